What follows belongs to an exercise in optimizing a design on an open flow for small area and a short achievable clock period; a production flow would make more cautious choices.
At most, simulation tests tie the RTL to the original design; equivalence was not proved.
Runs are listed by start time; runs that overlapped did not see each other's results, and the first one shown may already differ from the original design.
The series may have gaps, and a smaller design here may also do less where the tests do not look.
Only the layout flow was run in runs 2, 16, 17, 20 and 30; the RTL was not checked for function there.

$ cat flow/run.sh
#!/bin/bash
# synth_recipe.tcl (not shown) runs the flow's synth.tcl, then flattens the netlist and writes it again
# the make line also repeats each setting of config.mk as NAME=value (left out here)
make -C /OpenROAD-flow-scripts/flow DESIGN_CONFIG=/design/flow/config.mk WORK_HOME=/design/flow/orfs CLKGATE_MAP_FILE= SYNTH_SCRIPT=/design/flow/synth_recipe.tcl finish
$ cat flow/constraint.sdc
create_clock -name core_clock -period 35.0 [get_ports {clock}]
set_input_delay 7.0000 -clock core_clock [delete_from_list [all_inputs] [get_ports {clock}]]
set_output_delay 7.0000 -clock core_clock [all_outputs]
set_load 0.01 [all_outputs]
$ cat flow/design.v
module fp_addsub_core (a, b, op, z);
parameter sig_width = 17;
parameter exp_width = 6;
localparam W    = sig_width + exp_width + 1;
localparam EMAX = (1 << exp_width) - 1;
localparam SW1  = sig_width + 1;           
localparam XW   = SW1 + 3;                 
input  [W-1:0] a, b;
input          op;
output [W-1:0] z;
reg    [W-1:0] z;
wire                 sa = a[W-1];
wire                 sb = b[W-1] ^ op;
wire [exp_width-1:0] ea = a[W-2:sig_width];
wire [exp_width-1:0] eb = b[W-2:sig_width];
wire [sig_width-1:0] fa = a[sig_width-1:0];
wire [sig_width-1:0] fb = b[sig_width-1:0];
wire a_nan = (ea == EMAX) && (fa != 0);
wire b_nan = (eb == EMAX) && (fb != 0);
wire a_inf = (ea == EMAX) && (fa == 0);
wire b_inf = (eb == EMAX) && (fb == 0);
wire swap = {eb, fb} > {ea, fa};
wire                 sx = swap ? sb : sa;
wire                 sy = swap ? sa : sb;
wire [exp_width-1:0] ex = swap ? eb : ea;
wire [exp_width-1:0] ey = swap ? ea : eb;
wire [sig_width-1:0] fx = swap ? fb : fa;
wire [sig_width-1:0] fy = swap ? fa : fb;
wire [exp_width-1:0] ex1 = (ex == 0) ? 1 : ex;
wire [exp_width-1:0] ey1 = (ey == 0) ? 1 : ey;
wire [SW1-1:0] mx = {(ex != 0), fx};
wire [SW1-1:0] my = {(ey != 0), fy};
wire [exp_width-1:0] d = ex1 - ey1;
wire sub = sx ^ sy;
wire [2*XW-1:0] yshift = {my, 3'b000, {XW{1'b0}}} >> d;
wire [XW-1:0]   ax = {mx, 3'b000};
wire [XW-1:0]   ay = {yshift[2*XW-1:XW+1], yshift[XW] | (|yshift[XW-1:0])};
wire [XW:0]     sum = sub ? ({1'b0, ax} - {1'b0, ay}) : ({1'b0, ax} + {1'b0, ay});
reg  [XW:0] t;
reg  [4:0]  lz;
always @(*) begin
   t  = sum;
   lz = 5'd0;
   if (t[XW:XW-15] == 0) begin t = t << 16; lz = lz + 5'd16; end
   if (t[XW:XW-7]  == 0) begin t = t << 8;  lz = lz + 5'd8;  end
   if (t[XW:XW-3]  == 0) begin t = t << 4;  lz = lz + 5'd4;  end
   if (t[XW:XW-1]  == 0) begin t = t << 2;  lz = lz + 5'd2;  end
   if (t[XW]       == 0) begin t = t << 1;  lz = lz + 5'd1;  end
end
reg  [XW:0]          norm;
reg  [exp_width:0]   er;
always @(*) begin
   if (lz == 0) begin
      norm = {1'b0, sum[XW:2], sum[1] | sum[0]};
      er   = {1'b0, ex1} + 1'b1;
   end
   else if ({1'b0, lz} - 6'd1 < {1'b0, ex1}) begin
      norm = sum << (lz - 5'd1);
      er   = {1'b0, ex1} - ({2'b00, lz} - 7'd1);
   end
   else begin
      norm = sum << (ex1 - 1'b1);
      er   = 0;
   end
end
wire [SW1-1:0] sig = norm[XW-1:3];
wire           g   = norm[2];
wire           s   = norm[1] | norm[0];
wire           rup = g & (s | sig[0]);
wire [W-2:0]   mag = {er[exp_width-1:0], sig[sig_width-1:0]} + {{(W-2){1'b0}}, rup};
always @(*) begin
   if (a_nan || b_nan || (a_inf && b_inf && (sa != sb)))
      z = {1'b0, {exp_width{1'b1}}, {(sig_width-1){1'b0}}, 1'b1};
   else if (a_inf)
      z = {sa, {exp_width{1'b1}}, {sig_width{1'b0}}};
   else if (b_inf)
      z = {sb, {exp_width{1'b1}}, {sig_width{1'b0}}};
   else if (sum == 0)
      z = {sa & sb, {(W-1){1'b0}}};
   else if (er[exp_width] || er[exp_width-1:0] == EMAX || mag[W-2:sig_width] == EMAX)
      z = {sx, {exp_width{1'b1}}, {sig_width{1'b0}}};
   else
      z = {sx, mag};
end
endmodule
module fp_mult_core (a, b, z);
parameter sig_width = 17;
parameter exp_width = 6;
localparam W    = sig_width + exp_width + 1;
localparam EMAX = (1 << exp_width) - 1;
localparam BIAS = (1 << (exp_width - 1)) - 1;
localparam SW1  = sig_width + 1;           
localparam PW   = 2 * SW1;                 
localparam RW   = PW + 26;                 
input  [W-1:0] a, b;
output [W-1:0] z;
reg    [W-1:0] z;
wire                 sa = a[W-1];
wire                 sb = b[W-1];
wire [exp_width-1:0] ea = a[W-2:sig_width];
wire [exp_width-1:0] eb = b[W-2:sig_width];
wire [sig_width-1:0] fa = a[sig_width-1:0];
wire [sig_width-1:0] fb = b[sig_width-1:0];
wire                 sz = sa ^ sb;
wire a_nan  = (ea == EMAX) && (fa != 0);
wire b_nan  = (eb == EMAX) && (fb != 0);
wire a_inf  = (ea == EMAX) && (fa == 0);
wire b_inf  = (eb == EMAX) && (fb == 0);
wire a_zero = (ea == 0) && (fa == 0);
wire b_zero = (eb == 0) && (fb == 0);
wire [exp_width-1:0] ea1 = (ea == 0) ? 1 : ea;
wire [exp_width-1:0] eb1 = (eb == 0) ? 1 : eb;
wire [SW1-1:0] ma = {(ea != 0), fa};
wire [SW1-1:0] mb = {(eb != 0), fb};
wire [PW-1:0] p = ma * mb;
reg  [PW-1:0] n;
reg  [5:0]    lz;
always @(*) begin
   n  = p;
   lz = 6'd0;
   if (n[PW-1:PW-32] == 0) begin n = n << 32; lz = lz + 6'd32; end
   if (n[PW-1:PW-16] == 0) begin n = n << 16; lz = lz + 6'd16; end
   if (n[PW-1:PW-8]  == 0) begin n = n << 8;  lz = lz + 6'd8;  end
   if (n[PW-1:PW-4]  == 0) begin n = n << 4;  lz = lz + 6'd4;  end
   if (n[PW-1:PW-2]  == 0) begin n = n << 2;  lz = lz + 6'd2;  end
   if (n[PW-1]       == 0) begin n = n << 1;  lz = lz + 6'd1;  end
end
wire signed [8:0] er = $signed({3'b000, ea1}) + $signed({3'b000, eb1})
                       - BIAS + 1 - $signed({3'b000, lz});
wire [8:0]    rs_full = 9'd1 - er;
wire          rs_big  = (er < -60);
wire [5:0]    rs      = rs_full[5:0];
wire [RW-1:0] wide    = {n, 26'd0};
wire [RW-1:0] shr     = rs_big ? {RW{1'b0}} : (wide >> rs);
wire [RW-1:0] lostm   = rs_big ? {RW{1'b1}} : ~({RW{1'b1}} << rs);
wire          lost    = |(wide & lostm);
wire          norm_ok = (er >= 1);
wire [SW1-1:0] sig = norm_ok ? n[PW-1:PW-SW1] : shr[RW-1:RW-SW1];
wire           g   = norm_ok ? n[PW-SW1-1]    : shr[RW-SW1-1];
wire           s   = norm_ok ? (|n[PW-SW1-2:0]) : ((|shr[RW-SW1-2:0]) | lost);
wire           rup = g & (s | sig[0]);
wire [exp_width-1:0] ef = norm_ok ? er[exp_width-1:0] : {exp_width{1'b0}};
wire [W-2:0]   mag = {ef, sig[sig_width-1:0]} + {{(W-2){1'b0}}, rup};
always @(*) begin
   if (a_nan || b_nan || (a_inf && b_zero) || (b_inf && a_zero))
      z = {1'b0, {exp_width{1'b1}}, {(sig_width-1){1'b0}}, 1'b1};
   else if (a_inf || b_inf)
      z = {sz, {exp_width{1'b1}}, {sig_width{1'b0}}};
   else if (a_zero || b_zero)
      z = {sz, {(W-1){1'b0}}};
   else if ((er >= EMAX) || (mag[W-2:sig_width] == EMAX))
      z = {sz, {exp_width{1'b1}}, {sig_width{1'b0}}};
   else
      z = {sz, mag};
end
endmodule
module fp_addsub_24(in1,in2,mode,opt);
parameter sig_width = 17;
parameter exp_width = 6;
parameter ieee_compliance = 1;
input [sig_width+exp_width : 0] in1;
input [sig_width+exp_width: 0] in2;
output [sig_width+exp_width :0]opt;
input mode;
    fp_addsub_core #(sig_width, exp_width)
	  U1 ( .a(in1), .b(in2), .op(mode), .z(opt));
endmodule
module DW_fp_mult_inst( inst_a, inst_b,z_inst);
parameter sig_width = 17;
parameter exp_width = 6;
parameter ieee_compliance = 1;
input [sig_width+exp_width : 0] inst_a;
input [sig_width+exp_width: 0] inst_b;
output [sig_width+exp_width: 0] z_inst;
    fp_mult_core #(sig_width, exp_width)
	  U1 ( .a(inst_a), .b(inst_b), .z(z_inst) );
endmodule
module mlt_cplx(in1,in2,op,clock);
parameter width=48; 
parameter msb =(width)/2;
parameter lsb =(width-2)/2;
input [width-1 :0] in1,in2;
input clock;
output reg [(width-1) :0] op;
wire [(width-2)/2 :0] m_r_t,m_i_t;
wire [(width-2)/2 :0] in1_r,in1_i,in2_r,in2_i;
wire [(width-2)/2 :0] m_rr,m_ii,m_ri,m_ir;
assign in1_r=in1[width-1:msb];
assign in1_i=in1[lsb:0];
assign in2_r=in2[width-1:msb];
assign in2_i=in2[lsb:0];
DW_fp_mult_inst m1(in1_r,in2_r,m_rr);
DW_fp_mult_inst m2(in1_i,in2_i,m_ii);
DW_fp_mult_inst m3(in1_r,in2_i,m_ri);
DW_fp_mult_inst m4(in1_i,in2_r,m_ir);
fp_addsub_24 m5(m_rr,m_ii,1'b1,m_r_t);
fp_addsub_24 m6(m_ri,m_ir,1'b0,m_i_t); 
always@(posedge clock)
	op <= {m_r_t,m_i_t};
endmodule
$ cat flow/config.mk
export PLATFORM = sky130hd
export DESIGN_NAME = mlt_cplx
export DESIGN_NICKNAME = mlt_cplx
export VERILOG_FILES = /design/flow/design.v
export SDC_FILE = /design/flow/constraint.sdc
export NUM_CORES = 8
export LEC_CHECK = 0
export CAP_MARGIN = 20
export CORE_MARGIN = 2
export CORE_UTILIZATION = 40
export SLEW_MARGIN = 20
==> load_flow_metrics.sql, run 1 <==
INSERT INTO impl_metrics (metric_group, metric, value, unit) VALUES
('layout', 'largestRegisters', 'op x48', ''),
('grt', 'initial_antenna_violation_count', '30', ''),
('floorplan', 'floorplan.core_area', '248200', 'sq um'),
('worst_setup_path', 'critical_path_depth', '145', ''),
('timing', 'timing.final.max_slew_violations', '0', ''),
('routing', 'drt_first_iter_violations', '11470', ''),
('routing', 'viasPerCell', '6.000', ''),
('worst_setup_path', 'crit_path_top_delay_cell', 'fa_1', ''),
('timing', 'period_share', '97.22', '%'),
('worst_setup_path', 'worst_path_dominant_cell_family', 'simple AND/OR/NAND/NOR gates', ''),
('timing', 'rsz0062_at_grt', 'true', ''),
('place', 'dpl.cell_count', '18260', ''),
('worst_setup_path', 'critical_path_arrival', '34210', 'ps'),
('floorplan', 'die_h', '503.1', 'um'),
('timing', 'finalCriticalPeriod', '34030', 'ps'),
('worst_setup_path', 'critPathMaxStageDelay', '550', 'ps'),
('worst_setup_path', 'worstSetupPathType', 'input port to flop', ''),
('yosys', 'ys.flop_type', 'dfxtp_1', ''),
('run_status', 'status', 'timing/DRC/antenna clean', ''),
('timing', 'whs', '7736', 'ps'),
('yosys', 'synth.lib_cells_used.distinct', '184', ''),
('grt', 'maximum_number_of_pins_on_one_net_before_global_route_repair', '75', ''),
('layout', 'largest_reg_flops', '48', ''),
('floorplan', 'design.portCount', '145', ''),
('routing', 'wl_per_cell', '23.30', 'um'),
('grt', 'first_global_vias', '108400', ''),
('timing', 'final_hold_violations', '0', ''),
('yosys', 'synth_seq_cells', '48', ''),
('worst_setup_path', 'timing.critical_path.from_type', 'input port', ''),
('clocking', 'htree_num_levels', '2', ''),
('timing', 'fmaxAchievable', '29.39', 'MHz'),
('timing', 'setup_viol_count_final', '0', ''),
('layout', 'largest_register', 'op', ''),
('grt', 'gr-total-overflow', '0', ''),
('layout', 'mostFrequentLayoutCells', 'buf_4 (2,291), inv_1 (1,531), and2_1 (1,333), fa_1 (1,022), nand2_1 (1,016)', ''),
('routing', 'route.final.wire_length', '430.2', 'mm'),
('floorplan', 'die_w', '503.1', 'um'),
('yosys', 'synth-seq-area-share', '0.9644', '%'),
('routing', 'routed-via-count', '110800', ''),
('routing', 'first_pass_iters', '9', ''),
('yosys', 'yosysWarningCount', '3', ''),
('timing', 'timing_worst_slew_pin_value', '1190', 'ps'),
('place', 'numPortBuffers', '144', ''),
('worst_setup_path', 'cpMostUsedCell', 'nor2_1', ''),
('floorplan', 'fp.dieArea', '253100', 'sq um'),
('routing', 'detail_route.drc_violations', '0', ''),
('grt', 'grt_first_pass_wirelength', '649.7', 'mm'),
('yosys', 'synth_cells', '13400', ''),
('clocking', 'clock_sinks', '48', ''),
('yosys', 'cell_type_with_the_largest_total_area_after_synthesis', 'fa_1', ''),
('job', 'maxCapViolCount', '0', ''),
('grt', 'global_route.usage.total', '32.32', '%'),
('hold_path', 'holdPathStages', '4', ''),
('clocking', 'cts_root_buf', 'clkbuf_16', ''),
('worst_setup_path', 'critical_path.endpoint_type', 'flop', ''),
('clocking', 'holdBufCountCts', '0', ''),
('routing', 'drtAntennaViolNets', '0', ''),
('place', 'hpwlAfterDp', '346.1', 'mm'),
('hold_path', 'type_of_the_most_critical_hold_path', 'input port to flop', ''),
('timing', 'max-slew-margin-rel', '20.00', '%'),
('yosys', 'synth.top_cell.area_share', '20.86', '%'),
('yosys', 'async_reset_ff_share', '0', '%'),
('worst_setup_path', 'cp.required', '35180', 'ps'),
('worst_setup_path', 'path_max_fanout', '24', ''),
('layout', 'synthToLayoutAreaGrowth', '24.50', '%'),
('place', 'gpl.final_weighted_congestion', '1.046', ''),
('layout', 'nNetsFinal', '16970', ''),
('floorplan', 'initial_util', '40.14', '%'),
('worst_setup_path', 'crit_buf_inv', '23', ''),
('yosys', 'synthesis.area_per_instance', '7.437', 'sq um'),
('layout', 'post_route_non_filler_standard_cell_count', '18460', ''),
('clocking', 'clockBufferDepth', '2', ''),
('floorplan', 'floorplan.rows', '183', ''),
('yosys', 'yosys-top-cells-area', 'fa_1 (21%), ha_1 (9.0%), and2_1 (8.4%)', ''),
('layout', 'final_layout_size_suffix_gt1_share', '23.79', '%'),
('layout', 'final_common_cell', 'buf_4', ''),
('yosys', 'synth_edf_count', '0', ''),
('clocking', 'cts-buffers-inserted', '5', ''),
('layout', 'final_core_util', '49.98', '%'),
('clocking', 'clk_pin_slew_worst_paths', '70', 'ps'),
('yosys', 'synth.cell_area', '99640', 'sq um'),
('clocking', 'tritoncts_clock_tree', 'done', '');
-- repair_timing --
item                                    CTS  global route
pin swaps                                 6           345
endpoints found under the setup margin   39            46
gates cloned                              0            22
setup buffers                             3           159
gates resized for setup                  54           841
-- metrics by stage --
step / setup TNS [ps] / worst slack [ps] / instance area (sq um)
final: 0 / 972.4 / 124000
after global routing: -8561 / -393.1 / 124000
after CTS: 0 / 4.576 / 119000
after detailed placement: -26680 / -1215 / 118500
after global placement: -25030 / -1273 / 118500
after floorplan: 0 / 5.752 / 99970
-- path summary, 6_finish.rpt --
| kind | start | end | slack, ps |
|---|---|---|---|
| min | in1[47] | op[23] | 7740 |
| max | in1[21] | op[35] | 970 |
-- cell usage after synthesis (44+ instances only) --
library cell,number
nand2b_1,90
o22ai_1,107
mux2_2,111
buf_4,44
a31oi_1,173
a21oi_1,655
clkbuf_1,571
o2111ai_1,47
and2_1,1345
nor4_1,148
xor2_1,118
nor2_1,883
mux2i_1,243
inv_1,1549
or3_1,84
mux4_2,51
nand3_1,335
a2111oi_0,51
a221oi_1,60
a21o_1,156
a22oi_1,67
nor3_1,388
o21bai_1,80
a211oi_1,157
or2_2,71
o31ai_1,95
nor2b_1,45
dfxtp_1,48
xnor2_1,196
o211ai_1,187
buf_2,105
o21a_1,97
nand2_1,1039
a211o_1,50
and3_1,98
ha_1,718
nand4_1,155
o21ai_0,553
fa_1,1038
o21ai_1,59
o221ai_1,69
clkbuf_8,70
a32oi_1,50
-- per-layer routing --
metal,global-route usage [%],wire length (um)
met5,0,84
met4,11.00,18600
met1,44.33,184400
met2,52.44,192600
met3,3.772,34550
-- layout make-up --
class	instances	area, sq um
fillers	25020	124200
multi-input cells	10920	91890
repair buffers	2573	20930
inverters	1570	5902
well taps	3330	4167
flip-flops and latches	48	960.9
clock buffers	6	128.9
diodes	15	37.54
clock inverters	2	35.03
-- tightest hold or removal path, stage by stage --
cell and delay [ps]:
clkdlybuf4s50_1 450, xor2_1 230, nand4_1 100, a21boi_0 160
-- kinds of logic (layout without fill, tap and decap cells) --
| family | Yosys count | after routing | synth area share [%] |
|---|---|---|---|
| AOI/OAI and AO/OA | 3455 | 3455 | 24.73 |
| xor gates and xnor gates | 314 | 314 | 2.760 |
| adders and majority gates | 1759 | 1759 | 29.90 |
| buffers and inverters | 2431 | 4151 | 10.43 |
| DFF | 48 | 48 | 0.9644 |
| muxes | 414 | 414 | 4.980 |
| other | 0 | 15 | 0 |
| and+or+nand+nor | 4976 | 4976 | 26.23 |
Power of run 1 is not shown: default switching activity piles up to over one toggle a cycle in this logic, so the estimate is an artifact.
==> run 2, diff against run 1 <==
==> flow/design.v (replaced) <==
module fp_add(a, b, z);
parameter SUB = 0;
input  [23:0] a, b;
output reg [23:0] z;
wire        sa = a[23];
wire        sb = b[23] ^ SUB;
wire [5:0]  ea = a[22:17], eb = b[22:17];
wire [16:0] fa = a[16:0],  fb = b[16:0];
wire ha = |ea, hb = |eb;
wire a_max = &ea, b_max = &eb;
wire a_f0 = ~|fa, b_f0 = ~|fb;
wire a_nan = a_max & ~a_f0, b_nan = b_max & ~b_f0;
wire a_inf = a_max & a_f0,  b_inf = b_max & b_f0;
wire        swap = {eb, fb} > {ea, fa};
wire        sx  = swap ? sb : sa;
wire [5:0]  ex  = swap ? eb : ea;
wire [5:0]  ey  = swap ? ea : eb;
wire [17:0] mx  = swap ? {hb, fb} : {ha, fa};
wire [17:0] my  = swap ? {ha, fa} : {hb, fb};
wire [5:0]  ex1 = {ex[5:1], ex[0] | ~|ex};
wire [5:0]  ey1 = {ey[5:1], ey[0] | ~|ey};
wire [5:0]  d   = ex1 - ey1;
wire        eff_sub = sa ^ sb;
reg [20:0] v;
reg        st;
always @(*) begin
   v  = {my, 3'b000};
   st = 1'b0;
   if (d[5]) begin st = |v;          v = 21'd0;              end
   if (d[4]) begin st = st | |v[15:0]; v = {16'd0, v[20:16]}; end
   if (d[3]) begin st = st | |v[7:0];  v = {8'd0, v[20:8]};   end
   if (d[2]) begin st = st | |v[3:0];  v = {4'd0, v[20:4]};   end
   if (d[1]) begin st = st | |v[1:0];  v = {2'd0, v[20:2]};   end
   if (d[0]) begin st = st | v[0];     v = {1'd0, v[20:1]};   end
end
wire [20:0] ay  = {v[20:1], v[0] | st};
wire [20:0] ax  = {mx, 3'b000};
wire [21:0] sum = eff_sub ? ({1'b0, ax} - {1'b0, ay}) : ({1'b0, ax} + {1'b0, ay});
reg [4:0] lz;
integer k;
always @(*) begin
   lz = 5'd31;
   for (k = 0; k < 22; k = k + 1)
      if (sum[k]) lz = 21 - k;
end
wire        lim = ({1'b0, lz} > {1'b0, ex1}) ;
wire [5:0]  sh  = lim ? ex1 : {1'b0, lz};
wire [21:0] nrm = sum << sh;
wire [6:0]  en  = {1'b0, ex1} + 7'd1 - {1'b0, sh};
wire [5:0]  ee  = nrm[21] ? en[5:0] : 6'd0;
wire        g   = nrm[3];
wire        s   = |nrm[2:0];
wire        rup = g & (s | nrm[4]);
wire [22:0] mag = {ee, nrm[20:4]} + {22'd0, rup};
always @(*) begin
   if (a_nan || b_nan || (a_inf && b_inf && eff_sub))
      z = 24'h7e0001;
   else if (a_inf)
      z = {sa, 6'h3f, 17'd0};
   else if (b_inf)
      z = {sb, 6'h3f, 17'd0};
   else if (sum == 22'd0)
      z = {sa & sb, 23'd0};
   else if (en[6] || (en[5:0] == 6'h3f && nrm[21]) || mag[22:17] == 6'h3f)
      z = {sx, 6'h3f, 17'd0};
   else
      z = {sx, mag};
end
endmodule
module fp_unpack(x, s, e, m, c);
input  [23:0] x;
output        s;
output signed [7:0] e;
output [17:0] m;
output [2:0]  c;
wire [5:0]  ex = x[22:17];
wire [16:0] fx = x[16:0];
wire        en = (ex != 6'd0);
wire [17:0] mx = {en, fx};
reg [4:0] lz;
integer k;
always @(*) begin
   lz = 5'd17;
   for (k = 0; k < 18; k = k + 1)
      if (mx[k]) lz = 17 - k;
end
assign s = x[23];
assign m = mx << lz;
assign e = $signed({2'b00, en ? ex : 6'd1}) - $signed({3'b000, lz});
assign c = {(ex == 6'd63) && (fx != 0), (ex == 6'd63) && (fx == 0), !en && (fx == 0)};
endmodule
module fp_mult_core(sa, ea, ma, ca, sb, eb, mb, cb, z);
input        sa, sb;
input signed [7:0] ea, eb;
input [17:0] ma, mb;
input [2:0]  ca, cb;
output reg [23:0] z;
wire sz = sa ^ sb;
wire [35:0] p;
mul_sig u_mul (.a(ma[16:0]), .b(mb[16:0]), .p(p));
wire hi = p[35];
wire signed [8:0] er = ea + eb - 9'sd31 + $signed({8'd0, hi});
wire [18:0] sig19 = hi ? p[35:17] : p[34:16];
wire        st0   = hi ? (|p[16:0]) : (|p[15:0]);
wire        norm  = (er > 0);
wire        big   = (er < -9'sd18);
wire [4:0]  sh    = norm ? 5'd0 : big ? 5'd19 : (5'd1 - er[4:0]);
wire [18:0] sigs  = sig19 >> sh;
wire        lost  = |(sig19 & ~({19{1'b1}} << sh));
wire [17:0] fr  = sigs[18:1];
wire        g   = sigs[0];
wire        st  = st0 | lost;
wire        rup = g & (st | fr[0]);
wire [5:0]  ef  = norm ? er[5:0] : 6'd0;
wire [22:0] mag = {ef, fr[16:0]} + {22'd0, rup};
always @(*) begin
   if (ca[2] || cb[2] || (ca[1] && cb[0]) || (cb[1] && ca[0]))
      z = 24'h7e0001;
   else if (ca[1] || cb[1])
      z = {sz, 6'h3f, 17'd0};
   else if (ca[0] || cb[0])
      z = {sz, 23'd0};
   else if ((er >= 9'sd63) || (mag[22:17] == 6'h3f))
      z = {sz, 6'h3f, 17'd0};
   else
      z = {sz, mag};
end
endmodule
module mul_sig(a, b, p);
input  [16:0] a, b;
output [35:0] p;
wire pp1;
wire pp2;
wire pp3;
wire pp4;
wire pp5;
wire pp6;
wire pp7;
wire pp8;
wire pp9;
wire pp10;
wire pp11;
wire pp12;
wire pp13;
wire pp14;
wire pp15;
wire pp16;
wire pp17;
wire pp18;
wire pp19;
wire pp20;
wire pp21;
wire pp22;
wire pp23;
wire pp24;
wire pp25;
wire pp26;
wire pp27;
wire pp28;
wire pp29;
wire pp30;
wire pp31;
wire pp32;
wire pp33;
wire pp34;
wire pp35;
wire pp36;
wire pp37;
wire pp38;
wire pp39;
wire pp40;
wire pp41;
wire pp42;
wire pp43;
wire pp44;
wire pp45;
wire pp46;
wire pp47;
wire pp48;
wire pp49;
wire pp50;
wire pp51;
wire pp52;
wire pp53;
wire pp54;
wire pp55;
wire pp56;
wire pp57;
wire pp58;
wire pp59;
wire pp60;
wire pp61;
wire pp62;
wire pp63;
wire pp64;
wire pp65;
wire pp66;
wire pp67;
wire pp68;
wire pp69;
wire pp70;
wire pp71;
wire pp72;
wire pp73;
wire pp74;
wire pp75;
wire pp76;
wire pp77;
wire pp78;
wire pp79;
wire pp80;
wire pp81;
wire pp82;
wire pp83;
wire pp84;
wire pp85;
wire pp86;
wire pp87;
wire pp88;
wire pp89;
wire pp90;
wire pp91;
wire pp92;
wire pp93;
wire pp94;
wire pp95;
wire pp96;
wire pp97;
wire pp98;
wire pp99;
wire pp100;
wire pp101;
wire pp102;
wire pp103;
wire pp104;
wire pp105;
wire pp106;
wire pp107;
wire pp108;
wire pp109;
wire pp110;
wire pp111;
wire pp112;
wire pp113;
wire pp114;
wire pp115;
wire pp116;
wire pp117;
wire pp118;
wire pp119;
wire pp120;
wire pp121;
wire pp122;
wire pp123;
wire pp124;
wire pp125;
wire pp126;
wire pp127;
wire pp128;
wire pp129;
wire pp130;
wire pp131;
wire pp132;
wire pp133;
wire pp134;
wire pp135;
wire pp136;
wire pp137;
wire pp138;
wire pp139;
wire pp140;
wire pp141;
wire pp142;
wire pp143;
wire pp144;
wire pp145;
wire pp146;
wire pp147;
wire pp148;
wire pp149;
wire pp150;
wire pp151;
wire pp152;
wire pp153;
wire pp154;
wire pp155;
wire pp156;
wire pp157;
wire pp158;
wire pp159;
wire pp160;
wire pp161;
wire pp162;
wire pp163;
wire pp164;
wire pp165;
wire pp166;
wire pp167;
wire pp168;
wire pp169;
wire pp170;
wire pp171;
wire pp172;
wire pp173;
wire pp174;
wire pp175;
wire pp176;
wire pp177;
wire pp178;
wire pp179;
wire pp180;
wire pp181;
wire pp182;
wire pp183;
wire pp184;
wire pp185;
wire pp186;
wire pp187;
wire pp188;
wire pp189;
wire pp190;
wire pp191;
wire pp192;
wire pp193;
wire pp194;
wire pp195;
wire pp196;
wire pp197;
wire pp198;
wire pp199;
wire pp200;
wire pp201;
wire pp202;
wire pp203;
wire pp204;
wire pp205;
wire pp206;
wire pp207;
wire pp208;
wire pp209;
wire pp210;
wire pp211;
wire pp212;
wire pp213;
wire pp214;
wire pp215;
wire pp216;
wire pp217;
wire pp218;
wire pp219;
wire pp220;
wire pp221;
wire pp222;
wire pp223;
wire pp224;
wire pp225;
wire pp226;
wire pp227;
wire pp228;
wire pp229;
wire pp230;
wire pp231;
wire pp232;
wire pp233;
wire pp234;
wire pp235;
wire pp236;
wire pp237;
wire pp238;
wire pp239;
wire pp240;
wire pp241;
wire pp242;
wire pp243;
wire pp244;
wire pp245;
wire pp246;
wire pp247;
wire pp248;
wire pp249;
wire pp250;
wire pp251;
wire pp252;
wire pp253;
wire pp254;
wire pp255;
wire pp256;
wire pp257;
wire pp258;
wire pp259;
wire pp260;
wire pp261;
wire pp262;
wire pp263;
wire pp264;
wire pp265;
wire pp266;
wire pp267;
wire pp268;
wire pp269;
wire pp270;
wire pp271;
wire pp272;
wire pp273;
wire pp274;
wire pp275;
wire pp276;
wire pp277;
wire pp278;
wire pp279;
wire pp280;
wire pp281;
wire pp282;
wire pp283;
wire pp284;
wire pp285;
wire pp286;
wire pp287;
wire pp288;
wire pp289;
wire pa290;
wire pb291;
wire pa292;
wire pb293;
wire pa294;
wire pb295;
wire pa296;
wire pb297;
wire pa298;
wire pb299;
wire pa300;
wire pb301;
wire pa302;
wire pb303;
wire pa304;
wire pb305;
wire pa306;
wire pb307;
wire pa308;
wire pb309;
wire pa310;
wire pb311;
wire pa312;
wire pb313;
wire pa314;
wire pb315;
wire pa316;
wire pb317;
wire pa318;
wire pb319;
wire pa320;
wire pb321;
wire pa322;
wire pb323;
wire s324;
wire c325;
wire s326;
wire c327;
wire s328;
wire c329;
wire s330;
wire c331;
wire s332;
wire c333;
wire s334;
wire c335;
wire s336;
wire c337;
wire s338;
wire c339;
wire s340;
wire c341;
wire s342;
wire c343;
wire s344;
wire c345;
wire s346;
wire c347;
wire s348;
wire c349;
wire s350;
wire c351;
wire s352;
wire c353;
wire s354;
wire c355;
wire s356;
wire c357;
wire s358;
wire c359;
wire s360;
wire c361;
wire s362;
wire c363;
wire s364;
wire c365;
wire s366;
wire c367;
wire s368;
wire c369;
wire s370;
wire c371;
wire s372;
wire c373;
wire s374;
wire c375;
wire s376;
wire c377;
wire s378;
wire c379;
wire s380;
wire c381;
wire s382;
wire c383;
wire s384;
wire c385;
wire s386;
wire c387;
wire s388;
wire c389;
wire s390;
wire c391;
wire s392;
wire c393;
wire s394;
wire c395;
wire s396;
wire c397;
wire s398;
wire c399;
wire s400;
wire c401;
wire s402;
wire c403;
wire s404;
wire c405;
wire s406;
wire c407;
wire s408;
wire c409;
wire s410;
wire c411;
wire s412;
wire c413;
wire s414;
wire c415;
wire s416;
wire c417;
wire s418;
wire c419;
wire s420;
wire c421;
wire s422;
wire c423;
wire s424;
wire c425;
wire s426;
wire c427;
wire s428;
wire c429;
wire s430;
wire c431;
wire s432;
wire c433;
wire s434;
wire c435;
wire s436;
wire c437;
wire s438;
wire c439;
wire s440;
wire c441;
wire s442;
wire c443;
wire s444;
wire c445;
wire s446;
wire c447;
wire s448;
wire c449;
wire s450;
wire c451;
wire s452;
wire c453;
wire s454;
wire c455;
wire s456;
wire c457;
wire s458;
wire c459;
wire s460;
wire c461;
wire s462;
wire c463;
wire s464;
wire c465;
wire s466;
wire c467;
wire s468;
wire c469;
wire s470;
wire c471;
wire s472;
wire c473;
wire s474;
wire c475;
wire s476;
wire c477;
wire s478;
wire c479;
wire s480;
wire c481;
wire s482;
wire c483;
wire s484;
wire c485;
wire s486;
wire c487;
wire s488;
wire c489;
wire s490;
wire c491;
wire s492;
wire c493;
wire s494;
wire c495;
wire s496;
wire c497;
wire s498;
wire c499;
wire s500;
wire c501;
wire s502;
wire c503;
wire s504;
wire c505;
wire s506;
wire c507;
wire s508;
wire c509;
wire s510;
wire c511;
wire s512;
wire c513;
wire s514;
wire c515;
wire s516;
wire c517;
wire s518;
wire c519;
wire s520;
wire c521;
wire s522;
wire c523;
wire s524;
wire c525;
wire s526;
wire c527;
wire s528;
wire c529;
wire s530;
wire c531;
wire s532;
wire c533;
wire s534;
wire c535;
wire s536;
wire c537;
wire s538;
wire c539;
wire s540;
wire c541;
wire s542;
wire c543;
wire s544;
wire c545;
wire s546;
wire c547;
wire s548;
wire c549;
wire s550;
wire c551;
wire s552;
wire c553;
wire s554;
wire c555;
wire s556;
wire c557;
wire s558;
wire c559;
wire s560;
wire c561;
wire s562;
wire c563;
wire s564;
wire c565;
wire s566;
wire c567;
wire s568;
wire c569;
wire s570;
wire c571;
wire s572;
wire c573;
wire s574;
wire c575;
wire s576;
wire c577;
wire s578;
wire c579;
wire s580;
wire c581;
wire s582;
wire c583;
wire s584;
wire c585;
wire s586;
wire c587;
wire s588;
wire c589;
wire s590;
wire c591;
wire s592;
wire c593;
wire s594;
wire c595;
wire s596;
wire c597;
wire s598;
wire c599;
wire s600;
wire c601;
wire s602;
wire c603;
wire s604;
wire c605;
wire s606;
wire c607;
wire s608;
wire c609;
wire s610;
wire c611;
wire s612;
wire c613;
wire s614;
wire c615;
wire s616;
wire c617;
wire s618;
wire c619;
wire s620;
wire c621;
wire s622;
wire c623;
wire s624;
wire c625;
wire s626;
wire c627;
wire s628;
wire c629;
wire s630;
wire c631;
wire s632;
wire c633;
wire s634;
wire c635;
wire s636;
wire c637;
wire s638;
wire c639;
wire s640;
wire c641;
wire s642;
wire c643;
wire s644;
wire c645;
wire s646;
wire c647;
wire s648;
wire c649;
wire s650;
wire c651;
wire s652;
wire c653;
wire s654;
wire c655;
wire s656;
wire c657;
wire s658;
wire c659;
wire s660;
wire c661;
wire s662;
wire c663;
wire s664;
wire c665;
wire s666;
wire c667;
wire s668;
wire c669;
wire s670;
wire c671;
wire s672;
wire c673;
wire s674;
wire c675;
wire s676;
wire c677;
wire s678;
wire c679;
wire s680;
wire c681;
wire s682;
wire c683;
wire s684;
wire c685;
wire s686;
wire c687;
wire s688;
wire c689;
wire s690;
wire c691;
wire s692;
wire c693;
wire s694;
wire c695;
wire s696;
wire c697;
wire s698;
wire c699;
wire s700;
wire c701;
wire s702;
wire c703;
wire s704;
wire c705;
wire s706;
wire c707;
wire s708;
wire c709;
wire s710;
wire c711;
wire s712;
wire c713;
wire s714;
wire c715;
wire s716;
wire c717;
wire s718;
wire c719;
wire s720;
wire c721;
wire s722;
wire c723;
wire s724;
wire c725;
wire s726;
wire c727;
wire s728;
wire c729;
wire s730;
wire c731;
wire s732;
wire c733;
wire s734;
wire c735;
wire s736;
wire c737;
wire s738;
wire c739;
wire s740;
wire c741;
wire s742;
wire c743;
wire s744;
wire c745;
wire s746;
wire c747;
wire s748;
wire c749;
wire s750;
wire c751;
wire s752;
wire c753;
wire s754;
wire c755;
wire s756;
wire c757;
wire s758;
wire c759;
wire s760;
wire c761;
wire s762;
wire c763;
wire s764;
wire c765;
wire s766;
wire c767;
wire s768;
wire c769;
wire s770;
wire c771;
wire s772;
wire c773;
wire s774;
wire c775;
wire s776;
wire c777;
wire s778;
wire c779;
wire s780;
wire c781;
wire s782;
wire c783;
wire s784;
wire c785;
wire s786;
wire c787;
wire s788;
wire c789;
wire s790;
wire c791;
wire s792;
wire c793;
wire s794;
wire c795;
wire s796;
wire c797;
wire s798;
wire c799;
wire s800;
wire c801;
wire s802;
wire c803;
wire s804;
wire c805;
wire s806;
wire c807;
wire s808;
wire c809;
wire s810;
wire c811;
wire s812;
wire c813;
wire s814;
wire c815;
wire s816;
wire c817;
wire s818;
wire c819;
wire s820;
wire c821;
wire s822;
wire c823;
wire s824;
wire c825;
wire s826;
wire c827;
wire s828;
wire c829;
wire s830;
wire c831;
wire s832;
wire c833;
wire s834;
wire c835;
wire s836;
wire c837;
wire s838;
wire c839;
wire s840;
wire c841;
wire s842;
wire c843;
wire s844;
wire c845;
wire s846;
wire c847;
wire s848;
wire c849;
wire s850;
wire c851;
wire s852;
wire c853;
wire s854;
wire c855;
wire s856;
wire c857;
wire s858;
wire c859;
wire s860;
wire c861;
wire s862;
wire c863;
wire s864;
wire c865;
wire s866;
wire c867;
assign pp1 = ~(a[0] & b[0]);
assign pp2 = ~(a[0] & b[1]);
assign pp3 = ~(a[0] & b[2]);
assign pp4 = ~(a[0] & b[3]);
assign pp5 = ~(a[0] & b[4]);
assign pp6 = ~(a[0] & b[5]);
assign pp7 = ~(a[0] & b[6]);
assign pp8 = ~(a[0] & b[7]);
assign pp9 = ~(a[0] & b[8]);
assign pp10 = ~(a[0] & b[9]);
assign pp11 = ~(a[0] & b[10]);
assign pp12 = ~(a[0] & b[11]);
assign pp13 = ~(a[0] & b[12]);
assign pp14 = ~(a[0] & b[13]);
assign pp15 = ~(a[0] & b[14]);
assign pp16 = ~(a[0] & b[15]);
assign pp17 = ~(a[0] & b[16]);
assign pp18 = ~(a[1] & b[0]);
assign pp19 = ~(a[1] & b[1]);
assign pp20 = ~(a[1] & b[2]);
assign pp21 = ~(a[1] & b[3]);
assign pp22 = ~(a[1] & b[4]);
assign pp23 = ~(a[1] & b[5]);
assign pp24 = ~(a[1] & b[6]);
assign pp25 = ~(a[1] & b[7]);
assign pp26 = ~(a[1] & b[8]);
assign pp27 = ~(a[1] & b[9]);
assign pp28 = ~(a[1] & b[10]);
assign pp29 = ~(a[1] & b[11]);
assign pp30 = ~(a[1] & b[12]);
assign pp31 = ~(a[1] & b[13]);
assign pp32 = ~(a[1] & b[14]);
assign pp33 = ~(a[1] & b[15]);
assign pp34 = ~(a[1] & b[16]);
assign pp35 = ~(a[2] & b[0]);
assign pp36 = ~(a[2] & b[1]);
assign pp37 = ~(a[2] & b[2]);
assign pp38 = ~(a[2] & b[3]);
assign pp39 = ~(a[2] & b[4]);
assign pp40 = ~(a[2] & b[5]);
assign pp41 = ~(a[2] & b[6]);
assign pp42 = ~(a[2] & b[7]);
assign pp43 = ~(a[2] & b[8]);
assign pp44 = ~(a[2] & b[9]);
assign pp45 = ~(a[2] & b[10]);
assign pp46 = ~(a[2] & b[11]);
assign pp47 = ~(a[2] & b[12]);
assign pp48 = ~(a[2] & b[13]);
assign pp49 = ~(a[2] & b[14]);
assign pp50 = ~(a[2] & b[15]);
assign pp51 = ~(a[2] & b[16]);
assign pp52 = ~(a[3] & b[0]);
assign pp53 = ~(a[3] & b[1]);
assign pp54 = ~(a[3] & b[2]);
assign pp55 = ~(a[3] & b[3]);
assign pp56 = ~(a[3] & b[4]);
assign pp57 = ~(a[3] & b[5]);
assign pp58 = ~(a[3] & b[6]);
assign pp59 = ~(a[3] & b[7]);
assign pp60 = ~(a[3] & b[8]);
assign pp61 = ~(a[3] & b[9]);
assign pp62 = ~(a[3] & b[10]);
assign pp63 = ~(a[3] & b[11]);
assign pp64 = ~(a[3] & b[12]);
assign pp65 = ~(a[3] & b[13]);
assign pp66 = ~(a[3] & b[14]);
assign pp67 = ~(a[3] & b[15]);
assign pp68 = ~(a[3] & b[16]);
assign pp69 = ~(a[4] & b[0]);
assign pp70 = ~(a[4] & b[1]);
assign pp71 = ~(a[4] & b[2]);
assign pp72 = ~(a[4] & b[3]);
assign pp73 = ~(a[4] & b[4]);
assign pp74 = ~(a[4] & b[5]);
assign pp75 = ~(a[4] & b[6]);
assign pp76 = ~(a[4] & b[7]);
assign pp77 = ~(a[4] & b[8]);
assign pp78 = ~(a[4] & b[9]);
assign pp79 = ~(a[4] & b[10]);
assign pp80 = ~(a[4] & b[11]);
assign pp81 = ~(a[4] & b[12]);
assign pp82 = ~(a[4] & b[13]);
assign pp83 = ~(a[4] & b[14]);
assign pp84 = ~(a[4] & b[15]);
assign pp85 = ~(a[4] & b[16]);
assign pp86 = ~(a[5] & b[0]);
assign pp87 = ~(a[5] & b[1]);
assign pp88 = ~(a[5] & b[2]);
assign pp89 = ~(a[5] & b[3]);
assign pp90 = ~(a[5] & b[4]);
assign pp91 = ~(a[5] & b[5]);
assign pp92 = ~(a[5] & b[6]);
assign pp93 = ~(a[5] & b[7]);
assign pp94 = ~(a[5] & b[8]);
assign pp95 = ~(a[5] & b[9]);
assign pp96 = ~(a[5] & b[10]);
assign pp97 = ~(a[5] & b[11]);
assign pp98 = ~(a[5] & b[12]);
assign pp99 = ~(a[5] & b[13]);
assign pp100 = ~(a[5] & b[14]);
assign pp101 = ~(a[5] & b[15]);
assign pp102 = ~(a[5] & b[16]);
assign pp103 = ~(a[6] & b[0]);
assign pp104 = ~(a[6] & b[1]);
assign pp105 = ~(a[6] & b[2]);
assign pp106 = ~(a[6] & b[3]);
assign pp107 = ~(a[6] & b[4]);
assign pp108 = ~(a[6] & b[5]);
assign pp109 = ~(a[6] & b[6]);
assign pp110 = ~(a[6] & b[7]);
assign pp111 = ~(a[6] & b[8]);
assign pp112 = ~(a[6] & b[9]);
assign pp113 = ~(a[6] & b[10]);
assign pp114 = ~(a[6] & b[11]);
assign pp115 = ~(a[6] & b[12]);
assign pp116 = ~(a[6] & b[13]);
assign pp117 = ~(a[6] & b[14]);
assign pp118 = ~(a[6] & b[15]);
assign pp119 = ~(a[6] & b[16]);
assign pp120 = ~(a[7] & b[0]);
assign pp121 = ~(a[7] & b[1]);
assign pp122 = ~(a[7] & b[2]);
assign pp123 = ~(a[7] & b[3]);
assign pp124 = ~(a[7] & b[4]);
assign pp125 = ~(a[7] & b[5]);
assign pp126 = ~(a[7] & b[6]);
assign pp127 = ~(a[7] & b[7]);
assign pp128 = ~(a[7] & b[8]);
assign pp129 = ~(a[7] & b[9]);
assign pp130 = ~(a[7] & b[10]);
assign pp131 = ~(a[7] & b[11]);
assign pp132 = ~(a[7] & b[12]);
assign pp133 = ~(a[7] & b[13]);
assign pp134 = ~(a[7] & b[14]);
assign pp135 = ~(a[7] & b[15]);
assign pp136 = ~(a[7] & b[16]);
assign pp137 = ~(a[8] & b[0]);
assign pp138 = ~(a[8] & b[1]);
assign pp139 = ~(a[8] & b[2]);
assign pp140 = ~(a[8] & b[3]);
assign pp141 = ~(a[8] & b[4]);
assign pp142 = ~(a[8] & b[5]);
assign pp143 = ~(a[8] & b[6]);
assign pp144 = ~(a[8] & b[7]);
assign pp145 = ~(a[8] & b[8]);
assign pp146 = ~(a[8] & b[9]);
assign pp147 = ~(a[8] & b[10]);
assign pp148 = ~(a[8] & b[11]);
assign pp149 = ~(a[8] & b[12]);
assign pp150 = ~(a[8] & b[13]);
assign pp151 = ~(a[8] & b[14]);
assign pp152 = ~(a[8] & b[15]);
assign pp153 = ~(a[8] & b[16]);
assign pp154 = ~(a[9] & b[0]);
assign pp155 = ~(a[9] & b[1]);
assign pp156 = ~(a[9] & b[2]);
assign pp157 = ~(a[9] & b[3]);
assign pp158 = ~(a[9] & b[4]);
assign pp159 = ~(a[9] & b[5]);
assign pp160 = ~(a[9] & b[6]);
assign pp161 = ~(a[9] & b[7]);
assign pp162 = ~(a[9] & b[8]);
assign pp163 = ~(a[9] & b[9]);
assign pp164 = ~(a[9] & b[10]);
assign pp165 = ~(a[9] & b[11]);
assign pp166 = ~(a[9] & b[12]);
assign pp167 = ~(a[9] & b[13]);
assign pp168 = ~(a[9] & b[14]);
assign pp169 = ~(a[9] & b[15]);
assign pp170 = ~(a[9] & b[16]);
assign pp171 = ~(a[10] & b[0]);
assign pp172 = ~(a[10] & b[1]);
assign pp173 = ~(a[10] & b[2]);
assign pp174 = ~(a[10] & b[3]);
assign pp175 = ~(a[10] & b[4]);
assign pp176 = ~(a[10] & b[5]);
assign pp177 = ~(a[10] & b[6]);
assign pp178 = ~(a[10] & b[7]);
assign pp179 = ~(a[10] & b[8]);
assign pp180 = ~(a[10] & b[9]);
assign pp181 = ~(a[10] & b[10]);
assign pp182 = ~(a[10] & b[11]);
assign pp183 = ~(a[10] & b[12]);
assign pp184 = ~(a[10] & b[13]);
assign pp185 = ~(a[10] & b[14]);
assign pp186 = ~(a[10] & b[15]);
assign pp187 = ~(a[10] & b[16]);
assign pp188 = ~(a[11] & b[0]);
assign pp189 = ~(a[11] & b[1]);
assign pp190 = ~(a[11] & b[2]);
assign pp191 = ~(a[11] & b[3]);
assign pp192 = ~(a[11] & b[4]);
assign pp193 = ~(a[11] & b[5]);
assign pp194 = ~(a[11] & b[6]);
assign pp195 = ~(a[11] & b[7]);
assign pp196 = ~(a[11] & b[8]);
assign pp197 = ~(a[11] & b[9]);
assign pp198 = ~(a[11] & b[10]);
assign pp199 = ~(a[11] & b[11]);
assign pp200 = ~(a[11] & b[12]);
assign pp201 = ~(a[11] & b[13]);
assign pp202 = ~(a[11] & b[14]);
assign pp203 = ~(a[11] & b[15]);
assign pp204 = ~(a[11] & b[16]);
assign pp205 = ~(a[12] & b[0]);
assign pp206 = ~(a[12] & b[1]);
assign pp207 = ~(a[12] & b[2]);
assign pp208 = ~(a[12] & b[3]);
assign pp209 = ~(a[12] & b[4]);
assign pp210 = ~(a[12] & b[5]);
assign pp211 = ~(a[12] & b[6]);
assign pp212 = ~(a[12] & b[7]);
assign pp213 = ~(a[12] & b[8]);
assign pp214 = ~(a[12] & b[9]);
assign pp215 = ~(a[12] & b[10]);
assign pp216 = ~(a[12] & b[11]);
assign pp217 = ~(a[12] & b[12]);
assign pp218 = ~(a[12] & b[13]);
assign pp219 = ~(a[12] & b[14]);
assign pp220 = ~(a[12] & b[15]);
assign pp221 = ~(a[12] & b[16]);
assign pp222 = ~(a[13] & b[0]);
assign pp223 = ~(a[13] & b[1]);
assign pp224 = ~(a[13] & b[2]);
assign pp225 = ~(a[13] & b[3]);
assign pp226 = ~(a[13] & b[4]);
assign pp227 = ~(a[13] & b[5]);
assign pp228 = ~(a[13] & b[6]);
assign pp229 = ~(a[13] & b[7]);
assign pp230 = ~(a[13] & b[8]);
assign pp231 = ~(a[13] & b[9]);
assign pp232 = ~(a[13] & b[10]);
assign pp233 = ~(a[13] & b[11]);
assign pp234 = ~(a[13] & b[12]);
assign pp235 = ~(a[13] & b[13]);
assign pp236 = ~(a[13] & b[14]);
assign pp237 = ~(a[13] & b[15]);
assign pp238 = ~(a[13] & b[16]);
assign pp239 = ~(a[14] & b[0]);
assign pp240 = ~(a[14] & b[1]);
assign pp241 = ~(a[14] & b[2]);
assign pp242 = ~(a[14] & b[3]);
assign pp243 = ~(a[14] & b[4]);
assign pp244 = ~(a[14] & b[5]);
assign pp245 = ~(a[14] & b[6]);
assign pp246 = ~(a[14] & b[7]);
assign pp247 = ~(a[14] & b[8]);
assign pp248 = ~(a[14] & b[9]);
assign pp249 = ~(a[14] & b[10]);
assign pp250 = ~(a[14] & b[11]);
assign pp251 = ~(a[14] & b[12]);
assign pp252 = ~(a[14] & b[13]);
assign pp253 = ~(a[14] & b[14]);
assign pp254 = ~(a[14] & b[15]);
assign pp255 = ~(a[14] & b[16]);
assign pp256 = ~(a[15] & b[0]);
assign pp257 = ~(a[15] & b[1]);
assign pp258 = ~(a[15] & b[2]);
assign pp259 = ~(a[15] & b[3]);
assign pp260 = ~(a[15] & b[4]);
assign pp261 = ~(a[15] & b[5]);
assign pp262 = ~(a[15] & b[6]);
assign pp263 = ~(a[15] & b[7]);
assign pp264 = ~(a[15] & b[8]);
assign pp265 = ~(a[15] & b[9]);
assign pp266 = ~(a[15] & b[10]);
assign pp267 = ~(a[15] & b[11]);
assign pp268 = ~(a[15] & b[12]);
assign pp269 = ~(a[15] & b[13]);
assign pp270 = ~(a[15] & b[14]);
assign pp271 = ~(a[15] & b[15]);
assign pp272 = ~(a[15] & b[16]);
assign pp273 = ~(a[16] & b[0]);
assign pp274 = ~(a[16] & b[1]);
assign pp275 = ~(a[16] & b[2]);
assign pp276 = ~(a[16] & b[3]);
assign pp277 = ~(a[16] & b[4]);
assign pp278 = ~(a[16] & b[5]);
assign pp279 = ~(a[16] & b[6]);
assign pp280 = ~(a[16] & b[7]);
assign pp281 = ~(a[16] & b[8]);
assign pp282 = ~(a[16] & b[9]);
assign pp283 = ~(a[16] & b[10]);
assign pp284 = ~(a[16] & b[11]);
assign pp285 = ~(a[16] & b[12]);
assign pp286 = ~(a[16] & b[13]);
assign pp287 = ~(a[16] & b[14]);
assign pp288 = ~(a[16] & b[15]);
assign pp289 = ~(a[16] & b[16]);
assign pa290 = ~a[0];
assign pb291 = ~b[0];
assign pa292 = ~a[1];
assign pb293 = ~b[1];
assign pa294 = ~a[2];
assign pb295 = ~b[2];
assign pa296 = ~a[3];
assign pb297 = ~b[3];
assign pa298 = ~a[4];
assign pb299 = ~b[4];
assign pa300 = ~a[5];
assign pb301 = ~b[5];
assign pa302 = ~a[6];
assign pb303 = ~b[6];
assign pa304 = ~a[7];
assign pb305 = ~b[7];
assign pa306 = ~a[8];
assign pb307 = ~b[8];
assign pa308 = ~a[9];
assign pb309 = ~b[9];
assign pa310 = ~a[10];
assign pb311 = ~b[10];
assign pa312 = ~a[11];
assign pb313 = ~b[11];
assign pa314 = ~a[12];
assign pb315 = ~b[12];
assign pa316 = ~a[13];
assign pb317 = ~b[13];
assign pa318 = ~a[14];
assign pb319 = ~b[14];
assign pa320 = ~a[15];
assign pb321 = ~b[15];
assign pa322 = ~a[16];
assign pb323 = ~b[16];
assign s324 = ~(pp14 ^ pp30);
assign c325 = pp14 | pp30;
assign s326 = pp15 ^ pp31 ^ pp47;
assign c327 = (pp15 & pp31) | (pp15 & pp47) | (pp31 & pp47);
assign s328 = ~(pp63 ^ pp79);
assign c329 = pp63 | pp79;
assign s330 = pp16 ^ pp32 ^ pp48;
assign c331 = (pp16 & pp32) | (pp16 & pp48) | (pp32 & pp48);
assign s332 = pp64 ^ pp80 ^ pp96;
assign c333 = (pp64 & pp80) | (pp64 & pp96) | (pp80 & pp96);
assign s334 = ~(pp112 ^ pp128);
assign c335 = pp112 | pp128;
assign s336 = pp17 ^ pp33 ^ pp49;
assign c337 = (pp17 & pp33) | (pp17 & pp49) | (pp33 & pp49);
assign s338 = pp65 ^ pp81 ^ pp97;
assign c339 = (pp65 & pp81) | (pp65 & pp97) | (pp81 & pp97);
assign s340 = pp113 ^ pp129 ^ pp145;
assign c341 = (pp113 & pp129) | (pp113 & pp145) | (pp129 & pp145);
assign s342 = ~(pp161 ^ pp177);
assign c343 = pp161 | pp177;
assign s344 = pp34 ^ pp50 ^ pp66;
assign c345 = (pp34 & pp50) | (pp34 & pp66) | (pp50 & pp66);
assign s346 = pp82 ^ pp98 ^ pp114;
assign c347 = (pp82 & pp98) | (pp82 & pp114) | (pp98 & pp114);
assign s348 = pp130 ^ pp146 ^ pp162;
assign c349 = (pp130 & pp146) | (pp130 & pp162) | (pp146 & pp162);
assign s350 = pp178 ^ pp194 ^ pp210;
assign c351 = (pp178 & pp194) | (pp178 & pp210) | (pp194 & pp210);
assign s352 = ~(pp226 ^ pp242);
assign c353 = pp226 | pp242;
assign s354 = pp51 ^ pp67 ^ pp83;
assign c355 = (pp51 & pp67) | (pp51 & pp83) | (pp67 & pp83);
assign s356 = pp99 ^ pp115 ^ pp131;
assign c357 = (pp99 & pp115) | (pp99 & pp131) | (pp115 & pp131);
assign s358 = pp147 ^ pp163 ^ pp179;
assign c359 = (pp147 & pp163) | (pp147 & pp179) | (pp163 & pp179);
assign s360 = pp195 ^ pp211 ^ pp227;
assign c361 = (pp195 & pp211) | (pp195 & pp227) | (pp211 & pp227);
assign s362 = ~(pp243 ^ pp259);
assign c363 = pp243 | pp259;
assign s364 = pp68 ^ pp84 ^ pp100;
assign c365 = (pp68 & pp84) | (pp68 & pp100) | (pp84 & pp100);
assign s366 = pp116 ^ pp132 ^ pp148;
assign c367 = (pp116 & pp132) | (pp116 & pp148) | (pp132 & pp148);
assign s368 = pp164 ^ pp180 ^ pp196;
assign c369 = (pp164 & pp180) | (pp164 & pp196) | (pp180 & pp196);
assign s370 = pp212 ^ pp228 ^ pp244;
assign c371 = (pp212 & pp228) | (pp212 & pp244) | (pp228 & pp244);
assign s372 = pp85 ^ pp101 ^ pp117;
assign c373 = (pp85 & pp101) | (pp85 & pp117) | (pp101 & pp117);
assign s374 = pp133 ^ pp149 ^ pp165;
assign c375 = (pp133 & pp149) | (pp133 & pp165) | (pp149 & pp165);
assign s376 = pp181 ^ pp197 ^ pp213;
assign c377 = (pp181 & pp197) | (pp181 & pp213) | (pp197 & pp213);
assign s378 = pp102 ^ pp118 ^ pp134;
assign c379 = (pp102 & pp118) | (pp102 & pp134) | (pp118 & pp134);
assign s380 = pp150 ^ pp166 ^ pp182;
assign c381 = (pp150 & pp166) | (pp150 & pp182) | (pp166 & pp182);
assign s382 = pp119 ^ pp135 ^ pp151;
assign c383 = (pp119 & pp135) | (pp119 & pp151) | (pp135 & pp151);
assign s384 = ~(pp10 ^ pp26);
assign c385 = pp10 | pp26;
assign s386 = pp11 ^ pp27 ^ pp43;
assign c387 = (pp11 & pp27) | (pp11 & pp43) | (pp27 & pp43);
assign s388 = ~(pp59 ^ pp75);
assign c389 = pp59 | pp75;
assign s390 = pp12 ^ pp28 ^ pp44;
assign c391 = (pp12 & pp28) | (pp12 & pp44) | (pp28 & pp44);
assign s392 = pp60 ^ pp76 ^ pp92;
assign c393 = (pp60 & pp76) | (pp60 & pp92) | (pp76 & pp92);
assign s394 = ~(pp108 ^ pp124);
assign c395 = pp108 | pp124;
assign s396 = pp13 ^ pp29 ^ pp45;
assign c397 = (pp13 & pp29) | (pp13 & pp45) | (pp29 & pp45);
assign s398 = pp61 ^ pp77 ^ pp93;
assign c399 = (pp61 & pp77) | (pp61 & pp93) | (pp77 & pp93);
assign s400 = pp109 ^ pp125 ^ pp141;
assign c401 = (pp109 & pp125) | (pp109 & pp141) | (pp125 & pp141);
assign s402 = ~(pp157 ^ pp173);
assign c403 = pp157 | pp173;
assign s404 = s324 ^ pp46 ^ pp62;
assign c405 = (s324 & pp46) | (s324 & pp62) | (pp46 & pp62);
assign s406 = pp78 ^ pp94 ^ pp110;
assign c407 = (pp78 & pp94) | (pp78 & pp110) | (pp94 & pp110);
assign s408 = pp126 ^ pp142 ^ pp158;
assign c409 = (pp126 & pp142) | (pp126 & pp158) | (pp142 & pp158);
assign s410 = pp174 ^ pp190 ^ pp206;
assign c411 = (pp174 & pp190) | (pp174 & pp206) | (pp190 & pp206);
assign s412 = c325 ^ s326 ^ s328;
assign c413 = (c325 & s326) | (c325 & s328) | (s326 & s328);
assign s414 = pp95 ^ pp111 ^ pp127;
assign c415 = (pp95 & pp111) | (pp95 & pp127) | (pp111 & pp127);
assign s416 = pp143 ^ pp159 ^ pp175;
assign c417 = (pp143 & pp159) | (pp143 & pp175) | (pp159 & pp175);
assign s418 = pp191 ^ pp207 ^ pp223;
assign c419 = (pp191 & pp207) | (pp191 & pp223) | (pp207 & pp223);
assign s420 = c327 ^ c329 ^ s330;
assign c421 = (c327 & c329) | (c327 & s330) | (c329 & s330);
assign s422 = s332 ^ s334 ^ pp144;
assign c423 = (s332 & s334) | (s332 & pp144) | (s334 & pp144);
assign s424 = pp160 ^ pp176 ^ pp192;
assign c425 = (pp160 & pp176) | (pp160 & pp192) | (pp176 & pp192);
assign s426 = pp208 ^ pp224 ^ pp240;
assign c427 = (pp208 & pp224) | (pp208 & pp240) | (pp224 & pp240);
assign s428 = c331 ^ c333 ^ c335;
assign c429 = (c331 & c333) | (c331 & c335) | (c333 & c335);
assign s430 = s336 ^ s338 ^ s340;
assign c431 = (s336 & s338) | (s336 & s340) | (s338 & s340);
assign s432 = s342 ^ pp193 ^ pp209;
assign c433 = (s342 & pp193) | (s342 & pp209) | (pp193 & pp209);
assign s434 = pp225 ^ pp241 ^ pp257;
assign c435 = (pp225 & pp241) | (pp225 & pp257) | (pp241 & pp257);
assign s436 = c337 ^ c339 ^ c341;
assign c437 = (c337 & c339) | (c337 & c341) | (c339 & c341);
assign s438 = c343 ^ s344 ^ s346;
assign c439 = (c343 & s344) | (c343 & s346) | (s344 & s346);
assign s440 = s348 ^ s350 ^ s352;
assign c441 = (s348 & s350) | (s348 & s352) | (s350 & s352);
assign s442 = pp258 ^ pp274 ^ pa290;
assign c443 = (pp258 & pp274) | (pp258 & pa290) | (pp274 & pa290);
assign s444 = c345 ^ c347 ^ c349;
assign c445 = (c345 & c347) | (c345 & c349) | (c347 & c349);
assign s446 = c351 ^ c353 ^ s354;
assign c447 = (c351 & c353) | (c351 & s354) | (c353 & s354);
assign s448 = s356 ^ s358 ^ s360;
assign c449 = (s356 & s358) | (s356 & s360) | (s358 & s360);
assign s450 = s362 ^ pp275 ^ pa292;
assign c451 = (s362 & pp275) | (s362 & pa292) | (pp275 & pa292);
assign s452 = c355 ^ c357 ^ c359;
assign c453 = (c355 & c357) | (c355 & c359) | (c357 & c359);
assign s454 = c361 ^ c363 ^ s364;
assign c455 = (c361 & c363) | (c361 & s364) | (c363 & s364);
assign s456 = s366 ^ s368 ^ s370;
assign c457 = (s366 & s368) | (s366 & s370) | (s368 & s370);
assign s458 = pp260 ^ pp276 ^ pa294;
assign c459 = (pp260 & pp276) | (pp260 & pa294) | (pp276 & pa294);
assign s460 = c365 ^ c367 ^ c369;
assign c461 = (c365 & c367) | (c365 & c369) | (c367 & c369);
assign s462 = c371 ^ s372 ^ s374;
assign c463 = (c371 & s372) | (c371 & s374) | (s372 & s374);
assign s464 = s376 ^ pp229 ^ pp245;
assign c465 = (s376 & pp229) | (s376 & pp245) | (pp229 & pp245);
assign s466 = pp261 ^ pp277 ^ pa296;
assign c467 = (pp261 & pp277) | (pp261 & pa296) | (pp277 & pa296);
assign s468 = c373 ^ c375 ^ c377;
assign c469 = (c373 & c375) | (c373 & c377) | (c375 & c377);
assign s470 = s378 ^ s380 ^ pp198;
assign c471 = (s378 & s380) | (s378 & pp198) | (s380 & pp198);
assign s472 = pp214 ^ pp230 ^ pp246;
assign c473 = (pp214 & pp230) | (pp214 & pp246) | (pp230 & pp246);
assign s474 = pp262 ^ pp278 ^ pa298;
assign c475 = (pp262 & pp278) | (pp262 & pa298) | (pp278 & pa298);
assign s476 = c379 ^ c381 ^ s382;
assign c477 = (c379 & c381) | (c379 & s382) | (c381 & s382);
assign s478 = pp167 ^ pp183 ^ pp199;
assign c479 = (pp167 & pp183) | (pp167 & pp199) | (pp183 & pp199);
assign s480 = pp215 ^ pp231 ^ pp247;
assign c481 = (pp215 & pp231) | (pp215 & pp247) | (pp231 & pp247);
assign s482 = pp263 ^ pp279 ^ pa300;
assign c483 = (pp263 & pp279) | (pp263 & pa300) | (pp279 & pa300);
assign s484 = c383 ^ pp136 ^ pp152;
assign c485 = (c383 & pp136) | (c383 & pp152) | (pp136 & pp152);
assign s486 = pp168 ^ pp184 ^ pp200;
assign c487 = (pp168 & pp184) | (pp168 & pp200) | (pp184 & pp200);
assign s488 = pp216 ^ pp232 ^ pp248;
assign c489 = (pp216 & pp232) | (pp216 & pp248) | (pp232 & pp248);
assign s490 = pp264 ^ pp280 ^ pa302;
assign c491 = (pp264 & pp280) | (pp264 & pa302) | (pp280 & pa302);
assign s492 = pp153 ^ pp169 ^ pp185;
assign c493 = (pp153 & pp169) | (pp153 & pp185) | (pp169 & pp185);
assign s494 = pp201 ^ pp217 ^ pp233;
assign c495 = (pp201 & pp217) | (pp201 & pp233) | (pp217 & pp233);
assign s496 = pp249 ^ pp265 ^ pp281;
assign c497 = (pp249 & pp265) | (pp249 & pp281) | (pp265 & pp281);
assign s498 = pp170 ^ pp186 ^ pp202;
assign c499 = (pp170 & pp186) | (pp170 & pp202) | (pp186 & pp202);
assign s500 = pp218 ^ pp234 ^ pp250;
assign c501 = (pp218 & pp234) | (pp218 & pp250) | (pp234 & pp250);
assign s502 = pp187 ^ pp203 ^ pp219;
assign c503 = (pp187 & pp203) | (pp187 & pp219) | (pp203 & pp219);
assign s504 = ~(pp7 ^ pp23);
assign c505 = pp7 | pp23;
assign s506 = pp8 ^ pp24 ^ pp40;
assign c507 = (pp8 & pp24) | (pp8 & pp40) | (pp24 & pp40);
assign s508 = ~(pp56 ^ pp72);
assign c509 = pp56 | pp72;
assign s510 = pp9 ^ pp25 ^ pp41;
assign c511 = (pp9 & pp25) | (pp9 & pp41) | (pp25 & pp41);
assign s512 = pp57 ^ pp73 ^ pp89;
assign c513 = (pp57 & pp73) | (pp57 & pp89) | (pp73 & pp89);
assign s514 = ~(pp105 ^ pp121);
assign c515 = pp105 | pp121;
assign s516 = s384 ^ pp42 ^ pp58;
assign c517 = (s384 & pp42) | (s384 & pp58) | (pp42 & pp58);
assign s518 = pp74 ^ pp90 ^ pp106;
assign c519 = (pp74 & pp90) | (pp74 & pp106) | (pp90 & pp106);
assign s520 = pp122 ^ pp138 ^ pp154;
assign c521 = (pp122 & pp138) | (pp122 & pp154) | (pp138 & pp154);
assign s522 = c385 ^ s386 ^ s388;
assign c523 = (c385 & s386) | (c385 & s388) | (s386 & s388);
assign s524 = pp91 ^ pp107 ^ pp123;
assign c525 = (pp91 & pp107) | (pp91 & pp123) | (pp107 & pp123);
assign s526 = pp139 ^ pp155 ^ pp171;
assign c527 = (pp139 & pp155) | (pp139 & pp171) | (pp155 & pp171);
assign s528 = c387 ^ c389 ^ s390;
assign c529 = (c387 & c389) | (c387 & s390) | (c389 & s390);
assign s530 = s392 ^ s394 ^ pp140;
assign c531 = (s392 & s394) | (s392 & pp140) | (s394 & pp140);
assign s532 = pp156 ^ pp172 ^ pp188;
assign c533 = (pp156 & pp172) | (pp156 & pp188) | (pp172 & pp188);
assign s534 = c391 ^ c393 ^ c395;
assign c535 = (c391 & c393) | (c391 & c395) | (c393 & c395);
assign s536 = s396 ^ s398 ^ s400;
assign c537 = (s396 & s398) | (s396 & s400) | (s398 & s400);
assign s538 = s402 ^ pp189 ^ pp205;
assign c539 = (s402 & pp189) | (s402 & pp205) | (pp189 & pp205);
assign s540 = c397 ^ c399 ^ c401;
assign c541 = (c397 & c399) | (c397 & c401) | (c399 & c401);
assign s542 = c403 ^ s404 ^ s406;
assign c543 = (c403 & s404) | (c403 & s406) | (s404 & s406);
assign s544 = s408 ^ s410 ^ pp222;
assign c545 = (s408 & s410) | (s408 & pp222) | (s410 & pp222);
assign s546 = c405 ^ c407 ^ c409;
assign c547 = (c405 & c407) | (c405 & c409) | (c407 & c409);
assign s548 = c411 ^ s412 ^ s414;
assign c549 = (c411 & s412) | (c411 & s414) | (s412 & s414);
assign s550 = s416 ^ s418 ^ pp239;
assign c551 = (s416 & s418) | (s416 & pp239) | (s418 & pp239);
assign s552 = c413 ^ c415 ^ c417;
assign c553 = (c413 & c415) | (c413 & c417) | (c415 & c417);
assign s554 = c419 ^ s420 ^ s422;
assign c555 = (c419 & s420) | (c419 & s422) | (s420 & s422);
assign s556 = s424 ^ s426 ^ pp256;
assign c557 = (s424 & s426) | (s424 & pp256) | (s426 & pp256);
assign s558 = c421 ^ c423 ^ c425;
assign c559 = (c421 & c423) | (c421 & c425) | (c423 & c425);
assign s560 = c427 ^ s428 ^ s430;
assign c561 = (c427 & s428) | (c427 & s430) | (s428 & s430);
assign s562 = s432 ^ s434 ^ pp273;
assign c563 = (s432 & s434) | (s432 & pp273) | (s434 & pp273);
assign s564 = c429 ^ c431 ^ c433;
assign c565 = (c429 & c431) | (c429 & c433) | (c431 & c433);
assign s566 = c435 ^ s436 ^ s438;
assign c567 = (c435 & s436) | (c435 & s438) | (s436 & s438);
assign s568 = s440 ^ s442 ^ pb291;
assign c569 = (s440 & s442) | (s440 & pb291) | (s442 & pb291);
assign s570 = c437 ^ c439 ^ c441;
assign c571 = (c437 & c439) | (c437 & c441) | (c439 & c441);
assign s572 = c443 ^ s444 ^ s446;
assign c573 = (c443 & s444) | (c443 & s446) | (s444 & s446);
assign s574 = s448 ^ s450 ^ pb293;
assign c575 = (s448 & s450) | (s448 & pb293) | (s450 & pb293);
assign s576 = c445 ^ c447 ^ c449;
assign c577 = (c445 & c447) | (c445 & c449) | (c447 & c449);
assign s578 = c451 ^ s452 ^ s454;
assign c579 = (c451 & s452) | (c451 & s454) | (s452 & s454);
assign s580 = s456 ^ s458 ^ pb295;
assign c581 = (s456 & s458) | (s456 & pb295) | (s458 & pb295);
assign s582 = c453 ^ c455 ^ c457;
assign c583 = (c453 & c455) | (c453 & c457) | (c455 & c457);
assign s584 = c459 ^ s460 ^ s462;
assign c585 = (c459 & s460) | (c459 & s462) | (s460 & s462);
assign s586 = s464 ^ s466 ^ pb297;
assign c587 = (s464 & s466) | (s464 & pb297) | (s466 & pb297);
assign s588 = c461 ^ c463 ^ c465;
assign c589 = (c461 & c463) | (c461 & c465) | (c463 & c465);
assign s590 = c467 ^ s468 ^ s470;
assign c591 = (c467 & s468) | (c467 & s470) | (s468 & s470);
assign s592 = s472 ^ s474 ^ pb299;
assign c593 = (s472 & s474) | (s472 & pb299) | (s474 & pb299);
assign s594 = c469 ^ c471 ^ c473;
assign c595 = (c469 & c471) | (c469 & c473) | (c471 & c473);
assign s596 = c475 ^ s476 ^ s478;
assign c597 = (c475 & s476) | (c475 & s478) | (s476 & s478);
assign s598 = s480 ^ s482 ^ pb301;
assign c599 = (s480 & s482) | (s480 & pb301) | (s482 & pb301);
assign s600 = c477 ^ c479 ^ c481;
assign c601 = (c477 & c479) | (c477 & c481) | (c479 & c481);
assign s602 = c483 ^ s484 ^ s486;
assign c603 = (c483 & s484) | (c483 & s486) | (s484 & s486);
assign s604 = s488 ^ s490 ^ pb303;
assign c605 = (s488 & s490) | (s488 & pb303) | (s490 & pb303);
assign s606 = c485 ^ c487 ^ c489;
assign c607 = (c485 & c487) | (c485 & c489) | (c487 & c489);
assign s608 = c491 ^ s492 ^ s494;
assign c609 = (c491 & s492) | (c491 & s494) | (s492 & s494);
assign s610 = s496 ^ pa304 ^ pb305;
assign c611 = (s496 & pa304) | (s496 & pb305) | (pa304 & pb305);
assign s612 = c493 ^ c495 ^ c497;
assign c613 = (c493 & c495) | (c493 & c497) | (c495 & c497);
assign s614 = s498 ^ s500 ^ pp266;
assign c615 = (s498 & s500) | (s498 & pp266) | (s500 & pp266);
assign s616 = pp282 ^ pa306 ^ pb307;
assign c617 = (pp282 & pa306) | (pp282 & pb307) | (pa306 & pb307);
assign s618 = c499 ^ c501 ^ s502;
assign c619 = (c499 & c501) | (c499 & s502) | (c501 & s502);
assign s620 = pp235 ^ pp251 ^ pp267;
assign c621 = (pp235 & pp251) | (pp235 & pp267) | (pp251 & pp267);
assign s622 = pp283 ^ pa308 ^ pb309;
assign c623 = (pp283 & pa308) | (pp283 & pb309) | (pa308 & pb309);
assign s624 = c503 ^ pp204 ^ pp220;
assign c625 = (c503 & pp204) | (c503 & pp220) | (pp204 & pp220);
assign s626 = pp236 ^ pp252 ^ pp268;
assign c627 = (pp236 & pp252) | (pp236 & pp268) | (pp252 & pp268);
assign s628 = pp284 ^ pa310 ^ pb311;
assign c629 = (pp284 & pa310) | (pp284 & pb311) | (pa310 & pb311);
assign s630 = pp221 ^ pp237 ^ pp253;
assign c631 = (pp221 & pp237) | (pp221 & pp253) | (pp237 & pp253);
assign s632 = pp269 ^ pp285 ^ pa312;
assign c633 = (pp269 & pp285) | (pp269 & pa312) | (pp285 & pa312);
assign s634 = pp238 ^ pp254 ^ pp270;
assign c635 = (pp238 & pp254) | (pp238 & pp270) | (pp254 & pp270);
assign s636 = ~(pp5 ^ pp21);
assign c637 = pp5 | pp21;
assign s638 = pp6 ^ pp22 ^ pp38;
assign c639 = (pp6 & pp22) | (pp6 & pp38) | (pp22 & pp38);
assign s640 = ~(pp54 ^ pp70);
assign c641 = pp54 | pp70;
assign s642 = s504 ^ pp39 ^ pp55;
assign c643 = (s504 & pp39) | (s504 & pp55) | (pp39 & pp55);
assign s644 = pp71 ^ pp87 ^ pp103;
assign c645 = (pp71 & pp87) | (pp71 & pp103) | (pp87 & pp103);
assign s646 = c505 ^ s506 ^ s508;
assign c647 = (c505 & s506) | (c505 & s508) | (s506 & s508);
assign s648 = pp88 ^ pp104 ^ pp120;
assign c649 = (pp88 & pp104) | (pp88 & pp120) | (pp104 & pp120);
assign s650 = c507 ^ c509 ^ s510;
assign c651 = (c507 & c509) | (c507 & s510) | (c509 & s510);
assign s652 = s512 ^ s514 ^ pp137;
assign c653 = (s512 & s514) | (s512 & pp137) | (s514 & pp137);
assign s654 = c511 ^ c513 ^ c515;
assign c655 = (c511 & c513) | (c511 & c515) | (c513 & c515);
assign s656 = s516 ^ s518 ^ s520;
assign c657 = (s516 & s518) | (s516 & s520) | (s518 & s520);
assign s658 = c517 ^ c519 ^ c521;
assign c659 = (c517 & c519) | (c517 & c521) | (c519 & c521);
assign s660 = s522 ^ s524 ^ s526;
assign c661 = (s522 & s524) | (s522 & s526) | (s524 & s526);
assign s662 = c523 ^ c525 ^ c527;
assign c663 = (c523 & c525) | (c523 & c527) | (c525 & c527);
assign s664 = s528 ^ s530 ^ s532;
assign c665 = (s528 & s530) | (s528 & s532) | (s530 & s532);
assign s666 = c529 ^ c531 ^ c533;
assign c667 = (c529 & c531) | (c529 & c533) | (c531 & c533);
assign s668 = s534 ^ s536 ^ s538;
assign c669 = (s534 & s536) | (s534 & s538) | (s536 & s538);
assign s670 = c535 ^ c537 ^ c539;
assign c671 = (c535 & c537) | (c535 & c539) | (c537 & c539);
assign s672 = s540 ^ s542 ^ s544;
assign c673 = (s540 & s542) | (s540 & s544) | (s542 & s544);
assign s674 = c541 ^ c543 ^ c545;
assign c675 = (c541 & c543) | (c541 & c545) | (c543 & c545);
assign s676 = s546 ^ s548 ^ s550;
assign c677 = (s546 & s548) | (s546 & s550) | (s548 & s550);
assign s678 = c547 ^ c549 ^ c551;
assign c679 = (c547 & c549) | (c547 & c551) | (c549 & c551);
assign s680 = s552 ^ s554 ^ s556;
assign c681 = (s552 & s554) | (s552 & s556) | (s554 & s556);
assign s682 = c553 ^ c555 ^ c557;
assign c683 = (c553 & c555) | (c553 & c557) | (c555 & c557);
assign s684 = s558 ^ s560 ^ s562;
assign c685 = (s558 & s560) | (s558 & s562) | (s560 & s562);
assign s686 = c559 ^ c561 ^ c563;
assign c687 = (c559 & c561) | (c559 & c563) | (c561 & c563);
assign s688 = s564 ^ s566 ^ s568;
assign c689 = (s564 & s566) | (s564 & s568) | (s566 & s568);
assign s690 = c565 ^ c567 ^ c569;
assign c691 = (c565 & c567) | (c565 & c569) | (c567 & c569);
assign s692 = s570 ^ s572 ^ s574;
assign c693 = (s570 & s572) | (s570 & s574) | (s572 & s574);
assign s694 = c571 ^ c573 ^ c575;
assign c695 = (c571 & c573) | (c571 & c575) | (c573 & c575);
assign s696 = s576 ^ s578 ^ s580;
assign c697 = (s576 & s578) | (s576 & s580) | (s578 & s580);
assign s698 = c577 ^ c579 ^ c581;
assign c699 = (c577 & c579) | (c577 & c581) | (c579 & c581);
assign s700 = s582 ^ s584 ^ s586;
assign c701 = (s582 & s584) | (s582 & s586) | (s584 & s586);
assign s702 = c583 ^ c585 ^ c587;
assign c703 = (c583 & c585) | (c583 & c587) | (c585 & c587);
assign s704 = s588 ^ s590 ^ s592;
assign c705 = (s588 & s590) | (s588 & s592) | (s590 & s592);
assign s706 = c589 ^ c591 ^ c593;
assign c707 = (c589 & c591) | (c589 & c593) | (c591 & c593);
assign s708 = s594 ^ s596 ^ s598;
assign c709 = (s594 & s596) | (s594 & s598) | (s596 & s598);
assign s710 = c595 ^ c597 ^ c599;
assign c711 = (c595 & c597) | (c595 & c599) | (c597 & c599);
assign s712 = s600 ^ s602 ^ s604;
assign c713 = (s600 & s602) | (s600 & s604) | (s602 & s604);
assign s714 = c601 ^ c603 ^ c605;
assign c715 = (c601 & c603) | (c601 & c605) | (c603 & c605);
assign s716 = s606 ^ s608 ^ s610;
assign c717 = (s606 & s608) | (s606 & s610) | (s608 & s610);
assign s718 = c607 ^ c609 ^ c611;
assign c719 = (c607 & c609) | (c607 & c611) | (c609 & c611);
assign s720 = s612 ^ s614 ^ s616;
assign c721 = (s612 & s614) | (s612 & s616) | (s614 & s616);
assign s722 = c613 ^ c615 ^ c617;
assign c723 = (c613 & c615) | (c613 & c617) | (c615 & c617);
assign s724 = s618 ^ s620 ^ s622;
assign c725 = (s618 & s620) | (s618 & s622) | (s620 & s622);
assign s726 = c619 ^ c621 ^ c623;
assign c727 = (c619 & c621) | (c619 & c623) | (c621 & c623);
assign s728 = s624 ^ s626 ^ s628;
assign c729 = (s624 & s626) | (s624 & s628) | (s626 & s628);
assign s730 = c625 ^ c627 ^ c629;
assign c731 = (c625 & c627) | (c625 & c629) | (c627 & c629);
assign s732 = s630 ^ s632 ^ pb313;
assign c733 = (s630 & s632) | (s630 & pb313) | (s632 & pb313);
assign s734 = c631 ^ c633 ^ s634;
assign c735 = (c631 & c633) | (c631 & s634) | (c633 & s634);
assign s736 = pp286 ^ pa314 ^ pb315;
assign c737 = (pp286 & pa314) | (pp286 & pb315) | (pa314 & pb315);
assign s738 = c635 ^ pp255 ^ pp271;
assign c739 = (c635 & pp255) | (c635 & pp271) | (pp255 & pp271);
assign s740 = pp287 ^ pa316 ^ pb317;
assign c741 = (pp287 & pa316) | (pp287 & pb317) | (pa316 & pb317);
assign s742 = pp272 ^ pp288 ^ pa318;
assign c743 = (pp272 & pp288) | (pp272 & pa318) | (pp288 & pa318);
assign s744 = ~(pp4 ^ pp20);
assign c745 = pp4 | pp20;
assign s746 = s636 ^ pp37 ^ pp53;
assign c747 = (s636 & pp37) | (s636 & pp53) | (pp37 & pp53);
assign s748 = c637 ^ s638 ^ s640;
assign c749 = (c637 & s638) | (c637 & s640) | (s638 & s640);
assign s750 = c639 ^ c641 ^ s642;
assign c751 = (c639 & c641) | (c639 & s642) | (c641 & s642);
assign s752 = c643 ^ c645 ^ s646;
assign c753 = (c643 & c645) | (c643 & s646) | (c645 & s646);
assign s754 = c647 ^ c649 ^ s650;
assign c755 = (c647 & c649) | (c647 & s650) | (c649 & s650);
assign s756 = c651 ^ c653 ^ s654;
assign c757 = (c651 & c653) | (c651 & s654) | (c653 & s654);
assign s758 = c655 ^ c657 ^ s658;
assign c759 = (c655 & c657) | (c655 & s658) | (c657 & s658);
assign s760 = c659 ^ c661 ^ s662;
assign c761 = (c659 & c661) | (c659 & s662) | (c661 & s662);
assign s762 = c663 ^ c665 ^ s666;
assign c763 = (c663 & c665) | (c663 & s666) | (c665 & s666);
assign s764 = c667 ^ c669 ^ s670;
assign c765 = (c667 & c669) | (c667 & s670) | (c669 & s670);
assign s766 = c671 ^ c673 ^ s674;
assign c767 = (c671 & c673) | (c671 & s674) | (c673 & s674);
assign s768 = c675 ^ c677 ^ s678;
assign c769 = (c675 & c677) | (c675 & s678) | (c677 & s678);
assign s770 = c679 ^ c681 ^ s682;
assign c771 = (c679 & c681) | (c679 & s682) | (c681 & s682);
assign s772 = c683 ^ c685 ^ s686;
assign c773 = (c683 & c685) | (c683 & s686) | (c685 & s686);
assign s774 = c687 ^ c689 ^ s690;
assign c775 = (c687 & c689) | (c687 & s690) | (c689 & s690);
assign s776 = c691 ^ c693 ^ s694;
assign c777 = (c691 & c693) | (c691 & s694) | (c693 & s694);
assign s778 = c695 ^ c697 ^ s698;
assign c779 = (c695 & c697) | (c695 & s698) | (c697 & s698);
assign s780 = c699 ^ c701 ^ s702;
assign c781 = (c699 & c701) | (c699 & s702) | (c701 & s702);
assign s782 = c703 ^ c705 ^ s706;
assign c783 = (c703 & c705) | (c703 & s706) | (c705 & s706);
assign s784 = c707 ^ c709 ^ s710;
assign c785 = (c707 & c709) | (c707 & s710) | (c709 & s710);
assign s786 = c711 ^ c713 ^ s714;
assign c787 = (c711 & c713) | (c711 & s714) | (c713 & s714);
assign s788 = c715 ^ c717 ^ s718;
assign c789 = (c715 & c717) | (c715 & s718) | (c717 & s718);
assign s790 = c719 ^ c721 ^ s722;
assign c791 = (c719 & c721) | (c719 & s722) | (c721 & s722);
assign s792 = c723 ^ c725 ^ s726;
assign c793 = (c723 & c725) | (c723 & s726) | (c725 & s726);
assign s794 = c727 ^ c729 ^ s730;
assign c795 = (c727 & c729) | (c727 & s730) | (c729 & s730);
assign s796 = c731 ^ c733 ^ s734;
assign c797 = (c731 & c733) | (c731 & s734) | (c733 & s734);
assign s798 = c735 ^ c737 ^ s738;
assign c799 = (c735 & c737) | (c735 & s738) | (c737 & s738);
assign s800 = c739 ^ c741 ^ s742;
assign c801 = (c739 & c741) | (c739 & s742) | (c741 & s742);
assign s802 = c743 ^ pp289 ^ pa320;
assign c803 = (c743 & pp289) | (c743 & pa320) | (pp289 & pa320);
assign s804 = ~(pp3 ^ pp19);
assign c805 = pp3 | pp19;
assign s806 = s744 ^ pp36 ^ pp52;
assign c807 = (s744 & pp36) | (s744 & pp52) | (pp36 & pp52);
assign s808 = c745 ^ s746 ^ pp69;
assign c809 = (c745 & s746) | (c745 & pp69) | (s746 & pp69);
assign s810 = c747 ^ s748 ^ pp86;
assign c811 = (c747 & s748) | (c747 & pp86) | (s748 & pp86);
assign s812 = c749 ^ s750 ^ s644;
assign c813 = (c749 & s750) | (c749 & s644) | (s750 & s644);
assign s814 = c751 ^ s752 ^ s648;
assign c815 = (c751 & s752) | (c751 & s648) | (s752 & s648);
assign s816 = c753 ^ s754 ^ s652;
assign c817 = (c753 & s754) | (c753 & s652) | (s754 & s652);
assign s818 = c755 ^ s756 ^ s656;
assign c819 = (c755 & s756) | (c755 & s656) | (s756 & s656);
assign s820 = c757 ^ s758 ^ s660;
assign c821 = (c757 & s758) | (c757 & s660) | (s758 & s660);
assign s822 = c759 ^ s760 ^ s664;
assign c823 = (c759 & s760) | (c759 & s664) | (s760 & s664);
assign s824 = c761 ^ s762 ^ s668;
assign c825 = (c761 & s762) | (c761 & s668) | (s762 & s668);
assign s826 = c763 ^ s764 ^ s672;
assign c827 = (c763 & s764) | (c763 & s672) | (s764 & s672);
assign s828 = c765 ^ s766 ^ s676;
assign c829 = (c765 & s766) | (c765 & s676) | (s766 & s676);
assign s830 = c767 ^ s768 ^ s680;
assign c831 = (c767 & s768) | (c767 & s680) | (s768 & s680);
assign s832 = c769 ^ s770 ^ s684;
assign c833 = (c769 & s770) | (c769 & s684) | (s770 & s684);
assign s834 = c771 ^ s772 ^ s688;
assign c835 = (c771 & s772) | (c771 & s688) | (s772 & s688);
assign s836 = c773 ^ s774 ^ s692;
assign c837 = (c773 & s774) | (c773 & s692) | (s774 & s692);
assign s838 = c775 ^ s776 ^ s696;
assign c839 = (c775 & s776) | (c775 & s696) | (s776 & s696);
assign s840 = c777 ^ s778 ^ s700;
assign c841 = (c777 & s778) | (c777 & s700) | (s778 & s700);
assign s842 = c779 ^ s780 ^ s704;
assign c843 = (c779 & s780) | (c779 & s704) | (s780 & s704);
assign s844 = c781 ^ s782 ^ s708;
assign c845 = (c781 & s782) | (c781 & s708) | (s782 & s708);
assign s846 = c783 ^ s784 ^ s712;
assign c847 = (c783 & s784) | (c783 & s712) | (s784 & s712);
assign s848 = c785 ^ s786 ^ s716;
assign c849 = (c785 & s786) | (c785 & s716) | (s786 & s716);
assign s850 = c787 ^ s788 ^ s720;
assign c851 = (c787 & s788) | (c787 & s720) | (s788 & s720);
assign s852 = c789 ^ s790 ^ s724;
assign c853 = (c789 & s790) | (c789 & s724) | (s790 & s724);
assign s854 = c791 ^ s792 ^ s728;
assign c855 = (c791 & s792) | (c791 & s728) | (s792 & s728);
assign s856 = c793 ^ s794 ^ s732;
assign c857 = (c793 & s794) | (c793 & s732) | (s794 & s732);
assign s858 = c795 ^ s796 ^ s736;
assign c859 = (c795 & s796) | (c795 & s736) | (s796 & s736);
assign s860 = c797 ^ s798 ^ s740;
assign c861 = (c797 & s798) | (c797 & s740) | (s798 & s740);
assign s862 = c799 ^ s800 ^ pb319;
assign c863 = (c799 & s800) | (c799 & pb319) | (s800 & pb319);
assign s864 = c801 ^ s802 ^ pb321;
assign c865 = (c801 & s802) | (c801 & pb321) | (s802 & pb321);
assign s866 = c803 ^ pa322 ^ pb323;
assign c867 = (c803 & pa322) | (c803 & pb323) | (pa322 & pb323);
wire [35:0] x = {1'b1, c867, c865, c863, c861, c859, c857, c855, c853, c851, c849, c847, c845, c843, c841, c839, c837, c835, c833, c831, c829, c827, c825, c823, c821, c819, c817, c815, c813, c811, c809, c807, c805, s804, pp2, pp1};
wire [35:0] y = {1'b1, 1'b0, s866, s864, s862, s860, s858, s856, s854, s852, s850, s848, s846, s844, s842, s840, s838, s836, s834, s832, s830, s828, s826, s824, s822, s820, s818, s816, s814, s812, s810, s808, s806, pp35, pp18, 1'b1};
wire [35:0] g0 = ~(x | y);
wire [35:0] p0 = x ^ y;
wire G1 = g0[1] | (p0[1] & g0[0]);
wire P1 = p0[1] & p0[0];
wire G2 = g0[3] | (p0[3] & g0[2]);
wire P2 = p0[3] & p0[2];
wire G3 = g0[5] | (p0[5] & g0[4]);
wire P3 = p0[5] & p0[4];
wire G4 = g0[7] | (p0[7] & g0[6]);
wire P4 = p0[7] & p0[6];
wire G5 = g0[9] | (p0[9] & g0[8]);
wire P5 = p0[9] & p0[8];
wire G6 = g0[11] | (p0[11] & g0[10]);
wire P6 = p0[11] & p0[10];
wire G7 = g0[13] | (p0[13] & g0[12]);
wire P7 = p0[13] & p0[12];
wire G8 = g0[15] | (p0[15] & g0[14]);
wire P8 = p0[15] & p0[14];
wire G9 = g0[17] | (p0[17] & g0[16]);
wire P9 = p0[17] & p0[16];
wire G10 = g0[19] | (p0[19] & g0[18]);
wire P10 = p0[19] & p0[18];
wire G11 = g0[21] | (p0[21] & g0[20]);
wire P11 = p0[21] & p0[20];
wire G12 = g0[23] | (p0[23] & g0[22]);
wire P12 = p0[23] & p0[22];
wire G13 = g0[25] | (p0[25] & g0[24]);
wire P13 = p0[25] & p0[24];
wire G14 = g0[27] | (p0[27] & g0[26]);
wire P14 = p0[27] & p0[26];
wire G15 = g0[29] | (p0[29] & g0[28]);
wire P15 = p0[29] & p0[28];
wire G16 = g0[31] | (p0[31] & g0[30]);
wire P16 = p0[31] & p0[30];
wire G17 = g0[33] | (p0[33] & g0[32]);
wire P17 = p0[33] & p0[32];
wire G18 = g0[35] | (p0[35] & g0[34]);
wire P18 = p0[35] & p0[34];
wire G19 = g0[2] | (p0[2] & G1);
wire P19 = p0[2] & P1;
wire G20 = G2 | (P2 & G1);
wire P20 = P2 & P1;
wire G21 = g0[6] | (p0[6] & G3);
wire P21 = p0[6] & P3;
wire G22 = G4 | (P4 & G3);
wire P22 = P4 & P3;
wire G23 = g0[10] | (p0[10] & G5);
wire P23 = p0[10] & P5;
wire G24 = G6 | (P6 & G5);
wire P24 = P6 & P5;
wire G25 = g0[14] | (p0[14] & G7);
wire P25 = p0[14] & P7;
wire G26 = G8 | (P8 & G7);
wire P26 = P8 & P7;
wire G27 = g0[18] | (p0[18] & G9);
wire P27 = p0[18] & P9;
wire G28 = G10 | (P10 & G9);
wire P28 = P10 & P9;
wire G29 = g0[22] | (p0[22] & G11);
wire P29 = p0[22] & P11;
wire G30 = G12 | (P12 & G11);
wire P30 = P12 & P11;
wire G31 = g0[26] | (p0[26] & G13);
wire P31 = p0[26] & P13;
wire G32 = G14 | (P14 & G13);
wire P32 = P14 & P13;
wire G33 = g0[30] | (p0[30] & G15);
wire P33 = p0[30] & P15;
wire G34 = G16 | (P16 & G15);
wire P34 = P16 & P15;
wire G35 = g0[34] | (p0[34] & G17);
wire P35 = p0[34] & P17;
wire G36 = G18 | (P18 & G17);
wire P36 = P18 & P17;
wire G37 = g0[4] | (p0[4] & G20);
wire P37 = p0[4] & P20;
wire G38 = G3 | (P3 & G20);
wire P38 = P3 & P20;
wire G39 = G21 | (P21 & G20);
wire P39 = P21 & P20;
wire G40 = G22 | (P22 & G20);
wire P40 = P22 & P20;
wire G41 = g0[12] | (p0[12] & G24);
wire P41 = p0[12] & P24;
wire G42 = G7 | (P7 & G24);
wire P42 = P7 & P24;
wire G43 = G25 | (P25 & G24);
wire P43 = P25 & P24;
wire G44 = G26 | (P26 & G24);
wire P44 = P26 & P24;
wire G45 = g0[20] | (p0[20] & G28);
wire P45 = p0[20] & P28;
wire G46 = G11 | (P11 & G28);
wire P46 = P11 & P28;
wire G47 = G29 | (P29 & G28);
wire P47 = P29 & P28;
wire G48 = G30 | (P30 & G28);
wire P48 = P30 & P28;
wire G49 = g0[28] | (p0[28] & G32);
wire P49 = p0[28] & P32;
wire G50 = G15 | (P15 & G32);
wire P50 = P15 & P32;
wire G51 = G33 | (P33 & G32);
wire P51 = P33 & P32;
wire G52 = G34 | (P34 & G32);
wire P52 = P34 & P32;
wire G53 = g0[8] | (p0[8] & G40);
wire P53 = p0[8] & P40;
wire G54 = G5 | (P5 & G40);
wire P54 = P5 & P40;
wire G55 = G23 | (P23 & G40);
wire P55 = P23 & P40;
wire G56 = G24 | (P24 & G40);
wire P56 = P24 & P40;
wire G57 = G41 | (P41 & G40);
wire P57 = P41 & P40;
wire G58 = G42 | (P42 & G40);
wire P58 = P42 & P40;
wire G59 = G43 | (P43 & G40);
wire P59 = P43 & P40;
wire G60 = G44 | (P44 & G40);
wire P60 = P44 & P40;
wire G61 = g0[24] | (p0[24] & G48);
wire P61 = p0[24] & P48;
wire G62 = G13 | (P13 & G48);
wire P62 = P13 & P48;
wire G63 = G31 | (P31 & G48);
wire P63 = P31 & P48;
wire G64 = G32 | (P32 & G48);
wire P64 = P32 & P48;
wire G65 = G49 | (P49 & G48);
wire P65 = P49 & P48;
wire G66 = G50 | (P50 & G48);
wire P66 = P50 & P48;
wire G67 = G51 | (P51 & G48);
wire P67 = P51 & P48;
wire G68 = G52 | (P52 & G48);
wire P68 = P52 & P48;
wire G69 = g0[16] | (p0[16] & G60);
wire P69 = p0[16] & P60;
wire G70 = G9 | (P9 & G60);
wire P70 = P9 & P60;
wire G71 = G27 | (P27 & G60);
wire P71 = P27 & P60;
wire G72 = G28 | (P28 & G60);
wire P72 = P28 & P60;
wire G73 = G45 | (P45 & G60);
wire P73 = P45 & P60;
wire G74 = G46 | (P46 & G60);
wire P74 = P46 & P60;
wire G75 = G47 | (P47 & G60);
wire P75 = P47 & P60;
wire G76 = G48 | (P48 & G60);
wire P76 = P48 & P60;
wire G77 = G61 | (P61 & G60);
wire P77 = P61 & P60;
wire G78 = G62 | (P62 & G60);
wire P78 = P62 & P60;
wire G79 = G63 | (P63 & G60);
wire P79 = P63 & P60;
wire G80 = G64 | (P64 & G60);
wire P80 = P64 & P60;
wire G81 = G65 | (P65 & G60);
wire P81 = P65 & P60;
wire G82 = G66 | (P66 & G60);
wire P82 = P66 & P60;
wire G83 = G67 | (P67 & G60);
wire P83 = P67 & P60;
wire G84 = G68 | (P68 & G60);
wire P84 = P68 & P60;
wire G85 = g0[32] | (p0[32] & G84);
wire P85 = p0[32] & P84;
wire G86 = G17 | (P17 & G84);
wire P86 = P17 & P84;
wire G87 = G35 | (P35 & G84);
wire P87 = P35 & P84;
wire G88 = G36 | (P36 & G84);
wire P88 = P36 & P84;
wire [35:0] cg = {G88, G87, G86, G85, G84, G83, G82, G81, G80, G79, G78, G77, G76, G75, G74, G73, G72, G71, G70, G69, G60, G59, G58, G57, G56, G55, G54, G53, G40, G39, G38, G37, G20, G19, G1, g0[0]};
assign p = p0 ^ {cg[34:0], 1'b0};
endmodule
module mlt_cplx(in1, in2, op, clock);
input  [47:0] in1, in2;
input         clock;
output [47:0] op;
wire        s_ar, s_ai, s_br, s_bi;
wire signed [7:0] e_ar, e_ai, e_br, e_bi;
wire [17:0] m_ar, m_ai, m_br, m_bi;
wire [2:0]  c_ar, c_ai, c_br, c_bi;
fp_unpack u_ar (.x(in1[47:24]), .s(s_ar), .e(e_ar), .m(m_ar), .c(c_ar));
fp_unpack u_ai (.x(in1[23:0]),  .s(s_ai), .e(e_ai), .m(m_ai), .c(c_ai));
fp_unpack u_br (.x(in2[47:24]), .s(s_br), .e(e_br), .m(m_br), .c(c_br));
fp_unpack u_bi (.x(in2[23:0]),  .s(s_bi), .e(e_bi), .m(m_bi), .c(c_bi));
wire [23:0] rr, ii, ri, ir;
fp_mult_core m1 (s_ar, e_ar, m_ar, c_ar, s_br, e_br, m_br, c_br, rr);
fp_mult_core m2 (s_ai, e_ai, m_ai, c_ai, s_bi, e_bi, m_bi, c_bi, ii);
fp_mult_core m3 (s_ar, e_ar, m_ar, c_ar, s_bi, e_bi, m_bi, c_bi, ri);
fp_mult_core m4 (s_ai, e_ai, m_ai, c_ai, s_br, e_br, m_br, c_br, ir);
reg [23:0] p_rr, p_ii, p_ri, p_ir;
always @(posedge clock) begin
   p_rr <= rr;
   p_ii <= ii;
   p_ri <= ri;
   p_ir <= ir;
end
fp_add #(1) a_re (.a(p_rr), .b(p_ii), .z(op[47:24]));
fp_add #(0) a_im (.a(p_ri), .b(p_ir), .z(op[23:0]));
endmodule
==> load_flow_metrics.sql, run 2 <==
INSERT INTO impl_metrics (metric_group, metric, value, unit) VALUES
('timing', 'timing_worst_slew_pin_value', '1135', 'ps'),
('worst_setup_path', 'critPathMaxStageDelay', '760', 'ps'),
('timing', 'setup_tns', '0', 'ps'),
('clocking', 'htree_num_levels', '3', ''),
('routing', 'wl_per_cell', '23.63', 'um'),
('worst_setup_path', 'worstSetupPathType', 'flop to output port', ''),
('place', 'gpl.final_weighted_congestion', '1.022', ''),
('worst_setup_path', 'worst_setup_path_startpoint', 'p_rr[19]', ''),
('routing', 'route.final.wire_length', '276.0', 'mm'),
('floorplan', 'floorplan.core_area', '176100', 'sq um'),
('worst_setup_path', 'timing.critical_path.from_type', 'flop', ''),
('job', 'maxCapViolCount', '0', ''),
('grt', 'first_global_vias', '69770', ''),
('timing', 'finalCriticalPeriod', '26430', 'ps'),
('grt', 'maximum_number_of_pins_on_one_net_before_global_route_repair', '72', ''),
('yosys', 'yosys.cell_count.top_type', 'nor2_1', ''),
('worst_setup_path', 'worst_path_dominant_cell_family', 'compound AO/OA/AOI/OAI gates', ''),
('timing', 'max-slew-margin-rel', '22.36', '%'),
('clocking', 'clk_pin_slew_worst_paths', '70', 'ps'),
('floorplan', 'floorplan.rows', '154', ''),
('yosys', 'async_reset_ff_share', '0', '%'),
('timing', 'final_hold_violations', '0', ''),
('yosys', 'synth.lib_cells_used.distinct', '163', ''),
('place', 'numPortBuffers', '144', ''),
('hold_path', 'type_of_the_most_critical_hold_path', 'input port to flop', ''),
('worst_setup_path', 'path_max_fanout', '25', ''),
('worst_setup_path', 'crit_path_top_delay_cell', 'a21o_1', ''),
('clocking', 'cts_root_buf', 'clkbuf_16', ''),
('layout', 'final_common_cell', 'nor2_1', ''),
('floorplan', 'die_h', '425.1', 'um'),
('yosys', 'yosysWarningCount', '5', ''),
('routing', 'first_pass_iters', '6', ''),
('clocking', 'holdBufCountCts', '0', ''),
('floorplan', 'initial_util', '40.27', '%'),
('worst_setup_path', 'cpMostUsedCell', 'a21oi_1', ''),
('yosys', 'ys.flop_type', 'dfxtp_1', ''),
('floorplan', 'fp.dieArea', '180700', 'sq um'),
('routing', 'routed-via-count', '70290', ''),
('grt', 'global_route.usage.total', '30.05', '%'),
('run_status', 'status', 'timing/DRC/antenna clean', ''),
('yosys', 'synth_edf_count', '0', ''),
('timing', 'timing.final.max_slew_violations', '0', ''),
('layout', 'synthToLayoutAreaGrowth', '6.103', '%'),
('timing', 'period_share', '75.50', '%'),
('timing', 'rsz0062_at_grt', 'false', ''),
('routing', 'viasPerCell', '6.017', ''),
('clocking', 'cts-buffers-inserted', '9', ''),
('place', 'hpwlAfterDp', '217.8', 'mm'),
('yosys', 'synth_cells', '9456', ''),
('worst_setup_path', 'critical_path.endpoint_type', 'output port', ''),
('clocking', 'cts_repair_resize_count', '0', ''),
('yosys', 'synthesis.area_per_instance', '7.500', 'sq um'),
('layout', 'filler_cells', '18190', ''),
('layout', 'ff_latch_area', '1922', 'sq um'),
('clocking', 'tritoncts_clock_tree', 'done', ''),
('floorplan', 'die_w', '425.1', 'um'),
('routing', 'drt_first_iter_violations', '6528', ''),
('timing', 'setup_viol_count_final', '0', ''),
('yosys', 'synth_top_cells_by_count', 'nor2_1 (1,371), inv_1 (1,227), fa_1 (1,051)', ''),
('yosys', 'synth.top_cell.area_share', '29.67', '%'),
('yosys', 'synth-seq-area-share', '2.710', '%'),
('yosys', 'synth.cell_area', '70920', 'sq um'),
('clocking', 'post-cts-setup-buffer-count', '0', ''),
('routing', 'drtAntennaViolNets', '0', ''),
('routing', 'detail_route.drc_violations', '0', ''),
('grt', 'grt_first_pass_wirelength', '424.2', 'mm'),
('worst_setup_path', 'critical_path_arrival', '19430', 'ps'),
('yosys', 'yosys-top-cells-area', 'fa_1 (30%), ha_1 (7.9%), nor2_1 (7.3%)', ''),
('worst_setup_path', 'crit_buf_inv', '8', ''),
('clocking', 'clock_sinks', '96', ''),
('grt', 'gr-total-overflow', '0', ''),
('clocking', 'clockBufferDepth', '2', ''),
('layout', 'final_layout_size_suffix_gt1_share', '5.653', '%'),
('worst_setup_path', 'critical_path.endpoint', 'op[45]', ''),
('layout', 'nNetsFinal', '10930', ''),
('grt', 'initial_antenna_violation_count', '3', ''),
('layout', 'mostFrequentLayoutCells', 'nor2_1 (1,365), inv_1 (1,226), fa_1 (1,051), nand2_1 (1,037), a21oi_1 (479)', ''),
('layout', 'multiInputGateArea', '62450', 'sq um'),
('worst_setup_path', 'cp.required', '28000', 'ps'),
('yosys', 'synth_seq_cells', '96', ''),
('worst_setup_path', 'critical_path_depth', '69', ''),
('yosys', 'cell_type_with_the_largest_total_area_after_synthesis', 'fa_1', ''),
('timing', 'fmaxAchievable', '37.84', 'MHz'),
('floorplan', 'design.portCount', '145', '');
==> run 2: stage by stage <==
step / worst slack, ps / util (%) / hold WS, ps / instances / cell area, sq um
floorplan: 12520 / - / 7137 / 9456 / 70920
global placement: 9361 / 42.55 / 7823 / 11660 / 74930
detailed placement: 9216 / 42.55 / 7844 / 11660 / 74930
CTS: 8897 / 42.71 / 7451 / 11680 / 75210
global route: 6866 / 42.72 / 7484 / 11680 / 75240
finish: 8574 / 42.73 / 7454 / 11680 / 75250
==> run 2: logic make-up after synthesis <==
| logic type | after synthesis | share of synthesized area (%) |
|---|---|---|
| multiplexers | 289 | 4.391 |
| XOR/XNOR | 307 | 3.839 |
| flip-flops | 96 | 2.710 |
| AND/OR/NAND/NOR | 3588 | 23.17 |
| adder cells (fa/ha/maj) | 1499 | 37.57 |
| AO/OA/AOI/OAI | 1946 | 18.79 |
| buffers and inverters | 1731 | 9.534 |
==> run 2: layout make-up <==
class                   count  area share (%)
diodes                      2        0.006651
clock buffers              10          0.3043
clock inverters             6         0.06651
inverters                1255           6.274
multi-input cells        7629           82.99
flip-flops and latches     96           2.554
well taps                2340           3.891
repair buffers            344           3.911
==> run 2: worst min-delay path by stage <==
stage	start	endpoint	slack [ps]	cells after the start
6_report	in1[47]	p_ri[23]	7450	3
3_5_place_dp	in1[47]	p_ri[23]	7840	3
4_1_cts	in1[47]	p_ri[23]	7450	3
2_1_floorplan	in2[23]	p_ri[23]	7140	2
5_1_grt	in1[47]	p_ri[23]	7480	3
3_3_place_gp	in2[23]	p_ri[23]	7820	3
==> run 2: metal layers <==
| layer | up-vias | routed length (um) | track usage [%] |
|---|---|---|---|
| met1 | 34700 | 113300 | 39.96 |
| met5 | - | 41 | 0 |
| met3 | 660 | 22940 | 4.098 |
| met2 | 3359 | 126600 | 49.25 |
| li1 | 31560 | - | - |
| met4 | 6 | 13150 | 11.90 |
Power of run 2 is left out for the same reason.
==> run 3: too many edits to list; what changed since run 2 <==
flow/design.v: 2075 -> 1832 lines; modules unchanged: 0
  fp_add: edited, 69 -> 86 lines
  fp_unpack: edited, 22 -> 26 lines
  fp_mulr: new, 38 lines
  mul18: new, 1648 lines, shown in part
  fa_cell: new, 6 lines
  mlt_cplx: edited, 27 -> 28 lines
  removed: fp_mult_core, mul_sig
==> module fp_add as of run 3 <==
module fp_add(a, b, z);
parameter SUB = 0;
input  [23:0] a, b;
output reg [23:0] z;
wire        sa = a[23];
wire        sb = b[23] ^ SUB;
wire [5:0]  ea = a[22:17], eb = b[22:17];
wire [16:0] fa = a[16:0],  fb = b[16:0];
wire ha = |ea, hb = |eb;
wire a_max = &ea, b_max = &eb;
wire a_f0 = ~|fa, b_f0 = ~|fb;
wire a_nan = a_max & ~a_f0, b_nan = b_max & ~b_f0;
wire a_inf = a_max & a_f0,  b_inf = b_max & b_f0;
wire [5:0]  ea1 = {ea[5:1], ea[0] | ~ha};
wire [5:0]  eb1 = {eb[5:1], eb[0] | ~hb};
wire [6:0]  dab  = {1'b0, ea1} - {1'b0, eb1};
wire [5:0]  dba  = eb1 - ea1;
wire        swap = dab[6];
wire [5:0]  d    = swap ? dba : dab[5:0];
wire        sx   = swap ? sb : sa;
wire        sy   = swap ? sa : sb;
wire [5:0]  ex1  = swap ? eb1 : ea1;
wire [17:0] mx   = swap ? {hb, fb} : {ha, fa};
wire [17:0] my   = swap ? {ha, fa} : {hb, fb};
wire        eff_sub = sa ^ sb;
reg [20:0] v;
reg        st;
always @(*) begin
   v  = {my, 3'b000};
   st = 1'b0;
   if (d[5]) begin st = |v;            v = 21'd0;              end
   if (d[4]) begin st = st | |v[15:0]; v = {16'd0, v[20:16]}; end
   if (d[3]) begin st = st | |v[7:0];  v = {8'd0, v[20:8]};   end
   if (d[2]) begin st = st | |v[3:0];  v = {4'd0, v[20:4]};   end
   if (d[1]) begin st = st | |v[1:0];  v = {2'd0, v[20:2]};   end
   if (d[0]) begin st = st | v[0];     v = {1'd0, v[20:1]};   end
end
wire [20:0] ax = {mx, 3'b000};
wire [20:0] ay = {v[20:1], v[0] | st} ^ {21{eff_sub}};
wire [20:0] g0 = ax & ay, p0 = ax ^ ay;
reg  [20:0] gg, pp;    
integer i, k;
always @(*) begin
   gg = g0; pp = p0;
   for (k = 1; k < 21; k = k * 2)
      for (i = 20; i >= 0; i = i - 1)
         if (i & k) begin
            gg[i] = gg[i] | (pp[i] & gg[(i & ~(k - 1)) - 1]);
            pp[i] = pp[i] & pp[(i & ~(k - 1)) - 1];
         end
end
wire [21:0] s0 = {gg[20], p0 ^ {gg[19:0], 1'b0}};
wire [21:0] s1 = {gg[20] | pp[20], p0 ^ {gg[19:0] | pp[19:0], 1'b1}};
wire        neg = eff_sub & ~gg[20];
wire [21:0] sum = ~eff_sub ? s0 : (neg ? {1'b0, ~s0[20:0]} : {1'b0, s1[20:0]});
wire        sr  = neg ? sy : sx;
wire [21:0] mark = (ex1 > 6'd21) ? 22'd0 : (22'h200000 >> ex1);
wire [21:0] sm   = sum | mark;
reg  [4:0]  lz;
always @(*) begin
   lz = 5'd0;
   for (k = 0; k < 22; k = k + 1)
      if (sm[k]) lz = 21 - k;
end
wire [21:0] nrm = sum << lz;
wire [6:0]  en  = {1'b0, ex1} + 7'd1 - {2'b00, lz};
wire [5:0]  ee  = nrm[21] ? en[5:0] : 6'd0;
wire        g   = nrm[3];
wire        s   = |nrm[2:0];
wire        rup = g & (s | nrm[4]);
wire [22:0] mag = {ee, nrm[20:4]} + {22'd0, rup};
always @(*) begin
   if (a_nan || b_nan || (a_inf && b_inf && eff_sub))
      z = 24'h7e0001;
   else if (a_inf)
      z = {sa, 6'h3f, 17'd0};
   else if (b_inf)
      z = {sb, 6'h3f, 17'd0};
   else if (sum == 22'd0)
      z = {sa & sb, 23'd0};
   else if ((nrm[21] && (en[6] || (&en[5:0]))) || (&mag[22:17]))
      z = {sr, 6'h3f, 17'd0};
   else
      z = {sr, mag};
end
endmodule
==> module fp_unpack as of run 3 <==
module fp_unpack(x, e, f, tz, c);
input  [23:0] x;
output [6:0]  e;
output [16:0] f;
output reg [4:0] tz;
output [2:0]  c;
wire [5:0]  ex = x[22:17];
wire [16:0] fx = x[16:0];
wire        en = |ex;
reg [4:0] lz;
integer k;
always @(*) begin
   lz = 5'd17;
   for (k = 0; k < 17; k = k + 1)
      if (fx[k]) lz = 17 - k;
end
wire [4:0]  sh = en ? 5'd0 : lz;
assign f = fx << sh;
assign e = en ? {1'b0, ex} : (7'd1 - {2'b00, lz});
always @(*) begin
   tz = 5'd17;
   for (k = 16; k >= 0; k = k - 1)
      if (f[k]) tz = k;
end
assign c = {(&ex) & (|fx), (&ex) & ~(|fx), ~en & ~(|fx)};
endmodule
==> module fp_mulr as of run 3 <==
module fp_mulr(sa, ea, fa, ta, ca, sb, eb, fb, tb, cb, z);
input        sa, sb;
input [6:0]  ea, eb;
input [16:0] fa, fb;
input [4:0]  ta, tb;
input [2:0]  ca, cb;
output reg [23:0] z;
wire        sz = sa ^ sb;
wire [35:15] pn;
wire [35:15] p = ~pn;
mul18 u_mul (.a(fa), .b(fb), .pn(pn));
wire [7:0]  eb0 = {ea[6], ea} + {eb[6], eb} - 8'd31;
wire [7:0]  ebx = eb0 + 8'd1;
wire        nf  = ~eb0[7] & (eb0 != 8'd0);             
wire [7:0]  rr  = 8'd1 - eb0;
wire [4:0]  r   = nf ? 5'd0 : ((rr[7:5] != 3'd0) ? 5'd21 : (rr[4:0] > 5'd21 ? 5'd21 : rr[4:0]));
wire [5:0]  tzp = {1'b0, ta} + {1'b0, tb};
wire        st0 = tzp < ({1'b0, r} + 6'd16);
wire [20:0] w    = p[35:15] >> r;
wire        corr = w[20];
wire [17:0] sig  = corr ? w[20:3] : w[19:2];
wire        g    = corr ? w[2] : w[1];
wire        s    = st0 | (corr & w[1]);
wire        rup  = g & (s | sig[0]);
wire [7:0]  ee   = nf ? (corr ? ebx : eb0) : {7'd0, sig[17]};
wire [22:0] mag  = {ee[5:0], sig[16:0]} + {22'd0, rup};
wire        ovf  = (nf & ((ee[7:6] != 2'b00) | (&ee[5:0]))) | (&mag[22:17]);
always @(*) begin
   if (ca[2] || cb[2] || (ca[1] && cb[0]) || (cb[1] && ca[0]))
      z = 24'h7e0001;
   else if (ca[1] || cb[1] || ovf)
      z = {sz, 6'h3f, 17'd0};
   else if (ca[0] || cb[0])
      z = {sz, 23'd0};
   else
      z = {sz, mag};
end
endmodule
==> module mul18 as of run 3, first 156 of 1648 lines <==
module mul18(a, b, pn);
input  [16:0] a, b;
output [35:15] pn;
wire pp1;
wire pp2;
wire pp3;
wire pp4;
wire pp5;
wire pp6;
wire pp7;
wire pp8;
wire pp9;
wire pp10;
wire pp11;
wire pp12;
wire pp13;
wire pp14;
wire pp15;
wire pp16;
wire pp17;
wire pp18;
wire pp19;
wire pp20;
wire pp21;
wire pp22;
wire pp23;
wire pp24;
wire pp25;
wire pp26;
wire pp27;
wire pp28;
wire pp29;
wire pp30;
wire pp31;
wire pp32;
wire pp33;
wire pp34;
wire pp35;
wire pp36;
wire pp37;
wire pp38;
wire pp39;
wire pp40;
wire pp41;
wire pp42;
wire pp43;
wire pp44;
wire pp45;
wire pp46;
wire pp47;
wire pp48;
wire pp49;
wire pp50;
wire pp51;
wire pp52;
wire pp53;
wire pp54;
wire pp55;
wire pp56;
wire pp57;
wire pp58;
wire pp59;
wire pp60;
wire pp61;
wire pp62;
wire pp63;
wire pp64;
wire pp65;
wire pp66;
wire pp67;
wire pp68;
wire pp69;
wire pp70;
wire pp71;
wire pp72;
wire pp73;
wire pp74;
wire pp75;
wire pp76;
wire pp77;
wire pp78;
wire pp79;
wire pp80;
wire pp81;
wire pp82;
wire pp83;
wire pp84;
wire pp85;
wire pp86;
wire pp87;
wire pp88;
wire pp89;
wire pp90;
wire pp91;
wire pp92;
wire pp93;
wire pp94;
wire pp95;
wire pp96;
wire pp97;
wire pp98;
wire pp99;
wire pp100;
wire pp101;
wire pp102;
wire pp103;
wire pp104;
wire pp105;
wire pp106;
wire pp107;
wire pp108;
wire pp109;
wire pp110;
wire pp111;
wire pp112;
wire pp113;
wire pp114;
wire pp115;
wire pp116;
wire pp117;
wire pp118;
wire pp119;
wire pp120;
wire pp121;
wire pp122;
wire pp123;
wire pp124;
wire pp125;
wire pp126;
wire pp127;
wire pp128;
wire pp129;
wire pp130;
wire pp131;
wire pp132;
wire pp133;
wire pp134;
wire pp135;
wire pp136;
wire pp137;
wire pp138;
wire pp139;
wire pp140;
wire pp141;
wire pp142;
wire pp143;
wire pp144;
wire pp145;
wire pp146;
wire pp147;
wire pp148;
wire pp149;
wire pp150;
wire pp151;
wire pp152;
wire pp153;
==> module fa_cell as of run 3 <==
module fa_cell(a, b, c, s, co);
input a, b, c;
output s, co;
assign s = a ^ b ^ c;
assign co = (a & b) | (a & c) | (b & c);
endmodule
==> module mlt_cplx as of run 3 <==
module mlt_cplx(in1, in2, op, clock);
input  [47:0] in1, in2;
input         clock;
output [47:0] op;
wire [6:0]  e_ar, e_ai, e_br, e_bi;
wire [16:0] f_ar, f_ai, f_br, f_bi;
wire [4:0]  t_ar, t_ai, t_br, t_bi;
wire [2:0]  c_ar, c_ai, c_br, c_bi;
fp_unpack u_ar (.x(in1[47:24]), .e(e_ar), .f(f_ar), .tz(t_ar), .c(c_ar));
fp_unpack u_ai (.x(in1[23:0]),  .e(e_ai), .f(f_ai), .tz(t_ai), .c(c_ai));
fp_unpack u_br (.x(in2[47:24]), .e(e_br), .f(f_br), .tz(t_br), .c(c_br));
fp_unpack u_bi (.x(in2[23:0]),  .e(e_bi), .f(f_bi), .tz(t_bi), .c(c_bi));
wire s_ar = in1[47], s_ai = in1[23], s_br = in2[47], s_bi = in2[23];
wire [23:0] rr, ii, ri, ir;
fp_mulr m1 (s_ar, e_ar, f_ar, t_ar, c_ar, s_br, e_br, f_br, t_br, c_br, rr);
fp_mulr m2 (s_ai, e_ai, f_ai, t_ai, c_ai, s_bi, e_bi, f_bi, t_bi, c_bi, ii);
fp_mulr m3 (s_ar, e_ar, f_ar, t_ar, c_ar, s_bi, e_bi, f_bi, t_bi, c_bi, ri);
fp_mulr m4 (s_ai, e_ai, f_ai, t_ai, c_ai, s_br, e_br, f_br, t_br, c_br, ir);
reg [23:0] p_rr, p_ii, p_ri, p_ir;
always @(posedge clock) begin
   p_rr <= rr;
   p_ii <= ii;
   p_ri <= ri;
   p_ir <= ir;
end
fp_add #(1) a_re (.a(p_rr), .b(p_ii), .z(op[47:24]));
fp_add #(0) a_im (.a(p_ri), .b(p_ir), .z(op[23:0]));
endmodule
--- a/flow/config.mk
+++ b/flow/config.mk
@@ -6,6 +6,8 @@
 export NUM_CORES = 8
 export LEC_CHECK = 0
+export ABC_AREA = 1
 export CAP_MARGIN = 20
 export CORE_MARGIN = 2
-export CORE_UTILIZATION = 40
+export CORE_UTILIZATION = 60
 export SLEW_MARGIN = 20
+export SYNTH_HIERARCHICAL = 1
==> load_flow_metrics.sql, run 3 <==
INSERT INTO impl_metrics (metric_group, metric, value, unit) VALUES
('worst_setup_path', 'critical_path.endpoint_type', 'output port', ''),
('place', 'gpl.final_weighted_congestion', '1.012', ''),
('floorplan', 'floorplan.core_area', '117600', 'sq um'),
('layout', 'nNetsFinal', '11870', ''),
('clocking', 'holdBufCountCts', '0', ''),
('routing', 'detail_route.drc_violations', '0', ''),
('clocking', 'htree_num_levels', '3', ''),
('place', 'hpwlAfterDp', '181.6', 'mm'),
('clocking', 'cts_root_buf', 'clkbuf_16', ''),
('place', 'numPortBuffers', '144', ''),
('grt', 'grt_first_pass_wirelength', '372.8', 'mm'),
('floorplan', 'fp.dieArea', '120900', 'sq um'),
('clocking', 'clk_pin_slew_worst_paths', '70', 'ps'),
('layout', 'final_layout_size_suffix_gt1_share', '7.750', '%'),
('routing', 'drt_first_iter_violations', '7167', ''),
('worst_setup_path', 'timing.critical_path.from_type', 'flop', ''),
('worst_setup_path', 'cpMostUsedCell', 'nand2_1', ''),
('floorplan', 'initial_util', '60.24', '%'),
('timing', 'rsz0062_at_grt', 'false', ''),
('layout', 'final_common_cell', 'nand2_1', ''),
('timing', 'period_share', '57.03', '%'),
('layout', 'filler_cells', '11270', ''),
('grt', 'gr-total-overflow', '0', ''),
('grt', 'first_global_vias', '69090', ''),
('clocking', 'tritoncts_clock_tree', 'done', ''),
('worst_setup_path', 'cp.required', '28000', 'ps'),
('job', 'maxCapViolCount', '0', ''),
('layout', 'multiInputGateArea', '62030', 'sq um'),
('layout', 'mostFrequentLayoutCells', 'nand2_1 (3,457), nand3_1 (1,350), fa_1 (1,116), inv_1 (1,075), nor2_1 (611)', ''),
('timing', 'setup_tns', '0', 'ps'),
('timing', 'final_hold_violations', '0', ''),
('timing', 'timing.final.max_slew_violations', '0', ''),
('worst_setup_path', 'critPathMaxStageDelay', '600', 'ps'),
('yosys', 'synthesis.area_per_instance', '6.729', 'sq um'),
('timing', 'fmaxAchievable', '50.10', 'MHz'),
('yosys', 'synth.cell_area', '70850', 'sq um'),
('routing', 'wl_per_cell', '19.55', 'um'),
('floorplan', 'die_h', '347.6', 'um'),
('routing', 'drtAntennaViolNets', '0', ''),
('routing', 'viasPerCell', '5.964', ''),
('yosys', 'synth_cells', '10530', ''),
('worst_setup_path', 'critical_path_arrival', '12960', 'ps'),
('routing', 'route.final.wire_length', '231.9', 'mm'),
('worst_setup_path', 'worstSetupPathType', 'flop to output port', ''),
('floorplan', 'design.portCount', '145', ''),
('clocking', 'cts_repair_resize_count', '0', ''),
('timing', 'timing_worst_slew_pin_value', '1139', 'ps'),
('layout', 'synthToLayoutAreaGrowth', '2.760', '%'),
('run_status', 'status', 'timing/DRC/antenna clean', ''),
('clocking', 'cts-buffers-inserted', '9', ''),
('clocking', 'clockBufferDepth', '2', ''),
('floorplan', 'die_w', '347.6', 'um'),
('clocking', 'post-cts-setup-buffer-count', '0', ''),
('floorplan', 'floorplan.rows', '126', ''),
('routing', 'first_pass_iters', '9', ''),
('timing', 'max-slew-margin-rel', '23.79', '%'),
('worst_setup_path', 'path_max_fanout', '53', ''),
('timing', 'setup_viol_count_final', '0', ''),
('hold_path', 'type_of_the_most_critical_hold_path', 'input port to flop', ''),
('yosys', 'yosysWarningCount', '11', ''),
('grt', 'initial_antenna_violation_count', '1', ''),
('grt', 'global_route.usage.total', '38.47', '%'),
('layout', 'ff_latch_area', '1922', 'sq um'),
('clocking', 'clock_sinks', '96', ''),
('grt', 'maximum_number_of_pins_on_one_net_before_global_route_repair', '79', ''),
('worst_setup_path', 'crit_path_top_delay_cell', 'nor2_2', ''),
('routing', 'routed-via-count', '70730', ''),
('timing', 'finalCriticalPeriod', '19960', 'ps');
==> run 3: final timing paths <==
path	from	end	slack (ps)	cells past startpoint
setup / recovery	p_rr[18]	op[25]	15040	60
hold / removal	in1[23]	p_ir[23]	7320	3
==> run 3: stage by stage <==
step / setup WS (ps) / area, sq um / hold slack [ps] / utilization, % / std cells
after floorplan: 19110 / 71090 / 7152 / - / 10590
after global routing: 13870 / 72800 / 7332 / 61.90 / 11860
after detailed placement: 15680 / 72500 / 7720 / 61.64 / 11840
after global placement: 15960 / 72500 / 7705 / 61.64 / 11840
final: 15040 / 72810 / 7316 / 61.91 / 11860
after CTS: 15250 / 72800 / 7310 / 61.90 / 11860
==> run 3: layout make-up <==
type | count | area share [%]
clock buffers | 10 | 0.3282
repair buffers | 233 | 2.897
diodes | 2 | 0.006874
clock inverters | 6 | 0.08593
inverters | 1200 | 6.204
multi-input cells | 8777 | 85.20
well taps | 1536 | 2.640
flip-flops and latches | 96 | 2.640
==> run 3: per-layer routing <==
metal  track usage [%]  wire, um  up-vias  part of all wire [%]
li1                  -         -    32740                     -
met1             53.40     96430    33970                    42
met5                 0        13        -                0.0056
met4             13.97      9544        2                   4.1
met3             7.513     24330      532                    10
met2             59.73    101600     3485                    44
==> run 3: worst max-delay path, delay by kind of cell, from the launching register on <==
family                     cells  cell delay [ps]
AOI/OAI and AO/OA             12             2700
xor gates and xnor gates       2              350
adders and majority gates      6             1610
buffers and inverters         11             2660
DFF                            1              360
and+or+nand+nor               29             4870
Power of run 3 is left out for the same reason.
==> run 4, diff against run 3 <==
--- a/flow/config.mk
+++ b/flow/config.mk
@@ -9,5 +9,6 @@
 export CAP_MARGIN = 20
 export CORE_MARGIN = 2
-export CORE_UTILIZATION = 60
+export CORE_UTILIZATION = 40
+export GPL_TIMING_DRIVEN = 0
 export SLEW_MARGIN = 20
 export SYNTH_HIERARCHICAL = 1
==> load_flow_metrics.sql, run 4 <==
INSERT INTO impl_metrics (metric_group, metric, value, unit) VALUES
('run_status', 'status', 'timing/DRC/antenna clean', ''),
('grt', 'global_route.usage.total', '28.12', '%'),
('floorplan', 'fp.dieArea', '180500', 'sq um'),
('timing', 'finalCriticalPeriod', '19000', 'ps'),
('worst_setup_path', 'crit_buf_inv', '14', ''),
('grt', 'maximum_number_of_pins_on_one_net_before_global_route_repair', '22', ''),
('floorplan', 'floorplan.rows', '154', ''),
('place', 'gpl.final_weighted_congestion', '0.9997', ''),
('clocking', 'clockBufferDepth', '2', ''),
('routing', 'drt_first_iter_violations', '6445', ''),
('place', 'hpwlAfterDp', '218.7', 'mm'),
('routing', 'wl_per_cell', '19.62', 'um'),
('floorplan', 'design.portCount', '145', ''),
('job', 'maxCapViolCount', '0', ''),
('clocking', 'htree_num_levels', '3', ''),
('worst_setup_path', 'critical_path.endpoint_type', 'output port', ''),
('grt', 'gr-total-overflow', '0', ''),
('layout', 'final_layout_size_suffix_gt1_share', '8.212', '%'),
('layout', 'filler_cells', '18640', ''),
('timing', 'fmaxAchievable', '52.63', 'MHz'),
('place', 'numPortBuffers', '144', ''),
('routing', 'routed-via-count', '71520', ''),
('timing', 'period_share', '54.29', '%'),
('clocking', 'cts-buffers-inserted', '9', ''),
('floorplan', 'die_w', '424.9', 'um'),
('worst_setup_path', 'worstSetupPathType', 'flop to output port', ''),
('layout', 'ff_latch_area', '1922', 'sq um'),
('grt', 'initial_antenna_violation_count', '14', ''),
('routing', 'viasPerCell', '5.458', ''),
('hold_path', 'type_of_the_most_critical_hold_path', 'input port to flop', ''),
('timing', 'setup_tns', '0', 'ps'),
('floorplan', 'initial_util', '40.23', '%'),
('grt', 'first_global_vias', '71630', ''),
('worst_setup_path', 'worst_path_dominant_cell_family', 'simple AND/OR/NAND/NOR gates', ''),
('routing', 'route.final.wire_length', '257.0', 'mm'),
('clocking', 'post-cts-setup-buffer-count', '0', ''),
('worst_setup_path', 'critical_path_arrival', '12000', 'ps'),
('layout', 'multiInputGateArea', '61850', 'sq um'),
('hold_path', 'worst_hold_path.endpoint', 'p_ii[23]', ''),
('layout', 'nNetsFinal', '12300', ''),
('grt', 'grt_first_pass_wirelength', '403.0', 'mm'),
('floorplan', 'die_h', '424.9', 'um'),
('worst_setup_path', 'cp.required', '28000', 'ps'),
('clocking', 'cts_repair_resize_count', '0', ''),
('worst_setup_path', 'timing.critical_path.from_type', 'flop', ''),
('clocking', 'holdBufCountCts', '0', ''),
('yosys', 'yosysWarningCount', '11', ''),
('yosys', 'synthesis.area_per_instance', '6.729', 'sq um'),
('timing', 'rsz0062_at_grt', 'false', ''),
('yosys', 'synth.cell_area', '70850', 'sq um'),
('floorplan', 'floorplan.core_area', '176100', 'sq um'),
('routing', 'detail_route.drc_violations', '0', ''),
('routing', 'first_pass_iters', '6', ''),
('layout', 'final_common_cell', 'nand2_1', ''),
('clocking', 'clock_sinks', '96', ''),
('clocking', 'tritoncts_clock_tree', 'done', ''),
('clocking', 'cts_root_buf', 'clkbuf_16', ''),
('hold_path', 'hp-start', 'in1[23]', ''),
('layout', 'synthToLayoutAreaGrowth', '6.995', '%'),
('worst_setup_path', 'crit_path_top_delay_cell', 'clkdlybuf4s50_1', ''),
('worst_setup_path', 'cpMostUsedCell', 'nand2_1', ''),
('timing', 'final_hold_violations', '0', ''),
('timing', 'max-slew-margin-rel', '18.90', '%'),
('yosys', 'synth_cells', '10530', ''),
('timing', 'timing_worst_slew_pin_value', '1212', 'ps'),
('clocking', 'clk_pin_slew_worst_paths', '80', 'ps'),
('routing', 'drtAntennaViolNets', '0', ''),
('worst_setup_path', 'critPathMaxStageDelay', '530', 'ps'),
('layout', 'mostFrequentLayoutCells', 'nand2_1 (3,457), nand3_1 (1,350), fa_1 (1,116), inv_1 (1,077), nor2_1 (639)', ''),
('timing', 'setup_viol_count_final', '0', ''),
('timing', 'timing.final.max_slew_violations', '0', ''),
('worst_setup_path', 'path_max_fanout', '10', ''),
('hold_path', 'holdPathStages', '3', '');
## run 4: final cells by class
cell class              instances  share of cell area [%]
repair buffers                144                   1.901
multi-input cells            8777                   81.59
plain buffers                 520                   3.699
well taps                    2340                   3.862
inverters                    1200                   5.958
diodes                         10                 0.03301
clock inverters                 7                  0.1238
clock buffers                   9                  0.2971
flip-flops and latches         96                   2.535
## run 4: through the flow
stage | instances | util (%) | hold slack, ps | worst slack [ps] | cell area (sq um)
after floorplan | 10590 | - | 7152 | 19110 | 71090
after global placement | 13080 | 42.85 | 7778 | 16140 | 75460
after detailed placement | 13080 | 42.85 | 7778 | 16000 | 75460
after CTS | 13090 | 43.03 | 7386 | 16030 | 75780
after global routing | 13100 | 43.04 | 7467 | 14770 | 75800
final | 13100 | 43.04 | 7409 | 16000 | 75810
## run 4: worst max-delay path by stage
stage	startpoint	endpoint	depth (start not counted)
2_1_floorplan	p_ir[18]	op[10]	65
3_3_place_gp	in2[20]	p_ii[22]	49
3_5_place_dp	in2[20]	p_ii[7]	51
4_1_cts	p_ir[18]	op[7]	66
5_1_grt	p_ir[18]	op[13]	75
6_report	p_ir[18]	op[7]	66
## run 4: routing by layer
layer	track usage (%)	part of all wire [%]	up-vias
met4	12.00	4.9	8
met5	0	0.018	-
met2	46.06	46	2955
met3	2.619	6.4	492
met1	37.92	43	34410
li1	-	-	33660
Power of run 4 is left out for the same reason.
==> run 5, diff against run 4 <==
==> flow/flow/run.sh (new file) <==
#!/bin/bash
# The standard layout, with the port buffers made of plain buffers.
export BUFFER_PORTS_ARGS="-buffer_cell sky130_fd_sc_hd__buf_4"
bash standard.sh > standard.log 2>&1
==> flow/standard.sh (new file) <==
#!/bin/bash
# synth_recipe.tcl (not shown) runs the flow's synth.tcl, then flattens the netlist and writes it again
# the make line also repeats each setting of config.mk as NAME=value (left out here)
make -C /OpenROAD-flow-scripts/flow DESIGN_CONFIG=/design/flow/config.mk WORK_HOME=/design/flow/orfs CLKGATE_MAP_FILE= SYNTH_SCRIPT=/design/flow/synth_recipe.tcl "${@:-finish}"
removed: flow/run.sh
==> load_flow_metrics.sql, run 5 <==
INSERT INTO impl_metrics (metric_group, metric, value, unit) VALUES
('run_status', 'status', 'timing/DRC/antenna clean', ''),
('timing', 'max-slew-margin-rel', '25.29', '%'),
('layout', 'ff_latch_area', '1922', 'sq um'),
('yosys', 'yosysWarningCount', '11', ''),
('place', 'placement.setup.worst_slack', '16650', 'ps'),
('floorplan', 'floorplan.core_area', '176100', 'sq um'),
('clocking', 'clk_pin_slew_worst_paths', '80', 'ps'),
('routing', 'first_pass_iters', '8', ''),
('floorplan', 'fp.dieArea', '180500', 'sq um'),
('timing', 'fmaxAchievable', '53.42', 'MHz'),
('worst_setup_path', 'crit_path_top_delay_cell', 'fa_1', ''),
('timing', 'setup_tns', '0', 'ps'),
('grt', 'gr-usage-met3', '2.390', '%'),
('grt', 'met1_usage', '38.40', '%'),
('worst_setup_path', 'critical_path.endpoint_type', 'output port', ''),
('worst_setup_path', 'crit_buf_inv', '14', ''),
('worst_setup_path', 'timing.critical_path.from_type', 'flop', ''),
('timing', 'setup_viol_count_final', '0', ''),
('timing', 'finalCriticalPeriod', '18720', 'ps'),
('clocking', 'post-cts-setup-buffer-count', '0', ''),
('routing', 'routed-via-count', '71460', ''),
('floorplan', 'die_w', '424.9', 'um'),
('layout', 'final_core_util', '42.84', '%'),
('timing', 'timing_worst_slew_pin_value', '1116', 'ps'),
('routing', 'drt_first_iter_violations', '6427', ''),
('hold_path', 'type_of_the_most_critical_hold_path', 'input port to flop', ''),
('grt', 'initial_antenna_violation_count', '14', ''),
('grt', 'most_used_routing_layer', 'met2', ''),
('layout', 'final_common_cell', 'nand2_1', ''),
('layout', 'post_route_non_filler_standard_cell_count', '13110', ''),
('place', 'gpl.final_weighted_congestion', '1.013', ''),
('worst_setup_path', 'worst_setup_path_startpoint', 'p_ir[18]', ''),
('layout', 'final_layout_size_suffix_gt1_share', '9.559', '%'),
('clocking', 'clock_sinks', '96', ''),
('timing', 'postLayoutSetupSlackWorst', '16280', 'ps'),
('routing', 'drtAntennaViolNets', '0', ''),
('floorplan', 'design.portCount', '145', ''),
('yosys', 'synth.cell_area', '70850', 'sq um'),
('yosys', 'synth_cells', '10530', ''),
('timing', 'final_hold_violations', '0', ''),
('clocking', 'htree_num_levels', '3', ''),
('layout', 'multiInputGateArea', '61850', 'sq um'),
('worst_setup_path', 'critical_path_arrival', '11720', 'ps'),
('clocking', 'cts_repair_resize_count', '0', ''),
('routing', 'viasPerCell', '5.452', ''),
('layout', 'mostFrequentLayoutCells', 'nand2_1 (3,457), nand3_1 (1,350), fa_1 (1,116), inv_1 (1,077), nor2_1 (639)', ''),
('worst_setup_path', 'critPathMaxStageDelay', '490', 'ps'),
('clocking', 'cts_root_buf', 'clkbuf_16', ''),
('grt', 'globalRouteMet2Util', '46.28', '%'),
('grt', 'first_global_vias', '70680', ''),
('layout', 'synthToLayoutAreaGrowth', '6.497', '%'),
('layout', 'filler_cells', '18680', ''),
('worst_setup_path', 'cpMostUsedCell', 'nand2_1', ''),
('hold_path', 'hp-start', 'in1[23]', ''),
('grt', 'global_route.usage.total', '28.23', '%'),
('routing', 'detail_route.drc_violations', '0', ''),
('timing', 'period_share', '53.48', '%'),
('clocking', 'tritoncts_clock_tree', 'done', ''),
('place', 'dpl.cell_count', '13080', ''),
('routing', 'wl_per_cell', '19.72', 'um'),
('worst_setup_path', 'path_max_fanout', '10', ''),
('grt', 'maximum_number_of_pins_on_one_net_before_global_route_repair', '22', ''),
('worst_setup_path', 'cp.required', '28000', 'ps'),
('worst_setup_path', 'worst_path_dominant_cell_family', 'simple AND/OR/NAND/NOR gates', ''),
('timing', 'rsz0062_at_grt', 'false', ''),
('yosys', 'synthesis.area_per_instance', '6.729', 'sq um'),
('grt', 'grt_first_pass_wirelength', '403.8', 'mm'),
('job', 'maxCapViolCount', '0', ''),
('clocking', 'holdBufCountCts', '0', ''),
('routing', 'route.final.wire_length', '258.4', 'mm'),
('place', 'hpwlAfterDp', '220.1', 'mm'),
('floorplan', 'initial_util', '40.23', '%'),
('floorplan', 'die_h', '424.9', 'um'),
('grt', 'gr-total-overflow', '0', ''),
('worst_setup_path', 'worstSetupPathType', 'flop to output port', ''),
('clocking', 'clockBufferDepth', '2', ''),
('place', 'numPortBuffers', '144', ''),
('clocking', 'cts-buffers-inserted', '9', ''),
('layout', 'nNetsFinal', '12300', ''),
('floorplan', 'floorplan.rows', '154', ''),
('timing', 'timing.final.max_slew_violations', '0', '');
run 5: layout make-up:
type / count / share of cell area, %
diodes: 12 / 0.03980
plain buffers: 520 / 3.716
clock buffers: 9 / 0.2985
clock inverters: 7 / 0.1211
inverters: 1200 / 5.986
multi-input cells: 8777 / 81.97
flip-flops and latches: 96 / 2.547
well taps: 2340 / 3.880
repair buffers: 145 / 1.439
run 5: tightest hold or removal path: stages:
cell and delay [ps]:
buf_4 90, xnor2_1 110, nor2_1 110
run 5: final timing paths:
path	to	cells past startpoint
setup / recovery	op[13]	65
hold / removal	p_ii[23]	3
run 5: routing by layer:
| metal | wire [um] | part of all wire [%] | vias to the layer above |
|---|---|---|---|
| met1 | 112200 | 43 | 34530 |
| li1 | - | - | 33670 |
| met5 | 37 | 0.014 | - |
| met2 | 118600 | 46 | 2819 |
| met3 | 15720 | 6.1 | 440 |
| met4 | 11830 | 4.6 | 6 |
run 5: per-stage QoR:
stage,area (sq um),hold slack (ps)
floorplan,71090,7152
global placement,75100,7340
detailed placement,75110,7337
CTS,75420,6955
global route,75440,6987
finish,75450,6989
Power of run 5 is left out for the same reason.
==> run 6, diff against run 5 <==
==> flow/flow/run.sh (replaced) <==
#!/bin/bash
# Layout flow for this design.
#  1. Synthesis: the standard flow's own synthesis script (ORFS synth.tcl, hierarchical
#     as set in config.mk), changed so that only the full adders of the
#     multiplier arrays (module fa_cell) are mapped to adder cells; the rest
#     of the logic is flattened just before ABC, which maps it in one piece
#     with flow/abc.script.  Yosys's early "abc -fast" pass is skipped so
#     that the adders stay as written.  Registers are untouched, so they keep
#     the names and cell types of the standard synthesis.
#  2. Floorplan to finish: the standard steps (standard.sh).
# Each tool's output goes to a log file of its own in this folder.
set -o pipefail
W=$(pwd)
S=$FLOW_HOME/scripts

# synthesis script
sed -e "s|^source \$::env(SCRIPTS_DIR)/synth_preamble.tcl\$|&\nset abc_args [list -script $W/flow/abc.script {*}\$lib_args {*}\$lib_dont_use_args -constr \$::env(OBJECTS_DIR)/abc.constr]|" \
    -e "s|^\(  *\)extract_fa {\*}\[dont_use_extract_fa_args\]\$|\1extract_fa {*}[dont_use_extract_fa_args] fa_cell|" \
    -e "s|^\(  *\)log_cmd abc {\*}\$abc_args\$|\1setattr -mod -unset keep_hierarchy\n\1flatten\n\1hierarchy -top \$::env(DESIGN_NAME)\n\1opt_clean -purge\n&|" \
    $S/synth.tcl > my_synth.tcl
sed -e "s|yosys synth -nofsm -noshare|yosys synth -nofsm -noshare -noabc|" \
    -e "s|^source \$::env(SCRIPTS_DIR)/synth.tcl\$|source $W/my_synth.tcl|" \
    synth_recipe.tcl > my_synth_recipe.tcl
diff $S/synth.tcl my_synth.tcl > my_synth.diff
diff synth_recipe.tcl my_synth_recipe.tcl > my_synth_recipe.diff

# the standard make command, for the synthesis target with the script above
MK=$(grep '^make ' standard.sh | sed -e "s|SYNTH_SCRIPT=[^ ]*|SYNTH_SCRIPT=$W/my_synth_recipe.tcl|" -e 's|"\${@:-finish}"|synth|')
eval "$MK" > synth.log 2>&1 || exit 1

# floorplan to finish
bash standard.sh > standard.log 2>&1
==> flow/flow/abc.script (new file) <==
strash
dch
map -B 0.9
topo
stime -c
buffer -c
upsize -c
dnsize -c
--- a/flow/config.mk
+++ b/flow/config.mk
@@ -6,9 +6,7 @@
 export NUM_CORES = 8
 export LEC_CHECK = 0
-export ABC_AREA = 1
 export CAP_MARGIN = 20
 export CORE_MARGIN = 2
 export CORE_UTILIZATION = 40
-export GPL_TIMING_DRIVEN = 0
 export SLEW_MARGIN = 20
 export SYNTH_HIERARCHICAL = 1
==> load_flow_metrics.sql, run 6 <==
INSERT INTO impl_metrics (metric_group, metric, value, unit) VALUES
('clocking', 'clockBufferDepth', '2', ''),
('yosys', 'yosys-top-cells-area', 'fa_1 (34%), nand2_1 (21%), nand3_1 (9.7%)', ''),
('place', 'hpwlAfterDp', '203.0', 'mm'),
('yosys', 'synth.lib_cells_used.distinct', '79', ''),
('layout', 'final_common_cell', 'nand2_1', ''),
('grt', 'gr-total-overflow', '0', ''),
('layout', 'mostFrequentLayoutCells', 'nand2_1 (3,508), nand3_1 (1,226), fa_1 (1,088), inv_1 (1,003), nor2_1 (916)', ''),
('clocking', 'tritoncts_clock_tree', 'done', ''),
('hold_path', 'type_of_the_most_critical_hold_path', 'input port to flop', ''),
('layout', 'final_layout_size_suffix_gt1_share', '5.130', '%'),
('layout', 'synthToLayoutAreaGrowth', '6.048', '%'),
('clocking', 'holdBufCountCts', '0', ''),
('floorplan', 'fp.dieArea', '161800', 'sq um'),
('clocking', 'cts_repair_resize_count', '0', ''),
('worst_setup_path', 'cpMostUsedCell', 'nand2_1', ''),
('yosys', 'cell_type_with_the_largest_total_area_after_synthesis', 'fa_1', ''),
('timing', 'max-slew-margin-rel', '15.53', '%'),
('yosys', 'synth_top_cells_by_count', 'nand2_1 (3,508), nand3_1 (1,226), fa_1 (1,088)', ''),
('floorplan', 'floorplan.core_area', '158000', 'sq um'),
('timing', 'period_share', '58.42', '%'),
('timing', 'setup_viol_count_final', '0', ''),
('timing', 'finalCriticalPeriod', '20450', 'ps'),
('layout', 'fin_area', '67290', 'sq um'),
('worst_setup_path', 'worstSetupPathType', 'input port to flop', ''),
('yosys', 'synth_edf_count', '0', ''),
('yosys', 'ys.flop_type', 'dfxtp_1', ''),
('floorplan', 'initial_util', '40.16', '%'),
('timing', 'timing_worst_slew_pin_value', '1254', 'ps'),
('worst_setup_path', 'worst_path_dominant_cell_family', 'simple AND/OR/NAND/NOR gates', ''),
('routing', 'route.final.wire_length', '255.3', 'mm'),
('yosys', 'synth_cells', '10060', ''),
('yosys', 'synthesis.area_per_instance', '6.308', 'sq um'),
('floorplan', 'die_w', '402.3', 'um'),
('worst_setup_path', 'path_max_fanout', '36', ''),
('worst_setup_path', 'critical_path.endpoint_type', 'flop', ''),
('layout', 'filler_cells', '16850', ''),
('grt', 'global_route.usage.total', '31.11', '%'),
('worst_setup_path', 'crit_buf_inv', '9', ''),
('worst_setup_path', 'critical_path_arrival', '20700', 'ps'),
('worst_setup_path', 'timing.critical_path.from_type', 'input port', ''),
('yosys', 'synth_seq_cells', '96', ''),
('yosys', 'async_reset_ff_share', '0', '%'),
('clocking', 'cts_root_buf', 'clkbuf_16', ''),
('job', 'maxCapViolCount', '0', ''),
('yosys', 'yosys.cell_count.top_type', 'nand2_1', ''),
('clocking', 'clock_sinks', '96', ''),
('timing', 'rsz0062_at_grt', 'false', ''),
('timing', 'timing.final.max_slew_violations', '0', ''),
('floorplan', 'die_h', '402.3', 'um'),
('floorplan', 'design.portCount', '145', ''),
('yosys', 'synth.top_cell.area_share', '34.33', '%'),
('timing', 'setup_tns', '0', 'ps'),
('clocking', 'post-cts-setup-buffer-count', '0', ''),
('worst_setup_path', 'crit_path_top_delay_cell', 'nor2_1', ''),
('grt', 'initial_antenna_violation_count', '9', ''),
('clocking', 'htree_num_levels', '3', ''),
('layout', 'multiInputGateArea', '55970', 'sq um'),
('routing', 'wl_per_cell', '21.17', 'um'),
('routing', 'drt_first_iter_violations', '6469', ''),
('timing', 'fmaxAchievable', '48.91', 'MHz'),
('routing', 'viasPerCell', '5.597', ''),
('place', 'gpl.final_weighted_congestion', '0.9893', ''),
('grt', 'first_global_vias', '65750', ''),
('place', 'numPortBuffers', '144', ''),
('layout', 'ff_latch_area', '1922', 'sq um'),
('timing', 'final_hold_violations', '0', ''),
('layout', 'nNetsFinal', '11160', ''),
('clocking', 'cts-buffers-inserted', '9', ''),
('yosys', 'yosysWarningCount', '11', ''),
('place', 'detailed_place.area', '66930', 'sq um'),
('yosys', 'synth-seq-area-share', '3.029', '%'),
('routing', 'routed-via-count', '67490', ''),
('routing', 'first_pass_iters', '9', ''),
('yosys', 'synth.cell_area', '63450', 'sq um'),
('routing', 'detail_route.drc_violations', '0', ''),
('worst_setup_path', 'critPathMaxStageDelay', '960', 'ps'),
('grt', 'maximum_number_of_pins_on_one_net_before_global_route_repair', '72', ''),
('grt', 'grt_first_pass_wirelength', '391.7', 'mm'),
('worst_setup_path', 'cp.required', '35250', 'ps'),
('routing', 'drtAntennaViolNets', '0', ''),
('floorplan', 'floorplan.rows', '146', ''),
('run_status', 'status', 'timing/DRC/antenna clean', ''),
('clocking', 'clk_pin_slew_worst_paths', '70', 'ps');
-- run 6: cell families (layout without fill, tap and decap cells) --
group / count (synthesis) / count (layout) / synth area share, %
compound gates: 886 / 886 / 8.018
xor+xnor: 205 / 205 / 2.830
fa+ha+maj: 1095 / 1095 / 34.44
buf+inv: 1535 / 1389 / 9.570
flops: 96 / 96 / 3.029
mux: 5 / 5 / 0.07888
other cells: 1 / 75 / 0.005910
simple gates: 6236 / 6236 / 42.03
-- run 6: worst paths after layout --
| check | from | to | slack, ps | depth (start not counted) |
|---|---|---|---|---|
| setup / recovery | in2[20] | p_ri[22] | 14550 | 52 |
| hold / removal | in2[47] | p_rr[23] | 7390 | 3 |
-- run 6: cell type report --
class / count / share of cell area [%]
multi-input combinational: 8495 / 83.18
timing repair buffer: 247 / 3.291
clock buffer: 9 / 0.3347
clock inverter: 7 / 0.1748
tap: 2072 / 3.853
inverter: 1126 / 6.281
antenna: 7 / 0.02603
sequential: 96 / 2.856
-- run 6: worst min-delay path, cell delays in order --
cell,delay (ps)
clkdlybuf4s50_1,510
xnor2_1,130
nor2_1,110
-- run 6: layer usage --
| layer | global-route usage, % | vias up | wire (um) |
|---|---|---|---|
| li1 | - | 31400 | - |
| met1 | 42.72 | 32790 | 110000 |
| met2 | 49.15 | 2801 | 113900 |
| met3 | 4.113 | 502 | 19350 |
| met4 | 13.28 | 2 | 12130 |
| met5 | 0 | - | 7 |
-- run 6: metrics by stage --
| step | setup WS (ps) | cells | utilization [%] | hold WS, ps |
|---|---|---|---|---|
| after floorplan | 18250 | 10130 | - | 7152 |
| after global placement | 13710 | 12040 | 42.35 | 7797 |
| after detailed placement | 14320 | 12040 | 42.36 | 7811 |
| after CTS | 14700 | 12050 | 42.57 | 7385 |
| after global routing | 13230 | 12060 | 42.58 | 7407 |
| final | 14550 | 12060 | 42.58 | 7389 |
Power of run 6 is left out for the same reason.
==> run 7, diff against run 6 <==
--- a/flow/flow/run.sh
+++ b/flow/flow/run.sh
@@ -29,4 +29,7 @@
 eval "$MK" > synth.log 2>&1 || exit 1
 
-# floorplan to finish
+# floorplan to finish: port buffers of plain buffers, and the timing repair
+# aiming for extra setup slack (the clock and constraints are unchanged)
+export BUFFER_PORTS_ARGS="-buffer_cell sky130_fd_sc_hd__buf_4"
+export SETUP_SLACK_MARGIN=$(cat flow/margin.txt)
 bash standard.sh > standard.log 2>&1
==> flow/flow/margin.txt (new file) <==
19
==> load_flow_metrics.sql, run 7 <==
INSERT INTO impl_metrics (metric_group, metric, value, unit) VALUES
('run_status', 'status', 'timing/DRC/antenna clean', ''),
('routing', 'routed-via-count', '73390', ''),
('floorplan', 'die_w', '402.3', 'um'),
('routing', 'drtAntennaViolNets', '0', ''),
('yosys', 'yosys.area_share.xor_xnor', '2.830', '%'),
('yosys', 'synth_edf_count', '0', ''),
('hold_path', 'type_of_the_most_critical_hold_path', 'input port to flop', ''),
('grt', 'global_route.usage.total', '34.02', '%'),
('routing', 'route.final.wire_length', '289.2', 'mm'),
('timing', 'rsz0062_at_grt', 'true', ''),
('routing', 'route.met3.wl', '31.45', 'mm'),
('place', 'hpwlAfterDp', '200.1', 'mm'),
('place', 'numPortBuffers', '144', ''),
('routing', 'met2_wirelength', '124.5', 'mm'),
('timing', 'max-slew-margin-rel', '12.95', '%'),
('floorplan', 'fp.dieArea', '161800', 'sq um'),
('timing', 'setup_tns', '0', 'ps'),
('hold_path', 'hp-start', 'in1[23]', ''),
('timing', 'timing.final.max_slew_violations', '0', ''),
('yosys', 'main_combinational_cell_family_by_area_after_synthesis', 'simple AND/OR/NAND/NOR gates', ''),
('floorplan', 'design.portCount', '145', ''),
('grt', 'first_global_vias', '70790', ''),
('worst_setup_path', 'cp.required', '35290', 'ps'),
('layout', 'synthToLayoutAreaGrowth', '28.07', '%'),
('layout', 'post_route_non_filler_standard_cell_count', '12810', ''),
('timing', 'setup_viol_count_final', '0', ''),
('yosys', 'synth_seq_cells', '96', ''),
('grt', 'gr-total-overflow', '0', ''),
('timing', 'fmaxAchievable', '60.89', 'MHz'),
('clocking', 'cts-buffers-inserted', '9', ''),
('worst_setup_path', 'critical_path.endpoint_type', 'flop', ''),
('clocking', 'clockBufferDepth', '2', ''),
('yosys', 'yosys-mux-area-fraction', '0.07888', '%'),
('yosys', 'synth_top_cells_by_count', 'nand2_1 (3,508), nand3_1 (1,226), fa_1 (1,088)', ''),
('layout', 'final_common_cell', 'nand2_1', ''),
('yosys', 'yosysWarningCount', '11', ''),
('yosys', 'synthesized_area_fraction_occupied_by_ao_oa_aoi_and_oai_cells', '8.018', '%'),
('yosys', 'synth_cells', '10060', ''),
('floorplan', 'initial_util', '40.16', '%'),
('grt', 'maximum_number_of_pins_on_one_net_before_global_route_repair', '71', ''),
('yosys', 'synth-seq-area-share', '3.029', '%'),
('layout', 'mostFrequentLayoutCells', 'nand2_1 (3,264), nand3_1 (1,069), inv_1 (915), fa_1 (882), buf_4 (742)', ''),
('worst_setup_path', 'cpMostUsedCell', 'buf_4', ''),
('yosys', 'ys.flop_type', 'dfxtp_1', ''),
('worst_setup_path', 'critical_path_arrival', '16710', 'ps'),
('grt', 'initial_antenna_violation_count', '12', ''),
('layout', 'final_layout_size_suffix_gt1_share', '24.45', '%'),
('job', 'maxCapViolCount', '0', ''),
('floorplan', 'floorplan.core_area', '158000', 'sq um'),
('grt', 'grt_first_pass_wirelength', '425.3', 'mm'),
('routing', 'drt-met1-wl', '112.5', 'mm'),
('layout', 'nNetsFinal', '11910', ''),
('routing', 'drt_first_iter_violations', '7377', ''),
('routing', 'highest_layer', 'met5', ''),
('yosys', 'synth.lib_cells_used.distinct', '79', ''),
('worst_setup_path', 'crit_path_top_delay_cell', 'fa_2', ''),
('yosys', 'synth_adder_area_share', '34.44', '%'),
('floorplan', 'floorplan.rows', '146', ''),
('yosys', 'synth.top_cell.area_share', '34.33', '%'),
('clocking', 'clk_pin_slew_worst_paths', '70', 'ps'),
('timing', 'postLayoutSetupSlackWorst', '18580', 'ps'),
('place', 'gpl.final_weighted_congestion', '0.9714', ''),
('routing', 'wl_per_cell', '22.59', 'um'),
('place', 'dpl.cell_count', '12030', ''),
('worst_setup_path', 'path_max_fanout', '19', ''),
('yosys', 'yosys.area_share.simple', '42.03', '%'),
('worst_setup_path', 'critPathMaxStageDelay', '590', 'ps'),
('clocking', 'tritoncts_clock_tree', 'done', ''),
('yosys', 'cell_type_with_the_largest_total_area_after_synthesis', 'fa_1', ''),
('worst_setup_path', 'worst_setup_path_startpoint', 'in1[19]', ''),
('yosys', 'yosys-top-cells-area', 'fa_1 (34%), nand2_1 (21%), nand3_1 (9.7%)', ''),
('routing', 'first_pass_iters', '8', ''),
('yosys', 'synth.cell_area', '63450', 'sq um'),
('floorplan', 'die_h', '402.3', 'um'),
('routing', 'viasPerCell', '5.731', ''),
('clocking', 'cts_root_buf', 'clkbuf_16', ''),
('worst_setup_path', 'timing.critical_path.from_type', 'input port', ''),
('clocking', 'htree_num_levels', '3', ''),
('yosys', 'synthesis.area_per_instance', '6.308', 'sq um'),
('worst_setup_path', 'worstSetupPathType', 'input port to flop', ''),
('clocking', 'clock_sinks', '96', ''),
('place', 'placement.setup.worst_slack', '15430', 'ps'),
('timing', 'period_share', '46.92', '%'),
('yosys', 'async_reset_ff_share', '0', '%'),
('timing', 'finalCriticalPeriod', '16420', 'ps'),
('timing', 'final_hold_violations', '0', ''),
('routing', 'detail_route.drc_violations', '0', ''),
('timing', 'timing_worst_slew_pin_value', '1301', 'ps'),
('yosys', 'yosys.cell_count.top_type', 'nand2_1', '');
run 7: kinds of logic after synthesis:
group                      count (synthesis)
other                                      1
adders and majority gates               1095
xor gates and xnor gates                 205
AOI/OAI and AO/OA                        886
muxes                                      5
DFF                                       96
and+or+nand+nor                         6236
buffers and inverters                   1535
run 7: what timing repair did:
action,4_1_cts,5_1_grt
hold buffers,0,0
cloned,71,25
setup endpoints to repair,138,138
buffers inserted,432,222
pin swaps,372,466
gates resized for setup,1231,824
run 7: final timing paths:
| path | to | slack [ps] | cells past startpoint |
|---|---|---|---|
| setup / recovery | p_ii[20] | 18580 | 48 |
| hold / removal | p_ir[23] | 6890 | 3 |
run 7: critical path, delay by kind of cell:
| family | cells | cell delay [ps] |
|---|---|---|
| XOR/XNOR | 2 | 300 |
| buffers and inverters | 14 | 2670 |
| AO/OA/AOI/OAI | 6 | 1020 |
| adder cells (fa/ha/maj) | 6 | 2930 |
| AND/OR/NAND/NOR | 20 | 2740 |
run 7: layer usage:
layer	vias up	track usage, %
li1	33060	-
met1	35360	44.17
met2	3943	52.11
met3	1007	8.068
met4	16	18.84
met5	-	0
run 7: final cells by class:
cell class	count	area (sq um)
Antenna cell	5	12.51
Clock buffer	9	225.2
Inverter	1126	4582
Clock inverter	7	61.31
Multi-Input combinational cell	8530	62150
Timing Repair Buffer	947	9602
Sequential cell	96	1934
Tap cell	2072	2592
Timing Repair inverter	13	106.4
Fill cell	15570	76750
run 7: stage by stage:
step	area [sq um]	utilization (%)	hold slack, ps
floorplan	63860	-	7152
global placement	66590	42.14	7280
detailed placement	66590	42.14	7278
CTS	76040	48.12	6856
global route	81260	51.42	6924
finish	81260	51.43	6885
Power of run 7 is left out for the same reason.
==> run 8, diff against run 7 <==
==> flow/run.sh (new file) <==
#!/bin/bash
# synth_recipe.tcl (not shown) runs the flow's synth.tcl, then flattens the netlist and writes it again
# the make line also repeats each setting of config.mk as NAME=value (left out here)
make -C /OpenROAD-flow-scripts/flow DESIGN_CONFIG=/design/flow/config.mk WORK_HOME=/design/flow/orfs CLKGATE_MAP_FILE= SYNTH_SCRIPT=/design/flow/synth_recipe.tcl finish
--- a/flow/config.mk
+++ b/flow/config.mk
@@ -6,4 +6,5 @@
 export NUM_CORES = 8
 export LEC_CHECK = 0
+export ABC_AREA = 1
 export CAP_MARGIN = 20
 export CORE_MARGIN = 2
removed: flow/flow/run.sh
removed: flow/flow/abc.script
removed: flow/flow/margin.txt
removed: flow/standard.sh
==> load_flow_metrics.sql, run 8 <==
INSERT INTO impl_metrics (metric_group, metric, value, unit) VALUES
('grt', 'global_route.usage.total', '27.25', '%'),
('floorplan', 'floorplan.core_area', '176100', 'sq um'),
('grt', 'initial_antenna_violation_count', '7', ''),
('worst_setup_path', 'timing.critical_path.from_type', 'flop', ''),
('clocking', 'clock_sinks', '96', ''),
('worst_setup_path', 'worst_path_dominant_cell_family', 'simple AND/OR/NAND/NOR gates', ''),
('clocking', 'clockBufferDepth', '2', ''),
('place', 'numPortBuffers', '144', ''),
('routing', 'wl_per_cell', '19.49', 'um'),
('timing', 'rsz0062_at_grt', 'false', ''),
('worst_setup_path', 'worstSetupPathType', 'flop to output port', ''),
('clocking', 'clk_pin_slew_worst_paths', '60', 'ps'),
('timing', 'timing.final.max_slew_violations', '0', ''),
('hold_path', 'holdPathStages', '3', ''),
('routing', 'routed-via-count', '69210', ''),
('worst_setup_path', 'critical_path.endpoint_type', 'output port', ''),
('clocking', 'cts_root_buf', 'clkbuf_16', ''),
('timing', 'setup_tns', '0', 'ps'),
('clocking', 'cts-buffers-inserted', '9', ''),
('timing', 'fmaxAchievable', '50.52', 'MHz'),
('layout', 'filler_cells', '18480', ''),
('job', 'maxCapViolCount', '0', ''),
('worst_setup_path', 'cp.required', '28000', 'ps'),
('clocking', 'cts_repair_resize_count', '0', ''),
('grt', 'first_global_vias', '69030', ''),
('run_status', 'status', 'timing/DRC/antenna clean', ''),
('floorplan', 'die_h', '424.9', 'um'),
('clocking', 'post-cts-setup-buffer-count', '0', ''),
('clocking', 'holdBufCountCts', '0', ''),
('grt', 'grt_first_pass_wirelength', '390.7', 'mm'),
('worst_setup_path', 'critical_path_arrival', '12790', 'ps'),
('layout', 'final_layout_size_suffix_gt1_share', '7.917', '%'),
('worst_setup_path', 'path_max_fanout', '31', ''),
('timing', 'final_hold_violations', '0', ''),
('layout', 'nNetsFinal', '11870', ''),
('timing', 'finalCriticalPeriod', '19790', 'ps'),
('worst_setup_path', 'critPathMaxStageDelay', '690', 'ps'),
('yosys', 'yosysWarningCount', '11', ''),
('hold_path', 'worst_hold_path.endpoint', 'p_ii[23]', ''),
('routing', 'first_pass_iters', '8', ''),
('routing', 'viasPerCell', '5.465', ''),
('place', 'gpl.final_weighted_congestion', '0.9637', ''),
('routing', 'drt_first_iter_violations', '5744', ''),
('yosys', 'synth.cell_area', '70850', 'sq um'),
('clocking', 'htree_num_levels', '3', ''),
('hold_path', 'type_of_the_most_critical_hold_path', 'input port to flop', ''),
('floorplan', 'fp.dieArea', '180500', 'sq um'),
('place', 'hpwlAfterDp', '195.4', 'mm'),
('floorplan', 'floorplan.rows', '154', ''),
('worst_setup_path', 'crit_path_top_delay_cell', 'nor2_2', ''),
('grt', 'gr-total-overflow', '0', ''),
('floorplan', 'die_w', '424.9', 'um'),
('yosys', 'synth_cells', '10530', ''),
('timing', 'timing_worst_slew_pin_value', '1104', 'ps'),
('clocking', 'tritoncts_clock_tree', 'done', ''),
('layout', 'synthToLayoutAreaGrowth', '4.192', '%'),
('routing', 'route.final.wire_length', '246.9', 'mm'),
('worst_setup_path', 'crit_buf_inv', '12', ''),
('timing', 'setup_viol_count_final', '0', ''),
('routing', 'detail_route.drc_violations', '0', ''),
('yosys', 'synthesis.area_per_instance', '6.729', 'sq um'),
('timing', 'period_share', '56.56', '%'),
('layout', 'final_common_cell', 'nand2_1', ''),
('routing', 'drtAntennaViolNets', '0', ''),
('grt', 'maximum_number_of_pins_on_one_net_before_global_route_repair', '62', ''),
('worst_setup_path', 'cpMostUsedCell', 'nand2_1', ''),
('timing', 'max-slew-margin-rel', '26.29', '%'),
('floorplan', 'initial_util', '40.23', '%'),
('worst_setup_path', 'critical_path_depth', '63', ''),
('floorplan', 'design.portCount', '145', ''),
('hold_path', 'hp-start', 'in1[23]', ''),
('layout', 'mostFrequentLayoutCells', 'nand2_1 (3,457), nand3_1 (1,350), fa_1 (1,116), inv_1 (1,062), nor2_1 (608)', '');
[run 8: cell types whose count changed in the layout (fill, tap and decap cells not counted), moves of 118 or more]
cell	before	now
clkdlybuf4s50_1	0	144
buf_4	742	87
nand2_2	241	123
fa_1	882	1116
inv_1	915	1062
fa_2	206	0
nand2_1	3264	3457
nand3_1	1069	1350
nand3_2	164	42
ha_1	0	338
[run 8: metal layers]
layer  routed length (um)  part of all wire (%)  vias to the layer above  track usage, %
met5                    0                     0                        -               0
met4                11730                   4.8                        0           11.18
met3                17850                   7.2                      435           3.687
met2               113800                    46                     2627           44.99
met1               103500                    42                    33400           35.90
li1                     -                     -                    32750               -
[run 8: how the worst max path moves through the flow]
stage               slack [ps]     end  startpoint
finish                   15210  op[29]    p_rr[18]
global route             13920  op[26]    p_rr[18]
CTS                      15220  op[26]    p_rr[18]
detailed placement       15640  op[26]    p_rr[18]
global placement         15790  op[28]    p_rr[18]
floorplan                19110  op[10]    p_ir[18]
[run 8: area by class of cell]
class                      count  area (sq um)  area share, %
antenna                        5         12.51        0.01695
sequential                    96          1922          2.603
multi-input combinational   8777         62010          84.00
clock inverter                 6         115.1         0.1559
timing repair buffer         231          2095          2.837
inverter                    1200          4517          6.119
tap                         2340          2928          3.966
clock buffer                   9         225.2         0.3051
[run 8: metrics by stage]
step	cell area [sq um]	hold slack, ps	cells	setup slack [ps]	util [%]
4_1_cts	73810	7391	12660	15220	41.91
2_1_floorplan	71090	7152	10590	19110	-
3_3_place_gp	73460	7759	12640	15790	41.71
6_report	73820	7402	12660	15210	41.92
3_5_place_dp	73470	7772	12640	15640	41.71
5_1_grt	73820	7434	12660	13920	41.91
[run 8: tightest hold or removal path: stages]
cell and delay (ps):
clkdlybuf4s50_1 520, xnor2_1 110, nor2_1 100
Power of run 8 is left out for the same reason.
==> run 9, diff against run 8 <==
==> flow/flow/run.sh (new file) <==
#!/bin/bash
# The standard layout, with the port buffers made of plain buffers and the
# timing repair aiming for extra setup slack.
export BUFFER_PORTS_ARGS="-buffer_cell sky130_fd_sc_hd__buf_4"
export SETUP_SLACK_MARGIN=19
bash standard.sh > standard.log 2>&1
==> flow/standard.sh (new file) <==
#!/bin/bash
# synth_recipe.tcl (not shown) runs the flow's synth.tcl, then flattens the netlist and writes it again
# the make line also repeats each setting of config.mk as NAME=value (left out here)
make -C /OpenROAD-flow-scripts/flow DESIGN_CONFIG=/design/flow/config.mk WORK_HOME=/design/flow/orfs CLKGATE_MAP_FILE= SYNTH_SCRIPT=/design/flow/synth_recipe.tcl "${@:-finish}"
--- a/flow/config.mk
+++ b/flow/config.mk
@@ -10,4 +10,5 @@
 export CORE_MARGIN = 2
 export CORE_UTILIZATION = 40
+export GPL_TIMING_DRIVEN = 0
 export SLEW_MARGIN = 20
 export SYNTH_HIERARCHICAL = 1
removed: flow/run.sh
==> load_flow_metrics.sql, run 9 <==
INSERT INTO impl_metrics (metric_group, metric, value, unit) VALUES
('run_status', 'status', 'timing/DRC/antenna clean', ''),
('clocking', 'tritoncts_clock_tree', 'done', ''),
('floorplan', 'design.portCount', '145', ''),
('routing', 'route.final.wire_length', '275.1', 'mm'),
('layout', 'nNetsFinal', '12930', ''),
('place', 'hpwlAfterDp', '220.1', 'mm'),
('clocking', 'cts_root_buf', 'clkbuf_16', ''),
('grt', 'grt_first_pass_wirelength', '417.2', 'mm'),
('yosys', 'synthesis.area_per_instance', '6.729', 'sq um'),
('timing', 'whs', '6981', 'ps'),
('worst_setup_path', 'critical_path_arrival', '9560', 'ps'),
('timing', 'timing_worst_slew_pin_value', '1143', 'ps'),
('floorplan', 'initial_util', '40.23', '%'),
('layout', 'final_layout_size_suffix_gt1_share', '27.53', '%'),
('clocking', 'htree_num_levels', '3', ''),
('yosys', 'yosysWarningCount', '11', ''),
('layout', 'final_common_cell', 'nand2_1', ''),
('layout', 'mostFrequentLayoutCells', 'nand2_1 (3,209), nand3_1 (1,159), inv_1 (995), fa_1 (888), buf_4 (704)', ''),
('routing', 'drtAntennaViolNets', '0', ''),
('job', 'maxCapViolCount', '0', ''),
('timing', 'setup_tns', '0', 'ps'),
('layout', 'fin_area', '89110', 'sq um'),
('clocking', 'clock_sinks', '96', ''),
('hold_path', 'type_of_the_most_critical_hold_path', 'input port to flop', ''),
('timing', 'finalCriticalPeriod', '16560', 'ps'),
('timing', 'max-slew-margin-rel', '23.50', '%'),
('worst_setup_path', 'timing.critical_path.from_type', 'flop', ''),
('worst_setup_path', 'cp.required', '28000', 'ps'),
('timing', 'final_hold_violations', '0', ''),
('place', 'detailed_place.area', '75110', 'sq um'),
('clocking', 'clockBufferDepth', '2', ''),
('clocking', 'cts-buffers-inserted', '9', ''),
('grt', 'global_route.usage.total', '29.15', '%'),
('grt', 'maximum_number_of_pins_on_one_net_before_global_route_repair', '22', ''),
('layout', 'final_core_util', '50.60', '%'),
('worst_setup_path', 'crit_path_top_delay_cell', 'fa_2', ''),
('worst_setup_path', 'critPathMaxStageDelay', '560', 'ps'),
('grt', 'first_global_vias', '73650', ''),
('timing', 'setup_viol_count_final', '0', ''),
('timing', 'rsz0062_at_grt', 'true', ''),
('routing', 'viasPerCell', '5.490', ''),
('routing', 'first_pass_iters', '8', ''),
('worst_setup_path', 'worstSetupPathType', 'flop to output port', ''),
('routing', 'highest_layer', 'met5', ''),
('floorplan', 'floorplan.rows', '154', ''),
('layout', 'synthToLayoutAreaGrowth', '25.77', '%'),
('worst_setup_path', 'path_max_fanout', '6', ''),
('yosys', 'synth.cell_area', '70850', 'sq um'),
('timing', 'fmaxAchievable', '60.40', 'MHz'),
('timing', 'timing.final.max_slew_violations', '0', ''),
('floorplan', 'fp.dieArea', '180500', 'sq um'),
('floorplan', 'floorplan.core_area', '176100', 'sq um'),
('timing', 'period_share', '47.31', '%'),
('routing', 'drt-met1-wl', '115.1', 'mm'),
('place', 'gpl.final_weighted_congestion', '1.013', ''),
('routing', 'met2_wirelength', '129.7', 'mm'),
('routing', 'drt_first_iter_violations', '6465', ''),
('floorplan', 'die_w', '424.9', 'um'),
('routing', 'routed-via-count', '75400', ''),
('place', 'numPortBuffers', '144', ''),
('grt', 'gr-total-overflow', '0', ''),
('grt', 'initial_antenna_violation_count', '13', ''),
('clocking', 'clk_pin_slew_worst_paths', '80', 'ps'),
('routing', 'wl_per_cell', '20.03', 'um'),
('yosys', 'synth_cells', '10530', ''),
('floorplan', 'die_h', '424.9', 'um'),
('clocking', 'holdBufCountCts', '0', ''),
('routing', 'detail_route.drc_violations', '0', ''),
('routing', 'route.met3.wl', '17.05', 'mm'),
('worst_setup_path', 'critical_path.endpoint_type', 'output port', '');
==> run 9: layer usage <==
metal | vias up | track usage (%)
met2 | 3036 | 48.24
met5 | - | 0
met1 | 36830 | 38.73
li1 | 34960 | -
met4 | 10 | 12.60
met3 | 563 | 2.887
==> run 9: repair_timing <==
action,in CTS,in global routing
endpoints found under the setup margin,140,139
buffers inserted,341,269
cloned,11,12
resized for setup,1294,1189
pin swaps,279,534
==> run 9: final timing paths <==
kind / startpoint / end / slack [ps] / cells after the start
worst max-delay path: p_ir[17] / op[12] / 18440 / 74
worst min-delay path: in1[23] / p_ii[23] / 6980 / 3
==> run 9: critical path: cells and delay by family, from the launching register on <==
kind / cells / cell delay (ps)
fa+ha+maj: 6 / 1780
simple gates: 40 / 4240
flops: 1 / 350
compound gates: 7 / 960
xor+xnor: 1 / 170
buf+inv: 20 / 1660
==> run 9: layout make-up <==
| type | instances | area, sq um |
|---|---|---|
| clock inverter | 7 | 91.34 |
| antenna | 8 | 20.02 |
| clock buffer | 9 | 225.2 |
| timing repair inverter | 1 | 5.005 |
| multi-input combinational | 8780 | 67730 |
| sequential | 96 | 1964 |
| inverter | 1200 | 4621 |
| fill | 17320 | 87000 |
| tap | 2340 | 2928 |
| buffer | 520 | 4937 |
| timing repair buffer | 774 | 6588 |
==> run 9: metrics by stage <==
step	instances	worst slack, ps
2_1_floorplan	10590	19110
3_3_place_gp	13080	16700
3_5_place_dp	13080	16650
4_1_cts	13450	18570
5_1_grt	13730	17880
6_report	13740	18440
Power of run 9 is left out for the same reason.
==> run 10, diff against run 9 <==
==> flow/flow/run.sh (replaced) <==
#!/bin/bash
# The standard layout, with the port buffers made of plain buffers and the
# timing repair aiming for extra setup slack.
export BUFFER_PORTS_ARGS="-buffer_cell sky130_fd_sc_hd__buf_4"
export SETUP_SLACK_MARGIN=17
bash standard.sh > standard.log 2>&1
==> load_flow_metrics.sql, run 10 <==
INSERT INTO impl_metrics (metric_group, metric, value, unit) VALUES
('grt', 'initial_antenna_violation_count', '14', ''),
('clocking', 'cts-buffers-inserted', '9', ''),
('clocking', 'holdBufCountCts', '0', ''),
('clocking', 'clock_sinks', '96', ''),
('timing', 'timing.final.max_slew_violations', '0', ''),
('routing', 'route.final.wire_length', '259.5', 'mm'),
('clocking', 'htree_num_levels', '3', ''),
('place', 'dpl.cell_count', '13080', ''),
('layout', 'multiInputGateArea', '62230', 'sq um'),
('layout', 'final_layout_size_suffix_gt1_share', '11.99', '%'),
('clocking', 'clockBufferDepth', '2', ''),
('place', 'numPortBuffers', '144', ''),
('hold_path', 'type_of_the_most_critical_hold_path', 'input port to flop', ''),
('worst_setup_path', 'timing.critical_path.from_type', 'input port', ''),
('layout', 'ff_latch_area', '1924', 'sq um'),
('clocking', 'tritoncts_clock_tree', 'done', ''),
('floorplan', 'fp.dieArea', '180500', 'sq um'),
('layout', 'mostFrequentLayoutCells', 'nand2_1 (3,446), nand3_1 (1,348), fa_1 (1,112), inv_1 (1,069), nor2_1 (627)', ''),
('grt', 'global_route.usage.total', '28.25', '%'),
('routing', 'drt_first_iter_violations', '6200', ''),
('yosys', 'synth.cell_area', '70850', 'sq um'),
('job', 'maxCapViolCount', '0', ''),
('layout', 'filler_cells', '18630', ''),
('floorplan', 'floorplan.core_area', '176100', 'sq um'),
('grt', 'gr-usage-met3', '2.387', '%'),
('routing', 'viasPerCell', '5.460', ''),
('worst_setup_path', 'path_max_fanout', '10', ''),
('layout', 'final_core_util', '43.41', '%'),
('routing', 'first_pass_iters', '6', ''),
('layout', 'synthToLayoutAreaGrowth', '7.913', '%'),
('grt', 'globalRouteMet2Util', '46.32', '%'),
('hold_path', 'worst_hold_path.endpoint', 'p_ii[23]', ''),
('timing', 'rsz0062_at_grt', 'false', ''),
('worst_setup_path', 'critical_path_arrival', '17670', 'ps'),
('yosys', 'synthesis.area_per_instance', '6.729', 'sq um'),
('worst_setup_path', 'critical_path.endpoint_type', 'flop', ''),
('run_status', 'status', 'timing/DRC/antenna clean', ''),
('routing', 'routed-via-count', '71810', ''),
('routing', 'wl_per_cell', '19.73', 'um'),
('hold_path', 'hp-start', 'in1[23]', ''),
('worst_setup_path', 'cp.required', '35300', 'ps'),
('grt', 'maximum_number_of_pins_on_one_net_before_global_route_repair', '22', ''),
('place', 'hpwlAfterDp', '220.1', 'mm'),
('timing', 'final_hold_violations', '0', ''),
('floorplan', 'die_w', '424.9', 'um'),
('worst_setup_path', 'worstSetupPathType', 'input port to flop', ''),
('worst_setup_path', 'cpMostUsedCell', 'nand2_1', ''),
('grt', 'first_global_vias', '70710', ''),
('hold_path', 'holdPathStages', '3', ''),
('layout', 'final_common_cell', 'nand2_1', ''),
('timing', 'setup_viol_count_final', '0', ''),
('floorplan', 'die_h', '424.9', 'um'),
('clocking', 'cts_root_buf', 'clkbuf_16', ''),
('grt', 'most_used_routing_layer', 'met2', ''),
('timing', 'period_share', '49.61', '%'),
('yosys', 'yosysWarningCount', '11', ''),
('routing', 'detail_route.drc_violations', '0', ''),
('worst_setup_path', 'critPathMaxStageDelay', '610', 'ps'),
('layout', 'nNetsFinal', '12350', ''),
('worst_setup_path', 'crit_path_top_delay_cell', 'fa_1', ''),
('timing', 'fmaxAchievable', '57.60', 'MHz'),
('grt', 'gr-total-overflow', '0', ''),
('timing', 'postLayoutSetupSlackWorst', '17640', 'ps'),
('yosys', 'synth_cells', '10530', ''),
('timing', 'finalCriticalPeriod', '17360', 'ps'),
('layout', 'post_route_non_filler_standard_cell_count', '13150', ''),
('place', 'placement.setup.worst_slack', '16650', 'ps'),
('grt', 'grt_first_pass_wirelength', '404.0', 'mm'),
('grt', 'met1_usage', '38.42', '%'),
('timing', 'timing_worst_slew_pin_value', '1112', 'ps'),
('floorplan', 'initial_util', '40.23', '%'),
('place', 'gpl.final_weighted_congestion', '1.013', ''),
('floorplan', 'design.portCount', '145', ''),
('routing', 'drtAntennaViolNets', '0', ''),
('timing', 'setup_tns', '0', 'ps'),
('clocking', 'clk_pin_slew_worst_paths', '80', 'ps'),
('floorplan', 'floorplan.rows', '154', ''),
('timing', 'max-slew-margin-rel', '25.59', '%');
-- run 10: cell count changes in the layout (fill, tap and decap cells not counted), moves of 169 or more --
| cell | delta |
|---|---|
| buf_4 | -469 |
| fa_1 | +224 |
| fa_2 | -224 |
| nand2_1 | +237 |
| nand2_2 | -196 |
| nand3_1 | +189 |
| nand3_2 | -169 |
-- run 10: timing repair --
item / CTS / global route
endpoints found under the setup margin: 46 / 138
setup buffers: 3 / 44
gates cloned: 0 / 1
resized for setup: 23 / 374
hold endpoints to repair: 0 / 0
pin swaps: 5 / 29
-- run 10: layout make-up --
cell class / count / share of cell area (%)
Clock buffer: 9 / 0.2946
Clock inverter: 7 / 0.1195
Tap cell: 2340 / 3.829
Timing Repair Buffer: 193 / 1.915
Multi-Input combinational cell: 8777 / 81.39
Buffer: 520 / 3.977
Sequential cell: 96 / 2.517
Antenna cell: 10 / 0.03273
Inverter: 1200 / 5.921
-- run 10: metal layers --
layer	part of all wire (%)	up-vias
met5	0.019	-
met4	4.7	8
met3	6.3	484
met2	46	2811
met1	43	34750
li1	-	33760
-- run 10: worst max path at each step --
stage / startpoint / to / slack [ps] / cells past startpoint
after floorplan: p_ir[18] / op[10] / 19110 / 65
after global placement: in2[20] / p_ri[16] / 16700 / 53
after detailed placement: in2[20] / p_ri[16] / 16650 / 53
after CTS: in2[18] / p_ri[16] / 17000 / 53
after global routing: p_ii[18] / op[37] / 16970 / 78
final: in2[3] / p_ri[16] / 17640 / 65
-- run 10: worst max-delay path, delay by kind of cell --
| kind | cells | cell delay, ps |
|---|---|---|
| and+or+nand+nor | 45 | 4630 |
| xor gates and xnor gates | 1 | 200 |
| AOI/OAI and AO/OA | 4 | 620 |
| buffers and inverters | 6 | 1220 |
| adders and majority gates | 9 | 3950 |
-- run 10: stage by stage --
stage	hold WS, ps	area, sq um
2_1_floorplan	7152	71090
3_3_place_gp	7340	75100
3_5_place_dp	7337	75110
4_1_cts	6955	75510
5_1_grt	6987	76450
6_report	6987	76460
Power of run 10 is left out for the same reason.
==> run 11, diff against run 10 <==
==> flow/flow/run.sh (replaced) <==
#!/bin/bash
# The standard layout, with the port buffers made of plain buffers and the
# timing repair aiming for extra setup slack.
export BUFFER_PORTS_ARGS="-buffer_cell sky130_fd_sc_hd__buf_4"
export SETUP_SLACK_MARGIN=16
bash standard.sh > standard.log 2>&1
==> load_flow_metrics.sql, run 11 <==
INSERT INTO impl_metrics (metric_group, metric, value, unit) VALUES
('floorplan', 'floorplan.rows', '154', ''),
('hold_path', 'type_of_the_most_critical_hold_path', 'input port to flop', ''),
('yosys', 'synth_cells', '10530', ''),
('timing', 'fmaxAchievable', '54.61', 'MHz'),
('routing', 'drtAntennaViolNets', '0', ''),
('grt', 'first_global_vias', '70680', ''),
('place', 'numPortBuffers', '144', ''),
('clocking', 'cts-buffers-inserted', '9', ''),
('grt', 'maximum_number_of_pins_on_one_net_before_global_route_repair', '22', ''),
('timing', 'setup_viol_count_final', '0', ''),
('layout', 'fin_area', '75550', 'sq um'),
('floorplan', 'fp.dieArea', '180500', 'sq um'),
('yosys', 'synthesis.area_per_instance', '6.729', 'sq um'),
('worst_setup_path', 'crit_path_top_delay_cell', 'clkbuf_1', ''),
('timing', 'finalCriticalPeriod', '18310', 'ps'),
('place', 'hpwlAfterDp', '220.1', 'mm'),
('clocking', 'clock_sinks', '96', ''),
('clocking', 'clockBufferDepth', '2', ''),
('timing', 'max-slew-margin-rel', '25.76', '%'),
('timing', 'postLayoutSetupSlackWorst', '16690', 'ps'),
('timing', 'setup_tns', '0', 'ps'),
('worst_setup_path', 'critical_path_arrival', '18610', 'ps'),
('grt', 'global_route.usage.total', '28.23', '%'),
('clocking', 'clk_pin_slew_worst_paths', '80', 'ps'),
('worst_setup_path', 'path_max_fanout', '10', ''),
('worst_setup_path', 'critical_path.endpoint_type', 'flop', ''),
('clocking', 'cts_root_buf', 'clkbuf_16', ''),
('worst_setup_path', 'cpMostUsedCell', 'nand2_1', ''),
('routing', 'drt_first_iter_violations', '6592', ''),
('job', 'maxCapViolCount', '0', ''),
('floorplan', 'die_h', '424.9', 'um'),
('routing', 'route.final.wire_length', '258.1', 'mm'),
('place', 'detailed_place.area', '75110', 'sq um'),
('floorplan', 'die_w', '424.9', 'um'),
('clocking', 'htree_num_levels', '3', ''),
('layout', 'nNetsFinal', '12300', ''),
('timing', 'final_hold_violations', '0', ''),
('run_status', 'status', 'timing/DRC/antenna clean', ''),
('worst_setup_path', 'worstSetupPathType', 'input port to flop', ''),
('routing', 'viasPerCell', '5.442', ''),
('yosys', 'synth.cell_area', '70850', 'sq um'),
('grt', 'initial_antenna_violation_count', '14', ''),
('place', 'gpl.final_weighted_congestion', '1.013', ''),
('layout', 'final_layout_size_suffix_gt1_share', '9.742', '%'),
('timing', 'rsz0062_at_grt', 'true', ''),
('yosys', 'yosysWarningCount', '11', ''),
('worst_setup_path', 'cp.required', '35300', 'ps'),
('layout', 'synthToLayoutAreaGrowth', '6.630', '%'),
('floorplan', 'initial_util', '40.23', '%'),
('routing', 'routed-via-count', '71330', ''),
('timing', 'period_share', '52.31', '%'),
('worst_setup_path', 'worst_path_dominant_cell_family', 'simple AND/OR/NAND/NOR gates', ''),
('routing', 'wl_per_cell', '19.69', 'um'),
('clocking', 'tritoncts_clock_tree', 'done', ''),
('routing', 'detail_route.drc_violations', '0', ''),
('layout', 'mostFrequentLayoutCells', 'nand2_1 (3,457), nand3_1 (1,350), fa_1 (1,115), inv_1 (1,077), nor2_1 (639)', ''),
('grt', 'gr-total-overflow', '0', ''),
('worst_setup_path', 'timing.critical_path.from_type', 'input port', ''),
('floorplan', 'design.portCount', '145', ''),
('layout', 'final_common_cell', 'nand2_1', ''),
('routing', 'first_pass_iters', '8', ''),
('place', 'placement.setup.worst_slack', '16650', 'ps'),
('clocking', 'holdBufCountCts', '0', ''),
('timing', 'timing_worst_slew_pin_value', '1109', 'ps'),
('grt', 'grt_first_pass_wirelength', '403.8', 'mm'),
('floorplan', 'floorplan.core_area', '176100', 'sq um'),
('worst_setup_path', 'critPathMaxStageDelay', '710', 'ps'),
('timing', 'timing.final.max_slew_violations', '0', ''),
('worst_setup_path', 'crit_buf_inv', '7', '');
-- run 11: path summary, 6_finish.rpt --
| check | startpoint | endpoint | depth (start not counted) |
|---|---|---|---|
| worst max-delay path | in2[18] | p_ri[16] | 53 |
| worst min-delay path | in1[23] | p_ii[23] | 3 |
-- run 11: cell type report --
type                    count  area [sq um]
flip-flops and latches     96          1923
well taps                2340          2928
diodes                      8         20.02
plain buffers             520          2813
multi-input cells        8777         61910
clock inverters             7         91.34
clock buffers               9         225.2
fillers                 18680        100600
inverters                1200          4522
repair buffers            149          1116
-- run 11: worst min-delay path, stage by stage --
cell and delay, ps:
buf_4 90, xnor2_1 100, nor2_1 110
-- run 11: timing repair --
| item | 4_1_cts | 5_1_grt |
|---|---|---|
| setup endpoints to repair | 0 | 46 |
| setup buffers | 0 | 4 |
| gates resized for setup | 0 | 26 |
| endpoints found under the hold margin | 0 | 0 |
-- run 11: through the flow --
step / instances / utilization (%) / hold slack (ps)
floorplan: 10590 / - / 7152
global placement: 13080 / 42.64 / 7340
detailed placement: 13080 / 42.65 / 7337
CTS: 13090 / 42.83 / 6955
global route: 13110 / 42.90 / 6987
finish: 13110 / 42.90 / 6971
-- run 11: metal layers --
| layer | wire length, um | global-route usage (%) | up-vias | part of all wire [%] |
|---|---|---|---|---|
| met1 | 112200 | 38.40 | 34420 | 43 |
| li1 | - | - | 33690 | - |
| met2 | 118500 | 46.28 | 2774 | 46 |
| met5 | 66 | 0 | - | 0.026 |
| met4 | 11640 | 11.51 | 10 | 4.5 |
| met3 | 15620 | 2.390 | 434 | 6.1 |
Power of run 11 is left out for the same reason.
==> run 12, diff against run 11 <==
==> flow/flow/run.sh (replaced) <==
#!/bin/bash
# Layout flow for this design.
#  1. Synthesis: the standard flow's own synthesis script (ORFS synth.tcl, hierarchical
#     as set in config.mk), changed so that only the full adders of the
#     multiplier arrays (module fa_cell) are mapped to adder cells; the rest
#     of the logic is flattened just before ABC, which maps it in one piece
#     with flow/abc.script.  Yosys's early "abc -fast" pass is skipped so
#     that the adders stay as written.  Registers are untouched, so they keep
#     the names and cell types of the standard synthesis.
#  2. Floorplan to finish: the standard steps (standard.sh).
# Each tool's output goes to a log file of its own in this folder.
set -o pipefail
W=$(pwd)
S=$FLOW_HOME/scripts

# synthesis script
sed -e "s|^source \$::env(SCRIPTS_DIR)/synth_preamble.tcl\$|&\nset abc_args [list -script $W/flow/abc.script {*}\$lib_args {*}\$lib_dont_use_args -constr \$::env(OBJECTS_DIR)/abc.constr]|" \
    -e "s|^\(  *\)extract_fa {\*}\[dont_use_extract_fa_args\]\$|\1extract_fa {*}[dont_use_extract_fa_args] fa_cell|" \
    -e "s|^\(  *\)log_cmd abc {\*}\$abc_args\$|\1setattr -mod -unset keep_hierarchy\n\1flatten\n\1hierarchy -top \$::env(DESIGN_NAME)\n\1opt_clean -purge\n&|" \
    $S/synth.tcl > my_synth.tcl
sed -e "s|yosys synth -nofsm -noshare|yosys synth -nofsm -noshare -noabc|" \
    -e "s|^source \$::env(SCRIPTS_DIR)/synth.tcl\$|source $W/my_synth.tcl|" \
    synth_recipe.tcl > my_synth_recipe.tcl
diff $S/synth.tcl my_synth.tcl > my_synth.diff
diff synth_recipe.tcl my_synth_recipe.tcl > my_synth_recipe.diff

# the standard make command, for the synthesis target with the script above
MK=$(grep '^make ' standard.sh | sed -e "s|SYNTH_SCRIPT=[^ ]*|SYNTH_SCRIPT=$W/my_synth_recipe.tcl|" -e 's|"\${@:-finish}"|synth|')
eval "$MK" > synth.log 2>&1 || exit 1

# floorplan to finish: port buffers of plain buffers, and the timing repair
# aiming for extra setup slack (the clock and constraints are unchanged)
export BUFFER_PORTS_ARGS="-buffer_cell sky130_fd_sc_hd__buf_4"
export SETUP_SLACK_MARGIN=$(cat flow/margin.txt)
bash standard.sh > standard.log 2>&1
==> flow/flow/abc.script (new file) <==
strash
dch
map -B 0.9
topo
stime -c
buffer -c
upsize -c
dnsize -c
==> flow/flow/margin.txt (new file) <==
17
--- a/flow/config.mk
+++ b/flow/config.mk
@@ -6,9 +6,7 @@
 export NUM_CORES = 8
 export LEC_CHECK = 0
-export ABC_AREA = 1
 export CAP_MARGIN = 20
 export CORE_MARGIN = 2
 export CORE_UTILIZATION = 40
-export GPL_TIMING_DRIVEN = 0
 export SLEW_MARGIN = 20
 export SYNTH_HIERARCHICAL = 1
==> load_flow_metrics.sql, run 12 <==
INSERT INTO impl_metrics (metric_group, metric, value, unit) VALUES
('floorplan', 'die_h', '402.3', 'um'),
('run_status', 'status', 'timing/DRC/antenna clean', ''),
('timing', 'fmaxAchievable', '57.49', 'MHz'),
('timing', 'period_share', '49.70', '%'),
('timing', 'timing_worst_slew_pin_value', '1153', 'ps'),
('grt', 'gr-total-overflow', '0', ''),
('routing', 'met2_wirelength', '111.2', 'mm'),
('routing', 'first_pass_iters', '7', ''),
('clocking', 'clockBufferDepth', '2', ''),
('timing', 'postLayoutSetupSlackWorst', '17610', 'ps'),
('routing', 'highest_layer', 'met5', ''),
('layout', 'post_route_non_filler_standard_cell_count', '12110', ''),
('place', 'dpl.cell_count', '12040', ''),
('floorplan', 'design.portCount', '145', ''),
('yosys', 'synth_top_cells_by_count', 'nand2_1 (3,508), nand3_1 (1,226), fa_1 (1,088)', ''),
('timing', 'max-slew-margin-rel', '22.29', '%'),
('layout', 'synthToLayoutAreaGrowth', '7.718', '%'),
('grt', 'initial_antenna_violation_count', '6', ''),
('clocking', 'clk_pin_slew_worst_paths', '70', 'ps'),
('yosys', 'cell_type_with_the_largest_total_area_after_synthesis', 'fa_1', ''),
('place', 'numPortBuffers', '144', ''),
('yosys', 'yosys.cell_count.top_type', 'nand2_1', ''),
('grt', 'global_route.usage.total', '30.66', '%'),
('floorplan', 'floorplan.core_area', '158000', 'sq um'),
('yosys', 'synth_edf_count', '0', ''),
('place', 'placement.setup.worst_slack', '14970', 'ps'),
('worst_setup_path', 'critical_path_arrival', '17710', 'ps'),
('floorplan', 'die_w', '402.3', 'um'),
('place', 'gpl.final_weighted_congestion', '1.007', ''),
('worst_setup_path', 'timing.critical_path.from_type', 'input port', ''),
('clocking', 'cts_root_buf', 'clkbuf_16', ''),
('worst_setup_path', 'cp.required', '35320', 'ps'),
('floorplan', 'initial_util', '40.16', '%'),
('timing', 'finalCriticalPeriod', '17390', 'ps'),
('layout', 'final_layout_size_suffix_gt1_share', '8.372', '%'),
('yosys', 'synth.top_cell.area_share', '34.33', '%'),
('hold_path', 'type_of_the_most_critical_hold_path', 'input port to flop', ''),
('routing', 'drt-met1-wl', '107.7', 'mm'),
('layout', 'final_common_cell', 'nand2_1', ''),
('job', 'maxCapViolCount', '0', ''),
('routing', 'drtAntennaViolNets', '0', ''),
('clocking', 'clock_sinks', '96', ''),
('worst_setup_path', 'worstSetupPathType', 'input port to flop', ''),
('place', 'hpwlAfterDp', '199.2', 'mm'),
('layout', 'nNetsFinal', '11210', ''),
('routing', 'routed-via-count', '67860', ''),
('routing', 'route.final.wire_length', '252.4', 'mm'),
('yosys', 'synth_seq_cells', '96', ''),
('timing', 'final_hold_violations', '0', ''),
('grt', 'first_global_vias', '65450', ''),
('yosys', 'synth.cell_area', '63450', 'sq um'),
('yosys', 'synthesis.area_per_instance', '6.308', 'sq um'),
('worst_setup_path', 'crit_path_top_delay_cell', 'fa_1', ''),
('yosys', 'yosysWarningCount', '11', ''),
('yosys', 'synth-seq-area-share', '3.029', '%'),
('worst_setup_path', 'cpMostUsedCell', 'nand2_1', ''),
('worst_setup_path', 'path_max_fanout', '27', ''),
('routing', 'drt_first_iter_violations', '6296', ''),
('worst_setup_path', 'critPathMaxStageDelay', '580', 'ps'),
('routing', 'route.met3.wl', '21.27', 'mm'),
('clocking', 'htree_num_levels', '3', ''),
('timing', 'rsz0062_at_grt', 'false', ''),
('floorplan', 'floorplan.rows', '146', ''),
('clocking', 'holdBufCountCts', '0', ''),
('routing', 'wl_per_cell', '20.85', 'um'),
('yosys', 'synth.lib_cells_used.distinct', '79', ''),
('worst_setup_path', 'critical_path.endpoint_type', 'flop', ''),
('grt', 'maximum_number_of_pins_on_one_net_before_global_route_repair', '72', ''),
('timing', 'setup_viol_count_final', '0', ''),
('routing', 'viasPerCell', '5.606', ''),
('yosys', 'async_reset_ff_share', '0', '%'),
('clocking', 'cts-buffers-inserted', '9', ''),
('layout', 'mostFrequentLayoutCells', 'nand2_1 (3,483), nand3_1 (1,225), fa_1 (1,087), inv_1 (997), nor2_1 (881)', ''),
('routing', 'detail_route.drc_violations', '0', ''),
('yosys', 'ys.flop_type', 'dfxtp_1', ''),
('floorplan', 'fp.dieArea', '161800', 'sq um'),
('clocking', 'tritoncts_clock_tree', 'done', ''),
('grt', 'grt_first_pass_wirelength', '387.9', 'mm'),
('yosys', 'yosys-top-cells-area', 'fa_1 (34%), nand2_1 (21%), nand3_1 (9.7%)', ''),
('timing', 'setup_tns', '0', 'ps'),
('timing', 'timing.final.max_slew_violations', '0', ''),
('yosys', 'synth_cells', '10060', '');
[run 12: worst paths after layout]
path,to,depth (start not counted),startpoint,slack (ps)
max,p_ii[12],54,in1[19],17610
min,p_rr[23],3,in2[47],6980
[run 12: layer usage]
metal | track usage [%] | up-vias
met5 | 0 | -
met4 | 12.60 | 6
met3 | 4.968 | 475
met2 | 48.27 | 2923
met1 | 41.85 | 32920
li1 | - | 31540
[run 12: metrics by stage]
step                      util, %  hold WS [ps]  area [sq um]
final                       43.25          6978         68350
after global routing        43.25          7003         68350
after CTS                   42.58          6954         67280
after detailed placement    42.13          7372         66560
after global placement      42.12          7371         66550
after floorplan                 -          7152         63700
[run 12: layout make-up]
| class | instances | area (sq um) |
|---|---|---|
| antenna | 1 | 2.502 |
| clock buffer | 10 | 239.0 |
| clock inverter | 6 | 90.09 |
| fill | 16820 | 89670 |
| inverter | 1126 | 4324 |
| multi-input combinational | 8499 | 56670 |
| sequential | 96 | 1922 |
| tap | 2072 | 2592 |
| timing repair buffer | 296 | 2505 |
[run 12: cells by family after synthesis]
| logic type | Yosys count | share of synthesized area, % |
|---|---|---|
| xor+xnor | 205 | 2.830 |
| other cells | 1 | 0.005910 |
| mux | 5 | 0.07888 |
| compound gates | 886 | 8.018 |
| simple gates | 6236 | 42.03 |
| flops | 96 | 3.029 |
| fa+ha+maj | 1095 | 34.44 |
| buf+inv | 1535 | 9.570 |
[run 12: critical path, delay by kind of cell]
kind,cells,cell delay (ps)
AO/OA/AOI/OAI,9,1740
adder cells (fa/ha/maj),6,2990
buffers and inverters,13,2540
AND/OR/NAND/NOR,26,3370
[run 12: what timing repair did]
| action | CTS | global route |
|---|---|---|
| setup endpoints to repair | 92 | 111 |
| gates cloned | 0 | 6 |
| resized for setup | 91 | 233 |
| pin swaps | 5 | 27 |
| setup buffers | 14 | 34 |
Power of run 12 is left out for the same reason.
==> run 13, diff against run 12 <==
==> flow/flow/abc.script (replaced) <==
strash
dch
map -D 7000
topo
stime -c
buffer -c
upsize -c
dnsize -c
==> load_flow_metrics.sql, run 13 <==
INSERT INTO impl_metrics (metric_group, metric, value, unit) VALUES
('run_status', 'status', 'timing/DRC/antenna clean', ''),
('timing', 'setup_viol_count_final', '0', ''),
('worst_setup_path', 'critical_path.endpoint', 'p_rr[20]', ''),
('routing', 'routed-via-count', '62810', ''),
('worst_setup_path', 'worstSetupPathType', 'input port to flop', ''),
('worst_setup_path', 'cp.required', '35250', 'ps'),
('layout', 'final_common_cell', 'nand2_1', ''),
('routing', 'detail_route.drc_violations', '0', ''),
('routing', 'drt_first_iter_violations', '5539', ''),
('yosys', 'synth_top_cells_by_count', 'nand2_1 (2,580), nor2_1 (1,245), fa_1 (1,088)', ''),
('layout', 'mostFrequentLayoutCells', 'nand2_1 (2,492), nor2_1 (1,088), fa_1 (995), inv_1 (893), buf_4 (603)', ''),
('layout', 'filler_cells', '14500', ''),
('clocking', 'htree_num_levels', '3', ''),
('place', 'hpwlAfterDp', '170.8', 'mm'),
('worst_setup_path', 'cpMostUsedCell', 'nand2_1', ''),
('routing', 'wl_per_cell', '21.40', 'um'),
('yosys', 'yosysWarningCount', '11', ''),
('timing', 'max-slew-margin-rel', '12.87', '%'),
('layout', 'synthToLayoutAreaGrowth', '21.19', '%'),
('floorplan', 'floorplan.rows', '141', ''),
('floorplan', 'die_w', '388.8', 'um'),
('grt', 'initial_antenna_violation_count', '2', ''),
('worst_setup_path', 'path_max_fanout', '9', ''),
('worst_setup_path', 'critical_path_arrival', '19080', 'ps'),
('timing', 'period_share', '53.80', '%'),
('clocking', 'clock_sinks', '96', ''),
('floorplan', 'fp.dieArea', '151100', 'sq um'),
('timing', 'timing.final.max_slew_violations', '0', ''),
('timing', 'final_hold_violations', '0', ''),
('hold_path', 'type_of_the_most_critical_hold_path', 'input port to flop', ''),
('layout', 'multiInputGateArea', '55800', 'sq um'),
('grt', 'grt_first_pass_wirelength', '353.6', 'mm'),
('routing', 'drtAntennaViolNets', '0', ''),
('timing', 'timing_worst_slew_pin_value', '1293', 'ps'),
('routing', 'first_pass_iters', '9', ''),
('yosys', 'synth_edf_count', '0', ''),
('grt', 'global_route.usage.total', '29.95', '%'),
('clocking', 'clk_pin_slew_worst_paths', '70', 'ps'),
('yosys', 'synth.top_cell.area_share', '36.78', '%'),
('worst_setup_path', 'critPathMaxStageDelay', '550', 'ps'),
('yosys', 'synth.cell_area', '59220', 'sq um'),
('place', 'detailed_place.area', '62710', 'sq um'),
('yosys', 'synth.lib_cells_used.distinct', '105', ''),
('timing', 'finalCriticalPeriod', '18830', 'ps'),
('worst_setup_path', 'crit_path_top_delay_cell', 'fa_1', ''),
('yosys', 'synth_cells', '8856', ''),
('layout', 'ff_latch_area', '1924', 'sq um'),
('worst_setup_path', 'timing.critical_path.from_type', 'input port', ''),
('yosys', 'synth_seq_cells', '96', ''),
('grt', 'maximum_number_of_pins_on_one_net_before_global_route_repair', '67', ''),
('routing', 'route.final.wire_length', '240.5', 'mm'),
('job', 'maxCapViolCount', '0', ''),
('yosys', 'synth-seq-area-share', '3.246', '%'),
('floorplan', 'design.portCount', '145', ''),
('timing', 'fmaxAchievable', '53.11', 'MHz'),
('clocking', 'cts_root_buf', 'clkbuf_16', ''),
('timing', 'rsz0062_at_grt', 'true', ''),
('clocking', 'tritoncts_clock_tree', 'done', ''),
('place', 'numPortBuffers', '144', ''),
('timing', 'setup_tns', '0', 'ps'),
('yosys', 'async_reset_ff_share', '0', '%'),
('worst_setup_path', 'worst_setup_path_startpoint', 'in2[25]', ''),
('routing', 'viasPerCell', '5.587', ''),
('layout', 'final_layout_size_suffix_gt1_share', '18.61', '%'),
('yosys', 'synthesis.area_per_instance', '6.686', 'sq um'),
('floorplan', 'initial_util', '40.20', '%'),
('layout', 'nNetsFinal', '10490', ''),
('floorplan', 'floorplan.core_area', '147300', 'sq um'),
('layout', 'fin_area', '71760', 'sq um'),
('place', 'gpl.final_weighted_congestion', '0.9792', ''),
('clocking', 'cts-buffers-inserted', '9', ''),
('timing', 'postLayoutSetupSlackWorst', '16170', 'ps'),
('yosys', 'cell_type_with_the_largest_total_area_after_synthesis', 'fa_1', ''),
('floorplan', 'die_h', '388.8', 'um'),
('yosys', 'yosys.cell_count.top_type', 'nand2_1', ''),
('grt', 'gr-total-overflow', '0', ''),
('yosys', 'yosys-top-cells-area', 'fa_1 (37%), nand2_1 (16%), nor2_1 (7.9%)', ''),
('yosys', 'ys.flop_type', 'dfxtp_1', ''),
('worst_setup_path', 'critical_path.endpoint_type', 'flop', ''),
('clocking', 'clockBufferDepth', '2', ''),
('place', 'placement.setup.worst_slack', '13340', 'ps'),
('grt', 'first_global_vias', '61010', '');
-- run 13: cell types whose count changed in the layout (fill, tap and decap cells not counted), sizes merged, moves of 33 or more --
cell,before,now
nand4,103,66
and2,21,65
a31oi,24,80
nand2,3588,2604
nor3,99,174
buf,292,711
mux2i,5,54
o21ai,454,644
a21oi,212,380
nor4,46,79
inv,1090,974
xor2,153,215
nor2,1015,1287
nand3,1250,169
-- run 13: worst min-delay path by stage --
| stage | startpoint | end | cells after the start |
|---|---|---|---|
| 5_1_grt | in1[23] | p_ir[23] | 3 |
| 2_1_floorplan | in2[23] | p_ri[23] | 2 |
| 4_1_cts | in1[23] | p_ir[23] | 3 |
| 6_report | in1[23] | p_ir[23] | 3 |
| 3_3_place_gp | in1[23] | p_ir[23] | 3 |
| 3_5_place_dp | in1[23] | p_ir[23] | 3 |
-- run 13: per-stage QoR --
step | util (%) | std cells | hold slack, ps
final | 48.72 | 11240 | 6891
after global routing | 48.72 | 11240 | 6915
after CTS | 46.00 | 11020 | 6890
after detailed placement | 42.57 | 10700 | 7275
after global placement | 42.57 | 10700 | 7283
after floorplan | - | 8923 | 7152
-- run 13: cell families after synthesis --
kind of cell,share of synthesized area (%)
buffers and inverters,9.434
xor gates and xnor gates,4.251
other,0.006333
AOI/OAI and AO/OA,13.57
DFF,3.245
muxes,0.9339
adders and majority gates,36.85
and+or+nand+nor,31.70
-- run 13: critical path: cells and delay by family --
kind	cells	cell delay, ps
compound gates	21	2710
xor+xnor	2	300
fa+ha+maj	6	2910
buf+inv	13	1360
mux	1	230
simple gates	33	4550
-- run 13: timing repair --
action,in CTS,in global routing
pin swaps,212,264
hold buffers,0,0
endpoints found under the setup margin,138,138
endpoints found under the hold margin,0,0
buffers inserted,270,197
cloned,35,25
resized for setup,544,529
-- run 13: layout make-up --
class	instances	area share, %
Timing Repair Buffer	747	10.03
Antenna cell	2	0.006974
Sequential cell	96	2.682
Clock inverter	6	0.1604
Clock buffer	9	0.3138
Multi-Input combinational cell	7437	77.75
Tap cell	1930	3.365
Timing Repair inverter	8	0.07497
Inverter	1006	5.614
-- run 13: per-layer routing --
| layer | up-vias | GRT usage [%] | wire (um) |
|---|---|---|---|
| met5 | - | 0 | 0 |
| met4 | 0 | 13.16 | 14830 |
| met3 | 665 | 4.916 | 20290 |
| met2 | 2889 | 50.26 | 111700 |
| met1 | 30510 | 37.93 | 93770 |
| li1 | 28740 | - | - |
Power of run 13 is left out for the same reason.
--- run 14: outline of the changes from run 13 ---
flow/design.v: 1832 -> 1828 lines; modules unchanged: 2
  fp_opinfo: new, 18 lines
  fp_mulr: edited, 38 -> 41 lines
  mul18: edited, 1648 -> 1650 lines, shown in part
  mlt_cplx: edited, 28 -> 27 lines
  removed: fp_unpack
==> module fp_opinfo as of run 14 <==
module fp_opinfo(x, lz, tz, c);
input  [23:0] x;
output reg [4:0] lz, tz;
output [2:0] c;
wire [5:0]  e = x[22:17];
wire [16:0] f = x[16:0];
wire [17:0] m = {|e, f};
integer k;
always @(*) begin
   lz = 5'd18;
   tz = 5'd18;
   for (k = 0; k < 18; k = k + 1) begin
      if (m[k]) lz = 17 - k;
      if (m[17 - k]) tz = 17 - k;
   end
end
assign c = {(&e) & (|f), (&e) & ~(|f), ~(|e) & ~(|f)};
endmodule
==> module fp_mulr as of run 14 <==
module fp_mulr(a, la, ta, ca, b, lb, tb, cb, z);
input  [23:0] a, b;
input  [4:0]  la, ta, lb, tb;
input  [2:0]  ca, cb;
output reg [23:0] z;
wire        sz  = a[23] ^ b[23];
wire [5:0]  ea  = a[22:17], eb = b[22:17];
wire [5:0]  ea1 = {ea[5:1], ea[0] | ~|ea};
wire [5:0]  eb1 = {eb[5:1], eb[0] | ~|eb};
wire [35:0] pn;
wire [35:0] p = ~pn;
mul18 u_mul (.a({|ea, a[16:0]}), .b({|eb, b[16:0]}), .pn(pn));
wire signed [7:0] lm = 8'sd17 - $signed({3'b000, la}) - $signed({3'b000, lb});
wire signed [7:0] q  = 8'sd49 - $signed({2'b00, ea1}) - $signed({2'b00, eb1});
wire              nf = (lm >= q);                        
wire signed [7:0] l0 = nf ? lm : q;
wire [5:0]        sh = l0[7] ? 6'd0 : (l0[6] ? 6'd63 : l0[5:0]);
wire [7:0]        eb0 = {2'b00, ea1} + {2'b00, eb1} - {3'b000, la} - {3'b000, lb} - 8'd31;
wire [7:0]        eb1x = eb0 + 8'd1;
wire              st = ({2'b00, ta} + {2'b00, tb} + 7'd2) <= {1'b0, sh};
wire [36:0] p2 = {p, 1'b0};
wire [19:0] w  = p2 >> sh;
wire        corr = w[19];
wire [17:0] sig  = corr ? w[19:2] : w[18:1];
wire        g    = corr ? w[1] : w[0];
wire        s    = st | (corr & w[0]);
wire        rup  = g & (s | sig[0]);
wire [7:0]  ee   = nf ? (corr ? eb1x : eb0) : {7'd0, sig[17]};
wire [22:0] mag  = {ee[5:0], sig[16:0]} + {22'd0, rup};
wire        ovf  = (nf & ((ee[7:6] != 2'b00) | (&ee[5:0]))) | (&mag[22:17]);
always @(*) begin
   if (ca[2] || cb[2] || (ca[1] && cb[0]) || (cb[1] && ca[0]))
      z = 24'h7e0001;
   else if (ca[1] || cb[1] || ovf)
      z = {sz, 6'h3f, 17'd0};
   else if (ca[0] || cb[0])
      z = {sz, 23'd0};
   else
      z = {sz, mag};
end
endmodule
==> module mul18 as of run 14, first 156 of 1650 lines <==
module mul18(a, b, pn);
input  [17:0] a, b;
output [35:0] pn;
wire pp1;
wire pp2;
wire pp3;
wire pp4;
wire pp5;
wire pp6;
wire pp7;
wire pp8;
wire pp9;
wire pp10;
wire pp11;
wire pp12;
wire pp13;
wire pp14;
wire pp15;
wire pp16;
wire pp17;
wire pp18;
wire pp19;
wire pp20;
wire pp21;
wire pp22;
wire pp23;
wire pp24;
wire pp25;
wire pp26;
wire pp27;
wire pp28;
wire pp29;
wire pp30;
wire pp31;
wire pp32;
wire pp33;
wire pp34;
wire pp35;
wire pp36;
wire pp37;
wire pp38;
wire pp39;
wire pp40;
wire pp41;
wire pp42;
wire pp43;
wire pp44;
wire pp45;
wire pp46;
wire pp47;
wire pp48;
wire pp49;
wire pp50;
wire pp51;
wire pp52;
wire pp53;
wire pp54;
wire pp55;
wire pp56;
wire pp57;
wire pp58;
wire pp59;
wire pp60;
wire pp61;
wire pp62;
wire pp63;
wire pp64;
wire pp65;
wire pp66;
wire pp67;
wire pp68;
wire pp69;
wire pp70;
wire pp71;
wire pp72;
wire pp73;
wire pp74;
wire pp75;
wire pp76;
wire pp77;
wire pp78;
wire pp79;
wire pp80;
wire pp81;
wire pp82;
wire pp83;
wire pp84;
wire pp85;
wire pp86;
wire pp87;
wire pp88;
wire pp89;
wire pp90;
wire pp91;
wire pp92;
wire pp93;
wire pp94;
wire pp95;
wire pp96;
wire pp97;
wire pp98;
wire pp99;
wire pp100;
wire pp101;
wire pp102;
wire pp103;
wire pp104;
wire pp105;
wire pp106;
wire pp107;
wire pp108;
wire pp109;
wire pp110;
wire pp111;
wire pp112;
wire pp113;
wire pp114;
wire pp115;
wire pp116;
wire pp117;
wire pp118;
wire pp119;
wire pp120;
wire pp121;
wire pp122;
wire pp123;
wire pp124;
wire pp125;
wire pp126;
wire pp127;
wire pp128;
wire pp129;
wire pp130;
wire pp131;
wire pp132;
wire pp133;
wire pp134;
wire pp135;
wire pp136;
wire pp137;
wire pp138;
wire pp139;
wire pp140;
wire pp141;
wire pp142;
wire pp143;
wire pp144;
wire pp145;
wire pp146;
wire pp147;
wire pp148;
wire pp149;
wire pp150;
wire pp151;
wire pp152;
wire pp153;
==> module mlt_cplx as of run 14 <==
module mlt_cplx(in1, in2, op, clock);
input  [47:0] in1, in2;
input         clock;
output [47:0] op;
wire [23:0] ar = in1[47:24], ai = in1[23:0];
wire [23:0] br = in2[47:24], bi = in2[23:0];
wire [4:0] lz_ar, lz_ai, lz_br, lz_bi, tz_ar, tz_ai, tz_br, tz_bi;
wire [2:0] c_ar, c_ai, c_br, c_bi;
fp_opinfo o_ar (.x(ar), .lz(lz_ar), .tz(tz_ar), .c(c_ar));
fp_opinfo o_ai (.x(ai), .lz(lz_ai), .tz(tz_ai), .c(c_ai));
fp_opinfo o_br (.x(br), .lz(lz_br), .tz(tz_br), .c(c_br));
fp_opinfo o_bi (.x(bi), .lz(lz_bi), .tz(tz_bi), .c(c_bi));
wire [23:0] rr, ii, ri, ir;
fp_mulr m1 (.a(ar), .la(lz_ar), .ta(tz_ar), .ca(c_ar), .b(br), .lb(lz_br), .tb(tz_br), .cb(c_br), .z(rr));
fp_mulr m2 (.a(ai), .la(lz_ai), .ta(tz_ai), .ca(c_ai), .b(bi), .lb(lz_bi), .tb(tz_bi), .cb(c_bi), .z(ii));
fp_mulr m3 (.a(ar), .la(lz_ar), .ta(tz_ar), .ca(c_ar), .b(bi), .lb(lz_bi), .tb(tz_bi), .cb(c_bi), .z(ri));
fp_mulr m4 (.a(ai), .la(lz_ai), .ta(tz_ai), .ca(c_ai), .b(br), .lb(lz_br), .tb(tz_br), .cb(c_br), .z(ir));
reg [23:0] p_rr, p_ii, p_ri, p_ir;
always @(posedge clock) begin
   p_rr <= rr;
   p_ii <= ii;
   p_ri <= ri;
   p_ir <= ir;
end
fp_add #(1) a_re (.a(p_rr), .b(p_ii), .z(op[47:24]));
fp_add #(0) a_im (.a(p_ri), .b(p_ir), .z(op[23:0]));
endmodule
==> flow/flow/abc.script (replaced) <==
strash
dch
map -B 0.9
topo
stime -c
buffer -c
upsize -c
dnsize -c
==> load_flow_metrics.sql, run 14 <==
INSERT INTO impl_metrics (metric_group, metric, value, unit) VALUES
('routing', 'detail_route.drc_violations', '0', ''),
('routing', 'first_pass_iters', '8', ''),
('yosys', 'yosys.area_share.simple', '39.59', '%'),
('layout', 'mostFrequentLayoutCells', 'nand2_1 (4,030), fa_1 (1,088), nor2_1 (969), inv_1 (959), nand3_1 (868)', ''),
('timing', 'setup_tns', '0', 'ps'),
('floorplan', 'floorplan.rows', '151', ''),
('yosys', 'yosys-mux-area-fraction', '0.3970', '%'),
('yosys', 'async_reset_ff_share', '0', '%'),
('yosys', 'synth_cells', '10890', ''),
('grt', 'grt_first_pass_wirelength', '388.6', 'mm'),
('clocking', 'clockBufferDepth', '2', ''),
('clocking', 'htree_num_levels', '3', ''),
('clocking', 'tritoncts_clock_tree', 'done', ''),
('yosys', 'synth.lib_cells_used.distinct', '78', ''),
('layout', 'filler_cells', '18310', ''),
('run_status', 'status', 'timing/DRC/antenna clean', ''),
('grt', 'initial_antenna_violation_count', '12', ''),
('timing', 'finalCriticalPeriod', '16970', 'ps'),
('worst_setup_path', 'worstSetupPathType', 'input port to flop', ''),
('yosys', 'yosys.area_share.xor_xnor', '5.679', '%'),
('worst_setup_path', 'critical_path.endpoint_type', 'flop', ''),
('worst_setup_path', 'timing.critical_path.from_type', 'input port', ''),
('timing', 'timing_worst_slew_pin_value', '1188', 'ps'),
('worst_setup_path', 'worst_path_dominant_cell_family', 'simple AND/OR/NAND/NOR gates', ''),
('floorplan', 'die_w', '416.5', 'um'),
('floorplan', 'floorplan.core_area', '169300', 'sq um'),
('layout', 'final_common_cell', 'nand2_1', ''),
('floorplan', 'design.portCount', '145', ''),
('timing', 'final_hold_violations', '0', ''),
('place', 'gpl.final_weighted_congestion', '1.033', ''),
('place', 'detailed_place.area', '70150', 'sq um'),
('yosys', 'yosysWarningCount', '11', ''),
('timing', 'rsz0062_at_grt', 'false', ''),
('yosys', 'synth-seq-area-share', '2.823', '%'),
('yosys', 'ys.flop_type', 'dfxtp_1', ''),
('worst_setup_path', 'crit_path_top_delay_cell', 'nand2_1', ''),
('yosys', 'synthesis.area_per_instance', '6.253', 'sq um'),
('clocking', 'clk_pin_slew_worst_paths', '70', 'ps'),
('place', 'dpl.cell_count', '12830', ''),
('yosys', 'synth.top_cell.area_share', '32.00', '%'),
('yosys', 'synth_top_cells_by_count', 'nand2_1 (4,030), fa_1 (1,088), nor2_1 (971)', ''),
('routing', 'drtAntennaViolNets', '0', ''),
('worst_setup_path', 'critical_path_arrival', '17230', 'ps'),
('grt', 'global_route.usage.total', '28.19', '%'),
('timing', 'max-slew-margin-rel', '19.97', '%'),
('layout', 'nNetsFinal', '11800', ''),
('timing', 'whs', '6988', 'ps'),
('routing', 'route.final.wire_length', '248.5', 'mm'),
('routing', 'wl_per_cell', '19.34', 'um'),
('worst_setup_path', 'critPathMaxStageDelay', '610', 'ps'),
('timing', 'setup_viol_count_final', '0', ''),
('timing', 'timing.final.max_slew_violations', '0', ''),
('timing', 'period_share', '48.47', '%'),
('grt', 'first_global_vias', '69040', ''),
('yosys', 'synth.cell_area', '68070', 'sq um'),
('floorplan', 'die_h', '416.5', 'um'),
('yosys', 'synthesized_area_fraction_occupied_by_ao_oa_aoi_and_oai_cells', '9.771', '%'),
('place', 'numPortBuffers', '144', ''),
('floorplan', 'fp.dieArea', '173500', 'sq um'),
('layout', 'synthToLayoutAreaGrowth', '3.538', '%'),
('clocking', 'post-cts-setup-buffer-count', '0', ''),
('worst_setup_path', 'crit_buf_inv', '7', ''),
('yosys', 'synth_adder_area_share', '32.23', '%'),
('floorplan', 'initial_util', '40.21', '%'),
('yosys', 'main_combinational_cell_family_by_area_after_synthesis', 'simple AND/OR/NAND/NOR gates', ''),
('clocking', 'clock_sinks', '96', ''),
('routing', 'routed-via-count', '70180', ''),
('layout', 'post_route_non_filler_standard_cell_count', '12850', ''),
('yosys', 'yosys-top-cells-area', 'fa_1 (32%), nand2_1 (22%), nand3_1 (6.4%)', ''),
('yosys', 'cell_type_with_the_largest_total_area_after_synthesis', 'fa_1', ''),
('worst_setup_path', 'cpMostUsedCell', 'nand2_1', ''),
('place', 'hpwlAfterDp', '193.2', 'mm'),
('timing', 'fmaxAchievable', '58.94', 'MHz'),
('yosys', 'synth_edf_count', '0', ''),
('worst_setup_path', 'path_max_fanout', '25', ''),
('clocking', 'holdBufCountCts', '0', ''),
('worst_setup_path', 'cp.required', '35260', 'ps'),
('yosys', 'synth_seq_cells', '96', ''),
('grt', 'maximum_number_of_pins_on_one_net_before_global_route_repair', '79', ''),
('grt', 'gr-total-overflow', '0', ''),
('yosys', 'yosys.cell_count.top_type', 'nand2_1', ''),
('hold_path', 'type_of_the_most_critical_hold_path', 'input port to flop', ''),
('clocking', 'cts_root_buf', 'clkbuf_16', ''),
('clocking', 'cts-buffers-inserted', '9', ''),
('routing', 'drt_first_iter_violations', '5733', ''),
('job', 'maxCapViolCount', '0', ''),
('routing', 'viasPerCell', '5.462', ''),
('layout', 'final_layout_size_suffix_gt1_share', '5.733', '%'),
('layout', 'fin_area', '70480', 'sq um');
[run 14: cell families (layout without fill, tap and decap cells)]
group	Yosys count	after routing
buffers and inverters	1610	1279
DFF	96	96
xor gates and xnor gates	438	438
muxes	27	27
AOI/OAI and AO/OA	1196	1196
other	1	75
adders and majority gates	1104	1104
and+or+nand+nor	6415	6415
[run 14: final cells by class]
type	instances	area, sq um	share of cell area, %
Multi-Input combinational cell	9248	59970	85.09
Tap cell	2218	2775	3.937
Inverter	1069	4028	5.714
Antenna cell	7	17.52	0.02485
Timing Repair Buffer	194	1456	2.066
Clock inverter	6	72.57	0.1030
Clock buffer	10	239.0	0.3391
Sequential cell	96	1922	2.727
[run 14: what timing repair did]
item,CTS,global route
endpoints found under the hold margin,0,0
setup endpoints to repair,0,23
resized for setup,0,2
[run 14: worst paths after layout]
check | startpoint | end | slack, ps | depth (start not counted)
min | in2[47] | p_rr[23] | 6990 | 3
max | in2[18] | p_ii[2] | 18030 | 49
[run 14: metal layers]
layer / global-route usage, % / wire (um)
met5: 0 / 0
met4: 10.57 / 10170
met3: 2.667 / 15430
met2: 48.30 / 118300
met1: 36.76 / 104700
[run 14: through the flow]
step | worst slack, ps | util (%)
6_report | 18030 | 41.64
5_1_grt | 17010 | 41.64
4_1_cts | 18180 | 41.62
3_5_place_dp | 17800 | 41.44
3_3_place_gp | 17980 | 41.44
2_1_floorplan | 19630 | -
[run 14: tightest hold or removal path, stage by stage]
cell     delay, ps
buf_4           90
xnor2_1        100
nor2_1         120
Power of run 14 is left out for the same reason.
==> run 15, diff against run 14 <==
==> flow/design.v: back to that of run 3 <==
--- a/flow/flow/run.sh
+++ b/flow/flow/run.sh
@@ -4,7 +4,8 @@
 #     as set in config.mk), changed so that only the full adders of the
 #     multiplier arrays (module fa_cell) are mapped to adder cells; the rest
-#     of the logic is flattened just before ABC, which maps it in one piece
-#     with flow/abc.script.  Yosys's early "abc -fast" pass is skipped so
-#     that the adders stay as written.  Registers are untouched, so they keep
+#     of the logic, except the multiplier arrays (module mul18), is
+#     flattened just before ABC, which maps it with flow/abc.script.
+#     Yosys's early "abc -fast" pass is skipped so that the adders stay as
+#     written.  Registers are untouched, so they keep
 #     the names and cell types of the standard synthesis.
 #  2. Floorplan to finish: the standard steps (standard.sh).
@@ -17,5 +18,5 @@
 sed -e "s|^source \$::env(SCRIPTS_DIR)/synth_preamble.tcl\$|&\nset abc_args [list -script $W/flow/abc.script {*}\$lib_args {*}\$lib_dont_use_args -constr \$::env(OBJECTS_DIR)/abc.constr]|" \
     -e "s|^\(  *\)extract_fa {\*}\[dont_use_extract_fa_args\]\$|\1extract_fa {*}[dont_use_extract_fa_args] fa_cell|" \
-    -e "s|^\(  *\)log_cmd abc {\*}\$abc_args\$|\1setattr -mod -unset keep_hierarchy\n\1flatten\n\1hierarchy -top \$::env(DESIGN_NAME)\n\1opt_clean -purge\n&|" \
+    -e "s|^\(  *\)log_cmd abc {\*}\$abc_args\$|\1setattr -mod -unset keep_hierarchy\n\1setattr -mod -set keep_hierarchy 1 mul18\n\1flatten\n\1hierarchy -top \$::env(DESIGN_NAME)\n\1opt_clean -purge\n&|" \
     $S/synth.tcl > my_synth.tcl
 sed -e "s|yosys synth -nofsm -noshare|yosys synth -nofsm -noshare -noabc|" \
==> load_flow_metrics.sql, run 15 <==
INSERT INTO impl_metrics (metric_group, metric, value, unit) VALUES
('run_status', 'status', 'timing/DRC/antenna clean', ''),
('grt', 'grt_first_pass_wirelength', '372.5', 'mm'),
('layout', 'ff_latch_area', '1922', 'sq um'),
('layout', 'synthToLayoutAreaGrowth', '6.910', '%'),
('worst_setup_path', 'critical_path_arrival', '17540', 'ps'),
('timing', 'finalCriticalPeriod', '17260', 'ps'),
('timing', 'max-slew-margin-rel', '23.47', '%'),
('layout', 'nNetsFinal', '11380', ''),
('worst_setup_path', 'worst_setup_path_startpoint', 'in1[25]', ''),
('grt', 'global_route.usage.total', '28.04', '%'),
('timing', 'final_hold_violations', '0', ''),
('layout', 'mostFrequentLayoutCells', 'nand2_1 (3,617), inv_1 (1,177), fa_1 (1,088), nor2_1 (847), nand3_1 (830)', ''),
('worst_setup_path', 'critical_path.endpoint', 'p_rr[11]', ''),
('hold_path', 'type_of_the_most_critical_hold_path', 'input port to flop', ''),
('worst_setup_path', 'cpMostUsedCell', 'nand2_1', ''),
('timing', 'timing.final.max_slew_violations', '0', ''),
('timing', 'rsz0062_at_grt', 'false', ''),
('clocking', 'holdBufCountCts', '0', ''),
('layout', 'final_layout_size_suffix_gt1_share', '9.498', '%'),
('floorplan', 'die_h', '408.4', 'um'),
('clocking', 'htree_num_levels', '3', ''),
('yosys', 'synth_cells', '10280', ''),
('timing', 'timing_worst_slew_pin_value', '1148', 'ps'),
('routing', 'viasPerCell', '5.442', ''),
('grt', 'gr-total-overflow', '0', ''),
('timing', 'setup_viol_count_final', '0', ''),
('clocking', 'clock_sinks', '96', ''),
('timing', 'setup_tns', '0', 'ps'),
('floorplan', 'floorplan.core_area', '162600', 'sq um'),
('worst_setup_path', 'crit_path_top_delay_cell', 'fa_1', ''),
('yosys', 'synthesis.area_per_instance', '6.362', 'sq um'),
('clocking', 'cts-buffers-inserted', '9', ''),
('routing', 'detail_route.drc_violations', '0', ''),
('floorplan', 'fp.dieArea', '166800', 'sq um'),
('routing', 'route.final.wire_length', '239.2', 'mm'),
('routing', 'routed-via-count', '67370', ''),
('clocking', 'tritoncts_clock_tree', 'done', ''),
('worst_setup_path', 'cp.required', '35280', 'ps'),
('yosys', 'synth.cell_area', '65420', 'sq um'),
('timing', 'fmaxAchievable', '57.94', 'MHz'),
('grt', 'initial_antenna_violation_count', '6', ''),
('place', 'hpwlAfterDp', '186.9', 'mm'),
('worst_setup_path', 'timing.critical_path.from_type', 'input port', ''),
('grt', 'maximum_number_of_pins_on_one_net_before_global_route_repair', '74', ''),
('floorplan', 'design.portCount', '145', ''),
('floorplan', 'die_w', '408.4', 'um'),
('layout', 'filler_cells', '17280', ''),
('clocking', 'cts_root_buf', 'clkbuf_16', ''),
('job', 'maxCapViolCount', '0', ''),
('timing', 'period_share', '49.31', '%'),
('layout', 'final_common_cell', 'nand2_1', ''),
('clocking', 'clk_pin_slew_worst_paths', '70', 'ps'),
('yosys', 'yosysWarningCount', '11', ''),
('worst_setup_path', 'path_max_fanout', '38', ''),
('timing', 'whs', '6990', 'ps'),
('routing', 'first_pass_iters', '6', ''),
('routing', 'drtAntennaViolNets', '0', ''),
('clocking', 'clockBufferDepth', '2', ''),
('floorplan', 'initial_util', '40.24', '%'),
('floorplan', 'floorplan.rows', '148', ''),
('worst_setup_path', 'worstSetupPathType', 'input port to flop', ''),
('place', 'numPortBuffers', '144', ''),
('routing', 'wl_per_cell', '19.32', 'um'),
('place', 'gpl.final_weighted_congestion', '1.017', ''),
('worst_setup_path', 'critical_path.endpoint_type', 'flop', ''),
('worst_setup_path', 'critPathMaxStageDelay', '540', 'ps'),
('grt', 'first_global_vias', '66190', ''),
('routing', 'drt_first_iter_violations', '5866', ''),
('layout', 'multiInputGateArea', '57480', 'sq um');
run 15: area by class of cell:
| type | instances | area share, % |
|---|---|---|
| multi-input cells | 8499 | 82.19 |
| inverters | 1302 | 7.081 |
| well taps | 2175 | 3.891 |
| repair buffers | 288 | 3.648 |
| flip-flops and latches | 96 | 2.748 |
| clock buffers | 10 | 0.3274 |
| clock inverters | 6 | 0.09839 |
| repair inverters | 1 | 0.01073 |
| diodes | 2 | 0.007156 |
run 15: how the worst min path moves through the flow:
stage,start,end,slack [ps],cells past startpoint
after floorplan,in2[23],p_ii[23],7150,2
after global placement,in2[23],p_ii[23],7370,3
after detailed placement,in2[23],p_ii[23],7380,3
after CTS,in2[23],p_ii[23],6990,3
after global routing,in2[23],p_ii[23],7030,3
final,in2[23],p_ii[23],6990,3
run 15: repair_timing:
item,4_1_cts,5_1_grt
pin swaps,2,17
buffers inserted,7,34
setup endpoints to repair,83,92
gates resized for setup,30,185
gates cloned,0,8
run 15: per-layer routing:
| layer | wire length, um | global-route usage (%) | part of all wire [%] |
|---|---|---|---|
| met2 | 108300 | 45.84 | 45 |
| met5 | 23 | 0 | 0.0096 |
| met3 | 20520 | 4.099 | 8.6 |
| met1 | 101800 | 38.18 | 43 |
| met4 | 8586 | 8.761 | 3.6 |
run 15: worst max-delay path, delay by kind of cell:
kind / cells / cell delay [ps]
adders and majority gates: 6 / 2970
and+or+nand+nor: 29 / 4390
buffers and inverters: 10 / 1300
AOI/OAI and AO/OA: 14 / 1850
run 15: metrics by stage:
| stage | setup slack, ps | std cells | util, % | instance area, sq um |
|---|---|---|---|---|
| floorplan | 18410 | 10350 | - | 65660 |
| global placement | 15760 | 12310 | 42.14 | 68520 |
| detailed placement | 15710 | 12310 | 42.15 | 68530 |
| CTS | 17030 | 12340 | 42.44 | 69000 |
| global route | 16970 | 12380 | 43.01 | 69930 |
| finish | 17740 | 12380 | 43.02 | 69940 |
Power of run 15 is left out for the same reason.
==> run 16, diff against run 15 <==
--- a/flow/design.v
+++ b/flow/design.v
@@ -94,14 +94,41 @@
 wire [16:0] fx = x[16:0];
 wire        en = |ex;
-reg [4:0] lz;
-integer k;
-always @(*) begin
-   lz = 5'd17;
-   for (k = 0; k < 17; k = k + 1)
-      if (fx[k]) lz = 17 - k;
-end
+wire [31:0] q = {fx, 15'h7fff};
+wire [15:0] z1;    
+wire [15:0] c1;
+genvar i;
+generate
+   for (i = 0; i < 16; i = i + 1) begin : l1
+      assign z1[i] = ~q[2*i+1] & ~q[2*i];
+      assign c1[i] = ~q[2*i+1];
+   end
+endgenerate
+wire [7:0] z2;  wire [15:0] c2;
+generate
+   for (i = 0; i < 8; i = i + 1) begin : l2
+      assign z2[i] = z1[2*i+1] & z1[2*i];
+      assign c2[2*i+1:2*i] = z1[2*i+1] ? {1'b1, c1[2*i]} : {1'b0, c1[2*i+1]};
+   end
+endgenerate
+wire [3:0] z3;  wire [11:0] c3;
+generate
+   for (i = 0; i < 4; i = i + 1) begin : l3
+      assign z3[i] = z2[2*i+1] & z2[2*i];
+      assign c3[3*i+2:3*i] = z2[2*i+1] ? {1'b1, c2[4*i+1:4*i]} : {1'b0, c2[4*i+3:4*i+2]};
+   end
+endgenerate
+wire [1:0] z4;  wire [7:0] c4;
+generate
+   for (i = 0; i < 2; i = i + 1) begin : l4
+      assign z4[i] = z3[2*i+1] & z3[2*i];
+      assign c4[4*i+3:4*i] = z3[2*i+1] ? {1'b1, c3[6*i+2:6*i]} : {1'b0, c3[6*i+5:6*i+3]};
+   end
+endgenerate
+wire [4:0] lz0 = z4[1] ? {1'b1, c4[3:0]} : {1'b0, c4[7:4]};
+wire [4:0] lz = lz0 + 5'd1;
 wire [4:0]  sh = en ? 5'd0 : lz;
 assign f = fx << sh;
 assign e = en ? {1'b0, ex} : (7'd1 - {2'b00, lz});
+integer k;
 always @(*) begin
    tz = 5'd17;
@@ -111,5 +138,5 @@
 assign c = {(&ex) & (|fx), (&ex) & ~(|fx), ~en & ~(|fx)};
 endmodule
-module fp_mulr(sa, ea, fa, ta, ca, sb, eb, fb, tb, cb, z);
+module fp_mulr(sa, ea, fa, ta, ca, sb, eb, fb, tb, cb, u);
 input        sa, sb;
 input [6:0]  ea, eb;
@@ -117,11 +144,10 @@
 input [4:0]  ta, tb;
 input [2:0]  ca, cb;
-output reg [23:0] z;
+output [31:0] u;
 wire        sz = sa ^ sb;
-wire [35:15] pn;
-wire [35:15] p = ~pn;
+wire [35:16] pn;
 mul18 u_mul (.a(fa), .b(fb), .pn(pn));
+wire [35:16] p = ~pn;
 wire [7:0]  eb0 = {ea[6], ea} + {eb[6], eb} - 8'd31;
-wire [7:0]  ebx = eb0 + 8'd1;
 wire        nf  = ~eb0[7] & (eb0 != 8'd0);             
 wire [7:0]  rr  = 8'd1 - eb0;
@@ -129,27 +155,44 @@
 wire [5:0]  tzp = {1'b0, ta} + {1'b0, tb};
 wire        st0 = tzp < ({1'b0, r} + 6'd16);
-wire [20:0] w    = p[35:15] >> r;
+wire [6:0]  x   = nf ? eb0[6:0] : {2'b00, r};
+wire        nan  = ca[2] | cb[2] | (ca[1] & cb[0]) | (cb[1] & ca[0]);
+wire        inf  = ca[1] | cb[1];
+wire        zero = ca[0] | cb[0];
+wire [1:0]  cls  = nan ? 2'd3 : inf ? 2'd2 : zero ? 2'd1 : 2'd0;
+assign u = {sz, cls, nf, x, st0, p};
+endmodule
+module fp_round(u, z);
+input  [31:0] u;
+output reg [23:0] z;
+wire        sz  = u[31];
+wire [1:0]  cls = u[30:29];
+wire        nf  = u[28];
+wire [6:0]  x   = u[27:21];
+wire        st0 = u[20];
+wire [35:16] p  = u[19:0];
+wire [4:0]  r   = nf ? 5'd0 : x[4:0];
+wire [7:0]  eb0 = {1'b0, x};
+wire [7:0]  ebx = eb0 + 8'd1;
+wire [20:1] w    = p[35:16] >> r;
 wire        corr = w[20];
 wire [17:0] sig  = corr ? w[20:3] : w[19:2];
 wire        g    = corr ? w[2] : w[1];
 wire        s    = st0 | (corr & w[1]);
-wire        rup  = g & (s | sig[0]);
 wire [7:0]  ee   = nf ? (corr ? ebx : eb0) : {7'd0, sig[17]};
+wire        rup  = g & (s | sig[0]);
 wire [22:0] mag  = {ee[5:0], sig[16:0]} + {22'd0, rup};
-wire        ovf  = (nf & ((ee[7:6] != 2'b00) | (&ee[5:0]))) | (&mag[22:17]);
+wire        ovf  = (ee[7:6] != 2'b00) | (&ee[5:0]) | (&mag[22:17]);
 always @(*) begin
-   if (ca[2] || cb[2] || (ca[1] && cb[0]) || (cb[1] && ca[0]))
-      z = 24'h7e0001;
-   else if (ca[1] || cb[1] || ovf)
-      z = {sz, 6'h3f, 17'd0};
-   else if (ca[0] || cb[0])
-      z = {sz, 23'd0};
-   else
-      z = {sz, mag};
+   case (cls)
+      2'd3: z = 24'h7e0001;
+      2'd2: z = {sz, 6'h3f, 17'd0};
+      2'd1: z = {sz, 23'd0};
+      default: z = ovf ? {sz, 6'h3f, 17'd0} : {sz, mag};
+   endcase
 end
 endmodule
 module mul18(a, b, pn);
 input  [16:0] a, b;
-output [35:15] pn;
+output [35:16] pn;
 wire pp1;
 wire pp2;
@@ -1616,4 +1659,9 @@
 wire [35:0] x = {1'b1, c867, c865, c863, c861, c859, c857, c855, c853, c851, c849, c847, c845, c843, c841, c839, c837, c835, c833, c831, c829, c827, c825, c823, c821, c819, c817, c815, c813, c811, c809, c807, c805, s804, pp2, pp1};
 wire [35:0] y = {1'b1, 1'b0, s866, s864, s862, s860, s858, s856, s854, s852, s850, s848, s846, s844, s842, s840, s838, s836, s834, s832, s830, s828, s826, s824, s822, s820, s818, s816, s814, s812, s810, s808, s806, pp35, pp18, 1'b1};
+mul18_cpa u_cpa (.x(x), .y(y), .pn(pn));
+endmodule
+module mul18_cpa(x, y, pn);
+input  [35:0] x, y;
+output [35:16] pn;
 wire [35:0] g0 = x & y;
 wire [35:0] p0 = x ^ y;
@@ -1795,5 +1843,5 @@
 wire G88 = G36 | (P36 & G84);
 wire P88 = P36 & P84;
-assign pn = {(p0[35] ^ G87), (p0[34] ^ G86), (p0[33] ^ G85), (p0[32] ^ G84), (p0[31] ^ G83), (p0[30] ^ G82), (p0[29] ^ G81), (p0[28] ^ G80), (p0[27] ^ G79), (p0[26] ^ G78), (p0[25] ^ G77), (p0[24] ^ G76), (p0[23] ^ G75), (p0[22] ^ G74), (p0[21] ^ G73), (p0[20] ^ G72), (p0[19] ^ G71), (p0[18] ^ G70), (p0[17] ^ G69), (p0[16] ^ G60), (p0[15] ^ G59)};
+assign pn = {(p0[35] ^ G87), (p0[34] ^ G86), (p0[33] ^ G85), (p0[32] ^ G84), (p0[31] ^ G83), (p0[30] ^ G82), (p0[29] ^ G81), (p0[28] ^ G80), (p0[27] ^ G79), (p0[26] ^ G78), (p0[25] ^ G77), (p0[24] ^ G76), (p0[23] ^ G75), (p0[22] ^ G74), (p0[21] ^ G73), (p0[20] ^ G72), (p0[19] ^ G71), (p0[18] ^ G70), (p0[17] ^ G69), (p0[16] ^ G60)};
 endmodule
 module fa_cell(a, b, c, s, co);
@@ -1816,10 +1864,10 @@
 fp_unpack u_bi (.x(in2[23:0]),  .e(e_bi), .f(f_bi), .tz(t_bi), .c(c_bi));
 wire s_ar = in1[47], s_ai = in1[23], s_br = in2[47], s_bi = in2[23];
-wire [23:0] rr, ii, ri, ir;
+wire [31:0] rr, ii, ri, ir;
 fp_mulr m1 (s_ar, e_ar, f_ar, t_ar, c_ar, s_br, e_br, f_br, t_br, c_br, rr);
 fp_mulr m2 (s_ai, e_ai, f_ai, t_ai, c_ai, s_bi, e_bi, f_bi, t_bi, c_bi, ii);
 fp_mulr m3 (s_ar, e_ar, f_ar, t_ar, c_ar, s_bi, e_bi, f_bi, t_bi, c_bi, ri);
 fp_mulr m4 (s_ai, e_ai, f_ai, t_ai, c_ai, s_br, e_br, f_br, t_br, c_br, ir);
-reg [23:0] p_rr, p_ii, p_ri, p_ir;
+reg [31:0] p_rr, p_ii, p_ri, p_ir;
 always @(posedge clock) begin
    p_rr <= rr;
@@ -1828,5 +1876,10 @@
    p_ir <= ir;
 end
-fp_add #(1) a_re (.a(p_rr), .b(p_ii), .z(op[47:24]));
-fp_add #(0) a_im (.a(p_ri), .b(p_ir), .z(op[23:0]));
+wire [23:0] q_rr, q_ii, q_ri, q_ir;
+fp_round r1 (.u(p_rr), .z(q_rr));
+fp_round r2 (.u(p_ii), .z(q_ii));
+fp_round r3 (.u(p_ri), .z(q_ri));
+fp_round r4 (.u(p_ir), .z(q_ir));
+fp_add #(1) a_re (.a(q_rr), .b(q_ii), .z(op[47:24]));
+fp_add #(0) a_im (.a(q_ri), .b(q_ir), .z(op[23:0]));
 endmodule
==> flow/flow/margin.txt (replaced) <==
18
==> load_flow_metrics.sql, run 16 <==
INSERT INTO impl_metrics (metric_group, metric, value, unit) VALUES
('timing', 'period_share', '48.21', '%'),
('yosys', 'synth_top_cells_by_count', 'nand2_1 (3,763), nand3_1 (1,241), inv_1 (1,179)', ''),
('floorplan', 'fp.dieArea', '172900', 'sq um'),
('grt', 'global_route.usage.total', '28.06', '%'),
('routing', 'viasPerCell', '5.522', ''),
('yosys', 'synthesis.area_per_instance', '6.348', 'sq um'),
('yosys', 'yosys-top-cells-area', 'fa_1 (32%), nand2_1 (21%), nand3_1 (9.2%)', ''),
('yosys', 'synth_edf_count', '0', ''),
('timing', 'setup_tns', '0', 'ps'),
('yosys', 'yosys.cell_count.top_type', 'nand2_1', ''),
('routing', 'route.final.wire_length', '260.9', 'mm'),
('layout', 'filler_cells', '16860', ''),
('grt', 'maximum_number_of_pins_on_one_net_before_global_route_repair', '49', ''),
('timing', 'final_hold_violations', '0', ''),
('floorplan', 'floorplan.core_area', '168900', 'sq um'),
('yosys', 'ys.flop_type', 'dfxtp_1', ''),
('layout', 'final_common_cell', 'nand2_1', ''),
('yosys', 'synth.lib_cells_used.distinct', '84', ''),
('worst_setup_path', 'crit_path_top_delay_cell', 'dfxtp_4', ''),
('grt', 'grt_first_pass_wirelength', '387.3', 'mm'),
('worst_setup_path', 'worst_setup_path_startpoint', 'p_rr[28]', ''),
('routing', 'drtAntennaViolNets', '0', ''),
('layout', 'final_layout_size_suffix_gt1_share', '22.17', '%'),
('yosys', 'yosysWarningCount', '11', ''),
('floorplan', 'floorplan.rows', '151', ''),
('layout', 'nNetsFinal', '12240', ''),
('worst_setup_path', 'worstSetupPathType', 'flop to output port', ''),
('clocking', 'htree_num_levels', '4', ''),
('layout', 'mostFrequentLayoutCells', 'nand2_1 (3,406), inv_1 (1,148), fa_1 (1,088), nand3_1 (896), nor2_1 (682)', ''),
('clocking', 'clockBufferDepth', '2', ''),
('floorplan', 'die_w', '415.8', 'um'),
('timing', 'setup_viol_count_final', '0', ''),
('layout', 'synthToLayoutAreaGrowth', '22.07', '%'),
('yosys', 'async_reset_ff_share', '0', '%'),
('hold_path', 'hp-start', 'in1[23]', ''),
('timing', 'rsz0062_at_grt', 'true', ''),
('yosys', 'synth-seq-area-share', '3.777', '%'),
('job', 'maxCapViolCount', '0', ''),
('timing', 'timing.final.max_slew_violations', '0', ''),
('yosys', 'synth_seq_cells', '128', ''),
('timing', 'finalCriticalPeriod', '16870', 'ps'),
('grt', 'gr-total-overflow', '0', ''),
('routing', 'wl_per_cell', '19.61', 'um'),
('place', 'gpl.final_weighted_congestion', '0.9673', ''),
('hold_path', 'type_of_the_most_critical_hold_path', 'input port to flop', ''),
('grt', 'initial_antenna_violation_count', '5', ''),
('timing', 'fmaxAchievable', '59.27', 'MHz'),
('clocking', 'cts-buffers-inserted', '17', ''),
('grt', 'first_global_vias', '69250', ''),
('routing', 'routed-via-count', '73470', ''),
('place', 'numPortBuffers', '144', ''),
('timing', 'timing_worst_slew_pin_value', '1437', 'ps'),
('worst_setup_path', 'cp.required', '28000', 'ps'),
('floorplan', 'die_h', '415.8', 'um'),
('yosys', 'synth.cell_area', '67840', 'sq um'),
('place', 'hpwlAfterDp', '190.7', 'mm'),
('clocking', 'clk_pin_slew_worst_paths', '90', 'ps'),
('floorplan', 'design.portCount', '145', ''),
('clocking', 'tritoncts_clock_tree', 'done', ''),
('floorplan', 'initial_util', '40.16', '%'),
('yosys', 'cell_type_with_the_largest_total_area_after_synthesis', 'fa_1', ''),
('worst_setup_path', 'critical_path.endpoint_type', 'output port', ''),
('worst_setup_path', 'critical_path_arrival', '9870', 'ps'),
('layout', 'multiInputGateArea', '65180', 'sq um'),
('yosys', 'synth.top_cell.area_share', '32.11', '%'),
('run_status', 'status', 'timing/DRC/antenna clean', ''),
('timing', 'max-slew-margin-rel', '3.895', '%'),
('worst_setup_path', 'cpMostUsedCell', 'nand2_2', ''),
('worst_setup_path', 'timing.critical_path.from_type', 'flop', ''),
('clocking', 'clock_sinks', '128', ''),
('routing', 'detail_route.drc_violations', '0', ''),
('routing', 'drt_first_iter_violations', '6566', ''),
('layout', 'ff_latch_area', '2606', 'sq um'),
('worst_setup_path', 'critPathMaxStageDelay', '390', 'ps'),
('routing', 'first_pass_iters', '9', ''),
('yosys', 'synth_cells', '10690', ''),
('worst_setup_path', 'path_max_fanout', '8', ''),
('clocking', 'cts_root_buf', 'clkbuf_16', '');
run 16: stage by stage:
| step | hold slack [ps] | area, sq um | cells | worst slack, ps | utilization, % |
|---|---|---|---|---|---|
| after floorplan | 7093 | 68080 | 10750 | 20170 | - |
| after global placement | 7202 | 70480 | 12720 | 15660 | 41.73 |
| after detailed placement | 7208 | 70480 | 12720 | 15550 | 41.73 |
| after CTS | 6670 | 73310 | 12860 | 18010 | 43.40 |
| after global routing | 6695 | 82800 | 13300 | 17590 | 49.02 |
| final | 6690 | 82810 | 13310 | 18130 | 49.03 |
run 16: Yosys stat by module (local to each module, per instance):
module,cell area [sq um],flip-flops and latches,cells inside
mlt_cplx,34570,128,6834
mul18,8317,0,963
run 16: area by class of cell:
cell class | count | area share (%)
Antenna cell | 17 | 0.05137
Timing Repair inverter | 16 | 0.1617
Multi-Input combinational cell | 8881 | 78.71
Clock inverter | 14 | 0.2025
Timing Repair Buffer | 708 | 7.521
Tap cell | 2218 | 3.351
Inverter | 1305 | 6.328
Sequential cell | 128 | 3.147
Clock buffer | 18 | 0.5303
run 16: critical path: cells and delay by family (launching register included):
family,cells,cell delay (ps)
simple gates,50,5940
buf+inv,14,1860
compound gates,6,1140
flops,1,390
run 16: kinds of logic after synthesis:
group / count (synthesis) / synth area share [%]
adder cells (fa/ha/maj): 1097 / 32.24
flip-flops: 128 / 3.777
multiplexers: 13 / 0.1918
buffers and inverters: 1792 / 11.19
AO/OA/AOI/OAI: 880 / 7.569
XOR/XNOR: 242 / 3.274
AND/OR/NAND/NOR: 6530 / 41.73
other: 4 / 0.02213
run 16: what timing repair did:
action	4_1_cts	5_1_grt
gates resized for setup	274	1424
setup endpoints to repair	48	83
buffers inserted	84	372
endpoints found under the hold margin	0	0
gates cloned	28	53
hold buffers	0	0
pin swaps	58	462
run 16: worst paths after layout:
| kind | end | depth (start not counted) |
|---|---|---|
| worst max-delay path | op[37] | 70 |
| worst min-delay path | p_ir[31] | 2 |
run 16: per-layer routing:
layer / track usage (%) / wire (um) / vias up
met3: 3.658 / 20070 / 595
met4: 12.81 / 13530 / 2
met2: 45.55 / 121500 / 3235
met5: 0 / 13 / -
li1: - / - / 34040
met1: 37.20 / 105800 / 35600
Power of run 16 is left out for the same reason.
==> run 17, diff against run 16 <==
==> flow/flow/margin.txt (replaced) <==
16
==> load_flow_metrics.sql, run 17 <==
INSERT INTO impl_metrics (metric_group, metric, value, unit) VALUES
('clocking', 'clockBufferDepth', '2', ''),
('timing', 'finalCriticalPeriod', '17980', 'ps'),
('run_status', 'status', 'timing/DRC/antenna clean', ''),
('grt', 'gr-total-overflow', '0', ''),
('place', 'numPortBuffers', '144', ''),
('timing', 'final_hold_violations', '0', ''),
('worst_setup_path', 'critPathMaxStageDelay', '480', 'ps'),
('clocking', 'clock_sinks', '128', ''),
('timing', 'setup_tns', '0', 'ps'),
('routing', 'routed-via-count', '69620', ''),
('yosys', 'async_reset_ff_share', '0', '%'),
('place', 'hpwlAfterDp', '190.7', 'mm'),
('layout', 'synthToLayoutAreaGrowth', '6.094', '%'),
('yosys', 'ys.flop_type', 'dfxtp_1', ''),
('layout', 'filler_cells', '17960', ''),
('routing', 'drtAntennaViolNets', '0', ''),
('worst_setup_path', 'cpMostUsedCell', 'nand2_1', ''),
('worst_setup_path', 'worstSetupPathType', 'flop to output port', ''),
('timing', 'timing_worst_slew_pin_value', '1327', 'ps'),
('clocking', 'cts_root_buf', 'clkbuf_16', ''),
('floorplan', 'floorplan.core_area', '168900', 'sq um'),
('floorplan', 'die_w', '415.8', 'um'),
('grt', 'first_global_vias', '67990', ''),
('layout', 'multiInputGateArea', '58870', 'sq um'),
('grt', 'globalRouteMet2Util', '44.72', '%'),
('hold_path', 'holdPathStages', '2', ''),
('hold_path', 'worst_hold_path.endpoint', 'p_ir[31]', ''),
('layout', 'nNetsFinal', '11750', ''),
('yosys', 'yosys-top-cells-area', 'fa_1 (32%), nand2_1 (21%), nand3_1 (9.2%)', ''),
('yosys', 'yosys.cell_count.top_type', 'nand2_1', ''),
('yosys', 'synth.cell_area', '67840', 'sq um'),
('worst_setup_path', 'crit_path_top_delay_cell', 'nor2_1', ''),
('timing', 'fmaxAchievable', '55.61', 'MHz'),
('yosys', 'yosysWarningCount', '11', ''),
('worst_setup_path', 'path_max_fanout', '36', ''),
('grt', 'global_route.usage.total', '27.57', '%'),
('yosys', 'cell_type_with_the_largest_total_area_after_synthesis', 'fa_1', ''),
('routing', 'viasPerCell', '5.435', ''),
('worst_setup_path', 'critical_path.endpoint_type', 'output port', ''),
('clocking', 'clk_pin_slew_worst_paths', '90', 'ps'),
('routing', 'detail_route.drc_violations', '0', ''),
('layout', 'ff_latch_area', '2584', 'sq um'),
('clocking', 'cts-buffers-inserted', '17', ''),
('yosys', 'synth.lib_cells_used.distinct', '84', ''),
('yosys', 'synth.top_cell.area_share', '32.11', '%'),
('layout', 'fin_area', '71970', 'sq um'),
('layout', 'post_route_non_filler_standard_cell_count', '12810', ''),
('floorplan', 'die_h', '415.8', 'um'),
('timing', 'timing.final.max_slew_violations', '0', ''),
('timing', 'period_share', '51.38', '%'),
('grt', 'most_used_routing_layer', 'met2', ''),
('routing', 'wl_per_cell', '18.97', 'um'),
('yosys', 'synth_cells', '10690', ''),
('grt', 'grt_first_pass_wirelength', '380.3', 'mm'),
('yosys', 'synth_top_cells_by_count', 'nand2_1 (3,763), nand3_1 (1,241), inv_1 (1,179)', ''),
('timing', 'whs', '6701', 'ps'),
('floorplan', 'initial_util', '40.16', '%'),
('clocking', 'tritoncts_clock_tree', 'done', ''),
('yosys', 'synth-seq-area-share', '3.777', '%'),
('layout', 'mostFrequentLayoutCells', 'nand2_1 (3,758), nand3_1 (1,240), inv_1 (1,175), fa_1 (1,088), nor2_1 (821)', ''),
('routing', 'drt_first_iter_violations', '6163', ''),
('clocking', 'htree_num_levels', '4', ''),
('yosys', 'synth_seq_cells', '128', ''),
('hold_path', 'hp-start', 'in1[23]', ''),
('job', 'maxCapViolCount', '0', ''),
('hold_path', 'type_of_the_most_critical_hold_path', 'input port to flop', ''),
('grt', 'gr-usage-met3', '3.535', '%'),
('layout', 'final_common_cell', 'nand2_1', ''),
('floorplan', 'floorplan.rows', '151', ''),
('layout', 'final_layout_size_suffix_gt1_share', '9.040', '%'),
('timing', 'rsz0062_at_grt', 'false', ''),
('routing', 'first_pass_iters', '9', ''),
('floorplan', 'fp.dieArea', '172900', 'sq um'),
('worst_setup_path', 'critical_path_arrival', '10980', 'ps'),
('timing', 'setup_viol_count_final', '0', ''),
('place', 'detailed_place.area', '70480', 'sq um'),
('grt', 'met1_usage', '36.81', '%'),
('grt', 'initial_antenna_violation_count', '4', ''),
('floorplan', 'design.portCount', '145', ''),
('worst_setup_path', 'cp.required', '28000', 'ps'),
('yosys', 'synthesis.area_per_instance', '6.348', 'sq um'),
('place', 'dpl.cell_count', '12720', ''),
('worst_setup_path', 'timing.critical_path.from_type', 'flop', ''),
('grt', 'maximum_number_of_pins_on_one_net_before_global_route_repair', '73', ''),
('timing', 'max-slew-margin-rel', '11.24', '%'),
('routing', 'route.final.wire_length', '243.0', 'mm'),
('yosys', 'synth_edf_count', '0', ''),
('place', 'gpl.final_weighted_congestion', '0.9673', '');
## run 17: cell counts after synthesis
No cell type changed its count.
## run 17: through the flow
stage | worst slack (ps) | utilization, %
global placement | 15660 | 41.73
global route | 16010 | 42.61
detailed placement | 15550 | 41.73
finish | 17020 | 42.61
CTS | 15990 | 42.14
floorplan | 20170 | -
## run 17: critical path: cells and delay by family, from the launching register on
| family | cells | cell delay, ps |
|---|---|---|
| flip-flops | 1 | 360 |
| AND/OR/NAND/NOR | 58 | 7910 |
| AO/OA/AOI/OAI | 4 | 810 |
| buffers and inverters | 10 | 1350 |
## run 17: routing by layer
| layer | share of wire (%) | vias up |
|---|---|---|
| met5 | 0 | - |
| met2 | 45 | 2760 |
| met3 | 7.6 | 469 |
| li1 | - | 32980 |
| met4 | 4.8 | 0 |
| met1 | 42 | 33410 |
## run 17: kinds of logic (layout without fill, tap and decap cells)
| group | after synthesis | in the layout | synth area share (%) |
|---|---|---|---|
| simple gates | 6530 | 6538 | 41.73 |
| flops | 128 | 128 | 3.777 |
| fa+ha+maj | 1097 | 1097 | 32.24 |
| buf+inv | 1792 | 1607 | 11.19 |
| compound gates | 880 | 881 | 7.569 |
| other cells | 4 | 84 | 0.02213 |
| xor+xnor | 242 | 243 | 3.274 |
| mux | 13 | 13 | 0.1918 |
## run 17: area by class of cell
type | instances | share of cell area (%)
multi-input cells | 8840 | 81.79
inverters | 1305 | 6.922
well taps | 2218 | 3.856
flip-flops and latches | 128 | 3.590
repair buffers | 267 | 2.914
clock buffers | 18 | 0.6102
clock inverters | 14 | 0.2330
diodes | 16 | 0.05563
repair inverters | 3 | 0.02781
## run 17: modules after synthesis (local to each module, per instance)
module | times used | cell area (sq um) | flip-flops and latches | cells inside
mul18 | 4 | 8317 | 0 | 963
mlt_cplx | 1 | 34570 | 128 | 6834
## run 17: worst max-delay path by stage
| stage | from | endpoint | slack, ps | depth (start not counted) |
|---|---|---|---|---|
| final | p_rr[23] | op[24] | 17020 | 72 |
| after global routing | p_ii[23] | op[24] | 16010 | 80 |
| after CTS | p_ri[28] | op[15] | 15990 | 73 |
| after detailed placement | p_ir[28] | op[15] | 15550 | 62 |
| after global placement | p_ir[28] | op[0] | 15660 | 63 |
| after floorplan | p_ii[28] | op[25] | 20170 | 71 |
## run 17: timing repair
item	CTS	global route
endpoints found under the setup margin	46	46
gates resized for setup	11	104
buffers inserted	2	26
pin swaps	3	12
hold buffers	0	0
gates cloned	3	11
Power of run 17 is left out for the same reason.
==> run 18, diff against run 17 <==
==> flow/design.v: back to that of run 3 <==
==> flow/flow/margin.txt (replaced) <==
16.5
==> load_flow_metrics.sql, run 18 <==
INSERT INTO impl_metrics (metric_group, metric, value, unit) VALUES
('run_status', 'status', 'timing/DRC/antenna clean', ''),
('layout', 'final_antenna_diode_count', '0', ''),
('yosys', 'synth_cells', '10280', ''),
('grt', 'first_global_vias', '66170', ''),
('routing', 'drtAntennaViolNets', '0', ''),
('grt', 'grt_first_pass_wirelength', '372.0', 'mm'),
('worst_setup_path', 'cp.required', '35290', 'ps'),
('layout', 'filler_cells', '17330', ''),
('floorplan', 'initial_util', '40.24', '%'),
('worst_setup_path', 'timing.critical_path.from_type', 'input port', ''),
('worst_setup_path', 'path_max_fanout', '21', ''),
('timing', 'finalCriticalPeriod', '17810', 'ps'),
('routing', 'first_pass_iters', '6', ''),
('worst_setup_path', 'critical_path.endpoint_type', 'flop', ''),
('hold_path', 'hp-start', 'in2[23]', ''),
('hold_path', 'type_of_the_most_critical_hold_path', 'input port to flop', ''),
('worst_setup_path', 'worst_setup_path_startpoint', 'in2[43]', ''),
('grt', 'initial_antenna_violation_count', '6', ''),
('floorplan', 'floorplan.core_area', '162600', 'sq um'),
('timing', 'setup_viol_count_final', '0', ''),
('floorplan', 'design.portCount', '145', ''),
('routing', 'drt_first_iter_violations', '5697', ''),
('timing', 'rsz0062_at_grt', 'true', ''),
('timing', 'max-slew-margin-rel', '24.85', '%'),
('routing', 'routed-via-count', '66940', ''),
('floorplan', 'die_h', '408.4', 'um'),
('clocking', 'htree_num_levels', '3', ''),
('routing', 'detail_route.drc_violations', '0', ''),
('hold_path', 'holdPathStages', '3', ''),
('grt', 'maximum_number_of_pins_on_one_net_before_global_route_repair', '74', ''),
('worst_setup_path', 'critPathMaxStageDelay', '820', 'ps'),
('layout', 'final_layout_size_suffix_gt1_share', '8.990', '%'),
('floorplan', 'die_w', '408.4', 'um'),
('layout', 'multiInputGateArea', '57310', 'sq um'),
('worst_setup_path', 'worstSetupPathType', 'input port to flop', ''),
('timing', 'timing.final.max_slew_violations', '0', ''),
('routing', 'wl_per_cell', '19.15', 'um'),
('routing', 'route.final.wire_length', '236.4', 'mm'),
('place', 'hpwlAfterDp', '186.9', 'mm'),
('layout', 'ff_latch_area', '1922', 'sq um'),
('layout', 'synthToLayoutAreaGrowth', '5.935', '%'),
('layout', 'nNetsFinal', '11350', ''),
('timing', 'final_hold_violations', '0', ''),
('yosys', 'synthesis.area_per_instance', '6.362', 'sq um'),
('place', 'dpl.cell_count', '12310', ''),
('clocking', 'cts_root_buf', 'clkbuf_16', ''),
('clocking', 'clockBufferDepth', '2', ''),
('hold_path', 'worst_hold_path.endpoint', 'p_ii[23]', ''),
('grt', 'gr-total-overflow', '0', ''),
('floorplan', 'floorplan.rows', '148', ''),
('layout', 'final_common_cell', 'nand2_1', ''),
('clocking', 'clock_sinks', '96', ''),
('job', 'maxCapViolCount', '0', ''),
('layout', 'mostFrequentLayoutCells', 'nand2_1 (3,618), inv_1 (1,179), fa_1 (1,088), nor2_1 (852), nand3_1 (830)', ''),
('worst_setup_path', 'critical_path_arrival', '18110', 'ps'),
('timing', 'period_share', '50.89', '%'),
('floorplan', 'fp.dieArea', '166800', 'sq um'),
('clocking', 'holdBufCountCts', '0', ''),
('yosys', 'yosysWarningCount', '11', ''),
('grt', 'global_route.usage.total', '28.00', '%'),
('clocking', 'clk_pin_slew_worst_paths', '70', 'ps'),
('routing', 'viasPerCell', '5.423', ''),
('place', 'gpl.final_weighted_congestion', '1.017', ''),
('timing', 'fmaxAchievable', '56.14', 'MHz'),
('yosys', 'synth.cell_area', '65420', 'sq um'),
('layout', 'post_route_non_filler_standard_cell_count', '12340', ''),
('timing', 'timing_worst_slew_pin_value', '1127', 'ps'),
('worst_setup_path', 'crit_path_top_delay_cell', 'o21ai_4', ''),
('place', 'numPortBuffers', '144', ''),
('clocking', 'tritoncts_clock_tree', 'done', ''),
('timing', 'setup_tns', '0', 'ps'),
('clocking', 'cts-buffers-inserted', '9', '');
-- run 18: cell type report --
cell class / count / share of cell area, %
clock buffers: 10 / 0.3304
clock inverters: 6 / 0.09930
inverters: 1302 / 7.115
multi-input cells: 8496 / 82.69
well taps: 2175 / 3.927
flip-flops and latches: 96 / 2.773
repair buffers: 257 / 3.060
-- run 18: routing by layer --
| layer | global-route usage, % | part of all wire [%] | vias to the layer above |
|---|---|---|---|
| li1 | - | - | 31590 |
| met1 | 38.15 | 43 | 32290 |
| met2 | 45.89 | 46 | 2651 |
| met3 | 3.949 | 8.2 | 401 |
| met4 | 8.614 | 3.2 | 4 |
| met5 | 0 | 0.0097 | - |
-- run 18: worst max-delay path, delay by kind of cell --
family / cells / cell delay, ps
buffers and inverters: 11 / 1910
AO/OA/AOI/OAI: 6 / 1550
AND/OR/NAND/NOR: 29 / 4590
adder cells (fa/ha/maj): 6 / 2960
-- run 18: through the flow --
stage	hold slack, ps	cell area, sq um	utilization, %	setup slack (ps)
2_1_floorplan	7152	65660	-	18410
3_3_place_gp	7373	68520	42.14	15760
5_1_grt	7028	69300	42.62	16430
3_5_place_dp	7381	68530	42.15	15710
6_report	6988	69300	42.62	17190
4_1_cts	6991	68840	42.34	16500
-- run 18: how the worst max path moves through the flow --
stage / endpoint / slack [ps] / depth (start not counted)
after floorplan: p_rr[10] / 18410 / 58
after global placement: p_ii[22] / 15760 / 57
after detailed placement: p_ir[15] / 15710 / 54
after CTS: p_ii[21] / 16500 / 57
after global routing: p_ii[0] / 16430 / 58
final: p_ir[15] / 17190 / 52
-- run 18: repair_timing --
item,in CTS,in global routing
cloned,0,0
pin swaps,0,6
gates resized for setup,4,104
buffers inserted,0,14
setup endpoints to repair,52,92
Power of run 18 is left out for the same reason.
==> run 19, diff against run 18 <==
==> flow/flow/margin.txt (replaced) <==
17.5
==> load_flow_metrics.sql, run 19 <==
INSERT INTO impl_metrics (metric_group, metric, value, unit) VALUES
('floorplan', 'initial_util', '40.24', '%'),
('worst_setup_path', 'worstSetupPathType', 'input port to flop', ''),
('grt', 'global_route.usage.total', '28.05', '%'),
('timing', 'setup_tns', '0', 'ps'),
('worst_setup_path', 'critical_path_arrival', '17210', 'ps'),
('worst_setup_path', 'timing.critical_path.from_type', 'input port', ''),
('layout', 'final_common_cell', 'nand2_1', ''),
('layout', 'final_core_util', '44.07', '%'),
('yosys', 'synth_cells', '10280', ''),
('routing', 'detail_route.drc_violations', '0', ''),
('worst_setup_path', 'cp.required', '35240', 'ps'),
('clocking', 'tritoncts_clock_tree', 'done', ''),
('layout', 'final_antenna_diode_count', '0', ''),
('timing', 'finalCriticalPeriod', '16970', 'ps'),
('floorplan', 'design.portCount', '145', ''),
('worst_setup_path', 'critPathMaxStageDelay', '620', 'ps'),
('routing', 'drtAntennaViolNets', '0', ''),
('job', 'maxCapViolCount', '0', ''),
('timing', 'max-slew-margin-rel', '19.93', '%'),
('grt', 'first_global_vias', '66330', ''),
('grt', 'initial_antenna_violation_count', '7', ''),
('timing', 'final_hold_violations', '0', ''),
('grt', 'gr-total-overflow', '0', ''),
('floorplan', 'die_h', '408.4', 'um'),
('layout', 'synthToLayoutAreaGrowth', '9.517', '%'),
('place', 'numPortBuffers', '144', ''),
('layout', 'filler_cells', '17170', ''),
('worst_setup_path', 'critical_path.endpoint', 'p_rr[11]', ''),
('routing', 'routed-via-count', '67960', ''),
('routing', 'route.final.wire_length', '245.6', 'mm'),
('worst_setup_path', 'path_max_fanout', '39', ''),
('layout', 'mostFrequentLayoutCells', 'nand2_1 (3,600), inv_1 (1,169), fa_1 (1,083), nand3_1 (830), nor2_1 (827)', ''),
('clocking', 'cts_root_buf', 'clkbuf_16', ''),
('floorplan', 'fp.dieArea', '166800', 'sq um'),
('clocking', 'cts-buffers-inserted', '9', ''),
('layout', 'final_layout_size_suffix_gt1_share', '11.42', '%'),
('floorplan', 'floorplan.core_area', '162600', 'sq um'),
('timing', 'period_share', '48.48', '%'),
('layout', 'nNetsFinal', '11480', ''),
('clocking', 'clockBufferDepth', '2', ''),
('routing', 'viasPerCell', '5.447', ''),
('clocking', 'htree_num_levels', '3', ''),
('routing', 'first_pass_iters', '8', ''),
('floorplan', 'floorplan.rows', '148', ''),
('yosys', 'synthesis.area_per_instance', '6.362', 'sq um'),
('run_status', 'status', 'timing/DRC/antenna clean', ''),
('timing', 'timing.final.max_slew_violations', '0', ''),
('clocking', 'clock_sinks', '96', ''),
('grt', 'grt_first_pass_wirelength', '372.9', 'mm'),
('worst_setup_path', 'crit_path_top_delay_cell', 'nor2_1', ''),
('worst_setup_path', 'critical_path.endpoint_type', 'flop', ''),
('timing', 'rsz0062_at_grt', 'true', ''),
('timing', 'fmaxAchievable', '58.93', 'MHz'),
('grt', 'maximum_number_of_pins_on_one_net_before_global_route_repair', '74', ''),
('routing', 'wl_per_cell', '19.68', 'um'),
('hold_path', 'type_of_the_most_critical_hold_path', 'input port to flop', ''),
('clocking', 'clk_pin_slew_worst_paths', '70', 'ps'),
('yosys', 'yosysWarningCount', '11', ''),
('timing', 'timing_worst_slew_pin_value', '1201', 'ps'),
('routing', 'drt_first_iter_violations', '5741', ''),
('timing', 'setup_viol_count_final', '0', ''),
('worst_setup_path', 'worst_setup_path_startpoint', 'in1[44]', ''),
('floorplan', 'die_w', '408.4', 'um'),
('place', 'hpwlAfterDp', '186.9', 'mm'),
('place', 'gpl.final_weighted_congestion', '1.017', ''),
('yosys', 'synth.cell_area', '65420', 'sq um');
-- run 19: final cells by class --
| cell class | count | area, sq um | area share [%] |
|---|---|---|---|
| multi-input combinational | 8503 | 57990 | 80.94 |
| inverter | 1302 | 4967 | 6.933 |
| timing repair buffer | 385 | 3737 | 5.216 |
| tap | 2175 | 2721 | 3.798 |
| sequential | 96 | 1922 | 2.682 |
| clock buffer | 10 | 229.0 | 0.3196 |
| clock inverter | 6 | 68.82 | 0.09605 |
| timing repair inverter | 1 | 7.507 | 0.01048 |
-- run 19: worst min path at each step --
stage          startpoint  endpoint  slack, ps  cells after the start
2_1_floorplan     in2[23]  p_ii[23]       7150                      2
3_3_place_gp      in2[23]  p_ii[23]       7370                      3
3_5_place_dp      in2[23]  p_ii[23]       7380                      3
4_1_cts           in2[23]  p_ii[23]       6990                      3
5_1_grt           in2[23]  p_ii[23]       7030                      3
6_report          in2[23]  p_ii[23]       6990                      3
-- run 19: per-stage QoR --
step | hold WS, ps | instances | cell area [sq um] | worst slack [ps]
final | 6987 | 12480 | 71650 | 18030
after global routing | 7028 | 12480 | 71650 | 17320
after CTS | 6991 | 12340 | 69310 | 17510
after detailed placement | 7381 | 12310 | 68530 | 15710
after global placement | 7373 | 12310 | 68520 | 15760
after floorplan | 7152 | 10350 | 65660 | 18410
-- run 19: what timing repair did --
item | 4_1_cts | 5_1_grt
buffers inserted | 15 | 105
gates cloned | 0 | 29
pin swaps | 7 | 46
endpoints found under the hold margin | 0 | 0
endpoints found under the setup margin | 92 | 108
resized for setup | 99 | 336
hold buffers | 0 | 0
-- run 19: per-layer routing --
| layer | vias to the layer above | wire [um] | GRT usage [%] |
|---|---|---|---|
| met5 | - | 36 | 0 |
| met3 | 496 | 22310 | 4.473 |
| met4 | 6 | 9804 | 8.805 |
| li1 | 31880 | - | - |
| met1 | 32810 | 103300 | 37.91 |
| met2 | 2776 | 110100 | 45.90 |
-- run 19: critical path: cells and delay by family --
family          cells  cell delay (ps)
buf+inv            11             1940
simple gates       25             4470
compound gates      6              830
fa+ha+maj           6             2890
Power of run 19 is left out for the same reason.
==> run 20, diff against run 19 <==
--- a/flow/design.v
+++ b/flow/design.v
@@ -94,14 +94,41 @@
 wire [16:0] fx = x[16:0];
 wire        en = |ex;
-reg [4:0] lz;
-integer k;
-always @(*) begin
-   lz = 5'd17;
-   for (k = 0; k < 17; k = k + 1)
-      if (fx[k]) lz = 17 - k;
-end
+wire [31:0] q = {fx, 15'h7fff};
+wire [15:0] z1;    
+wire [15:0] c1;
+genvar i;
+generate
+   for (i = 0; i < 16; i = i + 1) begin : l1
+      assign z1[i] = ~q[2*i+1] & ~q[2*i];
+      assign c1[i] = ~q[2*i+1];
+   end
+endgenerate
+wire [7:0] z2;  wire [15:0] c2;
+generate
+   for (i = 0; i < 8; i = i + 1) begin : l2
+      assign z2[i] = z1[2*i+1] & z1[2*i];
+      assign c2[2*i+1:2*i] = z1[2*i+1] ? {1'b1, c1[2*i]} : {1'b0, c1[2*i+1]};
+   end
+endgenerate
+wire [3:0] z3;  wire [11:0] c3;
+generate
+   for (i = 0; i < 4; i = i + 1) begin : l3
+      assign z3[i] = z2[2*i+1] & z2[2*i];
+      assign c3[3*i+2:3*i] = z2[2*i+1] ? {1'b1, c2[4*i+1:4*i]} : {1'b0, c2[4*i+3:4*i+2]};
+   end
+endgenerate
+wire [1:0] z4;  wire [7:0] c4;
+generate
+   for (i = 0; i < 2; i = i + 1) begin : l4
+      assign z4[i] = z3[2*i+1] & z3[2*i];
+      assign c4[4*i+3:4*i] = z3[2*i+1] ? {1'b1, c3[6*i+2:6*i]} : {1'b0, c3[6*i+5:6*i+3]};
+   end
+endgenerate
+wire [4:0] lz0 = z4[1] ? {1'b1, c4[3:0]} : {1'b0, c4[7:4]};
+wire [4:0] lz = lz0 + 5'd1;
 wire [4:0]  sh = en ? 5'd0 : lz;
 assign f = fx << sh;
 assign e = en ? {1'b0, ex} : (7'd1 - {2'b00, lz});
+integer k;
 always @(*) begin
    tz = 5'd17;
@@ -111,5 +138,5 @@
 assign c = {(&ex) & (|fx), (&ex) & ~(|fx), ~en & ~(|fx)};
 endmodule
-module fp_mulr(sa, ea, fa, ta, ca, sb, eb, fb, tb, cb, z);
+module fp_mulr(sa, ea, fa, ta, ca, sb, eb, fb, tb, cb, u);
 input        sa, sb;
 input [6:0]  ea, eb;
@@ -117,9 +144,9 @@
 input [4:0]  ta, tb;
 input [2:0]  ca, cb;
-output reg [23:0] z;
+output [30:0] u;
 wire        sz = sa ^ sb;
 wire [35:15] pn;
-wire [35:15] p = ~pn;
 mul18 u_mul (.a(fa), .b(fb), .pn(pn));
+wire [35:15] p = ~pn;
 wire [7:0]  eb0 = {ea[6], ea} + {eb[6], eb} - 8'd31;
 wire [7:0]  ebx = eb0 + 8'd1;
@@ -134,17 +161,30 @@
 wire        g    = corr ? w[2] : w[1];
 wire        s    = st0 | (corr & w[1]);
-wire        rup  = g & (s | sig[0]);
 wire [7:0]  ee   = nf ? (corr ? ebx : eb0) : {7'd0, sig[17]};
-wire [22:0] mag  = {ee[5:0], sig[16:0]} + {22'd0, rup};
-wire        ovf  = (nf & ((ee[7:6] != 2'b00) | (&ee[5:0]))) | (&mag[22:17]);
+wire        nan  = ca[2] | cb[2] | (ca[1] & cb[0]) | (cb[1] & ca[0]);
+wire        inf  = ca[1] | cb[1];
+wire        zero = ca[0] | cb[0];
+wire [1:0]  cls  = nan ? 2'd3 : inf ? 2'd2 : zero ? 2'd1 : 2'd0;
+assign u = {sz, cls, ee, sig, g, s};
+endmodule
+module fp_round(u, z);
+input  [30:0] u;
+output reg [23:0] z;
+wire        sz  = u[30];
+wire [1:0]  cls = u[29:28];
+wire [7:0]  ee  = u[27:20];
+wire [17:0] sig = u[19:2];
+wire        g   = u[1];
+wire        s   = u[0];
+wire        rup = g & (s | sig[0]);
+wire [22:0] mag = {ee[5:0], sig[16:0]} + {22'd0, rup};
+wire        ovf = (ee[7:6] != 2'b00) | (&ee[5:0]) | (&mag[22:17]);
 always @(*) begin
-   if (ca[2] || cb[2] || (ca[1] && cb[0]) || (cb[1] && ca[0]))
-      z = 24'h7e0001;
-   else if (ca[1] || cb[1] || ovf)
-      z = {sz, 6'h3f, 17'd0};
-   else if (ca[0] || cb[0])
-      z = {sz, 23'd0};
-   else
-      z = {sz, mag};
+   case (cls)
+      2'd3: z = 24'h7e0001;
+      2'd2: z = {sz, 6'h3f, 17'd0};
+      2'd1: z = {sz, 23'd0};
+      default: z = ovf ? {sz, 6'h3f, 17'd0} : {sz, mag};
+   endcase
 end
 endmodule
@@ -1816,10 +1856,10 @@
 fp_unpack u_bi (.x(in2[23:0]),  .e(e_bi), .f(f_bi), .tz(t_bi), .c(c_bi));
 wire s_ar = in1[47], s_ai = in1[23], s_br = in2[47], s_bi = in2[23];
-wire [23:0] rr, ii, ri, ir;
+wire [30:0] rr, ii, ri, ir;
 fp_mulr m1 (s_ar, e_ar, f_ar, t_ar, c_ar, s_br, e_br, f_br, t_br, c_br, rr);
 fp_mulr m2 (s_ai, e_ai, f_ai, t_ai, c_ai, s_bi, e_bi, f_bi, t_bi, c_bi, ii);
 fp_mulr m3 (s_ar, e_ar, f_ar, t_ar, c_ar, s_bi, e_bi, f_bi, t_bi, c_bi, ri);
 fp_mulr m4 (s_ai, e_ai, f_ai, t_ai, c_ai, s_br, e_br, f_br, t_br, c_br, ir);
-reg [23:0] p_rr, p_ii, p_ri, p_ir;
+reg [30:0] p_rr, p_ii, p_ri, p_ir;
 always @(posedge clock) begin
    p_rr <= rr;
@@ -1828,5 +1868,10 @@
    p_ir <= ir;
 end
-fp_add #(1) a_re (.a(p_rr), .b(p_ii), .z(op[47:24]));
-fp_add #(0) a_im (.a(p_ri), .b(p_ir), .z(op[23:0]));
+wire [23:0] q_rr, q_ii, q_ri, q_ir;
+fp_round r1 (.u(p_rr), .z(q_rr));
+fp_round r2 (.u(p_ii), .z(q_ii));
+fp_round r3 (.u(p_ri), .z(q_ri));
+fp_round r4 (.u(p_ir), .z(q_ir));
+fp_add #(1) a_re (.a(q_rr), .b(q_ii), .z(op[47:24]));
+fp_add #(0) a_im (.a(q_ri), .b(q_ir), .z(op[23:0]));
 endmodule
--- a/flow/flow/run.sh
+++ b/flow/flow/run.sh
@@ -18,5 +18,5 @@
 sed -e "s|^source \$::env(SCRIPTS_DIR)/synth_preamble.tcl\$|&\nset abc_args [list -script $W/flow/abc.script {*}\$lib_args {*}\$lib_dont_use_args -constr \$::env(OBJECTS_DIR)/abc.constr]|" \
     -e "s|^\(  *\)extract_fa {\*}\[dont_use_extract_fa_args\]\$|\1extract_fa {*}[dont_use_extract_fa_args] fa_cell|" \
-    -e "s|^\(  *\)log_cmd abc {\*}\$abc_args\$|\1setattr -mod -unset keep_hierarchy\n\1setattr -mod -set keep_hierarchy 1 mul18\n\1flatten\n\1hierarchy -top \$::env(DESIGN_NAME)\n\1opt_clean -purge\n&|" \
+    -e "s|^\(  *\)log_cmd abc {\*}\$abc_args\$|\1setattr -mod -unset keep_hierarchy\n\1setattr -mod -set keep_hierarchy 1 mul18 fp_unpack\n\1flatten\n\1hierarchy -top \$::env(DESIGN_NAME)\n\1opt_clean -purge\n&|" \
     $S/synth.tcl > my_synth.tcl
 sed -e "s|yosys synth -nofsm -noshare|yosys synth -nofsm -noshare -noabc|" \
==> flow/flow/margin.txt (replaced) <==
17
==> load_flow_metrics.sql, run 20 <==
INSERT INTO impl_metrics (metric_group, metric, value, unit) VALUES
('layout', 'final_layout_size_suffix_gt1_share', '9.647', '%'),
('routing', 'routed-via-count', '68830', ''),
('worst_setup_path', 'timing.critical_path.from_type', 'input port', ''),
('floorplan', 'design.portCount', '145', ''),
('place', 'gpl.final_weighted_congestion', '0.9860', ''),
('worst_setup_path', 'crit_path_top_delay_cell', 'nor3_4', ''),
('floorplan', 'die_w', '417.0', 'um'),
('clocking', 'holdBufCountCts', '0', ''),
('hold_path', 'hp-start', 'in1[23]', ''),
('place', 'numPortBuffers', '144', ''),
('hold_path', 'type_of_the_most_critical_hold_path', 'input port to flop', ''),
('grt', 'grt_first_pass_wirelength', '373.4', 'mm'),
('routing', 'wl_per_cell', '18.53', 'um'),
('yosys', 'synthesis.area_per_instance', '6.388', 'sq um'),
('floorplan', 'floorplan.core_area', '169500', 'sq um'),
('layout', 'final_common_cell', 'nand2_1', ''),
('worst_setup_path', 'cp.required', '35300', 'ps'),
('worst_setup_path', 'cpMostUsedCell', 'inv_1', ''),
('grt', 'global_route.usage.total', '26.87', '%'),
('yosys', 'yosysWarningCount', '11', ''),
('routing', 'drt_first_iter_violations', '5603', ''),
('grt', 'initial_antenna_violation_count', '7', ''),
('worst_setup_path', 'critPathMaxStageDelay', '630', 'ps'),
('timing', 'fmaxAchievable', '58.70', 'MHz'),
('layout', 'filler_cells', '17930', ''),
('timing', 'timing_worst_slew_pin_value', '1118', 'ps'),
('timing', 'max-slew-margin-rel', '25.27', '%'),
('timing', 'final_hold_violations', '0', ''),
('timing', 'finalCriticalPeriod', '17040', 'ps'),
('layout', 'nNetsFinal', '11720', ''),
('clocking', 'cts_root_buf', 'clkbuf_16', ''),
('layout', 'final_core_util', '42.39', '%'),
('worst_setup_path', 'path_max_fanout', '35', ''),
('place', 'placement.setup.worst_slack', '17260', 'ps'),
('grt', 'maximum_number_of_pins_on_one_net_before_global_route_repair', '86', ''),
('timing', 'rsz0062_at_grt', 'false', ''),
('worst_setup_path', 'critical_path.endpoint_type', 'flop', ''),
('timing', 'period_share', '48.68', '%'),
('yosys', 'synth_cells', '10680', ''),
('grt', 'gr-total-overflow', '0', ''),
('floorplan', 'fp.dieArea', '173900', 'sq um'),
('clocking', 'clock_sinks', '120', ''),
('grt', 'first_global_vias', '67530', ''),
('job', 'maxCapViolCount', '0', ''),
('layout', 'synthToLayoutAreaGrowth', '5.296', '%'),
('timing', 'setup_viol_count_final', '0', ''),
('clocking', 'clockBufferDepth', '2', ''),
('routing', 'drtAntennaViolNets', '0', ''),
('run_status', 'status', 'timing/DRC/antenna clean', ''),
('clocking', 'tritoncts_clock_tree', 'done', ''),
('timing', 'timing.final.max_slew_violations', '0', ''),
('floorplan', 'floorplan.rows', '151', ''),
('routing', 'route.final.wire_length', '236.8', 'mm'),
('layout', 'mostFrequentLayoutCells', 'nand2_1 (3,986), inv_1 (1,110), fa_1 (1,088), nand3_1 (922), nor2_1 (846)', ''),
('place', 'hpwlAfterDp', '185.0', 'mm'),
('floorplan', 'die_h', '417.0', 'um'),
('worst_setup_path', 'worstSetupPathType', 'input port to flop', ''),
('clocking', 'cts-buffers-inserted', '17', ''),
('routing', 'detail_route.drc_violations', '0', ''),
('yosys', 'synth.cell_area', '68230', 'sq um'),
('routing', 'first_pass_iters', '8', ''),
('timing', 'postLayoutSetupSlackWorst', '17960', 'ps'),
('worst_setup_path', 'critical_path.endpoint', 'p_rr[26]', ''),
('worst_setup_path', 'critical_path_arrival', '17340', 'ps'),
('worst_setup_path', 'worst_setup_path_startpoint', 'in2[44]', ''),
('floorplan', 'initial_util', '40.26', '%'),
('timing', 'setup_tns', '0', 'ps'),
('routing', 'viasPerCell', '5.386', ''),
('clocking', 'clk_pin_slew_worst_paths', '70', 'ps'),
('clocking', 'htree_num_levels', '4', '');
[run 20: cell count changes in the layout (fill, tap and decap cells not counted), sizes merged, moves of 17 or more]
cell	delta
nor2	+20
o221ai	-20
buf	-106
nand3	+119
nand2	+380
a211oi	-19
and2	+27
o21ai	-106
nand4	+44
mux2i	-17
clkbuf	-17
inv	-41
dfxtp	+24
nor3	-20
[run 20: layer usage]
layer,wire length (um),global-route usage [%]
met1,97810,34.41
met5,13,0
met3,15760,3.083
met2,112700,45.97
met4,10510,11.05
[run 20: worst max-delay path, delay by kind of cell]
family	cells	cell delay (ps)
buf+inv	15	2620
simple gates	21	4150
fa+ha+maj	6	2990
compound gates	5	520
[run 20: through the flow]
stage	std cells	area, sq um	hold WS, ps
3_3_place_gp	12710	70830	7297
4_1_cts	12750	71440	6825
3_5_place_dp	12710	70830	7290
2_1_floorplan	10750	68470	7093
5_1_grt	12780	71830	6835
6_report	12780	71840	6850
[run 20: cell type report]
type / instances / area [sq um] / share of cell area [%]
Multi-Input combinational cell: 8899 / 59390 / 82.67
Inverter: 1247 / 4715 / 6.563
Tap cell: 2218 / 2775 / 3.863
Sequential cell: 120 / 2402 / 3.344
Timing Repair Buffer: 254 / 1944 / 2.707
Clock buffer: 18 / 439.2 / 0.6113
Clock inverter: 14 / 151.4 / 0.2107
Antenna cell: 8 / 20.02 / 0.02787
[run 20: how the worst min path moves through the flow]
stage          endpoint  slack [ps]  depth (start not counted)
2_1_floorplan  p_ii[30]        7090                          1
3_3_place_gp   p_ir[30]        7300                          2
3_5_place_dp   p_ir[30]        7290                          2
4_1_cts        p_ir[30]        6820                          2
5_1_grt        p_ir[30]        6840                          2
6_report       p_ir[30]        6850                          2
[run 20: timing repair]
item	in CTS	in global routing
setup buffers	0	21
pin swaps	0	5
gates resized for setup	0	38
setup endpoints to repair	1	48
cloned	1	3
Power of run 20 is left out for the same reason.
==> run 21, diff against run 20 <==
==> flow/design.v: back to that of run 3 <==
==> load_flow_metrics.sql, run 21 <==
INSERT INTO impl_metrics (metric_group, metric, value, unit) VALUES
('timing', 'rsz0062_at_grt', 'true', ''),
('grt', 'global_route.usage.total', '27.08', '%'),
('clocking', 'clock_sinks', '96', ''),
('timing', 'final_hold_violations', '0', ''),
('place', 'dpl.cell_count', '12350', ''),
('clocking', 'clk_pin_slew_worst_paths', '70', 'ps'),
('worst_setup_path', 'cp.required', '35270', 'ps'),
('worst_setup_path', 'crit_path_top_delay_cell', 'fa_1', ''),
('timing', 'fmaxAchievable', '57.47', 'MHz'),
('routing', 'met2_wirelength', '111.7', 'mm'),
('worst_setup_path', 'timing.critical_path.from_type', 'input port', ''),
('grt', 'maximum_number_of_pins_on_one_net_before_global_route_repair', '76', ''),
('place', 'gpl.final_weighted_congestion', '0.9641', ''),
('routing', 'wl_per_cell', '19.52', 'um'),
('yosys', 'synth_cells', '10350', ''),
('routing', 'route.met3.wl', '23.29', 'mm'),
('grt', 'grt_first_pass_wirelength', '363.3', 'mm'),
('timing', 'finalCriticalPeriod', '17400', 'ps'),
('floorplan', 'initial_util', '40.26', '%'),
('worst_setup_path', 'worst_path_dominant_cell_family', 'simple AND/OR/NAND/NOR gates', ''),
('layout', 'post_route_non_filler_standard_cell_count', '12670', ''),
('routing', 'route.final.wire_length', '247.2', 'mm'),
('timing', 'timing.final.max_slew_violations', '0', ''),
('floorplan', 'fp.dieArea', '166900', 'sq um'),
('floorplan', 'die_h', '408.5', 'um'),
('worst_setup_path', 'path_max_fanout', '21', ''),
('timing', 'setup_tns', '0', 'ps'),
('timing', 'period_share', '49.71', '%'),
('clocking', 'tritoncts_clock_tree', 'done', ''),
('place', 'hpwlAfterDp', '180.0', 'mm'),
('yosys', 'synthesis.area_per_instance', '6.324', 'sq um'),
('layout', 'mostFrequentLayoutCells', 'nand2_1 (3,667), inv_1 (1,157), fa_1 (1,071), nand3_1 (953), nor2_1 (777)', ''),
('routing', 'drtAntennaViolNets', '0', ''),
('clocking', 'cts_root_buf', 'clkbuf_16', ''),
('timing', 'timing_worst_slew_pin_value', '1359', 'ps'),
('layout', 'final_common_cell', 'nand2_1', ''),
('timing', 'max-slew-margin-rel', '8.708', '%'),
('routing', 'drt-met1-wl', '101.5', 'mm'),
('grt', 'first_global_vias', '65750', ''),
('grt', 'gr-total-overflow', '0', ''),
('layout', 'filler_cells', '17030', ''),
('run_status', 'status', 'timing/DRC/antenna clean', ''),
('timing', 'whs', '6960', 'ps'),
('clocking', 'holdBufCountCts', '0', ''),
('clocking', 'clockBufferDepth', '2', ''),
('worst_setup_path', 'worst_setup_path_startpoint', 'in1[2]', ''),
('place', 'numPortBuffers', '144', ''),
('floorplan', 'floorplan.core_area', '162600', 'sq um'),
('layout', 'final_layout_size_suffix_gt1_share', '13.00', '%'),
('clocking', 'cts-buffers-inserted', '9', ''),
('routing', 'detail_route.drc_violations', '0', ''),
('place', 'placement.setup.worst_slack', '15490', 'ps'),
('worst_setup_path', 'crit_buf_inv', '10', ''),
('worst_setup_path', 'critPathMaxStageDelay', '610', 'ps'),
('timing', 'postLayoutSetupSlackWorst', '17600', 'ps'),
('clocking', 'htree_num_levels', '3', ''),
('timing', 'setup_viol_count_final', '0', ''),
('routing', 'drt_first_iter_violations', '6135', ''),
('worst_setup_path', 'cpMostUsedCell', 'nand2_1', ''),
('worst_setup_path', 'critical_path_arrival', '17670', 'ps'),
('routing', 'highest_layer', 'met5', ''),
('layout', 'nNetsFinal', '11670', ''),
('yosys', 'yosysWarningCount', '11', ''),
('hold_path', 'type_of_the_most_critical_hold_path', 'input port to flop', ''),
('floorplan', 'design.portCount', '145', ''),
('yosys', 'synth.cell_area', '65450', 'sq um'),
('routing', 'first_pass_iters', '9', ''),
('hold_path', 'hp-start', 'in2[23]', ''),
('layout', 'synthToLayoutAreaGrowth', '11.57', '%'),
('worst_setup_path', 'worstSetupPathType', 'input port to flop', ''),
('routing', 'routed-via-count', '68700', ''),
('floorplan', 'die_w', '408.5', 'um'),
('routing', 'viasPerCell', '5.424', ''),
('floorplan', 'floorplan.rows', '148', ''),
('job', 'maxCapViolCount', '0', ''),
('grt', 'initial_antenna_violation_count', '4', ''),
('worst_setup_path', 'critical_path.endpoint_type', 'flop', '');
[run 21: cell type report]
type                       instances  area (sq um)  area share, %
antenna                            6         15.01        0.02056
clock buffer                      11         252.7         0.3461
clock inverter                     5         63.81        0.08739
inverter                        1322          5064          6.934
multi-input combinational       8551         57990          79.42
sequential                        96          1922          2.632
tap                             2175          2721          3.727
timing repair buffer             498          4981          6.821
timing repair inverter             2         10.01        0.01371
[run 21: through the flow]
step,area (sq um),util [%]
after floorplan,65690,-
after global placement,68060,41.86
after detailed placement,68070,41.86
after CTS,68930,42.39
after global routing,73010,44.91
final,73020,44.91
[run 21: timing repair]
action / in CTS / in global routing
cloned: 3 / 54
pin swaps: 10 / 97
endpoints found under the setup margin: 92 / 92
resized for setup: 62 / 420
setup buffers: 34 / 204
[run 21: path summary, 6_finish.rpt]
| kind | end | cells after the start |
|---|---|---|
| min | p_ri[23] | 3 |
| max | p_ii[16] | 73 |
[run 21: per-layer routing]
metal | up-vias | GRT usage (%)
li1 | 32260 | -
met1 | 32940 | 36.00
met2 | 2911 | 45.06
met3 | 585 | 4.526
met4 | 2 | 8.105
met5 | - | 0
[run 21: tightest hold or removal path: stages]
cell,delay (ps)
buf_4,120
xnor2_1,70
nor2_1,80
Power of run 21 is left out for the same reason.
==> run 22, diff against run 21 <==
--- a/flow/flow/run.sh
+++ b/flow/flow/run.sh
@@ -18,5 +18,5 @@
 sed -e "s|^source \$::env(SCRIPTS_DIR)/synth_preamble.tcl\$|&\nset abc_args [list -script $W/flow/abc.script {*}\$lib_args {*}\$lib_dont_use_args -constr \$::env(OBJECTS_DIR)/abc.constr]|" \
     -e "s|^\(  *\)extract_fa {\*}\[dont_use_extract_fa_args\]\$|\1extract_fa {*}[dont_use_extract_fa_args] fa_cell|" \
-    -e "s|^\(  *\)log_cmd abc {\*}\$abc_args\$|\1setattr -mod -unset keep_hierarchy\n\1setattr -mod -set keep_hierarchy 1 mul18 fp_unpack\n\1flatten\n\1hierarchy -top \$::env(DESIGN_NAME)\n\1opt_clean -purge\n&|" \
+    -e "s|^\(  *\)log_cmd abc {\*}\$abc_args\$|\1setattr -mod -unset keep_hierarchy\n\1setattr -mod -set keep_hierarchy 1 mul18\n\1flatten\n\1hierarchy -top \$::env(DESIGN_NAME)\n\1opt_clean -purge\n&|" \
     $S/synth.tcl > my_synth.tcl
 sed -e "s|yosys synth -nofsm -noshare|yosys synth -nofsm -noshare -noabc|" \
==> flow/flow/abc.script (replaced) <==
strash
dch
map -B 0.9
topo
stime -c
==> load_flow_metrics.sql, run 22 <==
INSERT INTO impl_metrics (metric_group, metric, value, unit) VALUES
('yosys', 'synth_cells', '9834', ''),
('routing', 'routed-via-count', '67430', ''),
('timing', 'setup_tns', '0', 'ps'),
('floorplan', 'initial_util', '40.36', '%'),
('clocking', 'clock_sinks', '96', ''),
('job', 'maxCapViolCount', '0', ''),
('grt', 'maximum_number_of_pins_on_one_net_before_global_route_repair', '61', ''),
('layout', 'fin_area', '69180', 'sq um'),
('timing', 'period_share', '49.35', '%'),
('routing', 'detail_route.drc_violations', '0', ''),
('layout', 'filler_cells', '16240', ''),
('timing', 'final_hold_violations', '0', ''),
('clocking', 'tritoncts_clock_tree', 'done', ''),
('clocking', 'cts_root_buf', 'clkbuf_16', ''),
('yosys', 'synth.cell_area', '61460', 'sq um'),
('floorplan', 'die_w', '396.0', 'um'),
('floorplan', 'floorplan.core_area', '152300', 'sq um'),
('timing', 'timing_worst_slew_pin_value', '1076', 'ps'),
('run_status', 'status', 'timing/DRC/antenna clean', ''),
('worst_setup_path', 'crit_path_top_delay_cell', 'fa_1', ''),
('floorplan', 'design.portCount', '145', ''),
('worst_setup_path', 'cp.required', '35280', 'ps'),
('clocking', 'clockBufferDepth', '2', ''),
('timing', 'finalCriticalPeriod', '17270', 'ps'),
('routing', 'drt_first_iter_violations', '5395', ''),
('worst_setup_path', 'cpMostUsedCell', 'nand2_1', ''),
('floorplan', 'die_h', '396.0', 'um'),
('hold_path', 'type_of_the_most_critical_hold_path', 'input port to flop', ''),
('grt', 'initial_antenna_violation_count', '5', ''),
('routing', 'viasPerCell', '5.488', ''),
('timing', 'timing.final.max_slew_violations', '0', ''),
('grt', 'first_global_vias', '66100', ''),
('routing', 'drtAntennaViolNets', '0', ''),
('worst_setup_path', 'path_max_fanout', '27', ''),
('routing', 'route.final.wire_length', '242.5', 'mm'),
('clocking', 'cts-buffers-inserted', '9', ''),
('routing', 'first_pass_iters', '8', ''),
('worst_setup_path', 'critical_path_arrival', '17560', 'ps'),
('timing', 'fmaxAchievable', '57.90', 'MHz'),
('layout', 'synthToLayoutAreaGrowth', '12.57', '%'),
('worst_setup_path', 'critPathMaxStageDelay', '580', 'ps'),
('clocking', 'clk_pin_slew_worst_paths', '70', 'ps'),
('worst_setup_path', 'critical_path.endpoint', 'p_ri[8]', ''),
('timing', 'max-slew-margin-rel', '27.60', '%'),
('layout', 'nNetsFinal', '11430', ''),
('grt', 'grt_first_pass_wirelength', '373.0', 'mm'),
('place', 'hpwlAfterDp', '186.5', 'mm'),
('worst_setup_path', 'timing.critical_path.from_type', 'input port', ''),
('worst_setup_path', 'critical_path.endpoint_type', 'flop', ''),
('worst_setup_path', 'worstSetupPathType', 'input port to flop', ''),
('clocking', 'holdBufCountCts', '0', ''),
('place', 'gpl.final_weighted_congestion', '0.9940', ''),
('layout', 'final_common_cell', 'nand2_1', ''),
('timing', 'rsz0062_at_grt', 'false', ''),
('yosys', 'yosysWarningCount', '11', ''),
('layout', 'final_layout_size_suffix_gt1_share', '6.770', '%'),
('place', 'numPortBuffers', '144', ''),
('timing', 'setup_viol_count_final', '0', ''),
('grt', 'global_route.usage.total', '30.04', '%'),
('worst_setup_path', 'worst_setup_path_startpoint', 'in2[1]', ''),
('clocking', 'htree_num_levels', '3', ''),
('grt', 'gr-total-overflow', '0', ''),
('layout', 'mostFrequentLayoutCells', 'nand2_1 (3,728), clkinv_1 (1,253), fa_1 (1,087), nor2_1 (942), nand3_1 (884)', ''),
('floorplan', 'fp.dieArea', '156800', 'sq um'),
('routing', 'wl_per_cell', '19.74', 'um'),
('yosys', 'synthesis.area_per_instance', '6.250', 'sq um'),
('floorplan', 'floorplan.rows', '143', ''),
('place', 'detailed_place.area', '66600', 'sq um');
run 22: per-layer routing:
layer / vias up / GRT usage [%] / part of all wire, %
li1: 31940 / - / -
met1: 32490 / 38.52 / 41
met2: 2527 / 50.81 / 47
met3: 471 / 5.252 / 7.9
met4: 2 / 10.50 / 4.6
met5: - / 0 / 0.0041
run 22: area by class of cell:
type | instances | area, sq um | share of cell area, %
Clock inverter | 7 | 98.84 | 0.1429
Inverter | 1302 | 4984 | 7.204
Timing Repair inverter | 2 | 11.26 | 0.01628
Timing Repair Buffer | 332 | 3217 | 4.650
Antenna cell | 5 | 12.51 | 0.01809
Tap cell | 2030 | 2540 | 3.671
Multi-Input combinational cell | 8503 | 56170 | 81.19
Sequential cell | 96 | 1922 | 2.778
Clock buffer | 9 | 225.2 | 0.3255
run 22: worst min-delay path by stage:
| stage | startpoint | end | slack (ps) | depth (start not counted) |
|---|---|---|---|---|
| finish | in1[23] | p_ir[23] | 7000 | 3 |
| global route | in1[23] | p_ir[23] | 6990 | 3 |
| CTS | in2[23] | p_ri[23] | 6990 | 3 |
| detailed placement | in2[23] | p_ri[23] | 7390 | 3 |
| global placement | in2[23] | p_ri[23] | 7400 | 3 |
| floorplan | in2[23] | p_ii[23] | 7150 | 2 |
run 22: what timing repair did:
| action | CTS | global route |
|---|---|---|
| gates cloned | 3 | 18 |
| setup buffers | 12 | 58 |
| resized for setup | 125 | 324 |
| pin swaps | 8 | 21 |
| setup endpoints to repair | 138 | 138 |
run 22: per-stage QoR:
stage	cells	setup WS, ps	util, %	hold slack, ps
detailed placement	12170	14800	43.74	7391
global placement	12170	15050	43.74	7395
finish	12290	17730	45.44	6999
floorplan	9898	17090	-	7152
global route	12290	16930	45.44	6987
CTS	12210	17000	44.29	6992
run 22: critical path, delay by kind of cell:
family / cells / cell delay [ps]
AND/OR/NAND/NOR: 27 / 3310
adder cells (fa/ha/maj): 6 / 2870
AO/OA/AOI/OAI: 15 / 2720
multiplexers: 1 / 310
buffers and inverters: 8 / 1180
XOR/XNOR: 1 / 90
Power of run 22 is left out for the same reason.
==> run 23, diff against run 22 <==
==> flow/flow/abc.script (replaced) <==
strash
dch
map -B 0.9
topo
stime -c
buffer -c
==> load_flow_metrics.sql, run 23 <==
INSERT INTO impl_metrics (metric_group, metric, value, unit) VALUES
('grt', 'maximum_number_of_pins_on_one_net_before_global_route_repair', '73', ''),
('grt', 'first_global_vias', '65760', ''),
('clocking', 'clock_sinks', '96', ''),
('worst_setup_path', 'cpMostUsedCell', 'nand2_1', ''),
('worst_setup_path', 'worst_path_dominant_cell_family', 'simple AND/OR/NAND/NOR gates', ''),
('routing', 'drtAntennaViolNets', '0', ''),
('routing', 'drt_first_iter_violations', '5378', ''),
('clocking', 'holdBufCountCts', '0', ''),
('layout', 'final_core_util', '41.36', '%'),
('floorplan', 'floorplan.rows', '150', ''),
('timing', 'finalCriticalPeriod', '17520', 'ps'),
('grt', 'initial_antenna_violation_count', '4', ''),
('grt', 'grt_first_pass_wirelength', '367.8', 'mm'),
('floorplan', 'die_w', '415.3', 'um'),
('clocking', 'tritoncts_clock_tree', 'done', ''),
('routing', 'route.final.wire_length', '238.1', 'mm'),
('layout', 'synthToLayoutAreaGrowth', '2.416', '%'),
('yosys', 'yosysWarningCount', '11', ''),
('clocking', 'clockBufferDepth', '2', ''),
('floorplan', 'floorplan.core_area', '167600', 'sq um'),
('job', 'maxCapViolCount', '0', ''),
('floorplan', 'die_h', '415.3', 'um'),
('floorplan', 'design.portCount', '145', ''),
('worst_setup_path', 'crit_buf_inv', '12', ''),
('run_status', 'status', 'timing/DRC/antenna clean', ''),
('routing', 'wl_per_cell', '19.10', 'um'),
('routing', 'viasPerCell', '5.380', ''),
('timing', 'period_share', '50.05', '%'),
('timing', 'timing_worst_slew_pin_value', '1177', 'ps'),
('place', 'hpwlAfterDp', '185.6', 'mm'),
('yosys', 'synth_cells', '10280', ''),
('clocking', 'cts_root_buf', 'clkbuf_16', ''),
('routing', 'first_pass_iters', '6', ''),
('timing', 'setup_viol_count_final', '0', ''),
('grt', 'gr-total-overflow', '0', ''),
('routing', 'routed-via-count', '67040', ''),
('worst_setup_path', 'critPathMaxStageDelay', '550', 'ps'),
('timing', 'max-slew-margin-rel', '21.24', '%'),
('clocking', 'cts-buffers-inserted', '9', ''),
('layout', 'final_common_cell', 'nand2_1', ''),
('clocking', 'clk_pin_slew_worst_paths', '70', 'ps'),
('timing', 'rsz0062_at_grt', 'true', ''),
('layout', 'mostFrequentLayoutCells', 'nand2_1 (3,712), inv_1 (1,257), fa_1 (1,086), nor2_1 (948), nand3_1 (884)', ''),
('timing', 'final_hold_violations', '0', ''),
('place', 'gpl.final_weighted_congestion', '1.006', ''),
('routing', 'detail_route.drc_violations', '0', ''),
('worst_setup_path', 'crit_path_top_delay_cell', 'fa_1', ''),
('timing', 'setup_tns', '0', 'ps'),
('floorplan', 'initial_util', '40.38', '%'),
('worst_setup_path', 'cp.required', '35250', 'ps'),
('layout', 'nNetsFinal', '11430', ''),
('place', 'numPortBuffers', '144', ''),
('worst_setup_path', 'worstSetupPathType', 'input port to flop', ''),
('floorplan', 'fp.dieArea', '172500', 'sq um'),
('timing', 'whs', '7021', 'ps'),
('worst_setup_path', 'timing.critical_path.from_type', 'input port', ''),
('timing', 'fmaxAchievable', '57.09', 'MHz'),
('yosys', 'synth.cell_area', '67670', 'sq um'),
('worst_setup_path', 'critical_path_arrival', '17770', 'ps'),
('grt', 'global_route.usage.total', '26.73', '%'),
('hold_path', 'type_of_the_most_critical_hold_path', 'input port to flop', ''),
('timing', 'timing.final.max_slew_violations', '0', ''),
('worst_setup_path', 'critical_path.endpoint_type', 'flop', ''),
('clocking', 'htree_num_levels', '3', ''),
('yosys', 'synthesis.area_per_instance', '6.581', 'sq um'),
('layout', 'final_layout_size_suffix_gt1_share', '6.846', '%'),
('worst_setup_path', 'path_max_fanout', '23', '');
## run 23: through the flow
stage / area (sq um) / cells / setup WS, ps
after floorplan: 67920 / 10350 / 18280
after global placement: 66830 / 12350 / 14610
after detailed placement: 66870 / 12350 / 14490
after CTS: 67780 / 12390 / 17010
after global routing: 69310 / 12460 / 16720
final: 69310 / 12460 / 17480
## run 23: layout make-up
type	count	area, sq um
flip-flops and latches	96	1922
clock inverters	6	57.56
inverters	1302	4959
repair inverters	5	35.03
clock buffers	10	239.0
fillers	17870	98290
multi-input cells	8503	56300
diodes	4	10.01
well taps	2204	2758
repair buffers	332	3028
## run 23: timing repair
item | in CTS | in global routing
resized for setup | 97 | 290
gates cloned | 3 | 15
setup buffers | 27 | 50
pin swaps | 13 | 29
setup endpoints to repair | 132 | 138
## run 23: per-layer routing
layer | track usage, % | up-vias | wire [um]
met2 | 44.48 | 2487 | 110000
met3 | 3.431 | 519 | 15950
met1 | 34.00 | 32250 | 97760
met5 | 0 | - | 0
met4 | 13.61 | 0 | 14410
li1 | - | 31790 | -
## run 23: worst paths after layout
| path | start | to | cells after the start |
|---|---|---|---|
| setup / recovery | in1[1] | p_ii[15] | 57 |
| hold / removal | in2[23] | p_ii[23] | 3 |
Power of run 23 is left out for the same reason.
==> run 24, diff against run 23 <==
==> flow/flow/abc.script (replaced) <==
strash
dch
amap
topo
stime -c
buffer -c
upsize -c
dnsize -c
==> load_flow_metrics.sql, run 24 <==
INSERT INTO impl_metrics (metric_group, metric, value, unit) VALUES
('layout', 'synthToLayoutAreaGrowth', '40.40', '%'),
('layout', 'nNetsFinal', '9792', ''),
('worst_setup_path', 'worst_setup_path_startpoint', 'in2[2]', ''),
('clocking', 'htree_num_levels', '3', ''),
('run_status', 'status', 'timing/DRC/antenna clean', ''),
('timing', 'timing.final.max_slew_violations', '0', ''),
('yosys', 'synthesis.area_per_instance', '7.340', 'sq um'),
('routing', 'detail_route.drc_violations', '0', ''),
('routing', 'drt_first_iter_violations', '7415', ''),
('timing', 'rsz0062_at_grt', 'true', ''),
('worst_setup_path', 'critPathMaxStageDelay', '620', 'ps'),
('timing', 'fmaxAchievable', '49.52', 'MHz'),
('timing', 'max-slew-margin-rel', '11.20', '%'),
('routing', 'wl_per_cell', '25.01', 'um'),
('hold_path', 'type_of_the_most_critical_hold_path', 'input port to flop', ''),
('floorplan', 'initial_util', '40.27', '%'),
('worst_setup_path', 'crit_buf_inv', '21', ''),
('clocking', 'cts-buffers-inserted', '9', ''),
('clocking', 'clockBufferDepth', '2', ''),
('grt', 'gr-total-overflow', '0', ''),
('layout', 'final_layout_size_suffix_gt1_share', '34.09', '%'),
('worst_setup_path', 'critical_path.endpoint_type', 'flop', ''),
('grt', 'initial_antenna_violation_count', '20', ''),
('yosys', 'synth.cell_area', '55360', 'sq um'),
('floorplan', 'die_w', '376.0', 'um'),
('grt', 'first_global_vias', '64130', ''),
('clocking', 'holdBufCountCts', '0', ''),
('yosys', 'yosysWarningCount', '11', ''),
('routing', 'drtAntennaViolNets', '0', ''),
('grt', 'grt_first_pass_wirelength', '377.2', 'mm'),
('job', 'maxCapViolCount', '0', ''),
('yosys', 'synth_cells', '7543', ''),
('floorplan', 'floorplan.core_area', '137500', 'sq um'),
('worst_setup_path', 'path_max_fanout', '17', ''),
('place', 'gpl.final_weighted_congestion', '0.9423', ''),
('grt', 'maximum_number_of_pins_on_one_net_before_global_route_repair', '61', ''),
('hold_path', 'hp-start', 'in2[23]', ''),
('floorplan', 'die_h', '376.0', 'um'),
('timing', 'timing_worst_slew_pin_value', '1328', 'ps'),
('floorplan', 'floorplan.rows', '136', ''),
('clocking', 'tritoncts_clock_tree', 'done', ''),
('place', 'numPortBuffers', '144', ''),
('routing', 'routed-via-count', '65700', ''),
('timing', 'final_hold_violations', '0', ''),
('layout', 'mostFrequentLayoutCells', 'nand2_1 (1,414), buf_4 (996), fa_1 (827), nor2_1 (821), inv_1 (536)', ''),
('worst_setup_path', 'worstSetupPathType', 'input port to flop', ''),
('worst_setup_path', 'worst_path_dominant_cell_family', 'simple AND/OR/NAND/NOR gates', ''),
('layout', 'final_core_util', '56.54', '%'),
('worst_setup_path', 'timing.critical_path.from_type', 'input port', ''),
('grt', 'global_route.usage.total', '34.37', '%'),
('timing', 'period_share', '57.69', '%'),
('worst_setup_path', 'cpMostUsedCell', 'nor2_4', ''),
('routing', 'route.final.wire_length', '260.4', 'mm'),
('worst_setup_path', 'crit_path_top_delay_cell', 'fa_1', ''),
('worst_setup_path', 'critical_path_arrival', '20440', 'ps'),
('layout', 'final_common_cell', 'nand2_1', ''),
('clocking', 'cts_root_buf', 'clkbuf_16', ''),
('worst_setup_path', 'cp.required', '35250', 'ps'),
('routing', 'viasPerCell', '6.309', ''),
('place', 'hpwlAfterDp', '152.8', 'mm'),
('timing', 'setup_viol_count_final', '0', ''),
('routing', 'first_pass_iters', '10', ''),
('floorplan', 'design.portCount', '145', ''),
('clocking', 'clock_sinks', '96', ''),
('floorplan', 'fp.dieArea', '141400', 'sq um'),
('clocking', 'clk_pin_slew_worst_paths', '80', 'ps'),
('timing', 'setup_tns', '0', 'ps'),
('timing', 'finalCriticalPeriod', '20190', 'ps');
[run 24: through the flow]
stage / hold slack [ps] / instance area, sq um / setup slack, ps / std cells
floorplan: 7104 / 57540 / 16150 / 7607
global placement: 7226 / 59810 / 11590 / 9189
detailed placement: 7227 / 59830 / 11970 / 9189
CTS: 6848 / 73070 / 15680 / 10150
global route: 6863 / 77720 / 14440 / 10410
finish: 6854 / 77730 / 14810 / 10410
[run 24: routing by layer]
metal	global-route usage, %	vias up	share of wire, %
met1	43.24	32220	37
met3	10.16	1197	13
met5	0	-	0.071
met2	53.90	4294	44
met4	16.79	26	6.4
li1	-	27960	-
[run 24: area by class of cell]
class	count	area (sq um)
timing repair buffer	1432	14200
clock inverter	5	40.04
clock buffer	11	242.7
multi-input combinational	6394	56220
tap	1794	2245
antenna	7	17.52
timing repair inverter	21	157.7
inverter	653	2674
sequential	96	1942
fill	11860	59760
[run 24: worst paths after layout]
path | end | slack, ps | cells past startpoint
max | p_ri[4] | 14810 | 75
min | p_ri[23] | 6850 | 2
[run 24: timing repair]
action,4_1_cts,5_1_grt
resized for setup,1095,632
pin swaps,421,450
buffers inserted,868,244
setup endpoints to repair,138,139
cloned,81,8
hold endpoints to repair,0,0
Power of run 24 is left out for the same reason.
==> run 25, diff against run 24 <==
==> flow/flow/abc.script (replaced) <==
strash
&get -n
&dch
&nf
&put
topo
stime -c
buffer -c
upsize -c
dnsize -c
==> load_flow_metrics.sql, run 25 <==
INSERT INTO impl_metrics (metric_group, metric, value, unit) VALUES
('clocking', 'clock_sinks', '96', ''),
('place', 'hpwlAfterDp', '164.2', 'mm'),
('worst_setup_path', 'timing.critical_path.from_type', 'input port', ''),
('layout', 'post_route_non_filler_standard_cell_count', '10040', ''),
('worst_setup_path', 'critical_path_arrival', '19060', 'ps'),
('timing', 'period_share', '53.61', '%'),
('grt', 'maximum_number_of_pins_on_one_net_before_global_route_repair', '40', ''),
('timing', 'finalCriticalPeriod', '18770', 'ps'),
('layout', 'ff_latch_area', '1937', 'sq um'),
('routing', 'route.final.wire_length', '248.8', 'mm'),
('clocking', 'cts_root_buf', 'clkbuf_16', ''),
('yosys', 'yosysWarningCount', '11', ''),
('clocking', 'tritoncts_clock_tree', 'done', ''),
('layout', 'final_common_cell', 'nand2_1', ''),
('job', 'maxCapViolCount', '0', ''),
('floorplan', 'die_h', '389.2', 'um'),
('clocking', 'clk_pin_slew_worst_paths', '70', 'ps'),
('yosys', 'synth.cell_area', '59370', 'sq um'),
('worst_setup_path', 'cp.required', '35290', 'ps'),
('routing', 'routed-via-count', '61310', ''),
('yosys', 'synthesis.area_per_instance', '7.876', 'sq um'),
('routing', 'viasPerCell', '6.106', ''),
('routing', 'wl_per_cell', '24.79', 'um'),
('floorplan', 'fp.dieArea', '151500', 'sq um'),
('layout', 'final_layout_size_suffix_gt1_share', '24.60', '%'),
('clocking', 'htree_num_levels', '3', ''),
('worst_setup_path', 'worstSetupPathType', 'input port to flop', ''),
('routing', 'drtAntennaViolNets', '0', ''),
('worst_setup_path', 'crit_path_top_delay_cell', 'o31ai_2', ''),
('timing', 'max-slew-margin-rel', '25.10', '%'),
('place', 'gpl.final_weighted_congestion', '0.9907', ''),
('floorplan', 'floorplan.rows', '141', ''),
('floorplan', 'initial_util', '40.25', '%'),
('timing', 'rsz0062_at_grt', 'true', ''),
('grt', 'initial_antenna_violation_count', '11', ''),
('worst_setup_path', 'worst_setup_path_startpoint', 'in2[21]', ''),
('worst_setup_path', 'path_max_fanout', '13', ''),
('layout', 'mostFrequentLayoutCells', 'nand2_1 (1,691), fa_1 (898), buf_4 (699), nor2_1 (560), a21oi_1 (350)', ''),
('place', 'detailed_place.area', '62900', 'sq um'),
('worst_setup_path', 'critPathMaxStageDelay', '850', 'ps'),
('run_status', 'status', 'timing/DRC/antenna clean', ''),
('worst_setup_path', 'crit_buf_inv', '17', ''),
('routing', 'detail_route.drc_violations', '0', ''),
('grt', 'gr-total-overflow', '0', ''),
('grt', 'first_global_vias', '61320', ''),
('layout', 'nNetsFinal', '9280', ''),
('timing', 'setup_tns', '0', 'ps'),
('layout', 'filler_cells', '13620', ''),
('worst_setup_path', 'cpMostUsedCell', 'buf_4', ''),
('routing', 'first_pass_iters', '8', ''),
('floorplan', 'die_w', '389.2', 'um'),
('routing', 'drt_first_iter_violations', '5936', ''),
('grt', 'grt_first_pass_wirelength', '372.1', 'mm'),
('hold_path', 'hp-start', 'in2[47]', ''),
('clocking', 'cts-buffers-inserted', '9', ''),
('timing', 'final_hold_violations', '0', ''),
('yosys', 'synth_cells', '7538', ''),
('timing', 'setup_viol_count_final', '0', ''),
('layout', 'multiInputGateArea', '60030', 'sq um'),
('floorplan', 'design.portCount', '145', ''),
('worst_setup_path', 'worst_path_dominant_cell_family', 'simple AND/OR/NAND/NOR gates', ''),
('timing', 'fmaxAchievable', '53.29', 'MHz'),
('clocking', 'clockBufferDepth', '2', ''),
('place', 'dpl.cell_count', '9344', ''),
('place', 'numPortBuffers', '144', ''),
('layout', 'fin_area', '75170', 'sq um'),
('timing', 'timing.final.max_slew_violations', '0', ''),
('floorplan', 'floorplan.core_area', '147500', 'sq um'),
('layout', 'synthToLayoutAreaGrowth', '26.62', '%'),
('grt', 'global_route.usage.total', '31.77', '%'),
('worst_setup_path', 'critical_path.endpoint_type', 'flop', ''),
('hold_path', 'type_of_the_most_critical_hold_path', 'input port to flop', ''),
('timing', 'timing_worst_slew_pin_value', '1119', 'ps');
-- run 25: layout make-up --
cell class              instances  area share, %
well taps                    1930          3.213
multi-input cells            6842          79.86
diodes                         10        0.03329
clock inverters                 6         0.1531
flip-flops and latches         96          2.577
inverters                     230          1.170
clock buffers                  10         0.3046
repair buffers                916          12.69
-- run 25: through the flow --
step	utilization, %	hold WS (ps)	worst slack, ps
after floorplan	-	7137	16850
after global placement	42.65	7292	13860
after detailed placement	42.65	7281	13800
after CTS	48.67	6898	16600
after global routing	50.95	6932	15790
final	50.97	6900	16230
-- run 25: timing repair --
item / 4_1_cts / 5_1_grt
setup endpoints to repair: 138 / 138
gates resized for setup: 747 / 445
gates cloned: 61 / 7
hold buffers: 0 / 0
pin swaps: 193 / 201
buffers inserted: 453 / 149
-- run 25: path summary, 6_finish.rpt --
path,endpoint,slack (ps),depth (start not counted)
worst max-delay path,p_ii[1],16230,54
worst min-delay path,p_rr[23],6900,3
-- run 25: layer usage --
metal	vias up	track usage, %	wire (um)
li1	26640	-	-
met1	30530	40.37	95500
met2	3365	50.14	110900
met3	763	9.903	29340
met4	10	12.82	12980
met5	-	0	125
Power of run 25 is left out for the same reason.
==> run 26, diff against run 25 <==
==> flow/design.v: back to that of run 14 <==
==> flow/flow/abc.script (replaced) <==
strash
dch
map -B 0.9
topo
stime -c
buffer -c
upsize -c
dnsize -c
==> flow/flow/margin.txt (replaced) <==
18.5
==> load_flow_metrics.sql, run 26 <==
INSERT INTO impl_metrics (metric_group, metric, value, unit) VALUES
('yosys', 'synth_cells', '11570', ''),
('yosys', 'yosys-top-cells-area', 'fa_1 (30%), nand2_1 (23%), nand3_1 (6.7%)', ''),
('layout', 'synthToLayoutAreaGrowth', '3.649', '%'),
('routing', 'routed-via-count', '74300', ''),
('yosys', 'synth.lib_cells_used.distinct', '81', ''),
('place', 'gpl.final_weighted_congestion', '0.9850', ''),
('yosys', 'synth.top_cell.area_share', '30.42', '%'),
('grt', 'initial_antenna_violation_count', '5', ''),
('worst_setup_path', 'critical_path_arrival', '16060', 'ps'),
('clocking', 'cts_root_buf', 'clkbuf_16', ''),
('layout', 'final_layout_size_suffix_gt1_share', '7.430', '%'),
('layout', 'filler_cells', '19190', ''),
('grt', 'gr-total-overflow', '0', ''),
('worst_setup_path', 'crit_path_top_delay_cell', 'fa_1', ''),
('yosys', 'ys.flop_type', 'dfxtp_1', ''),
('place', 'hpwlAfterDp', '203.3', 'mm'),
('clocking', 'clk_pin_slew_worst_paths', '80', 'ps'),
('worst_setup_path', 'cp.required', '35250', 'ps'),
('timing', 'final_hold_violations', '0', ''),
('yosys', 'synth_seq_cells', '96', ''),
('layout', 'final_common_cell', 'nand2_1', ''),
('layout', 'mostFrequentLayoutCells', 'nand2_1 (4,399), fa_1 (1,088), inv_1 (1,060), nand3_1 (950), nor2_1 (950)', ''),
('yosys', 'yosys-mux-area-fraction', '0.2237', '%'),
('floorplan', 'floorplan.rows', '155', ''),
('timing', 'period_share', '45.19', '%'),
('yosys', 'main_combinational_cell_family_by_area_after_synthesis', 'simple AND/OR/NAND/NOR gates', ''),
('yosys', 'synthesis.area_per_instance', '6.190', 'sq um'),
('grt', 'grt_first_pass_wirelength', '407.9', 'mm'),
('yosys', 'synth_edf_count', '0', ''),
('timing', 'setup_tns', '0', 'ps'),
('yosys', 'synthesized_area_fraction_occupied_by_ao_oa_aoi_and_oai_cells', '9.204', '%'),
('worst_setup_path', 'crit_buf_inv', '8', ''),
('yosys', 'synth_top_cells_by_count', 'nand2_1 (4,402), fa_1 (1,088), inv_1 (1,061)', ''),
('timing', 'rsz0062_at_grt', 'false', ''),
('floorplan', 'design.portCount', '145', ''),
('floorplan', 'fp.dieArea', '182400', 'sq um'),
('clocking', 'clockBufferDepth', '2', ''),
('yosys', 'async_reset_ff_share', '0', '%'),
('timing', 'finalCriticalPeriod', '15820', 'ps'),
('routing', 'route.final.wire_length', '258.4', 'mm'),
('routing', 'drtAntennaViolNets', '0', ''),
('routing', 'drt_first_iter_violations', '5846', ''),
('grt', 'maximum_number_of_pins_on_one_net_before_global_route_repair', '70', ''),
('clocking', 'clock_sinks', '96', ''),
('timing', 'timing_worst_slew_pin_value', '1094', 'ps'),
('clocking', 'tritoncts_clock_tree', 'done', ''),
('yosys', 'yosys.area_share.xor_xnor', '5.202', '%'),
('run_status', 'status', 'timing/DRC/antenna clean', ''),
('worst_setup_path', 'worst_path_dominant_cell_family', 'adder cells', ''),
('yosys', 'synth.cell_area', '71600', 'sq um'),
('routing', 'detail_route.drc_violations', '0', ''),
('clocking', 'htree_num_levels', '3', ''),
('grt', 'first_global_vias', '73680', ''),
('floorplan', 'die_h', '427.1', 'um'),
('worst_setup_path', 'timing.critical_path.from_type', 'input port', ''),
('routing', 'viasPerCell', '5.442', ''),
('clocking', 'holdBufCountCts', '0', ''),
('yosys', 'synth-seq-area-share', '2.684', '%'),
('hold_path', 'type_of_the_most_critical_hold_path', 'input port to flop', ''),
('job', 'maxCapViolCount', '0', ''),
('worst_setup_path', 'path_max_fanout', '25', ''),
('place', 'numPortBuffers', '144', ''),
('timing', 'setup_viol_count_final', '0', ''),
('worst_setup_path', 'cpMostUsedCell', 'nand2_1', ''),
('floorplan', 'die_w', '427.1', 'um'),
('routing', 'wl_per_cell', '18.93', 'um'),
('yosys', 'synth_adder_area_share', '30.77', '%'),
('yosys', 'cell_type_with_the_largest_total_area_after_synthesis', 'fa_1', ''),
('timing', 'fmaxAchievable', '63.22', 'MHz'),
('yosys', 'yosys.cell_count.top_type', 'nand2_1', ''),
('layout', 'nNetsFinal', '12470', ''),
('yosys', 'yosys.area_share.simple', '41.85', '%'),
('yosys', 'yosysWarningCount', '11', ''),
('grt', 'global_route.usage.total', '28.13', '%'),
('floorplan', 'floorplan.core_area', '178200', 'sq um'),
('timing', 'timing.final.max_slew_violations', '0', ''),
('timing', 'max-slew-margin-rel', '26.38', '%'),
('worst_setup_path', 'critical_path.endpoint_type', 'flop', ''),
('worst_setup_path', 'critPathMaxStageDelay', '740', 'ps'),
('clocking', 'cts-buffers-inserted', '9', ''),
('worst_setup_path', 'worstSetupPathType', 'input port to flop', ''),
('floorplan', 'initial_util', '40.17', '%'),
('routing', 'first_pass_iters', '6', '');
run 26: final timing paths:
kind | start | to | cells past startpoint
setup / recovery | in2[16] | p_ri[4] | 42
hold / removal | in2[47] | p_ir[23] | 3
run 26: Yosys stat by module (local to each module, per instance):
module | cells | cell area, sq um
mlt_cplx | 7430 | 36220
mul18 | 1034 | 8843
run 26: cell families (layout without fill, tap and decap cells):
group / Yosys count / in the layout
AND/OR/NAND/NOR: 7010 / 7012
buffers and inverters: 1747 / 1407
AO/OA/AOI/OAI: 1181 / 1181
adder cells (fa/ha/maj): 1113 / 1113
XOR/XNOR: 399 / 399
flip-flops: 96 / 96
multiplexers: 16 / 16
other: 4 / 73
run 26: worst min-delay path, delay by kind of cell:
kind / cells / cell delay [ps]
buffers and inverters: 1 / 90
XOR/XNOR: 1 / 210
AND/OR/NAND/NOR: 1 / 140
run 26: stage by stage:
stage | std cells | instance area (sq um) | utilization (%) | hold WS [ps] | setup WS [ps]
after floorplan | 11630 | 71840 | - | 7152 | 20350
after global placement | 13620 | 73590 | 41.29 | 7556 | 18360
after global routing | 13650 | 74210 | 41.64 | 7186 | 18490
final | 13650 | 74210 | 41.64 | 7147 | 19180
after CTS | 13640 | 73870 | 41.45 | 7145 | 18560
after detailed placement | 13620 | 73590 | 41.29 | 7550 | 18210
run 26: timing repair:
item                                   in CTS  in global routing
endpoints found under the hold margin       0                  0
gates resized for setup                     1                 65
cloned                                      0                  3
pin swaps                                   0                  3
buffers inserted                            0                  6
setup endpoints to repair                  19                113
run 26: per-layer routing:
metal  track usage [%]  share of wire, %  vias up
met1             36.02                42    35720
met4             10.66               4.2        2
met2             48.20                47     2705
met5                 0            0.0062        -
li1                  -                 -    35380
met3             3.543               6.6      490
run 26: layout make-up:
class                   count  area, sq um  share of cell area (%)
clock inverters             6        45.04                 0.06070
diodes                      5        12.51                 0.01686
multi-input cells        9789        62940                   84.82
inverters                1183         4478                   6.034
well taps                2355         2947                   3.971
repair buffers            207         1624                   2.188
flip-flops and latches     96         1927                   2.596
repair inverters            1        5.005                0.006744
clock buffers              10        229.0                  0.3085
Power of run 26 is left out for the same reason.
==> run 27, diff against run 26 <==
==> flow/flow/margin.txt (replaced) <==
20.5
==> load_flow_metrics.sql, run 27 <==
INSERT INTO impl_metrics (metric_group, metric, value, unit) VALUES
('floorplan', 'design.portCount', '145', ''),
('worst_setup_path', 'worstSetupPathType', 'flop to output port', ''),
('grt', 'initial_antenna_violation_count', '5', ''),
('timing', 'postLayoutSetupSlackWorst', '20430', 'ps'),
('clocking', 'htree_num_levels', '3', ''),
('worst_setup_path', 'critical_path_arrival', '7570', 'ps'),
('yosys', 'yosys-top-cells-area', 'fa_1 (30%), nand2_1 (23%), nand3_1 (6.7%)', ''),
('yosys', 'synth_edf_count', '0', ''),
('clocking', 'clock_sinks', '96', ''),
('clocking', 'clk_pin_slew_worst_paths', '70', 'ps'),
('routing', 'routed-via-count', '79010', ''),
('yosys', 'yosys.cell_count.top_type', 'nand2_1', ''),
('yosys', 'synth.cell_area', '71600', 'sq um'),
('worst_setup_path', 'crit_path_top_delay_cell', 'dfxtp_4', ''),
('layout', 'final_common_cell', 'nand2_1', ''),
('routing', 'wl_per_cell', '20.41', 'um'),
('yosys', 'yosysWarningCount', '11', ''),
('yosys', 'synth_seq_cells', '96', ''),
('timing', 'timing_worst_slew_pin_value', '1171', 'ps'),
('worst_setup_path', 'timing.critical_path.from_type', 'flop', ''),
('layout', 'final_layout_size_suffix_gt1_share', '24.56', '%'),
('routing', 'viasPerCell', '5.571', ''),
('timing', 'max-slew-margin-rel', '21.19', '%'),
('hold_path', 'type_of_the_most_critical_hold_path', 'input port to flop', ''),
('worst_setup_path', 'critical_path.endpoint_type', 'output port', ''),
('routing', 'drtAntennaViolNets', '0', ''),
('routing', 'detail_route.drc_violations', '0', ''),
('yosys', 'synth.top_cell.area_share', '30.42', '%'),
('grt', 'maximum_number_of_pins_on_one_net_before_global_route_repair', '60', ''),
('worst_setup_path', 'path_max_fanout', '11', ''),
('layout', 'mostFrequentLayoutCells', 'nand2_1 (3,931), inv_1 (993), fa_1 (926), nor2_1 (705), nand3_1 (657)', ''),
('timing', 'rsz0062_at_grt', 'true', ''),
('worst_setup_path', 'critPathMaxStageDelay', '400', 'ps'),
('layout', 'final_antenna_diode_count', '0', ''),
('run_status', 'status', 'timing/DRC/antenna clean', ''),
('worst_setup_path', 'cp.required', '28000', 'ps'),
('yosys', 'ys.flop_type', 'dfxtp_1', ''),
('timing', 'fmaxAchievable', '68.62', 'MHz'),
('yosys', 'synth.lib_cells_used.distinct', '81', ''),
('place', 'placement.setup.worst_slack', '18440', 'ps'),
('grt', 'global_route.usage.total', '29.72', '%'),
('yosys', 'synth_cells', '11570', ''),
('grt', 'grt_first_pass_wirelength', '427.7', 'mm'),
('timing', 'period_share', '41.64', '%'),
('timing', 'timing.final.max_slew_violations', '0', ''),
('clocking', 'clockBufferDepth', '2', ''),
('clocking', 'tritoncts_clock_tree', 'done', ''),
('floorplan', 'initial_util', '40.17', '%'),
('timing', 'finalCriticalPeriod', '14570', 'ps'),
('floorplan', 'floorplan.rows', '155', ''),
('floorplan', 'die_w', '427.1', 'um'),
('yosys', 'synth-seq-area-share', '2.684', '%'),
('clocking', 'cts-buffers-inserted', '9', ''),
('routing', 'route.final.wire_length', '289.4', 'mm'),
('yosys', 'async_reset_ff_share', '0', '%'),
('yosys', 'synthesis.area_per_instance', '6.190', 'sq um'),
('job', 'maxCapViolCount', '0', ''),
('floorplan', 'floorplan.core_area', '178200', 'sq um'),
('timing', 'setup_tns', '0', 'ps'),
('yosys', 'synth_top_cells_by_count', 'nand2_1 (4,402), fa_1 (1,088), inv_1 (1,061)', ''),
('yosys', 'cell_type_with_the_largest_total_area_after_synthesis', 'fa_1', ''),
('routing', 'drt_first_iter_violations', '6099', ''),
('timing', 'final_hold_violations', '0', ''),
('routing', 'first_pass_iters', '6', ''),
('grt', 'first_global_vias', '76130', ''),
('layout', 'filler_cells', '17780', ''),
('place', 'gpl.final_weighted_congestion', '1.008', ''),
('layout', 'nNetsFinal', '13010', ''),
('floorplan', 'fp.dieArea', '182400', 'sq um'),
('timing', 'setup_viol_count_final', '0', ''),
('floorplan', 'die_h', '427.1', 'um'),
('place', 'numPortBuffers', '144', ''),
('layout', 'synthToLayoutAreaGrowth', '23.69', '%'),
('clocking', 'cts_root_buf', 'clkbuf_16', ''),
('place', 'hpwlAfterDp', '209.7', 'mm'),
('grt', 'gr-total-overflow', '0', '');
## run 27: cell counts after synthesis
No cell type changed its count.
## run 27: worst paths after layout
path,from,endpoint,slack [ps],cells after the start
setup / recovery,p_ir[21],op[11],20430,57
hold / removal,in2[23],p_ii[23],7170,3
## run 27: Yosys stat by module (local to each module, per instance)
module	times used	cells inside
mlt_cplx	1	7430
mul18	4	1034
## run 27: stage by stage
| stage | utilization, % | cells | cell area (sq um) | hold slack [ps] |
|---|---|---|---|---|
| final | 49.69 | 14180 | 88560 | 7166 |
| after global routing | 49.69 | 14180 | 88560 | 7152 |
| after CTS | 44.18 | 13830 | 78730 | 7178 |
| after detailed placement | 41.30 | 13620 | 73600 | 7566 |
| after global placement | 41.30 | 13620 | 73600 | 7560 |
| after floorplan | - | 11630 | 71850 | 7152 |
## run 27: cell type report
type	count	area, sq um	share of cell area, %
inverters	1183	4800	5.420
repair inverters	15	121.4	0.1370
repair buffers	688	7166	8.091
clock buffers	9	225.2	0.2543
multi-input cells	9828	71220	80.42
clock inverters	7	93.84	0.1060
flip-flops and latches	96	1989	2.246
well taps	2355	2947	3.327
## run 27: kinds of logic (layout without fill, tap and decap cells)
kind of cell               Yosys count  count (layout)  share of synthesized area (%)
other                                4              68                        0.02096
adders and majority gates         1113            1113                          30.77
and+or+nand+nor                   7010            7050                          41.85
xor gates and xnor gates           399             399                          5.202
AOI/OAI and AO/OA                 1181            1182                          9.204
DFF                                 96              96                          2.684
muxes                               16              16                         0.2237
buffers and inverters             1747            1902                          10.04
## run 27: worst max-delay path, delay by kind of cell, from the launching register on
family          cells  cell delay [ps]
simple gates       39             4430
compound gates      6              810
buf+inv            12             1490
flops               1              400
## run 27: metal layers
metal	track usage [%]	up-vias	wire (um)
met5	0	-	26
met4	11.43	4	15230
met3	3.152	782	20860
met2	52.62	3245	140400
met1	36.98	38410	112800
li1	-	36570	-
## run 27: what timing repair did
action,CTS,global route
gates cloned,44,40
setup endpoints to repair,138,138
hold buffers,0,0
buffers inserted,149,309
resized for setup,836,1845
pin swaps,163,652
Power of run 27 is left out for the same reason.
==> run 28, diff against run 27 <==
==> flow/flow/margin.txt (replaced) <==
19.5
==> load_flow_metrics.sql, run 28 <==
INSERT INTO impl_metrics (metric_group, metric, value, unit) VALUES
('floorplan', 'die_w', '427.1', 'um'),
('floorplan', 'initial_util', '40.17', '%'),
('grt', 'gr-total-overflow', '0', ''),
('layout', 'synthToLayoutAreaGrowth', '6.950', '%'),
('yosys', 'synthesis.area_per_instance', '6.190', 'sq um'),
('timing', 'timing.final.max_slew_violations', '0', ''),
('routing', 'detail_route.drc_violations', '0', ''),
('routing', 'routed-via-count', '75030', ''),
('worst_setup_path', 'timing.critical_path.from_type', 'input port', ''),
('yosys', 'synth.cell_area', '71600', 'sq um'),
('worst_setup_path', 'critPathMaxStageDelay', '560', 'ps'),
('clocking', 'cts_root_buf', 'clkbuf_16', ''),
('timing', 'rsz0062_at_grt', 'true', ''),
('layout', 'final_layout_size_suffix_gt1_share', '9.720', '%'),
('clocking', 'tritoncts_clock_tree', 'done', ''),
('yosys', 'ys.flop_type', 'dfxtp_1', ''),
('place', 'dpl.cell_count', '13620', ''),
('layout', 'post_route_non_filler_standard_cell_count', '13760', ''),
('timing', 'max-slew-margin-rel', '26.69', '%'),
('grt', 'grt_first_pass_wirelength', '409.1', 'mm'),
('routing', 'drtAntennaViolNets', '0', ''),
('worst_setup_path', 'worstSetupPathType', 'input port to flop', ''),
('clocking', 'htree_num_levels', '3', ''),
('floorplan', 'fp.dieArea', '182400', 'sq um'),
('grt', 'initial_antenna_violation_count', '4', ''),
('yosys', 'synth_seq_cells', '96', ''),
('place', 'numPortBuffers', '144', ''),
('place', 'gpl.final_weighted_congestion', '0.9850', ''),
('yosys', 'synth.lib_cells_used.distinct', '81', ''),
('worst_setup_path', 'critical_path.endpoint_type', 'flop', ''),
('yosys', 'async_reset_ff_share', '0', '%'),
('worst_setup_path', 'crit_buf_inv', '7', ''),
('clocking', 'clock_sinks', '96', ''),
('timing', 'setup_viol_count_final', '0', ''),
('timing', 'final_hold_violations', '0', ''),
('yosys', 'synth-seq-area-share', '2.684', '%'),
('yosys', 'synth_edf_count', '0', ''),
('hold_path', 'type_of_the_most_critical_hold_path', 'input port to flop', ''),
('floorplan', 'die_h', '427.1', 'um'),
('routing', 'first_pass_iters', '8', ''),
('place', 'detailed_place.area', '73590', 'sq um'),
('place', 'hpwlAfterDp', '203.3', 'mm'),
('floorplan', 'floorplan.rows', '155', ''),
('clocking', 'clk_pin_slew_worst_paths', '80', 'ps'),
('job', 'maxCapViolCount', '0', ''),
('worst_setup_path', 'path_max_fanout', '12', ''),
('floorplan', 'design.portCount', '145', ''),
('grt', 'first_global_vias', '73890', ''),
('layout', 'fin_area', '76570', 'sq um'),
('layout', 'final_common_cell', 'nand2_1', ''),
('grt', 'global_route.usage.total', '28.21', '%'),
('worst_setup_path', 'worst_path_dominant_cell_family', 'adder cells', ''),
('layout', 'nNetsFinal', '12580', ''),
('worst_setup_path', 'cpMostUsedCell', 'nand2_1', ''),
('yosys', 'yosysWarningCount', '11', ''),
('layout', 'mostFrequentLayoutCells', 'nand2_1 (4,357), fa_1 (1,084), inv_1 (1,051), nand3_1 (930), nor2_1 (910)', ''),
('timing', 'finalCriticalPeriod', '15060', 'ps'),
('routing', 'viasPerCell', '5.453', ''),
('worst_setup_path', 'crit_path_top_delay_cell', 'fa_1', ''),
('yosys', 'synth_cells', '11570', ''),
('routing', 'drt_first_iter_violations', '5867', ''),
('worst_setup_path', 'cp.required', '35300', 'ps'),
('yosys', 'yosys-top-cells-area', 'fa_1 (30%), nand2_1 (23%), nand3_1 (6.7%)', ''),
('timing', 'period_share', '43.03', '%'),
('worst_setup_path', 'critical_path_arrival', '15360', 'ps'),
('clocking', 'cts-buffers-inserted', '9', ''),
('floorplan', 'floorplan.core_area', '178200', 'sq um'),
('grt', 'maximum_number_of_pins_on_one_net_before_global_route_repair', '60', ''),
('timing', 'setup_tns', '0', 'ps'),
('routing', 'wl_per_cell', '19.09', 'um'),
('yosys', 'cell_type_with_the_largest_total_area_after_synthesis', 'fa_1', ''),
('timing', 'timing_worst_slew_pin_value', '1090', 'ps'),
('yosys', 'synth_top_cells_by_count', 'nand2_1 (4,402), fa_1 (1,088), inv_1 (1,061)', ''),
('yosys', 'yosys.cell_count.top_type', 'nand2_1', ''),
('routing', 'route.final.wire_length', '262.7', 'mm'),
('timing', 'fmaxAchievable', '66.40', 'MHz'),
('run_status', 'status', 'timing/DRC/antenna clean', ''),
('yosys', 'synth.top_cell.area_share', '30.42', '%'),
('clocking', 'clockBufferDepth', '2', '');
## run 28: cell types whose count changed in the layout (fill, tap and decap cells not counted), sizes merged, moves of 5 or more
| cell | delta |
|---|---|
| buf | -372 |
| bufbuf | -8 |
| clkbuf | -15 |
| clkinvlp | -10 |
| diode | +5 |
| nand2 | -22 |
## run 28: timing repair
item	in CTS	in global routing
hold endpoints to repair	0	0
buffers inserted	6	82
cloned	3	25
pin swaps	5	48
gates resized for setup	77	382
endpoints found under the setup margin	137	138
hold buffers	0	0
## run 28: area by class of cell
class / instances / area [sq um]
timing repair inverter: 4 / 30.03
antenna: 5 / 12.51
inverter: 1183 / 4588
timing repair buffer: 292 / 2643
clock buffer: 10 / 229.0
multi-input combinational: 9808 / 64140
clock inverter: 6 / 45.04
sequential: 96 / 1942
fill: 19010 / 101700
tap: 2355 / 2947
## run 28: cells by family after synthesis
group | synth area share, %
adder cells (fa/ha/maj) | 30.77
AO/OA/AOI/OAI | 9.204
multiplexers | 0.2237
other | 0.02096
flip-flops | 2.684
AND/OR/NAND/NOR | 41.85
XOR/XNOR | 5.202
buffers and inverters | 10.04
## run 28: path summary, 6_finish.rpt
check / from / to / depth (start not counted)
setup / recovery: in2[18] / p_ii[16] / 44
hold / removal: in2[47] / p_ir[23] / 3
## run 28: per-layer routing
layer | vias up | GRT usage (%) | wire (um)
met5 | - | 0 | 0
met4 | 0 | 10.83 | 11060
met3 | 536 | 3.475 | 17810
met2 | 2838 | 48.29 | 124200
met1 | 36010 | 36.17 | 109600
li1 | 35640 | - | -
## run 28: Yosys stat by module (local to each module, per instance)
module	flip-flops and latches	copies in the design	cell area (sq um)	cells inside
mlt_cplx	96	1	36220	7430
mul18	0	4	8843	1034
## run 28: through the flow
| step | hold slack (ps) | util (%) | setup WS [ps] |
|---|---|---|---|
| CTS | 7145 | 41.67 | 19470 |
| finish | 7214 | 42.96 | 19940 |
| global placement | 7556 | 41.29 | 18360 |
| detailed placement | 7550 | 41.29 | 18210 |
| global route | 7207 | 42.96 | 19390 |
| floorplan | 7152 | - | 20350 |
Power of run 28 is left out for the same reason.
==> run 29, diff against run 28 <==
==> flow/flow/abc.script (replaced) <==
strash
dch
map -B 0.9
topo
stime -c
==> load_flow_metrics.sql, run 29 <==
INSERT INTO impl_metrics (metric_group, metric, value, unit) VALUES
('run_status', 'status', 'timing/DRC/antenna clean', ''),
('place', 'hpwlAfterDp', '203.3', 'mm'),
('job', 'maxCapViolCount', '0', ''),
('routing', 'drt-met1-wl', '114.1', 'mm'),
('yosys', 'yosys-top-cells-area', 'fa_1 (33%), nand2_1 (26%), nand3_1 (7.5%)', ''),
('yosys', 'yosysWarningCount', '11', ''),
('worst_setup_path', 'crit_path_top_delay_cell', 'fa_1', ''),
('clocking', 'cts-buffers-inserted', '9', ''),
('layout', 'mostFrequentLayoutCells', 'nand2_1 (4,420), clkinv_1 (1,110), fa_1 (1,085), nand3_1 (962), nor2_1 (937)', ''),
('grt', 'maximum_number_of_pins_on_one_net_before_global_route_repair', '55', ''),
('floorplan', 'fp.dieArea', '170700', 'sq um'),
('hold_path', 'holdPathStages', '3', ''),
('floorplan', 'die_h', '413.2', 'um'),
('routing', 'met2_wirelength', '125.3', 'mm'),
('clocking', 'cts_root_buf', 'clkbuf_16', ''),
('routing', 'first_pass_iters', '10', ''),
('grt', 'gr-total-overflow', '0', ''),
('routing', 'viasPerCell', '5.587', ''),
('yosys', 'synth_cells', '11010', ''),
('hold_path', 'hp-start', 'in1[23]', ''),
('timing', 'setup_tns', '0', 'ps'),
('yosys', 'synth_seq_cells', '96', ''),
('grt', 'grt_first_pass_wirelength', '414.9', 'mm'),
('clocking', 'clk_pin_slew_worst_paths', '70', 'ps'),
('yosys', 'yosys.cell_count.top_type', 'nand2_1', ''),
('layout', 'final_layout_size_suffix_gt1_share', '9.477', '%'),
('timing', 'finalCriticalPeriod', '15050', 'ps'),
('routing', 'detail_route.drc_violations', '0', ''),
('worst_setup_path', 'critical_path.endpoint_type', 'flop', ''),
('routing', 'route.met3.wl', '20.75', 'mm'),
('worst_setup_path', 'cpMostUsedCell', 'nand2_1', ''),
('hold_path', 'worst_hold_path.endpoint', 'p_ir[23]', ''),
('worst_setup_path', 'worstSetupPathType', 'input port to flop', ''),
('layout', 'nNetsFinal', '12640', ''),
('timing', 'fmaxAchievable', '66.44', 'MHz'),
('place', 'gpl.final_weighted_congestion', '1.005', ''),
('worst_setup_path', 'worst_setup_path_startpoint', 'in1[32]', ''),
('worst_setup_path', 'critical_path_arrival', '15250', 'ps'),
('timing', 'timing.final.max_slew_violations', '0', ''),
('routing', 'highest_layer', 'met5', ''),
('hold_path', 'type_of_the_most_critical_hold_path', 'input port to flop', ''),
('yosys', 'synth.cell_area', '66980', 'sq um'),
('floorplan', 'floorplan.core_area', '166700', 'sq um'),
('grt', 'global_route.usage.total', '30.92', '%'),
('layout', 'post_route_non_filler_standard_cell_count', '13670', ''),
('place', 'numPortBuffers', '144', ''),
('timing', 'period_share', '43.00', '%'),
('routing', 'route.final.wire_length', '270.2', 'mm'),
('clocking', 'clockBufferDepth', '2', ''),
('clocking', 'clock_sinks', '96', ''),
('yosys', 'synth-seq-area-share', '2.869', '%'),
('worst_setup_path', 'crit_buf_inv', '5', ''),
('floorplan', 'floorplan.rows', '150', ''),
('place', 'placement.setup.worst_slack', '15720', 'ps'),
('timing', 'setup_viol_count_final', '0', ''),
('place', 'dpl.cell_count', '13460', ''),
('routing', 'drtAntennaViolNets', '0', ''),
('yosys', 'synth_top_cells_by_count', 'nand2_1 (4,572), clkinv_1 (1,183), nor2_1 (1,107)', ''),
('worst_setup_path', 'critPathMaxStageDelay', '700', 'ps'),
('layout', 'synthToLayoutAreaGrowth', '14.27', '%'),
('timing', 'final_hold_violations', '0', ''),
('clocking', 'holdBufCountCts', '0', ''),
('yosys', 'ys.flop_type', 'dfxtp_1', ''),
('routing', 'wl_per_cell', '19.77', 'um'),
('yosys', 'synth_edf_count', '0', ''),
('grt', 'initial_antenna_violation_count', '9', ''),
('timing', 'postLayoutSetupSlackWorst', '19950', 'ps'),
('worst_setup_path', 'timing.critical_path.from_type', 'input port', ''),
('routing', 'drt_first_iter_violations', '6698', ''),
('floorplan', 'design.portCount', '145', ''),
('floorplan', 'die_w', '413.2', 'um'),
('worst_setup_path', 'path_max_fanout', '38', ''),
('floorplan', 'initial_util', '40.19', '%'),
('yosys', 'synthesis.area_per_instance', '6.083', 'sq um'),
('layout', 'final_common_cell', 'nand2_1', ''),
('timing', 'max-slew-margin-rel', '15.45', '%'),
('timing', 'rsz0062_at_grt', 'false', ''),
('yosys', 'synth.top_cell.area_share', '32.52', '%'),
('routing', 'routed-via-count', '76360', ''),
('clocking', 'tritoncts_clock_tree', 'done', ''),
('worst_setup_path', 'cp.required', '35200', 'ps'),
('grt', 'first_global_vias', '73440', ''),
('yosys', 'synth.lib_cells_used.distinct', '47', ''),
('yosys', 'cell_type_with_the_largest_total_area_after_synthesis', 'fa_1', ''),
('yosys', 'async_reset_ff_share', '0', '%'),
('worst_setup_path', 'worst_path_dominant_cell_family', 'adder cells', ''),
('clocking', 'htree_num_levels', '3', ''),
('timing', 'timing_worst_slew_pin_value', '1259', 'ps');
run 29: changes by cell type in the layout (fill, tap and decap cells not counted), sizes merged:
cell / before / now
nand3: 1011 / 1020
buf: 288 / 332
a21boi: 12 / 11
nand3b: 18 / 17
clkinvlp: 10 / 8
nand2: 4588 / 4599
nor2: 1108 / 1107
clkinv: 29 / 1143
inv: 1154 / 40
diode: 5 / 6
bufinv: 0 / 1
nor2b: 1 / 0
and2b: 0 / 1
run 29: what timing repair did:
action,in CTS,in global routing
cloned,22,22
endpoints found under the hold margin,0,0
setup endpoints to repair,140,138
setup buffers,31,115
gates resized for setup,351,654
pin swaps,32,109
run 29: layout make-up:
type | count | area (sq um)
Sequential cell | 96 | 1939
Fill cell | 17770 | 90120
Timing Repair Buffer | 336 | 2950
Inverter | 1183 | 4664
Antenna cell | 6 | 15.01
Clock inverter | 6 | 67.56
Tap cell | 2204 | 2758
Clock buffer | 10 | 229.0
Multi-Input combinational cell | 9825 | 63890
Timing Repair inverter | 3 | 22.52
run 29: worst max path at each step:
stage	endpoint	slack, ps	depth (start not counted)
after CTS	op[32]	19500	62
after global placement	p_rr[2]	15590	52
final	p_rr[0]	19950	39
after global routing	op[31]	19390	59
after floorplan	p_rr[13]	19500	48
after detailed placement	p_rr[2]	15720	52
run 29: Yosys stat by module, one instance, submodules excluded:
module / cells / flip-flops and latches / times used / cell area (sq um)
mlt_cplx: 7166 / 96 / 1 / 33770
mul18: 961 / 0 / 4 / 8302
run 29: cells by family (layout without fill, tap and decap cells):
logic type               Yosys count  in the layout  share of synthesized area, %
AND/OR/NAND/NOR                 7010           7047                         42.36
flip-flops                        96             96                         2.869
XOR/XNOR                         399            399                         5.270
multiplexers                      16             16                        0.2391
buffers and inverters           1191           1538                         6.720
other                              4             74                       0.02241
adder cells (fa/ha/maj)         1113           1113                         32.89
AO/OA/AOI/OAI                   1181           1182                         9.628
run 29: metal layers:
| layer | GRT usage [%] | up-vias |
|---|---|---|
| met4 | 10.39 | 4 |
| met5 | 0 | - |
| met2 | 51.36 | 3082 |
| met1 | 41.54 | 36810 |
| met3 | 3.776 | 515 |
| li1 | - | 35950 |
run 29: per-stage QoR:
stage               instance area, sq um  hold slack [ps]  utilization [%]
detailed placement                 71490             7433            42.90
global placement                   71490             7434            42.90
CTS                                73380             7043            44.03
global route                       76540             7025            45.92
finish                             76540             7047            45.92
floorplan                          67370             7152                -
run 29: worst min-delay path: stages:
cell,delay [ps]
buf_4,90
xnor2_1,150
nor2_1,130
Power of run 29 is left out for the same reason.
==> run 30, diff against run 29 <==
--- a/flow/design.v
+++ b/flow/design.v
@@ -24,4 +24,5 @@
 wire [17:0] my   = swap ? {ha, fa} : {hb, fb};
 wire        eff_sub = sa ^ sb;
+wire        near = eff_sub & (d[5:1] == 5'd0);
 reg [20:0] v;
 reg        st;
@@ -37,32 +38,32 @@
 end
 wire [20:0] ax = {mx, 3'b000};
-wire [20:0] ay = {v[20:1], v[0] | st} ^ {21{eff_sub}};
-wire [20:0] g0 = ax & ay, p0 = ax ^ ay;
-reg  [20:0] gg, pp;    
-integer i, k;
-always @(*) begin
-   gg = g0; pp = p0;
-   for (k = 1; k < 21; k = k * 2)
-      for (i = 20; i >= 0; i = i - 1)
-         if (i & k) begin
-            gg[i] = gg[i] | (pp[i] & gg[(i & ~(k - 1)) - 1]);
-            pp[i] = pp[i] & pp[(i & ~(k - 1)) - 1];
-         end
-end
-wire [21:0] s0 = {gg[20], p0 ^ {gg[19:0], 1'b0}};
-wire [21:0] s1 = {gg[20] | pp[20], p0 ^ {gg[19:0] | pp[19:0], 1'b1}};
-wire        neg = eff_sub & ~gg[20];
-wire [21:0] sum = ~eff_sub ? s0 : (neg ? {1'b0, ~s0[20:0]} : {1'b0, s1[20:0]});
-wire        sr  = neg ? sy : sx;
+wire [20:0] ay = {v[20:1], v[0] | st};
+wire [21:0] sf = {1'b0, ax} + {eff_sub, ay ^ {21{eff_sub}}} + {21'd0, eff_sub};
+wire        f1 = ~sf[21] & (sf[20] | ~|ex1[5:1]);
+wire        f2 = ~sf[21] & ~sf[20] & |ex1[5:1];
+wire [21:0] nf = f2 ? {sf[19:0], 2'b00} : (f1 ? {sf[20:0], 1'b0} : sf);
+wire [1:0]  shf = {f2, f1};
+wire [18:0] an = {mx, 1'b0};
+wire [18:0] bn = d[0] ? {1'b0, my} : {my, 1'b0};
+wire [19:0] dp = {1'b0, an} - {1'b0, bn};
+wire [18:0] dq = bn - an;
+wire        negn = dp[19];
+wire [18:0] dn = negn ? dq : dp[18:0];
+wire [21:0] sn = {1'b0, dn, 2'b00};
 wire [21:0] mark = (ex1 > 6'd21) ? 22'd0 : (22'h200000 >> ex1);
-wire [21:0] sm   = sum | mark;
-reg  [4:0]  lz;
+wire [21:0] sm   = sn | mark;
+reg  [4:0]  lzn;
+integer k;
 always @(*) begin
-   lz = 5'd0;
+   lzn = 5'd0;
    for (k = 0; k < 22; k = k + 1)
-      if (sm[k]) lz = 21 - k;
+      if (sm[k]) lzn = 21 - k;
 end
-wire [21:0] nrm = sum << lz;
-wire [6:0]  en  = {1'b0, ex1} + 7'd1 - {2'b00, lz};
+wire [21:0] nn = sn << lzn;
+wire [21:0] nrm = near ? nn : nf;
+wire [4:0]  sh  = near ? lzn : {3'd0, shf};
+wire [6:0]  en  = {1'b0, ex1} + 7'd1 - {2'b00, sh};
+wire        sr  = (near & negn) ? sy : sx;
+wire        zr  = near ? (dn == 19'd0) : (sf == 22'd0);
 wire [5:0]  ee  = nrm[21] ? en[5:0] : 6'd0;
 wire        g   = nrm[3];
@@ -77,5 +78,5 @@
    else if (b_inf)
       z = {sb, 6'h3f, 17'd0};
-   else if (sum == 22'd0)
+   else if (zr)
       z = {sa & sb, 23'd0};
    else if ((nrm[21] && (en[6] || (&en[5:0]))) || (&mag[22:17]))
==> flow/flow/abc.script (replaced) <==
strash
dch
map -B 0.9
topo
stime -c
buffer -c
upsize -c
dnsize -c
==> load_flow_metrics.sql, run 30 <==
INSERT INTO impl_metrics (metric_group, metric, value, unit) VALUES
('run_status', 'status', 'timing/DRC/antenna clean', ''),
('floorplan', 'die_w', '449.3', 'um'),
('grt', 'maximum_number_of_pins_on_one_net_before_global_route_repair', '93', ''),
('grt', 'gr-total-overflow', '0', ''),
('worst_setup_path', 'cp.required', '28000', 'ps'),
('yosys', 'yosys.area_share.xor_xnor', '4.984', '%'),
('yosys', 'yosysWarningCount', '11', ''),
('yosys', 'synthesized_area_fraction_occupied_by_ao_oa_aoi_and_oai_cells', '6.354', '%'),
('worst_setup_path', 'crit_path_top_delay_cell', 'nor2_1', ''),
('floorplan', 'die_h', '449.3', 'um'),
('yosys', 'synth_top_cells_by_count', 'nand2_1 (4,936), nand3_1 (1,791), inv_1 (1,202)', ''),
('clocking', 'cts-buffers-inserted', '9', ''),
('yosys', 'synthesis.area_per_instance', '6.042', 'sq um'),
('worst_setup_path', 'critPathMaxStageDelay', '620', 'ps'),
('timing', 'final_hold_violations', '0', ''),
('hold_path', 'hp-start', 'in1[23]', ''),
('layout', 'final_common_cell', 'nand2_1', ''),
('routing', 'drtAntennaViolNets', '0', ''),
('layout', 'mostFrequentLayoutCells', 'nand2_1 (4,930), nand3_1 (1,788), inv_1 (1,200), fa_1 (1,088), nor2_1 (998)', ''),
('clocking', 'clk_pin_slew_worst_paths', '80', 'ps'),
('worst_setup_path', 'crit_buf_inv', '6', ''),
('clocking', 'htree_num_levels', '3', ''),
('clocking', 'holdBufCountCts', '0', ''),
('routing', 'wl_per_cell', '18.81', 'um'),
('place', 'numPortBuffers', '144', ''),
('yosys', 'ys.flop_type', 'dfxtp_1', ''),
('grt', 'initial_antenna_violation_count', '7', ''),
('place', 'hpwlAfterDp', '226.6', 'mm'),
('timing', 'rsz0062_at_grt', 'true', ''),
('layout', 'filler_cells', '21750', ''),
('routing', 'drt_first_iter_violations', '8238', ''),
('job', 'maxCapViolCount', '0', ''),
('timing', 'period_share', '42.76', '%'),
('timing', 'postLayoutSetupSlackWorst', '20040', 'ps'),
('timing', 'fmaxAchievable', '66.83', 'MHz'),
('clocking', 'clockBufferDepth', '2', ''),
('timing', 'timing.final.max_slew_violations', '0', ''),
('floorplan', 'design.portCount', '145', ''),
('clocking', 'clock_sinks', '96', ''),
('floorplan', 'floorplan.rows', '163', ''),
('place', 'gpl.final_weighted_congestion', '1.037', ''),
('grt', 'first_global_vias', '81100', ''),
('hold_path', 'worst_hold_path.endpoint', 'p_ir[23]', ''),
('worst_setup_path', 'worst_path_dominant_cell_family', 'simple AND/OR/NAND/NOR gates', ''),
('timing', 'finalCriticalPeriod', '14960', 'ps'),
('yosys', 'synth-seq-area-share', '2.424', '%'),
('yosys', 'synth.top_cell.area_share', '27.47', '%'),
('floorplan', 'fp.dieArea', '201800', 'sq um'),
('yosys', 'main_combinational_cell_family_by_area_after_synthesis', 'simple AND/OR/NAND/NOR gates', ''),
('hold_path', 'holdPathStages', '3', ''),
('yosys', 'synth_adder_area_share', '27.71', '%'),
('yosys', 'async_reset_ff_share', '0', '%'),
('timing', 'max-slew-margin-rel', '27.00', '%'),
('routing', 'viasPerCell', '5.459', ''),
('yosys', 'synth.lib_cells_used.distinct', '85', ''),
('timing', 'setup_tns', '0', 'ps'),
('yosys', 'synth_cells', '13120', ''),
('floorplan', 'initial_util', '40.21', '%'),
('yosys', 'synth.cell_area', '79300', 'sq um'),
('worst_setup_path', 'worstSetupPathType', 'flop to output port', ''),
('yosys', 'synth_edf_count', '0', ''),
('place', 'placement.setup.worst_slack', '18810', 'ps'),
('routing', 'routed-via-count', '84440', ''),
('yosys', 'yosys-top-cells-area', 'fa_1 (27%), nand2_1 (23%), nand3_1 (11%)', ''),
('yosys', 'yosys-mux-area-fraction', '0', '%'),
('floorplan', 'floorplan.core_area', '197200', 'sq um'),
('worst_setup_path', 'critical_path.endpoint_type', 'output port', ''),
('yosys', 'yosys.area_share.simple', '48.08', '%'),
('clocking', 'cts_root_buf', 'clkbuf_16', ''),
('routing', 'first_pass_iters', '12', ''),
('layout', 'fin_area', '82110', 'sq um'),
('layout', 'synthToLayoutAreaGrowth', '3.550', '%'),
('layout', 'nNetsFinal', '14000', ''),
('timing', 'setup_viol_count_final', '0', ''),
('timing', 'timing_worst_slew_pin_value', '1083', 'ps'),
('worst_setup_path', 'critical_path_arrival', '7960', 'ps'),
('clocking', 'tritoncts_clock_tree', 'done', ''),
('yosys', 'cell_type_with_the_largest_total_area_after_synthesis', 'fa_1', ''),
('worst_setup_path', 'path_max_fanout', '46', ''),
('place', 'detailed_place.area', '81090', 'sq um'),
('hold_path', 'type_of_the_most_critical_hold_path', 'input port to flop', ''),
('worst_setup_path', 'cpMostUsedCell', 'nand2_1', ''),
('layout', 'final_layout_size_suffix_gt1_share', '7.589', '%'),
('yosys', 'yosys.cell_count.top_type', 'nand2_1', ''),
('routing', 'detail_route.drc_violations', '0', ''),
('grt', 'global_route.usage.total', '28.20', '%'),
('worst_setup_path', 'timing.critical_path.from_type', 'flop', ''),
('yosys', 'synth_seq_cells', '96', ''),
('grt', 'grt_first_pass_wirelength', '458.9', 'mm'),
('routing', 'route.final.wire_length', '290.9', 'mm');
==> run 30: logic make-up (layout without fill, tap and decap cells) <==
logic type,count (synthesis),after routing
and+or+nand+nor,8673,8680
buffers and inverters,1941,1566
adders and majority gates,1107,1107
AOI/OAI and AO/OA,877,879
xor gates and xnor gates,426,426
DFF,96,96
other,4,76
==> run 30: repair_timing <==
action	4_1_cts	5_1_grt
cloned	1	10
setup endpoints to repair	65	132
gates resized for setup	11	86
buffers inserted	0	20
pin swaps	1	10
==> run 30: cell type report <==
cell class	instances	area (sq um)	area share, %
clock buffers	11	252.7	0.3078
well taps	2640	3303	4.023
repair buffers	217	1737	2.115
diodes	8	20.02	0.02438
repair inverters	2	10.01	0.01219
clock inverters	5	63.81	0.07771
flip-flops and latches	96	1922	2.340
multi-input cells	11160	69760	84.95
inverters	1331	5047	6.147
==> run 30: how the worst max path moves through the flow <==
stage	startpoint	to	slack, ps	cells after the start
4_1_cts	p_rr[21]	op[24]	19510	46
2_1_floorplan	in2[43]	p_rr[2]	20500	47
3_3_place_gp	in2[21]	p_ri[2]	18890	39
3_5_place_dp	in2[21]	p_ri[6]	18810	39
6_report	p_ii[19]	op[24]	20040	48
5_1_grt	p_rr[19]	op[24]	19460	51
==> run 30: per-module statistics from Yosys (local to each module, per instance) <==
module / flops+latches / times used / cells
mlt_cplx: 96 / 1 / 8988
mul18: 0 / 4 / 1034
==> run 30: per-stage QoR <==
| stage | hold WS (ps) | util [%] | cells |
|---|---|---|---|
| global placement | 7351 | 41.12 | 15420 |
| CTS | 6969 | 41.31 | 15430 |
| detailed placement | 7353 | 41.12 | 15420 |
| finish | 6974 | 41.64 | 15470 |
| global route | 7017 | 41.64 | 15470 |
| floorplan | 7152 | - | 13190 |
==> run 30: layer usage <==
layer  track usage [%]  vias to the layer above  part of all wire [%]
li1                  -                    40640                     -
met1             38.32                    39900                    43
met2             46.14                     3390                    45
met3             2.985                      514                   7.2
met4             10.51                        0                   4.3
met5                 0                        -                     0
Power of run 30 is left out for the same reason.
==> run 31, diff against run 30 <==
--- a/flow/design.v
+++ b/flow/design.v
@@ -24,5 +24,4 @@
 wire [17:0] my   = swap ? {ha, fa} : {hb, fb};
 wire        eff_sub = sa ^ sb;
-wire        near = eff_sub & (d[5:1] == 5'd0);
 reg [20:0] v;
 reg        st;
@@ -38,32 +37,32 @@
 end
 wire [20:0] ax = {mx, 3'b000};
-wire [20:0] ay = {v[20:1], v[0] | st};
-wire [21:0] sf = {1'b0, ax} + {eff_sub, ay ^ {21{eff_sub}}} + {21'd0, eff_sub};
-wire        f1 = ~sf[21] & (sf[20] | ~|ex1[5:1]);
-wire        f2 = ~sf[21] & ~sf[20] & |ex1[5:1];
-wire [21:0] nf = f2 ? {sf[19:0], 2'b00} : (f1 ? {sf[20:0], 1'b0} : sf);
-wire [1:0]  shf = {f2, f1};
-wire [18:0] an = {mx, 1'b0};
-wire [18:0] bn = d[0] ? {1'b0, my} : {my, 1'b0};
-wire [19:0] dp = {1'b0, an} - {1'b0, bn};
-wire [18:0] dq = bn - an;
-wire        negn = dp[19];
-wire [18:0] dn = negn ? dq : dp[18:0];
-wire [21:0] sn = {1'b0, dn, 2'b00};
+wire [20:0] ay = {v[20:1], v[0] | st} ^ {21{eff_sub}};
+wire [20:0] g0 = ax & ay, p0 = ax ^ ay;
+reg  [20:0] gg, pp;    
+integer i, k;
+always @(*) begin
+   gg = g0; pp = p0;
+   for (k = 1; k < 21; k = k * 2)
+      for (i = 20; i >= 0; i = i - 1)
+         if (i & k) begin
+            gg[i] = gg[i] | (pp[i] & gg[(i & ~(k - 1)) - 1]);
+            pp[i] = pp[i] & pp[(i & ~(k - 1)) - 1];
+         end
+end
+wire [21:0] s0 = {gg[20], p0 ^ {gg[19:0], 1'b0}};
+wire [21:0] s1 = {gg[20] | pp[20], p0 ^ {gg[19:0] | pp[19:0], 1'b1}};
+wire        neg = eff_sub & ~gg[20];
+wire [21:0] sum = ~eff_sub ? s0 : (neg ? {1'b0, ~s0[20:0]} : {1'b0, s1[20:0]});
+wire        sr  = neg ? sy : sx;
 wire [21:0] mark = (ex1 > 6'd21) ? 22'd0 : (22'h200000 >> ex1);
-wire [21:0] sm   = sn | mark;
-reg  [4:0]  lzn;
-integer k;
+wire [21:0] sm   = sum | mark;
+reg  [4:0]  lz;
 always @(*) begin
-   lzn = 5'd0;
+   lz = 5'd0;
    for (k = 0; k < 22; k = k + 1)
-      if (sm[k]) lzn = 21 - k;
+      if (sm[k]) lz = 21 - k;
 end
-wire [21:0] nn = sn << lzn;
-wire [21:0] nrm = near ? nn : nf;
-wire [4:0]  sh  = near ? lzn : {3'd0, shf};
-wire [6:0]  en  = {1'b0, ex1} + 7'd1 - {2'b00, sh};
-wire        sr  = (near & negn) ? sy : sx;
-wire        zr  = near ? (dn == 19'd0) : (sf == 22'd0);
+wire [21:0] nrm = sum << lz;
+wire [6:0]  en  = {1'b0, ex1} + 7'd1 - {2'b00, lz};
 wire [5:0]  ee  = nrm[21] ? en[5:0] : 6'd0;
 wire        g   = nrm[3];
@@ -78,5 +77,5 @@
    else if (b_inf)
       z = {sb, 6'h3f, 17'd0};
-   else if (zr)
+   else if (sum == 22'd0)
       z = {sa & sb, 23'd0};
    else if ((nrm[21] && (en[6] || (&en[5:0]))) || (&mag[22:17]))
==> flow/flow/margin.txt (replaced) <==
19.0
==> load_flow_metrics.sql, run 31 <==
INSERT INTO impl_metrics (metric_group, metric, value, unit) VALUES
('yosys', 'synth-seq-area-share', '2.684', '%'),
('clocking', 'clockBufferDepth', '2', ''),
('grt', 'initial_antenna_violation_count', '6', ''),
('job', 'maxCapViolCount', '0', ''),
('yosys', 'synthesis.area_per_instance', '6.190', 'sq um'),
('yosys', 'synth_cells', '11570', ''),
('worst_setup_path', 'cpMostUsedCell', 'nand2_1', ''),
('floorplan', 'initial_util', '40.17', '%'),
('yosys', 'synth_edf_count', '0', ''),
('layout', 'final_layout_size_suffix_gt1_share', '7.936', '%'),
('layout', 'nNetsFinal', '12500', ''),
('yosys', 'yosys.area_share.simple', '41.85', '%'),
('yosys', 'yosys.area_share.xor_xnor', '5.202', '%'),
('yosys', 'synth.lib_cells_used.distinct', '81', ''),
('yosys', 'async_reset_ff_share', '0', '%'),
('floorplan', 'die_h', '427.1', 'um'),
('routing', 'route.final.wire_length', '259.6', 'mm'),
('clocking', 'tritoncts_clock_tree', 'done', ''),
('timing', 'period_share', '43.90', '%'),
('yosys', 'synthesized_area_fraction_occupied_by_ao_oa_aoi_and_oai_cells', '9.204', '%'),
('hold_path', 'type_of_the_most_critical_hold_path', 'input port to flop', ''),
('timing', 'max-slew-margin-rel', '26.90', '%'),
('layout', 'final_common_cell', 'nand2_1', ''),
('place', 'hpwlAfterDp', '203.3', 'mm'),
('routing', 'detail_route.drc_violations', '0', ''),
('yosys', 'synth_top_cells_by_count', 'nand2_1 (4,402), fa_1 (1,088), inv_1 (1,061)', ''),
('timing', 'setup_viol_count_final', '0', ''),
('place', 'numPortBuffers', '144', ''),
('floorplan', 'floorplan.rows', '155', ''),
('place', 'gpl.final_weighted_congestion', '0.9850', ''),
('yosys', 'yosys.cell_count.top_type', 'nand2_1', ''),
('grt', 'gr-total-overflow', '0', ''),
('grt', 'first_global_vias', '73690', ''),
('yosys', 'ys.flop_type', 'dfxtp_1', ''),
('yosys', 'yosysWarningCount', '11', ''),
('yosys', 'cell_type_with_the_largest_total_area_after_synthesis', 'fa_1', ''),
('timing', 'finalCriticalPeriod', '15360', 'ps'),
('grt', 'maximum_number_of_pins_on_one_net_before_global_route_repair', '70', ''),
('worst_setup_path', 'critical_path.endpoint_type', 'flop', ''),
('yosys', 'main_combinational_cell_family_by_area_after_synthesis', 'simple AND/OR/NAND/NOR gates', ''),
('run_status', 'status', 'timing/DRC/antenna clean', ''),
('yosys', 'yosys-top-cells-area', 'fa_1 (30%), nand2_1 (23%), nand3_1 (6.7%)', ''),
('clocking', 'cts-buffers-inserted', '9', ''),
('floorplan', 'floorplan.core_area', '178200', 'sq um'),
('grt', 'global_route.usage.total', '28.13', '%'),
('timing', 'setup_tns', '0', 'ps'),
('timing', 'rsz0062_at_grt', 'false', ''),
('routing', 'routed-via-count', '74450', ''),
('worst_setup_path', 'path_max_fanout', '23', ''),
('yosys', 'synth_adder_area_share', '30.77', '%'),
('clocking', 'htree_num_levels', '3', ''),
('worst_setup_path', 'critical_path_arrival', '15620', 'ps'),
('floorplan', 'fp.dieArea', '182400', 'sq um'),
('layout', 'synthToLayoutAreaGrowth', '4.461', '%'),
('yosys', 'synth.cell_area', '71600', 'sq um'),
('routing', 'viasPerCell', '5.444', ''),
('clocking', 'clock_sinks', '96', ''),
('worst_setup_path', 'critPathMaxStageDelay', '650', 'ps'),
('layout', 'final_core_util', '41.96', '%'),
('worst_setup_path', 'crit_path_top_delay_cell', 'o21ai_0', ''),
('worst_setup_path', 'cp.required', '35250', 'ps'),
('timing', 'fmaxAchievable', '65.08', 'MHz'),
('routing', 'drt_first_iter_violations', '6194', ''),
('layout', 'mostFrequentLayoutCells', 'nand2_1 (4,390), fa_1 (1,088), inv_1 (1,058), nand3_1 (946), nor2_1 (942)', ''),
('timing', 'final_hold_violations', '0', ''),
('yosys', 'synth_seq_cells', '96', ''),
('yosys', 'yosys-mux-area-fraction', '0.2237', '%'),
('timing', 'timing.final.max_slew_violations', '0', ''),
('clocking', 'holdBufCountCts', '0', ''),
('timing', 'timing_worst_slew_pin_value', '1086', 'ps'),
('floorplan', 'die_w', '427.1', 'um'),
('routing', 'first_pass_iters', '6', ''),
('worst_setup_path', 'worstSetupPathType', 'input port to flop', ''),
('yosys', 'synth.top_cell.area_share', '30.42', '%'),
('floorplan', 'design.portCount', '145', ''),
('clocking', 'clk_pin_slew_worst_paths', '80', 'ps'),
('routing', 'wl_per_cell', '18.98', 'um'),
('clocking', 'cts_root_buf', 'clkbuf_16', ''),
('routing', 'drtAntennaViolNets', '0', ''),
('worst_setup_path', 'timing.critical_path.from_type', 'input port', ''),
('grt', 'grt_first_pass_wirelength', '407.9', 'mm');
[run 31: logic make-up (layout without fill, tap and decap cells)]
kind of cell / after synthesis / count (layout)
AO/OA/AOI/OAI: 1181 / 1182
adder cells (fa/ha/maj): 1113 / 1113
buffers and inverters: 1747 / 1424
flip-flops: 96 / 96
other: 4 / 74
AND/OR/NAND/NOR: 7010 / 7017
XOR/XNOR: 399 / 399
multiplexers: 16 / 16
[run 31: path summary, 6_finish.rpt]
path	startpoint	to	slack (ps)	cells after the start
worst max-delay path	in2[22]	p_ii[16]	19640	42
worst min-delay path	in2[47]	p_ir[23]	7110	3
[run 31: per-stage QoR]
stage	setup slack, ps	instances	hold slack, ps	cell area (sq um)
final	19640	13680	7113	74790
after global routing	19000	13670	7186	74790
after detailed placement	18210	13620	7550	73590
after CTS	19000	13640	7145	73940
after global placement	18360	13620	7556	73590
after floorplan	20350	11630	7152	71840
[run 31: layer usage]
metal,routed length (um),up-vias,share of wire (%),track usage (%)
met5,16,-,0.0062,0
met4,10230,2,3.9,10.69
met2,123000,2802,47,48.19
met1,109100,35720,42,36.04
li1,-,35450,-,-
met3,17200,478,6.6,3.536
[run 31: layout make-up]
type                    count  area [sq um]
clock inverters             6         45.04
diodes                      6         15.01
flip-flops and latches     96          1933
well taps                2355          2947
inverters                1183          4517
fillers                 19160        103400
repair buffers            223          1799
multi-input cells        9795         63290
clock buffers              10         229.0
repair inverters            2         13.76
[run 31: per-module statistics from Yosys (local to each module, per instance)]
module	cell area, sq um	flip-flops and latches
mlt_cplx	36220	96
mul18	8843	0
[run 31: what timing repair did]
item	4_1_cts	5_1_grt
setup endpoints to repair	65	138
cloned	0	10
pin swaps	0	11
resized for setup	17	155
setup buffers	0	22
[run 31: worst max-delay path, delay by kind of cell]
family | cells | cell delay (ps)
adder cells (fa/ha/maj) | 6 | 3030
AND/OR/NAND/NOR | 21 | 2400
AO/OA/AOI/OAI | 5 | 1230
buffers and inverters | 7 | 1170
XOR/XNOR | 3 | 730
Power of run 31 is left out for the same reason.
==> run 32, diff against run 31 <==
--- a/flow/flow/run.sh
+++ b/flow/flow/run.sh
@@ -32,5 +32,5 @@
 # floorplan to finish: port buffers of plain buffers, and the timing repair
 # aiming for extra setup slack (the clock and constraints are unchanged)
-export BUFFER_PORTS_ARGS="-buffer_cell sky130_fd_sc_hd__buf_4"
+export BUFFER_PORTS_ARGS="-buffer_cell sky130_fd_sc_hd__buf_2"
 export SETUP_SLACK_MARGIN=$(cat flow/margin.txt)
 bash standard.sh > standard.log 2>&1
==> flow/flow/margin.txt (replaced) <==
19.5
==> load_flow_metrics.sql, run 32 <==
INSERT INTO impl_metrics (metric_group, metric, value, unit) VALUES
('run_status', 'status', 'timing/DRC/antenna clean', ''),
('grt', 'met1_usage', '37.01', '%'),
('worst_setup_path', 'path_max_fanout', '39', ''),
('worst_setup_path', 'critical_path_arrival', '15330', 'ps'),
('grt', 'grt_first_pass_wirelength', '409.4', 'mm'),
('grt', 'most_used_routing_layer', 'met2', ''),
('floorplan', 'fp.dieArea', '182400', 'sq um'),
('worst_setup_path', 'cpMostUsedCell', 'nand2_1', ''),
('clocking', 'clock_sinks', '96', ''),
('layout', 'final_layout_size_suffix_gt1_share', '9.915', '%'),
('hold_path', 'type_of_the_most_critical_hold_path', 'input port to flop', ''),
('yosys', 'synth_top_cells_by_count', 'nand2_1 (4,402), fa_1 (1,088), inv_1 (1,061)', ''),
('layout', 'synthToLayoutAreaGrowth', '6.968', '%'),
('yosys', 'synthesis.area_per_instance', '6.190', 'sq um'),
('place', 'numPortBuffers', '144', ''),
('yosys', 'synth-seq-area-share', '2.684', '%'),
('timing', 'timing_worst_slew_pin_value', '1136', 'ps'),
('hold_path', 'worst_hold_path.endpoint', 'p_ir[23]', ''),
('yosys', 'synth_cells', '11570', ''),
('layout', 'filler_cells', '18950', ''),
('grt', 'gr-usage-met3', '4.449', '%'),
('clocking', 'htree_num_levels', '3', ''),
('yosys', 'synth.top_cell.area_share', '30.42', '%'),
('place', 'gpl.final_weighted_congestion', '0.9814', ''),
('clocking', 'tritoncts_clock_tree', 'done', ''),
('timing', 'setup_viol_count_final', '0', ''),
('yosys', 'synth.cell_area', '71600', 'sq um'),
('yosys', 'synth_seq_cells', '96', ''),
('routing', 'first_pass_iters', '9', ''),
('grt', 'maximum_number_of_pins_on_one_net_before_global_route_repair', '75', ''),
('clocking', 'cts-buffers-inserted', '9', ''),
('yosys', 'async_reset_ff_share', '0', '%'),
('floorplan', 'design.portCount', '145', ''),
('layout', 'mostFrequentLayoutCells', 'nand2_1 (4,374), fa_1 (1,085), inv_1 (1,055), nand3_1 (933), nor2_1 (913)', ''),
('timing', 'setup_tns', '0', 'ps'),
('grt', 'global_route.usage.total', '28.47', '%'),
('yosys', 'yosysWarningCount', '11', ''),
('floorplan', 'floorplan.rows', '155', ''),
('hold_path', 'hp-start', 'in1[23]', ''),
('timing', 'final_hold_violations', '0', ''),
('clocking', 'clk_pin_slew_worst_paths', '70', 'ps'),
('yosys', 'cell_type_with_the_largest_total_area_after_synthesis', 'fa_1', ''),
('hold_path', 'holdPathStages', '3', ''),
('timing', 'period_share', '43.05', '%'),
('timing', 'fmaxAchievable', '66.37', 'MHz'),
('timing', 'rsz0062_at_grt', 'false', ''),
('floorplan', 'die_w', '427.1', 'um'),
('timing', 'max-slew-margin-rel', '24.08', '%'),
('timing', 'finalCriticalPeriod', '15070', 'ps'),
('routing', 'drtAntennaViolNets', '0', ''),
('layout', 'final_common_cell', 'nand2_1', ''),
('grt', 'first_global_vias', '73040', ''),
('routing', 'drt_first_iter_violations', '6725', ''),
('routing', 'wl_per_cell', '19.36', 'um'),
('yosys', 'ys.flop_type', 'dfxtp_1', ''),
('worst_setup_path', 'crit_path_top_delay_cell', 'xor2_1', ''),
('job', 'maxCapViolCount', '0', ''),
('routing', 'detail_route.drc_violations', '0', ''),
('routing', 'viasPerCell', '5.455', ''),
('timing', 'timing.final.max_slew_violations', '0', ''),
('routing', 'routed-via-count', '75270', ''),
('floorplan', 'die_h', '427.1', 'um'),
('worst_setup_path', 'worstSetupPathType', 'input port to flop', ''),
('grt', 'initial_antenna_violation_count', '18', ''),
('floorplan', 'floorplan.core_area', '178200', 'sq um'),
('layout', 'ff_latch_area', '1939', 'sq um'),
('layout', 'multiInputGateArea', '64040', 'sq um'),
('worst_setup_path', 'timing.critical_path.from_type', 'input port', ''),
('yosys', 'synth.lib_cells_used.distinct', '81', ''),
('floorplan', 'initial_util', '40.17', '%'),
('grt', 'globalRouteMet2Util', '47.58', '%'),
('worst_setup_path', 'critical_path.endpoint_type', 'flop', ''),
('routing', 'route.final.wire_length', '267.2', 'mm'),
('layout', 'nNetsFinal', '12620', ''),
('clocking', 'cts_root_buf', 'clkbuf_16', ''),
('clocking', 'holdBufCountCts', '0', ''),
('worst_setup_path', 'critPathMaxStageDelay', '640', 'ps'),
('yosys', 'yosys.cell_count.top_type', 'nand2_1', ''),
('worst_setup_path', 'cp.required', '35260', 'ps'),
('place', 'hpwlAfterDp', '205.6', 'mm'),
('grt', 'gr-total-overflow', '0', ''),
('yosys', 'yosys-top-cells-area', 'fa_1 (30%), nand2_1 (23%), nand3_1 (6.7%)', ''),
('clocking', 'clockBufferDepth', '2', ''),
('yosys', 'synth_edf_count', '0', '');
==> run 32: cell counts after synthesis <==
Identical to the previous run, type by type.
==> run 32: metal layers <==
layer | routed length, um | part of all wire, %
met1 | 111000 | 42
met2 | 123000 | 46
met3 | 21110 | 7.9
met4 | 12090 | 4.5
met5 | 27 | 0.010
==> run 32: stage by stage <==
| stage | worst slack [ps] | utilization (%) | cells | hold slack (ps) | area [sq um] |
|---|---|---|---|---|---|
| after CTS | 19510 | 41.67 | 13700 | 7157 | 74270 |
| after floorplan | 20350 | - | 11630 | 7152 | 71840 |
| final | 19930 | 42.97 | 13800 | 7156 | 76590 |
| after global placement | 18750 | 41.28 | 13670 | 7564 | 73580 |
| after global routing | 19430 | 42.97 | 13800 | 7171 | 76580 |
| after detailed placement | 18620 | 41.28 | 13670 | 7556 | 73580 |
==> run 32: kinds of logic (layout without fill, tap and decap cells) <==
group                      after synthesis  in the layout  synth area share (%)
DFF                                     96             96                 2.684
other                                    4             75               0.02096
and+or+nand+nor                       7010           7027                 41.85
AOI/OAI and AO/OA                     1181           1184                 9.204
muxes                                   16             16                0.2237
xor gates and xnor gates               399            399                 5.202
buffers and inverters                 1747           1534                 10.04
adders and majority gates             1113           1113                 30.77
==> run 32: worst max-delay path by stage <==
| stage | from | end | slack (ps) | cells past startpoint |
|---|---|---|---|---|
| final | in1[24] | p_rr[9] | 19930 | 42 |
| after global placement | in2[14] | p_ri[4] | 18750 | 44 |
| after floorplan | in2[20] | p_ii[3] | 20350 | 42 |
| after detailed placement | in2[14] | p_ri[3] | 18620 | 45 |
| after global routing | p_ri[20] | op[14] | 19430 | 52 |
| after CTS | in2[5] | p_ri[3] | 19510 | 40 |
==> run 32: area by class of cell <==
type / count / share of cell area (%)
diodes: 7 / 0.02287
clock buffers: 10 / 0.3120
clock inverters: 5 / 0.1127
inverters: 1183 / 5.981
multi-input cells: 9807 / 83.62
flip-flops and latches: 96 / 2.532
well taps: 2355 / 3.847
repair buffers: 333 / 3.540
repair inverters: 3 / 0.03267
==> run 32: per-module statistics from Yosys (local to each module, per instance) <==
module / cell area [sq um] / copies in the design
mlt_cplx: 36220 / 1
mul18: 8843 / 4
==> run 32: critical path: cells and delay by family <==
kind,cells,cell delay [ps]
buffers and inverters,6,680
AO/OA/AOI/OAI,5,1150
AND/OR/NAND/NOR,23,2740
adder cells (fa/ha/maj),6,2950
XOR/XNOR,2,800
==> run 32: what timing repair did <==
action | in CTS | in global routing
pin swaps | 5 | 55
endpoints found under the hold margin | 0 | 0
resized for setup | 65 | 397
setup buffers | 8 | 69
gates cloned | 3 | 28
setup endpoints to repair | 138 | 138
Power of run 32 is left out for the same reason.
==> run 33, diff against run 32 <==
--- a/flow/flow/run.sh
+++ b/flow/flow/run.sh
@@ -32,5 +32,5 @@
 # floorplan to finish: port buffers of plain buffers, and the timing repair
 # aiming for extra setup slack (the clock and constraints are unchanged)
-export BUFFER_PORTS_ARGS="-buffer_cell sky130_fd_sc_hd__buf_2"
+export BUFFER_PORTS_ARGS="-buffer_cell sky130_fd_sc_hd__buf_4"
 export SETUP_SLACK_MARGIN=$(cat flow/margin.txt)
 bash standard.sh > standard.log 2>&1
--- a/flow/config.mk
+++ b/flow/config.mk
@@ -9,4 +9,5 @@
 export CORE_MARGIN = 2
 export CORE_UTILIZATION = 40
+export PLACE_DENSITY = 0.75
 export SLEW_MARGIN = 20
 export SYNTH_HIERARCHICAL = 1
==> load_flow_metrics.sql, run 33 <==
INSERT INTO impl_metrics (metric_group, metric, value, unit) VALUES
('floorplan', 'floorplan.rows', '155', ''),
('grt', 'initial_antenna_violation_count', '2', ''),
('routing', 'drtAntennaViolNets', '0', ''),
('timing', 'setup_tns', '0', 'ps'),
('grt', 'gr-total-overflow', '0', ''),
('timing', 'finalCriticalPeriod', '15060', 'ps'),
('yosys', 'synth_top_cells_by_count', 'nand2_1 (4,402), fa_1 (1,088), inv_1 (1,061)', ''),
('clocking', 'clock_sinks', '96', ''),
('place', 'detailed_place.area', '73480', 'sq um'),
('worst_setup_path', 'worstSetupPathType', 'input port to flop', ''),
('clocking', 'cts_root_buf', 'clkbuf_16', ''),
('timing', 'period_share', '43.03', '%'),
('yosys', 'synth.cell_area', '71600', 'sq um'),
('routing', 'detail_route.drc_violations', '0', ''),
('clocking', 'clk_pin_slew_worst_paths', '70', 'ps'),
('hold_path', 'holdPathStages', '3', ''),
('clocking', 'tritoncts_clock_tree', 'done', ''),
('routing', 'first_pass_iters', '8', ''),
('worst_setup_path', 'cp.required', '35230', 'ps'),
('layout', 'final_layout_size_suffix_gt1_share', '9.195', '%'),
('yosys', 'async_reset_ff_share', '0', '%'),
('yosys', 'ys.flop_type', 'dfxtp_1', ''),
('worst_setup_path', 'crit_buf_inv', '7', ''),
('timing', 'timing.final.max_slew_violations', '0', ''),
('grt', 'first_global_vias', '71470', ''),
('hold_path', 'type_of_the_most_critical_hold_path', 'input port to flop', ''),
('yosys', 'yosys-top-cells-area', 'fa_1 (30%), nand2_1 (23%), nand3_1 (6.7%)', ''),
('clocking', 'htree_num_levels', '3', ''),
('job', 'maxCapViolCount', '0', ''),
('routing', 'drt_first_iter_violations', '6832', ''),
('yosys', 'synth_cells', '11570', ''),
('yosys', 'synthesis.area_per_instance', '6.190', 'sq um'),
('worst_setup_path', 'critical_path_depth', '41', ''),
('layout', 'fin_area', '75900', 'sq um'),
('layout', 'synthToLayoutAreaGrowth', '6.013', '%'),
('routing', 'route.final.wire_length', '244.8', 'mm'),
('floorplan', 'fp.dieArea', '182400', 'sq um'),
('worst_setup_path', 'critical_path_arrival', '15290', 'ps'),
('timing', 'setup_viol_count_final', '0', ''),
('routing', 'routed-via-count', '74800', ''),
('timing', 'final_hold_violations', '0', ''),
('worst_setup_path', 'critical_path.endpoint_type', 'flop', ''),
('run_status', 'status', 'timing/DRC/antenna clean', ''),
('yosys', 'synth.lib_cells_used.distinct', '81', ''),
('layout', 'final_core_util', '42.59', '%'),
('floorplan', 'floorplan.core_area', '178200', 'sq um'),
('place', 'numPortBuffers', '144', ''),
('clocking', 'clockBufferDepth', '2', ''),
('layout', 'mostFrequentLayoutCells', 'nand2_1 (4,369), fa_1 (1,088), inv_1 (1,054), nand3_1 (935), nor2_1 (913)', ''),
('timing', 'max-slew-margin-rel', '26.09', '%'),
('worst_setup_path', 'timing.critical_path.from_type', 'input port', ''),
('clocking', 'cts-buffers-inserted', '9', ''),
('floorplan', 'die_h', '427.1', 'um'),
('routing', 'viasPerCell', '5.451', ''),
('worst_setup_path', 'critPathMaxStageDelay', '580', 'ps'),
('yosys', 'cell_type_with_the_largest_total_area_after_synthesis', 'fa_1', ''),
('yosys', 'synth_seq_cells', '96', ''),
('clocking', 'holdBufCountCts', '0', ''),
('grt', 'grt_first_pass_wirelength', '385.0', 'mm'),
('timing', 'fmaxAchievable', '66.40', 'MHz'),
('place', 'gpl.final_weighted_congestion', '1.039', ''),
('yosys', 'synth_edf_count', '0', ''),
('timing', 'rsz0062_at_grt', 'false', ''),
('grt', 'global_route.usage.total', '26.30', '%'),
('floorplan', 'initial_util', '40.17', '%'),
('layout', 'nNetsFinal', '12550', ''),
('floorplan', 'die_w', '427.1', 'um'),
('layout', 'final_common_cell', 'nand2_1', ''),
('timing', 'timing_worst_slew_pin_value', '1081', 'ps'),
('place', 'hpwlAfterDp', '189.3', 'mm'),
('worst_setup_path', 'path_max_fanout', '23', ''),
('worst_setup_path', 'crit_path_top_delay_cell', 'fa_1', ''),
('yosys', 'synth.top_cell.area_share', '30.42', '%'),
('yosys', 'yosys.cell_count.top_type', 'nand2_1', ''),
('worst_setup_path', 'cpMostUsedCell', 'nand2_1', ''),
('yosys', 'yosysWarningCount', '11', ''),
('worst_setup_path', 'worst_path_dominant_cell_family', 'adder cells', ''),
('floorplan', 'design.portCount', '145', ''),
('routing', 'wl_per_cell', '17.84', 'um'),
('yosys', 'synth-seq-area-share', '2.684', '%'),
('grt', 'maximum_number_of_pins_on_one_net_before_global_route_repair', '60', '');
==> run 33: tightest hold or removal path: cells and delay by family <==
family	cells	cell delay (ps)
buffers and inverters	1	90
XOR/XNOR	1	230
AND/OR/NAND/NOR	1	120
==> run 33: worst paths after layout <==
kind | startpoint | endpoint | slack [ps]
max | in2[18] | p_ii[22] | 19940
min | in1[47] | p_ri[23] | 7150
==> run 33: layer usage <==
layer	track usage, %	part of all wire (%)	vias up
met5	0	0	-
met4	10.75	4.9	0
met3	3.646	8.5	660
met2	44.65	47	3443
met1	33.53	40	35130
li1	-	-	35560
==> run 33: layout make-up <==
cell class / count / area, sq um
Fill cell: 18720 / 102300
Multi-Input combinational cell: 9807 / 63940
Inverter: 1183 / 4564
Tap cell: 2355 / 2947
Timing Repair Buffer: 261 / 2205
Sequential cell: 96 / 1929
Clock buffer: 9 / 225.2
Clock inverter: 7 / 67.56
Timing Repair inverter: 2 / 17.52
Antenna cell: 2 / 5.005
==> run 33: cells by family (layout without fill, tap and decap cells) <==
group | Yosys count | count (layout) | synth area share [%]
adders and majority gates | 1113 | 1113 | 30.77
muxes | 16 | 16 | 0.2237
buffers and inverters | 1747 | 1462 | 10.04
DFF | 96 | 96 | 2.684
AOI/OAI and AO/OA | 1181 | 1183 | 9.204
and+or+nand+nor | 7010 | 7028 | 41.85
other | 4 | 70 | 0.02096
xor gates and xnor gates | 399 | 399 | 5.202
==> run 33: modules after synthesis (local to each module, per instance) <==
module | flip-flops and latches | cells inside | area, sq um
mul18 | 0 | 1034 | 8843
mlt_cplx | 96 | 7430 | 36220
==> run 33: what timing repair did <==
action	CTS	global route
pin swaps	3	40
buffers inserted	4	70
gates cloned	1	21
resized for setup	42	345
endpoints found under the setup margin	97	138
==> run 33: per-stage QoR <==
step	setup WS, ps	instances	hold slack, ps
5_1_grt	19410	13720	7164
6_report	19940	13720	7155
3_5_place_dp	18830	13610	7558
2_1_floorplan	20350	11630	7152
4_1_cts	19500	13630	7165
3_3_place_gp	18920	13610	7558
Power of run 33 is left out for the same reason.

==> what the ideal ports hide <==
No port has a modelled driver above. Below, the same layouts with a new extraction and two added sets of constraints.
Step 1 assumes that a clkbuf_16 drives the clock port and a buf_2 every other input.
Step 2 times the ports against the registers' clock, not the clock port: input delays grow and output delays shrink by t, the midpoint of the rising clock arrivals with the driver on.
a / b / c = ideal ports / drivers / drivers and shift; a / b = the first two.
run | t, ns | setup slack, ns | hold slack, ns | worst setup path after step 2 | cell pins on the clock port's net
run 1 | 0.338 | 0.972 / 0.947 / 0.610 | 7.736 / 7.792 / 7.762 | input to register | 1
run 2 | 0.447 | 8.574 / 8.507 / 8.736 | 7.454 / 7.437 / 7.883 | input to register | 1
run 3 | 0.458 | 15.039 / 14.959 / 15.417 | 7.316 / 7.282 / 7.740 | register to output | 1
run 4 | 0.426 | 16.000 / 15.940 / 15.760 | 7.409 / 7.379 / 7.805 | input to register | 1
run 5 | 0.416 | 16.281 / 16.221 / 16.302 | 6.989 / 6.954 / 7.370 | input to register | 1
run 6 | 0.462 | 14.553 / 14.590 / 14.128 | 7.389 / 7.346 / 7.808 | input to register | 1
run 7 | 0.456 | 18.578 / 18.616 / 18.160 | 6.885 / 6.876 / 7.332 | input to register | 1
run 8 | 0.412 | 15.205 / 15.155 / 15.567 | 7.402 / 7.382 / 7.794 | register to output | 1
run 9 | 0.424 | 18.443 / 18.379 / 18.495 | 6.981 / 6.944 / 7.369 | input to register | 1
run 10 | 0.417 | 17.638 / 17.562 / 17.145 | 6.987 / 6.952 / 7.369 | input to register | 1
run 11 | 0.417 | 16.690 / 16.728 / 16.310 | 6.971 / 6.936 / 7.353 | input to register | 1
run 12 | 0.459 | 17.606 / 17.638 / 17.180 | 6.978 / 6.935 / 7.393 | input to register | 1
run 13 | 0.418 | 16.170 / 16.128 / 15.710 | 6.891 / 6.861 / 7.279 | input to register | 1
run 14 | 0.409 | 18.035 / 17.995 / 17.586 | 6.988 / 6.959 / 7.368 | input to register | 1
run 15 | 0.425 | 17.740 / 17.752 / 17.327 | 6.990 / 6.964 / 7.389 | input to register | 1
run 16 | 0.542 | 18.128 / 18.060 / 18.018 | 6.690 / 6.652 / 7.194 | input to register | 1
run 17 | 0.540 | 17.017 / 16.947 / 17.487 | 6.701 / 6.661 / 7.201 | register to output | 1
run 18 | 0.424 | 17.187 / 17.215 / 16.790 | 6.988 / 6.962 / 7.387 | input to register | 1
run 19 | 0.423 | 18.032 / 18.044 / 17.620 | 6.987 / 6.963 / 7.386 | input to register | 1
run 20 | 0.478 | 17.963 / 17.941 / 17.516 | 6.850 / 6.817 / 7.295 | input to register | 1
run 21 | 0.423 | 17.600 / 17.637 / 17.214 | 6.960 / 6.925 / 7.348 | input to register | 1
run 22 | 0.439 | 17.728 / 17.642 / 17.204 | 6.999 / 6.960 / 7.398 | input to register | 1
run 23 | 0.400 | 17.484 / 17.500 / 17.101 | 7.021 / 7.008 / 7.408 | input to register | 1
run 24 | 0.419 | 14.808 / 14.807 / 14.388 | 6.854 / 6.886 / 7.305 | input to register | 1
run 25 | 0.430 | 16.235 / 16.166 / 15.736 | 6.900 / 6.878 / 7.308 | input to register | 1
run 26 | 0.423 | 19.183 / 19.145 / 18.722 | 7.147 / 7.118 / 7.541 | input to register | 1
run 27 | 0.429 | 20.426 / 20.362 / 20.076 | 7.166 / 7.128 / 7.558 | input to register | 1
run 28 | 0.427 | 19.939 / 19.907 / 19.480 | 7.214 / 7.182 / 7.609 | input to register | 1
run 29 | 0.429 | 19.949 / 19.884 / 19.454 | 7.047 / 7.011 / 7.440 | input to register | 1
run 30 | 0.418 | 20.036 / 19.981 / 19.586 | 6.974 / 6.943 / 7.361 | input to register | 1
run 31 | 0.425 | 19.635 / 19.595 / 19.170 | 7.113 / 7.083 / 7.508 | input to register | 1
run 32 | 0.428 | 19.934 / 19.902 / 19.545 | 7.156 / 7.117 / 7.545 | input to register | 1
run 33 | 0.422 | 19.939 / 19.918 / 19.543 | 7.155 / 7.118 / 7.540 | input to register | 1
After both steps setup and hold are still met in every run listed. The setup slack of run 22, which loses most, moves by -0.086 ns with the drivers and by -0.524 ns with both steps.
